This design comes from an exercise in tuning for small area on the open sky130 flow, not from production work.
RTL that was checked went through simulation tests only; none was proved equivalent to the original.
Order is by start time. A run may have started before the one above it ended, and the first run may already hold edits.
Not every run is shown, and edits may drop behaviour that the tests do not exercise.
For runs 2, 3, 6 to 9, 11, 12, 15, 16, 23 and 24, only the layout was checked, not whether the RTL still works.
No activity file was given, so power comes from the tool's default toggle rates.

==> design/flow/design.v <==
module hadder
(
	input logic a, b,
	output logic s, o
);
always_comb
begin
	s = a ^ b;
	o = a & b;
end
endmodule
module fadder
(
	input logic a, b, c,
	output logic s, o
);
	logic h;
always_comb
begin
	h = a ^ b;
	s = h ^ c;
	o = (a & b) | (h & c);
end
endmodule
module la_adder
(
	input logic a, b, c,
	output logic s
);
always_comb
begin
	s = a ^ b ^ c;
end
endmodule
module la_logic
(
	input logic [3:0] a, b,
	input logic c,
	output logic [3:0] o
);
	logic p0, p1, p2, p3;
	logic g0, g1, g2, g3;
	logic gg;
always_comb
begin
	g0 = a[0] & b[0];
	g1 = a[1] & b[1];
	g2 = a[2] & b[2];
	g3 = a[3] & b[3];
	p0 = a[0] | b[0]; 
	p1 = a[1] | b[1];
	p2 = a[2] | b[2];
	p3 = a[3] | b[3];
	gg = g3 | (g2 & p3) | (g1 & p3 & p2) | (g0 & p3 & p2 & p1);
	o[0] = g0 | (p0 & c);
	o[1] = g1 | (p1 & o[0]);
	o[2] = g2 | (p2 & o[1]);
	o[3] = (p0 & p1 & p2 & p3 & c) | gg;
end
endmodule
module la_4
(
	input logic [3:0] a, b,
	input logic c,
	output logic [3:0] s,
	output logic o
);
	logic [3:0] c_wire;
	assign o = c_wire[3];
	la_adder unit0
	(
		.a(a[0]),
		.b(b[0]),
		.c(c),
		.s(s[0])
	);
	la_adder unit1
	(
		.a(a[1]),
		.b(b[1]),
		.c(c_wire[0]),
		.s(s[1])
	);
	la_adder unit2
	(
		.a(a[2]),
		.b(b[2]),
		.c(c_wire[1]),
		.s(s[2])
	);
	la_adder unit3
	(
		.a(a[3]),
		.b(b[3]),
		.c(c_wire[2]),
		.s(s[3])
	);
	la_logic unitA
	(
		.a(a),
		.b(b),
		.c(c),
		.o(c_wire)
	);
endmodule
module la_8
(
	input logic [7:0] a, b,
	input logic c,
	output logic [7:0] s,
	output logic o
);
	logic c_wire;
	la_4 unit0
	(
		.a(a[3:0]),
		.b(b[3:0]),
		.c(c),
		.s(s[3:0]),
		.o(c_wire)
	);
	la_4 unit1
	(
		.a(a[7:4]),
		.b(b[7:4]),
		.c(c_wire),
		.s(s[7:4]),
		.o(o)
	);
endmodule
module la_16
(
	input logic [15:0] a, b,
	input logic c,
	output logic [15:0] s,
	output logic o
);
	logic c_wire;
	la_8 unit0
	(
		.a(a[7:0]),
		.b(b[7:0]),
		.c(c),
		.s(s[7:0]),
		.o(c_wire)
	);
	la_8 unit1
	(
		.a(a[15:8]),
		.b(b[15:8]),
		.c(c_wire),
		.s(s[15:8]),
		.o(o)
	);
endmodule
module la_20
(
	input logic [19:0] a, b,
	input logic c,
	output logic [19:0] s,
	output logic o
);
	logic c_wire;
	la_16 unit0
	(
		.a(a[15:0]),
		.b(b[15:0]),
		.c(c),
		.s(s[15:0]),
		.o(c_wire)
	);
	la_4 unit1
	(
		.a(a[19:16]),
		.b(b[19:16]),
		.c(c_wire),
		.s(s[19:16]),
		.o(o)
	);
endmodule
module csa_4
(
	input logic [3:0] a, b, c,
	output logic [3:0] s, o
);
	fadder unit0
	(
		.a(a[0]),
		.b(b[0]),
		.c(c[0]),
		.s(s[0]),
		.o(o[0])
	);
	fadder unit1
	(
		.a(a[1]),
		.b(b[1]),
		.c(c[1]),
		.s(s[1]),
		.o(o[1])
	);
	fadder unit2
	(
		.a(a[2]),
		.b(b[2]),
		.c(c[2]),
		.s(s[2]),
		.o(o[2])
	);
	fadder unit3
	(
		.a(a[3]),
		.b(b[3]),
		.c(c[3]),
		.s(s[3]),
		.o(o[3])
	);	
endmodule
module csa_16
(
	input logic [15:0] a, b, c,
	output logic [15:0] s, o
);
	csa_4 unit0
	(
		.a(a[3:0]),
		.b(b[3:0]),
		.c(c[3:0]),
		.s(s[3:0]),
		.o(o[3:0])
	);
	csa_4 unit1
	(
		.a(a[7:4]),
		.b(b[7:4]),
		.c(c[7:4]),
		.s(s[7:4]),
		.o(o[7:4])
	);
	csa_4 unit2
	(
		.a(a[11:8]),
		.b(b[11:8]),
		.c(c[11:8]),
		.s(s[11:8]),
		.o(o[11:8])
	);
	csa_4 unit3
	(
		.a(a[15:12]),
		.b(b[15:12]),
		.c(c[15:12]),
		.s(s[15:12]),
		.o(o[15:12])
	);	
endmodule
module register #(parameter width = 16)
(
    input clk,
    input load,
    input [width-1:0] in,
    output logic [width-1:0] out
);
logic [width-1:0] data;
always @(posedge clk)
begin
    if (load)
    begin
        data <= in;
    end
end
always_comb
begin
    out = data;
end
endmodule
module dec_mux 
(
	input logic [2:0] sel,
	input logic [9:0] zer, p1, p2, m1, m2,
	output logic [9:0] o
);
always_comb
begin
	if (sel == 3'b000)
		o = zer;
	else if (sel == 3'b001)
		o = p1;
	else if (sel == 3'b010)
		o = p1;
	else if (sel == 3'b011)
		o = p2;
	else if (sel == 3'b100)
		o = m2;
	else if (sel == 3'b101)
		o = m1;
	else if (sel == 3'b110)
		o = m1;
	else
		o = zer;
end
endmodule
module booth_pp
(
	input logic [7:0] a, b,
	output logic [9:0] pp0, pp1, pp2, pp3
);
	logic [2:0] dec0, dec1, dec2, dec3;
	logic [7:0] invb;
	logic [7:0] negb;
	logic [9:0] zeros;
	logic negc;
	logic [9:0] p1;
	logic [9:0] p2;
	logic [9:0] m1;
	logic [9:0] m2;
	assign zeros = 10'h000;
	assign dec0[2:1] = a[1:0];
	assign dec0[0] = 1'b0;
	assign dec1 = a[3:1];
	assign dec2 = a[5:3];
	assign dec3 = a[7:5];
	assign invb = ~b;
	la_8 unitA
	(
		.a(zeros[7:0]),
		.b(invb),
		.c(1'b1),
		.s(negb),
		.o(negc)
	);
	assign p1 = {b[7], b[7], b};
	assign p2 = {b[7], b, 1'b0};	
	assign m1 = {~b[7] ^ negc, ~b[7] ^ negc, negb};
	assign m2 = {~b[7] ^ negc, negb, 1'b0};	
	dec_mux unit0
	(
		.sel(dec0),
		.zer(zeros),
		.p1(p1),
		.p2(p2),
		.m1(m1),
		.m2(m2),
		.o(pp0)
	);	
	dec_mux unit1
	(
		.sel(dec1),
		.zer(zeros),
		.p1(p1),
		.p2(p2),
		.m1(m1),
		.m2(m2),
		.o(pp1)
	);	
		dec_mux unit2
	(
		.sel(dec2),
		.zer(zeros),
		.p1(p1),
		.p2(p2),
		.m1(m1),
		.m2(m2),
		.o(pp2)
	);	
		dec_mux unit3
	(
		.sel(dec3),
		.zer(zeros),
		.p1(p1),
		.p2(p2),
		.m1(m1),
		.m2(m2),
		.o(pp3)
	);	
endmodule
module csa_12
(
	input logic [9:0] pp0, pp1, pp2, pp3,
	output logic [15:0] fp0, fp1
);
	logic [15:0] x0, x1, x2, x3;
	logic [15:0] s1, o1, s2, o2;
	assign x0 = {{6{pp0[9]}}, pp0};
	assign x1 = {{4{pp1[9]}}, pp1, 2'b00};
	assign x2 = {{2{pp2[9]}}, pp2, 4'b0000};
	assign x3 = {pp3, 6'b000000};
	csa_16 unit0 (.a(x0), .b(x1), .c(x2), .s(s1), .o(o1));
	csa_16 unit1 (.a(s1), .b({o1[14:0], 1'b0}), .c(x3), .s(s2), .o(o2));
	assign fp0 = s2;
	assign fp1 = {o2[14:0], 1'b0};
endmodule
module multi8_8
(
	input logic clk, load,
	input logic [7:0] a, b,
	output logic [15:0] m
);
	logic [9:0] pp0, pp1, pp2, pp3;
	logic [9:0] ppr0, ppr1, ppr2, ppr3;
	logic [15:0] fp0, fp1;
	booth_pp unit_0
	(
		.a(a),
		.b(b),
		.pp0(pp0),
		.pp1(pp1),
		.pp2(pp2),
		.pp3(pp3)
	);
	register #(10) unit_A
	(
		.clk(clk),
		.load(load),
		.in(pp0),
		.out(ppr0)
	);
	register #(10) unit_B
	(
		.clk(clk),
		.load(load),
		.in(pp1),
		.out(ppr1)
	);
	register #(10) unit_C
	(
		.clk(clk),
		.load(load),
		.in(pp2),
		.out(ppr2)
	);
	register #(10) unit_D
	(
		.clk(clk),
		.load(load),
		.in(pp3),
		.out(ppr3)
	);
	csa_12 unit_1
	(
		.pp0(ppr0),
		.pp1(ppr1),
		.pp2(ppr2),
		.pp3(ppr3),
		.fp0(fp0),
		.fp1(fp1)
	);
	la_16 unit_2
	(
		.a(fp0),
		.b(fp1),
		.c(1'b0),
		.s(m),
		.o()
	);	
endmodule
module accumulator_unit 
(
    input clk,
    input load,
    input [15:0] a,
	input [19:0] b,
    output logic [19:0] out
);
	logic [19:0] ase;
	logic [19:0] adder_out;
	assign ase = {a[15], a[15], a[15], a[15], a};
	la_20 unit_0
	(
		.a(ase),
		.b(b),
		.c(1'b0),
		.s(adder_out),
		.o()
	);
	register #(20) unit_1
	(
		.clk(clk),
		.load(load),
		.in(adder_out),
		.out(out)
	);
endmodule
module multiply_accumulate_unit
(
    input clk,
    input load,
    input [7:0] a, 
	input [7:0] b,
	input [19:0] c,
    output logic [19:0] out
);
	logic [15:0] multi_out;
	logic [15:0] reg_out;
	multi8_8 unit_0
	(
		.clk(clk),
		.load(load),
		.a(a),
		.b(b),
		.m(multi_out)
	);	
	register #(16) unit_1
	(
		.clk(clk),
		.load(load),
		.in(multi_out),
		.out(reg_out)
	);	
	accumulator_unit unit_2
	(
		.clk(clk),
		.load(load),
		.a(reg_out),
		.b(c),
		.out(out)
	);
endmodule
module multiply_accumulate_slice
(
    input clk,
    input load,
    input [7:0] a0, a1, a2, a3, a4, a5, a6, a7, 
	input [7:0] b0, b1, b2, b3, b4, b5, b6, b7,
	input [19:0] c,
    output logic [19:0] out
);
	logic [19:0] w01, w12, w23, w34, w45, w56, w67;
	multiply_accumulate_unit unit_0
	(
		.clk(clk),
		.load(load),
		.a(a0), 
		.b(b0),
		.c(c),
		.out(w01)
	);
	multiply_accumulate_unit unit_1
	(
		.clk(clk),
		.load(load),
		.a(a1), 
		.b(b1),
		.c(w01),
		.out(w12)
	);
	multiply_accumulate_unit unit_2
	(
		.clk(clk),
		.load(load),
		.a(a2), 
		.b(b2),
		.c(w12),
		.out(w23)
	);
	multiply_accumulate_unit unit_3
	(
		.clk(clk),
		.load(load),
		.a(a3), 
		.b(b3),
		.c(w23),
		.out(w34)
	);
	multiply_accumulate_unit unit_4
	(
		.clk(clk),
		.load(load),
		.a(a4), 
		.b(b4),
		.c(w34),
		.out(w45)
	);	
	multiply_accumulate_unit unit_5
	(
		.clk(clk),
		.load(load),
		.a(a5), 
		.b(b5),
		.c(w45),
		.out(w56)
	);
	multiply_accumulate_unit unit_6
	(
		.clk(clk),
		.load(load),
		.a(a6), 
		.b(b6),
		.c(w56),
		.out(w67)
	);
	multiply_accumulate_unit unit_7
	(
		.clk(clk),
		.load(load),
		.a(a7), 
		.b(b7),
		.c(w67),
		.out(out)
	);	
endmodule
module slice_reg
(
    input clk,
    input load,
	input load_w,
	input [19:0] c,
    input [63:0] a,
	input [63:0] b,
	output [63:0] breg,
    output logic [19:0] out
);
	register #(64) unit0
	(
		.clk(clk),
		.load(load_w),
		.in(b),
		.out(breg)
	);
	multiply_accumulate_slice unit1
	(
		.clk(clk),
		.load(load),
		.a0(a[7:0]), .a1(a[15:8]), .a2(a[23:16]), .a3(a[31:24]), .a4(a[39:32]), .a5(a[47:40]), .a6(a[55:48]), .a7(a[63:56]), 
		.b0(breg[7:0]), .b1(breg[15:8]), .b2(breg[23:16]), .b3(breg[31:24]), .b4(breg[39:32]), .b5(breg[47:40]), .b6(breg[55:48]), .b7(breg[63:56]),
		.c(c),
		.out(out)
	);
endmodule
module multiply_matrix
(
    input clk,
    input load,
	input load_w,
	input [159:0] c,
    input [63:0] a,
	input [63:0] b,
    output logic [159:0] out
);
	logic [63:0] b01, b12, b23, b34, b45, b56, b67;
	logic [63:0] ad;
	input_delay_chain inst
	(
		.clk(clk),
		.load(load),
		.a(a),
		.a_out(ad)
	);
	slice_reg unit0
	(
		.clk(clk),
		.load(load),
		.load_w(load_w),
		.c(c[19:0]),
		.a(ad),
		.b(b),
		.breg(b01),
		.out(out[19:0])
	);
	slice_reg unit1
	(
		.clk(clk),
		.load(load),
		.load_w(load_w),
		.c(c[39:20]),
		.a(ad),
		.b(b01),
		.breg(b12),
		.out(out[39:20])
	);
	slice_reg unit2
	(
		.clk(clk),
		.load(load),
		.load_w(load_w),
		.c(c[59:40]),
		.a(ad),
		.b(b12),
		.breg(b23),
		.out(out[59:40])
	);
	slice_reg unit3
	(
		.clk(clk),
		.load(load),
		.load_w(load_w),
		.c(c[79:60]),
		.a(ad),
		.b(b23),
		.breg(b34),
		.out(out[79:60])
	);
	slice_reg unit4
	(
		.clk(clk),
		.load(load),
		.load_w(load_w),
		.c(c[99:80]),
		.a(ad),
		.b(b34),
		.breg(b45),
		.out(out[99:80])
	);
	slice_reg unit5
	(
		.clk(clk),
		.load(load),
		.load_w(load_w),
		.c(c[119:100]),
		.a(ad),
		.b(b45),
		.breg(b56),
		.out(out[119:100])
	);
	slice_reg unit6
	(
		.clk(clk),
		.load(load),
		.load_w(load_w),
		.c(c[139:120]),
		.a(ad),
		.b(b56),
		.breg(b67),
		.out(out[139:120])
	);
	slice_reg unit7
	(
		.clk(clk),
		.load(load),
		.load_w(load_w),
		.c(c[159:140]),
		.a(ad),
		.b(b67),
		.breg(),
		.out(out[159:140])
	);	
endmodule
module input_delay_chain
(
    input clk,
    input load,
    input [63:0] a,
    output logic [63:0] a_out
);
	logic [7:0] a10, a11;
	logic [7:0] a20, a21, a22;
	logic [7:0] a30, a31, a32, a33;
	logic [7:0] a40, a41, a42, a43, a44;
	logic [7:0] a50, a51, a52, a53, a54, a55;
	logic [7:0] a60, a61, a62, a63, a64, a65, a66;
	logic [7:0] a70, a71, a72, a73, a74, a75, a76, a77;
	assign a10 = a[15:8];
	assign a20 = a[23:16];
	assign a30 = a[31:24];
	assign a40 = a[39:32];
	assign a50 = a[47:40];
	assign a60 = a[55:48];
	assign a70 = a[63:56];
	register #(8) unit1_0 (.clk(clk), .load(load), .in(a10), .out(a11));
	register #(8) unit2_0 (.clk(clk), .load(load), .in(a20), .out(a21));	
	register #(8) unit2_1 (.clk(clk), .load(load), .in(a21), .out(a22));
	register #(8) unit3_0 (.clk(clk), .load(load), .in(a30), .out(a31));
	register #(8) unit3_1 (.clk(clk), .load(load), .in(a31), .out(a32));
	register #(8) unit3_2 (.clk(clk), .load(load), .in(a32), .out(a33));
	register #(8) unit4_0 (.clk(clk), .load(load), .in(a40), .out(a41));
	register #(8) unit4_1 (.clk(clk), .load(load), .in(a41), .out(a42));
	register #(8) unit4_2 (.clk(clk), .load(load), .in(a42), .out(a43));
	register #(8) unit4_3 (.clk(clk), .load(load), .in(a43), .out(a44));
	register #(8) unit5_0 (.clk(clk), .load(load), .in(a50), .out(a51));
	register #(8) unit5_1 (.clk(clk), .load(load), .in(a51), .out(a52));
	register #(8) unit5_2 (.clk(clk), .load(load), .in(a52), .out(a53));
	register #(8) unit5_3 (.clk(clk), .load(load), .in(a53), .out(a54));
	register #(8) unit5_4 (.clk(clk), .load(load), .in(a54), .out(a55));
	register #(8) unit6_0 (.clk(clk), .load(load), .in(a60), .out(a61));
	register #(8) unit6_1 (.clk(clk), .load(load), .in(a61), .out(a62));
	register #(8) unit6_2 (.clk(clk), .load(load), .in(a62), .out(a63));
	register #(8) unit6_3 (.clk(clk), .load(load), .in(a63), .out(a64));
	register #(8) unit6_4 (.clk(clk), .load(load), .in(a64), .out(a65));
	register #(8) unit6_5 (.clk(clk), .load(load), .in(a65), .out(a66));
	register #(8) unit7_0 (.clk(clk), .load(load), .in(a70), .out(a71));
	register #(8) unit7_1 (.clk(clk), .load(load), .in(a71), .out(a72));
	register #(8) unit7_2 (.clk(clk), .load(load), .in(a72), .out(a73));
	register #(8) unit7_3 (.clk(clk), .load(load), .in(a73), .out(a74));
	register #(8) unit7_4 (.clk(clk), .load(load), .in(a74), .out(a75));
	register #(8) unit7_5 (.clk(clk), .load(load), .in(a75), .out(a76));
	register #(8) unit7_6 (.clk(clk), .load(load), .in(a76), .out(a77));
	assign a_out = {a77, a66, a55, a44, a33, a22, a11, a[7:0]};
endmodule
==> design/flow/run.sh <==
#!/bin/bash
# synth_recipe.tcl (not shown) runs the flow's synth.tcl, then flattens the netlist and writes it again
# the make line also repeats each setting of config.mk as NAME=value (left out here)
make -C /OpenROAD-flow-scripts/flow DESIGN_CONFIG=/design/flow/config.mk WORK_HOME=/design/flow/orfs CLKGATE_MAP_FILE= SYNTH_SCRIPT=/design/flow/synth_recipe.tcl finish
==> design/flow/config.mk <==
export PLATFORM = sky130hd
export DESIGN_NAME = multiply_matrix
export DESIGN_NICKNAME = multiply_matrix
export VERILOG_FILES = /design/flow/design.v
export SDC_FILE = /design/flow/constraint.sdc
export NUM_CORES = 8
export LEC_CHECK = 0
export CAP_MARGIN = 20
export CORE_MARGIN = 2
export CORE_UTILIZATION = 40
export SLEW_MARGIN = 20
==> design/flow/constraint.sdc <==
create_clock -name core_clock -period 5.0 [get_ports {clk}]
set_input_delay 1.0000 -clock core_clock [delete_from_list [all_inputs] [get_ports {clk}]]
set_output_delay 1.0000 -clock core_clock [all_outputs]
set_load 0.01 [all_outputs]
==> results.sh, run 1 <==
export IMPL_cp_end_kind="flip-flop"
export IMPL_num_rows=356
export IMPL_grt_pass1_vias=248000
export IMPL_drtAntennaViolNets=0
export IMPL_r2r_slack_ps=630
export IMPL_cts_hold_buffers=0
export IMPL_design_portCount=451
export IMPL_drt_pass1_iterations=10
export IMPL_fmax_mhz=229
export IMPL_seq_power_share_pct=37.3
export IMPL_finish_utilization_pct=44.3
export IMPL_grt_ovfl_total=0
export IMPL_hold_end="unit1.unit1.unit_2.unit_1.data[14]"
export IMPL_status="no timing/DRC/antenna violations"
export IMPL_wl_per_cell_um=25.8
export IMPL_cts_root_buf="clkbuf_16"
export IMPL_cts_path_max_buffers=5
export IMPL_setup_ws_ps=631
export IMPL_pwr_share_clk_pct=21.9
export IMPL_pre_cts_ws_ps=37.4
export IMPL_dp_hpwl_um=855000
export IMPL_fin_nets=38200
export IMPL_grt_max_degree=156
export IMPL_min_from="load"
export IMPL_worstPathCellList="inv_1 > fa_1 > fa_1 > inv_1 > ha_1 > a21oi_1 > nor2_1 > a211oi_1 > o21bai_1 > fa_1 > fa_1"
export IMPL_async_reset_ff_share_pct=0
export IMPL_area_growth_pct=10.6
export IMPL_routed_wl_um=1150000
export IMPL_finalSetupViolations=0
export IMPL_cpPeakStageDelay_ps=1000
export IMPL_clock_skew_ps=110
export IMPL_numClockSinks=5600
export IMPL_drt_initial_drc_count=29900
export IMPL_ys_top_cells_by_area="edfxtp_1, fa_1, ha_1"
export IMPL_p_comb_share_pct=40.8
export IMPL_hold_viol=0
export IMPL_power_switching_mw=91.1
export IMPL_port_buffers=450
export IMPL_ctsHtreeMaxLevel=6
export IMPL_critPathKind="flip-flop to flip-flop"
export IMPL_rsz0062_at_grt="false"
export IMPL_grt_usage_pct=23.8
export IMPL_syn_inst=31900
export IMPL_p_int_mw=135
export IMPL_leakage_nw=177
export IMPL_slew_headroom_pct=15.5
export IMPL_synth_seq_cells=5600
export IMPL_stdcell_area_sq_um=415000
export IMPL_yosysTopAreaCell="edfxtp_1"
export IMPL_reg2reg_from="unit4.unit1.unit_5.unit_0.unit_A.data[9]"
export IMPL_regToRegEndpoint="unit4.unit1.unit_5.unit_1.data[13]"
export IMPL_clkSlewWorstSetupHoldPaths_ps=60
export IMPL_numCtsBuffers=678
export IMPL_cts_setup_buffers=0
export IMPL_initial_core_util_pct=40.0
export IMPL_ys_flop_type="edfxtp_1"
export IMPL_netlist_area_sq_um=376000
export IMPL_synth_edf_count=5600
export IMPL_min_path_type="input port to flip-flop"
export IMPL_die_height_um=973
export IMPL_cp_arrival_ps=5120
export IMPL_die_area_sq_um=947000
export IMPL_finalMaxSlewViolations=0
export IMPL_finalCriticalPeriod_ps=4370
export IMPL_synth_common_cells="inv_1, edfxtp_1, ha_1"
export IMPL_crit_top_cell="fa_1"
export IMPL_vdd_drop_max_uv=340
export IMPL_core_sq_um=938000
export IMPL_cts_tree="done"
export IMPL_gp_congestion=0.918
export IMPL_cts_resized=0
export IMPL_r2r_cells=11
export IMPL_crit_path_start_kind="flip-flop"
export IMPL_synth_distinct_cells=59
export IMPL_clkLatencyLatePin_ps=1160
export IMPL_power_density_nw_per_um2=545
export IMPL_syn_area_per_cell_sq_um=11.8
export IMPL_swShare_pct=40.3
export IMPL_yosysSeqAreaShare_pct=44.8
export IMPL_worst_path_max_fanout=6
export IMPL_tightest_slew_ps=1270
export IMPL_place_area_sq_um=393000
export IMPL_synth_warnings=9
export IMPL_drc=0
export IMPL_post_drt_via_cell_ratio=5.54
export IMPL_yosysMostFrequentCell="inv_1"
export IMPL_max_cap_viol_count=0
export IMPL_via_count=248000
export IMPL_power_total_mw=226
export IMPL_required_ps=5750
export IMPL_fin_crit_sh_pct=87.4
export IMPL_synth_top_area_share_pct=44.8
export IMPL_cp_slowest_cell="fa_1"
export IMPL_nFillCells=85100
export IMPL_min_path_cells=1
export IMPL_drive_gt1_share_pct=5.84
export IMPL_die_w_um=973
export IMPL_grt_first_pass_wirelength_um=1670000
export IMPL_antenna_found_initial=128
## power groups by stage
| stage | Combinational, mW | Clock [mW] | Sequential, mW |
|---|---|---|---|
| 6_report | 92.3 | 49.5 | 84.5 |
| 2_1_floorplan | 50.9 | 0 | 77.8 |
| 5_1_grt | 102 | 52.0 | 85.6 |
| 4_1_cts | 93.0 | 50.3 | 84.5 |
| 3_5_place_dp | 92.4 | 0 | 85.4 |
| 3_3_place_gp | 90.0 | 0 | 85.1 |
## worst max-delay path by stage
| stage | startpoint | end | slack [ps] | depth (start not counted) |
|---|---|---|---|---|
| floorplan | unit7.unit1.unit_6.unit_0.unit_A.data[9] | unit7.unit1.unit_6.unit_1.data[15] | 1300 | 15 |
| global placement | c[1] | unit0.unit1.unit_0.unit_2.unit_1.data[19] | -80 | 16 |
| detailed placement | c[0] | unit0.unit1.unit_0.unit_2.unit_1.data[19] | 40 | 15 |
| CTS | unit4.unit1.unit_6.unit_0.unit_A.data[9] | unit4.unit1.unit_6.unit_1.data[14] | 730 | 14 |
| global route | unit4.unit1.unit_7.unit_0.unit_A.data[9] | unit4.unit1.unit_7.unit_1.data[15] | 480 | 15 |
| finish | unit4.unit1.unit_5.unit_0.unit_A.data[9] | unit4.unit1.unit_5.unit_1.data[13] | 630 | 11 |
## stage by stage
stage               hold slack, ps  TNS, ps  std cells
global route                   282        0      44700
floorplan                      400        0      31900
global placement               401    -77.8      43400
finish                         322        0      44800
CTS                            253        0      44600
detailed placement             405        0      43400
## metal layers
metal | global-route usage (%) | vias to the layer above | wire [um] | part of all wire [%]
li1 | - | 109000 | - | -
met1 | 29.6 | 124000 | 437000 | 38
met2 | 38.3 | 12400 | 534000 | 46
met3 | 5.19 | 2805 | 104000 | 9.0
met4 | 13.9 | 46 | 78500 | 6.8
met5 | 0.00500 | - | 301 | 0.026
## cells in the final DEF (no fill, tap or decap), drive strengths merged, types with 118 or more instances in the layout
cell / count
edfxtp: 5600
nor3: 295
a211o: 707
a21oi: 1762
o21ai: 1227
o22ai: 930
buf: 546
o31ai: 194
a21o: 129
o32ai: 192
a22oi: 435
nor2b: 118
ha: 3712
a22o: 277
a31oi: 128
nor2: 560
o21bai: 128
diode: 178
xnor2: 569
clkinv: 278
o211ai: 810
and2: 151
fa: 2624
inv: 6510
a221oi: 415
mux2i: 433
nand2: 854
clkbuf: 800
nor4: 128
clkdlybuf4s50: 443
xor2: 307
## state kept, by name (all words and copies together) (netlist names), 64 cells and up
| signal | flops |
|---|---|
| unit2.unit0.data | 64 |
| unit6.unit0.data | 64 |
| unit7.unit0.data | 64 |
| unit4.unit0.data | 64 |
| unit3.unit0.data | 64 |
| unit1.unit0.data | 64 |
| unit5.unit0.data | 64 |
| unit0.unit0.data | 64 |
## worst max-delay path, delay by kind of cell (launching register included)
kind,cells,cell delay [ps]
compound gates,3,580
flops,1,460
simple gates,1,60
buf+inv,2,290
fa+ha+maj,5,2620
## layout make-up
cell class / instances / area (sq um) / share of cell area (%)
Antenna cell: 178 / 445 / 0.107
Clock buffer: 800 / 17600 / 4.25
Clock inverter: 384 / 3930 / 0.946
Inverter: 6514 / 24500 / 5.89
Multi-Input combinational cell: 17800 / 175000 / 42.2
Sequential cell: 5600 / 168000 / 40.5
Tap cell: 12500 / 15700 / 3.77
Timing Repair Buffer: 989 / 9790 / 2.36
## logic make-up after synthesis
family | synth area share [%]
xor+xnor | 2.06
mux | 1.30
buf+inv | 8.84
simple gates | 3.16
compound gates | 13.5
fa+ha+maj | 26.3
flops | 44.8
==> inputs of run 2 (changes only) <==
==> design/flow/design.v (replaced) <==
module fa
(
	input logic a, b, ci,
	output logic s, co
);
	assign s = a ^ b ^ ci;
	assign co = (a & b) | (a & ci) | (b & ci);
endmodule
module booth_enc
(
	input logic [63:0] a,
	output logic [31:0] one, two, neg,
	output logic [19:0] nk
);
	integer k, i;
	logic [19:0] n;
	logic x2, x1, x0;
	always_comb begin
		n = 20'd0;
		for (k = 0; k < 8; k = k + 1) begin
			for (i = 0; i < 4; i = i + 1) begin
				x2 = a[8*k + 2*i + 1];
				x1 = a[8*k + 2*i];
				x0 = (i == 0) ? 1'b0 : a[8*k + 2*i - 1];
				one[4*k + i] = x1 ^ x0;
				two[4*k + i] = (x2 & ~x1 & ~x0) | (~x2 & x1 & x0);
				neg[4*k + i] = x2;
				n = n + ({19'd0, x2} << (2*i));
			end
		end
		nk = n + 20'hD5800;
	end
endmodule
module dot_row
(
	input logic [31:0] one, two, neg,
	input logic [63:0] w,
	input logic [19:0] c,
	input logic [19:0] nk,
	output logic [19:0] s
);
  wire p0_0_0 = (one[0] & w[0]) ^ neg[0];
  wire p0_0_1 = ((one[0] & w[1]) | (two[0] & w[0])) ^ neg[0];
  wire p0_0_2 = ((one[0] & w[2]) | (two[0] & w[1])) ^ neg[0];
  wire p0_0_3 = ((one[0] & w[3]) | (two[0] & w[2])) ^ neg[0];
  wire p0_0_4 = ((one[0] & w[4]) | (two[0] & w[3])) ^ neg[0];
  wire p0_0_5 = ((one[0] & w[5]) | (two[0] & w[4])) ^ neg[0];
  wire p0_0_6 = ((one[0] & w[6]) | (two[0] & w[5])) ^ neg[0];
  wire p0_0_7 = ((one[0] & w[7]) | (two[0] & w[6])) ^ neg[0];
  wire p0_0_8 = ~(((one[0] | two[0]) & w[7]) ^ neg[0]);
  wire p0_1_0 = (one[1] & w[0]) ^ neg[1];
  wire p0_1_1 = ((one[1] & w[1]) | (two[1] & w[0])) ^ neg[1];
  wire p0_1_2 = ((one[1] & w[2]) | (two[1] & w[1])) ^ neg[1];
  wire p0_1_3 = ((one[1] & w[3]) | (two[1] & w[2])) ^ neg[1];
  wire p0_1_4 = ((one[1] & w[4]) | (two[1] & w[3])) ^ neg[1];
  wire p0_1_5 = ((one[1] & w[5]) | (two[1] & w[4])) ^ neg[1];
  wire p0_1_6 = ((one[1] & w[6]) | (two[1] & w[5])) ^ neg[1];
  wire p0_1_7 = ((one[1] & w[7]) | (two[1] & w[6])) ^ neg[1];
  wire p0_1_8 = ~(((one[1] | two[1]) & w[7]) ^ neg[1]);
  wire p0_2_0 = (one[2] & w[0]) ^ neg[2];
  wire p0_2_1 = ((one[2] & w[1]) | (two[2] & w[0])) ^ neg[2];
  wire p0_2_2 = ((one[2] & w[2]) | (two[2] & w[1])) ^ neg[2];
  wire p0_2_3 = ((one[2] & w[3]) | (two[2] & w[2])) ^ neg[2];
  wire p0_2_4 = ((one[2] & w[4]) | (two[2] & w[3])) ^ neg[2];
  wire p0_2_5 = ((one[2] & w[5]) | (two[2] & w[4])) ^ neg[2];
  wire p0_2_6 = ((one[2] & w[6]) | (two[2] & w[5])) ^ neg[2];
  wire p0_2_7 = ((one[2] & w[7]) | (two[2] & w[6])) ^ neg[2];
  wire p0_2_8 = ~(((one[2] | two[2]) & w[7]) ^ neg[2]);
  wire p0_3_0 = (one[3] & w[0]) ^ neg[3];
  wire p0_3_1 = ((one[3] & w[1]) | (two[3] & w[0])) ^ neg[3];
  wire p0_3_2 = ((one[3] & w[2]) | (two[3] & w[1])) ^ neg[3];
  wire p0_3_3 = ((one[3] & w[3]) | (two[3] & w[2])) ^ neg[3];
  wire p0_3_4 = ((one[3] & w[4]) | (two[3] & w[3])) ^ neg[3];
  wire p0_3_5 = ((one[3] & w[5]) | (two[3] & w[4])) ^ neg[3];
  wire p0_3_6 = ((one[3] & w[6]) | (two[3] & w[5])) ^ neg[3];
  wire p0_3_7 = ((one[3] & w[7]) | (two[3] & w[6])) ^ neg[3];
  wire p0_3_8 = ~(((one[3] | two[3]) & w[7]) ^ neg[3]);
  wire p1_0_0 = (one[4] & w[8]) ^ neg[4];
  wire p1_0_1 = ((one[4] & w[9]) | (two[4] & w[8])) ^ neg[4];
  wire p1_0_2 = ((one[4] & w[10]) | (two[4] & w[9])) ^ neg[4];
  wire p1_0_3 = ((one[4] & w[11]) | (two[4] & w[10])) ^ neg[4];
  wire p1_0_4 = ((one[4] & w[12]) | (two[4] & w[11])) ^ neg[4];
  wire p1_0_5 = ((one[4] & w[13]) | (two[4] & w[12])) ^ neg[4];
  wire p1_0_6 = ((one[4] & w[14]) | (two[4] & w[13])) ^ neg[4];
  wire p1_0_7 = ((one[4] & w[15]) | (two[4] & w[14])) ^ neg[4];
  wire p1_0_8 = ~(((one[4] | two[4]) & w[15]) ^ neg[4]);
  wire p1_1_0 = (one[5] & w[8]) ^ neg[5];
  wire p1_1_1 = ((one[5] & w[9]) | (two[5] & w[8])) ^ neg[5];
  wire p1_1_2 = ((one[5] & w[10]) | (two[5] & w[9])) ^ neg[5];
  wire p1_1_3 = ((one[5] & w[11]) | (two[5] & w[10])) ^ neg[5];
  wire p1_1_4 = ((one[5] & w[12]) | (two[5] & w[11])) ^ neg[5];
  wire p1_1_5 = ((one[5] & w[13]) | (two[5] & w[12])) ^ neg[5];
  wire p1_1_6 = ((one[5] & w[14]) | (two[5] & w[13])) ^ neg[5];
  wire p1_1_7 = ((one[5] & w[15]) | (two[5] & w[14])) ^ neg[5];
  wire p1_1_8 = ~(((one[5] | two[5]) & w[15]) ^ neg[5]);
  wire p1_2_0 = (one[6] & w[8]) ^ neg[6];
  wire p1_2_1 = ((one[6] & w[9]) | (two[6] & w[8])) ^ neg[6];
  wire p1_2_2 = ((one[6] & w[10]) | (two[6] & w[9])) ^ neg[6];
  wire p1_2_3 = ((one[6] & w[11]) | (two[6] & w[10])) ^ neg[6];
  wire p1_2_4 = ((one[6] & w[12]) | (two[6] & w[11])) ^ neg[6];
  wire p1_2_5 = ((one[6] & w[13]) | (two[6] & w[12])) ^ neg[6];
  wire p1_2_6 = ((one[6] & w[14]) | (two[6] & w[13])) ^ neg[6];
  wire p1_2_7 = ((one[6] & w[15]) | (two[6] & w[14])) ^ neg[6];
  wire p1_2_8 = ~(((one[6] | two[6]) & w[15]) ^ neg[6]);
  wire p1_3_0 = (one[7] & w[8]) ^ neg[7];
  wire p1_3_1 = ((one[7] & w[9]) | (two[7] & w[8])) ^ neg[7];
  wire p1_3_2 = ((one[7] & w[10]) | (two[7] & w[9])) ^ neg[7];
  wire p1_3_3 = ((one[7] & w[11]) | (two[7] & w[10])) ^ neg[7];
  wire p1_3_4 = ((one[7] & w[12]) | (two[7] & w[11])) ^ neg[7];
  wire p1_3_5 = ((one[7] & w[13]) | (two[7] & w[12])) ^ neg[7];
  wire p1_3_6 = ((one[7] & w[14]) | (two[7] & w[13])) ^ neg[7];
  wire p1_3_7 = ((one[7] & w[15]) | (two[7] & w[14])) ^ neg[7];
  wire p1_3_8 = ~(((one[7] | two[7]) & w[15]) ^ neg[7]);
  wire p2_0_0 = (one[8] & w[16]) ^ neg[8];
  wire p2_0_1 = ((one[8] & w[17]) | (two[8] & w[16])) ^ neg[8];
  wire p2_0_2 = ((one[8] & w[18]) | (two[8] & w[17])) ^ neg[8];
  wire p2_0_3 = ((one[8] & w[19]) | (two[8] & w[18])) ^ neg[8];
  wire p2_0_4 = ((one[8] & w[20]) | (two[8] & w[19])) ^ neg[8];
  wire p2_0_5 = ((one[8] & w[21]) | (two[8] & w[20])) ^ neg[8];
  wire p2_0_6 = ((one[8] & w[22]) | (two[8] & w[21])) ^ neg[8];
  wire p2_0_7 = ((one[8] & w[23]) | (two[8] & w[22])) ^ neg[8];
  wire p2_0_8 = ~(((one[8] | two[8]) & w[23]) ^ neg[8]);
  wire p2_1_0 = (one[9] & w[16]) ^ neg[9];
  wire p2_1_1 = ((one[9] & w[17]) | (two[9] & w[16])) ^ neg[9];
  wire p2_1_2 = ((one[9] & w[18]) | (two[9] & w[17])) ^ neg[9];
  wire p2_1_3 = ((one[9] & w[19]) | (two[9] & w[18])) ^ neg[9];
  wire p2_1_4 = ((one[9] & w[20]) | (two[9] & w[19])) ^ neg[9];
  wire p2_1_5 = ((one[9] & w[21]) | (two[9] & w[20])) ^ neg[9];
  wire p2_1_6 = ((one[9] & w[22]) | (two[9] & w[21])) ^ neg[9];
  wire p2_1_7 = ((one[9] & w[23]) | (two[9] & w[22])) ^ neg[9];
  wire p2_1_8 = ~(((one[9] | two[9]) & w[23]) ^ neg[9]);
  wire p2_2_0 = (one[10] & w[16]) ^ neg[10];
  wire p2_2_1 = ((one[10] & w[17]) | (two[10] & w[16])) ^ neg[10];
  wire p2_2_2 = ((one[10] & w[18]) | (two[10] & w[17])) ^ neg[10];
  wire p2_2_3 = ((one[10] & w[19]) | (two[10] & w[18])) ^ neg[10];
  wire p2_2_4 = ((one[10] & w[20]) | (two[10] & w[19])) ^ neg[10];
  wire p2_2_5 = ((one[10] & w[21]) | (two[10] & w[20])) ^ neg[10];
  wire p2_2_6 = ((one[10] & w[22]) | (two[10] & w[21])) ^ neg[10];
  wire p2_2_7 = ((one[10] & w[23]) | (two[10] & w[22])) ^ neg[10];
  wire p2_2_8 = ~(((one[10] | two[10]) & w[23]) ^ neg[10]);
  wire p2_3_0 = (one[11] & w[16]) ^ neg[11];
  wire p2_3_1 = ((one[11] & w[17]) | (two[11] & w[16])) ^ neg[11];
  wire p2_3_2 = ((one[11] & w[18]) | (two[11] & w[17])) ^ neg[11];
  wire p2_3_3 = ((one[11] & w[19]) | (two[11] & w[18])) ^ neg[11];
  wire p2_3_4 = ((one[11] & w[20]) | (two[11] & w[19])) ^ neg[11];
  wire p2_3_5 = ((one[11] & w[21]) | (two[11] & w[20])) ^ neg[11];
  wire p2_3_6 = ((one[11] & w[22]) | (two[11] & w[21])) ^ neg[11];
  wire p2_3_7 = ((one[11] & w[23]) | (two[11] & w[22])) ^ neg[11];
  wire p2_3_8 = ~(((one[11] | two[11]) & w[23]) ^ neg[11]);
  wire p3_0_0 = (one[12] & w[24]) ^ neg[12];
  wire p3_0_1 = ((one[12] & w[25]) | (two[12] & w[24])) ^ neg[12];
  wire p3_0_2 = ((one[12] & w[26]) | (two[12] & w[25])) ^ neg[12];
  wire p3_0_3 = ((one[12] & w[27]) | (two[12] & w[26])) ^ neg[12];
  wire p3_0_4 = ((one[12] & w[28]) | (two[12] & w[27])) ^ neg[12];
  wire p3_0_5 = ((one[12] & w[29]) | (two[12] & w[28])) ^ neg[12];
  wire p3_0_6 = ((one[12] & w[30]) | (two[12] & w[29])) ^ neg[12];
  wire p3_0_7 = ((one[12] & w[31]) | (two[12] & w[30])) ^ neg[12];
  wire p3_0_8 = ~(((one[12] | two[12]) & w[31]) ^ neg[12]);
  wire p3_1_0 = (one[13] & w[24]) ^ neg[13];
  wire p3_1_1 = ((one[13] & w[25]) | (two[13] & w[24])) ^ neg[13];
  wire p3_1_2 = ((one[13] & w[26]) | (two[13] & w[25])) ^ neg[13];
  wire p3_1_3 = ((one[13] & w[27]) | (two[13] & w[26])) ^ neg[13];
  wire p3_1_4 = ((one[13] & w[28]) | (two[13] & w[27])) ^ neg[13];
  wire p3_1_5 = ((one[13] & w[29]) | (two[13] & w[28])) ^ neg[13];
  wire p3_1_6 = ((one[13] & w[30]) | (two[13] & w[29])) ^ neg[13];
  wire p3_1_7 = ((one[13] & w[31]) | (two[13] & w[30])) ^ neg[13];
  wire p3_1_8 = ~(((one[13] | two[13]) & w[31]) ^ neg[13]);
  wire p3_2_0 = (one[14] & w[24]) ^ neg[14];
  wire p3_2_1 = ((one[14] & w[25]) | (two[14] & w[24])) ^ neg[14];
  wire p3_2_2 = ((one[14] & w[26]) | (two[14] & w[25])) ^ neg[14];
  wire p3_2_3 = ((one[14] & w[27]) | (two[14] & w[26])) ^ neg[14];
  wire p3_2_4 = ((one[14] & w[28]) | (two[14] & w[27])) ^ neg[14];
  wire p3_2_5 = ((one[14] & w[29]) | (two[14] & w[28])) ^ neg[14];
  wire p3_2_6 = ((one[14] & w[30]) | (two[14] & w[29])) ^ neg[14];
  wire p3_2_7 = ((one[14] & w[31]) | (two[14] & w[30])) ^ neg[14];
  wire p3_2_8 = ~(((one[14] | two[14]) & w[31]) ^ neg[14]);
  wire p3_3_0 = (one[15] & w[24]) ^ neg[15];
  wire p3_3_1 = ((one[15] & w[25]) | (two[15] & w[24])) ^ neg[15];
  wire p3_3_2 = ((one[15] & w[26]) | (two[15] & w[25])) ^ neg[15];
  wire p3_3_3 = ((one[15] & w[27]) | (two[15] & w[26])) ^ neg[15];
  wire p3_3_4 = ((one[15] & w[28]) | (two[15] & w[27])) ^ neg[15];
  wire p3_3_5 = ((one[15] & w[29]) | (two[15] & w[28])) ^ neg[15];
  wire p3_3_6 = ((one[15] & w[30]) | (two[15] & w[29])) ^ neg[15];
  wire p3_3_7 = ((one[15] & w[31]) | (two[15] & w[30])) ^ neg[15];
  wire p3_3_8 = ~(((one[15] | two[15]) & w[31]) ^ neg[15]);
  wire p4_0_0 = (one[16] & w[32]) ^ neg[16];
  wire p4_0_1 = ((one[16] & w[33]) | (two[16] & w[32])) ^ neg[16];
  wire p4_0_2 = ((one[16] & w[34]) | (two[16] & w[33])) ^ neg[16];
  wire p4_0_3 = ((one[16] & w[35]) | (two[16] & w[34])) ^ neg[16];
  wire p4_0_4 = ((one[16] & w[36]) | (two[16] & w[35])) ^ neg[16];
  wire p4_0_5 = ((one[16] & w[37]) | (two[16] & w[36])) ^ neg[16];
  wire p4_0_6 = ((one[16] & w[38]) | (two[16] & w[37])) ^ neg[16];
  wire p4_0_7 = ((one[16] & w[39]) | (two[16] & w[38])) ^ neg[16];
  wire p4_0_8 = ~(((one[16] | two[16]) & w[39]) ^ neg[16]);
  wire p4_1_0 = (one[17] & w[32]) ^ neg[17];
  wire p4_1_1 = ((one[17] & w[33]) | (two[17] & w[32])) ^ neg[17];
  wire p4_1_2 = ((one[17] & w[34]) | (two[17] & w[33])) ^ neg[17];
  wire p4_1_3 = ((one[17] & w[35]) | (two[17] & w[34])) ^ neg[17];
  wire p4_1_4 = ((one[17] & w[36]) | (two[17] & w[35])) ^ neg[17];
  wire p4_1_5 = ((one[17] & w[37]) | (two[17] & w[36])) ^ neg[17];
  wire p4_1_6 = ((one[17] & w[38]) | (two[17] & w[37])) ^ neg[17];
  wire p4_1_7 = ((one[17] & w[39]) | (two[17] & w[38])) ^ neg[17];
  wire p4_1_8 = ~(((one[17] | two[17]) & w[39]) ^ neg[17]);
  wire p4_2_0 = (one[18] & w[32]) ^ neg[18];
  wire p4_2_1 = ((one[18] & w[33]) | (two[18] & w[32])) ^ neg[18];
  wire p4_2_2 = ((one[18] & w[34]) | (two[18] & w[33])) ^ neg[18];
  wire p4_2_3 = ((one[18] & w[35]) | (two[18] & w[34])) ^ neg[18];
  wire p4_2_4 = ((one[18] & w[36]) | (two[18] & w[35])) ^ neg[18];
  wire p4_2_5 = ((one[18] & w[37]) | (two[18] & w[36])) ^ neg[18];
  wire p4_2_6 = ((one[18] & w[38]) | (two[18] & w[37])) ^ neg[18];
  wire p4_2_7 = ((one[18] & w[39]) | (two[18] & w[38])) ^ neg[18];
  wire p4_2_8 = ~(((one[18] | two[18]) & w[39]) ^ neg[18]);
  wire p4_3_0 = (one[19] & w[32]) ^ neg[19];
  wire p4_3_1 = ((one[19] & w[33]) | (two[19] & w[32])) ^ neg[19];
  wire p4_3_2 = ((one[19] & w[34]) | (two[19] & w[33])) ^ neg[19];
  wire p4_3_3 = ((one[19] & w[35]) | (two[19] & w[34])) ^ neg[19];
  wire p4_3_4 = ((one[19] & w[36]) | (two[19] & w[35])) ^ neg[19];
  wire p4_3_5 = ((one[19] & w[37]) | (two[19] & w[36])) ^ neg[19];
  wire p4_3_6 = ((one[19] & w[38]) | (two[19] & w[37])) ^ neg[19];
  wire p4_3_7 = ((one[19] & w[39]) | (two[19] & w[38])) ^ neg[19];
  wire p4_3_8 = ~(((one[19] | two[19]) & w[39]) ^ neg[19]);
  wire p5_0_0 = (one[20] & w[40]) ^ neg[20];
  wire p5_0_1 = ((one[20] & w[41]) | (two[20] & w[40])) ^ neg[20];
  wire p5_0_2 = ((one[20] & w[42]) | (two[20] & w[41])) ^ neg[20];
  wire p5_0_3 = ((one[20] & w[43]) | (two[20] & w[42])) ^ neg[20];
  wire p5_0_4 = ((one[20] & w[44]) | (two[20] & w[43])) ^ neg[20];
  wire p5_0_5 = ((one[20] & w[45]) | (two[20] & w[44])) ^ neg[20];
  wire p5_0_6 = ((one[20] & w[46]) | (two[20] & w[45])) ^ neg[20];
  wire p5_0_7 = ((one[20] & w[47]) | (two[20] & w[46])) ^ neg[20];
  wire p5_0_8 = ~(((one[20] | two[20]) & w[47]) ^ neg[20]);
  wire p5_1_0 = (one[21] & w[40]) ^ neg[21];
  wire p5_1_1 = ((one[21] & w[41]) | (two[21] & w[40])) ^ neg[21];
  wire p5_1_2 = ((one[21] & w[42]) | (two[21] & w[41])) ^ neg[21];
  wire p5_1_3 = ((one[21] & w[43]) | (two[21] & w[42])) ^ neg[21];
  wire p5_1_4 = ((one[21] & w[44]) | (two[21] & w[43])) ^ neg[21];
  wire p5_1_5 = ((one[21] & w[45]) | (two[21] & w[44])) ^ neg[21];
  wire p5_1_6 = ((one[21] & w[46]) | (two[21] & w[45])) ^ neg[21];
  wire p5_1_7 = ((one[21] & w[47]) | (two[21] & w[46])) ^ neg[21];
  wire p5_1_8 = ~(((one[21] | two[21]) & w[47]) ^ neg[21]);
  wire p5_2_0 = (one[22] & w[40]) ^ neg[22];
  wire p5_2_1 = ((one[22] & w[41]) | (two[22] & w[40])) ^ neg[22];
  wire p5_2_2 = ((one[22] & w[42]) | (two[22] & w[41])) ^ neg[22];
  wire p5_2_3 = ((one[22] & w[43]) | (two[22] & w[42])) ^ neg[22];
  wire p5_2_4 = ((one[22] & w[44]) | (two[22] & w[43])) ^ neg[22];
  wire p5_2_5 = ((one[22] & w[45]) | (two[22] & w[44])) ^ neg[22];
  wire p5_2_6 = ((one[22] & w[46]) | (two[22] & w[45])) ^ neg[22];
  wire p5_2_7 = ((one[22] & w[47]) | (two[22] & w[46])) ^ neg[22];
  wire p5_2_8 = ~(((one[22] | two[22]) & w[47]) ^ neg[22]);
  wire p5_3_0 = (one[23] & w[40]) ^ neg[23];
  wire p5_3_1 = ((one[23] & w[41]) | (two[23] & w[40])) ^ neg[23];
  wire p5_3_2 = ((one[23] & w[42]) | (two[23] & w[41])) ^ neg[23];
  wire p5_3_3 = ((one[23] & w[43]) | (two[23] & w[42])) ^ neg[23];
  wire p5_3_4 = ((one[23] & w[44]) | (two[23] & w[43])) ^ neg[23];
  wire p5_3_5 = ((one[23] & w[45]) | (two[23] & w[44])) ^ neg[23];
  wire p5_3_6 = ((one[23] & w[46]) | (two[23] & w[45])) ^ neg[23];
  wire p5_3_7 = ((one[23] & w[47]) | (two[23] & w[46])) ^ neg[23];
  wire p5_3_8 = ~(((one[23] | two[23]) & w[47]) ^ neg[23]);
  wire p6_0_0 = (one[24] & w[48]) ^ neg[24];
  wire p6_0_1 = ((one[24] & w[49]) | (two[24] & w[48])) ^ neg[24];
  wire p6_0_2 = ((one[24] & w[50]) | (two[24] & w[49])) ^ neg[24];
  wire p6_0_3 = ((one[24] & w[51]) | (two[24] & w[50])) ^ neg[24];
  wire p6_0_4 = ((one[24] & w[52]) | (two[24] & w[51])) ^ neg[24];
  wire p6_0_5 = ((one[24] & w[53]) | (two[24] & w[52])) ^ neg[24];
  wire p6_0_6 = ((one[24] & w[54]) | (two[24] & w[53])) ^ neg[24];
  wire p6_0_7 = ((one[24] & w[55]) | (two[24] & w[54])) ^ neg[24];
  wire p6_0_8 = ~(((one[24] | two[24]) & w[55]) ^ neg[24]);
  wire p6_1_0 = (one[25] & w[48]) ^ neg[25];
  wire p6_1_1 = ((one[25] & w[49]) | (two[25] & w[48])) ^ neg[25];
  wire p6_1_2 = ((one[25] & w[50]) | (two[25] & w[49])) ^ neg[25];
  wire p6_1_3 = ((one[25] & w[51]) | (two[25] & w[50])) ^ neg[25];
  wire p6_1_4 = ((one[25] & w[52]) | (two[25] & w[51])) ^ neg[25];
  wire p6_1_5 = ((one[25] & w[53]) | (two[25] & w[52])) ^ neg[25];
  wire p6_1_6 = ((one[25] & w[54]) | (two[25] & w[53])) ^ neg[25];
  wire p6_1_7 = ((one[25] & w[55]) | (two[25] & w[54])) ^ neg[25];
  wire p6_1_8 = ~(((one[25] | two[25]) & w[55]) ^ neg[25]);
  wire p6_2_0 = (one[26] & w[48]) ^ neg[26];
  wire p6_2_1 = ((one[26] & w[49]) | (two[26] & w[48])) ^ neg[26];
  wire p6_2_2 = ((one[26] & w[50]) | (two[26] & w[49])) ^ neg[26];
  wire p6_2_3 = ((one[26] & w[51]) | (two[26] & w[50])) ^ neg[26];
  wire p6_2_4 = ((one[26] & w[52]) | (two[26] & w[51])) ^ neg[26];
  wire p6_2_5 = ((one[26] & w[53]) | (two[26] & w[52])) ^ neg[26];
  wire p6_2_6 = ((one[26] & w[54]) | (two[26] & w[53])) ^ neg[26];
  wire p6_2_7 = ((one[26] & w[55]) | (two[26] & w[54])) ^ neg[26];
  wire p6_2_8 = ~(((one[26] | two[26]) & w[55]) ^ neg[26]);
  wire p6_3_0 = (one[27] & w[48]) ^ neg[27];
  wire p6_3_1 = ((one[27] & w[49]) | (two[27] & w[48])) ^ neg[27];
  wire p6_3_2 = ((one[27] & w[50]) | (two[27] & w[49])) ^ neg[27];
  wire p6_3_3 = ((one[27] & w[51]) | (two[27] & w[50])) ^ neg[27];
  wire p6_3_4 = ((one[27] & w[52]) | (two[27] & w[51])) ^ neg[27];
  wire p6_3_5 = ((one[27] & w[53]) | (two[27] & w[52])) ^ neg[27];
  wire p6_3_6 = ((one[27] & w[54]) | (two[27] & w[53])) ^ neg[27];
  wire p6_3_7 = ((one[27] & w[55]) | (two[27] & w[54])) ^ neg[27];
  wire p6_3_8 = ~(((one[27] | two[27]) & w[55]) ^ neg[27]);
  wire p7_0_0 = (one[28] & w[56]) ^ neg[28];
  wire p7_0_1 = ((one[28] & w[57]) | (two[28] & w[56])) ^ neg[28];
  wire p7_0_2 = ((one[28] & w[58]) | (two[28] & w[57])) ^ neg[28];
  wire p7_0_3 = ((one[28] & w[59]) | (two[28] & w[58])) ^ neg[28];
  wire p7_0_4 = ((one[28] & w[60]) | (two[28] & w[59])) ^ neg[28];
  wire p7_0_5 = ((one[28] & w[61]) | (two[28] & w[60])) ^ neg[28];
  wire p7_0_6 = ((one[28] & w[62]) | (two[28] & w[61])) ^ neg[28];
  wire p7_0_7 = ((one[28] & w[63]) | (two[28] & w[62])) ^ neg[28];
  wire p7_0_8 = ~(((one[28] | two[28]) & w[63]) ^ neg[28]);
  wire p7_1_0 = (one[29] & w[56]) ^ neg[29];
  wire p7_1_1 = ((one[29] & w[57]) | (two[29] & w[56])) ^ neg[29];
  wire p7_1_2 = ((one[29] & w[58]) | (two[29] & w[57])) ^ neg[29];
  wire p7_1_3 = ((one[29] & w[59]) | (two[29] & w[58])) ^ neg[29];
  wire p7_1_4 = ((one[29] & w[60]) | (two[29] & w[59])) ^ neg[29];
  wire p7_1_5 = ((one[29] & w[61]) | (two[29] & w[60])) ^ neg[29];
  wire p7_1_6 = ((one[29] & w[62]) | (two[29] & w[61])) ^ neg[29];
  wire p7_1_7 = ((one[29] & w[63]) | (two[29] & w[62])) ^ neg[29];
  wire p7_1_8 = ~(((one[29] | two[29]) & w[63]) ^ neg[29]);
  wire p7_2_0 = (one[30] & w[56]) ^ neg[30];
  wire p7_2_1 = ((one[30] & w[57]) | (two[30] & w[56])) ^ neg[30];
  wire p7_2_2 = ((one[30] & w[58]) | (two[30] & w[57])) ^ neg[30];
  wire p7_2_3 = ((one[30] & w[59]) | (two[30] & w[58])) ^ neg[30];
  wire p7_2_4 = ((one[30] & w[60]) | (two[30] & w[59])) ^ neg[30];
  wire p7_2_5 = ((one[30] & w[61]) | (two[30] & w[60])) ^ neg[30];
  wire p7_2_6 = ((one[30] & w[62]) | (two[30] & w[61])) ^ neg[30];
  wire p7_2_7 = ((one[30] & w[63]) | (two[30] & w[62])) ^ neg[30];
  wire p7_2_8 = ~(((one[30] | two[30]) & w[63]) ^ neg[30]);
  wire p7_3_0 = (one[31] & w[56]) ^ neg[31];
  wire p7_3_1 = ((one[31] & w[57]) | (two[31] & w[56])) ^ neg[31];
  wire p7_3_2 = ((one[31] & w[58]) | (two[31] & w[57])) ^ neg[31];
  wire p7_3_3 = ((one[31] & w[59]) | (two[31] & w[58])) ^ neg[31];
  wire p7_3_4 = ((one[31] & w[60]) | (two[31] & w[59])) ^ neg[31];
  wire p7_3_5 = ((one[31] & w[61]) | (two[31] & w[60])) ^ neg[31];
  wire p7_3_6 = ((one[31] & w[62]) | (two[31] & w[61])) ^ neg[31];
  wire p7_3_7 = ((one[31] & w[63]) | (two[31] & w[62])) ^ neg[31];
  wire p7_3_8 = ~(((one[31] | two[31]) & w[63]) ^ neg[31]);
  wire s1, c2;
  fa us1 (.a(c[0]), .b(nk[0]), .ci(p0_0_0), .s(s1), .co(c2));
  wire s3, c4;
  fa us3 (.a(p1_0_0), .b(p2_0_0), .ci(p3_0_0), .s(s3), .co(c4));
  wire s5, c6;
  fa us5 (.a(p4_0_0), .b(p5_0_0), .ci(p6_0_0), .s(s5), .co(c6));
  wire s7, c8;
  fa us7 (.a(p7_0_0), .b(s1), .ci(s3), .s(s7), .co(c8));
  wire s9, c10;
  fa us9 (.a(c[1]), .b(nk[1]), .ci(p0_0_1), .s(s9), .co(c10));
  wire s11, c12;
  fa us11 (.a(p1_0_1), .b(p2_0_1), .ci(p3_0_1), .s(s11), .co(c12));
  wire s13, c14;
  fa us13 (.a(p4_0_1), .b(p5_0_1), .ci(p6_0_1), .s(s13), .co(c14));
  wire s15, c16;
  fa us15 (.a(p7_0_1), .b(c2), .ci(c4), .s(s15), .co(c16));
  wire s17, c18;
  fa us17 (.a(c6), .b(s11), .ci(s13), .s(s17), .co(c18));
  wire s19, c20;
  fa us19 (.a(s9), .b(c8), .ci(s15), .s(s19), .co(c20));
  wire s21, c22;
  fa us21 (.a(c[2]), .b(nk[2]), .ci(p0_0_2), .s(s21), .co(c22));
  wire s23, c24;
  fa us23 (.a(p0_1_0), .b(p1_0_2), .ci(p1_1_0), .s(s23), .co(c24));
  wire s25, c26;
  fa us25 (.a(p2_0_2), .b(p2_1_0), .ci(p3_0_2), .s(s25), .co(c26));
  wire s27, c28;
  fa us27 (.a(p3_1_0), .b(p4_0_2), .ci(p4_1_0), .s(s27), .co(c28));
  wire s29, c30;
  fa us29 (.a(p5_0_2), .b(p5_1_0), .ci(p6_0_2), .s(s29), .co(c30));
  wire s31, c32;
  fa us31 (.a(p6_1_0), .b(p7_0_2), .ci(p7_1_0), .s(s31), .co(c32));
  wire s33, c34;
  fa us33 (.a(c10), .b(c12), .ci(c14), .s(s33), .co(c34));
  wire s35, c36;
  fa us35 (.a(s21), .b(s23), .ci(s25), .s(s35), .co(c36));
  wire s37, c38;
  fa us37 (.a(s27), .b(s29), .ci(s31), .s(s37), .co(c38));
  wire s39, c40;
  fa us39 (.a(c16), .b(c18), .ci(s33), .s(s39), .co(c40));
  wire s41, c42;
  fa us41 (.a(s35), .b(s37), .ci(c20), .s(s41), .co(c42));
  wire s43, c44;
  fa us43 (.a(c[3]), .b(nk[3]), .ci(p0_0_3), .s(s43), .co(c44));
  wire s45, c46;
  fa us45 (.a(p0_1_1), .b(p1_0_3), .ci(p1_1_1), .s(s45), .co(c46));
  wire s47, c48;
  fa us47 (.a(p2_0_3), .b(p2_1_1), .ci(p3_0_3), .s(s47), .co(c48));
  wire s49, c50;
  fa us49 (.a(p3_1_1), .b(p4_0_3), .ci(p4_1_1), .s(s49), .co(c50));
  wire s51, c52;
  fa us51 (.a(p5_0_3), .b(p5_1_1), .ci(p6_0_3), .s(s51), .co(c52));
  wire s53, c54;
  fa us53 (.a(p6_1_1), .b(p7_0_3), .ci(p7_1_1), .s(s53), .co(c54));
  wire s55, c56;
  fa us55 (.a(c22), .b(c24), .ci(c26), .s(s55), .co(c56));
  wire s57, c58;
  fa us57 (.a(c28), .b(c30), .ci(c32), .s(s57), .co(c58));
  wire s59, c60;
  fa us59 (.a(s43), .b(s45), .ci(s47), .s(s59), .co(c60));
  wire s61, c62;
  fa us61 (.a(s49), .b(s51), .ci(s53), .s(s61), .co(c62));
  wire s63, c64;
  fa us63 (.a(c34), .b(c36), .ci(c38), .s(s63), .co(c64));
  wire s65, c66;
  fa us65 (.a(s55), .b(s57), .ci(s59), .s(s65), .co(c66));
  wire s67, c68;
  fa us67 (.a(s61), .b(c40), .ci(s63), .s(s67), .co(c68));
  wire s69, c70;
  fa us69 (.a(s65), .b(c42), .ci(s67), .s(s69), .co(c70));
  wire s71, c72;
  fa us71 (.a(c[4]), .b(nk[4]), .ci(p0_0_4), .s(s71), .co(c72));
  wire s73, c74;
  fa us73 (.a(p0_1_2), .b(p0_2_0), .ci(p1_0_4), .s(s73), .co(c74));
  wire s75, c76;
  fa us75 (.a(p1_1_2), .b(p1_2_0), .ci(p2_0_4), .s(s75), .co(c76));
  wire s77, c78;
  fa us77 (.a(p2_1_2), .b(p2_2_0), .ci(p3_0_4), .s(s77), .co(c78));
  wire s79, c80;
  fa us79 (.a(p3_1_2), .b(p3_2_0), .ci(p4_0_4), .s(s79), .co(c80));
  wire s81, c82;
  fa us81 (.a(p4_1_2), .b(p4_2_0), .ci(p5_0_4), .s(s81), .co(c82));
  wire s83, c84;
  fa us83 (.a(p5_1_2), .b(p5_2_0), .ci(p6_0_4), .s(s83), .co(c84));
  wire s85, c86;
  fa us85 (.a(p6_1_2), .b(p6_2_0), .ci(p7_0_4), .s(s85), .co(c86));
  wire s87, c88;
  fa us87 (.a(p7_1_2), .b(p7_2_0), .ci(c44), .s(s87), .co(c88));
  wire s89, c90;
  fa us89 (.a(c46), .b(c48), .ci(c50), .s(s89), .co(c90));
  wire s91, c92;
  fa us91 (.a(c52), .b(c54), .ci(s71), .s(s91), .co(c92));
  wire s93, c94;
  fa us93 (.a(s73), .b(s75), .ci(s77), .s(s93), .co(c94));
  wire s95, c96;
  fa us95 (.a(s79), .b(s81), .ci(s83), .s(s95), .co(c96));
  wire s97, c98;
  fa us97 (.a(s85), .b(c56), .ci(c58), .s(s97), .co(c98));
  wire s99, c100;
  fa us99 (.a(c60), .b(c62), .ci(s87), .s(s99), .co(c100));
  wire s101, c102;
  fa us101 (.a(s89), .b(s91), .ci(s93), .s(s101), .co(c102));
  wire s103, c104;
  fa us103 (.a(s95), .b(c64), .ci(s97), .s(s103), .co(c104));
  wire s105, c106;
  fa us105 (.a(c66), .b(s99), .ci(s101), .s(s105), .co(c106));
  wire s107, c108;
  fa us107 (.a(c68), .b(s103), .ci(s105), .s(s107), .co(c108));
  wire s109, c110;
  fa us109 (.a(c[5]), .b(nk[5]), .ci(p0_0_5), .s(s109), .co(c110));
  wire s111, c112;
  fa us111 (.a(p0_1_3), .b(p0_2_1), .ci(p1_0_5), .s(s111), .co(c112));
  wire s113, c114;
  fa us113 (.a(p1_1_3), .b(p1_2_1), .ci(p2_0_5), .s(s113), .co(c114));
  wire s115, c116;
  fa us115 (.a(p2_1_3), .b(p2_2_1), .ci(p3_0_5), .s(s115), .co(c116));
  wire s117, c118;
  fa us117 (.a(p3_1_3), .b(p3_2_1), .ci(p4_0_5), .s(s117), .co(c118));
  wire s119, c120;
  fa us119 (.a(p4_1_3), .b(p4_2_1), .ci(p5_0_5), .s(s119), .co(c120));
  wire s121, c122;
  fa us121 (.a(p5_1_3), .b(p5_2_1), .ci(p6_0_5), .s(s121), .co(c122));
  wire s123, c124;
  fa us123 (.a(p6_1_3), .b(p6_2_1), .ci(p7_0_5), .s(s123), .co(c124));
  wire s125, c126;
  fa us125 (.a(p7_1_3), .b(p7_2_1), .ci(c72), .s(s125), .co(c126));
  wire s127, c128;
  fa us127 (.a(c74), .b(c76), .ci(c78), .s(s127), .co(c128));
  wire s129, c130;
  fa us129 (.a(c80), .b(c82), .ci(c84), .s(s129), .co(c130));
  wire s131, c132;
  fa us131 (.a(c86), .b(s109), .ci(s111), .s(s131), .co(c132));
  wire s133, c134;
  fa us133 (.a(s113), .b(s115), .ci(s117), .s(s133), .co(c134));
  wire s135, c136;
  fa us135 (.a(s119), .b(s121), .ci(s123), .s(s135), .co(c136));
  wire s137, c138;
  fa us137 (.a(c88), .b(c90), .ci(c92), .s(s137), .co(c138));
  wire s139, c140;
  fa us139 (.a(c94), .b(c96), .ci(s125), .s(s139), .co(c140));
  wire s141, c142;
  fa us141 (.a(s127), .b(s129), .ci(s131), .s(s141), .co(c142));
  wire s143, c144;
  fa us143 (.a(s133), .b(s135), .ci(c98), .s(s143), .co(c144));
  wire s145, c146;
  fa us145 (.a(c100), .b(c102), .ci(s137), .s(s145), .co(c146));
  wire s147, c148;
  fa us147 (.a(s139), .b(s141), .ci(c104), .s(s147), .co(c148));
  wire s149, c150;
  fa us149 (.a(s143), .b(c106), .ci(s145), .s(s149), .co(c150));
  wire s151, c152;
  fa us151 (.a(s147), .b(c108), .ci(s149), .s(s151), .co(c152));
  wire s153, c154;
  fa us153 (.a(c[6]), .b(nk[6]), .ci(p0_0_6), .s(s153), .co(c154));
  wire s155, c156;
  fa us155 (.a(p0_1_4), .b(p0_2_2), .ci(p0_3_0), .s(s155), .co(c156));
  wire s157, c158;
  fa us157 (.a(p1_0_6), .b(p1_1_4), .ci(p1_2_2), .s(s157), .co(c158));
  wire s159, c160;
  fa us159 (.a(p1_3_0), .b(p2_0_6), .ci(p2_1_4), .s(s159), .co(c160));
  wire s161, c162;
  fa us161 (.a(p2_2_2), .b(p2_3_0), .ci(p3_0_6), .s(s161), .co(c162));
  wire s163, c164;
  fa us163 (.a(p3_1_4), .b(p3_2_2), .ci(p3_3_0), .s(s163), .co(c164));
  wire s165, c166;
  fa us165 (.a(p4_0_6), .b(p4_1_4), .ci(p4_2_2), .s(s165), .co(c166));
  wire s167, c168;
  fa us167 (.a(p4_3_0), .b(p5_0_6), .ci(p5_1_4), .s(s167), .co(c168));
  wire s169, c170;
  fa us169 (.a(p5_2_2), .b(p5_3_0), .ci(p6_0_6), .s(s169), .co(c170));
  wire s171, c172;
  fa us171 (.a(p6_1_4), .b(p6_2_2), .ci(p6_3_0), .s(s171), .co(c172));
  wire s173, c174;
  fa us173 (.a(p7_0_6), .b(p7_1_4), .ci(p7_2_2), .s(s173), .co(c174));
  wire s175, c176;
  fa us175 (.a(p7_3_0), .b(c110), .ci(c112), .s(s175), .co(c176));
  wire s177, c178;
  fa us177 (.a(c114), .b(c116), .ci(c118), .s(s177), .co(c178));
  wire s179, c180;
  fa us179 (.a(c120), .b(c122), .ci(c124), .s(s179), .co(c180));
  wire s181, c182;
  fa us181 (.a(s153), .b(s155), .ci(s157), .s(s181), .co(c182));
  wire s183, c184;
  fa us183 (.a(s159), .b(s161), .ci(s163), .s(s183), .co(c184));
  wire s185, c186;
  fa us185 (.a(s165), .b(s167), .ci(s169), .s(s185), .co(c186));
  wire s187, c188;
  fa us187 (.a(s171), .b(s173), .ci(c126), .s(s187), .co(c188));
  wire s189, c190;
  fa us189 (.a(c128), .b(c130), .ci(c132), .s(s189), .co(c190));
  wire s191, c192;
  fa us191 (.a(c134), .b(c136), .ci(s175), .s(s191), .co(c192));
  wire s193, c194;
  fa us193 (.a(s177), .b(s179), .ci(s181), .s(s193), .co(c194));
  wire s195, c196;
  fa us195 (.a(s183), .b(s185), .ci(c138), .s(s195), .co(c196));
  wire s197, c198;
  fa us197 (.a(c140), .b(s187), .ci(c142), .s(s197), .co(c198));
  wire s199, c200;
  fa us199 (.a(s189), .b(s191), .ci(s193), .s(s199), .co(c200));
  wire s201, c202;
  fa us201 (.a(c144), .b(c146), .ci(s195), .s(s201), .co(c202));
  wire s203, c204;
  fa us203 (.a(s197), .b(s199), .ci(c148), .s(s203), .co(c204));
  wire s205, c206;
  fa us205 (.a(c150), .b(s201), .ci(s203), .s(s205), .co(c206));
  wire s207, c208;
  fa us207 (.a(c[7]), .b(nk[7]), .ci(p0_0_7), .s(s207), .co(c208));
  wire s209, c210;
  fa us209 (.a(p0_1_5), .b(p0_2_3), .ci(p0_3_1), .s(s209), .co(c210));
  wire s211, c212;
  fa us211 (.a(p1_0_7), .b(p1_1_5), .ci(p1_2_3), .s(s211), .co(c212));
  wire s213, c214;
  fa us213 (.a(p1_3_1), .b(p2_0_7), .ci(p2_1_5), .s(s213), .co(c214));
  wire s215, c216;
  fa us215 (.a(p2_2_3), .b(p2_3_1), .ci(p3_0_7), .s(s215), .co(c216));
  wire s217, c218;
  fa us217 (.a(p3_1_5), .b(p3_2_3), .ci(p3_3_1), .s(s217), .co(c218));
  wire s219, c220;
  fa us219 (.a(p4_0_7), .b(p4_1_5), .ci(p4_2_3), .s(s219), .co(c220));
  wire s221, c222;
  fa us221 (.a(p4_3_1), .b(p5_0_7), .ci(p5_1_5), .s(s221), .co(c222));
  wire s223, c224;
  fa us223 (.a(p5_2_3), .b(p5_3_1), .ci(p6_0_7), .s(s223), .co(c224));
  wire s225, c226;
  fa us225 (.a(p6_1_5), .b(p6_2_3), .ci(p6_3_1), .s(s225), .co(c226));
  wire s227, c228;
  fa us227 (.a(p7_0_7), .b(p7_1_5), .ci(p7_2_3), .s(s227), .co(c228));
  wire s229, c230;
  fa us229 (.a(p7_3_1), .b(c154), .ci(c156), .s(s229), .co(c230));
  wire s231, c232;
  fa us231 (.a(c158), .b(c160), .ci(c162), .s(s231), .co(c232));
  wire s233, c234;
  fa us233 (.a(c164), .b(c166), .ci(c168), .s(s233), .co(c234));
  wire s235, c236;
  fa us235 (.a(c170), .b(c172), .ci(c174), .s(s235), .co(c236));
  wire s237, c238;
  fa us237 (.a(s207), .b(s209), .ci(s211), .s(s237), .co(c238));
  wire s239, c240;
  fa us239 (.a(s213), .b(s215), .ci(s217), .s(s239), .co(c240));
  wire s241, c242;
  fa us241 (.a(s219), .b(s221), .ci(s223), .s(s241), .co(c242));
  wire s243, c244;
  fa us243 (.a(s225), .b(s227), .ci(c176), .s(s243), .co(c244));
  wire s245, c246;
  fa us245 (.a(c178), .b(c180), .ci(c182), .s(s245), .co(c246));
  wire s247, c248;
  fa us247 (.a(c184), .b(c186), .ci(s229), .s(s247), .co(c248));
  wire s249, c250;
  fa us249 (.a(s231), .b(s233), .ci(s235), .s(s249), .co(c250));
  wire s251, c252;
  fa us251 (.a(s237), .b(s239), .ci(s241), .s(s251), .co(c252));
  wire s253, c254;
  fa us253 (.a(c188), .b(c190), .ci(c192), .s(s253), .co(c254));
  wire s255, c256;
  fa us255 (.a(s243), .b(c194), .ci(s245), .s(s255), .co(c256));
  wire s257, c258;
  fa us257 (.a(s247), .b(s249), .ci(s251), .s(s257), .co(c258));
  wire s259, c260;
  fa us259 (.a(c196), .b(c198), .ci(s253), .s(s259), .co(c260));
  wire s261, c262;
  fa us261 (.a(c200), .b(s255), .ci(s257), .s(s261), .co(c262));
  wire s263, c264;
  fa us263 (.a(c202), .b(s259), .ci(c204), .s(s263), .co(c264));
  wire s265, c266;
  fa us265 (.a(s261), .b(c206), .ci(s263), .s(s265), .co(c266));
  wire s267, c268;
  fa us267 (.a(c[8]), .b(nk[8]), .ci(p0_0_8), .s(s267), .co(c268));
  wire s269, c270;
  fa us269 (.a(p0_1_6), .b(p0_2_4), .ci(p0_3_2), .s(s269), .co(c270));
  wire s271, c272;
  fa us271 (.a(p1_0_8), .b(p1_1_6), .ci(p1_2_4), .s(s271), .co(c272));
  wire s273, c274;
  fa us273 (.a(p1_3_2), .b(p2_0_8), .ci(p2_1_6), .s(s273), .co(c274));
  wire s275, c276;
  fa us275 (.a(p2_2_4), .b(p2_3_2), .ci(p3_0_8), .s(s275), .co(c276));
  wire s277, c278;
  fa us277 (.a(p3_1_6), .b(p3_2_4), .ci(p3_3_2), .s(s277), .co(c278));
  wire s279, c280;
  fa us279 (.a(p4_0_8), .b(p4_1_6), .ci(p4_2_4), .s(s279), .co(c280));
  wire s281, c282;
  fa us281 (.a(p4_3_2), .b(p5_0_8), .ci(p5_1_6), .s(s281), .co(c282));
  wire s283, c284;
  fa us283 (.a(p5_2_4), .b(p5_3_2), .ci(p6_0_8), .s(s283), .co(c284));
  wire s285, c286;
  fa us285 (.a(p6_1_6), .b(p6_2_4), .ci(p6_3_2), .s(s285), .co(c286));
  wire s287, c288;
  fa us287 (.a(p7_0_8), .b(p7_1_6), .ci(p7_2_4), .s(s287), .co(c288));
  wire s289, c290;
  fa us289 (.a(p7_3_2), .b(c208), .ci(c210), .s(s289), .co(c290));
  wire s291, c292;
  fa us291 (.a(c212), .b(c214), .ci(c216), .s(s291), .co(c292));
  wire s293, c294;
  fa us293 (.a(c218), .b(c220), .ci(c222), .s(s293), .co(c294));
  wire s295, c296;
  fa us295 (.a(c224), .b(c226), .ci(c228), .s(s295), .co(c296));
  wire s297, c298;
  fa us297 (.a(s267), .b(s269), .ci(s271), .s(s297), .co(c298));
  wire s299, c300;
  fa us299 (.a(s273), .b(s275), .ci(s277), .s(s299), .co(c300));
  wire s301, c302;
  fa us301 (.a(s279), .b(s281), .ci(s283), .s(s301), .co(c302));
  wire s303, c304;
  fa us303 (.a(s285), .b(s287), .ci(c230), .s(s303), .co(c304));
  wire s305, c306;
  fa us305 (.a(c232), .b(c234), .ci(c236), .s(s305), .co(c306));
  wire s307, c308;
  fa us307 (.a(c238), .b(c240), .ci(c242), .s(s307), .co(c308));
  wire s309, c310;
  fa us309 (.a(s289), .b(s291), .ci(s293), .s(s309), .co(c310));
  wire s311, c312;
  fa us311 (.a(s295), .b(s297), .ci(s299), .s(s311), .co(c312));
  wire s313, c314;
  fa us313 (.a(s301), .b(c244), .ci(c246), .s(s313), .co(c314));
  wire s315, c316;
  fa us315 (.a(c248), .b(c250), .ci(s303), .s(s315), .co(c316));
  wire s317, c318;
  fa us317 (.a(s305), .b(c252), .ci(s307), .s(s317), .co(c318));
  wire s319, c320;
  fa us319 (.a(s309), .b(s311), .ci(c254), .s(s319), .co(c320));
  wire s321, c322;
  fa us321 (.a(c256), .b(s313), .ci(s315), .s(s321), .co(c322));
  wire s323, c324;
  fa us323 (.a(c258), .b(s317), .ci(c260), .s(s323), .co(c324));
  wire s325, c326;
  fa us325 (.a(s319), .b(s321), .ci(c262), .s(s325), .co(c326));
  wire s327, c328;
  fa us327 (.a(s323), .b(c264), .ci(s325), .s(s327), .co(c328));
  wire s329, c330;
  fa us329 (.a(c[9]), .b(nk[9]), .ci(p0_1_7), .s(s329), .co(c330));
  wire s331, c332;
  fa us331 (.a(p0_2_5), .b(p0_3_3), .ci(p1_1_7), .s(s331), .co(c332));
  wire s333, c334;
  fa us333 (.a(p1_2_5), .b(p1_3_3), .ci(p2_1_7), .s(s333), .co(c334));
  wire s335, c336;
  fa us335 (.a(p2_2_5), .b(p2_3_3), .ci(p3_1_7), .s(s335), .co(c336));
  wire s337, c338;
  fa us337 (.a(p3_2_5), .b(p3_3_3), .ci(p4_1_7), .s(s337), .co(c338));
  wire s339, c340;
  fa us339 (.a(p4_2_5), .b(p4_3_3), .ci(p5_1_7), .s(s339), .co(c340));
  wire s341, c342;
  fa us341 (.a(p5_2_5), .b(p5_3_3), .ci(p6_1_7), .s(s341), .co(c342));
  wire s343, c344;
  fa us343 (.a(p6_2_5), .b(p6_3_3), .ci(p7_1_7), .s(s343), .co(c344));
  wire s345, c346;
  fa us345 (.a(p7_2_5), .b(p7_3_3), .ci(c268), .s(s345), .co(c346));
  wire s347, c348;
  fa us347 (.a(c270), .b(c272), .ci(c274), .s(s347), .co(c348));
  wire s349, c350;
  fa us349 (.a(c276), .b(c278), .ci(c280), .s(s349), .co(c350));
  wire s351, c352;
  fa us351 (.a(c282), .b(c284), .ci(c286), .s(s351), .co(c352));
  wire s353, c354;
  fa us353 (.a(c288), .b(s329), .ci(s331), .s(s353), .co(c354));
  wire s355, c356;
  fa us355 (.a(s333), .b(s335), .ci(s337), .s(s355), .co(c356));
  wire s357, c358;
  fa us357 (.a(s339), .b(s341), .ci(s343), .s(s357), .co(c358));
  wire s359, c360;
  fa us359 (.a(c290), .b(c292), .ci(c294), .s(s359), .co(c360));
  wire s361, c362;
  fa us361 (.a(c296), .b(c298), .ci(c300), .s(s361), .co(c362));
  wire s363, c364;
  fa us363 (.a(c302), .b(s345), .ci(s347), .s(s363), .co(c364));
  wire s365, c366;
  fa us365 (.a(s349), .b(s351), .ci(s353), .s(s365), .co(c366));
  wire s367, c368;
  fa us367 (.a(s355), .b(s357), .ci(c304), .s(s367), .co(c368));
  wire s369, c370;
  fa us369 (.a(c306), .b(c308), .ci(c310), .s(s369), .co(c370));
  wire s371, c372;
  fa us371 (.a(s359), .b(c312), .ci(s361), .s(s371), .co(c372));
  wire s373, c374;
  fa us373 (.a(s363), .b(s365), .ci(c314), .s(s373), .co(c374));
  wire s375, c376;
  fa us375 (.a(c316), .b(s367), .ci(c318), .s(s375), .co(c376));
  wire s377, c378;
  fa us377 (.a(s369), .b(s371), .ci(c320), .s(s377), .co(c378));
  wire s379, c380;
  fa us379 (.a(c322), .b(s373), .ci(s375), .s(s379), .co(c380));
  wire s381, c382;
  fa us381 (.a(c324), .b(s377), .ci(c326), .s(s381), .co(c382));
  wire s383, c384;
  fa us383 (.a(s379), .b(c328), .ci(s381), .s(s383), .co(c384));
  wire s385, c386;
  fa us385 (.a(c[10]), .b(nk[10]), .ci(p0_1_8), .s(s385), .co(c386));
  wire s387, c388;
  fa us387 (.a(p0_2_6), .b(p0_3_4), .ci(p1_1_8), .s(s387), .co(c388));
  wire s389, c390;
  fa us389 (.a(p1_2_6), .b(p1_3_4), .ci(p2_1_8), .s(s389), .co(c390));
  wire s391, c392;
  fa us391 (.a(p2_2_6), .b(p2_3_4), .ci(p3_1_8), .s(s391), .co(c392));
  wire s393, c394;
  fa us393 (.a(p3_2_6), .b(p3_3_4), .ci(p4_1_8), .s(s393), .co(c394));
  wire s395, c396;
  fa us395 (.a(p4_2_6), .b(p4_3_4), .ci(p5_1_8), .s(s395), .co(c396));
  wire s397, c398;
  fa us397 (.a(p5_2_6), .b(p5_3_4), .ci(p6_1_8), .s(s397), .co(c398));
  wire s399, c400;
  fa us399 (.a(p6_2_6), .b(p6_3_4), .ci(p7_1_8), .s(s399), .co(c400));
  wire s401, c402;
  fa us401 (.a(p7_2_6), .b(p7_3_4), .ci(c330), .s(s401), .co(c402));
  wire s403, c404;
  fa us403 (.a(c332), .b(c334), .ci(c336), .s(s403), .co(c404));
  wire s405, c406;
  fa us405 (.a(c338), .b(c340), .ci(c342), .s(s405), .co(c406));
  wire s407, c408;
  fa us407 (.a(c344), .b(s385), .ci(s387), .s(s407), .co(c408));
  wire s409, c410;
  fa us409 (.a(s389), .b(s391), .ci(s393), .s(s409), .co(c410));
  wire s411, c412;
  fa us411 (.a(s395), .b(s397), .ci(s399), .s(s411), .co(c412));
  wire s413, c414;
  fa us413 (.a(c346), .b(c348), .ci(c350), .s(s413), .co(c414));
  wire s415, c416;
  fa us415 (.a(c352), .b(c354), .ci(c356), .s(s415), .co(c416));
  wire s417, c418;
  fa us417 (.a(c358), .b(s401), .ci(s403), .s(s417), .co(c418));
  wire s419, c420;
  fa us419 (.a(s405), .b(s407), .ci(s409), .s(s419), .co(c420));
  wire s421, c422;
  fa us421 (.a(s411), .b(c360), .ci(c362), .s(s421), .co(c422));
  wire s423, c424;
  fa us423 (.a(c364), .b(s413), .ci(c366), .s(s423), .co(c424));
  wire s425, c426;
  fa us425 (.a(s415), .b(s417), .ci(s419), .s(s425), .co(c426));
  wire s427, c428;
  fa us427 (.a(c368), .b(c370), .ci(c372), .s(s427), .co(c428));
  wire s429, c430;
  fa us429 (.a(s421), .b(s423), .ci(s425), .s(s429), .co(c430));
  wire s431, c432;
  fa us431 (.a(c374), .b(c376), .ci(s427), .s(s431), .co(c432));
  wire s433, c434;
  fa us433 (.a(c378), .b(s429), .ci(c380), .s(s433), .co(c434));
  wire s435, c436;
  fa us435 (.a(s431), .b(c382), .ci(s433), .s(s435), .co(c436));
  wire s437, c438;
  fa us437 (.a(c[11]), .b(nk[11]), .ci(p0_2_7), .s(s437), .co(c438));
  wire s439, c440;
  fa us439 (.a(p0_3_5), .b(p1_2_7), .ci(p1_3_5), .s(s439), .co(c440));
  wire s441, c442;
  fa us441 (.a(p2_2_7), .b(p2_3_5), .ci(p3_2_7), .s(s441), .co(c442));
  wire s443, c444;
  fa us443 (.a(p3_3_5), .b(p4_2_7), .ci(p4_3_5), .s(s443), .co(c444));
  wire s445, c446;
  fa us445 (.a(p5_2_7), .b(p5_3_5), .ci(p6_2_7), .s(s445), .co(c446));
  wire s447, c448;
  fa us447 (.a(p6_3_5), .b(p7_2_7), .ci(p7_3_5), .s(s447), .co(c448));
  wire s449, c450;
  fa us449 (.a(c386), .b(c388), .ci(c390), .s(s449), .co(c450));
  wire s451, c452;
  fa us451 (.a(c392), .b(c394), .ci(c396), .s(s451), .co(c452));
  wire s453, c454;
  fa us453 (.a(c398), .b(c400), .ci(s437), .s(s453), .co(c454));
  wire s455, c456;
  fa us455 (.a(s439), .b(s441), .ci(s443), .s(s455), .co(c456));
  wire s457, c458;
  fa us457 (.a(s445), .b(s447), .ci(c402), .s(s457), .co(c458));
  wire s459, c460;
  fa us459 (.a(c404), .b(c406), .ci(c408), .s(s459), .co(c460));
  wire s461, c462;
  fa us461 (.a(c410), .b(c412), .ci(s449), .s(s461), .co(c462));
  wire s463, c464;
  fa us463 (.a(s451), .b(s453), .ci(s455), .s(s463), .co(c464));
  wire s465, c466;
  fa us465 (.a(c414), .b(c416), .ci(c418), .s(s465), .co(c466));
  wire s467, c468;
  fa us467 (.a(s457), .b(c420), .ci(s459), .s(s467), .co(c468));
  wire s469, c470;
  fa us469 (.a(s461), .b(s463), .ci(c422), .s(s469), .co(c470));
  wire s471, c472;
  fa us471 (.a(c424), .b(s465), .ci(c426), .s(s471), .co(c472));
  wire s473, c474;
  fa us473 (.a(s467), .b(c428), .ci(s469), .s(s473), .co(c474));
  wire s475, c476;
  fa us475 (.a(c430), .b(s471), .ci(c432), .s(s475), .co(c476));
  wire s477, c478;
  fa us477 (.a(s473), .b(c434), .ci(s475), .s(s477), .co(c478));
  wire s479, c480;
  fa us479 (.a(c[12]), .b(nk[12]), .ci(p0_2_8), .s(s479), .co(c480));
  wire s481, c482;
  fa us481 (.a(p0_3_6), .b(p1_2_8), .ci(p1_3_6), .s(s481), .co(c482));
  wire s483, c484;
  fa us483 (.a(p2_2_8), .b(p2_3_6), .ci(p3_2_8), .s(s483), .co(c484));
  wire s485, c486;
  fa us485 (.a(p3_3_6), .b(p4_2_8), .ci(p4_3_6), .s(s485), .co(c486));
  wire s487, c488;
  fa us487 (.a(p5_2_8), .b(p5_3_6), .ci(p6_2_8), .s(s487), .co(c488));
  wire s489, c490;
  fa us489 (.a(p6_3_6), .b(p7_2_8), .ci(p7_3_6), .s(s489), .co(c490));
  wire s491, c492;
  fa us491 (.a(c438), .b(c440), .ci(c442), .s(s491), .co(c492));
  wire s493, c494;
  fa us493 (.a(c444), .b(c446), .ci(c448), .s(s493), .co(c494));
  wire s495, c496;
  fa us495 (.a(s479), .b(s481), .ci(s483), .s(s495), .co(c496));
  wire s497, c498;
  fa us497 (.a(s485), .b(s487), .ci(s489), .s(s497), .co(c498));
  wire s499, c500;
  fa us499 (.a(c450), .b(c452), .ci(c454), .s(s499), .co(c500));
  wire s501, c502;
  fa us501 (.a(c456), .b(s491), .ci(s493), .s(s501), .co(c502));
  wire s503, c504;
  fa us503 (.a(s495), .b(s497), .ci(c458), .s(s503), .co(c504));
  wire s505, c506;
  fa us505 (.a(c460), .b(c462), .ci(c464), .s(s505), .co(c506));
  wire s507, c508;
  fa us507 (.a(s499), .b(s501), .ci(c466), .s(s507), .co(c508));
  wire s509, c510;
  fa us509 (.a(s503), .b(c468), .ci(s505), .s(s509), .co(c510));
  wire s511, c512;
  fa us511 (.a(c470), .b(s507), .ci(c472), .s(s511), .co(c512));
  wire s513, c514;
  fa us513 (.a(s509), .b(c474), .ci(s511), .s(s513), .co(c514));
  wire s515, c516;
  fa us515 (.a(c476), .b(s513), .ci(c478), .s(s515), .co(c516));
  wire s517, c518;
  fa us517 (.a(c[13]), .b(nk[13]), .ci(p0_3_7), .s(s517), .co(c518));
  wire s519, c520;
  fa us519 (.a(p1_3_7), .b(p2_3_7), .ci(p3_3_7), .s(s519), .co(c520));
  wire s521, c522;
  fa us521 (.a(p4_3_7), .b(p5_3_7), .ci(p6_3_7), .s(s521), .co(c522));
  wire s523, c524;
  fa us523 (.a(p7_3_7), .b(c480), .ci(c482), .s(s523), .co(c524));
  wire s525, c526;
  fa us525 (.a(c484), .b(c486), .ci(c488), .s(s525), .co(c526));
  wire s527, c528;
  fa us527 (.a(c490), .b(s517), .ci(s519), .s(s527), .co(c528));
  wire s529, c530;
  fa us529 (.a(s521), .b(c492), .ci(c494), .s(s529), .co(c530));
  wire s531, c532;
  fa us531 (.a(c496), .b(c498), .ci(s523), .s(s531), .co(c532));
  wire s533, c534;
  fa us533 (.a(s525), .b(s527), .ci(c500), .s(s533), .co(c534));
  wire s535, c536;
  fa us535 (.a(c502), .b(s529), .ci(s531), .s(s535), .co(c536));
  wire s537, c538;
  fa us537 (.a(c504), .b(c506), .ci(s533), .s(s537), .co(c538));
  wire s539, c540;
  fa us539 (.a(s535), .b(c508), .ci(c510), .s(s539), .co(c540));
  wire s541, c542;
  fa us541 (.a(s537), .b(c512), .ci(s539), .s(s541), .co(c542));
  wire s543, c544;
  fa us543 (.a(c514), .b(s541), .ci(c516), .s(s543), .co(c544));
  wire s545, c546;
  fa us545 (.a(c[14]), .b(nk[14]), .ci(p0_3_8), .s(s545), .co(c546));
  wire s547, c548;
  fa us547 (.a(p1_3_8), .b(p2_3_8), .ci(p3_3_8), .s(s547), .co(c548));
  wire s549, c550;
  fa us549 (.a(p4_3_8), .b(p5_3_8), .ci(p6_3_8), .s(s549), .co(c550));
  wire s551, c552;
  fa us551 (.a(p7_3_8), .b(c518), .ci(c520), .s(s551), .co(c552));
  wire s553, c554;
  fa us553 (.a(c522), .b(s545), .ci(s547), .s(s553), .co(c554));
  wire s555, c556;
  fa us555 (.a(s549), .b(c524), .ci(c526), .s(s555), .co(c556));
  wire s557, c558;
  fa us557 (.a(c528), .b(s551), .ci(s553), .s(s557), .co(c558));
  wire s559, c560;
  fa us559 (.a(c530), .b(c532), .ci(s555), .s(s559), .co(c560));
  wire s561, c562;
  fa us561 (.a(s557), .b(c534), .ci(c536), .s(s561), .co(c562));
  wire s563, c564;
  fa us563 (.a(s559), .b(c538), .ci(s561), .s(s563), .co(c564));
  wire s565, c566;
  fa us565 (.a(c540), .b(s563), .ci(c542), .s(s565), .co(c566));
  wire s567, c568;
  fa us567 (.a(c[15]), .b(nk[15]), .ci(c546), .s(s567), .co(c568));
  wire s569, c570;
  fa us569 (.a(c548), .b(c550), .ci(c552), .s(s569), .co(c570));
  wire s571, c572;
  fa us571 (.a(c554), .b(s567), .ci(c556), .s(s571), .co(c572));
  wire s573, c574;
  fa us573 (.a(s569), .b(c558), .ci(c560), .s(s573), .co(c574));
  wire s575, c576;
  fa us575 (.a(s571), .b(c562), .ci(s573), .s(s575), .co(c576));
  wire s577, c578;
  fa us577 (.a(c564), .b(s575), .ci(c566), .s(s577), .co(c578));
  wire s579, c580;
  fa us579 (.a(c[16]), .b(nk[16]), .ci(c568), .s(s579), .co(c580));
  wire s581, c582;
  fa us581 (.a(c570), .b(s579), .ci(c572), .s(s581), .co(c582));
  wire s583, c584;
  fa us583 (.a(c574), .b(s581), .ci(c576), .s(s583), .co(c584));
  wire s585, c586;
  fa us585 (.a(c[17]), .b(nk[17]), .ci(c580), .s(s585), .co(c586));
  wire s587, c588;
  fa us587 (.a(s585), .b(c582), .ci(c584), .s(s587), .co(c588));
  wire s589, c590;
  fa us589 (.a(c[18]), .b(nk[18]), .ci(c586), .s(s589), .co(c590));
  wire s591, c592;
  fa us591 (.a(c[19]), .b(nk[19]), .ci(c590), .s(s591), .co(c592));
  wire [19:0] ra = {s591, s589, s587, s583, s577, s565, s543, s515, c436, c384, s383, c266, s265, c152, s151, c70, s69, s39, s17, s5};
  wire [19:0] rb = {1'b0, c588, 1'b0, c578, 1'b0, c544, 1'b0, 1'b0, s477, s435, 1'b0, s327, 1'b0, s205, 1'b0, s107, 1'b0, s41, s19, s7};
  assign s = ra + rb;
endmodule
module multiply_matrix
(
    input clk,
    input load,
	input load_w,
	input [159:0] c,
    input [63:0] a,
	input [63:0] b,
    output logic [159:0] out
);
	logic [63:0] w [0:7];
	logic [63:0] a1, a2;
	logic [159:0] s [0:7];
	logic [31:0] one, two, neg;
	logic [19:0] nk;
	booth_enc enc (.a(a2), .one(one), .two(two), .neg(neg), .nk(nk));
	logic [159:0] sum;
	genvar j;
	generate
		for (j = 0; j < 8; j = j + 1) begin : g_dot
			dot_row dr (.one(one), .two(two), .neg(neg), .w(w[j]), .c(c[20*j +: 20]), .nk(nk), .s(sum[20*j +: 20]));
		end
	endgenerate
	integer i;
	always @(posedge clk) begin
		if (load_w) begin
			w[0] <= b;
			for (i = 1; i < 8; i = i + 1)
				w[i] <= w[i-1];
		end
		if (load) begin
			a1 <= a;
			a2 <= a1;
			s[0] <= sum;
			for (i = 1; i < 8; i = i + 1)
				s[i] <= s[i-1];
		end
	end
	assign out = s[7];
endmodule
--- a/design/flow/config.mk
+++ b/design/flow/config.mk
@@ -9,3 +9,4 @@
 export CORE_MARGIN = 2
 export CORE_UTILIZATION = 40
 export SLEW_MARGIN = 20
+export SYNTH_HIERARCHICAL = 1
==> run 2 against run 1 <==
The layout now fails its checks (negative setup slack). Count of clock-buffer cells in the layout shrank 550. Critical path depth grew 19. Hold slack gained 52 ps. Synthesized cell count shrank 65%. Clock skew shrank 36 ps. Setup slack lost 4800 ps. Core utilization grew 5.9 points. Synthesized area shrank 59%. Critical endpoint is now s[0][139].
==> results.sh, run 2 <==
export IMPL_antenna_found_initial=23
export IMPL_ys_flop_type="edfxtp_1"
export IMPL_syn_area_per_cell_sq_um=13.8
export IMPL_mostFrequentLayoutCells="fa_1, xnor2_1, buf_4"
export IMPL_slew_headroom_pct=19.9
export IMPL_status="finished with violations"
export IMPL_synth_edf_count=1920
export IMPL_fmax_mhz=109
export IMPL_layout_commonest_cell="fa_1"
export IMPL_die_w_um=622
export IMPL_cp_depth=30
export IMPL_crit_buf_inv=5
export IMPL_grt_pass1_vias=113000
export IMPL_post_drt_via_cell_ratio=5.90
export IMPL_syn_inst=11100
export IMPL_setup_ws_ps=-4180
export IMPL_tightest_slew_ps=1200
export IMPL_fin_nets=15700
export IMPL_yosysMostFrequentCell="fa_1"
export IMPL_num_rows=227
export IMPL_grt_ovfl_total=0
export IMPL_min_path_type="flip-flop to flip-flop"
export IMPL_ys_top_cells_by_area="edfxtp_1, fa_1, xnor2_1"
export IMPL_top_regs="s: 1280 flops, w: 512 flops"
export IMPL_clkSlewWorstSetupHoldPaths_ps=70
export IMPL_grt_max_degree=152
export IMPL_worst_path_max_fanout=4
export IMPL_port_buffers=450
export IMPL_r2r_cells=30
export IMPL_clkLatencyLatePin_ps=970
export IMPL_async_reset_ff_share_pct=0
export IMPL_die_height_um=622
export IMPL_wl_per_cell_um=36.0
export IMPL_cp_slowest_cell="fa_1"
export IMPL_design_portCount=451
export IMPL_core_sq_um=381000
export IMPL_drc=0
export IMPL_synth_common_cells="fa_1, xnor2_1, edfxtp_1"
export IMPL_routed_wl_um=652000
export IMPL_fin_crit_sh_pct=184
export IMPL_area_growth_pct=25.0
export IMPL_cts_tree="done"
export IMPL_die_area_sq_um=387000
export IMPL_required_ps=5660
export IMPL_clock_skew_ps=74.0
export IMPL_finalSetupViolations=146
export IMPL_cp_arrival_ps=9840
export IMPL_netlist_area_sq_um=153000
export IMPL_gp_congestion=1.04
export IMPL_drt_initial_drc_count=13400
export IMPL_grt_first_pass_wirelength_um=896000
export IMPL_initial_core_util_pct=40.1
export IMPL_regMostFlops="s"
export IMPL_synth_distinct_cells=45
export IMPL_fin_tns_setup_ps=-430850
export IMPL_yosysTopAreaCell="edfxtp_1"
export IMPL_yosysSeqAreaShare_pct=37.7
export IMPL_critPathKind="flip-flop to flip-flop"
export IMPL_synth_top_area_share_pct=37.7
export IMPL_cpPeakStageDelay_ps=560
export IMPL_multi_input_area_sq_um=93800
export IMPL_hold_viol=0
export IMPL_drt_pass1_iterations=6
export IMPL_drtAntennaViolNets=0
export IMPL_rsz0062_at_grt="true"
export IMPL_finish_utilization_pct=50.1
export IMPL_max_cap_viol_count=0
export IMPL_grt_usage_pct=33.5
export IMPL_crit_path_start_kind="flip-flop"
export IMPL_cts_path_max_buffers=4
export IMPL_numCtsBuffers=211
export IMPL_nFillCells=32500
export IMPL_drive_gt1_share_pct=25.4
export IMPL_cp_top_family="adder cells"
export IMPL_violations="negative setup slack"
export IMPL_via_count=107000
export IMPL_cts_root_buf="clkbuf_16"
export IMPL_synth_seq_cells=1920
export IMPL_regArea_sq_um=57700
export IMPL_synth_warnings=12
export IMPL_finalCriticalPeriod_ps=9180
export IMPL_ctsHtreeMaxLevel=4
export IMPL_min_path_cells=0
export IMPL_numClockSinks=1920
export IMPL_dp_hpwl_um=516000
export IMPL_cp_end_kind="flip-flop"
export IMPL_largest_register_ffs=1280
export IMPL_finalMaxSlewViolations=0
==> run 2: cell types whose count changed after synthesis, moves of 1358 or more <==
cell and delta:
a21oi_1 -1726, a22oi_1 +1358, edfxtp_1 -3680, ha_1 -3602
inv_1 -6450, xnor2_1 +1546
==> run 2: worst reg2reg max path, delay by kind of cell, from the launching register on <==
family	cells	cell delay, ps
adders and majority gates	16	6360
AOI/OAI and AO/OA	5	1120
buffers and inverters	5	470
DFF	1	420
and+or+nand+nor	3	350
xor gates and xnor gates	1	150
==> run 2: timing repair <==
item                       4_1_cts  5_1_grt
hold buffers                     0        0
gates resized for setup        439      114
pin swaps                      205      122
setup endpoints to repair      144      145
gates cloned                     0        0
buffers inserted                55       32
==> run 2: layer usage <==
metal / routed length [um] / vias to the layer above / part of all wire, % / GRT usage (%)
met5: 188 / - / 0.029 / 0.284
met2: 287000 / 6743 / 44 / 50.7
met1: 248000 / 55900 / 38 / 43.1
met3: 61900 / 1696 / 9.5 / 7.26
met4: 54900 / 8 / 8.4 / 22.9
li1: - / 42400 / - / -
==> run 2: layout make-up <==
class | instances | share of cell area [%]
multi-input combinational | 7873 | 49.0
sequential | 1920 | 30.1
timing repair buffer | 2844 | 14.0
tap | 5038 | 3.30
clock buffer | 250 | 2.87
clock inverter | 138 | 0.637
inverter | 36 | 0.0706
antenna | 12 | 0.0157
==> run 2: path summary, 6_finish.rpt <==
kind | to | slack, ps | from
max | s[0][139] | -4180 | a2[19]
min | s[5][6] | 370 | s[4][6]
max reg2reg | s[0][139] | -4180 | a2[19]
min reg2reg | s[5][6] | 370 | s[4][6]
==> run 2: kinds of logic after synthesis <==
group           after synthesis  share of synthesized area [%]
compound gates             2316                           10.9
buf+inv                    1302                           3.32
flops                      1920                           37.7
simple gates                585                           1.76
other cells                   2                        0.00491
xor+xnor                   2459                           14.1
fa+ha+maj                  2503                           32.2
==> run 2: modules after synthesis, one instance, submodules excluded <==
module	area [sq um]	cells inside
booth_enc	1950	239
fa	20.0	1
dot_row	5750	820
multiply_matrix	57700	1920
==> run 2: metrics by stage <==
stage	cell area, sq um	hold slack, ps	cells	setup WS, ps
floorplan	154000	400	11100	-3910
global placement	182000	400	17600	-4340
detailed placement	182000	405	17600	-4360
CTS	191000	358	18100	-4120
global route	191000	374	18100	-4390
finish	191000	374	18100	-4180
Power of run 2 is left out: the tool's default activity adds up to more than one toggle a clock period on the data nets, which glitch-free logic cannot reach.
## Run 3: large edit since run 2, in outline
design/flow/design.v: 965 -> 1065 lines; modules unchanged: 1
  ha: new, 8 lines
  booth_enc: edited, 25 -> 21 lines
  booth_negsum: new, 19 lines
  dot_lo: new, 484 lines, shown in part
  dot_hi: new, 472 lines, not shown
  multiply_matrix: edited, 40 -> 53 lines
  removed: dot_row
==> module ha as of run 3 <==
module ha
(
	input logic a, b,
	output logic s, co
);
	assign s = a ^ b;
	assign co = a & b;
endmodule
==> module booth_enc as of run 3 <==
module booth_enc
(
	input logic [31:0] a,
	output logic [15:0] one, two, neg, nz
);
	integer k, i;
	logic x2, x1, x0;
	always_comb begin
		for (k = 0; k < 4; k = k + 1) begin
			for (i = 0; i < 4; i = i + 1) begin
				x2 = a[8*k + 2*i + 1];
				x1 = a[8*k + 2*i];
				x0 = (i == 0) ? 1'b0 : a[8*k + 2*i - 1];
				one[4*k + i] = x1 ^ x0;
				two[4*k + i] = (x2 & ~x1 & ~x0) | (~x2 & x1 & x0);
				neg[4*k + i] = x2 & ~(x1 & x0);
				nz[4*k + i] = one[4*k + i] | two[4*k + i];
			end
		end
	end
endmodule
==> module booth_negsum as of run 3 <==
module booth_negsum
(
	input logic [31:0] a,
	output logic [8:0] n
);
	integer k, i;
	logic x2, x1, x0;
	always_comb begin
		n = 9'd0;
		for (k = 0; k < 4; k = k + 1) begin
			for (i = 0; i < 4; i = i + 1) begin
				x2 = a[8*k + 2*i + 1];
				x1 = a[8*k + 2*i];
				x0 = (i == 0) ? 1'b0 : a[8*k + 2*i - 1];
				n = n + ({8'd0, x2 & ~(x1 & x0)} << (2*i));
			end
		end
	end
endmodule
==> module dot_lo as of run 3, first 38 of 484 lines <==
module dot_lo
(
	input logic [15:0] one, two, neg, nz,
	input logic [31:0] w,
	input logic [19:0] acc,
	input logic [8:0] n,
	output logic [19:0] s
);
  wire [7:0] t0_0 = w[0 +: 8] ^ {8{neg[0]}};
  wire p0_0_0 = (one[0] & t0_0[0]) | (two[0] & neg[0]);
  wire p0_0_1 = (one[0] & t0_0[1]) | (two[0] & t0_0[0]);
  wire p0_0_2 = (one[0] & t0_0[2]) | (two[0] & t0_0[1]);
  wire p0_0_3 = (one[0] & t0_0[3]) | (two[0] & t0_0[2]);
  wire p0_0_4 = (one[0] & t0_0[4]) | (two[0] & t0_0[3]);
  wire p0_0_5 = (one[0] & t0_0[5]) | (two[0] & t0_0[4]);
  wire p0_0_6 = (one[0] & t0_0[6]) | (two[0] & t0_0[5]);
  wire p0_0_7 = (one[0] & t0_0[7]) | (two[0] & t0_0[6]);
  wire p0_0_8 = ~(nz[0] & t0_0[7]);
  wire [7:0] t0_1 = w[0 +: 8] ^ {8{neg[1]}};
  wire p0_1_0 = (one[1] & t0_1[0]) | (two[1] & neg[1]);
  wire p0_1_1 = (one[1] & t0_1[1]) | (two[1] & t0_1[0]);
  wire p0_1_2 = (one[1] & t0_1[2]) | (two[1] & t0_1[1]);
  wire p0_1_3 = (one[1] & t0_1[3]) | (two[1] & t0_1[2]);
  wire p0_1_4 = (one[1] & t0_1[4]) | (two[1] & t0_1[3]);
  wire p0_1_5 = (one[1] & t0_1[5]) | (two[1] & t0_1[4]);
  wire p0_1_6 = (one[1] & t0_1[6]) | (two[1] & t0_1[5]);
  wire p0_1_7 = (one[1] & t0_1[7]) | (two[1] & t0_1[6]);
  wire p0_1_8 = ~(nz[1] & t0_1[7]);
  wire [7:0] t0_2 = w[0 +: 8] ^ {8{neg[2]}};
  wire p0_2_0 = (one[2] & t0_2[0]) | (two[2] & neg[2]);
  wire p0_2_1 = (one[2] & t0_2[1]) | (two[2] & t0_2[0]);
  wire p0_2_2 = (one[2] & t0_2[2]) | (two[2] & t0_2[1]);
  wire p0_2_3 = (one[2] & t0_2[3]) | (two[2] & t0_2[2]);
  wire p0_2_4 = (one[2] & t0_2[4]) | (two[2] & t0_2[3]);
  wire p0_2_5 = (one[2] & t0_2[5]) | (two[2] & t0_2[4]);
  wire p0_2_6 = (one[2] & t0_2[6]) | (two[2] & t0_2[5]);
  wire p0_2_7 = (one[2] & t0_2[7]) | (two[2] & t0_2[6]);
  wire p0_2_8 = ~(nz[2] & t0_2[7]);
==> module multiply_matrix as of run 3 <==
module multiply_matrix
(
    input clk,
    input load,
	input load_w,
	input [159:0] c,
    input [63:0] a,
	input [63:0] b,
    output logic [159:0] out
);
	logic [63:0] w [0:7];
	logic [63:0] a1, a2;
	logic [31:0] a3;
	logic [8:0] n2, n3;
	logic [159:0] s [0:7];
	logic [15:0] one_lo, two_lo, neg_lo, nz_lo;
	logic [15:0] one_hi, two_hi, neg_hi, nz_hi;
	booth_enc enc_lo (.a(a2[31:0]), .one(one_lo), .two(two_lo), .neg(neg_lo), .nz(nz_lo));
	booth_enc enc_hi (.a(a3), .one(one_hi), .two(two_hi), .neg(neg_hi), .nz(nz_hi));
	logic [8:0] n_lo, n_hi;
	booth_negsum ns_lo (.a(a1[31:0]), .n(n_lo));
	booth_negsum ns_hi (.a(a2[63:32]), .n(n_hi));
	logic [159:0] sum_lo, sum_hi;
	genvar j;
	generate
		for (j = 0; j < 8; j = j + 1) begin : g_dot
			dot_lo dl (.one(one_lo), .two(two_lo), .neg(neg_lo), .nz(nz_lo), .w(w[j][31:0]),
				.acc(c[20*j +: 20]), .n(n2), .s(sum_lo[20*j +: 20]));
			dot_hi dh (.one(one_hi), .two(two_hi), .neg(neg_hi), .nz(nz_hi), .w(w[j][63:32]),
				.acc(s[0][20*j +: 20]), .n(n3), .s(sum_hi[20*j +: 20]));
		end
	endgenerate
	integer i;
	always @(posedge clk) begin
		if (load_w) begin
			w[0] <= b;
			for (i = 1; i < 8; i = i + 1)
				w[i] <= w[i-1];
		end
		if (load) begin
			a1 <= a;
			a2 <= a1;
			a3 <= a2[63:32];
			n2 <= n_lo;
			n3 <= n_hi;
			s[0] <= sum_lo;
			s[1] <= sum_hi;
			for (i = 2; i < 8; i = i + 1)
				s[i] <= s[i-1];
		end
	end
	assign out = s[7];
endmodule
--- a/design/flow/config.mk
+++ b/design/flow/config.mk
@@ -5,6 +5,7 @@
 export SDC_FILE = /design/flow/constraint.sdc
 export NUM_CORES = 8
 export LEC_CHECK = 0
+export ABC_AREA = 1
 export CAP_MARGIN = 20
 export CORE_MARGIN = 2
 export CORE_UTILIZATION = 40
==> run 3 against run 2 <==
The layout still fails its checks (negative setup slack). Setup slack improved by 3400 ps. Sequential cell count up 50. Register-to-register slack better by 3400 ps. Cell area is 14% higher. Synthesized cell count is 31% higher. Non-clock buffer count is 1310 higher.
==> results.sh, run 3 <==
export IMPL_required_ps=5700
export IMPL_dp_hpwl_um=527000
export IMPL_clkLatencyLatePin_ps=1000
export IMPL_yosysTopAreaCell="edfxtp_1"
export IMPL_drt_pass1_iterations=19
export IMPL_port_buffers=450
export IMPL_ys_top_cells_by_area="edfxtp_1, fa_1, xnor2_1"
export IMPL_fmax_mhz=173
export IMPL_cts_tree="done"
export IMPL_finalMaxSlewViolations=0
export IMPL_violations="negative setup slack"
export IMPL_worst_path_max_fanout=15
export IMPL_core_sq_um=412000
export IMPL_ys_flop_type="edfxtp_1"
export IMPL_grt_max_degree=142
export IMPL_finalSetupViolations=240
export IMPL_min_path_type="flip-flop to flip-flop"
export IMPL_r2r_slack_ps=-780
export IMPL_gp_congestion=1.04
export IMPL_max_cap_viol_count=0
export IMPL_synth_edf_count=1970
export IMPL_area_growth_pct=32.0
export IMPL_die_height_um=647
export IMPL_grt_usage_pct=30.0
export IMPL_cts_hold_buffers=0
export IMPL_die_area_sq_um=418000
export IMPL_regMostFlops="s"
export IMPL_r2r_cells=23
export IMPL_cp_end_kind="flip-flop"
export IMPL_drc=0
export IMPL_clkSlewWorstSetupHoldPaths_ps=70
export IMPL_post_drt_via_cell_ratio=5.30
export IMPL_regArea_sq_um=59200
export IMPL_fin_crit_sh_pct=116
export IMPL_via_count=126000
export IMPL_syn_area_per_cell_sq_um=11.4
export IMPL_routed_wl_um=634000
export IMPL_synth_top_area_share_pct=35.8
export IMPL_die_w_um=647
export IMPL_yosysSeqAreaShare_pct=35.8
export IMPL_regToRegEndpoint="s[1][138]"
export IMPL_min_from="s[2][20]"
export IMPL_fin_nets=21200
export IMPL_grt_first_pass_wirelength_um=890000
export IMPL_crit_path_start_kind="flip-flop"
export IMPL_wl_per_cell_um=26.7
export IMPL_numCtsBuffers=227
export IMPL_antenna_found_initial=42
export IMPL_min_path_cells=0
export IMPL_tightest_slew_ps=1020
export IMPL_async_reset_ff_share_pct=0
export IMPL_drive_gt1_share_pct=28.3
export IMPL_crit_start="a3[5]"
export IMPL_setup_ws_ps=-778
export IMPL_yosysMostFrequentCell="fa_1"
export IMPL_netlist_area_sq_um=165000
export IMPL_reg2reg_from="a3[5]"
export IMPL_grt_pass1_vias=125000
export IMPL_drtAntennaViolNets=0
export IMPL_top_regs="s: 1280 flops, w: 512 flops"
export IMPL_slew_headroom_pct=31.8
export IMPL_synth_warnings=13
export IMPL_clock_skew_ps=100
export IMPL_initial_core_util_pct=40.1
export IMPL_synth_distinct_cells=31
export IMPL_numClockSinks=1970
export IMPL_multi_input_area_sq_um=103000
export IMPL_hold_viol=0
export IMPL_design_portCount=451
export IMPL_finalCriticalPeriod_ps=5780
export IMPL_cts_path_max_buffers=4
export IMPL_synth_common_cells="fa_1, xnor2_1, nand2_1"
export IMPL_critPathKind="flip-flop to flip-flop"
export IMPL_nFillCells=36100
export IMPL_syn_inst=14500
export IMPL_num_rows=236
export IMPL_largest_register_ffs=1280
export IMPL_rsz0062_at_grt="true"
export IMPL_hold_end="s[3][20]"
export IMPL_synth_seq_cells=1970
export IMPL_cts_root_buf="clkbuf_16"
export IMPL_status="finished with violations"
export IMPL_finish_utilization_pct=52.9
export IMPL_cp_arrival_ps=6470
export IMPL_drt_initial_drc_count=13200
export IMPL_layout_commonest_cell="buf_4"
export IMPL_ctsHtreeMaxLevel=4
export IMPL_mostFrequentLayoutCells="buf_4, fa_1, edfxtp_1"
export IMPL_fin_tns_setup_ps=-144350
export IMPL_grt_ovfl_total=0
run 3: modules after synthesis (local to each module, per instance):
module	copies in the design	flip-flops and latches	cells inside
booth_enc	2	0	128
ha	240	0	1
fa	2184	0	1
booth_negsum	2	0	71
multiply_matrix	1	1970	1970
dot_hi	8	0	600
dot_lo	8	0	614
run 3: worst max-delay path by stage:
stage | endpoint | depth (start not counted)
after floorplan | s[1][93] | 20
after global placement | s[0][98] | 16
after detailed placement | s[0][98] | 16
after CTS | s[1][157] | 22
after global routing | s[0][113] | 23
final | s[1][138] | 23
run 3: metrics by stage:
step	hold slack (ps)	setup slack (ps)	instances	area [sq um]
global route	371	-952	23800	218000
detailed placement	405	-1050	23200	205000
finish	374	-778	23800	218000
CTS	344	-738	23700	216000
floorplan	400	-192	14500	167000
global placement	400	-997	23200	205000
run 3: kinds of logic (layout without fill, tap and decap cells):
logic type	Yosys count	in the layout	share of synthesized area, %
AOI/OAI and AO/OA	2406	2406	8.74
other	0	13	0
adders and majority gates	2786	2786	31.1
buffers and inverters	2236	6020	5.31
DFF	1970	1970	35.8
xor gates and xnor gates	2214	2214	11.7
and+or+nand+nor	2892	2892	7.29
run 3: worst max-delay path: stages (launching register included):
cell      delay (ps)
edfxtp_1         440
inv_2             90
buf_6            100
nor2_4            40
buf_12           120
buf_12           140
buf_16           160
buf_4            140
xnor2_1          210
o22ai_1          130
fa_1             500
fa_2             600
fa_1             440
fa_1             390
fa_1             510
fa_1             460
ha_4             320
nand2_1           80
nor2_1           130
nand3_1          100
nand3_2          150
nand2_1           90
nand3_1           70
nand2_1           50
run 3: routing by layer:
| metal | global-route usage [%] | up-vias | part of all wire (%) |
|---|---|---|---|
| met5 | 0 | - | 0.012 |
| met4 | 13.6 | 12 | 5.7 |
| met3 | 5.95 | 1097 | 9.0 |
| met2 | 44.6 | 5517 | 43 |
| met1 | 42.3 | 63000 | 43 |
| li1 | - | 56400 | - |
run 3: area by class of cell:
cell class	instances	share of cell area [%]
timing repair buffer	4154	16.7
tap	5474	3.14
clock inverter	156	0.738
clock buffer	258	2.66
multi-input combinational	10300	47.1
inverter	1452	2.51
sequential	1970	27.1
antenna	13	0.0149
run 3: timing repair:
action,CTS,global route
setup endpoints to repair,242,250
pin swaps,137,173
buffers inserted,88,43
gates cloned,13,3
resized for setup,550,406
Power of run 3 is left out for the same reason.
## Run 4: large edit since run 3, in outline
design/flow/design.v: 1065 -> 913 lines; modules unchanged: 2
  booth_sel: new, 17 lines
  booth_enc: edited, 21 -> 23 lines
  dot_lo: edited, 484 -> 355 lines, not shown
  dot_hi: edited, 472 -> 380 lines, shown in part
  cpa20: new, 61 lines, not shown
  multiply_matrix: edited, 53 -> 61 lines
  removed: booth_negsum
==> module booth_sel as of run 4 <==
module booth_sel
(
	input logic onen, twon, negn, nzn,
	input logic [7:0] w,
	output logic [8:0] p
);
	logic [7:0] tn;
	assign tn = w ^ {8{negn}};
	assign p[0] = ~((onen | tn[0]) & (twon | negn));
	genvar b;
	generate
		for (b = 1; b < 8; b = b + 1) begin : g_b
			assign p[b] = ~((onen | tn[b]) & (twon | tn[b-1]));
		end
	endgenerate
	assign p[8] = nzn | tn[7];
endmodule
==> module booth_enc as of run 4 <==
module booth_enc
(
	input logic [31:0] a,
	output logic [47:0] e,
	output logic [8:0] n
);
	integer k, i;
	logic x2, x1, x0;
	always_comb begin
		n = 9'd0;
		for (k = 0; k < 4; k = k + 1) begin
			for (i = 0; i < 4; i = i + 1) begin
				x2 = a[8*k + 2*i + 1];
				x1 = a[8*k + 2*i];
				x0 = (i == 0) ? 1'b0 : a[8*k + 2*i - 1];
				e[4*k + i] = ~(x1 ^ x0);
				e[16 + 4*k + i] = ~((x2 & ~x1 & ~x0) | (~x2 & x1 & x0));
				e[32 + 4*k + i] = ~(x2 & ~(x1 & x0));
				n = n + ({8'd0, x2 & ~(x1 & x0)} << (2*i));
			end
		end
	end
endmodule
==> module dot_hi, changes in run 4, first 40 of 711 lines <==
@@ -1,472 +1,380 @@
 module dot_hi
 (
-	input logic [15:0] one, two, neg, nz,
+	input logic [15:0] onen, twon, negn, nzn,
 	input logic [31:0] w,
-	input logic [19:0] acc,
+	input logic [19:0] acc0,
+	input logic [19:0] acc1,
 	input logic [8:0] n,
-	output logic [19:0] s
+	output logic [19:0] sa, sb
 );
-  wire [7:0] t0_0 = w[0 +: 8] ^ {8{neg[0]}};
-  wire p0_0_0 = (one[0] & t0_0[0]) | (two[0] & neg[0]);
-  wire p0_0_1 = (one[0] & t0_0[1]) | (two[0] & t0_0[0]);
-  wire p0_0_2 = (one[0] & t0_0[2]) | (two[0] & t0_0[1]);
-  wire p0_0_3 = (one[0] & t0_0[3]) | (two[0] & t0_0[2]);
-  wire p0_0_4 = (one[0] & t0_0[4]) | (two[0] & t0_0[3]);
-  wire p0_0_5 = (one[0] & t0_0[5]) | (two[0] & t0_0[4]);
-  wire p0_0_6 = (one[0] & t0_0[6]) | (two[0] & t0_0[5]);
-  wire p0_0_7 = (one[0] & t0_0[7]) | (two[0] & t0_0[6]);
-  wire p0_0_8 = ~(nz[0] & t0_0[7]);
-  wire [7:0] t0_1 = w[0 +: 8] ^ {8{neg[1]}};
-  wire p0_1_0 = (one[1] & t0_1[0]) | (two[1] & neg[1]);
-  wire p0_1_1 = (one[1] & t0_1[1]) | (two[1] & t0_1[0]);
-  wire p0_1_2 = (one[1] & t0_1[2]) | (two[1] & t0_1[1]);
-  wire p0_1_3 = (one[1] & t0_1[3]) | (two[1] & t0_1[2]);
-  wire p0_1_4 = (one[1] & t0_1[4]) | (two[1] & t0_1[3]);
-  wire p0_1_5 = (one[1] & t0_1[5]) | (two[1] & t0_1[4]);
-  wire p0_1_6 = (one[1] & t0_1[6]) | (two[1] & t0_1[5]);
-  wire p0_1_7 = (one[1] & t0_1[7]) | (two[1] & t0_1[6]);
-  wire p0_1_8 = ~(nz[1] & t0_1[7]);
-  wire [7:0] t0_2 = w[0 +: 8] ^ {8{neg[2]}};
-  wire p0_2_0 = (one[2] & t0_2[0]) | (two[2] & neg[2]);
-  wire p0_2_1 = (one[2] & t0_2[1]) | (two[2] & t0_2[0]);
-  wire p0_2_2 = (one[2] & t0_2[2]) | (two[2] & t0_2[1]);
-  wire p0_2_3 = (one[2] & t0_2[3]) | (two[2] & t0_2[2]);
-  wire p0_2_4 = (one[2] & t0_2[4]) | (two[2] & t0_2[3]);
-  wire p0_2_5 = (one[2] & t0_2[5]) | (two[2] & t0_2[4]);
==> module multiply_matrix as of run 4 <==
module multiply_matrix
(
    input clk,
    input load,
	input load_w,
	input [159:0] c,
    input [63:0] a,
	input [63:0] b,
    output logic [159:0] out
);
	logic [63:0] w [0:7];
	logic [63:0] a1;
	logic [31:0] a2;
	logic [47:0] e2, e3;
	logic [8:0] n2, n3;
	logic [159:0] s0a, s0b, s1a, s1b;
	logic [159:0] s [2:7];
	logic [47:0] e_lo, e_hi;
	logic [8:0] n_lo, n_hi;
	booth_enc enc_lo (.a(a1[31:0]), .e(e_lo), .n(n_lo));
	booth_enc enc_hi (.a(a2), .e(e_hi), .n(n_hi));
	logic [15:0] nzn2, nzn3;
	assign nzn2 = e2[15:0] & e2[31:16];
	assign nzn3 = e3[15:0] & e3[31:16];
	logic [159:0] t0a, t0b, t1a, t1b, sum;
	genvar j;
	generate
		for (j = 0; j < 8; j = j + 1) begin : g_dot
			dot_lo dl (.onen(e2[15:0]), .twon(e2[31:16]), .negn(e2[47:32]), .nzn(nzn2), .w(w[j][31:0]),
				.acc0(c[20*j +: 20]), .n(n2), .sa(t0a[20*j +: 20]), .sb(t0b[20*j +: 20]));
			dot_hi dh (.onen(e3[15:0]), .twon(e3[31:16]), .negn(e3[47:32]), .nzn(nzn3), .w(w[j][63:32]),
				.acc0(s0a[20*j +: 20]), .acc1(s0b[20*j +: 20]), .n(n3),
				.sa(t1a[20*j +: 20]), .sb(t1b[20*j +: 20]));
			cpa20 ad (.a(s1a[20*j +: 20]), .b(s1b[20*j +: 20]), .s(sum[20*j +: 20]));
		end
	endgenerate
	integer i;
	always @(posedge clk) begin
		if (load_w) begin
			w[0] <= b;
			for (i = 1; i < 8; i = i + 1)
				w[i] <= w[i-1];
		end
		if (load) begin
			a1 <= a;
			e2 <= e_lo;
			n2 <= n_lo;
			a2 <= a1[63:32];
			e3 <= e_hi;
			n3 <= n_hi;
			s0a <= t0a;
			s0b <= t0b;
			s1a <= t1a;
			s1b <= t1b;
			s[2] <= sum;
			for (i = 3; i < 8; i = i + 1)
				s[i] <= s[i-1];
		end
	end
	assign out = s[7];
endmodule
--- a/design/flow/config.mk
+++ b/design/flow/config.mk
@@ -5,7 +5,6 @@
 export SDC_FILE = /design/flow/constraint.sdc
 export NUM_CORES = 8
 export LEC_CHECK = 0
-export ABC_AREA = 1
 export CAP_MARGIN = 20
 export CORE_MARGIN = 2
 export CORE_UTILIZATION = 40
==> run 4 against run 3 <==
The run now finishes clean. Sequential cell count grew 352. Global-route usage shrank 1.4 points. Setup slack gained 950 ps. Hold slack gained 20 ps. Largest cell class unchanged.
==> results.sh, run 4 <==
export IMPL_worst_path_max_fanout=30
export IMPL_regMostFlops="s"
export IMPL_design_portCount=451
export IMPL_cts_path_max_buffers=4
export IMPL_die_area_sq_um=427000
export IMPL_layout_commonest_cell="fa_1"
export IMPL_grt_first_pass_wirelength_um=847000
export IMPL_drc=0
export IMPL_regToRegEndpoint="s0b[49]"
export IMPL_critPathKind="flip-flop to flip-flop"
export IMPL_gp_congestion=1.01
export IMPL_finish_utilization_pct=44.0
export IMPL_fin_tns_setup_ps=0
export IMPL_grt_ovfl_total=0
export IMPL_synth_seq_cells=2322
export IMPL_die_w_um=653
export IMPL_wl_per_cell_um=36.0
export IMPL_min_from="s[2][65]"
export IMPL_reg2reg_from="e2[37]"
export IMPL_regArea_sq_um=69700
export IMPL_ys_top_cells_by_area="edfxtp_1, fa_1, xor2_1"
export IMPL_place_area_sq_um=175000
export IMPL_finalMaxSlewViolations=0
export IMPL_status="no timing/DRC/antenna violations"
export IMPL_fin_crit_sh_pct=96.5
export IMPL_initial_core_util_pct=40.2
export IMPL_async_reset_ff_share_pct=0
export IMPL_drtAntennaViolNets=0
export IMPL_ctsHtreeMaxLevel=5
export IMPL_synth_common_cells="fa_1, edfxtp_1, xor2_1"
export IMPL_tightest_slew_ps=1050
export IMPL_crit_path_start_kind="flip-flop"
export IMPL_clock_skew_ps=55.2
export IMPL_min_path_cells=0
export IMPL_yosysMostFrequentCell="fa_1"
export IMPL_area_growth_pct=9.65
export IMPL_wl_met1_um=256000
export IMPL_slew_headroom_pct=30.1
export IMPL_mostFrequentLayoutCells="fa_1, edfxtp_1, xor2_1"
export IMPL_cts_root_buf="clkbuf_16"
export IMPL_cts_hold_buffers=0
export IMPL_synth_warnings=12
export IMPL_cts_tree="done"
export IMPL_hold_end="s[3][65]"
export IMPL_nFillCells=37300
export IMPL_syn_inst=11400
export IMPL_hold_viol=0
export IMPL_highest_signal_layer="met5"
export IMPL_rsz0062_at_grt="false"
export IMPL_cp_end_kind="flip-flop"
export IMPL_via_count=99500
export IMPL_drt_initial_drc_count=12200
export IMPL_r2r_slack_ps=170
export IMPL_syn_area_per_cell_sq_um=14.7
export IMPL_ys_flop_type="edfxtp_1"
export IMPL_whs_ps=394
export IMPL_clkSlewWorstSetupHoldPaths_ps=60
export IMPL_die_height_um=653
export IMPL_netlist_area_sq_um=169000
export IMPL_largest_register_ffs=960
export IMPL_top_regs="s: 960 flops, w: 512 flops"
export IMPL_synth_top_area_share_pct=41.4
export IMPL_max_cap_viol_count=0
export IMPL_yosysTopAreaCell="edfxtp_1"
export IMPL_min_path_type="flip-flop to flip-flop"
export IMPL_r2r_cells=9
export IMPL_finalSetupViolations=0
export IMPL_numCtsBuffers=281
export IMPL_num_rows=238
export IMPL_core_sq_um=420000
export IMPL_grt_usage_pct=28.6
export IMPL_wl_met3_um=69600
export IMPL_fmax_mhz=207
export IMPL_port_buffers=450
export IMPL_finalCriticalPeriod_ps=4830
export IMPL_synth_distinct_cells=30
export IMPL_fin_nets=14300
export IMPL_multi_input_area_sq_um=88400
export IMPL_post_drt_via_cell_ratio=5.86
export IMPL_drt_pass1_iterations=6
export IMPL_cp_arrival_ps=5500
export IMPL_synth_edf_count=2322
export IMPL_grt_pass1_vias=104000
export IMPL_clkLatencyLatePin_ps=950
export IMPL_yosysSeqAreaShare_pct=41.4
export IMPL_numClockSinks=2322
export IMPL_drive_gt1_share_pct=8.20
export IMPL_dp_hpwl_um=468000
export IMPL_routed_wl_um=612000
export IMPL_required_ps=5670
export IMPL_grt_max_degree=156
export IMPL_route_met2_wl_um=255000
export IMPL_stdcell_area_sq_um=185000
export IMPL_antenna_found_initial=49
-- run 4: changes by cell type in the layout (fill, tap and decap cells not counted), moves of 281 or more --
cell / delta
buf_4: -3033
xor2_1: +1979
xnor2_1: -1918
nand2_1: -1855
inv_1: -1283
fa_1: +485
o22ai_1: +404
edfxtp_1: +352
nand3_1: -286
o21ai_0: -281
-- run 4: layout make-up --
| type | count | share of cell area, % |
|---|---|---|
| diodes | 62 | 0.0839 |
| flip-flops and latches | 2322 | 37.7 |
| inverters | 124 | 0.252 |
| clock buffers | 318 | 3.95 |
| clock inverters | 178 | 1.05 |
| multi-input cells | 7530 | 47.8 |
| well taps | 5520 | 3.74 |
| repair buffers | 918 | 5.40 |
-- run 4: timing repair --
action                                  4_1_cts  5_1_grt
endpoints found under the hold margin         0        0
setup buffers                                 0        0
endpoints found under the setup margin        0        2
gates resized for setup                       0        1
-- run 4: worst max path at each step --
stage | from | end | depth (start not counted)
finish | e2[37] | s0b[49] | 9
global route | e2[37] | s0b[49] | 9
CTS | e3[33] | s1b[69] | 10
detailed placement | e3[33] | s1b[69] | 10
global placement | e3[33] | s1b[69] | 10
floorplan | e3[32] | s1b[109] | 10
-- run 4: per-stage QoR --
stage | std cells | setup slack, ps
final | 17000 | 174
after global routing | 16900 | 130
after CTS | 16900 | 117
after detailed placement | 16400 | 104
after global placement | 16400 | 133
after floorplan | 11400 | 735
-- run 4: cells by family (layout without fill, tap and decap cells) --
logic type / count (synthesis) / in the layout / share of synthesized area (%)
adders and majority gates: 2794 / 2794 / 31.7
and+or+nand+nor: 498 / 498 / 1.78
other: 0 / 62 / 0
buffers and inverters: 1588 / 1538 / 6.22
xor gates and xnor gates: 2144 / 2144 / 11.1
DFF: 2322 / 2322 / 41.4
AOI/OAI and AO/OA: 2094 / 2094 / 7.80
-- run 4: per-module statistics from Yosys (local to each module, per instance) --
| module | area [sq um] | copies in the design |
|---|---|---|
| multiply_matrix | 69900 | 1 |
| booth_enc | 873 | 2 |
| dot_lo | 323 | 8 |
| dot_hi | 300 | 8 |
| cpa20 | 279 | 8 |
| booth_sel | 145 | 256 |
| fa | 20.0 | 2456 |
| ha | 12.5 | 272 |
-- run 4: layer usage --
layer  vias up  GRT usage, %
met2      6164          40.6
met5         -        0.0679
met1     52400          40.0
met3      1175          9.58
li1      39700             -
met4        24          11.9
-- run 4: critical path, stage by stage, from the launching register on --
cell and delay [ps]:
edfxtp_1 400, buf_12 270, xor2_1 600, o22ai_1 210
fa_1 580, fa_1 470, fa_1 500, fa_1 480
fa_1 540, fa_1 440
Power of run 4 is not shown: the default activity estimate is doubtful for this run.
==> inputs of run 5 (changes only) <==
--- a/design/flow/config.mk
+++ b/design/flow/config.mk
@@ -8,5 +8,8 @@
 export CAP_MARGIN = 20
 export CORE_MARGIN = 2
 export CORE_UTILIZATION = 40
+export CTS_BUF_LIST = sky130_fd_sc_hd__clkbuf_4 sky130_fd_sc_hd__clkbuf_8
+export CTS_CLUSTER_DIAMETER = 60
+export CTS_CLUSTER_SIZE = 20
 export SLEW_MARGIN = 20
 export SYNTH_HIERARCHICAL = 1
==> run 5 against run 4 <==
Cell area down 1.4%. Synthesized area stayed put. Non-clock buffer count did not move. Core utilization down 0.62 points. Highest routed layer unchanged. Still clean on timing, DRC and antenna. Clock skew increased by 57 ps. Register-to-register slack got worse by 20 ps. Sequential share of layout area is 0.54 points higher. Largest cell class unchanged. Final cell count grew 0.15%. First-iteration DRC count increased by 2.1%. Count of clock-buffer cells in the layout fell by 24. Fmax decreased by 0.40%. Synthesized cell count stayed put.
==> results.sh, run 5 <==
export IMPL_numClockSinks=2322
export IMPL_synth_seq_cells=2322
export IMPL_min_path_cells=1
export IMPL_num_rows=238
export IMPL_cpPeakStageDelay_ps=650
export IMPL_cts_root_buf="clkbuf_8"
export IMPL_cts_path_max_buffers=4
export IMPL_fin_crit_sh_pct=96.9
export IMPL_finalCriticalPeriod_ps=4850
export IMPL_required_ps=5900
export IMPL_ctsHtreeMaxLevel=5
export IMPL_r2r_slack_ps=150
export IMPL_status="no timing/DRC/antenna violations"
export IMPL_grt_pass1_vias=104000
export IMPL_largest_register_ffs=960
export IMPL_initial_core_util_pct=40.2
export IMPL_drtAntennaViolNets=0
export IMPL_cp_end_kind="flip-flop"
export IMPL_r2r_cells=9
export IMPL_layout_commonest_cell="fa_1"
export IMPL_finalMaxSlewViolations=0
export IMPL_clkSlewWorstSetupHoldPaths_ps=100
export IMPL_dp_hpwl_um=468000
export IMPL_netlist_area_sq_um=169000
export IMPL_slew_headroom_pct=30.6
export IMPL_gp_congestion=1.01
export IMPL_wl_per_cell_um=35.9
export IMPL_grt_max_degree=156
export IMPL_cts_tree="done"
export IMPL_fin_nets=14300
export IMPL_critPathKind="flip-flop to flip-flop"
export IMPL_drc=0
export IMPL_cp_top_family="adder cells"
export IMPL_finalSetupViolations=0
export IMPL_core_sq_um=420000
export IMPL_yosysTopAreaCell="edfxtp_1"
export IMPL_post_drt_via_cell_ratio=5.86
export IMPL_fin_cells=17000
export IMPL_synth_common_cells="fa_1, edfxtp_1, xor2_1"
export IMPL_die_height_um=653
export IMPL_cp_arrival_ps=5750
export IMPL_synth_edf_count=2322
export IMPL_rsz0062_at_grt="false"
export IMPL_grt_first_pass_wirelength_um=845000
export IMPL_max_cap_viol_count=0
export IMPL_drt_pass1_iterations=6
export IMPL_grt_usage_pct=28.5
export IMPL_synth_top_area_share_pct=41.4
export IMPL_die_w_um=653
export IMPL_worst_path_max_fanout=53
export IMPL_regMostFlops="s"
export IMPL_die_area_sq_um=427000
export IMPL_antenna_found_initial=49
export IMPL_numCtsBuffers=279
export IMPL_syn_inst=11400
export IMPL_cts_resized=0
export IMPL_regToRegEndpoint="s0b[67]"
export IMPL_synth_warnings=12
export IMPL_top_regs="s: 960 flops, w: 512 flops"
export IMPL_ys_flop_type="edfxtp_1"
export IMPL_cp_slowest_cell="fa_1"
export IMPL_drive_gt1_share_pct=8.98
export IMPL_ys_top_cells_by_area="edfxtp_1, fa_1, xor2_1"
export IMPL_crit_path_start_kind="flip-flop"
export IMPL_worstPathCellList="buf_12 > xor2_1 > o22ai_1 > fa_1 > fa_1 > fa_1 > fa_1 > fa_1 > fa_1"
export IMPL_design_portCount=451
export IMPL_hold_end="a1[14]"
export IMPL_yosysMostFrequentCell="fa_1"
export IMPL_min_path_type="input port to flip-flop"
export IMPL_hold_viol=0
export IMPL_fmax_mhz=206
export IMPL_cts_hold_buffers=0
export IMPL_grt_ovfl_total=0
export IMPL_cts_setup_buffers=0
export IMPL_min_from="a[14]"
export IMPL_routed_wl_um=611000
export IMPL_drt_initial_drc_count=12500
export IMPL_tightest_slew_ps=1040
export IMPL_syn_area_per_cell_sq_um=14.7
export IMPL_crit_buf_inv=1
export IMPL_fin_tns_setup_ps=0
export IMPL_synth_distinct_cells=30
export IMPL_area_growth_pct=8.10
export IMPL_dp_cells=16400
export IMPL_clkLatencyLatePin_ps=1200
export IMPL_async_reset_ff_share_pct=0
export IMPL_reg2reg_from="e2[33]"
export IMPL_crit_top_cell="fa_1"
export IMPL_yosysSeqAreaShare_pct=41.4
export IMPL_port_buffers=450
export IMPL_via_count=99500
export IMPL_mostFrequentLayoutCells="fa_1, edfxtp_1, xor2_1"
export IMPL_clock_skew_ps=113
run 5: layout make-up:
cell class,instances,area (sq um)
Fill cell,37600,238000
Multi-Input combinational cell,7530,88400
Sequential cell,2322,69700
Timing Repair Buffer,918,9990
Tap cell,5520,6910
Clock buffer,294,4000
Clock inverter,217,2590
Inverter,124,465
Antenna cell,73,183
run 5: Yosys stat by module (local to each module, per instance):
| module | flops+latches | cells inside |
|---|---|---|
| dot_hi | 0 | 40 |
| cpa20 | 0 | 34 |
| booth_sel | 0 | 20 |
| ha | 0 | 1 |
| dot_lo | 0 | 46 |
| fa | 0 | 1 |
| booth_enc | 0 | 139 |
| multiply_matrix | 2322 | 2354 |
run 5: how the worst max path moves through the flow:
| stage | from | end | depth (start not counted) |
|---|---|---|---|
| after floorplan | e3[32] | s1b[109] | 10 |
| after detailed placement | e3[33] | s1b[69] | 10 |
| final | e2[33] | s0b[67] | 9 |
| after global routing | e2[37] | s0b[49] | 9 |
| after global placement | e3[33] | s1b[69] | 10 |
| after CTS | e3[33] | s1b[69] | 10 |
run 5: logic make-up after synthesis:
kind of cell	Yosys count	synth area share, %
xor+xnor	2144	11.1
compound gates	2094	7.80
buf+inv	1588	6.22
fa+ha+maj	2794	31.7
flops	2322	41.4
simple gates	498	1.78
run 5: metal layers:
metal  up-vias  part of all wire (%)  track usage, %
li1      39700                     -               -
met1     52300                    42            39.9
met2      6435                    42            40.5
met3      1119                    12            9.66
met4         8                   4.5            11.6
met5         -                0.0084          0.0340
run 5: stage by stage:
step	utilization, %	hold WS (ps)	setup WS [ps]	area [sq um]
2_1_floorplan	-	400	735	169000
3_3_place_gp	41.8	401	133	175000
3_5_place_dp	41.8	405	104	175000
4_1_cts	43.4	262	92.5	182000
5_1_grt	43.4	298	99.6	182000
6_report	43.4	348	154	182000
Power of run 5 is not shown: the default activity estimate is doubtful for this run.
==> run 6: too many edits to list; what changed since run 5 <==
design/flow/design.v: 913 -> 893 lines; modules unchanged: 6
  dot_lo: edited, 355 -> 343 lines, not shown
  dot_hi: edited, 380 -> 372 lines, shown in part
==> module dot_hi, changes in run 6, first 37 of 515 lines <==
@@ -43,338 +43,330 @@
   fa f1 (.a(acc0[4]), .b(acc1[4]), .ci(n[4]), .s(s1), .co(c1));
   wire s2, c2;
   fa f2 (.a(acc0[5]), .b(acc1[5]), .ci(n[5]), .s(s2), .co(c2));
-  wire hs1, hc1;
-  ha h1 (.a(p0_0[5]), .b(p0_1[3]), .s(hs1), .co(hc1));
   wire s3, c3;
-  fa f3 (.a(acc0[6]), .b(acc1[6]), .ci(n[6]), .s(s3), .co(c3));
+  fa f3 (.a(p0_0[5]), .b(p0_1[3]), .ci(p0_2[1]), .s(s3), .co(c3));
   wire s4, c4;
-  fa f4 (.a(p0_0[6]), .b(p0_1[4]), .ci(p0_2[2]), .s(s4), .co(c4));
+  fa f4 (.a(acc0[6]), .b(acc1[6]), .ci(n[6]), .s(s4), .co(c4));
   wire s5, c5;
-  fa f5 (.a(p0_3[0]), .b(p1_0[6]), .ci(p1_1[4]), .s(s5), .co(c5));
+  fa f5 (.a(p0_0[6]), .b(p0_1[4]), .ci(p0_2[2]), .s(s5), .co(c5));
   wire s6, c6;
-  fa f6 (.a(p1_2[2]), .b(p1_3[0]), .ci(p2_0[6]), .s(s6), .co(c6));
+  fa f6 (.a(p0_3[0]), .b(p1_0[6]), .ci(p1_1[4]), .s(s6), .co(c6));
   wire s7, c7;
-  fa f7 (.a(acc0[7]), .b(acc1[7]), .ci(n[7]), .s(s7), .co(c7));
+  fa f7 (.a(p1_2[2]), .b(p1_3[0]), .ci(p2_0[6]), .s(s7), .co(c7));
   wire s8, c8;
-  fa f8 (.a(p0_0[7]), .b(p0_1[5]), .ci(p0_2[3]), .s(s8), .co(c8));
+  fa f8 (.a(acc0[7]), .b(acc1[7]), .ci(n[7]), .s(s8), .co(c8));
   wire s9, c9;
-  fa f9 (.a(p0_3[1]), .b(p1_0[7]), .ci(p1_1[5]), .s(s9), .co(c9));
+  fa f9 (.a(p0_0[7]), .b(p0_1[5]), .ci(p0_2[3]), .s(s9), .co(c9));
   wire s10, c10;
-  fa f10 (.a(p1_2[3]), .b(p1_3[1]), .ci(p2_0[7]), .s(s10), .co(c10));
+  fa f10 (.a(p0_3[1]), .b(p1_0[7]), .ci(p1_1[5]), .s(s10), .co(c10));
   wire s11, c11;
-  fa f11 (.a(p2_1[5]), .b(p2_2[3]), .ci(p2_3[1]), .s(s11), .co(c11));
+  fa f11 (.a(p1_2[3]), .b(p1_3[1]), .ci(p2_0[7]), .s(s11), .co(c11));
   wire s12, c12;
-  fa f12 (.a(acc0[8]), .b(acc1[8]), .ci(n[8]), .s(s12), .co(c12));
+  fa f12 (.a(p2_1[5]), .b(p2_2[3]), .ci(p2_3[1]), .s(s12), .co(c12));
   wire s13, c13;
--- a/design/flow/config.mk
+++ b/design/flow/config.mk
@@ -7,9 +7,10 @@
 export LEC_CHECK = 0
 export CAP_MARGIN = 20
 export CORE_MARGIN = 2
-export CORE_UTILIZATION = 40
+export CORE_UTILIZATION = 60
 export CTS_BUF_LIST = sky130_fd_sc_hd__clkbuf_4 sky130_fd_sc_hd__clkbuf_8
 export CTS_CLUSTER_DIAMETER = 60
 export CTS_CLUSTER_SIZE = 20
+export PLACE_DENSITY = 0.72
 export SLEW_MARGIN = 20
 export SYNTH_HIERARCHICAL = 1
==> run 6 against run 5 <==
Synthesized cell count fell by 0.56%. Fmax grew 1.5%. Sequential cell count unchanged. Cell area shrank 2.7%. Sequential share of layout area grew 1.0 points. First-iteration DRC count up 22%. Via count increased by 0.87%. Core utilization up 20 points. Synthesized area down 0.49%. Routed wire length decreased by 5.5%. Hold slack gained 24 ps. Final cell count fell by 12%. Critical path type unchanged. Largest cell class unchanged.
==> results.sh, run 6 <==
export IMPL_status="no timing/DRC/antenna violations"
export IMPL_clkSlewWorstSetupHoldPaths_ps=110
export IMPL_die_area_sq_um=284000
export IMPL_critPathKind="flip-flop to flip-flop"
export IMPL_top_regs="s: 960 flops, w: 512 flops"
export IMPL_via_count=100000
export IMPL_drc=0
export IMPL_grt_first_pass_wirelength_um=803000
export IMPL_drt_initial_drc_count=15200
export IMPL_yosysMostFrequentCell="fa_1"
export IMPL_post_drt_via_cell_ratio=6.71
export IMPL_fmax_mhz=210
export IMPL_min_path_type="flip-flop to flip-flop"
export IMPL_grt_usage_pct=41.0
export IMPL_max_cap_viol_count=0
export IMPL_yosysTopAreaCell="edfxtp_1"
export IMPL_slew_headroom_pct=30.7
export IMPL_wl_per_cell_um=38.5
export IMPL_synth_distinct_cells=31
export IMPL_grt_ovfl_total=0
export IMPL_cts_hold_buffers=0
export IMPL_clkLatencyLatePin_ps=1140
export IMPL_die_w_um=533
export IMPL_num_rows=194
export IMPL_async_reset_ff_share_pct=0
export IMPL_cts_root_buf="clkbuf_8"
export IMPL_port_buffers=450
export IMPL_r2r_slack_ps=230
export IMPL_ctsHtreeMaxLevel=4
export IMPL_crit_path_start_kind="flip-flop"
export IMPL_syn_area_per_cell_sq_um=14.7
export IMPL_cts_setup_buffers=0
export IMPL_grt_pass1_vias=104000
export IMPL_tightest_slew_ps=1040
export IMPL_initial_core_util_pct=60.2
export IMPL_regMostFlops="s"
export IMPL_cp_end_kind="flip-flop"
export IMPL_cts_resized=0
export IMPL_fin_nets=14100
export IMPL_finalSetupViolations=0
export IMPL_drtAntennaViolNets=0
export IMPL_required_ps=5780
export IMPL_grt_max_degree=194
export IMPL_cts_path_max_buffers=4
export IMPL_rsz0062_at_grt="false"
export IMPL_gp_congestion=1.06
export IMPL_layout_commonest_cell="fa_1"
export IMPL_design_portCount=451
export IMPL_area_growth_pct=5.73
export IMPL_mostFrequentLayoutCells="fa_1, edfxtp_1, xor2_1"
export IMPL_r2r_cells=10
export IMPL_numCtsBuffers=206
export IMPL_drive_gt1_share_pct=7.93
export IMPL_dp_hpwl_um=448000
export IMPL_antenna_found_initial=33
export IMPL_numClockSinks=2322
export IMPL_netlist_area_sq_um=168000
export IMPL_largest_register_ffs=960
export IMPL_core_sq_um=279000
export IMPL_fin_crit_sh_pct=95.4
export IMPL_finalMaxSlewViolations=0
export IMPL_syn_inst=11400
export IMPL_cts_tree="done"
export IMPL_finalCriticalPeriod_ps=4770
export IMPL_synth_seq_cells=2322
export IMPL_routed_wl_um=577000
export IMPL_synth_common_cells="fa_1, edfxtp_1, xor2_1"
export IMPL_die_height_um=533
export IMPL_hold_viol=0
export IMPL_ys_flop_type="edfxtp_1"
export IMPL_fin_tns_setup_ps=0
export IMPL_cp_arrival_ps=5550
export IMPL_synth_warnings=12
export IMPL_drt_pass1_iterations=7
export IMPL_synth_top_area_share_pct=41.6
export IMPL_yosysSeqAreaShare_pct=41.6
export IMPL_synth_edf_count=2322
export IMPL_clock_skew_ps=110
export IMPL_min_path_cells=0
export IMPL_worst_path_max_fanout=31
export IMPL_ys_top_cells_by_area="edfxtp_1, fa_1, xor2_1"
[run 6: cell types whose count changed after synthesis]
cell    delta
ha_1      -96
conb_1    +16
fa_1      +16
[run 6: final cells by class]
cell class / instances / area (sq um)
Fill cell: 20200 / 101000
Multi-Input combinational cell: 7466 / 87600
Sequential cell: 2322 / 69700
Timing Repair Buffer: 945 / 10200
Tap cell: 3724 / 4660
Clock buffer: 216 / 2930
Clock inverter: 131 / 1730
Inverter: 124 / 465
Antenna cell: 40 / 100
[run 6: per-module statistics from Yosys (local to each module, per instance)]
module | times used | cells inside
multiply_matrix | 1 | 2354
cpa20 | 8 | 34
dot_hi | 8 | 41
fa | 2472 | 1
booth_enc | 2 | 139
ha | 176 | 1
dot_lo | 8 | 47
booth_sel | 256 | 20
[run 6: final timing paths]
| kind | start | endpoint |
|---|---|---|
| hold / removal | s[2][5] | s[3][5] |
| setup reg to reg | e3[37] | s1b[110] |
| hold reg to reg | s[2][5] | s[3][5] |
| setup / recovery | e3[37] | s1b[110] |
[run 6: worst max-delay path: stages, from the launching register on]
cell and delay, ps:
edfxtp_1 410, buf_12 280, buf_4 260, xor2_1 300, o22ai_1 170, fa_1 430, fa_1 450, fa_1 490
fa_1 460, fa_1 620, fa_1 430
[run 6: stage by stage]
step                utilization [%]  worst slack (ps)  cell area [sq um]  cells  hold WS (ps)
floorplan                         -               737             168000  11400           400
global placement               62.0               355             173000  14600           400
detailed placement             62.0               411             173000  14600           405
CTS                            63.6               320             177000  14900           335
global route                   63.6               155             177000  14900           384
finish                         63.7               228             177000  15000           373
[run 6: routing by layer]
layer / up-vias / share of wire [%] / global-route usage [%]
li1: 39200 / - / -
met1: 51900 / 39 / 58.2
met2: 7901 / 41 / 55.7
met3: 1447 / 14 / 15.9
met4: 12 / 5.8 / 19.1
met5: - / 0.016 / 0
[run 6: cells by family after synthesis]
logic type,synth area share (%)
adder cells (fa/ha/maj),31.3
flip-flops,41.6
XOR/XNOR,11.2
AO/OA/AOI/OAI,7.84
buffers and inverters,6.25
AND/OR/NAND/NOR,1.79
other,0.0358
Power of run 6 is not shown: the default activity estimate is doubtful for this run.
==> inputs of run 7 (changes only) <==
==> design/flow/design.v (replaced) <==
module booth_sel
(
	input logic onen, twon, negn, nzn,
	input logic [7:0] w,
	output logic [8:0] p
);
	logic [7:0] tn;
	assign tn = w ^ {8{negn}};
	assign p[0] = ~((onen | tn[0]) & (twon | negn));
	genvar b;
	generate
		for (b = 1; b < 8; b = b + 1) begin : g_b
			assign p[b] = ~((onen | tn[b]) & (twon | tn[b-1]));
		end
	endgenerate
	assign p[8] = nzn | tn[7];
endmodule
module fa
(
	input logic a, b, ci,
	output logic s, co
);
	assign s = a ^ b ^ ci;
	assign co = (a & b) | (a & ci) | (b & ci);
endmodule
module fac
(
	input logic a, b,
	output logic s, co
);
	assign s = ~(a ^ b);
	assign co = a | b;
endmodule
module ha
(
	input logic a, b,
	output logic s, co
);
	assign s = a ^ b;
	assign co = a & b;
endmodule
module booth_enc
(
	input logic [31:0] a,
	output logic [47:0] e
);
	integer k, i;
	logic x2, x1, x0;
	always_comb begin
		for (k = 0; k < 4; k = k + 1) begin
			for (i = 0; i < 4; i = i + 1) begin
				x2 = a[8*k + 2*i + 1];
				x1 = a[8*k + 2*i];
				x0 = (i == 0) ? 1'b0 : a[8*k + 2*i - 1];
				e[4*k + i] = ~(x1 ^ x0);
				e[16 + 4*k + i] = ~((x2 & ~x1 & ~x0) | (~x2 & x1 & x0));
				e[32 + 4*k + i] = ~(x2 & ~(x1 & x0));
			end
		end
	end
endmodule
module negsum
(
	input logic [63:0] a,
	output logic [9:0] n
);
	integer k, i;
	logic x2, x1, x0;
	always_comb begin
		n = 10'd0;
		for (k = 0; k < 8; k = k + 1) begin
			for (i = 0; i < 4; i = i + 1) begin
				x2 = a[8*k + 2*i + 1];
				x1 = a[8*k + 2*i];
				x0 = (i == 0) ? 1'b0 : a[8*k + 2*i - 1];
				n = n + ({9'd0, x2 & ~(x1 & x0)} << (2*i));
			end
		end
	end
endmodule
module dot_lo
(
	input logic [15:0] onen, twon, negn, nzn,
	input logic [31:0] w,
	input logic [19:0] acc0,
	input logic [9:0] n,
	output logic [19:0] sa, sb
);
  wire [8:0] p0_0;
  booth_sel b0_0 (.onen(onen[0]), .twon(twon[0]), .negn(negn[0]), .nzn(nzn[0]), .w(w[0 +: 8]), .p(p0_0));
  wire [8:0] p0_1;
  booth_sel b0_1 (.onen(onen[1]), .twon(twon[1]), .negn(negn[1]), .nzn(nzn[1]), .w(w[0 +: 8]), .p(p0_1));
  wire [8:0] p0_2;
  booth_sel b0_2 (.onen(onen[2]), .twon(twon[2]), .negn(negn[2]), .nzn(nzn[2]), .w(w[0 +: 8]), .p(p0_2));
  wire [8:0] p0_3;
  booth_sel b0_3 (.onen(onen[3]), .twon(twon[3]), .negn(negn[3]), .nzn(nzn[3]), .w(w[0 +: 8]), .p(p0_3));
  wire [8:0] p1_0;
  booth_sel b1_0 (.onen(onen[4]), .twon(twon[4]), .negn(negn[4]), .nzn(nzn[4]), .w(w[8 +: 8]), .p(p1_0));
  wire [8:0] p1_1;
  booth_sel b1_1 (.onen(onen[5]), .twon(twon[5]), .negn(negn[5]), .nzn(nzn[5]), .w(w[8 +: 8]), .p(p1_1));
  wire [8:0] p1_2;
  booth_sel b1_2 (.onen(onen[6]), .twon(twon[6]), .negn(negn[6]), .nzn(nzn[6]), .w(w[8 +: 8]), .p(p1_2));
  wire [8:0] p1_3;
  booth_sel b1_3 (.onen(onen[7]), .twon(twon[7]), .negn(negn[7]), .nzn(nzn[7]), .w(w[8 +: 8]), .p(p1_3));
  wire [8:0] p2_0;
  booth_sel b2_0 (.onen(onen[8]), .twon(twon[8]), .negn(negn[8]), .nzn(nzn[8]), .w(w[16 +: 8]), .p(p2_0));
  wire [8:0] p2_1;
  booth_sel b2_1 (.onen(onen[9]), .twon(twon[9]), .negn(negn[9]), .nzn(nzn[9]), .w(w[16 +: 8]), .p(p2_1));
  wire [8:0] p2_2;
  booth_sel b2_2 (.onen(onen[10]), .twon(twon[10]), .negn(negn[10]), .nzn(nzn[10]), .w(w[16 +: 8]), .p(p2_2));
  wire [8:0] p2_3;
  booth_sel b2_3 (.onen(onen[11]), .twon(twon[11]), .negn(negn[11]), .nzn(nzn[11]), .w(w[16 +: 8]), .p(p2_3));
  wire [8:0] p3_0;
  booth_sel b3_0 (.onen(onen[12]), .twon(twon[12]), .negn(negn[12]), .nzn(nzn[12]), .w(w[24 +: 8]), .p(p3_0));
  wire [8:0] p3_1;
  booth_sel b3_1 (.onen(onen[13]), .twon(twon[13]), .negn(negn[13]), .nzn(nzn[13]), .w(w[24 +: 8]), .p(p3_1));
  wire [8:0] p3_2;
  booth_sel b3_2 (.onen(onen[14]), .twon(twon[14]), .negn(negn[14]), .nzn(nzn[14]), .w(w[24 +: 8]), .p(p3_2));
  wire [8:0] p3_3;
  booth_sel b3_3 (.onen(onen[15]), .twon(twon[15]), .negn(negn[15]), .nzn(nzn[15]), .w(w[24 +: 8]), .p(p3_3));
  wire ks1, kc1;
  fac k1 (.a(p0_2[7]), .b(p0_3[5]), .s(ks1), .co(kc1));
  wire ks2, kc2;
  fac k2 (.a(p0_2[8]), .b(p0_3[6]), .s(ks2), .co(kc2));
  wire ks3, kc3;
  fac k3 (.a(p0_3[8]), .b(p1_3[8]), .s(ks3), .co(kc3));
  wire i16_0 = ~acc0[16];
  wire i18_0 = ~acc0[18];
  wire ks4, kc4;
  fac k4 (.a(acc0[18]), .b(acc0[19]), .s(ks4), .co(kc4));
  wire s1, c1;
  fa f1 (.a(n[4]), .b(p0_0[4]), .ci(p0_1[2]), .s(s1), .co(c1));
  wire s2, c2;
  fa f2 (.a(n[5]), .b(p0_0[5]), .ci(p0_1[3]), .s(s2), .co(c2));
  wire s3, c3;
  fa f3 (.a(n[6]), .b(p0_0[6]), .ci(p0_1[4]), .s(s3), .co(c3));
  wire s4, c4;
  fa f4 (.a(p0_2[2]), .b(p0_3[0]), .ci(p1_0[6]), .s(s4), .co(c4));
  wire s5, c5;
  fa f5 (.a(p1_1[4]), .b(p1_2[2]), .ci(p1_3[0]), .s(s5), .co(c5));
  wire s6, c6;
  fa f6 (.a(n[7]), .b(p0_0[7]), .ci(p0_1[5]), .s(s6), .co(c6));
  wire s7, c7;
  fa f7 (.a(p0_2[3]), .b(p0_3[1]), .ci(p1_0[7]), .s(s7), .co(c7));
  wire s8, c8;
  fa f8 (.a(p1_1[5]), .b(p1_2[3]), .ci(p1_3[1]), .s(s8), .co(c8));
  wire s9, c9;
  fa f9 (.a(p2_0[7]), .b(p2_1[5]), .ci(p2_2[3]), .s(s9), .co(c9));
  wire s10, c10;
  fa f10 (.a(n[8]), .b(p0_0[8]), .ci(p0_1[6]), .s(s10), .co(c10));
  wire s11, c11;
  fa f11 (.a(p0_2[4]), .b(p0_3[2]), .ci(p1_0[8]), .s(s11), .co(c11));
  wire s12, c12;
  fa f12 (.a(p1_1[6]), .b(p1_2[4]), .ci(p1_3[2]), .s(s12), .co(c12));
  wire s13, c13;
  fa f13 (.a(p2_0[8]), .b(p2_1[6]), .ci(p2_2[4]), .s(s13), .co(c13));
  wire s14, c14;
  fa f14 (.a(p2_3[2]), .b(p3_0[8]), .ci(p3_1[6]), .s(s14), .co(c14));
  wire s15, c15;
  fa f15 (.a(n[9]), .b(p0_1[7]), .ci(p0_2[5]), .s(s15), .co(c15));
  wire s16, c16;
  fa f16 (.a(p0_3[3]), .b(p1_1[7]), .ci(p1_2[5]), .s(s16), .co(c16));
  wire s17, c17;
  fa f17 (.a(p1_3[3]), .b(p2_1[7]), .ci(p2_2[5]), .s(s17), .co(c17));
  wire s18, c18;
  fa f18 (.a(p0_1[8]), .b(p0_2[6]), .ci(p0_3[4]), .s(s18), .co(c18));
  wire s19, c19;
  fa f19 (.a(p1_1[8]), .b(p1_2[6]), .ci(p1_3[4]), .s(s19), .co(c19));
  wire s20, c20;
  fa f20 (.a(n[2]), .b(p0_0[2]), .ci(p0_1[0]), .s(s20), .co(c20));
  wire s21, c21;
  fa f21 (.a(n[3]), .b(p0_0[3]), .ci(p0_1[1]), .s(s21), .co(c21));
  wire s22, c22;
  fa f22 (.a(p0_2[0]), .b(p1_0[4]), .ci(p1_1[2]), .s(s22), .co(c22));
  wire s23, c23;
  fa f23 (.a(p1_2[0]), .b(p2_0[4]), .ci(p2_1[2]), .s(s23), .co(c23));
  wire s24, c24;
  fa f24 (.a(p0_2[1]), .b(p1_0[5]), .ci(p1_1[3]), .s(s24), .co(c24));
  wire s25, c25;
  fa f25 (.a(p1_2[1]), .b(p2_0[5]), .ci(p2_1[3]), .s(s25), .co(c25));
  wire s26, c26;
  fa f26 (.a(p2_2[1]), .b(p3_0[5]), .ci(p3_1[3]), .s(s26), .co(c26));
  wire s27, c27;
  fa f27 (.a(p2_0[6]), .b(p2_1[4]), .ci(p2_2[2]), .s(s27), .co(c27));
  wire s28, c28;
  fa f28 (.a(p2_3[0]), .b(p3_0[6]), .ci(p3_1[4]), .s(s28), .co(c28));
  wire s29, c29;
  fa f29 (.a(p3_2[2]), .b(p3_3[0]), .ci(acc0[6]), .s(s29), .co(c29));
  wire s30, c30;
  fa f30 (.a(c2), .b(s3), .ci(s4), .s(s30), .co(c30));
  wire s31, c31;
  fa f31 (.a(p2_3[1]), .b(p3_0[7]), .ci(p3_1[5]), .s(s31), .co(c31));
  wire s32, c32;
  fa f32 (.a(p3_2[3]), .b(p3_3[1]), .ci(acc0[7]), .s(s32), .co(c32));
  wire s33, c33;
  fa f33 (.a(c3), .b(c4), .ci(c5), .s(s33), .co(c33));
  wire s34, c34;
  fa f34 (.a(s6), .b(s7), .ci(s8), .s(s34), .co(c34));
  wire s35, c35;
  fa f35 (.a(p3_2[4]), .b(p3_3[2]), .ci(acc0[8]), .s(s35), .co(c35));
  wire s36, c36;
  fa f36 (.a(c6), .b(c7), .ci(c8), .s(s36), .co(c36));
  wire s37, c37;
  fa f37 (.a(c9), .b(s10), .ci(s11), .s(s37), .co(c37));
  wire s38, c38;
  fa f38 (.a(s12), .b(s13), .ci(s14), .s(s38), .co(c38));
  wire s39, c39;
  fa f39 (.a(p2_3[3]), .b(p3_1[7]), .ci(p3_2[5]), .s(s39), .co(c39));
  wire s40, c40;
  fa f40 (.a(p3_3[3]), .b(acc0[9]), .ci(c10), .s(s40), .co(c40));
  wire s41, c41;
  fa f41 (.a(c11), .b(c12), .ci(c13), .s(s41), .co(c41));
  wire s42, c42;
  fa f42 (.a(c14), .b(s15), .ci(s16), .s(s42), .co(c42));
  wire s43, c43;
  fa f43 (.a(p2_1[8]), .b(p2_2[6]), .ci(p2_3[4]), .s(s43), .co(c43));
  wire s44, c44;
  fa f44 (.a(p3_1[8]), .b(p3_2[6]), .ci(p3_3[4]), .s(s44), .co(c44));
  wire s45, c45;
  fa f45 (.a(acc0[10]), .b(c15), .ci(c16), .s(s45), .co(c45));
  wire s46, c46;
  fa f46 (.a(c17), .b(s18), .ci(s19), .s(s46), .co(c46));
  wire s47, c47;
  fa f47 (.a(p1_2[7]), .b(p1_3[5]), .ci(p2_2[7]), .s(s47), .co(c47));
  wire s48, c48;
  fa f48 (.a(p2_3[5]), .b(p3_2[7]), .ci(p3_3[5]), .s(s48), .co(c48));
  wire s49, c49;
  fa f49 (.a(ks1), .b(acc0[11]), .ci(c18), .s(s49), .co(c49));
  wire s50, c50;
  fa f50 (.a(p1_2[8]), .b(p1_3[6]), .ci(p2_2[8]), .s(s50), .co(c50));
  wire s51, c51;
  fa f51 (.a(p2_3[6]), .b(p3_2[8]), .ci(p3_3[6]), .s(s51), .co(c51));
  wire s52, c52;
  fa f52 (.a(p1_0[2]), .b(p1_1[0]), .ci(p2_0[2]), .s(s52), .co(c52));
  wire s53, c53;
  fa f53 (.a(p1_0[3]), .b(p1_1[1]), .ci(p2_0[3]), .s(s53), .co(c53));
  wire s54, c54;
  fa f54 (.a(p2_1[1]), .b(p3_0[3]), .ci(p3_1[1]), .s(s54), .co(c54));
  wire s55, c55;
  fa f55 (.a(p2_2[0]), .b(p3_0[4]), .ci(p3_1[2]), .s(s55), .co(c55));
  wire s56, c56;
  fa f56 (.a(p3_2[0]), .b(acc0[4]), .ci(c21), .s(s56), .co(c56));
  wire s57, c57;
  fa f57 (.a(s1), .b(s22), .ci(s23), .s(s57), .co(c57));
  wire s58, c58;
  fa f58 (.a(p3_2[1]), .b(acc0[5]), .ci(c1), .s(s58), .co(c58));
  wire s59, c59;
  fa f59 (.a(c22), .b(c23), .ci(s2), .s(s59), .co(c59));
  wire s60, c60;
  fa f60 (.a(s24), .b(s25), .ci(s26), .s(s60), .co(c60));
  wire s61, c61;
  fa f61 (.a(c24), .b(c25), .ci(c26), .s(s61), .co(c61));
  wire s62, c62;
  fa f62 (.a(s27), .b(s28), .ci(s5), .s(s62), .co(c62));
  wire hs5, hc5;
  ha h5 (.a(s29), .b(s30), .s(hs5), .co(hc5));
  wire s63, c63;
  fa f63 (.a(c27), .b(c28), .ci(s31), .s(s63), .co(c63));
  wire s64, c64;
  fa f64 (.a(s9), .b(c29), .ci(s32), .s(s64), .co(c64));
  wire s65, c65;
  fa f65 (.a(c30), .b(s33), .ci(s34), .s(s65), .co(c65));
  wire s66, c66;
  fa f66 (.a(c31), .b(c32), .ci(s35), .s(s66), .co(c66));
  wire s67, c67;
  fa f67 (.a(c33), .b(c34), .ci(s36), .s(s67), .co(c67));
  wire hs6, hc6;
  ha h6 (.a(s37), .b(s38), .s(hs6), .co(hc6));
  wire s68, c68;
  fa f68 (.a(s17), .b(s39), .ci(c35), .s(s68), .co(c68));
  wire s69, c69;
  fa f69 (.a(c36), .b(s40), .ci(c37), .s(s69), .co(c69));
  wire s70, c70;
  fa f70 (.a(c38), .b(s41), .ci(s42), .s(s70), .co(c70));
  wire s71, c71;
  fa f71 (.a(c39), .b(s43), .ci(s44), .s(s71), .co(c71));
  wire s72, c72;
  fa f72 (.a(c40), .b(c41), .ci(c42), .s(s72), .co(c72));
  wire hs7, hc7;
  ha h7 (.a(s45), .b(s46), .s(hs7), .co(hc7));
  wire s73, c73;
  fa f73 (.a(c19), .b(c43), .ci(c44), .s(s73), .co(c73));
  wire s74, c74;
  fa f74 (.a(s47), .b(s48), .ci(c45), .s(s74), .co(c74));
  wire hs8, hc8;
  ha h8 (.a(s49), .b(c46), .s(hs8), .co(hc8));
  wire s75, c75;
  fa f75 (.a(kc1), .b(ks2), .ci(acc0[12]), .s(s75), .co(c75));
  wire s76, c76;
  fa f76 (.a(c47), .b(c48), .ci(s50), .s(s76), .co(c76));
  wire hs9, hc9;
  ha h9 (.a(s51), .b(c49), .s(hs9), .co(hc9));
  wire s77, c77;
  fa f77 (.a(p0_3[7]), .b(p1_3[7]), .ci(p2_3[7]), .s(s77), .co(c77));
  wire s78, c78;
  fa f78 (.a(p3_3[7]), .b(kc2), .ci(acc0[13]), .s(s78), .co(c78));
  wire hs10, hc10;
  ha h10 (.a(c50), .b(c51), .s(hs10), .co(hc10));
  wire s79, c79;
  fa f79 (.a(p2_3[8]), .b(p3_3[8]), .ci(ks3), .s(s79), .co(c79));
  wire s80, c80;
  fa f80 (.a(n[0]), .b(p0_0[0]), .ci(p1_0[0]), .s(s80), .co(c80));
  wire s81, c81;
  fa f81 (.a(n[1]), .b(p0_0[1]), .ci(p1_0[1]), .s(s81), .co(c81));
  wire s82, c82;
  fa f82 (.a(p2_0[1]), .b(p3_0[1]), .ci(acc0[1]), .s(s82), .co(c82));
  wire s83, c83;
  fa f83 (.a(p2_1[0]), .b(p3_0[2]), .ci(p3_1[0]), .s(s83), .co(c83));
  wire s84, c84;
  fa f84 (.a(acc0[2]), .b(s20), .ci(s52), .s(s84), .co(c84));
  wire s85, c85;
  fa f85 (.a(acc0[3]), .b(c20), .ci(c52), .s(s85), .co(c85));
  wire s86, c86;
  fa f86 (.a(s21), .b(s53), .ci(s54), .s(s86), .co(c86));
  wire s87, c87;
  fa f87 (.a(c53), .b(c54), .ci(s55), .s(s87), .co(c87));
  wire hs11, hc11;
  ha h11 (.a(s56), .b(s57), .s(hs11), .co(hc11));
  wire s88, c88;
  fa f88 (.a(c55), .b(c56), .ci(s58), .s(s88), .co(c88));
  wire s89, c89;
  fa f89 (.a(c57), .b(s59), .ci(s60), .s(s89), .co(c89));
  wire s90, c90;
  fa f90 (.a(c58), .b(c59), .ci(c60), .s(s90), .co(c90));
  wire s91, c91;
  fa f91 (.a(s61), .b(s62), .ci(hs5), .s(s91), .co(c91));
  wire s92, c92;
  fa f92 (.a(c61), .b(c62), .ci(s63), .s(s92), .co(c92));
  wire s93, c93;
  fa f93 (.a(s64), .b(hc5), .ci(s65), .s(s93), .co(c93));
  wire s94, c94;
  fa f94 (.a(c63), .b(c64), .ci(s66), .s(s94), .co(c94));
  wire s95, c95;
  fa f95 (.a(hs6), .b(c65), .ci(s67), .s(s95), .co(c95));
  wire s96, c96;
  fa f96 (.a(s68), .b(c66), .ci(c67), .s(s96), .co(c96));
  wire s97, c97;
  fa f97 (.a(hc6), .b(s69), .ci(s70), .s(s97), .co(c97));
  wire s98, c98;
  fa f98 (.a(s71), .b(c68), .ci(c69), .s(s98), .co(c98));
  wire s99, c99;
  fa f99 (.a(hs7), .b(s72), .ci(c70), .s(s99), .co(c99));
  wire s100, c100;
  fa f100 (.a(c71), .b(s73), .ci(hs8), .s(s100), .co(c100));
  wire s101, c101;
  fa f101 (.a(s74), .b(c72), .ci(hc7), .s(s101), .co(c101));
  wire s102, c102;
  fa f102 (.a(c73), .b(s75), .ci(s76), .s(s102), .co(c102));
  wire s103, c103;
  fa f103 (.a(hs9), .b(c74), .ci(hc8), .s(s103), .co(c103));
  wire s104, c104;
  fa f104 (.a(s77), .b(hs10), .ci(c75), .s(s104), .co(c104));
  wire s105, c105;
  fa f105 (.a(s78), .b(c76), .ci(hc9), .s(s105), .co(c105));
  wire s106, c106;
  fa f106 (.a(acc0[14]), .b(c77), .ci(hc10), .s(s106), .co(c106));
  wire hs12, hc12;
  ha h12 (.a(c78), .b(s79), .s(hs12), .co(hc12));
  wire s107, c107;
  fa f107 (.a(kc3), .b(acc0[15]), .ci(c79), .s(s107), .co(c107));
  wire s108, c108;
  fa f108 (.a(p2_0[0]), .b(p3_0[0]), .ci(acc0[0]), .s(s108), .co(c108));
  wire s109, c109;
  fa f109 (.a(c80), .b(s81), .ci(s82), .s(s109), .co(c109));
  wire s110, c110;
  fa f110 (.a(c81), .b(s83), .ci(c82), .s(s110), .co(c110));
  wire s111, c111;
  fa f111 (.a(c83), .b(c84), .ci(s85), .s(s111), .co(c111));
  wire s112, c112;
  fa f112 (.a(c85), .b(c86), .ci(s87), .s(s112), .co(c112));
  wire s113, c113;
  fa f113 (.a(c87), .b(hc11), .ci(s88), .s(s113), .co(c113));
  wire s114, c114;
  fa f114 (.a(c88), .b(c89), .ci(s90), .s(s114), .co(c114));
  wire s115, c115;
  fa f115 (.a(c90), .b(s92), .ci(c91), .s(s115), .co(c115));
  wire s116, c116;
  fa f116 (.a(c92), .b(s94), .ci(c93), .s(s116), .co(c116));
  wire s117, c117;
  fa f117 (.a(c94), .b(s96), .ci(c95), .s(s117), .co(c117));
  wire s118, c118;
  fa f118 (.a(c96), .b(s98), .ci(c97), .s(s118), .co(c118));
  wire s119, c119;
  fa f119 (.a(s100), .b(c98), .ci(c99), .s(s119), .co(c119));
  wire s120, c120;
  fa f120 (.a(s102), .b(c100), .ci(c101), .s(s120), .co(c120));
  wire s121, c121;
  fa f121 (.a(s104), .b(c102), .ci(s105), .s(s121), .co(c121));
  wire s122, c122;
  fa f122 (.a(hs12), .b(c104), .ci(s106), .s(s122), .co(c122));
  wire s123, c123;
  fa f123 (.a(hc12), .b(c106), .ci(s107), .s(s123), .co(c123));
  wire s124, c124;
  fa f124 (.a(s84), .b(s110), .ci(c109), .s(s124), .co(c124));
  wire s125, c125;
  fa f125 (.a(s86), .b(c110), .ci(s111), .s(s125), .co(c125));
  wire s126, c126;
  fa f126 (.a(c111), .b(hs11), .ci(s112), .s(s126), .co(c126));
  wire s127, c127;
  fa f127 (.a(c112), .b(s89), .ci(s113), .s(s127), .co(c127));
  wire s128, c128;
  fa f128 (.a(c113), .b(s91), .ci(s114), .s(s128), .co(c128));
  wire s129, c129;
  fa f129 (.a(c114), .b(s93), .ci(s115), .s(s129), .co(c129));
  wire s130, c130;
  fa f130 (.a(s95), .b(c115), .ci(s116), .s(s130), .co(c130));
  wire s131, c131;
  fa f131 (.a(s97), .b(c116), .ci(s117), .s(s131), .co(c131));
  wire s132, c132;
  fa f132 (.a(s99), .b(c117), .ci(s118), .s(s132), .co(c132));
  wire s133, c133;
  fa f133 (.a(s101), .b(c118), .ci(s119), .s(s133), .co(c133));
  wire s134, c134;
  fa f134 (.a(s103), .b(s120), .ci(c119), .s(s134), .co(c134));
  wire s135, c135;
  fa f135 (.a(c103), .b(s121), .ci(c120), .s(s135), .co(c135));
  wire s136, c136;
  fa f136 (.a(c105), .b(s122), .ci(c121), .s(s136), .co(c136));
  wire hs13, hc13;
  ha h13 (.a(c122), .b(s123), .s(hs13), .co(hc13));
  wire s137, c137;
  fa f137 (.a(i16_0), .b(c107), .ci(c123), .s(s137), .co(c137));
  wire hs14, hc14;
  ha h14 (.a(acc0[16]), .b(acc0[17]), .s(hs14), .co(hc14));
  assign sa = {ks4, hc14, c137, hc13, c136, c135, c134, c133, c132, c131, c130, c129, c128, c127, c126, c125, c124, s124, c108, s80};
  assign sb = {1'b0, i18_0, hs14, s137, hs13, s136, s135, s134, s133, s132, s131, s130, s129, s128, s127, s126, s125, 1'b0, s109, s108};
endmodule
module dot_hi
(
	input logic [15:0] onen, twon, negn, nzn,
	input logic [31:0] w,
	input logic [19:0] acc0,
	input logic [19:0] acc1,
	output logic [19:0] sa, sb
);
  wire [8:0] p0_0;
  booth_sel b0_0 (.onen(onen[0]), .twon(twon[0]), .negn(negn[0]), .nzn(nzn[0]), .w(w[0 +: 8]), .p(p0_0));
  wire [8:0] p0_1;
  booth_sel b0_1 (.onen(onen[1]), .twon(twon[1]), .negn(negn[1]), .nzn(nzn[1]), .w(w[0 +: 8]), .p(p0_1));
  wire [8:0] p0_2;
  booth_sel b0_2 (.onen(onen[2]), .twon(twon[2]), .negn(negn[2]), .nzn(nzn[2]), .w(w[0 +: 8]), .p(p0_2));
  wire [8:0] p0_3;
  booth_sel b0_3 (.onen(onen[3]), .twon(twon[3]), .negn(negn[3]), .nzn(nzn[3]), .w(w[0 +: 8]), .p(p0_3));
  wire [8:0] p1_0;
  booth_sel b1_0 (.onen(onen[4]), .twon(twon[4]), .negn(negn[4]), .nzn(nzn[4]), .w(w[8 +: 8]), .p(p1_0));
  wire [8:0] p1_1;
  booth_sel b1_1 (.onen(onen[5]), .twon(twon[5]), .negn(negn[5]), .nzn(nzn[5]), .w(w[8 +: 8]), .p(p1_1));
  wire [8:0] p1_2;
  booth_sel b1_2 (.onen(onen[6]), .twon(twon[6]), .negn(negn[6]), .nzn(nzn[6]), .w(w[8 +: 8]), .p(p1_2));
  wire [8:0] p1_3;
  booth_sel b1_3 (.onen(onen[7]), .twon(twon[7]), .negn(negn[7]), .nzn(nzn[7]), .w(w[8 +: 8]), .p(p1_3));
  wire [8:0] p2_0;
  booth_sel b2_0 (.onen(onen[8]), .twon(twon[8]), .negn(negn[8]), .nzn(nzn[8]), .w(w[16 +: 8]), .p(p2_0));
  wire [8:0] p2_1;
  booth_sel b2_1 (.onen(onen[9]), .twon(twon[9]), .negn(negn[9]), .nzn(nzn[9]), .w(w[16 +: 8]), .p(p2_1));
  wire [8:0] p2_2;
  booth_sel b2_2 (.onen(onen[10]), .twon(twon[10]), .negn(negn[10]), .nzn(nzn[10]), .w(w[16 +: 8]), .p(p2_2));
  wire [8:0] p2_3;
  booth_sel b2_3 (.onen(onen[11]), .twon(twon[11]), .negn(negn[11]), .nzn(nzn[11]), .w(w[16 +: 8]), .p(p2_3));
  wire [8:0] p3_0;
  booth_sel b3_0 (.onen(onen[12]), .twon(twon[12]), .negn(negn[12]), .nzn(nzn[12]), .w(w[24 +: 8]), .p(p3_0));
  wire [8:0] p3_1;
  booth_sel b3_1 (.onen(onen[13]), .twon(twon[13]), .negn(negn[13]), .nzn(nzn[13]), .w(w[24 +: 8]), .p(p3_1));
  wire [8:0] p3_2;
  booth_sel b3_2 (.onen(onen[14]), .twon(twon[14]), .negn(negn[14]), .nzn(nzn[14]), .w(w[24 +: 8]), .p(p3_2));
  wire [8:0] p3_3;
  booth_sel b3_3 (.onen(onen[15]), .twon(twon[15]), .negn(negn[15]), .nzn(nzn[15]), .w(w[24 +: 8]), .p(p3_3));
  wire s1, c1;
  fa f1 (.a(acc0[4]), .b(acc1[4]), .ci(p0_0[4]), .s(s1), .co(c1));
  wire s2, c2;
  fa f2 (.a(acc0[5]), .b(acc1[5]), .ci(p0_0[5]), .s(s2), .co(c2));
  wire s3, c3;
  fa f3 (.a(acc0[6]), .b(acc1[6]), .ci(p0_0[6]), .s(s3), .co(c3));
  wire s4, c4;
  fa f4 (.a(p0_1[4]), .b(p0_2[2]), .ci(p0_3[0]), .s(s4), .co(c4));
  wire s5, c5;
  fa f5 (.a(p1_0[6]), .b(p1_1[4]), .ci(p1_2[2]), .s(s5), .co(c5));
  wire s6, c6;
  fa f6 (.a(acc0[7]), .b(acc1[7]), .ci(p0_0[7]), .s(s6), .co(c6));
  wire s7, c7;
  fa f7 (.a(p0_1[5]), .b(p0_2[3]), .ci(p0_3[1]), .s(s7), .co(c7));
  wire s8, c8;
  fa f8 (.a(p1_0[7]), .b(p1_1[5]), .ci(p1_2[3]), .s(s8), .co(c8));
  wire s9, c9;
  fa f9 (.a(p1_3[1]), .b(p2_0[7]), .ci(p2_1[5]), .s(s9), .co(c9));
  wire s10, c10;
  fa f10 (.a(acc0[8]), .b(acc1[8]), .ci(p0_0[8]), .s(s10), .co(c10));
  wire s11, c11;
  fa f11 (.a(p0_1[6]), .b(p0_2[4]), .ci(p0_3[2]), .s(s11), .co(c11));
  wire s12, c12;
  fa f12 (.a(p1_0[8]), .b(p1_1[6]), .ci(p1_2[4]), .s(s12), .co(c12));
  wire s13, c13;
  fa f13 (.a(p1_3[2]), .b(p2_0[8]), .ci(p2_1[6]), .s(s13), .co(c13));
  wire s14, c14;
  fa f14 (.a(p2_2[4]), .b(p2_3[2]), .ci(p3_0[8]), .s(s14), .co(c14));
  wire s15, c15;
  fa f15 (.a(acc0[9]), .b(acc1[9]), .ci(p0_1[7]), .s(s15), .co(c15));
  wire s16, c16;
  fa f16 (.a(p0_2[5]), .b(p0_3[3]), .ci(p1_1[7]), .s(s16), .co(c16));
  wire s17, c17;
  fa f17 (.a(p1_2[5]), .b(p1_3[3]), .ci(p2_1[7]), .s(s17), .co(c17));
  wire s18, c18;
  fa f18 (.a(acc0[10]), .b(acc1[10]), .ci(p0_1[8]), .s(s18), .co(c18));
  wire s19, c19;
  fa f19 (.a(p0_2[6]), .b(p0_3[4]), .ci(p1_1[8]), .s(s19), .co(c19));
  wire s20, c20;
  fa f20 (.a(acc0[2]), .b(acc1[2]), .ci(p0_0[2]), .s(s20), .co(c20));
  wire s21, c21;
  fa f21 (.a(acc0[3]), .b(acc1[3]), .ci(p0_0[3]), .s(s21), .co(c21));
  wire s22, c22;
  fa f22 (.a(p0_1[2]), .b(p0_2[0]), .ci(p1_0[4]), .s(s22), .co(c22));
  wire s23, c23;
  fa f23 (.a(p1_1[2]), .b(p1_2[0]), .ci(p2_0[4]), .s(s23), .co(c23));
  wire s24, c24;
  fa f24 (.a(p0_1[3]), .b(p0_2[1]), .ci(p1_0[5]), .s(s24), .co(c24));
  wire s25, c25;
  fa f25 (.a(p1_1[3]), .b(p1_2[1]), .ci(p2_0[5]), .s(s25), .co(c25));
  wire s26, c26;
  fa f26 (.a(p2_1[3]), .b(p2_2[1]), .ci(p3_0[5]), .s(s26), .co(c26));
  wire s27, c27;
  fa f27 (.a(p1_3[0]), .b(p2_0[6]), .ci(p2_1[4]), .s(s27), .co(c27));
  wire s28, c28;
  fa f28 (.a(p2_2[2]), .b(p2_3[0]), .ci(p3_0[6]), .s(s28), .co(c28));
  wire s29, c29;
  fa f29 (.a(p3_1[4]), .b(p3_2[2]), .ci(p3_3[0]), .s(s29), .co(c29));
  wire s30, c30;
  fa f30 (.a(c2), .b(s3), .ci(s4), .s(s30), .co(c30));
  wire s31, c31;
  fa f31 (.a(p2_2[3]), .b(p2_3[1]), .ci(p3_0[7]), .s(s31), .co(c31));
  wire s32, c32;
  fa f32 (.a(p3_1[5]), .b(p3_2[3]), .ci(p3_3[1]), .s(s32), .co(c32));
  wire s33, c33;
  fa f33 (.a(c3), .b(c4), .ci(c5), .s(s33), .co(c33));
  wire s34, c34;
  fa f34 (.a(s6), .b(s7), .ci(s8), .s(s34), .co(c34));
  wire s35, c35;
  fa f35 (.a(p3_1[6]), .b(p3_2[4]), .ci(p3_3[2]), .s(s35), .co(c35));
  wire s36, c36;
  fa f36 (.a(c6), .b(c7), .ci(c8), .s(s36), .co(c36));
  wire s37, c37;
  fa f37 (.a(c9), .b(s10), .ci(s11), .s(s37), .co(c37));
  wire s38, c38;
  fa f38 (.a(s12), .b(s13), .ci(s14), .s(s38), .co(c38));
  wire s39, c39;
  fa f39 (.a(p2_2[5]), .b(p2_3[3]), .ci(p3_1[7]), .s(s39), .co(c39));
  wire s40, c40;
  fa f40 (.a(p3_2[5]), .b(p3_3[3]), .ci(c10), .s(s40), .co(c40));
  wire s41, c41;
  fa f41 (.a(c11), .b(c12), .ci(c13), .s(s41), .co(c41));
  wire s42, c42;
  fa f42 (.a(c14), .b(s15), .ci(s16), .s(s42), .co(c42));
  wire s43, c43;
  fa f43 (.a(p1_2[6]), .b(p1_3[4]), .ci(p2_1[8]), .s(s43), .co(c43));
  wire s44, c44;
  fa f44 (.a(p2_2[6]), .b(p2_3[4]), .ci(p3_1[8]), .s(s44), .co(c44));
  wire s45, c45;
  fa f45 (.a(p3_2[6]), .b(p3_3[4]), .ci(c15), .s(s45), .co(c45));
  wire s46, c46;
  fa f46 (.a(c16), .b(c17), .ci(s18), .s(s46), .co(c46));
  wire s47, c47;
  fa f47 (.a(acc0[11]), .b(acc1[11]), .ci(p0_2[7]), .s(s47), .co(c47));
  wire s48, c48;
  fa f48 (.a(p0_3[5]), .b(p1_2[7]), .ci(p1_3[5]), .s(s48), .co(c48));
  wire s49, c49;
  fa f49 (.a(p2_2[7]), .b(p2_3[5]), .ci(p3_2[7]), .s(s49), .co(c49));
  wire s50, c50;
  fa f50 (.a(p3_3[5]), .b(c18), .ci(c19), .s(s50), .co(c50));
  wire s51, c51;
  fa f51 (.a(acc0[12]), .b(acc1[12]), .ci(p0_2[8]), .s(s51), .co(c51));
  wire s52, c52;
  fa f52 (.a(p0_3[6]), .b(p1_2[8]), .ci(p1_3[6]), .s(s52), .co(c52));
  wire s53, c53;
  fa f53 (.a(p2_2[8]), .b(p2_3[6]), .ci(p3_2[8]), .s(s53), .co(c53));
  wire s54, c54;
  fa f54 (.a(p0_1[0]), .b(p1_0[2]), .ci(p1_1[0]), .s(s54), .co(c54));
  wire s55, c55;
  fa f55 (.a(p0_1[1]), .b(p1_0[3]), .ci(p1_1[1]), .s(s55), .co(c55));
  wire s56, c56;
  fa f56 (.a(p2_0[3]), .b(p2_1[1]), .ci(p3_0[3]), .s(s56), .co(c56));
  wire s57, c57;
  fa f57 (.a(p2_1[2]), .b(p2_2[0]), .ci(p3_0[4]), .s(s57), .co(c57));
  wire s58, c58;
  fa f58 (.a(p3_1[2]), .b(p3_2[0]), .ci(c21), .s(s58), .co(c58));
  wire s59, c59;
  fa f59 (.a(s1), .b(s22), .ci(s23), .s(s59), .co(c59));
  wire s60, c60;
  fa f60 (.a(p3_1[3]), .b(p3_2[1]), .ci(c1), .s(s60), .co(c60));
  wire s61, c61;
  fa f61 (.a(c22), .b(c23), .ci(s2), .s(s61), .co(c61));
  wire s62, c62;
  fa f62 (.a(s24), .b(s25), .ci(s26), .s(s62), .co(c62));
  wire s63, c63;
  fa f63 (.a(c24), .b(c25), .ci(c26), .s(s63), .co(c63));
  wire s64, c64;
  fa f64 (.a(s27), .b(s28), .ci(s29), .s(s64), .co(c64));
  wire hs1, hc1;
  ha h1 (.a(s5), .b(s30), .s(hs1), .co(hc1));
  wire s65, c65;
  fa f65 (.a(c27), .b(c28), .ci(c29), .s(s65), .co(c65));
  wire s66, c66;
  fa f66 (.a(s31), .b(s32), .ci(s9), .s(s66), .co(c66));
  wire s67, c67;
  fa f67 (.a(c30), .b(s33), .ci(s34), .s(s67), .co(c67));
  wire s68, c68;
  fa f68 (.a(c31), .b(c32), .ci(s35), .s(s68), .co(c68));
  wire s69, c69;
  fa f69 (.a(c33), .b(c34), .ci(s36), .s(s69), .co(c69));
  wire hs2, hc2;
  ha h2 (.a(s37), .b(s38), .s(hs2), .co(hc2));
  wire s70, c70;
  fa f70 (.a(c35), .b(s17), .ci(s39), .s(s70), .co(c70));
  wire s71, c71;
  fa f71 (.a(c36), .b(s40), .ci(c37), .s(s71), .co(c71));
  wire s72, c72;
  fa f72 (.a(c38), .b(s41), .ci(s42), .s(s72), .co(c72));
  wire s73, c73;
  fa f73 (.a(c39), .b(s19), .ci(s43), .s(s73), .co(c73));
  wire s74, c74;
  fa f74 (.a(s44), .b(c40), .ci(c41), .s(s74), .co(c74));
  wire s75, c75;
  fa f75 (.a(s45), .b(c42), .ci(s46), .s(s75), .co(c75));
  wire s76, c76;
  fa f76 (.a(c43), .b(c44), .ci(s47), .s(s76), .co(c76));
  wire s77, c77;
  fa f77 (.a(s48), .b(s49), .ci(c45), .s(s77), .co(c77));
  wire hs3, hc3;
  ha h3 (.a(c46), .b(s50), .s(hs3), .co(hc3));
  wire s78, c78;
  fa f78 (.a(p3_3[6]), .b(c47), .ci(c48), .s(s78), .co(c78));
  wire s79, c79;
  fa f79 (.a(c49), .b(s51), .ci(s52), .s(s79), .co(c79));
  wire hs4, hc4;
  ha h4 (.a(s53), .b(c50), .s(hs4), .co(hc4));
  wire s80, c80;
  fa f80 (.a(acc0[13]), .b(acc1[13]), .ci(p0_3[7]), .s(s80), .co(c80));
  wire s81, c81;
  fa f81 (.a(p1_3[7]), .b(p2_3[7]), .ci(p3_3[7]), .s(s81), .co(c81));
  wire s82, c82;
  fa f82 (.a(c51), .b(c52), .ci(c53), .s(s82), .co(c82));
  wire s83, c83;
  fa f83 (.a(acc0[14]), .b(acc1[14]), .ci(p0_3[8]), .s(s83), .co(c83));
  wire s84, c84;
  fa f84 (.a(p1_3[8]), .b(p2_3[8]), .ci(p3_3[8]), .s(s84), .co(c84));
  wire s85, c85;
  fa f85 (.a(acc0[0]), .b(acc1[0]), .ci(p0_0[0]), .s(s85), .co(c85));
  wire s86, c86;
  fa f86 (.a(acc0[1]), .b(acc1[1]), .ci(p0_0[1]), .s(s86), .co(c86));
  wire s87, c87;
  fa f87 (.a(p1_0[1]), .b(p2_0[1]), .ci(p3_0[1]), .s(s87), .co(c87));
  wire s88, c88;
  fa f88 (.a(p2_0[2]), .b(p2_1[0]), .ci(p3_0[2]), .s(s88), .co(c88));
  wire s89, c89;
  fa f89 (.a(p3_1[0]), .b(s20), .ci(s54), .s(s89), .co(c89));
  wire s90, c90;
  fa f90 (.a(p3_1[1]), .b(c20), .ci(c54), .s(s90), .co(c90));
  wire s91, c91;
  fa f91 (.a(s21), .b(s55), .ci(s56), .s(s91), .co(c91));
  wire s92, c92;
  fa f92 (.a(c55), .b(c56), .ci(s57), .s(s92), .co(c92));
  wire hs5, hc5;
  ha h5 (.a(s58), .b(s59), .s(hs5), .co(hc5));
  wire s93, c93;
  fa f93 (.a(c57), .b(c58), .ci(s60), .s(s93), .co(c93));
  wire s94, c94;
  fa f94 (.a(c59), .b(s61), .ci(s62), .s(s94), .co(c94));
  wire s95, c95;
  fa f95 (.a(c60), .b(c61), .ci(c62), .s(s95), .co(c95));
  wire s96, c96;
  fa f96 (.a(s63), .b(s64), .ci(hs1), .s(s96), .co(c96));
  wire s97, c97;
  fa f97 (.a(c63), .b(c64), .ci(s65), .s(s97), .co(c97));
  wire s98, c98;
  fa f98 (.a(s66), .b(hc1), .ci(s67), .s(s98), .co(c98));
  wire s99, c99;
  fa f99 (.a(c65), .b(c66), .ci(s68), .s(s99), .co(c99));
  wire s100, c100;
  fa f100 (.a(hs2), .b(c67), .ci(s69), .s(s100), .co(c100));
  wire s101, c101;
  fa f101 (.a(c68), .b(s70), .ci(c69), .s(s101), .co(c101));
  wire s102, c102;
  fa f102 (.a(hc2), .b(s71), .ci(s72), .s(s102), .co(c102));
  wire s103, c103;
  fa f103 (.a(c70), .b(s73), .ci(c71), .s(s103), .co(c103));
  wire s104, c104;
  fa f104 (.a(s74), .b(c72), .ci(s75), .s(s104), .co(c104));
  wire s105, c105;
  fa f105 (.a(c73), .b(s76), .ci(c74), .s(s105), .co(c105));
  wire s106, c106;
  fa f106 (.a(hs3), .b(s77), .ci(c75), .s(s106), .co(c106));
  wire s107, c107;
  fa f107 (.a(c76), .b(s78), .ci(s79), .s(s107), .co(c107));
  wire s108, c108;
  fa f108 (.a(hs4), .b(c77), .ci(hc3), .s(s108), .co(c108));
  wire s109, c109;
  fa f109 (.a(s80), .b(s81), .ci(c78), .s(s109), .co(c109));
  wire s110, c110;
  fa f110 (.a(c79), .b(s82), .ci(hc4), .s(s110), .co(c110));
  wire s111, c111;
  fa f111 (.a(c80), .b(c81), .ci(s83), .s(s111), .co(c111));
  wire hs6, hc6;
  ha h6 (.a(s84), .b(c82), .s(hs6), .co(hc6));
  wire s112, c112;
  fa f112 (.a(acc0[15]), .b(acc1[15]), .ci(c83), .s(s112), .co(c112));
  wire s113, c113;
  fa f113 (.a(p1_0[0]), .b(p2_0[0]), .ci(p3_0[0]), .s(s113), .co(c113));
  wire s114, c114;
  fa f114 (.a(c85), .b(s86), .ci(s87), .s(s114), .co(c114));
  wire s115, c115;
  fa f115 (.a(c86), .b(c87), .ci(s88), .s(s115), .co(c115));
  wire s116, c116;
  fa f116 (.a(c88), .b(c89), .ci(s90), .s(s116), .co(c116));
  wire s117, c117;
  fa f117 (.a(c90), .b(c91), .ci(s92), .s(s117), .co(c117));
  wire s118, c118;
  fa f118 (.a(c92), .b(hc5), .ci(s93), .s(s118), .co(c118));
  wire s119, c119;
  fa f119 (.a(c93), .b(s95), .ci(c94), .s(s119), .co(c119));
  wire s120, c120;
  fa f120 (.a(c95), .b(s97), .ci(c96), .s(s120), .co(c120));
  wire s121, c121;
  fa f121 (.a(c97), .b(s99), .ci(c98), .s(s121), .co(c121));
  wire s122, c122;
  fa f122 (.a(c99), .b(s101), .ci(c100), .s(s122), .co(c122));
  wire s123, c123;
  fa f123 (.a(c101), .b(s103), .ci(c102), .s(s123), .co(c123));
  wire s124, c124;
  fa f124 (.a(s105), .b(c103), .ci(s106), .s(s124), .co(c124));
  wire s125, c125;
  fa f125 (.a(s107), .b(c105), .ci(c106), .s(s125), .co(c125));
  wire s126, c126;
  fa f126 (.a(s109), .b(c107), .ci(s110), .s(s126), .co(c126));
  wire s127, c127;
  fa f127 (.a(s111), .b(hs6), .ci(c109), .s(s127), .co(c127));
  wire s128, c128;
  fa f128 (.a(c84), .b(c111), .ci(s112), .s(s128), .co(c128));
  wire s129, c129;
  fa f129 (.a(acc0[16]), .b(acc1[16]), .ci(c112), .s(s129), .co(c129));
  wire s130, c130;
  fa f130 (.a(c114), .b(s115), .ci(s89), .s(s130), .co(c130));
  wire s131, c131;
  fa f131 (.a(c115), .b(s91), .ci(s116), .s(s131), .co(c131));
  wire s132, c132;
  fa f132 (.a(c116), .b(hs5), .ci(s117), .s(s132), .co(c132));
  wire s133, c133;
  fa f133 (.a(c117), .b(s94), .ci(s118), .s(s133), .co(c133));
  wire s134, c134;
  fa f134 (.a(c118), .b(s96), .ci(s119), .s(s134), .co(c134));
  wire s135, c135;
  fa f135 (.a(c119), .b(s98), .ci(s120), .s(s135), .co(c135));
  wire s136, c136;
  fa f136 (.a(s100), .b(c120), .ci(s121), .s(s136), .co(c136));
  wire s137, c137;
  fa f137 (.a(s102), .b(c121), .ci(s122), .s(s137), .co(c137));
  wire s138, c138;
  fa f138 (.a(s104), .b(c122), .ci(s123), .s(s138), .co(c138));
  wire s139, c139;
  fa f139 (.a(c104), .b(c123), .ci(s124), .s(s139), .co(c139));
  wire s140, c140;
  fa f140 (.a(s108), .b(c124), .ci(s125), .s(s140), .co(c140));
  wire s141, c141;
  fa f141 (.a(c108), .b(s126), .ci(c125), .s(s141), .co(c141));
  wire s142, c142;
  fa f142 (.a(c110), .b(s127), .ci(c126), .s(s142), .co(c142));
  wire s143, c143;
  fa f143 (.a(hc6), .b(s128), .ci(c127), .s(s143), .co(c143));
  wire hs7, hc7;
  ha h7 (.a(c128), .b(s129), .s(hs7), .co(hc7));
  wire s144, c144;
  fa f144 (.a(acc0[17]), .b(acc1[17]), .ci(c129), .s(s144), .co(c144));
  wire hs8, hc8;
  ha h8 (.a(acc0[18]), .b(acc1[18]), .s(hs8), .co(hc8));
  wire hs9, hc9;
  ha h9 (.a(acc0[19]), .b(acc1[19]), .s(hs9), .co(hc9));
  assign sa = {hc8, c144, hc7, c143, c142, c141, c140, c139, c138, c137, c136, c135, c134, c133, c132, c131, c130, s130, c113, s85};
  assign sb = {hs9, hs8, s144, hs7, s143, s142, s141, s140, s139, s138, s137, s136, s135, s134, s133, s132, s131, 1'b0, s114, s113};
endmodule
module cpa20
(
	input logic [19:0] a, b,
	output logic [19:0] s
);
  wire [19:0] r, g;
  ha h0 (.a(a[0]), .b(b[0]), .s(r[0]), .co(g[0]));
  fa f1 (.a(a[1]), .b(b[1]), .ci(g[0]), .s(r[1]), .co(g[1]));
  fa f2 (.a(a[2]), .b(b[2]), .ci(g[1]), .s(r[2]), .co(g[2]));
  fa f3 (.a(a[3]), .b(b[3]), .ci(g[2]), .s(r[3]), .co(g[3]));
  fa f4 (.a(a[4]), .b(b[4]), .ci(g[3]), .s(r[4]), .co(g[4]));
  fa f5 (.a(a[5]), .b(b[5]), .ci(g[4]), .s(r[5]), .co(g[5]));
  fa f6 (.a(a[6]), .b(b[6]), .ci(g[5]), .s(r[6]), .co(g[6]));
  assign s[6:0] = r[6:0];
  wire c1 = g[6];
  ha h7 (.a(a[7]), .b(b[7]), .s(r[7]), .co(g[7]));
  fa f8 (.a(a[8]), .b(b[8]), .ci(g[7]), .s(r[8]), .co(g[8]));
  fa f9 (.a(a[9]), .b(b[9]), .ci(g[8]), .s(r[9]), .co(g[9]));
  fa f10 (.a(a[10]), .b(b[10]), .ci(g[9]), .s(r[10]), .co(g[10]));
  fa f11 (.a(a[11]), .b(b[11]), .ci(g[10]), .s(r[11]), .co(g[11]));
  fa f12 (.a(a[12]), .b(b[12]), .ci(g[11]), .s(r[12]), .co(g[12]));
  fa f13 (.a(a[13]), .b(b[13]), .ci(g[12]), .s(r[13]), .co(g[13]));
  wire [7:0] p1;
  assign p1[0] = 1'b1;
  assign p1[1] = p1[0] & r[7];
  assign s[7] = r[7] ^ (c1 & p1[0]);
  assign p1[2] = p1[1] & r[8];
  assign s[8] = r[8] ^ (c1 & p1[1]);
  assign p1[3] = p1[2] & r[9];
  assign s[9] = r[9] ^ (c1 & p1[2]);
  assign p1[4] = p1[3] & r[10];
  assign s[10] = r[10] ^ (c1 & p1[3]);
  assign p1[5] = p1[4] & r[11];
  assign s[11] = r[11] ^ (c1 & p1[4]);
  assign p1[6] = p1[5] & r[12];
  assign s[12] = r[12] ^ (c1 & p1[5]);
  assign p1[7] = p1[6] & r[13];
  assign s[13] = r[13] ^ (c1 & p1[6]);
  wire c2 = g[13] | (c1 & p1[7]);
  ha h14 (.a(a[14]), .b(b[14]), .s(r[14]), .co(g[14]));
  fa f15 (.a(a[15]), .b(b[15]), .ci(g[14]), .s(r[15]), .co(g[15]));
  fa f16 (.a(a[16]), .b(b[16]), .ci(g[15]), .s(r[16]), .co(g[16]));
  fa f17 (.a(a[17]), .b(b[17]), .ci(g[16]), .s(r[17]), .co(g[17]));
  fa f18 (.a(a[18]), .b(b[18]), .ci(g[17]), .s(r[18]), .co(g[18]));
  fa f19 (.a(a[19]), .b(b[19]), .ci(g[18]), .s(r[19]), .co(g[19]));
  wire [6:0] p2;
  assign p2[0] = 1'b1;
  assign p2[1] = p2[0] & r[14];
  assign s[14] = r[14] ^ (c2 & p2[0]);
  assign p2[2] = p2[1] & r[15];
  assign s[15] = r[15] ^ (c2 & p2[1]);
  assign p2[3] = p2[2] & r[16];
  assign s[16] = r[16] ^ (c2 & p2[2]);
  assign p2[4] = p2[3] & r[17];
  assign s[17] = r[17] ^ (c2 & p2[3]);
  assign p2[5] = p2[4] & r[18];
  assign s[18] = r[18] ^ (c2 & p2[4]);
  assign p2[6] = p2[5] & r[19];
  assign s[19] = r[19] ^ (c2 & p2[5]);
  wire c3 = g[19] | (c2 & p2[6]);
endmodule
module multiply_matrix
(
    input clk,
    input load,
	input load_w,
	input [159:0] c,
    input [63:0] a,
	input [63:0] b,
    output logic [159:0] out
);
	logic [63:0] w [0:7];
	logic [63:0] a1;
	logic [31:0] a2;
	logic [47:0] e2, e3;
	logic [9:0] n2;
	logic [159:0] s0a, s0b, s1a, s1b;
	logic [159:0] s [2:7];
	logic [47:0] e_lo, e_hi;
	logic [9:0] n1;
	booth_enc enc_lo (.a(a1[31:0]), .e(e_lo));
	booth_enc enc_hi (.a(a2), .e(e_hi));
	negsum ns (.a(a1), .n(n1));
	logic [15:0] nzn2, nzn3;
	assign nzn2 = e2[15:0] & e2[31:16];
	assign nzn3 = e3[15:0] & e3[31:16];
	logic [159:0] t0a, t0b, t1a, t1b, sum;
	genvar j;
	generate
		for (j = 0; j < 8; j = j + 1) begin : g_dot
			dot_lo dl (.onen(e2[15:0]), .twon(e2[31:16]), .negn(e2[47:32]), .nzn(nzn2), .w(w[j][31:0]),
				.acc0(c[20*j +: 20]), .n(n2), .sa(t0a[20*j +: 20]), .sb(t0b[20*j +: 20]));
			dot_hi dh (.onen(e3[15:0]), .twon(e3[31:16]), .negn(e3[47:32]), .nzn(nzn3), .w(w[j][63:32]),
				.acc0(s0a[20*j +: 20]), .acc1(s0b[20*j +: 20]),
				.sa(t1a[20*j +: 20]), .sb(t1b[20*j +: 20]));
			cpa20 ad (.a(s1a[20*j +: 20]), .b(s1b[20*j +: 20]), .s(sum[20*j +: 20]));
		end
	endgenerate
	integer i;
	always @(posedge clk) begin
		if (load_w) begin
			w[0] <= b;
			for (i = 1; i < 8; i = i + 1)
				w[i] <= w[i-1];
		end
		if (load) begin
			a1 <= a;
			e2 <= e_lo;
			n2 <= n1;
			a2 <= a1[63:32];
			e3 <= e_hi;
			s0a <= t0a;
			s0b <= t0b;
			s1a <= t1a;
			s1b <= t1b;
			s[2] <= sum;
			for (i = 3; i < 8; i = i + 1)
				s[i] <= s[i-1];
		end
	end
	assign out = s[7];
endmodule
--- a/design/flow/config.mk
+++ b/design/flow/config.mk
@@ -7,10 +7,9 @@
 export LEC_CHECK = 0
 export CAP_MARGIN = 20
 export CORE_MARGIN = 2
-export CORE_UTILIZATION = 60
+export CORE_UTILIZATION = 40
 export CTS_BUF_LIST = sky130_fd_sc_hd__clkbuf_4 sky130_fd_sc_hd__clkbuf_8
 export CTS_CLUSTER_DIAMETER = 60
 export CTS_CLUSTER_SIZE = 20
-export PLACE_DENSITY = 0.72
 export SLEW_MARGIN = 20
 export SYNTH_HIERARCHICAL = 1
==> run 7 against run 6 <==
Cell area is 2.0% higher. First-iteration DRC count decreased by 18%. Clock skew increased by 1.5 ps. Critical endpoint is now s0b[51]. Largest cell class unchanged. Highest routed layer unchanged.
==> results.sh, run 7 <==
export IMPL_min_path_type="input port to flip-flop"
export IMPL_design_portCount=451
export IMPL_grt_usage_pct=28.9
export IMPL_clkSlewWorstSetupHoldPaths_ps=110
export IMPL_cp_end_kind="flip-flop"
export IMPL_cts_path_max_buffers=4
export IMPL_slew_headroom_pct=21.4
export IMPL_syn_inst=11400
export IMPL_clock_skew_ps=111
export IMPL_wl_per_cell_um=36.3
export IMPL_die_w_um=650
export IMPL_required_ps=5870
export IMPL_ctsHtreeMaxLevel=5
export IMPL_r2r_slack_ps=130
export IMPL_die_area_sq_um=422000
export IMPL_post_drt_via_cell_ratio=5.81
export IMPL_min_path_cells=1
export IMPL_regToRegEndpoint="s0b[51]"
export IMPL_reg2reg_from="e2[33]"
export IMPL_dp_cells=16400
export IMPL_netlist_area_sq_um=167000
export IMPL_crit_start="e2[33]"
export IMPL_initial_core_util_pct=40.1
export IMPL_cts_resized=0
export IMPL_hold_viol=0
export IMPL_fmax_mhz=205
export IMPL_fin_crit_sh_pct=97.4
export IMPL_routed_wl_um=616000
export IMPL_worst_path_max_fanout=38
export IMPL_grt_first_pass_wirelength_um=851000
export IMPL_syn_area_per_cell_sq_um=14.6
export IMPL_clkLatencyLatePin_ps=1180
export IMPL_numCtsBuffers=272
export IMPL_fin_cells=17000
export IMPL_grt_ovfl_total=0
export IMPL_tightest_slew_ps=1170
export IMPL_area_growth_pct=8.43
export IMPL_gp_congestion=1.03
export IMPL_drtAntennaViolNets=0
export IMPL_status="no timing/DRC/antenna violations"
export IMPL_cts_setup_buffers=0
export IMPL_fin_nets=14200
export IMPL_grt_max_degree=152
export IMPL_fin_tns_setup_ps=0
export IMPL_dp_hpwl_um=476000
export IMPL_mostFrequentLayoutCells="fa_1, edfxtp_1, xor2_1"
export IMPL_largest_register_ffs=960
export IMPL_num_rows=237
export IMPL_grt_pass1_vias=104000
export IMPL_drt_initial_drc_count=12500
export IMPL_via_count=98700
export IMPL_critPathKind="flip-flop to flip-flop"
export IMPL_cts_tree="done"
export IMPL_top_regs="s: 960 flops, w: 512 flops"
export IMPL_rsz0062_at_grt="false"
export IMPL_antenna_found_initial=37
export IMPL_drive_gt1_share_pct=9.51
export IMPL_drc=0
export IMPL_drt_pass1_iterations=6
export IMPL_regMostFlops="s"
export IMPL_stdcell_area_sq_um=181000
export IMPL_synth_warnings=13
export IMPL_cp_arrival_ps=5740
export IMPL_die_height_um=650
export IMPL_crit_path_start_kind="flip-flop"
export IMPL_max_cap_viol_count=0
export IMPL_port_buffers=450
export IMPL_cts_root_buf="clkbuf_8"
export IMPL_finalCriticalPeriod_ps=4870
export IMPL_r2r_cells=9
export IMPL_endpoint="s0b[51]"
export IMPL_cts_hold_buffers=0
export IMPL_finalSetupViolations=0
export IMPL_numClockSinks=2314
export IMPL_layout_commonest_cell="fa_1"
export IMPL_finalMaxSlewViolations=0
export IMPL_core_sq_um=416000
export IMPL_place_area_sq_um=175000
[run 7: through the flow]
stage / hold WS [ps] / util, % / setup WS (ps)
after global routing: 335 / 43.5 / 50.9
final: 326 / 43.5 / 130
after detailed placement: 405 / 42.0 / 250
after CTS: 252 / 43.5 / 238
after global placement: 400 / 42.0 / 263
after floorplan: 400 / - / 762
[run 7: layer usage]
layer  up-vias  global-route usage, %  wire [um]
li1      39500                      -          -
met1     52200                   41.3     263000
met2      5995                   41.1     257000
met3       994                   9.07      67700
met4        24                   11.0      27700
met5         -                  0.328        313
[run 7: worst min path at each step]
stage / from / endpoint / slack (ps)
after detailed placement: s[2][104] / s[3][104] / 400
after global placement: s[4][157] / s[5][157] / 400
after CTS: load / s[4][16] / 250
final: load / s[4][16] / 330
after floorplan: a1[32] / a2[0] / 400
after global routing: load / s[3][15] / 330
[run 7: cell type report]
| cell class | count | area, sq um |
|---|---|---|
| flip-flops and latches | 2314 | 69500 |
| inverters | 207 | 777 |
| clock inverters | 202 | 2270 |
| repair buffers | 997 | 10900 |
| multi-input cells | 7430 | 86700 |
| diodes | 42 | 105 |
| fillers | 37200 | 235000 |
| well taps | 5497 | 6880 |
| clock buffers | 287 | 3870 |
[run 7: worst max-delay path: stages (launching register included)]
cell and delay [ps]:
edfxtp_1 580, buf_12 360, xor2_1 410, o22ai_1 160, fa_1 550, fa_1 560, fa_1 460, fa_1 420
fa_1 400, fa_1 600
Power of run 7 is not shown: the default activity estimate is doubtful for this run.
==> inputs of run 8 (changes only) <==
--- a/design/flow/config.mk
+++ b/design/flow/config.mk
@@ -7,9 +7,10 @@
 export LEC_CHECK = 0
 export CAP_MARGIN = 20
 export CORE_MARGIN = 2
-export CORE_UTILIZATION = 40
-export CTS_BUF_LIST = sky130_fd_sc_hd__clkbuf_4 sky130_fd_sc_hd__clkbuf_8
+export CORE_UTILIZATION = 60
+export CTS_BUF_LIST = sky130_fd_sc_hd__clkbuf_8 sky130_fd_sc_hd__clkbuf_16
 export CTS_CLUSTER_DIAMETER = 60
 export CTS_CLUSTER_SIZE = 20
+export PLACE_DENSITY = 0.72
 export SLEW_MARGIN = 20
 export SYNTH_HIERARCHICAL = 1
==> run 8 against run 7 <==
Final cell count fell by 12%. Routed wire length fell by 4.4%. Sequential share of layout area rose by 0.55 points. First-iteration DRC count rose by 23%. Critical path type unchanged. Non-clock buffer count fell by 78. Die area fell by 33%. Still clean.
==> results.sh, run 8 <==
export IMPL_status="no timing/DRC/antenna violations"
export IMPL_crit_path_start_kind="flip-flop"
export IMPL_cp_end_kind="flip-flop"
export IMPL_top_regs="s: 960 flops, w: 512 flops"
export IMPL_hold_viol=0
export IMPL_cp_arrival_ps=5530
export IMPL_post_drt_via_cell_ratio=6.78
export IMPL_place_area_sq_um=171000
export IMPL_clock_skew_ps=61.1
export IMPL_clkSlewWorstSetupHoldPaths_ps=80
export IMPL_fin_tns_setup_ps=0
export IMPL_drc=0
export IMPL_cts_path_max_buffers=4
export IMPL_ctsHtreeMaxLevel=4
export IMPL_fmax_mhz=205
export IMPL_slew_headroom_pct=30.1
export IMPL_die_height_um=531
export IMPL_synth_warnings=13
export IMPL_grt_max_degree=137
export IMPL_cts_hold_buffers=0
export IMPL_design_portCount=451
export IMPL_drt_initial_drc_count=15400
export IMPL_critPathKind="flip-flop to flip-flop"
export IMPL_finalCriticalPeriod_ps=4870
export IMPL_die_w_um=531
export IMPL_area_growth_pct=6.88
export IMPL_antenna_found_initial=32
export IMPL_largest_register_ffs=960
export IMPL_drive_gt1_share_pct=7.62
export IMPL_fin_nets=14000
export IMPL_nFillCells=19400
export IMPL_drtAntennaViolNets=0
export IMPL_stdcell_area_sq_um=178000
export IMPL_num_rows=193
export IMPL_cts_root_buf="clkbuf_16"
export IMPL_initial_core_util_pct=60.4
export IMPL_via_count=101000
export IMPL_grt_pass1_vias=105000
export IMPL_finalMaxSlewViolations=0
export IMPL_cts_setup_buffers=0
export IMPL_dp_cells=14600
export IMPL_fin_cells=14900
export IMPL_port_buffers=450
export IMPL_routed_wl_um=589000
export IMPL_die_area_sq_um=282000
export IMPL_finalSetupViolations=0
export IMPL_numCtsBuffers=201
export IMPL_netlist_area_sq_um=167000
export IMPL_required_ps=5660
export IMPL_rsz0062_at_grt="false"
export IMPL_cts_resized=0
export IMPL_clkLatencyLatePin_ps=930
export IMPL_grt_ovfl_total=0
export IMPL_core_sq_um=276000
export IMPL_layout_commonest_cell="fa_1"
export IMPL_syn_inst=11400
export IMPL_numClockSinks=2314
export IMPL_cts_tree="done"
export IMPL_regMostFlops="s"
export IMPL_dp_hpwl_um=444000
export IMPL_grt_first_pass_wirelength_um=820000
export IMPL_max_cap_viol_count=0
export IMPL_wl_per_cell_um=39.4
export IMPL_worst_path_max_fanout=31
export IMPL_grt_usage_pct=41.9
export IMPL_min_path_type="flip-flop to flip-flop"
export IMPL_gp_congestion=1.06
export IMPL_fin_crit_sh_pct=97.5
export IMPL_syn_area_per_cell_sq_um=14.6
export IMPL_mostFrequentLayoutCells="fa_1, edfxtp_1, xor2_1"
export IMPL_drt_pass1_iterations=9
export IMPL_tightest_slew_ps=1050
run 8: area by class of cell:
class                   count  area [sq um]  share of cell area, %
inverters                 207           777                  0.436
flip-flops and latches   2314         69500                   39.0
well taps                3705          4640                   2.60
clock buffers             203          5080                   2.85
clock inverters           134          1780                   1.00
diodes                     29          72.6                 0.0407
repair buffers            919          9910                   5.56
multi-input cells        7430         86600                   48.6
run 8: metal layers:
metal,part of all wire [%],track usage [%]
met5,0.089,0.945
met4,5.4,17.9
met3,15,16.9
met2,41,56.9
met1,39,59.6
run 8: worst max-delay path, stage by stage (launching register included):
cell and delay [ps]:
edfxtp_1 380, buf_12 280, buf_4 270, xor2_1 460
o22ai_1 210, fa_1 550, fa_1 610, fa_1 440
fa_1 400, fa_1 520, fa_1 400
run 8: metrics by stage:
stage,hold WS (ps),setup WS (ps),util [%]
finish,410,126,64.5
global route,412,0.317,64.5
CTS,406,269,64.5
detailed placement,405,293,62.0
global placement,401,266,62.0
floorplan,400,762,-
run 8: worst paths after layout:
kind,depth (start not counted),startpoint,slack [ps],end
worst min register to register,0,s[2][109],410,s[3][109]
worst max register to register,10,e3[43],130,s1b[130]
worst min-delay path,0,s[2][109],410,s[3][109]
worst max-delay path,10,e3[43],130,s1b[130]
Power of run 8 is not shown: the default activity estimate is doubtful for this run.
==> inputs of run 9 (changes only) <==
==> design/flow/flow/run.sh (new file) <==
#!/bin/bash
# Layout: the standard flow (standard.sh, unchanged synthesis and steps),
# with the input and output port buffers made of sky130_fd_sc_hd__buf_1.
set -euo pipefail
export BUFFER_PORTS_ARGS="-buffer_cell sky130_fd_sc_hd__buf_1"
bash standard.sh > standard_flow.log 2>&1
==> design/flow/standard.sh (new file) <==
#!/bin/bash
# synth_recipe.tcl (not shown) runs the flow's synth.tcl, then flattens the netlist and writes it again
# the make line also repeats each setting of config.mk as NAME=value (left out here)
make -C /OpenROAD-flow-scripts/flow DESIGN_CONFIG=/design/flow/config.mk WORK_HOME=/design/flow/orfs CLKGATE_MAP_FILE= SYNTH_SCRIPT=/design/flow/synth_recipe.tcl "${@:-finish}"
removed: design/flow/run.sh
==> run 9 against run 8 <==
Cell area fell by 1.2%. Synthesized area did not move. Count of clock-buffer cells in the layout rose by 19. Sequential share of layout area rose by 0.46 points. Final cell count rose by 0.23%. Still clean on timing, DRC and antenna. Clock skew fell by 9.3 ps. Critical endpoint is now s0a[111]. Setup slack improved by 83 ps. Non-clock buffer count did not move. Register-to-register slack improved by 80 ps. Critical path depth fell by 1. Fmax rose by 1.7%.
==> results.sh, run 9 <==
export IMPL_status="no timing/DRC/antenna violations"
export IMPL_multi_input_area_sq_um=86600
export IMPL_stdcell_area_sq_um=176000
export IMPL_drtAntennaViolNets=0
export IMPL_grt_max_degree=166
export IMPL_critPathKind="flip-flop to flip-flop"
export IMPL_syn_area_per_cell_sq_um=14.6
export IMPL_cts_root_buf="clkbuf_16"
export IMPL_numClockSinks=2314
export IMPL_nFillCells=20100
export IMPL_num_rows=193
export IMPL_clock_skew_ps=51.8
export IMPL_via_count=99900
export IMPL_fmax_mhz=209
export IMPL_die_area_sq_um=282000
export IMPL_cts_resized=0
export IMPL_syn_inst=11400
export IMPL_ctsHtreeMaxLevel=4
export IMPL_fin_tns_setup_ps=0
export IMPL_synth_warnings=13
export IMPL_regMostFlops="s"
export IMPL_core_sq_um=276000
export IMPL_worst_path_max_fanout=30
export IMPL_crit_path_start_kind="flip-flop"
export IMPL_dp_hpwl_um=429000
export IMPL_post_drt_via_cell_ratio=6.67
export IMPL_drc=0
export IMPL_routed_wl_um=565000
export IMPL_min_path_type="input port to flip-flop"
export IMPL_grt_use_met3_pct=16.3
export IMPL_cp_arrival_ps=5410
export IMPL_finalMaxSlewViolations=0
export IMPL_die_height_um=531
export IMPL_port_buffers=450
export IMPL_cts_setup_buffers=0
export IMPL_clkLatencyLatePin_ps=950
export IMPL_design_portCount=451
export IMPL_required_ps=5610
export IMPL_grt_use_met1_pct=57.4
export IMPL_grt_first_pass_wirelength_um=792000
export IMPL_mostFrequentLayoutCells="fa_1, edfxtp_1, xor2_1"
export IMPL_layout_commonest_cell="fa_1"
export IMPL_finalCriticalPeriod_ps=4790
export IMPL_setup_ws_ps=209
export IMPL_place_area_sq_um=169000
export IMPL_rsz0062_at_grt="false"
export IMPL_drive_gt1_share_pct=7.86
export IMPL_finalSetupViolations=0
export IMPL_drt_initial_drc_count=14600
export IMPL_regArea_sq_um=69500
export IMPL_met2_usage_pct=54.7
export IMPL_initial_core_util_pct=60.4
export IMPL_clkSlewWorstSetupHoldPaths_ps=80
export IMPL_die_w_um=531
export IMPL_tightest_slew_ps=1190
export IMPL_wl_per_cell_um=37.7
export IMPL_top_regs="s: 960 flops, w: 512 flops"
export IMPL_max_cap_viol_count=0
export IMPL_antenna_found_initial=25
export IMPL_fin_nets=14100
export IMPL_grt_pass1_vias=104000
export IMPL_gp_congestion=1.06
export IMPL_area_growth_pct=5.62
export IMPL_cts_tree="done"
export IMPL_pre_cts_ws_ps=348
export IMPL_hold_viol=0
export IMPL_grt_usage_pct=40.2
export IMPL_cp_end_kind="flip-flop"
export IMPL_fin_crit_sh_pct=95.8
export IMPL_cts_path_max_buffers=4
export IMPL_grt_ovfl_total=0
export IMPL_numCtsBuffers=217
export IMPL_grt_busiest_layer="met1"
export IMPL_largest_register_ffs=960
export IMPL_drt_pass1_iterations=8
export IMPL_cts_hold_buffers=0
export IMPL_finish_utilization_pct=63.8
export IMPL_slew_headroom_pct=20.4
export IMPL_netlist_area_sq_um=167000
==> run 9: metrics by stage <==
step / std cells / hold slack [ps]
floorplan: 11400 / 400
global placement: 14600 / 400
detailed placement: 14600 / 405
CTS: 14900 / 168
global route: 15000 / 206
finish: 15000 / 220
==> run 9: final timing paths <==
check / start / to / slack, ps / cells past startpoint
min: b[12] / w[0][12] / 220 / 1
max: e2[35] / s0a[111] / 210 / 9
min reg2reg: s[6][69] / s[7][69] / 420 / 0
max reg2reg: e2[35] / s0a[111] / 210 / 9
==> run 9: final cells by class <==
| type | instances | area share (%) |
|---|---|---|
| well taps | 3705 | 2.63 |
| clock buffers | 222 | 3.15 |
| inverters | 207 | 0.441 |
| flip-flops and latches | 2314 | 39.4 |
| multi-input cells | 7430 | 49.1 |
| repair buffers | 919 | 4.08 |
| diodes | 36 | 0.0511 |
| clock inverters | 143 | 1.09 |
==> run 9: critical path, cell delays in order, from the launching register on <==
cell and delay [ps]:
edfxtp_1 570, buf_12 330, xor2_1 390, o22ai_1 200, fa_1 490, fa_1 580
fa_1 460, fa_1 420, fa_1 470, fa_1 520
==> run 9: metal layers <==
layer | vias up | part of all wire, %
li1 | 39300 | -
met4 | 18 | 5.2
met1 | 51500 | 39
met3 | 1345 | 15
met5 | - | 0.062
met2 | 7766 | 41
Power of run 9 is not shown: the default activity estimate is doubtful for this run.
==> inputs of run 10 (changes only) <==
--- a/design/flow/design.v
+++ b/design/flow/design.v
@@ -84,7 +84,9 @@
 	input logic [31:0] w,
 	input logic [19:0] acc0,
 	input logic [9:0] n,
-	output logic [19:0] sa, sb
+	output logic [19:0] sa,
+	output logic [13:0] sb,
+	output logic sc
 );
   wire [8:0] p0_0;
   booth_sel b0_0 (.onen(onen[0]), .twon(twon[0]), .negn(negn[0]), .nzn(nzn[0]), .w(w[0 +: 8]), .p(p0_0));
@@ -422,16 +424,32 @@
   fa f137 (.a(i16_0), .b(c107), .ci(c123), .s(s137), .co(c137));
   wire hs14, hc14;
   ha h14 (.a(acc0[16]), .b(acc0[17]), .s(hs14), .co(hc14));
-  assign sa = {ks4, hc14, c137, hc13, c136, c135, c134, c133, c132, c131, c130, c129, c128, c127, c126, c125, c124, s124, c108, s80};
-  assign sb = {1'b0, i18_0, hs14, s137, hs13, s136, s135, s134, s133, s132, s131, s130, s129, s128, s127, s126, s125, 1'b0, s109, s108};
+  wire rs15, rc15;
+  ha r15 (.a(i18_0), .b(hc14), .s(rs15), .co(rc15));
+  wire rs16, rc16;
+  ha r16 (.a(ks4), .b(rc15), .s(rs16), .co(rc16));
+  wire rs17, rc17;
+  ha r17 (.a(s80), .b(s108), .s(rs17), .co(rc17));
+  wire s138, c138;
+  fa f138 (.a(c108), .b(rc17), .ci(s109), .s(s138), .co(c138));
+  wire rs18, rc18;
+  ha r18 (.a(c138), .b(s124), .s(rs18), .co(rc18));
+  wire s139, c139;
+  fa f139 (.a(c124), .b(s125), .ci(rc18), .s(s139), .co(c139));
+  assign sa = {rs16, rs15, c137, hc13, c136, c135, c134, c133, c132, c131, c130, c129, c128, c127, c126, c125, s139, rs18, s138, rs17};
+  assign sb = {hs14, s137, hs13, s136, s135, s134, s133, s132, s131, s130, s129, s128, s127, s126};
+  assign sc = c139;
 endmodule
 module dot_hi
 (
 	input logic [15:0] onen, twon, negn, nzn,
 	input logic [31:0] w,
 	input logic [19:0] acc0,
-	input logic [19:0] acc1,
-	output logic [19:0] sa, sb
+	input logic [13:0] acc1,
+	input logic [0:0] acc2,
+	output logic [19:0] sa,
+	output logic [11:0] sb,
+	output logic sc
 );
   wire [8:0] p0_0;
   booth_sel b0_0 (.onen(onen[0]), .twon(twon[0]), .negn(negn[0]), .nzn(nzn[0]), .w(w[0 +: 8]), .p(p0_0));
@@ -466,17 +484,17 @@
   wire [8:0] p3_3;
   booth_sel b3_3 (.onen(onen[15]), .twon(twon[15]), .negn(negn[15]), .nzn(nzn[15]), .w(w[24 +: 8]), .p(p3_3));
   wire s1, c1;
-  fa f1 (.a(acc0[4]), .b(acc1[4]), .ci(p0_0[4]), .s(s1), .co(c1));
+  fa f1 (.a(acc0[4]), .b(acc1[0]), .ci(acc2[0]), .s(s1), .co(c1));
   wire s2, c2;
-  fa f2 (.a(acc0[5]), .b(acc1[5]), .ci(p0_0[5]), .s(s2), .co(c2));
+  fa f2 (.a(acc0[5]), .b(acc1[1]), .ci(p0_0[5]), .s(s2), .co(c2));
   wire s3, c3;
-  fa f3 (.a(acc0[6]), .b(acc1[6]), .ci(p0_0[6]), .s(s3), .co(c3));
+  fa f3 (.a(acc0[6]), .b(acc1[2]), .ci(p0_0[6]), .s(s3), .co(c3));
   wire s4, c4;
   fa f4 (.a(p0_1[4]), .b(p0_2[2]), .ci(p0_3[0]), .s(s4), .co(c4));
   wire s5, c5;
   fa f5 (.a(p1_0[6]), .b(p1_1[4]), .ci(p1_2[2]), .s(s5), .co(c5));
   wire s6, c6;
-  fa f6 (.a(acc0[7]), .b(acc1[7]), .ci(p0_0[7]), .s(s6), .co(c6));
+  fa f6 (.a(acc0[7]), .b(acc1[3]), .ci(p0_0[7]), .s(s6), .co(c6));
   wire s7, c7;
   fa f7 (.a(p0_1[5]), .b(p0_2[3]), .ci(p0_3[1]), .s(s7), .co(c7));
   wire s8, c8;
@@ -484,7 +502,7 @@
   wire s9, c9;
   fa f9 (.a(p1_3[1]), .b(p2_0[7]), .ci(p2_1[5]), .s(s9), .co(c9));
   wire s10, c10;
-  fa f10 (.a(acc0[8]), .b(acc1[8]), .ci(p0_0[8]), .s(s10), .co(c10));
+  fa f10 (.a(acc0[8]), .b(acc1[4]), .ci(p0_0[8]), .s(s10), .co(c10));
   wire s11, c11;
   fa f11 (.a(p0_1[6]), .b(p0_2[4]), .ci(p0_3[2]), .s(s11), .co(c11));
   wire s12, c12;
@@ -494,346 +512,341 @@
   wire s14, c14;
   fa f14 (.a(p2_2[4]), .b(p2_3[2]), .ci(p3_0[8]), .s(s14), .co(c14));
   wire s15, c15;
-  fa f15 (.a(acc0[9]), .b(acc1[9]), .ci(p0_1[7]), .s(s15), .co(c15));
+  fa f15 (.a(acc0[9]), .b(acc1[5]), .ci(p0_1[7]), .s(s15), .co(c15));
   wire s16, c16;
   fa f16 (.a(p0_2[5]), .b(p0_3[3]), .ci(p1_1[7]), .s(s16), .co(c16));
   wire s17, c17;
   fa f17 (.a(p1_2[5]), .b(p1_3[3]), .ci(p2_1[7]), .s(s17), .co(c17));
   wire s18, c18;
-  fa f18 (.a(acc0[10]), .b(acc1[10]), .ci(p0_1[8]), .s(s18), .co(c18));
+  fa f18 (.a(acc0[10]), .b(acc1[6]), .ci(p0_1[8]), .s(s18), .co(c18));
   wire s19, c19;
   fa f19 (.a(p0_2[6]), .b(p0_3[4]), .ci(p1_1[8]), .s(s19), .co(c19));
   wire s20, c20;
-  fa f20 (.a(acc0[2]), .b(acc1[2]), .ci(p0_0[2]), .s(s20), .co(c20));
+  fa f20 (.a(p0_0[4]), .b(p0_1[2]), .ci(p0_2[0]), .s(s20), .co(c20));
   wire s21, c21;
-  fa f21 (.a(acc0[3]), .b(acc1[3]), .ci(p0_0[3]), .s(s21), .co(c21));
+  fa f21 (.a(p1_0[4]), .b(p1_1[2]), .ci(p1_2[0]), .s(s21), .co(c21));
   wire s22, c22;
-  fa f22 (.a(p0_1[2]), .b(p0_2[0]), .ci(p1_0[4]), .s(s22), .co(c22));
+  fa f22 (.a(p0_1[3]), .b(p0_2[1]), .ci(p1_0[5]), .s(s22), .co(c22));
   wire s23, c23;
-  fa f23 (.a(p1_1[2]), .b(p1_2[0]), .ci(p2_0[4]), .s(s23), .co(c23));
+  fa f23 (.a(p1_1[3]), .b(p1_2[1]), .ci(p2_0[5]), .s(s23), .co(c23));
   wire s24, c24;
-  fa f24 (.a(p0_1[3]), .b(p0_2[1]), .ci(p1_0[5]), .s(s24), .co(c24));
+  fa f24 (.a(p2_1[3]), .b(p2_2[1]), .ci(p3_0[5]), .s(s24), .co(c24));
   wire s25, c25;
-  fa f25 (.a(p1_1[3]), .b(p1_2[1]), .ci(p2_0[5]), .s(s25), .co(c25));
+  fa f25 (.a(p1_3[0]), .b(p2_0[6]), .ci(p2_1[4]), .s(s25), .co(c25));
   wire s26, c26;
-  fa f26 (.a(p2_1[3]), .b(p2_2[1]), .ci(p3_0[5]), .s(s26), .co(c26));
+  fa f26 (.a(p2_2[2]), .b(p2_3[0]), .ci(p3_0[6]), .s(s26), .co(c26));
   wire s27, c27;
-  fa f27 (.a(p1_3[0]), .b(p2_0[6]), .ci(p2_1[4]), .s(s27), .co(c27));
+  fa f27 (.a(p3_1[4]), .b(p3_2[2]), .ci(p3_3[0]), .s(s27), .co(c27));
   wire s28, c28;
-  fa f28 (.a(p2_2[2]), .b(p2_3[0]), .ci(p3_0[6]), .s(s28), .co(c28));
+  fa f28 (.a(c2), .b(s3), .ci(s4), .s(s28), .co(c28));
   wire s29, c29;
-  fa f29 (.a(p3_1[4]), .b(p3_2[2]), .ci(p3_3[0]), .s(s29), .co(c29));
+  fa f29 (.a(p2_2[3]), .b(p2_3[1]), .ci(p3_0[7]), .s(s29), .co(c29));
   wire s30, c30;
-  fa f30 (.a(c2), .b(s3), .ci(s4), .s(s30), .co(c30));
+  fa f30 (.a(p3_1[5]), .b(p3_2[3]), .ci(p3_3[1]), .s(s30), .co(c30));
   wire s31, c31;
-  fa f31 (.a(p2_2[3]), .b(p2_3[1]), .ci(p3_0[7]), .s(s31), .co(c31));
+  fa f31 (.a(c3), .b(c4), .ci(c5), .s(s31), .co(c31));
   wire s32, c32;
-  fa f32 (.a(p3_1[5]), .b(p3_2[3]), .ci(p3_3[1]), .s(s32), .co(c32));
+  fa f32 (.a(s6), .b(s7), .ci(s8), .s(s32), .co(c32));
   wire s33, c33;
-  fa f33 (.a(c3), .b(c4), .ci(c5), .s(s33), .co(c33));
+  fa f33 (.a(p3_1[6]), .b(p3_2[4]), .ci(p3_3[2]), .s(s33), .co(c33));
   wire s34, c34;
-  fa f34 (.a(s6), .b(s7), .ci(s8), .s(s34), .co(c34));
+  fa f34 (.a(c6), .b(c7), .ci(c8), .s(s34), .co(c34));
   wire s35, c35;
-  fa f35 (.a(p3_1[6]), .b(p3_2[4]), .ci(p3_3[2]), .s(s35), .co(c35));
+  fa f35 (.a(c9), .b(s10), .ci(s11), .s(s35), .co(c35));
   wire s36, c36;
-  fa f36 (.a(c6), .b(c7), .ci(c8), .s(s36), .co(c36));
+  fa f36 (.a(s12), .b(s13), .ci(s14), .s(s36), .co(c36));
   wire s37, c37;
-  fa f37 (.a(c9), .b(s10), .ci(s11), .s(s37), .co(c37));
+  fa f37 (.a(p2_2[5]), .b(p2_3[3]), .ci(p3_1[7]), .s(s37), .co(c37));
   wire s38, c38;
-  fa f38 (.a(s12), .b(s13), .ci(s14), .s(s38), .co(c38));
+  fa f38 (.a(p3_2[5]), .b(p3_3[3]), .ci(c10), .s(s38), .co(c38));
   wire s39, c39;
-  fa f39 (.a(p2_2[5]), .b(p2_3[3]), .ci(p3_1[7]), .s(s39), .co(c39));
+  fa f39 (.a(c11), .b(c12), .ci(c13), .s(s39), .co(c39));
   wire s40, c40;
-  fa f40 (.a(p3_2[5]), .b(p3_3[3]), .ci(c10), .s(s40), .co(c40));
+  fa f40 (.a(c14), .b(s15), .ci(s16), .s(s40), .co(c40));
   wire s41, c41;
-  fa f41 (.a(c11), .b(c12), .ci(c13), .s(s41), .co(c41));
+  fa f41 (.a(p1_2[6]), .b(p1_3[4]), .ci(p2_1[8]), .s(s41), .co(c41));
   wire s42, c42;
-  fa f42 (.a(c14), .b(s15), .ci(s16), .s(s42), .co(c42));
+  fa f42 (.a(p2_2[6]), .b(p2_3[4]), .ci(p3_1[8]), .s(s42), .co(c42));
   wire s43, c43;
-  fa f43 (.a(p1_2[6]), .b(p1_3[4]), .ci(p2_1[8]), .s(s43), .co(c43));
+  fa f43 (.a(p3_2[6]), .b(p3_3[4]), .ci(c15), .s(s43), .co(c43));
   wire s44, c44;
-  fa f44 (.a(p2_2[6]), .b(p2_3[4]), .ci(p3_1[8]), .s(s44), .co(c44));
+  fa f44 (.a(c16), .b(c17), .ci(s18), .s(s44), .co(c44));
   wire s45, c45;
-  fa f45 (.a(p3_2[6]), .b(p3_3[4]), .ci(c15), .s(s45), .co(c45));
+  fa f45 (.a(acc0[11]), .b(acc1[7]), .ci(p0_2[7]), .s(s45), .co(c45));
   wire s46, c46;
-  fa f46 (.a(c16), .b(c17), .ci(s18), .s(s46), .co(c46));
+  fa f46 (.a(p0_3[5]), .b(p1_2[7]), .ci(p1_3[5]), .s(s46), .co(c46));
   wire s47, c47;
-  fa f47 (.a(acc0[11]), .b(acc1[11]), .ci(p0_2[7]), .s(s47), .co(c47));
+  fa f47 (.a(p2_2[7]), .b(p2_3[5]), .ci(p3_2[7]), .s(s47), .co(c47));
   wire s48, c48;
-  fa f48 (.a(p0_3[5]), .b(p1_2[7]), .ci(p1_3[5]), .s(s48), .co(c48));
+  fa f48 (.a(p3_3[5]), .b(c18), .ci(c19), .s(s48), .co(c48));
   wire s49, c49;
-  fa f49 (.a(p2_2[7]), .b(p2_3[5]), .ci(p3_2[7]), .s(s49), .co(c49));
+  fa f49 (.a(acc0[12]), .b(acc1[8]), .ci(p0_2[8]), .s(s49), .co(c49));
   wire s50, c50;
-  fa f50 (.a(p3_3[5]), .b(c18), .ci(c19), .s(s50), .co(c50));
+  fa f50 (.a(p0_3[6]), .b(p1_2[8]), .ci(p1_3[6]), .s(s50), .co(c50));
   wire s51, c51;
-  fa f51 (.a(acc0[12]), .b(acc1[12]), .ci(p0_2[8]), .s(s51), .co(c51));
+  fa f51 (.a(p2_2[8]), .b(p2_3[6]), .ci(p3_2[8]), .s(s51), .co(c51));
   wire s52, c52;
-  fa f52 (.a(p0_3[6]), .b(p1_2[8]), .ci(p1_3[6]), .s(s52), .co(c52));
+  fa f52 (.a(acc0[2]), .b(p0_0[2]), .ci(p0_1[0]), .s(s52), .co(c52));
   wire s53, c53;
-  fa f53 (.a(p2_2[8]), .b(p2_3[6]), .ci(p3_2[8]), .s(s53), .co(c53));
+  fa f53 (.a(p1_0[2]), .b(p1_1[0]), .ci(p2_0[2]), .s(s53), .co(c53));
   wire s54, c54;
-  fa f54 (.a(p0_1[0]), .b(p1_0[2]), .ci(p1_1[0]), .s(s54), .co(c54));
+  fa f54 (.a(acc0[3]), .b(p0_0[3]), .ci(p0_1[1]), .s(s54), .co(c54));
   wire s55, c55;
-  fa f55 (.a(p0_1[1]), .b(p1_0[3]), .ci(p1_1[1]), .s(s55), .co(c55));
+  fa f55 (.a(p1_0[3]), .b(p1_1[1]), .ci(p2_0[3]), .s(s55), .co(c55));
   wire s56, c56;
-  fa f56 (.a(p2_0[3]), .b(p2_1[1]), .ci(p3_0[3]), .s(s56), .co(c56));
+  fa f56 (.a(p2_1[1]), .b(p3_0[3]), .ci(p3_1[1]), .s(s56), .co(c56));
   wire s57, c57;
-  fa f57 (.a(p2_1[2]), .b(p2_2[0]), .ci(p3_0[4]), .s(s57), .co(c57));
+  fa f57 (.a(p2_0[4]), .b(p2_1[2]), .ci(p2_2[0]), .s(s57), .co(c57));
   wire s58, c58;
-  fa f58 (.a(p3_1[2]), .b(p3_2[0]), .ci(c21), .s(s58), .co(c58));
+  fa f58 (.a(p3_0[4]), .b(p3_1[2]), .ci(p3_2[0]), .s(s58), .co(c58));
   wire s59, c59;
-  fa f59 (.a(s1), .b(s22), .ci(s23), .s(s59), .co(c59));
+  fa f59 (.a(s1), .b(s20), .ci(s21), .s(s59), .co(c59));
   wire s60, c60;
   fa f60 (.a(p3_1[3]), .b(p3_2[1]), .ci(c1), .s(s60), .co(c60));
   wire s61, c61;
-  fa f61 (.a(c22), .b(c23), .ci(s2), .s(s61), .co(c61));
+  fa f61 (.a(c20), .b(c21), .ci(s2), .s(s61), .co(c61));
   wire s62, c62;
-  fa f62 (.a(s24), .b(s25), .ci(s26), .s(s62), .co(c62));
+  fa f62 (.a(s22), .b(s23), .ci(s24), .s(s62), .co(c62));
   wire s63, c63;
-  fa f63 (.a(c24), .b(c25), .ci(c26), .s(s63), .co(c63));
+  fa f63 (.a(c22), .b(c23), .ci(c24), .s(s63), .co(c63));
   wire s64, c64;
-  fa f64 (.a(s27), .b(s28), .ci(s29), .s(s64), .co(c64));
+  fa f64 (.a(s25), .b(s26), .ci(s27), .s(s64), .co(c64));
   wire hs1, hc1;
-  ha h1 (.a(s5), .b(s30), .s(hs1), .co(hc1));
+  ha h1 (.a(s5), .b(s28), .s(hs1), .co(hc1));
   wire s65, c65;
-  fa f65 (.a(c27), .b(c28), .ci(c29), .s(s65), .co(c65));
+  fa f65 (.a(c25), .b(c26), .ci(c27), .s(s65), .co(c65));
   wire s66, c66;
-  fa f66 (.a(s31), .b(s32), .ci(s9), .s(s66), .co(c66));
+  fa f66 (.a(s29), .b(s30), .ci(s9), .s(s66), .co(c66));
   wire s67, c67;
-  fa f67 (.a(c30), .b(s33), .ci(s34), .s(s67), .co(c67));
+  fa f67 (.a(c28), .b(s31), .ci(s32), .s(s67), .co(c67));
   wire s68, c68;
-  fa f68 (.a(c31), .b(c32), .ci(s35), .s(s68), .co(c68));
+  fa f68 (.a(c29), .b(c30), .ci(s33), .s(s68), .co(c68));
   wire s69, c69;
-  fa f69 (.a(c33), .b(c34), .ci(s36), .s(s69), .co(c69));
+  fa f69 (.a(c31), .b(c32), .ci(s34), .s(s69), .co(c69));
   wire hs2, hc2;
-  ha h2 (.a(s37), .b(s38), .s(hs2), .co(hc2));
+  ha h2 (.a(s35), .b(s36), .s(hs2), .co(hc2));
   wire s70, c70;
-  fa f70 (.a(c35), .b(s17), .ci(s39), .s(s70), .co(c70));
+  fa f70 (.a(c33), .b(s17), .ci(s37), .s(s70), .co(c70));
   wire s71, c71;
-  fa f71 (.a(c36), .b(s40), .ci(c37), .s(s71), .co(c71));
+  fa f71 (.a(c34), .b(s38), .ci(c35), .s(s71), .co(c71));
   wire s72, c72;
-  fa f72 (.a(c38), .b(s41), .ci(s42), .s(s72), .co(c72));
+  fa f72 (.a(c36), .b(s39), .ci(s40), .s(s72), .co(c72));
   wire s73, c73;
-  fa f73 (.a(c39), .b(s19), .ci(s43), .s(s73), .co(c73));
+  fa f73 (.a(c37), .b(s19), .ci(s41), .s(s73), .co(c73));
   wire s74, c74;
-  fa f74 (.a(s44), .b(c40), .ci(c41), .s(s74), .co(c74));
+  fa f74 (.a(s42), .b(c38), .ci(c39), .s(s74), .co(c74));
   wire s75, c75;
-  fa f75 (.a(s45), .b(c42), .ci(s46), .s(s75), .co(c75));
+  fa f75 (.a(s43), .b(c40), .ci(s44), .s(s75), .co(c75));
   wire s76, c76;
-  fa f76 (.a(c43), .b(c44), .ci(s47), .s(s76), .co(c76));
+  fa f76 (.a(c41), .b(c42), .ci(s45), .s(s76), .co(c76));
   wire s77, c77;
-  fa f77 (.a(s48), .b(s49), .ci(c45), .s(s77), .co(c77));
+  fa f77 (.a(s46), .b(s47), .ci(c43), .s(s77), .co(c77));
   wire hs3, hc3;
-  ha h3 (.a(c46), .b(s50), .s(hs3), .co(hc3));
+  ha h3 (.a(c44), .b(s48), .s(hs3), .co(hc3));
   wire s78, c78;
-  fa f78 (.a(p3_3[6]), .b(c47), .ci(c48), .s(s78), .co(c78));
+  fa f78 (.a(p3_3[6]), .b(c45), .ci(c46), .s(s78), .co(c78));
   wire s79, c79;
-  fa f79 (.a(c49), .b(s51), .ci(s52), .s(s79), .co(c79));
+  fa f79 (.a(c47), .b(s49), .ci(s50), .s(s79), .co(c79));
   wire hs4, hc4;
-  ha h4 (.a(s53), .b(c50), .s(hs4), .co(hc4));
+  ha h4 (.a(s51), .b(c48), .s(hs4), .co(hc4));
   wire s80, c80;
-  fa f80 (.a(acc0[13]), .b(acc1[13]), .ci(p0_3[7]), .s(s80), .co(c80));
+  fa f80 (.a(acc0[13]), .b(acc1[9]), .ci(p0_3[7]), .s(s80), .co(c80));
   wire s81, c81;
   fa f81 (.a(p1_3[7]), .b(p2_3[7]), .ci(p3_3[7]), .s(s81), .co(c81));
   wire s82, c82;
-  fa f82 (.a(c51), .b(c52), .ci(c53), .s(s82), .co(c82));
+  fa f82 (.a(c49), .b(c50), .ci(c51), .s(s82), .co(c82));
   wire s83, c83;
-  fa f83 (.a(acc0[14]), .b(acc1[14]), .ci(p0_3[8]), .s(s83), .co(c83));
+  fa f83 (.a(acc0[14]), .b(acc1[10]), .ci(p0_3[8]), .s(s83), .co(c83));
   wire s84, c84;
   fa f84 (.a(p1_3[8]), .b(p2_3[8]), .ci(p3_3[8]), .s(s84), .co(c84));
   wire s85, c85;
-  fa f85 (.a(acc0[0]), .b(acc1[0]), .ci(p0_0[0]), .s(s85), .co(c85));
+  fa f85 (.a(acc0[0]), .b(p0_0[0]), .ci(p1_0[0]), .s(s85), .co(c85));
   wire s86, c86;
-  fa f86 (.a(acc0[1]), .b(acc1[1]), .ci(p0_0[1]), .s(s86), .co(c86));
+  fa f86 (.a(acc0[1]), .b(p0_0[1]), .ci(p1_0[1]), .s(s86), .co(c86));
   wire s87, c87;
-  fa f87 (.a(p1_0[1]), .b(p2_0[1]), .ci(p3_0[1]), .s(s87), .co(c87));
+  fa f87 (.a(p2_1[0]), .b(p3_0[2]), .ci(p3_1[0]), .s(s87), .co(c87));
   wire s88, c88;
-  fa f88 (.a(p2_0[2]), .b(p2_1[0]), .ci(p3_0[2]), .s(s88), .co(c88));
+  fa f88 (.a(c52), .b(c53), .ci(s54), .s(s88), .co(c88));
   wire s89, c89;
-  fa f89 (.a(p3_1[0]), .b(s20), .ci(s54), .s(s89), .co(c89));
+  fa f89 (.a(c54), .b(c55), .ci(c56), .s(s89), .co(c89));
   wire s90, c90;
-  fa f90 (.a(p3_1[1]), .b(c20), .ci(c54), .s(s90), .co(c90));
+  fa f90 (.a(s57), .b(s58), .ci(s59), .s(s90), .co(c90));
   wire s91, c91;
-  fa f91 (.a(s21), .b(s55), .ci(s56), .s(s91), .co(c91));
+  fa f91 (.a(c57), .b(c58), .ci(s60), .s(s91), .co(c91));
   wire s92, c92;
-  fa f92 (.a(c55), .b(c56), .ci(s57), .s(s92), .co(c92));
-  wire hs5, hc5;
-  ha h5 (.a(s58), .b(s59), .s(hs5), .co(hc5));
+  fa f92 (.a(c59), .b(s61), .ci(s62), .s(s92), .co(c92));
   wire s93, c93;
-  fa f93 (.a(c57), .b(c58), .ci(s60), .s(s93), .co(c93));
+  fa f93 (.a(c60), .b(c61), .ci(c62), .s(s93), .co(c93));
   wire s94, c94;
-  fa f94 (.a(c59), .b(s61), .ci(s62), .s(s94), .co(c94));
+  fa f94 (.a(s63), .b(s64), .ci(hs1), .s(s94), .co(c94));
   wire s95, c95;
-  fa f95 (.a(c60), .b(c61), .ci(c62), .s(s95), .co(c95));
+  fa f95 (.a(c63), .b(c64), .ci(s65), .s(s95), .co(c95));
   wire s96, c96;
-  fa f96 (.a(s63), .b(s64), .ci(hs1), .s(s96), .co(c96));
+  fa f96 (.a(s66), .b(hc1), .ci(s67), .s(s96), .co(c96));
   wire s97, c97;
-  fa f97 (.a(c63), .b(c64), .ci(s65), .s(s97), .co(c97));
+  fa f97 (.a(c65), .b(c66), .ci(s68), .s(s97), .co(c97));
   wire s98, c98;
-  fa f98 (.a(s66), .b(hc1), .ci(s67), .s(s98), .co(c98));
+  fa f98 (.a(hs2), .b(c67), .ci(s69), .s(s98), .co(c98));
   wire s99, c99;
-  fa f99 (.a(c65), .b(c66), .ci(s68), .s(s99), .co(c99));
+  fa f99 (.a(c68), .b(s70), .ci(c69), .s(s99), .co(c99));
   wire s100, c100;
-  fa f100 (.a(hs2), .b(c67), .ci(s69), .s(s100), .co(c100));
+  fa f100 (.a(hc2), .b(s71), .ci(s72), .s(s100), .co(c100));
   wire s101, c101;
-  fa f101 (.a(c68), .b(s70), .ci(c69), .s(s101), .co(c101));
+  fa f101 (.a(c70), .b(s73), .ci(c71), .s(s101), .co(c101));
   wire s102, c102;
-  fa f102 (.a(hc2), .b(s71), .ci(s72), .s(s102), .co(c102));
+  fa f102 (.a(s74), .b(c72), .ci(s75), .s(s102), .co(c102));
   wire s103, c103;
-  fa f103 (.a(c70), .b(s73), .ci(c71), .s(s103), .co(c103));
+  fa f103 (.a(c73), .b(s76), .ci(c74), .s(s103), .co(c103));
   wire s104, c104;
-  fa f104 (.a(s74), .b(c72), .ci(s75), .s(s104), .co(c104));
+  fa f104 (.a(hs3), .b(s77), .ci(c75), .s(s104), .co(c104));
   wire s105, c105;
-  fa f105 (.a(c73), .b(s76), .ci(c74), .s(s105), .co(c105));
+  fa f105 (.a(c76), .b(s78), .ci(s79), .s(s105), .co(c105));
   wire s106, c106;
-  fa f106 (.a(hs3), .b(s77), .ci(c75), .s(s106), .co(c106));
+  fa f106 (.a(hs4), .b(c77), .ci(hc3), .s(s106), .co(c106));
   wire s107, c107;
-  fa f107 (.a(c76), .b(s78), .ci(s79), .s(s107), .co(c107));
+  fa f107 (.a(s80), .b(s81), .ci(c78), .s(s107), .co(c107));
   wire s108, c108;
-  fa f108 (.a(hs4), .b(c77), .ci(hc3), .s(s108), .co(c108));
+  fa f108 (.a(c79), .b(s82), .ci(hc4), .s(s108), .co(c108));
   wire s109, c109;
-  fa f109 (.a(s80), .b(s81), .ci(c78), .s(s109), .co(c109));
+  fa f109 (.a(c80), .b(c81), .ci(s83), .s(s109), .co(c109));
+  wire hs5, hc5;
+  ha h5 (.a(s84), .b(c82), .s(hs5), .co(hc5));
   wire s110, c110;
-  fa f110 (.a(c79), .b(s82), .ci(hc4), .s(s110), .co(c110));
+  fa f110 (.a(acc0[15]), .b(acc1[11]), .ci(c83), .s(s110), .co(c110));
   wire s111, c111;
-  fa f111 (.a(c80), .b(c81), .ci(s83), .s(s111), .co(c111));
-  wire hs6, hc6;
-  ha h6 (.a(s84), .b(c82), .s(hs6), .co(hc6));
+  fa f111 (.a(p2_0[1]), .b(p3_0[1]), .ci(c85), .s(s111), .co(c111));
   wire s112, c112;
-  fa f112 (.a(acc0[15]), .b(acc1[15]), .ci(c83), .s(s112), .co(c112));
+  fa f112 (.a(c86), .b(s52), .ci(s53), .s(s112), .co(c112));
   wire s113, c113;
-  fa f113 (.a(p1_0[0]), .b(p2_0[0]), .ci(p3_0[0]), .s(s113), .co(c113));
+  fa f113 (.a(c87), .b(s55), .ci(s56), .s(s113), .co(c113));
   wire s114, c114;
-  fa f114 (.a(c85), .b(s86), .ci(s87), .s(s114), .co(c114));
+  fa f114 (.a(c88), .b(s89), .ci(s90), .s(s114), .co(c114));
   wire s115, c115;
-  fa f115 (.a(c86), .b(c87), .ci(s88), .s(s115), .co(c115));
+  fa f115 (.a(c89), .b(s91), .ci(c90), .s(s115), .co(c115));
   wire s116, c116;
-  fa f116 (.a(c88), .b(c89), .ci(s90), .s(s116), .co(c116));
+  fa f116 (.a(c91), .b(s93), .ci(c92), .s(s116), .co(c116));
   wire s117, c117;
-  fa f117 (.a(c90), .b(c91), .ci(s92), .s(s117), .co(c117));
+  fa f117 (.a(c93), .b(s95), .ci(c94), .s(s117), .co(c117));
   wire s118, c118;
-  fa f118 (.a(c92), .b(hc5), .ci(s93), .s(s118), .co(c118));
+  fa f118 (.a(c95), .b(s97), .ci(c96), .s(s118), .co(c118));
   wire s119, c119;
-  fa f119 (.a(c93), .b(s95), .ci(c94), .s(s119), .co(c119));
+  fa f119 (.a(c97), .b(s99), .ci(c98), .s(s119), .co(c119));
   wire s120, c120;
-  fa f120 (.a(c95), .b(s97), .ci(c96), .s(s120), .co(c120));
+  fa f120 (.a(c99), .b(s101), .ci(c100), .s(s120), .co(c120));
   wire s121, c121;
-  fa f121 (.a(c97), .b(s99), .ci(c98), .s(s121), .co(c121));
+  fa f121 (.a(s103), .b(c101), .ci(s104), .s(s121), .co(c121));
   wire s122, c122;
-  fa f122 (.a(c99), .b(s101), .ci(c100), .s(s122), .co(c122));
+  fa f122 (.a(s105), .b(c103), .ci(c104), .s(s122), .co(c122));
   wire s123, c123;
-  fa f123 (.a(c101), .b(s103), .ci(c102), .s(s123), .co(c123));
+  fa f123 (.a(s107), .b(c105), .ci(s108), .s(s123), .co(c123));
   wire s124, c124;
-  fa f124 (.a(s105), .b(c103), .ci(s106), .s(s124), .co(c124));
+  fa f124 (.a(s109), .b(hs5), .ci(c107), .s(s124), .co(c124));
   wire s125, c125;
-  fa f125 (.a(s107), .b(c105), .ci(c106), .s(s125), .co(c125));
+  fa f125 (.a(c84), .b(c109), .ci(s110), .s(s125), .co(c125));
   wire s126, c126;
-  fa f126 (.a(s109), .b(c107), .ci(s110), .s(s126), .co(c126));
+  fa f126 (.a(acc0[16]), .b(acc1[12]), .ci(c110), .s(s126), .co(c126));
   wire s127, c127;
-  fa f127 (.a(s111), .b(hs6), .ci(c109), .s(s127), .co(c127));
+  fa f127 (.a(p2_0[0]), .b(p3_0[0]), .ci(s85), .s(s127), .co(c127));
+  wire hs6, hc6;
+  ha h6 (.a(s86), .b(s111), .s(hs6), .co(hc6));
   wire s128, c128;
-  fa f128 (.a(c84), .b(c111), .ci(s112), .s(s128), .co(c128));
+  fa f128 (.a(s87), .b(c111), .ci(s112), .s(s128), .co(c128));
   wire s129, c129;
-  fa f129 (.a(acc0[16]), .b(acc1[16]), .ci(c112), .s(s129), .co(c129));
+  fa f129 (.a(c112), .b(s88), .ci(s113), .s(s129), .co(c129));
+  wire hs7, hc7;
+  ha h7 (.a(c113), .b(s114), .s(hs7), .co(hc7));
   wire s130, c130;
-  fa f130 (.a(c114), .b(s115), .ci(s89), .s(s130), .co(c130));
+  fa f130 (.a(s92), .b(c114), .ci(s115), .s(s130), .co(c130));
   wire s131, c131;
-  fa f131 (.a(c115), .b(s91), .ci(s116), .s(s131), .co(c131));
+  fa f131 (.a(s94), .b(c115), .ci(s116), .s(s131), .co(c131));
   wire s132, c132;
-  fa f132 (.a(c116), .b(hs5), .ci(s117), .s(s132), .co(c132));
+  fa f132 (.a(c116), .b(s96), .ci(s117), .s(s132), .co(c132));
   wire s133, c133;
-  fa f133 (.a(c117), .b(s94), .ci(s118), .s(s133), .co(c133));
+  fa f133 (.a(s98), .b(c117), .ci(s118), .s(s133), .co(c133));
   wire s134, c134;
-  fa f134 (.a(c118), .b(s96), .ci(s119), .s(s134), .co(c134));
+  fa f134 (.a(s100), .b(c118), .ci(s119), .s(s134), .co(c134));
   wire s135, c135;
-  fa f135 (.a(c119), .b(s98), .ci(s120), .s(s135), .co(c135));
+  fa f135 (.a(s102), .b(c119), .ci(s120), .s(s135), .co(c135));
   wire s136, c136;
-  fa f136 (.a(s100), .b(c120), .ci(s121), .s(s136), .co(c136));
+  fa f136 (.a(c102), .b(c120), .ci(s121), .s(s136), .co(c136));
   wire s137, c137;
-  fa f137 (.a(s102), .b(c121), .ci(s122), .s(s137), .co(c137));
+  fa f137 (.a(s106), .b(c121), .ci(s122), .s(s137), .co(c137));
   wire s138, c138;
-  fa f138 (.a(s104), .b(c122), .ci(s123), .s(s138), .co(c138));
+  fa f138 (.a(c106), .b(s123), .ci(c122), .s(s138), .co(c138));
   wire s139, c139;
-  fa f139 (.a(c104), .b(c123), .ci(s124), .s(s139), .co(c139));
+  fa f139 (.a(c108), .b(s124), .ci(c123), .s(s139), .co(c139));
   wire s140, c140;
-  fa f140 (.a(s108), .b(c124), .ci(s125), .s(s140), .co(c140));
+  fa f140 (.a(hc5), .b(s125), .ci(c124), .s(s140), .co(c140));
+  wire hs8, hc8;
+  ha h8 (.a(c125), .b(s126), .s(hs8), .co(hc8));
   wire s141, c141;
-  fa f141 (.a(c108), .b(s126), .ci(c125), .s(s141), .co(c141));
+  fa f141 (.a(acc0[17]), .b(acc1[13]), .ci(c126), .s(s141), .co(c141));
+  wire rs9, rc9;
+  ha r9 (.a(hc8), .b(s141), .s(rs9), .co(rc9));
   wire s142, c142;
-  fa f142 (.a(c110), .b(s127), .ci(c126), .s(s142), .co(c142));
+  fa f142 (.a(acc0[18]), .b(c141), .ci(rc9), .s(s142), .co(c142));
+  wire rs10, rc10;
+  ha r10 (.a(acc0[19]), .b(c142), .s(rs10), .co(rc10));
+  wire rs11, rc11;
+  ha r11 (.a(c127), .b(hs6), .s(rs11), .co(rc11));
   wire s143, c143;
-  fa f143 (.a(hc6), .b(s128), .ci(c127), .s(s143), .co(c143));
-  wire hs7, hc7;
-  ha h7 (.a(c128), .b(s129), .s(hs7), .co(hc7));
+  fa f143 (.a(hc6), .b(rc11), .ci(s128), .s(s143), .co(c143));
   wire s144, c144;
-  fa f144 (.a(acc0[17]), .b(acc1[17]), .ci(c129), .s(s144), .co(c144));
-  wire hs8, hc8;
-  ha h8 (.a(acc0[18]), .b(acc1[18]), .s(hs8), .co(hc8));
-  wire hs9, hc9;
-  ha h9 (.a(acc0[19]), .b(acc1[19]), .s(hs9), .co(hc9));
-  assign sa = {hc8, c144, hc7, c143, c142, c141, c140, c139, c138, c137, c136, c135, c134, c133, c132, c131, c130, s130, c113, s85};
-  assign sb = {hs9, hs8, s144, hs7, s143, s142, s141, s140, s139, s138, s137, s136, s135, s134, s133, s132, s131, 1'b0, s114, s113};
+  fa f144 (.a(c128), .b(s129), .ci(c143), .s(s144), .co(c144));
+  wire s145, c145;
+  fa f145 (.a(c129), .b(hs7), .ci(c144), .s(s145), .co(c145));
+  assign sa = {rs10, s142, rs9, c140, c139, c138, c137, c136, c135, c134, c133, c132, c131, c130, hc7, s145, s144, s143, rs11, s127};
+  assign sb = {hs8, s140, s139, s138, s137, s136, s135, s134, s133, s132, s131, s130};
+  assign sc = c145;
 endmodule
 module cpa20
 (
-	input logic [19:0] a, b,
+	input logic [19:0] a,
+	input logic [11:0] b,
+	input logic ci,
 	output logic [19:0] s
 );
   wire [19:0] r, g;
-  ha h0 (.a(a[0]), .b(b[0]), .s(r[0]), .co(g[0]));
-  fa f1 (.a(a[1]), .b(b[1]), .ci(g[0]), .s(r[1]), .co(g[1]));
-  fa f2 (.a(a[2]), .b(b[2]), .ci(g[1]), .s(r[2]), .co(g[2]));
-  fa f3 (.a(a[3]), .b(b[3]), .ci(g[2]), .s(r[3]), .co(g[3]));
-  fa f4 (.a(a[4]), .b(b[4]), .ci(g[3]), .s(r[4]), .co(g[4]));
-  fa f5 (.a(a[5]), .b(b[5]), .ci(g[4]), .s(r[5]), .co(g[5]));
-  fa f6 (.a(a[6]), .b(b[6]), .ci(g[5]), .s(r[6]), .co(g[6]));
-  assign s[6:0] = r[6:0];
-  wire c1 = g[6];
-  ha h7 (.a(a[7]), .b(b[7]), .s(r[7]), .co(g[7]));
-  fa f8 (.a(a[8]), .b(b[8]), .ci(g[7]), .s(r[8]), .co(g[8]));
-  fa f9 (.a(a[9]), .b(b[9]), .ci(g[8]), .s(r[9]), .co(g[9]));
-  fa f10 (.a(a[10]), .b(b[10]), .ci(g[9]), .s(r[10]), .co(g[10]));
-  fa f11 (.a(a[11]), .b(b[11]), .ci(g[10]), .s(r[11]), .co(g[11]));
-  fa f12 (.a(a[12]), .b(b[12]), .ci(g[11]), .s(r[12]), .co(g[12]));
-  fa f13 (.a(a[13]), .b(b[13]), .ci(g[12]), .s(r[13]), .co(g[13]));
+  assign s[4:0] = a[4:0];
+  fa f5 (.a(a[5]), .b(b[0]), .ci(ci), .s(r[5]), .co(g[5]));
+  fa f6 (.a(a[6]), .b(b[1]), .ci(g[5]), .s(r[6]), .co(g[6]));
+  fa f7 (.a(a[7]), .b(b[2]), .ci(g[6]), .s(r[7]), .co(g[7]));
+  fa f8 (.a(a[8]), .b(b[3]), .ci(g[7]), .s(r[8]), .co(g[8]));
+  fa f9 (.a(a[9]), .b(b[4]), .ci(g[8]), .s(r[9]), .co(g[9]));
+  fa f10 (.a(a[10]), .b(b[5]), .ci(g[9]), .s(r[10]), .co(g[10]));
+  fa f11 (.a(a[11]), .b(b[6]), .ci(g[10]), .s(r[11]), .co(g[11]));
+  assign s[11:5] = r[11:5];
+  wire c1 = g[11];
+  ha h12 (.a(a[12]), .b(b[7]), .s(r[12]), .co(g[12]));
+  fa f13 (.a(a[13]), .b(b[8]), .ci(g[12]), .s(r[13]), .co(g[13]));
+  fa f14 (.a(a[14]), .b(b[9]), .ci(g[13]), .s(r[14]), .co(g[14]));
+  fa f15 (.a(a[15]), .b(b[10]), .ci(g[14]), .s(r[15]), .co(g[15]));
+  fa f16 (.a(a[16]), .b(b[11]), .ci(g[15]), .s(r[16]), .co(g[16]));
+  ha h17 (.a(a[17]), .b(g[16]), .s(r[17]), .co(g[17]));
+  ha h18 (.a(a[18]), .b(g[17]), .s(r[18]), .co(g[18]));
   wire [7:0] p1;
   assign p1[0] = 1'b1;
-  assign p1[1] = p1[0] & r[7];
-  assign s[7] = r[7] ^ (c1 & p1[0]);
-  assign p1[2] = p1[1] & r[8];
-  assign s[8] = r[8] ^ (c1 & p1[1]);
-  assign p1[3] = p1[2] & r[9];
-  assign s[9] = r[9] ^ (c1 & p1[2]);
-  assign p1[4] = p1[3] & r[10];
-  assign s[10] = r[10] ^ (c1 & p1[3]);
-  assign p1[5] = p1[4] & r[11];
-  assign s[11] = r[11] ^ (c1 & p1[4]);
-  assign p1[6] = p1[5] & r[12];
-  assign s[12] = r[12] ^ (c1 & p1[5]);
-  assign p1[7] = p1[6] & r[13];
-  assign s[13] = r[13] ^ (c1 & p1[6]);
-  wire c2 = g[13] | (c1 & p1[7]);
-  ha h14 (.a(a[14]), .b(b[14]), .s(r[14]), .co(g[14]));
-  fa f15 (.a(a[15]), .b(b[15]), .ci(g[14]), .s(r[15]), .co(g[15]));
-  fa f16 (.a(a[16]), .b(b[16]), .ci(g[15]), .s(r[16]), .co(g[16]));
-  fa f17 (.a(a[17]), .b(b[17]), .ci(g[16]), .s(r[17]), .co(g[17]));
-  fa f18 (.a(a[18]), .b(b[18]), .ci(g[17]), .s(r[18]), .co(g[18]));
-  fa f19 (.a(a[19]), .b(b[19]), .ci(g[18]), .s(r[19]), .co(g[19]));
-  wire [6:0] p2;
+  assign p1[1] = p1[0] & r[12];
+  assign s[12] = r[12] ^ (c1 & p1[0]);
+  assign p1[2] = p1[1] & r[13];
+  assign s[13] = r[13] ^ (c1 & p1[1]);
+  assign p1[3] = p1[2] & r[14];
+  assign s[14] = r[14] ^ (c1 & p1[2]);
+  assign p1[4] = p1[3] & r[15];
+  assign s[15] = r[15] ^ (c1 & p1[3]);
+  assign p1[5] = p1[4] & r[16];
+  assign s[16] = r[16] ^ (c1 & p1[4]);
+  assign p1[6] = p1[5] & r[17];
+  assign s[17] = r[17] ^ (c1 & p1[5]);
+  assign p1[7] = p1[6] & r[18];
+  assign s[18] = r[18] ^ (c1 & p1[6]);
+  wire c2 = g[18] | (c1 & p1[7]);
+  assign r[19] = a[19];
+  assign g[19] = 1'b0;
+  wire [1:0] p2;
   assign p2[0] = 1'b1;
-  assign p2[1] = p2[0] & r[14];
-  assign s[14] = r[14] ^ (c2 & p2[0]);
-  assign p2[2] = p2[1] & r[15];
-  assign s[15] = r[15] ^ (c2 & p2[1]);
-  assign p2[3] = p2[2] & r[16];
-  assign s[16] = r[16] ^ (c2 & p2[2]);
-  assign p2[4] = p2[3] & r[17];
-  assign s[17] = r[17] ^ (c2 & p2[3]);
-  assign p2[5] = p2[4] & r[18];
-  assign s[18] = r[18] ^ (c2 & p2[4]);
-  assign p2[6] = p2[5] & r[19];
-  assign s[19] = r[19] ^ (c2 & p2[5]);
-  wire c3 = g[19] | (c2 & p2[6]);
+  assign p2[1] = p2[0] & r[19];
+  assign s[19] = r[19] ^ (c2 & p2[0]);
 endmodule
 module multiply_matrix
 (
@@ -850,7 +863,10 @@
 	logic [31:0] a2;
 	logic [47:0] e2, e3;
 	logic [9:0] n2;
-	logic [159:0] s0a, s0b, s1a, s1b;
+	logic [159:0] s0a, s1a;
+	logic [111:0] s0b;
+	logic [95:0] s1b;
+	logic [7:0] s0c, s1c;
 	logic [159:0] s [2:7];
 	logic [47:0] e_lo, e_hi;
 	logic [9:0] n1;
@@ -860,16 +876,20 @@
 	logic [15:0] nzn2, nzn3;
 	assign nzn2 = e2[15:0] & e2[31:16];
 	assign nzn3 = e3[15:0] & e3[31:16];
-	logic [159:0] t0a, t0b, t1a, t1b, sum;
+	logic [159:0] t0a, t1a, sum;
+	logic [111:0] t0b;
+	logic [95:0] t1b;
+	logic [7:0] t0c, t1c;
 	genvar j;
 	generate
 		for (j = 0; j < 8; j = j + 1) begin : g_dot
 			dot_lo dl (.onen(e2[15:0]), .twon(e2[31:16]), .negn(e2[47:32]), .nzn(nzn2), .w(w[j][31:0]),
-				.acc0(c[20*j +: 20]), .n(n2), .sa(t0a[20*j +: 20]), .sb(t0b[20*j +: 20]));
+				.acc0(c[20*j +: 20]), .n(n2),
+				.sa(t0a[20*j +: 20]), .sb(t0b[14*j +: 14]), .sc(t0c[j]));
 			dot_hi dh (.onen(e3[15:0]), .twon(e3[31:16]), .negn(e3[47:32]), .nzn(nzn3), .w(w[j][63:32]),
-				.acc0(s0a[20*j +: 20]), .acc1(s0b[20*j +: 20]),
-				.sa(t1a[20*j +: 20]), .sb(t1b[20*j +: 20]));
-			cpa20 ad (.a(s1a[20*j +: 20]), .b(s1b[20*j +: 20]), .s(sum[20*j +: 20]));
+				.acc0(s0a[20*j +: 20]), .acc1(s0b[14*j +: 14]), .acc2(s0c[j]),
+				.sa(t1a[20*j +: 20]), .sb(t1b[12*j +: 12]), .sc(t1c[j]));
+			cpa20 ad (.a(s1a[20*j +: 20]), .b(s1b[12*j +: 12]), .ci(s1c[j]), .s(sum[20*j +: 20]));
 		end
 	endgenerate
 	integer i;
@@ -887,8 +907,10 @@
 			e3 <= e_hi;
 			s0a <= t0a;
 			s0b <= t0b;
+			s0c <= t0c;
 			s1a <= t1a;
 			s1b <= t1b;
+			s1c <= t1c;
 			s[2] <= sum;
 			for (i = 3; i < 8; i = i + 1)
 				s[i] <= s[i-1];
--- a/design/flow/config.mk
+++ b/design/flow/config.mk
@@ -7,10 +7,10 @@
 export LEC_CHECK = 0
 export CAP_MARGIN = 20
 export CORE_MARGIN = 2
-export CORE_UTILIZATION = 60
+export CORE_UTILIZATION = 50
 export CTS_BUF_LIST = sky130_fd_sc_hd__clkbuf_8 sky130_fd_sc_hd__clkbuf_16
 export CTS_CLUSTER_DIAMETER = 60
 export CTS_CLUSTER_SIZE = 20
-export PLACE_DENSITY = 0.72
+export PLACE_DENSITY = 0.65
 export SLEW_MARGIN = 20
 export SYNTH_HIERARCHICAL = 1
==> run 10 against run 9 <==
Setup slack worse by 70 ps. Core utilization is 10 points lower. Critical endpoint is now s1b[39]. Global-route usage is 6.0 points lower. Register-to-register slack worse by 70 ps. Largest cell class unchanged.
==> results.sh, run 10 <==
export IMPL_antenna_found_initial=42
export IMPL_grt_usage_pct=34.3
export IMPL_nFillCells=26500
export IMPL_cp_arrival_ps=5580
export IMPL_cp_slowest_cell="xor2_1"
export IMPL_cts_hold_buffers=0
export IMPL_via_count=96800
export IMPL_grt_pass1_vias=100000
export IMPL_grt_ovfl_total=0
export IMPL_regMostFlops="s"
export IMPL_cts_path_max_buffers=4
export IMPL_worstPathCellList="buf_12 > xor2_1 > buf_4 > o22ai_1 > fa_1 > fa_1 > fa_1 > fa_1 > fa_1 > fa_1"
export IMPL_finalCriticalPeriod_ps=4860
export IMPL_area_growth_pct=6.70
export IMPL_drive_gt1_share_pct=7.55
export IMPL_cts_resized=0
export IMPL_status="no timing/DRC/antenna violations"
export IMPL_grt_first_pass_wirelength_um=784000
export IMPL_tightest_slew_ps=1150
export IMPL_drt_initial_drc_count=13100
export IMPL_syn_inst=11200
export IMPL_largest_register_ffs=960
export IMPL_hold_viol=0
export IMPL_finalSetupViolations=0
export IMPL_wl_per_cell_um=36.6
export IMPL_top_regs="s: 960 flops, w: 512 flops"
export IMPL_synth_warnings=13
export IMPL_crit_top_cell="fa_1"
export IMPL_die_w_um=574
export IMPL_routed_wl_um=564000
export IMPL_fin_nets=13800
export IMPL_clock_skew_ps=69.6
export IMPL_dp_cells=15000
export IMPL_grt_max_degree=190
export IMPL_fmax_mhz=206
export IMPL_critPathKind="flip-flop to flip-flop"
export IMPL_rsz0062_at_grt="false"
export IMPL_cts_root_buf="clkbuf_16"
export IMPL_ctsHtreeMaxLevel=4
export IMPL_drt_pass1_iterations=25
export IMPL_fin_tns_setup_ps=0
export IMPL_pre_cts_ws_ps=245
export IMPL_netlist_area_sq_um=163000
export IMPL_clkLatencyLatePin_ps=980
export IMPL_max_cap_viol_count=0
export IMPL_syn_area_per_cell_sq_um=14.6
export IMPL_slew_headroom_pct=23.4
export IMPL_core_sq_um=324000
export IMPL_die_area_sq_um=330000
export IMPL_crit_path_start_kind="flip-flop"
export IMPL_fin_crit_sh_pct=97.2
export IMPL_mostFrequentLayoutCells="fa_1, edfxtp_1, xor2_1"
export IMPL_cpPeakStageDelay_ps=680
export IMPL_layout_commonest_cell="fa_1"
export IMPL_setup_ws_ps=139
export IMPL_cts_tree="done"
export IMPL_required_ps=5720
export IMPL_port_buffers=450
export IMPL_drc=0
export IMPL_cts_setup_buffers=0
export IMPL_worst_path_max_fanout=28
export IMPL_min_path_type="input port to flip-flop"
export IMPL_dp_hpwl_um=431000
export IMPL_initial_core_util_pct=50.2
export IMPL_gp_congestion=1.02
export IMPL_fin_cells=15400
export IMPL_cp_end_kind="flip-flop"
export IMPL_finalMaxSlewViolations=0
export IMPL_die_height_um=574
export IMPL_numClockSinks=2218
export IMPL_numCtsBuffers=228
export IMPL_num_rows=209
export IMPL_clkSlewWorstSetupHoldPaths_ps=80
export IMPL_post_drt_via_cell_ratio=6.28
export IMPL_drtAntennaViolNets=0
export IMPL_design_portCount=451
run 10: cell count changes in the layout (fill, tap and decap cells not counted), sizes merged, moves of 20 or more:
cell / delta
edfxtp: -96
xor2: -48
buf: -43
ha: +40
diode: +25
conb: -24
fa: -24
clkinv: +20
run 10: worst paths after layout:
path	endpoint	from	cells past startpoint	slack, ps
max reg2reg	s1b[39]	e3[32]	10	140
max	s1b[39]	e3[32]	10	140
min	w[0][32]	b[32]	1	180
min reg2reg	s[2][23]	s1a[23]	0	390
run 10: per-stage QoR:
stage               hold slack (ps)  util [%]  cell area (sq um)
CTS                             126      53.5             173000
floorplan                       400         -             163000
global placement                400      51.0             165000
finish                          183      53.6             174000
detailed placement              405      51.0             165000
global route                    148      53.6             174000
run 10: layout make-up:
cell class,instances,area [sq um],area share [%]
multi-input combinational,7342,85800,49.4
tap,4325,5410,3.12
antenna,61,153,0.0879
inverter,199,747,0.430
clock inverter,178,2350,1.35
clock buffer,228,5710,3.29
sequential,2218,66600,38.4
timing repair buffer,876,6810,3.92
run 10: critical path: cells and delay by family (launching register included):
kind	cells	cell delay, ps
buffers and inverters	2	520
AO/OA/AOI/OAI	1	80
flip-flops	1	390
XOR/XNOR	1	680
adder cells (fa/ha/maj)	6	2950
run 10: per-layer routing:
| layer | GRT usage [%] | routed length [um] | up-vias |
|---|---|---|---|
| li1 | - | - | 38700 |
| met1 | 47.8 | 227000 | 50200 |
| met2 | 47.0 | 229000 | 6731 |
| met3 | 14.1 | 79300 | 1176 |
| met4 | 14.8 | 29100 | 26 |
| met5 | 0.301 | 282 | - |
Power of run 10 is not shown: the default activity estimate is doubtful for this run.
## Run 11: large edit since run 10, in outline
design/flow/design.v: 920 -> 976 lines; modules unchanged: 4
  low_sel: new, 15 lines
  booth_enc: edited, 20 -> 26 lines
  negsum: edited, 19 -> 27 lines
  dot_lo: edited, 362 -> 364 lines, shown in part
  dot_hi: edited, 359 -> 359 lines, not shown
  cpa20: edited, 49 -> 49 lines
  multiply_matrix: edited, 70 -> 95 lines, not shown
==> module low_sel as of run 11 <==
module low_sel
(
	input logic p1, p2, m1, p12, z,
	input logic [7:0] w, wn,
	output logic [8:0] p
);
	assign p[0] = ~((p1 & wn[0]) | p2 | (m1 & w[0]));
	genvar b;
	generate
		for (b = 1; b < 8; b = b + 1) begin : g_b
			assign p[b] = ~((p1 & wn[b]) | (p2 & wn[b-1]) | (m1 & w[b]));
		end
	endgenerate
	assign p[8] = ~((p12 & w[7]) | (m1 & wn[7]) | z);
endmodule
==> module booth_enc as of run 11 <==
module booth_enc
(
	input logic [31:0] a,
	output logic [47:0] e
);
	integer k, i;
	logic [2:0] r;
	logic cy;
	logic signed [2:0] t;
	always_comb begin
		for (k = 0; k < 4; k = k + 1) begin
			cy = 1'b0;
			for (i = 0; i < 3; i = i + 1) begin
				r = {1'b0, a[8*k + 2*i + 1], a[8*k + 2*i]} + {2'b0, cy};
				e[12*k + 3*i] = (r == 3'd1);
				e[12*k + 3*i + 1] = (r == 3'd2);
				e[12*k + 3*i + 2] = (r == 3'd3);
				cy = r[2] | (r[1] & r[0]);
			end
			t = $signed({a[8*k + 7], a[8*k + 7], a[8*k + 6]}) + $signed({2'b0, cy});
			e[12*k + 9] = ~((t == 3'sd1) | (t == -3'sd1));
			e[12*k + 10] = ~((t == 3'sd2) | (t == -3'sd2));
			e[12*k + 11] = ~(t < 3'sd0);
		end
	end
endmodule
==> module negsum as of run 11 <==
module negsum
(
	input logic [63:0] a,
	output logic [9:0] n
);
	integer k, i;
	logic [2:0] r;
	logic cy;
	logic signed [2:0] t;
	logic [31:0] u;
	always_comb begin
		for (k = 0; k < 8; k = k + 1) begin
			cy = 1'b0;
			for (i = 0; i < 3; i = i + 1) begin
				r = {1'b0, a[8*k + 2*i + 1], a[8*k + 2*i]} + {2'b0, cy};
				u[4*k + i] = (r == 3'd0) | (r == 3'd3) | (r == 3'd4);
				cy = r[2] | (r[1] & r[0]);
			end
			t = $signed({a[8*k + 7], a[8*k + 7], a[8*k + 6]}) + $signed({2'b0, cy});
			u[4*k + 3] = t < 3'sd0;
		end
		n = 10'd0;
		for (k = 0; k < 8; k = k + 1)
			for (i = 0; i < 4; i = i + 1)
				n = n + ({9'd0, u[4*k + i]} << (2*i));
	end
endmodule
==> module dot_lo, changes in run 11, first 32 of 429 lines <==
@@ -1,6 +1,7 @@
 module dot_lo
 (
-	input logic [15:0] onen, twon, negn, nzn,
+	input logic [11:0] p1, p2, m1, p12, z,
+	input logic [3:0] onen, twon, negn, nzn,
 	input logic [31:0] w,
 	input logic [19:0] acc0,
 	input logic [9:0] n,
@@ -8,42 +9,43 @@
 	output logic [13:0] sb,
 	output logic sc
 );
+  wire [31:0] wn = ~w;
   wire [8:0] p0_0;
-  booth_sel b0_0 (.onen(onen[0]), .twon(twon[0]), .negn(negn[0]), .nzn(nzn[0]), .w(w[0 +: 8]), .p(p0_0));
+  low_sel b0_0 (.p1(p1[0]), .p2(p2[0]), .m1(m1[0]), .p12(p12[0]), .z(z[0]), .w(w[0 +: 8]), .wn(wn[0 +: 8]), .p(p0_0));
   wire [8:0] p0_1;
-  booth_sel b0_1 (.onen(onen[1]), .twon(twon[1]), .negn(negn[1]), .nzn(nzn[1]), .w(w[0 +: 8]), .p(p0_1));
+  low_sel b0_1 (.p1(p1[1]), .p2(p2[1]), .m1(m1[1]), .p12(p12[1]), .z(z[1]), .w(w[0 +: 8]), .wn(wn[0 +: 8]), .p(p0_1));
   wire [8:0] p0_2;
-  booth_sel b0_2 (.onen(onen[2]), .twon(twon[2]), .negn(negn[2]), .nzn(nzn[2]), .w(w[0 +: 8]), .p(p0_2));
+  low_sel b0_2 (.p1(p1[2]), .p2(p2[2]), .m1(m1[2]), .p12(p12[2]), .z(z[2]), .w(w[0 +: 8]), .wn(wn[0 +: 8]), .p(p0_2));
   wire [8:0] p0_3;
-  booth_sel b0_3 (.onen(onen[3]), .twon(twon[3]), .negn(negn[3]), .nzn(nzn[3]), .w(w[0 +: 8]), .p(p0_3));
+  booth_sel b0_3 (.onen(onen[0]), .twon(twon[0]), .negn(negn[0]), .nzn(nzn[0]), .w(w[0 +: 8]), .p(p0_3));
   wire [8:0] p1_0;
-  booth_sel b1_0 (.onen(onen[4]), .twon(twon[4]), .negn(negn[4]), .nzn(nzn[4]), .w(w[8 +: 8]), .p(p1_0));
+  low_sel b1_0 (.p1(p1[3]), .p2(p2[3]), .m1(m1[3]), .p12(p12[3]), .z(z[3]), .w(w[8 +: 8]), .wn(wn[8 +: 8]), .p(p1_0));
   wire [8:0] p1_1;
-  booth_sel b1_1 (.onen(onen[5]), .twon(twon[5]), .negn(negn[5]), .nzn(nzn[5]), .w(w[8 +: 8]), .p(p1_1));
+  low_sel b1_1 (.p1(p1[4]), .p2(p2[4]), .m1(m1[4]), .p12(p12[4]), .z(z[4]), .w(w[8 +: 8]), .wn(wn[8 +: 8]), .p(p1_1));
==> module cpa20, changes in run 11 <==
@@ -1,7 +1,7 @@
 module cpa20
 (
 	input logic [19:0] a,
-	input logic [11:0] b,
+	input logic [12:0] b,
 	input logic ci,
 	output logic [19:0] s
 );
@@ -21,7 +21,7 @@
   fa f14 (.a(a[14]), .b(b[9]), .ci(g[13]), .s(r[14]), .co(g[14]));
   fa f15 (.a(a[15]), .b(b[10]), .ci(g[14]), .s(r[15]), .co(g[15]));
   fa f16 (.a(a[16]), .b(b[11]), .ci(g[15]), .s(r[16]), .co(g[16]));
-  ha h17 (.a(a[17]), .b(g[16]), .s(r[17]), .co(g[17]));
+  fa f17 (.a(a[17]), .b(b[12]), .ci(g[16]), .s(r[17]), .co(g[17]));
   ha h18 (.a(a[18]), .b(g[17]), .s(r[18]), .co(g[18]));
   wire [7:0] p1;
   assign p1[0] = 1'b1;
--- a/design/flow/config.mk
+++ b/design/flow/config.mk
@@ -7,10 +7,10 @@
 export LEC_CHECK = 0
 export CAP_MARGIN = 20
 export CORE_MARGIN = 2
-export CORE_UTILIZATION = 50
+export CORE_UTILIZATION = 60
 export CTS_BUF_LIST = sky130_fd_sc_hd__clkbuf_8 sky130_fd_sc_hd__clkbuf_16
 export CTS_CLUSTER_DIAMETER = 60
 export CTS_CLUSTER_SIZE = 20
-export PLACE_DENSITY = 0.65
+export PLACE_DENSITY = 0.72
 export SLEW_MARGIN = 20
 export SYNTH_HIERARCHICAL = 1
==> run 11 against run 10 <==
The layout now fails its checks (negative setup slack). Via count increased by 9.4%. Sequential share of layout area increased by 1.1 points. Die area decreased by 19%. Global-route usage increased by 10 points. Critical endpoint is now n2[9]. Largest cell class unchanged. Highest routed layer unchanged.
==> results.sh, run 11 <==
export IMPL_min_path_type="input port to flip-flop"
export IMPL_synth_warnings=13
export IMPL_port_buffers=450
export IMPL_initial_core_util_pct=60.2
export IMPL_crit_top_cell="inv_2"
export IMPL_critPathKind="flip-flop to flip-flop"
export IMPL_ctsHtreeMaxLevel=4
export IMPL_reg2reg_from="a1[40]"
export IMPL_grt_first_pass_wirelength_um=822000
export IMPL_grt_busiest_layer="met2"
export IMPL_finalCriticalPeriod_ps=5110
export IMPL_area_growth_pct=7.51
export IMPL_cp_arrival_ps=5770
export IMPL_violations="negative setup slack"
export IMPL_stdcell_area_sq_um=169000
export IMPL_finish_utilization_pct=64.7
export IMPL_cp_end_kind="flip-flop"
export IMPL_tightest_slew_ps=1110
export IMPL_rsz0062_at_grt="true"
export IMPL_grt_ovfl_total=0
export IMPL_nFillCells=18300
export IMPL_place_area_sq_um=163000
export IMPL_drt_pass1_iterations=28
export IMPL_setup_ws_ps=-114
export IMPL_cts_path_max_buffers=4
export IMPL_fin_crit_sh_pct=102
export IMPL_dp_hpwl_um=446000
export IMPL_clock_skew_ps=62.0
export IMPL_fin_cells=13900
export IMPL_antenna_found_initial=18
export IMPL_crit_path_start_kind="flip-flop"
export IMPL_top_regs="s: 960 flops, w: 512 flops"
export IMPL_drc=0
export IMPL_hold_viol=0
export IMPL_finalMaxSlewViolations=0
export IMPL_drt_initial_drc_count=31600
export IMPL_fin_nets=13300
export IMPL_regMostFlops="s"
export IMPL_drtAntennaViolNets=0
export IMPL_core_sq_um=262000
export IMPL_pre_cts_ws_ps=-438
export IMPL_worst_path_max_fanout=3
export IMPL_cp_slowest_cell="fa_2"
export IMPL_gp_congestion=1.08
export IMPL_cpPeakStageDelay_ps=560
export IMPL_wl_per_cell_um=43.0
export IMPL_clkSlewWorstSetupHoldPaths_ps=80
export IMPL_grt_usage_pct=44.8
export IMPL_dp_cells=13600
export IMPL_grt_use_met3_pct=20.9
export IMPL_via_count=106000
export IMPL_die_area_sq_um=267000
export IMPL_min_path_cells=1
export IMPL_grt_use_met1_pct=60.1
export IMPL_met2_usage_pct=60.4
export IMPL_clkLatencyLatePin_ps=920
export IMPL_routed_wl_um=597000
export IMPL_syn_inst=10200
export IMPL_numCtsBuffers=192
export IMPL_post_drt_via_cell_ratio=7.63
export IMPL_min_from="b[57]"
export IMPL_grt_pass1_vias=107000
export IMPL_slew_headroom_pct=25.7
export IMPL_finalSetupViolations=5
export IMPL_cts_tree="done"
export IMPL_grt_max_degree=131
export IMPL_die_height_um=516
export IMPL_r2r_cells=20
export IMPL_netlist_area_sq_um=158000
export IMPL_drive_gt1_share_pct=11.1
export IMPL_cts_hold_buffers=0
export IMPL_numClockSinks=2226
export IMPL_status="finished with violations"
export IMPL_largest_register_ffs=960
export IMPL_worstPathCellList="ha_2 > ha_4 > inv_2 > fa_2 > inv_2 > ha_4 > fa_2 > buf_6 > clkinvlp_4 > fa_1 > ha_2 > inv_2 > fa_1 > inv_2 > fa_2 > ha_4 > nand3_1 > nand2_2 > a31oi_4 > o21ai_1"
export IMPL_num_rows=188
export IMPL_die_w_um=516
export IMPL_required_ps=5660
export IMPL_design_portCount=451
export IMPL_mostFrequentLayoutCells="fa_1, edfxtp_1, a222oi_1"
export IMPL_layout_commonest_cell="fa_1"
export IMPL_cts_root_buf="clkbuf_16"
export IMPL_max_cap_viol_count=0
export IMPL_crit_start="a1[40]"
export IMPL_syn_area_per_cell_sq_um=15.4
export IMPL_fmax_mhz=196
-- run 11: final timing paths --
path / end / slack (ps)
worst max-delay path: n2[9] / -110
worst min-delay path: w[0][57] / 240
worst max register to register: n2[9] / -110
worst min register to register: s[3][111] / 400
-- run 11: per-layer routing --
metal,up-vias,routed length [um]
met5,-,77
met4,12,43100
met3,2147,106000
met2,11000,238000
met1,53600,209000
li1,39200,-
-- run 11: what timing repair did --
item | 4_1_cts | 5_1_grt
gates resized for setup | 24 | 8
hold endpoints to repair | 0 | 0
pin swaps | 14 | 8
endpoints found under the setup margin | 6 | 9
setup buffers | 2 | 3
-- run 11: final cells by class --
cell class              instances  area, sq um  share of cell area, %
inverters                     716         2690                   1.59
multi-input cells            5868        79500                   46.9
flip-flops and latches       2226        66800                   39.5
diodes                         18         45.0                 0.0266
clock buffers                 194         4850                   2.87
repair buffers               1232         9540                   5.63
clock inverters               115         1490                  0.881
well taps                    3515         4400                   2.60
-- run 11: per-stage QoR --
step	setup TNS, ps	hold slack (ps)
after floorplan	0	400
after global placement	-1710	400
after detailed placement	-1640	405
after CTS	-292	213
after global routing	-816	245
final	-350	244
-- run 11: worst max-delay path: cells and delay by family (launching register included) --
| kind | cells | cell delay, ps |
|---|---|---|
| fa+ha+maj | 10 | 3490 |
| buf+inv | 6 | 470 |
| flops | 1 | 430 |
| compound gates | 2 | 250 |
| simple gates | 2 | 180 |
Power of run 11 is not shown: the default activity estimate is doubtful for this run.
==> inputs of run 12 (changes only) <==
==> design/flow/flow/run.sh (replaced) <==
#!/bin/bash
# Layout: the standard flow (standard.sh, unchanged synthesis and steps),
# with the input and output port buffers made of sky130_fd_sc_hd__buf_1 and
# clock tree synthesis without dummy loads and with larger sink clusters.
set -euo pipefail
export BUFFER_PORTS_ARGS="-buffer_cell sky130_fd_sc_hd__buf_1"
export CTS_ARGS="-sink_clustering_enable -repair_clock_nets -dont_use_dummy_load -sink_clustering_size 30 -sink_clustering_max_diameter 80 -buf_list sky130_fd_sc_hd__clkbuf_16"
bash standard.sh > standard_flow.log 2>&1
==> run 12 against run 11 <==
Still fails the layout checks on negative setup slack. Count of clock-buffer cells in the layout decreased by 52. Cell area fell by 1.6%. Sequential share of layout area grew 0.66 points. Critical path type unchanged. Highest routed layer unchanged.
==> results.sh, run 12 <==
export IMPL_status="finished with violations"
export IMPL_violations="negative setup slack"
export IMPL_wl_per_cell_um=43.1
export IMPL_setup_ws_ps=-163
export IMPL_die_height_um=516
export IMPL_drc=0
export IMPL_cts_root_buf="clkbuf_16"
export IMPL_worst_path_max_fanout=4
export IMPL_fin_tns_setup_ps=-506
export IMPL_reg2reg_from="a1[40]"
export IMPL_port_buffers=450
export IMPL_syn_inst=10200
export IMPL_fin_crit_sh_pct=103
export IMPL_crit_start="a1[40]"
export IMPL_post_drt_via_cell_ratio=7.65
export IMPL_synth_warnings=13
export IMPL_layout_commonest_cell="fa_1"
export IMPL_drt_pass1_iterations=23
export IMPL_drive_gt1_share_pct=9.72
export IMPL_cts_path_max_buffers=4
export IMPL_crit_path_start_kind="flip-flop"
export IMPL_clock_skew_ps=106
export IMPL_tightest_slew_ps=1160
export IMPL_hold_viol=0
export IMPL_clkLatencyLatePin_ps=910
export IMPL_ctsHtreeMaxLevel=4
export IMPL_whs_ps=261
export IMPL_min_from="b[16]"
export IMPL_required_ps=5620
export IMPL_crit_buf_inv=7
export IMPL_grt_max_degree=131
export IMPL_clkSlewWorstSetupHoldPaths_ps=110
export IMPL_mostFrequentLayoutCells="fa_1, edfxtp_1, a222oi_1"
export IMPL_rsz0062_at_grt="true"
export IMPL_grt_usage_pct=44.3
export IMPL_worstPathCellList="ha_4 > ha_4 > inv_2 > fa_2 > inv_2 > ha_4 > fa_2 > buf_6 > clkinvlp_4 > fa_1 > ha_2 > inv_2 > fa_1 > inv_2 > fa_2 > ha_4 > buf_6 > o21ai_2 > o21bai_1 > a21oi_2 > xnor2_1"
export IMPL_cts_tree="done"
export IMPL_die_area_sq_um=267000
export IMPL_critPathKind="flip-flop to flip-flop"
export IMPL_cpPeakStageDelay_ps=570
export IMPL_fmax_mhz=194
export IMPL_grt_first_pass_wirelength_um=813000
export IMPL_netlist_area_sq_um=158000
export IMPL_largest_register_ffs=960
export IMPL_grt_ovfl_total=0
export IMPL_drtAntennaViolNets=0
export IMPL_nFillCells=18600
export IMPL_drt_initial_drc_count=31000
export IMPL_top_regs="s: 960 flops, w: 512 flops"
export IMPL_initial_core_util_pct=60.2
export IMPL_cp_end_kind="flip-flop"
export IMPL_finalCriticalPeriod_ps=5160
export IMPL_routed_wl_um=591000
export IMPL_core_sq_um=262000
export IMPL_numCtsBuffers=142
export IMPL_die_w_um=516
export IMPL_cp_arrival_ps=5780
export IMPL_area_growth_pct=5.75
export IMPL_numClockSinks=2226
export IMPL_cp_slowest_cell="fa_2"
export IMPL_grt_pass1_vias=106000
export IMPL_min_path_type="input port to flip-flop"
export IMPL_finish_utilization_pct=63.6
export IMPL_fin_nets=13200
export IMPL_finalSetupViolations=4
export IMPL_via_count=105000
export IMPL_antenna_found_initial=17
export IMPL_slew_headroom_pct=22.8
export IMPL_dp_hpwl_um=446000
export IMPL_finalMaxSlewViolations=0
export IMPL_syn_area_per_cell_sq_um=15.4
export IMPL_max_cap_viol_count=0
export IMPL_num_rows=188
export IMPL_regMostFlops="s"
export IMPL_gp_congestion=1.08
export IMPL_cp_top_family="adder cells"
export IMPL_design_portCount=451
==> run 12: layout make-up <==
type	instances	area, sq um	share of cell area [%]
multi-input cells	5868	79500	47.7
flip-flops and latches	2226	66800	40.1
repair buffers	1231	9530	5.72
well taps	3515	4400	2.64
clock buffers	142	3550	2.13
inverters	716	2690	1.62
diodes	19	47.5	0.0285
==> run 12: final timing paths <==
kind	endpoint	slack, ps	depth (start not counted)
min reg2reg	s[3][80]	360	0
max reg2reg	n2[8]	-160	21
min	w[0][16]	260	1
max	n2[8]	-160	21
==> run 12: stage by stage <==
| stage | setup WS, ps | instances | area (sq um) |
|---|---|---|---|
| 2_1_floorplan | 124 | 10200 | 158000 |
| 3_3_place_gp | -463 | 13600 | 163000 |
| 3_5_place_dp | -438 | 13600 | 163000 |
| 4_1_cts | -161 | 13700 | 166000 |
| 5_1_grt | -281 | 13700 | 167000 |
| 6_report | -163 | 13700 | 167000 |
==> run 12: what timing repair did <==
item                                    in CTS  in global routing
buffers inserted                             2                  2
endpoints found under the hold margin        0                  0
resized for setup                           22                 13
hold buffers                                 0                  0
pin swaps                                   13                  7
endpoints found under the setup margin       7                  9
==> run 12: per-layer routing <==
metal  wire length [um]  up-vias  track usage (%)  share of wire [%]
met1             209000    53300             59.7                 35
met2             237000    10600             59.8                 40
met5                460        -             1.08              0.078
li1                   -    39000                -                  -
met4              41100       14             23.0                7.0
met3             103000     2045             20.7                 18
Power of run 12 is not shown: the default activity estimate is doubtful for this run.
==> inputs of run 13 (changes only) <==
==> design/flow/design.v: back to that of run 10 <==
==> design/flow/flow/run.sh (replaced) <==
#!/bin/bash
# Layout: the standard flow (standard.sh, unchanged synthesis and steps),
# with the input and output port buffers made of sky130_fd_sc_hd__buf_1.
set -euo pipefail
export BUFFER_PORTS_ARGS="-buffer_cell sky130_fd_sc_hd__buf_1"
bash standard.sh > standard_flow.log 2>&1
==> run 13 against run 12 <==
Fmax up 4.5%. Global-route usage fell by 4.7 points. Via count is 7.0% lower. Critical endpoint is now s1a[19]. Routed wire length shrank 8.3%. Highest routed layer unchanged. Core utilization fell by 0.43 points. Sequential share of layout area shrank 1.1 points. Now clean on timing, DRC and antenna. Non-clock buffer count shrank 375.
==> results.sh, run 13 <==
export IMPL_required_ps=5670
export IMPL_cts_hold_buffers=0
export IMPL_finalMaxSlewViolations=0
export IMPL_antenna_found_initial=41
export IMPL_core_sq_um=270000
export IMPL_route_met2_wl_um=223000
export IMPL_top_regs="s: 960 flops, w: 512 flops"
export IMPL_drive_gt1_share_pct=6.71
export IMPL_layout_commonest_cell="fa_1"
export IMPL_syn_inst=11200
export IMPL_fin_tns_setup_ps=0
export IMPL_die_height_um=525
export IMPL_clock_skew_ps=58.2
export IMPL_r2r_cells=10
export IMPL_endpoint="s1a[19]"
export IMPL_area_growth_pct=5.01
export IMPL_grt_first_pass_wirelength_um=761000
export IMPL_largest_register_ffs=960
export IMPL_highest_signal_layer="met5"
export IMPL_synth_warnings=13
export IMPL_status="no timing/DRC/antenna violations"
export IMPL_slew_headroom_pct=19.9
export IMPL_drtAntennaViolNets=0
export IMPL_crit_path_start_kind="flip-flop"
export IMPL_gp_congestion=1.05
export IMPL_wl_met1_um=209000
export IMPL_fmax_mhz=202
export IMPL_mostFrequentLayoutCells="fa_1, edfxtp_1, xor2_1"
export IMPL_wl_per_cell_um=37.2
export IMPL_dp_hpwl_um=412000
export IMPL_cts_tree="done"
export IMPL_numCtsBuffers=192
export IMPL_clkSlewWorstSetupHoldPaths_ps=90
export IMPL_r2r_slack_ps=60
export IMPL_numClockSinks=2218
export IMPL_grt_pass1_vias=101000
export IMPL_crit_start="e3[35]"
export IMPL_multi_input_area_sq_um=85800
export IMPL_cts_setup_buffers=0
export IMPL_finalSetupViolations=0
export IMPL_grt_usage_pct=39.6
export IMPL_die_w_um=525
export IMPL_critPathKind="flip-flop to flip-flop"
export IMPL_finalCriticalPeriod_ps=4940
export IMPL_port_buffers=450
export IMPL_tightest_slew_ps=1200
export IMPL_initial_core_util_pct=60.2
export IMPL_grt_max_degree=153
export IMPL_nFillCells=19900
export IMPL_drt_pass1_iterations=8
export IMPL_regToRegEndpoint="s1a[19]"
export IMPL_reg2reg_from="e3[35]"
export IMPL_clkLatencyLatePin_ps=940
export IMPL_min_path_type="input port to flip-flop"
export IMPL_rsz0062_at_grt="false"
export IMPL_ctsHtreeMaxLevel=4
export IMPL_post_drt_via_cell_ratio=6.71
export IMPL_regArea_sq_um=66600
export IMPL_max_cap_viol_count=0
export IMPL_syn_area_per_cell_sq_um=14.6
export IMPL_via_count=97600
export IMPL_cp_end_kind="flip-flop"
export IMPL_drc=0
export IMPL_cts_path_max_buffers=4
export IMPL_cp_arrival_ps=5610
export IMPL_cts_resized=0
export IMPL_netlist_area_sq_um=163000
export IMPL_hold_viol=0
export IMPL_die_area_sq_um=275000
export IMPL_routed_wl_um=542000
export IMPL_fin_nets=13800
export IMPL_design_portCount=451
export IMPL_regMostFlops="s"
export IMPL_wl_met3_um=77200
export IMPL_drt_initial_drc_count=13700
export IMPL_fin_crit_sh_pct=98.8
export IMPL_num_rows=191
export IMPL_cts_root_buf="clkbuf_16"
export IMPL_grt_ovfl_total=0
export IMPL_worst_path_max_fanout=31
==> run 13: worst max-delay path, stage by stage, from the launching register on <==
cell and delay, ps:
edfxtp_1 370, buf_12 270, xor2_1 780, o22ai_1 600, fa_1 570, fa_1 460, fa_1 470, ha_1 230
ha_1 210, fa_1 370, ha_1 280
==> run 13: worst min path at each step <==
| stage | start | to | slack (ps) | depth (start not counted) |
|---|---|---|---|---|
| detailed placement | s1a[140] | s[2][140] | 400 | 0 |
| global route | a[32] | a1[32] | 240 | 1 |
| finish | a[29] | a1[29] | 230 | 1 |
| CTS | a[16] | a1[16] | 200 | 1 |
| global placement | s[4][5] | s[5][5] | 400 | 0 |
| floorplan | a1[32] | a2[0] | 400 | 0 |
==> run 13: metal layers <==
metal | up-vias | GRT usage (%)
li1 | 38400 | -
met4 | 16 | 19.3
met5 | - | 0.173
met2 | 7192 | 54.5
met1 | 50600 | 54.7
met3 | 1344 | 15.8
==> run 13: cell type report <==
type / count / area share [%]
multi-input combinational: 7342 / 50.2
sequential: 2218 / 39.0
timing repair buffer: 856 / 3.84
clock buffer: 194 / 2.84
tap: 3570 / 2.61
clock inverter: 124 / 0.977
inverter: 199 / 0.437
antenna: 48 / 0.0703
==> run 13: stage by stage <==
step | std cells | cell area [sq um] | hold slack (ps) | setup WS [ps] | utilization [%]
finish | 14600 | 171000 | 234 | 58.4 | 63.2
detailed placement | 14200 | 164000 | 405 | 302 | 60.7
CTS | 14500 | 171000 | 200 | 240 | 63.2
global placement | 14200 | 164000 | 400 | 184 | 60.7
floorplan | 11200 | 163000 | 400 | 762 | -
global route | 14500 | 171000 | 240 | 25.6 | 63.2
Power of run 13 is not shown: the default activity estimate is doubtful for this run.
==> inputs of run 14 (changes only) <==
==> design/flow/flow/run.sh (replaced) <==
#!/bin/bash
# Layout: the standard flow (standard.sh, unchanged synthesis and steps),
# with the input and output port buffers made of sky130_fd_sc_hd__buf_1 and
# clock tree synthesis without dummy loads and with larger sink clusters.
set -euo pipefail
export BUFFER_PORTS_ARGS="-buffer_cell sky130_fd_sc_hd__buf_1"
export CTS_ARGS="-sink_clustering_enable -repair_clock_nets -dont_use_dummy_load -sink_clustering_size 30 -sink_clustering_max_diameter 80 -buf_list sky130_fd_sc_hd__clkbuf_16"
bash standard.sh > standard_flow.log 2>&1
==> run 14 against run 13 <==
Highest routed layer unchanged. Register-to-register slack better by 50 ps. Cell area down 1.8%. Still clean. Synthesized area unchanged. Critical endpoint is now s1a[159].
==> results.sh, run 14 <==
export IMPL_regToRegEndpoint="s1a[159]"
export IMPL_core_sq_um=270000
export IMPL_required_ps=5620
export IMPL_hold_viol=0
export IMPL_design_portCount=451
export IMPL_numClockSinks=2218
export IMPL_mostFrequentLayoutCells="fa_1, edfxtp_1, xor2_1"
export IMPL_grt_first_pass_wirelength_um=757000
export IMPL_via_count=96900
export IMPL_die_area_sq_um=275000
export IMPL_cts_tree="done"
export IMPL_r2r_cells=10
export IMPL_gp_congestion=1.05
export IMPL_grt_max_degree=153
export IMPL_status="no timing/DRC/antenna violations"
export IMPL_synth_warnings=13
export IMPL_routed_wl_um=539000
export IMPL_cp_arrival_ps=5510
export IMPL_worst_path_max_fanout=31
export IMPL_fmax_mhz=204
export IMPL_fin_crit_sh_pct=97.8
export IMPL_drive_gt1_share_pct=5.24
export IMPL_antenna_found_initial=45
export IMPL_cp_end_kind="flip-flop"
export IMPL_post_drt_via_cell_ratio=6.75
export IMPL_r2r_slack_ps=110
export IMPL_critPathKind="flip-flop to flip-flop"
export IMPL_crit_path_start_kind="flip-flop"
export IMPL_port_buffers=450
export IMPL_initial_core_util_pct=60.2
export IMPL_finalSetupViolations=0
export IMPL_nFillCells=20200
export IMPL_slew_headroom_pct=19.0
export IMPL_reg2reg_from="e3[35]"
export IMPL_clkSlewWorstSetupHoldPaths_ps=110
export IMPL_drt_initial_drc_count=14000
export IMPL_top_regs="s: 960 flops, w: 512 flops"
export IMPL_netlist_area_sq_um=163000
export IMPL_max_cap_viol_count=0
export IMPL_clkLatencyLatePin_ps=900
export IMPL_drt_pass1_iterations=6
export IMPL_dp_hpwl_um=412000
export IMPL_numCtsBuffers=141
export IMPL_min_path_type="input port to flip-flop"
export IMPL_ctsHtreeMaxLevel=4
export IMPL_die_w_um=525
export IMPL_grt_ovfl_total=0
export IMPL_cts_path_max_buffers=4
export IMPL_grt_pass1_vias=100000
export IMPL_worstPathCellList="buf_12 > xor2_1 > o22ai_1 > fa_1 > fa_1 > fa_1 > ha_1 > ha_1 > fa_1 > ha_1"
export IMPL_cp_slowest_cell="xor2_1"
export IMPL_finalCriticalPeriod_ps=4890
export IMPL_crit_start="e3[35]"
export IMPL_fin_tns_setup_ps=0
export IMPL_fin_nets=13700
export IMPL_hold_end="w[0][34]"
export IMPL_cts_resized=0
export IMPL_cts_setup_buffers=0
export IMPL_cts_root_buf="clkbuf_16"
export IMPL_drc=0
export IMPL_syn_area_per_cell_sq_um=14.6
export IMPL_min_from="b[34]"
export IMPL_tightest_slew_ps=1210
export IMPL_cpPeakStageDelay_ps=790
export IMPL_layout_commonest_cell="fa_1"
export IMPL_grt_usage_pct=39.4
export IMPL_rsz0062_at_grt="false"
export IMPL_min_path_cells=1
export IMPL_clock_skew_ps=93.7
export IMPL_num_rows=191
export IMPL_regMostFlops="s"
export IMPL_largest_register_ffs=960
export IMPL_drtAntennaViolNets=0
export IMPL_area_growth_pct=3.16
export IMPL_crit_top_cell="fa_1"
export IMPL_wl_per_cell_um=37.5
export IMPL_die_height_um=525
export IMPL_cts_hold_buffers=0
export IMPL_syn_inst=11200
export IMPL_finalMaxSlewViolations=0
-- run 14: metal layers --
metal | share of wire [%] | track usage [%]
met1 | 39 | 54.9
met2 | 41 | 54.3
met3 | 14 | 15.3
met4 | 5.8 | 19.0
met5 | 0.025 | 0.173
-- run 14: cell type report --
type	instances	area (sq um)	share of cell area [%]
multi-input cells	7342	85800	51.1
flip-flops and latches	2218	66600	39.7
repair buffers	856	6560	3.91
well taps	3570	4470	2.66
clock buffers	141	3530	2.10
inverters	199	747	0.445
diodes	42	105	0.0626
-- run 14: critical path, delay by kind of cell (launching register included) --
family                     cells  cell delay (ps)
adders and majority gates      7             2530
AOI/OAI and AO/OA              1              670
xor gates and xnor gates       1              790
DFF                            1              370
buffers and inverters          1              270
-- run 14: how the worst max path moves through the flow --
stage / to / slack, ps
after CTS: s1a[19] / 270
final: s1a[159] / 110
after detailed placement: s1a[159] / 300
after floorplan: s1b[17] / 760
after global routing: s1a[159] / 100
after global placement: s1a[159] / 180
-- run 14: per-stage QoR --
step	instances	utilization (%)	setup slack, ps	hold WS, ps	cell area, sq um
3_5_place_dp	14200	60.7	302	405	164000
2_1_floorplan	11200	-	762	400	163000
4_1_cts	14300	62.1	266	207	168000
6_report	14400	62.1	109	248	168000
5_1_grt	14300	62.1	104	230	168000
3_3_place_gp	14200	60.7	184	400	164000
Power of run 14 is not shown: the default activity estimate is doubtful for this run.
--- run 15: outline of the changes from run 14 ---
design/flow/design.v: 920 -> 1015 lines; modules unchanged: 5
  low_sel: new, 15 lines
  booth_enc: edited, 20 -> 26 lines
  negsum: edited, 19 -> 64 lines, not shown
  dot_lo: edited, 362 -> 364 lines, not shown
  dot_hi: edited, 359 -> 361 lines, shown in part
  multiply_matrix: edited, 70 -> 95 lines, not shown
==> module low_sel as of run 15 <==
module low_sel
(
	input logic p1, p2, m1, p12, z,
	input logic [7:0] w, wn,
	output logic [8:0] p
);
	assign p[0] = ~((p1 & wn[0]) | p2 | (m1 & w[0]));
	genvar b;
	generate
		for (b = 1; b < 8; b = b + 1) begin : g_b
			assign p[b] = ~((p1 & wn[b]) | (p2 & wn[b-1]) | (m1 & w[b]));
		end
	endgenerate
	assign p[8] = ~((p12 & w[7]) | (m1 & wn[7]) | z);
endmodule
==> module booth_enc as of run 15 <==
module booth_enc
(
	input logic [31:0] a,
	output logic [47:0] e
);
	integer k, i;
	logic [2:0] r;
	logic cy;
	logic signed [2:0] t;
	always_comb begin
		for (k = 0; k < 4; k = k + 1) begin
			cy = 1'b0;
			for (i = 0; i < 3; i = i + 1) begin
				r = {1'b0, a[8*k + 2*i + 1], a[8*k + 2*i]} + {2'b0, cy};
				e[12*k + 3*i] = (r == 3'd1);
				e[12*k + 3*i + 1] = (r == 3'd2);
				e[12*k + 3*i + 2] = (r == 3'd3);
				cy = r[2] | (r[1] & r[0]);
			end
			t = $signed({a[8*k + 7], a[8*k + 7], a[8*k + 6]}) + $signed({2'b0, cy});
			e[12*k + 9] = ~((t == 3'sd1) | (t == -3'sd1));
			e[12*k + 10] = ~((t == 3'sd2) | (t == -3'sd2));
			e[12*k + 11] = ~(t < 3'sd0);
		end
	end
endmodule
==> module dot_hi, changes in run 15, first 31 of 270 lines <==
@@ -1,6 +1,7 @@
 module dot_hi
 (
-	input logic [15:0] onen, twon, negn, nzn,
+	input logic [11:0] p1, p2, m1, p12, z,
+	input logic [3:0] onen, twon, negn, nzn,
 	input logic [31:0] w,
 	input logic [19:0] acc0,
 	input logic [13:0] acc1,
@@ -9,38 +10,39 @@
 	output logic [11:0] sb,
 	output logic sc
 );
+  wire [31:0] wn = ~w;
   wire [8:0] p0_0;
-  booth_sel b0_0 (.onen(onen[0]), .twon(twon[0]), .negn(negn[0]), .nzn(nzn[0]), .w(w[0 +: 8]), .p(p0_0));
+  low_sel b0_0 (.p1(p1[0]), .p2(p2[0]), .m1(m1[0]), .p12(p12[0]), .z(z[0]), .w(w[0 +: 8]), .wn(wn[0 +: 8]), .p(p0_0));
   wire [8:0] p0_1;
-  booth_sel b0_1 (.onen(onen[1]), .twon(twon[1]), .negn(negn[1]), .nzn(nzn[1]), .w(w[0 +: 8]), .p(p0_1));
+  low_sel b0_1 (.p1(p1[1]), .p2(p2[1]), .m1(m1[1]), .p12(p12[1]), .z(z[1]), .w(w[0 +: 8]), .wn(wn[0 +: 8]), .p(p0_1));
   wire [8:0] p0_2;
-  booth_sel b0_2 (.onen(onen[2]), .twon(twon[2]), .negn(negn[2]), .nzn(nzn[2]), .w(w[0 +: 8]), .p(p0_2));
+  low_sel b0_2 (.p1(p1[2]), .p2(p2[2]), .m1(m1[2]), .p12(p12[2]), .z(z[2]), .w(w[0 +: 8]), .wn(wn[0 +: 8]), .p(p0_2));
   wire [8:0] p0_3;
-  booth_sel b0_3 (.onen(onen[3]), .twon(twon[3]), .negn(negn[3]), .nzn(nzn[3]), .w(w[0 +: 8]), .p(p0_3));
+  booth_sel b0_3 (.onen(onen[0]), .twon(twon[0]), .negn(negn[0]), .nzn(nzn[0]), .w(w[0 +: 8]), .p(p0_3));
   wire [8:0] p1_0;
-  booth_sel b1_0 (.onen(onen[4]), .twon(twon[4]), .negn(negn[4]), .nzn(nzn[4]), .w(w[8 +: 8]), .p(p1_0));
+  low_sel b1_0 (.p1(p1[3]), .p2(p2[3]), .m1(m1[3]), .p12(p12[3]), .z(z[3]), .w(w[8 +: 8]), .wn(wn[8 +: 8]), .p(p1_0));
   wire [8:0] p1_1;
-  booth_sel b1_1 (.onen(onen[5]), .twon(twon[5]), .negn(negn[5]), .nzn(nzn[5]), .w(w[8 +: 8]), .p(p1_1));
==> design/flow/flow/run.sh (replaced) <==
#!/bin/bash
# Layout: the standard flow (standard.sh, unchanged synthesis and steps),
# with the input and output port buffers made of sky130_fd_sc_hd__buf_1,
# clock tree synthesis without dummy loads and with larger sink clusters, and
# global routing that offers less of met1/met2 (flow/fastroute.tcl).
set -euo pipefail
export BUFFER_PORTS_ARGS="-buffer_cell sky130_fd_sc_hd__buf_1"
export CTS_ARGS="-sink_clustering_enable -repair_clock_nets -dont_use_dummy_load -sink_clustering_size 30 -sink_clustering_max_diameter 80 -buf_list sky130_fd_sc_hd__clkbuf_16"
export FASTROUTE_TCL="$PWD/flow/fastroute.tcl"
bash standard.sh > standard_flow.log 2>&1
==> design/flow/flow/fastroute.tcl (new file) <==
# Global routing layers as the platform sets them, with less of met1 and met2
# offered to the global router so that it uses more met3 and met4.
set_global_routing_layer_adjustment $::env(MIN_ROUTING_LAYER)-$::env(MAX_ROUTING_LAYER) 0.2
set_global_routing_layer_adjustment met1 0.5
set_global_routing_layer_adjustment met2 0.4

set_routing_layers -clock $::env(MIN_CLK_ROUTING_LAYER)-$::env(MAX_ROUTING_LAYER)
set_routing_layers -signal $::env(MIN_ROUTING_LAYER)-$::env(MAX_ROUTING_LAYER)
--- a/design/flow/config.mk
+++ b/design/flow/config.mk
@@ -7,10 +7,10 @@
 export LEC_CHECK = 0
 export CAP_MARGIN = 20
 export CORE_MARGIN = 2
-export CORE_UTILIZATION = 60
+export CORE_UTILIZATION = 55
 export CTS_BUF_LIST = sky130_fd_sc_hd__clkbuf_8 sky130_fd_sc_hd__clkbuf_16
 export CTS_CLUSTER_DIAMETER = 60
 export CTS_CLUSTER_SIZE = 20
-export PLACE_DENSITY = 0.72
+export PLACE_DENSITY = 0.68
 export SLEW_MARGIN = 20
 export SYNTH_HIERARCHICAL = 1
==> run 15 against run 14 <==
The layout now fails its checks (negative setup slack). First-iteration DRC count increased by 17%. Routed wire length increased by 17%. Non-clock buffer count grew 504. Fmax decreased by 2.2%. Register-to-register slack worse by 110 ps. Die area up 5.5%. Critical endpoint is now s1b[17]. Largest cell class unchanged.
==> results.sh, run 15 <==
export IMPL_violations="negative setup slack"
export IMPL_numClockSinks=2218
export IMPL_ctsHtreeMaxLevel=4
export IMPL_fin_nets=13400
export IMPL_finish_utilization_pct=58.9
export IMPL_finalMaxSlewViolations=0
export IMPL_place_area_sq_um=164000
export IMPL_fmax_mhz=200
export IMPL_grt_ovfl_total=0
export IMPL_drt_initial_drc_count=16500
export IMPL_status="finished with violations"
export IMPL_top_regs="s: 960 flops, w: 512 flops"
export IMPL_cp_end_kind="flip-flop"
export IMPL_antenna_found_initial=45
export IMPL_tightest_slew_ps=1200
export IMPL_drt_pass1_iterations=17
export IMPL_post_drt_via_cell_ratio=7.36
export IMPL_gp_congestion=1.13
export IMPL_worst_path_max_fanout=5
export IMPL_num_rows=196
export IMPL_cts_root_buf="clkbuf_16"
export IMPL_finalSetupViolations=1
export IMPL_dp_hpwl_um=477000
export IMPL_pre_cts_ws_ps=-193
export IMPL_grt_max_degree=137
export IMPL_die_height_um=539
export IMPL_cts_path_max_buffers=4
export IMPL_clock_skew_ps=91.5
export IMPL_syn_area_per_cell_sq_um=15.4
export IMPL_netlist_area_sq_um=157000
export IMPL_die_area_sq_um=290000
export IMPL_area_growth_pct=6.64
export IMPL_numCtsBuffers=141
export IMPL_cp_arrival_ps=5650
export IMPL_crit_path_start_kind="flip-flop"
export IMPL_grt_first_pass_wirelength_um=878000
export IMPL_regMostFlops="s"
export IMPL_routed_wl_um=631000
export IMPL_clkLatencyLatePin_ps=920
export IMPL_whs_ps=250
export IMPL_die_w_um=539
export IMPL_drc=0
export IMPL_slew_headroom_pct=19.9
export IMPL_required_ps=5640
export IMPL_layout_commonest_cell="fa_1"
export IMPL_min_path_type="input port to flip-flop"
export IMPL_wl_per_cell_um=44.6
export IMPL_max_cap_viol_count=0
export IMPL_multi_input_area_sq_um=79500
export IMPL_largest_register_ffs=960
export IMPL_hold_viol=0
export IMPL_core_sq_um=285000
export IMPL_initial_core_util_pct=55.2
export IMPL_setup_ws_ps=-1.95
export IMPL_regArea_sq_um=66600
export IMPL_syn_inst=10200
export IMPL_grt_pass1_vias=118000
export IMPL_grt_usage_pct=54.4
export IMPL_mostFrequentLayoutCells="fa_1, edfxtp_1, a222oi_1"
export IMPL_critPathKind="flip-flop to flip-flop"
export IMPL_finalCriticalPeriod_ps=5000
export IMPL_drive_gt1_share_pct=10.8
export IMPL_drtAntennaViolNets=0
export IMPL_cts_tree="done"
export IMPL_synth_warnings=13
export IMPL_nFillCells=21500
export IMPL_fin_crit_sh_pct=100
export IMPL_stdcell_area_sq_um=168000
export IMPL_design_portCount=451
export IMPL_port_buffers=450
export IMPL_via_count=104000
export IMPL_clkSlewWorstSetupHoldPaths_ps=100
-- run 15: what timing repair did --
action	in CTS	in global routing
setup buffers	0	5
hold buffers	0	0
pin swaps	0	11
resized for setup	6	23
endpoints found under the setup margin	6	78
-- run 15: routing by layer --
| layer | part of all wire [%] | vias to the layer above | wire [um] | track usage (%) |
|---|---|---|---|---|
| li1 | - | 39300 | - | - |
| met1 | 32 | 51800 | 200000 | 69.4 |
| met2 | 37 | 10200 | 233000 | 69.7 |
| met3 | 21 | 2716 | 131000 | 41.1 |
| met4 | 10 | 76 | 64700 | 40.0 |
| met5 | 0.46 | - | 2920 | 7.63 |
-- run 15: worst max-delay path: stages (launching register included) --
cell	delay, ps
edfxtp_1	420
or2_1	290
buf_12	170
a221oi_1	990
fa_1	600
fa_1	430
fa_1	480
fa_1	430
fa_1	530
fa_1	410
-- run 15: path summary, 6_finish.rpt --
check / slack [ps] / startpoint / end / depth (start not counted)
max: -2 / e3[37] / s1b[17] / 9
min: 250 / a[62] / a1[62] / 1
max reg2reg: -2 / e3[37] / s1b[17] / 9
min reg2reg: 370 / s[4][158] / s[5][158] / 0
-- run 15: cell type report --
cell class	instances	area share [%]
clock buffer	141	2.10
sequential	2218	39.7
tap	3762	2.81
antenna	38	0.0567
multi-input combinational	5872	47.4
inverter	737	1.65
timing repair buffer	1360	6.30
-- run 15: stage by stage --
stage	TNS [ps]	cells
finish	-1.95	14100
global route	-3.26	14100
CTS	-35.9	14100
detailed placement	-487	13900
global placement	-730	13900
floorplan	0	10200
Power of run 15 is not shown: the default activity estimate is doubtful for this run.
==> inputs of run 16 (changes only) <==
--- a/design/flow/config.mk
+++ b/design/flow/config.mk
@@ -7,10 +7,10 @@
 export LEC_CHECK = 0
 export CAP_MARGIN = 20
 export CORE_MARGIN = 2
-export CORE_UTILIZATION = 55
+export CORE_UTILIZATION = 45
 export CTS_BUF_LIST = sky130_fd_sc_hd__clkbuf_8 sky130_fd_sc_hd__clkbuf_16
 export CTS_CLUSTER_DIAMETER = 60
 export CTS_CLUSTER_SIZE = 20
-export PLACE_DENSITY = 0.68
+export PLACE_DENSITY = 0.6
 export SLEW_MARGIN = 20
 export SYNTH_HIERARCHICAL = 1
==> run 16 against run 15 <==
Synthesized cell count is the same. Hold slack worse by 49 ps. Clock skew increased by 25 ps. Die area is 22% higher. Critical path depth unchanged. Via count down 2.5%. Cell area increased by 1.2%. Global-route usage down 7.5 points. Non-clock buffer count is 93 higher. The run now finishes clean. Final cell count grew 6.6%. Routed wire length up 5.8%.
==> results.sh, run 16 <==
export IMPL_tightest_slew_ps=1130
export IMPL_ctsHtreeMaxLevel=4
export IMPL_pre_cts_ws_ps=-144
export IMPL_mostFrequentLayoutCells="fa_1, edfxtp_1, a222oi_1"
export IMPL_required_ps=5620
export IMPL_setup_ws_ps=96.2
export IMPL_cts_hold_buffers=0
export IMPL_finalMaxSlewViolations=0
export IMPL_antenna_found_initial=57
export IMPL_hold_viol=0
export IMPL_core_sq_um=349000
export IMPL_dp_hpwl_um=514000
export IMPL_routed_wl_um=668000
export IMPL_grt_usage_pct=47.0
export IMPL_top_regs="s: 960 flops, w: 512 flops"
export IMPL_cpPeakStageDelay_ps=720
export IMPL_drtAntennaViolNets=0
export IMPL_rsz0062_at_grt="false"
export IMPL_grt_first_pass_wirelength_um=912000
export IMPL_status="no timing/DRC/antenna violations"
export IMPL_worstPathCellList="buf_12 > buf_12 > a222oi_1 > fa_1 > fa_1 > fa_1 > fa_1 > fa_1 > fa_1"
export IMPL_drt_initial_drc_count=15400
export IMPL_drive_gt1_share_pct=11.5
export IMPL_critPathKind="flip-flop to flip-flop"
export IMPL_worst_path_max_fanout=17
export IMPL_finalSetupViolations=0
export IMPL_fin_nets=13500
export IMPL_clkSlewWorstSetupHoldPaths_ps=100
export IMPL_grt_use_met1_pct=63.3
export IMPL_die_height_um=595
export IMPL_grt_max_degree=102
export IMPL_wl_per_cell_um=44.3
export IMPL_max_cap_viol_count=0
export IMPL_crit_path_start_kind="flip-flop"
export IMPL_min_path_type="input port to flip-flop"
export IMPL_largest_register_ffs=960
export IMPL_fin_crit_sh_pct=98.1
export IMPL_clock_skew_ps=116
export IMPL_cp_slowest_cell="a222oi_1"
export IMPL_cp_end_kind="flip-flop"
export IMPL_drt_pass1_iterations=17
export IMPL_numClockSinks=2218
export IMPL_gp_congestion=1.07
export IMPL_area_growth_pct=7.93
export IMPL_grt_busiest_layer="met1"
export IMPL_netlist_area_sq_um=157000
export IMPL_finalCriticalPeriod_ps=4900
export IMPL_via_count=101000
export IMPL_die_w_um=595
export IMPL_port_buffers=450
export IMPL_design_portCount=451
export IMPL_regMostFlops="s"
export IMPL_syn_inst=10200
export IMPL_cts_path_max_buffers=4
export IMPL_slew_headroom_pct=24.4
export IMPL_fin_cells=15100
export IMPL_clkLatencyLatePin_ps=960
export IMPL_numCtsBuffers=150
export IMPL_grt_pass1_vias=114000
export IMPL_drc=0
export IMPL_layout_commonest_cell="fa_1"
export IMPL_dp_cells=14900
export IMPL_cts_root_buf="clkbuf_16"
export IMPL_fin_tns_setup_ps=0
export IMPL_die_area_sq_um=354000
export IMPL_grt_ovfl_total=0
export IMPL_fmax_mhz=204
export IMPL_cts_tree="done"
export IMPL_crit_top_cell="fa_1"
export IMPL_num_rows=217
export IMPL_synth_warnings=13
export IMPL_syn_area_per_cell_sq_um=15.4
export IMPL_met2_usage_pct=62.5
export IMPL_grt_use_met3_pct=33.1
export IMPL_initial_core_util_pct=45.1
export IMPL_cp_arrival_ps=5520
export IMPL_post_drt_via_cell_ratio=6.74
## run 16: cell types whose count changed in the layout (fill, tap and decap cells not counted), sizes merged
| cell | previous run | this run |
|---|---|---|
| clkbuf | 143 | 152 |
| diode | 38 | 36 |
| clkinv | 0 | 1 |
| inv | 737 | 736 |
| buf | 1358 | 1451 |
## run 16: worst max-delay path: cells and delay by family, from the launching register on
| kind | cells | cell delay [ps] |
|---|---|---|
| adder cells (fa/ha/maj) | 6 | 3030 |
| flip-flops | 1 | 420 |
| buffers and inverters | 2 | 390 |
| AO/OA/AOI/OAI | 1 | 720 |
## run 16: worst paths after layout
kind,startpoint,end,slack (ps),cells after the start
worst max register to register,e2[6],s0b[62],100,9
worst min-delay path,b[45],w[0][45],200,1
worst max-delay path,e2[6],s0b[62],100,9
worst min register to register,s[4][107],s[5][107],380,0
## run 16: routing by layer
| metal | wire length, um | up-vias |
|---|---|---|
| met4 | 59700 | 68 |
| met1 | 227000 | 51700 |
| met2 | 250000 | 8176 |
| met5 | 1320 | - |
| met3 | 129000 | 2113 |
| li1 | - | 39500 |
## run 16: per-stage QoR
| step | hold slack, ps | instance area (sq um) | utilization [%] |
|---|---|---|---|
| after CTS | 159 | 170000 | 48.7 |
| after detailed placement | 405 | 166000 | 47.6 |
| final | 201 | 170000 | 48.7 |
| after global routing | 180 | 170000 | 48.7 |
| after global placement | 400 | 166000 | 47.6 |
| after floorplan | 400 | 157000 | - |
## run 16: timing repair
action / CTS / global route
cloned: 0 / 0
buffers inserted: 0 / 3
setup endpoints to repair: 3 / 9
resized for setup: 3 / 12
pin swaps: 0 / 2
## run 16: layout make-up
cell class | instances | area, sq um
well taps | 4599 | 5750
inverters | 737 | 2770
flip-flops and latches | 2218 | 66600
multi-input cells | 5872 | 79400
clock buffers | 150 | 3750
fillers | 29700 | 179000
diodes | 36 | 90.1
repair buffers | 1453 | 11400
Power of run 16 is not shown: the default activity estimate is doubtful for this run.
==> inputs of run 17 (changes only) <==
==> design/flow/design.v: back to that of run 10 <==
==> design/flow/flow/run.sh (replaced) <==
#!/bin/bash
# Layout: the standard flow (standard.sh, unchanged synthesis and steps),
# with the input and output port buffers made of sky130_fd_sc_hd__buf_1 and
# clock tree synthesis without dummy loads and with larger sink clusters.
set -euo pipefail
export BUFFER_PORTS_ARGS="-buffer_cell sky130_fd_sc_hd__buf_1"
export CTS_ARGS="-sink_clustering_enable -repair_clock_nets -dont_use_dummy_load -sink_clustering_size 30 -sink_clustering_max_diameter 80 -buf_list sky130_fd_sc_hd__clkbuf_16"
bash standard.sh > standard_flow.log 2>&1
==> design/flow/config.mk (replaced) <==
export PLATFORM = sky130hd
export DESIGN_NAME = multiply_matrix
export DESIGN_NICKNAME = multiply_matrix
export VERILOG_FILES = /design/flow/design.v
export SDC_FILE = /design/flow/constraint.sdc
export NUM_CORES = 8
export LEC_CHECK = 0
export CAP_MARGIN = 5
export CORE_MARGIN = 2
export CORE_UTILIZATION = 60
export CTS_BUF_LIST = sky130_fd_sc_hd__clkbuf_8 sky130_fd_sc_hd__clkbuf_16
export CTS_CLUSTER_DIAMETER = 60
export CTS_CLUSTER_SIZE = 20
export PLACE_DENSITY = 0.72
export SLEW_MARGIN = 5
export SYNTH_HIERARCHICAL = 1
removed: design/flow/flow/fastroute.tcl
==> run 17 against run 16 <==
Clock skew decreased by 22 ps. Synthesized cell count increased by 9.1%. Core utilization increased by 13 points. Critical path type unchanged. Critical endpoint is now s1a[159]. Highest routed layer unchanged.
==> results.sh, run 17 <==
export IMPL_highest_signal_layer="met5"
export IMPL_grt_ovfl_total=0
export IMPL_tightest_slew_ps=1420
export IMPL_dp_cells=14200
export IMPL_post_drt_via_cell_ratio=6.75
export IMPL_drt_pass1_iterations=6
export IMPL_numClockSinks=2218
export IMPL_finalSetupViolations=0
export IMPL_regMostFlops="s"
export IMPL_die_height_um=525
export IMPL_grt_max_degree=153
export IMPL_clkLatencyLatePin_ps=900
export IMPL_min_from="b[34]"
export IMPL_slew_headroom_pct=5.54
export IMPL_grt_pass1_vias=100000
export IMPL_clkSlewWorstSetupHoldPaths_ps=110
export IMPL_largest_register_ffs=960
export IMPL_antenna_found_initial=45
export IMPL_hold_end="w[0][34]"
export IMPL_reg2reg_from="e3[35]"
export IMPL_syn_area_per_cell_sq_um=14.6
export IMPL_netlist_area_sq_um=163000
export IMPL_setup_ws_ps=109
export IMPL_min_path_type="input port to flip-flop"
export IMPL_gp_congestion=1.05
export IMPL_crit_top_cell="fa_1"
export IMPL_cts_setup_buffers=0
export IMPL_cpPeakStageDelay_ps=790
export IMPL_mostFrequentLayoutCells="fa_1, edfxtp_1, xor2_1"
export IMPL_drive_gt1_share_pct=5.23
export IMPL_drtAntennaViolNets=0
export IMPL_worstPathCellList="buf_12 > xor2_1 > o22ai_1 > fa_1 > fa_1 > fa_1 > ha_1 > ha_1 > fa_1 > ha_1"
export IMPL_ctsHtreeMaxLevel=4
export IMPL_fin_cells=14400
export IMPL_cts_hold_buffers=0
export IMPL_numCtsBuffers=141
export IMPL_drt_initial_drc_count=14000
export IMPL_port_buffers=450
export IMPL_area_growth_pct=3.17
export IMPL_required_ps=5620
export IMPL_fin_tns_setup_ps=0
export IMPL_cp_end_kind="flip-flop"
export IMPL_max_cap_viol_count=0
export IMPL_cts_root_buf="clkbuf_16"
export IMPL_min_path_cells=1
export IMPL_grt_first_pass_wirelength_um=757000
export IMPL_regToRegEndpoint="s1a[159]"
export IMPL_fmax_mhz=204
export IMPL_status="no timing/DRC/antenna violations"
export IMPL_dp_hpwl_um=412000
export IMPL_wl_met1_um=209000
export IMPL_initial_core_util_pct=60.2
export IMPL_fin_nets=13700
export IMPL_synth_warnings=13
export IMPL_critPathKind="flip-flop to flip-flop"
export IMPL_die_area_sq_um=275000
export IMPL_r2r_slack_ps=110
export IMPL_wl_per_cell_um=37.5
export IMPL_syn_inst=11200
export IMPL_r2r_cells=10
export IMPL_finalCriticalPeriod_ps=4890
export IMPL_rsz0062_at_grt="false"
export IMPL_drc=0
export IMPL_worst_path_max_fanout=31
export IMPL_cp_slowest_cell="xor2_1"
export IMPL_routed_wl_um=539000
export IMPL_design_portCount=451
export IMPL_finalMaxSlewViolations=0
export IMPL_grt_usage_pct=39.4
export IMPL_route_met2_wl_um=222000
export IMPL_cts_resized=0
export IMPL_num_rows=191
export IMPL_crit_path_start_kind="flip-flop"
export IMPL_via_count=96900
export IMPL_layout_commonest_cell="fa_1"
export IMPL_wl_met3_um=76400
export IMPL_top_regs="s: 960 flops, w: 512 flops"
export IMPL_fin_crit_sh_pct=97.8
export IMPL_hold_viol=0
export IMPL_cts_tree="done"
export IMPL_die_w_um=525
export IMPL_core_sq_um=270000
export IMPL_pre_cts_ws_ps=287
export IMPL_clock_skew_ps=93.9
export IMPL_cp_arrival_ps=5510
export IMPL_cts_path_max_buffers=4
run 17: critical path, delay by kind of cell (launching register included):
family	cells	cell delay, ps
buffers and inverters	1	270
flip-flops	1	370
adder cells (fa/ha/maj)	7	2530
AO/OA/AOI/OAI	1	670
XOR/XNOR	1	790
run 17: how the worst max path moves through the flow:
| stage | end | slack, ps | cells after the start | start |
|---|---|---|---|---|
| finish | s1a[159] | 110 | 10 | e3[35] |
| global route | s1a[159] | 100 | 10 | e3[35] |
| CTS | s1a[19] | 270 | 10 | e3[35] |
| detailed placement | s1a[39] | 290 | 10 | e3[19] |
| global placement | s1a[159] | 180 | 10 | e3[35] |
| floorplan | s1b[17] | 760 | 10 | e3[36] |
run 17: per-layer routing:
metal,up-vias,GRT usage [%]
met5,-,0.173
met4,16,19.0
met3,1269,15.3
met2,7059,54.3
met1,50400,54.9
li1,38200,-
run 17: area by class of cell:
type | count | area [sq um]
clock buffer | 141 | 3530
timing repair buffer | 856 | 6560
multi-input combinational | 7342 | 85800
fill | 20200 | 102000
sequential | 2218 | 66600
tap | 3570 | 4470
inverter | 199 | 747
antenna | 46 | 115
run 17: stage by stage:
step	hold WS (ps)	area (sq um)	utilization [%]
floorplan	400	163000	-
global placement	400	164000	60.7
detailed placement	405	164000	60.7
CTS	207	168000	62.1
global route	230	168000	62.1
finish	248	168000	62.1
Power of run 17 is not shown: the default activity estimate is doubtful for this run.
==> inputs of run 18 (changes only) <==
==> design/flow/config.mk (replaced) <==
export PLATFORM = sky130hd
export DESIGN_NAME = multiply_matrix
export DESIGN_NICKNAME = multiply_matrix
export VERILOG_FILES = /design/flow/design.v
export SDC_FILE = /design/flow/constraint.sdc
export NUM_CORES = 8
export LEC_CHECK = 0
export CAP_MARGIN = 20
export CORE_MARGIN = 2
export CORE_UTILIZATION = 66
export CTS_BUF_LIST = sky130_fd_sc_hd__clkbuf_8 sky130_fd_sc_hd__clkbuf_16
export CTS_CLUSTER_DIAMETER = 60
export CTS_CLUSTER_SIZE = 20
export PLACE_DENSITY = 0.78
export SLEW_MARGIN = 20
export SYNTH_HIERARCHICAL = 1
==> run 18 against run 17 <==
Highest routed layer unchanged. Sequential share of layout area grew 0.056 points. Critical endpoint is now s1b[90]. Register-to-register slack gained 170 ps. Count of clock-buffer cells in the layout shrank 4. Synthesized cell count is the same. Global-route usage grew 5.5 points. Still clean on timing, DRC and antenna. Routed wire length grew 3.2%. Via count grew 4.0%. Cell area shrank 0.14%. Final cell count shrank 2.1%. Setup slack gained 170 ps.
==> results.sh, run 18 <==
export IMPL_drt_initial_drc_count=16800
export IMPL_finalMaxSlewViolations=0
export IMPL_fin_nets=13800
export IMPL_post_drt_via_cell_ratio=7.17
export IMPL_hold_viol=0
export IMPL_drtAntennaViolNets=0
export IMPL_critPathKind="flip-flop to flip-flop"
export IMPL_cp_end_kind="flip-flop"
export IMPL_clock_skew_ps=125
export IMPL_fin_crit_sh_pct=94.5
export IMPL_max_cap_viol_count=0
export IMPL_worst_path_max_fanout=17
export IMPL_min_path_cells=1
export IMPL_top_regs="s: 960 flops, w: 512 flops"
export IMPL_die_height_um=500
export IMPL_cts_setup_buffers=0
export IMPL_finalCriticalPeriod_ps=4720
export IMPL_drt_pass1_iterations=10
export IMPL_gp_congestion=1.04
export IMPL_via_count=101000
export IMPL_grt_pass1_vias=104000
export IMPL_num_rows=182
export IMPL_reg2reg_from="e3[43]"
export IMPL_dp_hpwl_um=417000
export IMPL_status="no timing/DRC/antenna violations"
export IMPL_finalSetupViolations=0
export IMPL_slew_headroom_pct=19.4
export IMPL_fin_tns_setup_ps=0
export IMPL_numCtsBuffers=137
export IMPL_fmax_mhz=212
export IMPL_crit_path_start_kind="flip-flop"
export IMPL_clkLatencyLatePin_ps=880
export IMPL_syn_area_per_cell_sq_um=14.6
export IMPL_design_portCount=451
export IMPL_r2r_cells=10
export IMPL_die_w_um=500
export IMPL_cts_hold_buffers=0
export IMPL_ctsHtreeMaxLevel=4
export IMPL_mostFrequentLayoutCells="fa_1, edfxtp_1, xor2_1"
export IMPL_rsz0062_at_grt="false"
export IMPL_die_area_sq_um=250000
export IMPL_hold_end="w[0][46]"
export IMPL_regToRegEndpoint="s1b[90]"
export IMPL_wl_per_cell_um=39.6
export IMPL_core_sq_um=245000
export IMPL_cts_root_buf="clkbuf_16"
export IMPL_cts_tree="done"
export IMPL_antenna_found_initial=36
export IMPL_largest_register_ffs=960
export IMPL_port_buffers=450
export IMPL_grt_use_met1_pct=60.9
export IMPL_grt_use_met3_pct=18.9
export IMPL_met2_usage_pct=61.7
export IMPL_regMostFlops="s"
export IMPL_grt_ovfl_total=0
export IMPL_layout_commonest_cell="fa_1"
export IMPL_netlist_area_sq_um=163000
export IMPL_cts_path_max_buffers=3
export IMPL_drc=0
export IMPL_required_ps=5530
export IMPL_r2r_slack_ps=280
export IMPL_clkSlewWorstSetupHoldPaths_ps=110
export IMPL_area_growth_pct=3.02
export IMPL_min_path_type="input port to flip-flop"
export IMPL_grt_usage_pct=44.9
export IMPL_grt_max_degree=110
export IMPL_cp_arrival_ps=5260
export IMPL_grt_busiest_layer="met2"
export IMPL_cts_resized=0
export IMPL_synth_warnings=13
export IMPL_syn_inst=11200
export IMPL_routed_wl_um=557000
export IMPL_grt_first_pass_wirelength_um=778000
export IMPL_min_from="b[46]"
export IMPL_tightest_slew_ps=1210
export IMPL_initial_core_util_pct=66.3
export IMPL_drive_gt1_share_pct=5.50
export IMPL_numClockSinks=2218
[run 18: worst max path at each step]
stage	from	slack, ps	end
finish	e3[43]	280	s1b[90]
global route	e3[32]	270	s1b[64]
CTS	e3[43]	370	s1b[90]
detailed placement	e3[43]	390	s1b[90]
global placement	e3[43]	390	s1b[89]
floorplan	e3[36]	760	s1b[17]
[run 18: critical path: stages, from the launching register on]
cell,delay (ps)
edfxtp_1,380
buf_12,280
buf_4,330
xor2_1,390
o22ai_1,190
fa_1,530
fa_1,600
fa_1,440
fa_1,400
fa_1,440
fa_1,480
[run 18: area by class of cell]
| class | count | area [sq um] |
|---|---|---|
| Fill cell | 16400 | 77900 |
| Inverter | 199 | 747 |
| Clock buffer | 137 | 3430 |
| Tap cell | 3220 | 4030 |
| Timing Repair Buffer | 895 | 6850 |
| Sequential cell | 2218 | 66600 |
| Antenna cell | 57 | 143 |
| Multi-Input combinational cell | 7342 | 85800 |
[run 18: metal layers]
layer | part of all wire (%) | vias to the layer above
li1 | - | 38200
met1 | 36 | 51200
met2 | 41 | 9247
met3 | 16 | 2118
met4 | 7.2 | 24
met5 | 0.029 | -
[run 18: metrics by stage]
| stage | setup slack, ps | hold WS, ps | util, % | std cells | area [sq um] |
|---|---|---|---|---|---|
| CTS | 374 | 267 | 68.2 | 14000 | 167000 |
| global route | 273 | 288 | 68.2 | 14000 | 168000 |
| detailed placement | 387 | 405 | 66.8 | 13900 | 164000 |
| finish | 275 | 306 | 68.3 | 14100 | 168000 |
| floorplan | 762 | 400 | - | 11200 | 163000 |
| global placement | 392 | 400 | 66.8 | 13900 | 164000 |
Power of run 18 is not shown: the default activity estimate is doubtful for this run.
==> inputs of run 19 (changes only) <==
--- a/design/flow/config.mk
+++ b/design/flow/config.mk
@@ -7,10 +7,11 @@
 export LEC_CHECK = 0
 export CAP_MARGIN = 20
 export CORE_MARGIN = 2
-export CORE_UTILIZATION = 66
+export CORE_UTILIZATION = 60
 export CTS_BUF_LIST = sky130_fd_sc_hd__clkbuf_8 sky130_fd_sc_hd__clkbuf_16
 export CTS_CLUSTER_DIAMETER = 60
 export CTS_CLUSTER_SIZE = 20
-export PLACE_DENSITY = 0.78
+export GPL_TIMING_DRIVEN = 0
+export PLACE_DENSITY = 0.72
 export SLEW_MARGIN = 20
 export SYNTH_HIERARCHICAL = 1
==> run 19 against run 18 <==
Now fails the layout checks on negative setup slack. Non-clock buffer count grew 1273. First-iteration DRC count is 13% lower. Clock skew grew 15 ps. Critical path type unchanged. Largest cell class unchanged.
==> results.sh, run 19 <==
export IMPL_num_rows=191
export IMPL_cp_arrival_ps=5820
export IMPL_clock_skew_ps=141
export IMPL_grt_ovfl_total=0
export IMPL_via_count=102000
export IMPL_grt_first_pass_wirelength_um=770000
export IMPL_cp_slowest_cell="and2_1"
export IMPL_design_portCount=451
export IMPL_crit_path_start_kind="flip-flop"
export IMPL_min_path_type="input port to flip-flop"
export IMPL_finalSetupViolations=15
export IMPL_drtAntennaViolNets=0
export IMPL_max_cap_viol_count=0
export IMPL_post_drt_via_cell_ratio=6.47
export IMPL_core_sq_um=270000
export IMPL_grt_pass1_vias=102000
export IMPL_setup_ws_ps=-190
export IMPL_syn_inst=11200
export IMPL_finalCriticalPeriod_ps=5190
export IMPL_grt_use_met3_pct=11.5
export IMPL_die_area_sq_um=275000
export IMPL_netlist_area_sq_um=163000
export IMPL_fin_crit_sh_pct=104
export IMPL_status="finished with violations"
export IMPL_crit_top_cell="fa_1"
export IMPL_required_ps=5630
export IMPL_nFillCells=18700
export IMPL_cts_path_max_buffers=4
export IMPL_area_growth_pct=9.03
export IMPL_drt_pass1_iterations=7
export IMPL_regMostFlops="s"
export IMPL_worst_path_max_fanout=13
export IMPL_dp_hpwl_um=457000
export IMPL_grt_busiest_layer="met1"
export IMPL_antenna_found_initial=55
export IMPL_clkLatencyLatePin_ps=900
export IMPL_numClockSinks=2218
export IMPL_grt_max_degree=41
export IMPL_port_buffers=450
export IMPL_drive_gt1_share_pct=11.5
export IMPL_finish_utilization_pct=65.6
export IMPL_cts_tree="done"
export IMPL_cts_hold_buffers=0
export IMPL_tightest_slew_ps=1290
export IMPL_grt_use_met1_pct=57.9
export IMPL_largest_register_ffs=960
export IMPL_top_regs="s: 960 flops, w: 512 flops"
export IMPL_hold_viol=0
export IMPL_gp_congestion=1.02
export IMPL_die_w_um=525
export IMPL_critPathKind="flip-flop to flip-flop"
export IMPL_ctsHtreeMaxLevel=4
export IMPL_syn_area_per_cell_sq_um=14.6
export IMPL_wl_per_cell_um=35.7
export IMPL_numCtsBuffers=134
export IMPL_drc=0
export IMPL_die_height_um=525
export IMPL_cpPeakStageDelay_ps=1060
export IMPL_stdcell_area_sq_um=177000
export IMPL_drt_initial_drc_count=14600
export IMPL_grt_usage_pct=40.7
export IMPL_slew_headroom_pct=14.2
export IMPL_layout_commonest_cell="fa_1"
export IMPL_fin_nets=15000
export IMPL_cp_end_kind="flip-flop"
export IMPL_synth_warnings=13
export IMPL_mostFrequentLayoutCells="fa_1, edfxtp_1, xor2_1"
export IMPL_met2_usage_pct=57.2
export IMPL_fmax_mhz=193
export IMPL_worstPathCellList="and2_1 > or2_1 > fa_1 > fa_1 > fa_1 > fa_1 > fa_1 > buf_4"
export IMPL_initial_core_util_pct=60.2
export IMPL_routed_wl_um=560000
export IMPL_place_area_sq_um=172000
export IMPL_violations="negative setup slack"
export IMPL_clkSlewWorstSetupHoldPaths_ps=110
export IMPL_finalMaxSlewViolations=0
export IMPL_cts_root_buf="clkbuf_16"
==> run 19: layout make-up <==
type / instances / area (sq um) / share of cell area, %
diodes: 72 / 180 / 0.102
clock buffers: 134 / 3350 / 1.89
well taps: 3570 / 4470 / 2.52
inverters: 199 / 747 / 0.421
flip-flops and latches: 2218 / 66600 / 37.6
plain buffers: 1400 / 9530 / 5.37
multi-input cells: 7342 / 85900 / 48.4
repair buffers: 768 / 6620 / 3.73
==> run 19: through the flow <==
step / cells / hold slack [ps] / setup slack (ps) / TNS [ps]
after floorplan: 11200 / 400 / 762 / 0
after detailed placement: 15300 / 405 / -1030 / -292310
after CTS: 15600 / 206 / 2.35 / 0
after global placement: 15200 / 400 / -58170 / -
after global routing: 15700 / 243 / -3.19 / -3.19
final: 15700 / 256 / -190 / -1090
==> run 19: metal layers <==
| metal | part of all wire, % | wire length, um |
|---|---|---|
| met3 | 12 | 67800 |
| met1 | 40 | 221000 |
| met2 | 42 | 233000 |
| met5 | 0.023 | 129 |
| met4 | 6.7 | 37500 |
==> run 19: repair_timing <==
| action | CTS | global route |
|---|---|---|
| buffers inserted | 117 | 32 |
| cloned | 0 | 2 |
| gates resized for setup | 20 | 11 |
| setup endpoints to repair | 307 | 232 |
==> run 19: path summary, 6_finish.rpt <==
kind	start	to	slack (ps)	cells after the start
worst max-delay path	e3[10]	s1b[92]	-190	8
worst min-delay path	a[50]	a1[50]	260	1
worst max register to register	e3[10]	s1b[92]	-190	8
worst min register to register	s[4][136]	s[5][136]	390	0
==> run 19: critical path, delay by kind of cell, from the launching register on <==
kind / cells / cell delay [ps]
simple gates: 2 / 1520
flops: 1 / 1020
buf+inv: 1 / 140
fa+ha+maj: 5 / 2200
Power of run 19 is not shown: the default activity estimate is doubtful for this run.
==> inputs of run 20 (changes only) <==
--- a/design/flow/config.mk
+++ b/design/flow/config.mk
@@ -11,7 +11,6 @@
 export CTS_BUF_LIST = sky130_fd_sc_hd__clkbuf_8 sky130_fd_sc_hd__clkbuf_16
 export CTS_CLUSTER_DIAMETER = 60
 export CTS_CLUSTER_SIZE = 20
-export GPL_TIMING_DRIVEN = 0
-export PLACE_DENSITY = 0.72
+export PLACE_DENSITY = 0.65
 export SLEW_MARGIN = 20
 export SYNTH_HIERARCHICAL = 1
==> run 20 against run 19 <==
Now clean on timing, DRC and antenna. Hold slack gained 12 ps. Setup slack gained 370 ps. Final cell count shrank 7.9%. Fmax grew 7.7%. Core utilization shrank 3.1 points. Critical path depth grew 2. Synthesized cell count is the same. Die area is the same. Critical endpoint is now s1b[39]. Count of clock-buffer cells in the layout grew 10.
==> results.sh, run 20 <==
export IMPL_status="no timing/DRC/antenna violations"
export IMPL_ctsHtreeMaxLevel=4
export IMPL_syn_area_per_cell_sq_um=14.6
export IMPL_numClockSinks=2218
export IMPL_min_path_cells=1
export IMPL_top_regs="s: 960 flops, w: 512 flops"
export IMPL_grt_first_pass_wirelength_um=772000
export IMPL_min_path_type="input port to flip-flop"
export IMPL_num_rows=191
export IMPL_gp_congestion=1.05
export IMPL_fmax_mhz=208
export IMPL_die_w_um=525
export IMPL_cts_tree="done"
export IMPL_synth_warnings=13
export IMPL_crit_start="e3[33]"
export IMPL_hold_viol=0
export IMPL_max_cap_viol_count=0
export IMPL_cp_end_kind="flip-flop"
export IMPL_mostFrequentLayoutCells="fa_1, edfxtp_1, xor2_1"
export IMPL_initial_core_util_pct=60.2
export IMPL_grt_pass1_vias=101000
export IMPL_area_growth_pct=3.86
export IMPL_dp_hpwl_um=426000
export IMPL_finalMaxSlewViolations=0
export IMPL_fin_nets=13900
export IMPL_numCtsBuffers=144
export IMPL_worst_path_max_fanout=11
export IMPL_cts_path_max_buffers=4
export IMPL_fin_tns_setup_ps=0
export IMPL_core_sq_um=270000
export IMPL_grt_max_degree=172
export IMPL_min_from="a[34]"
export IMPL_grt_usage_pct=40.4
export IMPL_rsz0062_at_grt="false"
export IMPL_required_ps=5620
export IMPL_drive_gt1_share_pct=6.21
export IMPL_die_height_um=525
export IMPL_finalSetupViolations=0
export IMPL_netlist_area_sq_um=163000
export IMPL_cts_resized=0
export IMPL_port_buffers=450
export IMPL_crit_top_cell="fa_1"
export IMPL_drt_initial_drc_count=14000
export IMPL_post_drt_via_cell_ratio=6.74
export IMPL_drc=0
export IMPL_slew_headroom_pct=23.2
export IMPL_drtAntennaViolNets=0
export IMPL_r2r_cells=10
export IMPL_largest_register_ffs=960
export IMPL_cp_slowest_cell="fa_1"
export IMPL_cts_root_buf="clkbuf_16"
export IMPL_drt_pass1_iterations=6
export IMPL_crit_path_start_kind="flip-flop"
export IMPL_via_count=97500
export IMPL_design_portCount=451
export IMPL_wl_per_cell_um=38.2
export IMPL_cts_setup_buffers=0
export IMPL_layout_commonest_cell="fa_1"
export IMPL_reg2reg_from="e3[33]"
export IMPL_cp_arrival_ps=5440
export IMPL_clkLatencyLatePin_ps=900
export IMPL_critPathKind="flip-flop to flip-flop"
export IMPL_antenna_found_initial=35
export IMPL_routed_wl_um=553000
export IMPL_clock_skew_ps=102
export IMPL_die_area_sq_um=275000
export IMPL_finalCriticalPeriod_ps=4820
export IMPL_fin_crit_sh_pct=96.4
export IMPL_cts_hold_buffers=0
export IMPL_cpPeakStageDelay_ps=600
export IMPL_regMostFlops="s"
export IMPL_clkSlewWorstSetupHoldPaths_ps=100
export IMPL_syn_inst=11200
export IMPL_worstPathCellList="buf_12 > buf_4 > xor2_1 > o22ai_1 > fa_1 > fa_1 > fa_1 > fa_1 > fa_1 > fa_1"
export IMPL_tightest_slew_ps=1150
export IMPL_grt_ovfl_total=0
-- run 20: cell type report --
| class | count | area, sq um |
|---|---|---|
| inverters | 199 | 747 |
| diodes | 26 | 65.1 |
| repair buffers | 968 | 7660 |
| well taps | 3570 | 4470 |
| clock buffers | 144 | 3600 |
| multi-input cells | 7342 | 85800 |
| fillers | 19900 | 101000 |
| flip-flops and latches | 2218 | 66600 |
-- run 20: final timing paths --
check	endpoint	slack, ps
worst max-delay path	s1b[39]	180
worst min-delay path	a1[34]	270
worst max register to register	s1b[39]	180
worst min register to register	s[5][33]	370
-- run 20: worst max-delay path: cells and delay by family (launching register included) --
family                     cells  cell delay (ps)
xor gates and xnor gates       1              420
AOI/OAI and AO/OA              1              240
DFF                            1              470
adders and majority gates      6             2960
buffers and inverters          2              450
-- run 20: metal layers --
| metal | track usage [%] | vias to the layer above | wire, um | share of wire [%] |
|---|---|---|---|---|
| met5 | 0 | - | 214 | 0.039 |
| met4 | 18.8 | 22 | 32000 | 5.8 |
| met3 | 16.2 | 1313 | 79800 | 14 |
| met2 | 55.1 | 7283 | 225000 | 41 |
| met1 | 56.8 | 50500 | 216000 | 39 |
| li1 | - | 38400 | - | - |
-- run 20: stage by stage --
step                setup WS (ps)  util, %  hold slack (ps)  instances  area (sq um)
floorplan                     762        -              400      11200        163000
global placement              266     61.2              400      14300        165000
detailed placement            293     61.2              405      14300        165000
CTS                           294     62.5              229      14400        169000
global route                  124     62.5              269      14400        169000
finish                        182     62.5              268      14500        169000
Power of run 20 is not shown: the default activity estimate is doubtful for this run.
==> inputs of run 21 (changes only) <==
--- a/design/flow/config.mk
+++ b/design/flow/config.mk
@@ -11,6 +11,6 @@
 export CTS_BUF_LIST = sky130_fd_sc_hd__clkbuf_8 sky130_fd_sc_hd__clkbuf_16
 export CTS_CLUSTER_DIAMETER = 60
 export CTS_CLUSTER_SIZE = 20
-export PLACE_DENSITY = 0.65
+export PLACE_DENSITY = 0.8
 export SLEW_MARGIN = 20
 export SYNTH_HIERARCHICAL = 1
==> run 21 against run 20 <==
Hold slack got worse by 35 ps. Via count increased by 0.26%. Fmax increased by 0.15%. Global-route usage decreased by 0.46 points. Count of clock-buffer cells in the layout increased by 2. Synthesized cell count unchanged. Core utilization decreased by 0.17 points. Synthesized area unchanged. Clock skew decreased by 3.5 ps. Sequential share of layout area increased by 0.11 points. Cell area decreased by 0.28%. First-iteration DRC count increased by 3.0%.
==> results.sh, run 21 <==
export IMPL_mostFrequentLayoutCells="fa_1, edfxtp_1, xor2_1"
export IMPL_routed_wl_um=547000
export IMPL_cpPeakStageDelay_ps=550
export IMPL_rsz0062_at_grt="false"
export IMPL_cts_hold_buffers=0
export IMPL_fin_nets=13800
export IMPL_grt_first_pass_wirelength_um=766000
export IMPL_critPathKind="flip-flop to flip-flop"
export IMPL_cp_top_family="adder cells"
export IMPL_gp_congestion=1.06
export IMPL_die_area_sq_um=275000
export IMPL_post_drt_via_cell_ratio=6.78
export IMPL_fin_crit_sh_pct=96.2
export IMPL_required_ps=5560
export IMPL_finalMaxSlewViolations=0
export IMPL_numClockSinks=2218
export IMPL_antenna_found_initial=32
export IMPL_cts_tree="done"
export IMPL_syn_inst=11200
export IMPL_top_regs="s: 960 flops, w: 512 flops"
export IMPL_max_cap_viol_count=0
export IMPL_crit_top_cell="fa_1"
export IMPL_reg2reg_from="e2[39]"
export IMPL_tightest_slew_ps=1250
export IMPL_dp_cells=14200
export IMPL_cts_root_buf="clkbuf_16"
export IMPL_crit_buf_inv=2
export IMPL_min_path_type="input port to flip-flop"
export IMPL_crit_start="e2[39]"
export IMPL_finalSetupViolations=0
export IMPL_num_rows=191
export IMPL_cts_path_max_buffers=4
export IMPL_clkLatencyLatePin_ps=910
export IMPL_clkSlewWorstSetupHoldPaths_ps=110
export IMPL_port_buffers=450
export IMPL_met2_usage_pct=54.6
export IMPL_finish_utilization_pct=62.3
export IMPL_core_sq_um=270000
export IMPL_design_portCount=451
export IMPL_clock_skew_ps=98.3
export IMPL_cp_slowest_cell="fa_1"
export IMPL_drive_gt1_share_pct=5.79
export IMPL_synth_warnings=13
export IMPL_finalCriticalPeriod_ps=4810
export IMPL_netlist_area_sq_um=163000
export IMPL_initial_core_util_pct=60.2
export IMPL_die_height_um=525
export IMPL_hold_viol=0
export IMPL_cp_depth=10
export IMPL_fin_cells=14400
export IMPL_dp_hpwl_um=418000
export IMPL_cp_arrival_ps=5370
export IMPL_grt_ovfl_total=0
export IMPL_regToRegEndpoint="s0b[46]"
export IMPL_via_count=97800
export IMPL_endpoint="s0b[46]"
export IMPL_wl_per_cell_um=37.9
export IMPL_largest_register_ffs=960
export IMPL_grt_use_met3_pct=16.0
export IMPL_slew_headroom_pct=16.6
export IMPL_regMostFlops="s"
export IMPL_layout_commonest_cell="fa_1"
export IMPL_grt_usage_pct=39.9
export IMPL_grt_pass1_vias=101000
export IMPL_die_w_um=525
export IMPL_r2r_cells=10
export IMPL_r2r_slack_ps=190
export IMPL_fin_tns_setup_ps=0
export IMPL_drc=0
export IMPL_nFillCells=19900
export IMPL_status="no timing/DRC/antenna violations"
export IMPL_drt_pass1_iterations=9
export IMPL_worst_path_max_fanout=33
export IMPL_grt_use_met1_pct=55.0
export IMPL_cp_end_kind="flip-flop"
export IMPL_ctsHtreeMaxLevel=4
export IMPL_numCtsBuffers=146
export IMPL_area_growth_pct=3.57
export IMPL_crit_path_start_kind="flip-flop"
export IMPL_grt_max_degree=133
export IMPL_fmax_mhz=208
export IMPL_syn_area_per_cell_sq_um=14.6
export IMPL_drtAntennaViolNets=0
export IMPL_grt_busiest_layer="met1"
export IMPL_drt_initial_drc_count=14400
export IMPL_worstPathCellList="buf_12 > buf_4 > xor2_1 > o22ai_1 > fa_1 > fa_1 > fa_1 > fa_1 > fa_1 > fa_1"
-- run 21: cell count changes in the layout (fill, tap and decap cells not counted), moves of 2 or more --
cell / delta
clkbuf_16: +2
buf_12: -13
diode_2: +4
buf_4: -36
-- run 21: routing by layer --
layer,vias up,wire (um)
met2,7627,224000
met1,50400,207000
met3,1495,80400
met4,26,35200
met5,-,369
li1,38300,-
-- run 21: stage by stage --
stage / hold slack [ps] / instance area [sq um] / setup WS [ps]
2_1_floorplan: 400 / 163000 / 762
3_3_place_gp: 400 / 165000 / 195
3_5_place_dp: 405 / 165000 / 152
4_1_cts: 180 / 168000 / 186
5_1_grt: 239 / 168000 / 156
6_report: 233 / 168000 / 189
-- run 21: area by class of cell --
type	instances	area (sq um)	area share, %
diodes	30	75.1	0.0446
clock buffers	146	3650	2.17
inverters	199	747	0.443
multi-input cells	7342	85800	50.9
flip-flops and latches	2218	66600	39.5
well taps	3570	4470	2.65
repair buffers	919	7130	4.23
-- run 21: repair_timing --
item,4_1_cts,5_1_grt
endpoints found under the setup margin,0,3
endpoints found under the hold margin,0,0
resized for setup,0,1
setup buffers,0,0
-- run 21: worst reg2reg max path, stage by stage, from the launching register on --
cell,delay [ps]
edfxtp_1,400
buf_12,280
buf_4,350
xor2_1,290
o22ai_1,170
fa_1,520
fa_1,440
fa_1,510
fa_1,410
fa_1,540
fa_1,550
-- run 21: how the worst min path moves through the flow --
stage              start         to  slack, ps  depth (start not counted)
2_1_floorplan     a1[32]      a2[0]        400                          0
3_3_place_gp    s[5][97]   s[6][97]        400                          0
3_5_place_dp   s[2][101]  s[3][101]        400                          0
4_1_cts            b[48]   w[0][48]        180                          1
5_1_grt            b[48]   w[0][48]        240                          1
6_report           b[48]   w[0][48]        230                          1
Power of run 21 is not shown: the default activity estimate is doubtful for this run.
==> inputs of run 22 (changes only) <==
==> design/flow/flow/run.sh (replaced) <==
#!/bin/bash
# Layout: the standard flow (standard.sh, unchanged synthesis and steps),
# with the input and output port buffers made of sky130_fd_sc_hd__buf_1 and
# clock tree synthesis without dummy loads and with larger sink clusters.
set -euo pipefail
export BUFFER_PORTS_ARGS="-buffer_cell sky130_fd_sc_hd__buf_1"
export CTS_ARGS="-sink_clustering_enable -repair_clock_nets -dont_use_dummy_load -sink_clustering_size 30 -sink_clustering_max_diameter 90 -buf_list sky130_fd_sc_hd__clkbuf_16"
bash standard.sh > standard_flow.log 2>&1
--- a/design/flow/config.mk
+++ b/design/flow/config.mk
@@ -11,6 +11,6 @@
 export CTS_BUF_LIST = sky130_fd_sc_hd__clkbuf_8 sky130_fd_sc_hd__clkbuf_16
 export CTS_CLUSTER_DIAMETER = 60
 export CTS_CLUSTER_SIZE = 20
-export PLACE_DENSITY = 0.8
+export PLACE_DENSITY = 0.72
 export SLEW_MARGIN = 20
 export SYNTH_HIERARCHICAL = 1
==> run 22 against run 21 <==
Critical endpoint is now s0a[91]. Synthesized area unchanged. Critical path type unchanged. Final cell count fell by 0.46%. Fmax down 1.1%.
==> results.sh, run 22 <==
export IMPL_cts_tree="done"
export IMPL_synth_warnings=13
export IMPL_clock_skew_ps=86.5
export IMPL_die_height_um=525
export IMPL_fin_tns_setup_ps=0
export IMPL_clkLatencyLatePin_ps=960
export IMPL_grt_pass1_vias=100000
export IMPL_syn_inst=11200
export IMPL_nFillCells=20300
export IMPL_design_portCount=451
export IMPL_die_area_sq_um=275000
export IMPL_finalCriticalPeriod_ps=4860
export IMPL_cts_resized=0
export IMPL_min_path_type="input port to flip-flop"
export IMPL_drive_gt1_share_pct=5.10
export IMPL_worst_path_max_fanout=8
export IMPL_required_ps=5580
export IMPL_rsz0062_at_grt="false"
export IMPL_tightest_slew_ps=1190
export IMPL_grt_ovfl_total=0
export IMPL_fmax_mhz=206
export IMPL_wl_per_cell_um=37.5
export IMPL_syn_area_per_cell_sq_um=14.6
export IMPL_via_count=97100
export IMPL_area_growth_pct=2.92
export IMPL_dp_hpwl_um=412000
export IMPL_cp_arrival_ps=5440
export IMPL_cts_path_max_buffers=4
export IMPL_numCtsBuffers=125
export IMPL_drt_initial_drc_count=14300
export IMPL_hold_viol=0
export IMPL_mostFrequentLayoutCells="fa_1, edfxtp_1, xor2_1"
export IMPL_max_cap_viol_count=0
export IMPL_numClockSinks=2218
export IMPL_whs_ps=207
export IMPL_die_w_um=525
export IMPL_drc=0
export IMPL_grt_usage_pct=39.3
export IMPL_num_rows=191
export IMPL_fin_crit_sh_pct=97.3
export IMPL_gp_congestion=1.05
export IMPL_slew_headroom_pct=20.8
export IMPL_initial_core_util_pct=60.2
export IMPL_fin_nets=13700
export IMPL_largest_register_ffs=960
export IMPL_cts_hold_buffers=0
export IMPL_place_area_sq_um=164000
export IMPL_critPathKind="flip-flop to flip-flop"
export IMPL_routed_wl_um=539000
export IMPL_finalSetupViolations=0
export IMPL_port_buffers=450
export IMPL_post_drt_via_cell_ratio=6.76
export IMPL_grt_first_pass_wirelength_um=756000
export IMPL_finish_utilization_pct=62.0
export IMPL_stdcell_area_sq_um=167000
export IMPL_antenna_found_initial=41
export IMPL_clkSlewWorstSetupHoldPaths_ps=110
export IMPL_status="no timing/DRC/antenna violations"
export IMPL_crit_path_start_kind="flip-flop"
export IMPL_regMostFlops="s"
export IMPL_drt_pass1_iterations=6
export IMPL_drtAntennaViolNets=0
export IMPL_top_regs="s: 960 flops, w: 512 flops"
export IMPL_finalMaxSlewViolations=0
export IMPL_ctsHtreeMaxLevel=3
export IMPL_core_sq_um=270000
export IMPL_netlist_area_sq_um=163000
export IMPL_grt_max_degree=153
export IMPL_cts_setup_buffers=0
export IMPL_cts_root_buf="clkbuf_16"
export IMPL_cp_end_kind="flip-flop"
export IMPL_layout_commonest_cell="fa_1"
run 22: routing by layer:
layer  GRT usage [%]  wire length (um)  up-vias
met3            15.0             76100     1295
met5           0.173               179        -
met2            54.4            223000     7267
li1                -                 -    38100
met1            55.0            209000    50300
met4            18.4             30500       24
run 22: worst max-delay path: stages (launching register included):
cell      delay [ps]
edfxtp_1         840
buf_4            350
xor2_1           280
o22ai_1          140
fa_1             490
fa_1             470
fa_1             410
fa_1             570
fa_1             460
fa_1             510
run 22: worst paths after layout:
| check | depth (start not counted) | slack [ps] | endpoint | from |
|---|---|---|---|---|
| setup / recovery | 9 | 140 | s0a[91] | e2[41] |
| hold / removal | 1 | 210 | w[0][34] | b[34] |
| setup reg to reg | 9 | 140 | s0a[91] | e2[41] |
| hold reg to reg | 0 | 350 | s[2][82] | s1a[82] |
run 22: area by class of cell:
type | instances | area, sq um | share of cell area (%)
antenna | 48 | 120 | 0.0717
clock buffer | 125 | 3130 | 1.87
multi-input combinational | 7342 | 85800 | 51.3
timing repair buffer | 856 | 6560 | 3.92
sequential | 2218 | 66600 | 39.8
inverter | 199 | 747 | 0.446
tap | 3570 | 4470 | 2.67
run 22: metrics by stage:
stage          setup WS (ps)  cells
2_1_floorplan            762  11200
3_3_place_gp             184  14200
3_5_place_dp             302  14200
4_1_cts                  241  14300
5_1_grt                 75.1  14300
6_report                 136  14400
Power of run 22 is not shown: the default activity estimate is doubtful for this run.
==> inputs of run 23 (changes only) <==
==> design/flow/design.v (replaced) <==
module booth_sel
(
	input logic onen, twon, negn, nzn,
	input logic [7:0] w,
	output logic [8:0] p
);
	logic [7:0] tn;
	assign tn = w ^ {8{negn}};
	assign p[0] = ~((onen | tn[0]) & (twon | negn));
	genvar b;
	generate
		for (b = 1; b < 8; b = b + 1) begin : g_b
			assign p[b] = ~((onen | tn[b]) & (twon | tn[b-1]));
		end
	endgenerate
	assign p[8] = nzn | tn[7];
endmodule
module fa
(
	input logic a, b, ci,
	output logic s, co
);
	assign s = a ^ b ^ ci;
	assign co = (a & b) | (a & ci) | (b & ci);
endmodule
module fac
(
	input logic a, b,
	output logic s, co
);
	assign s = ~(a ^ b);
	assign co = a | b;
endmodule
module ha
(
	input logic a, b,
	output logic s, co
);
	assign s = a ^ b;
	assign co = a & b;
endmodule
module booth_enc
(
	input logic [31:0] a,
	output logic [47:0] e
);
	integer k, i;
	logic x2, x1, x0;
	always_comb begin
		for (k = 0; k < 4; k = k + 1) begin
			for (i = 0; i < 4; i = i + 1) begin
				x2 = a[8*k + 2*i + 1];
				x1 = a[8*k + 2*i];
				x0 = (i == 0) ? 1'b0 : a[8*k + 2*i - 1];
				e[4*k + i] = ~(x1 ^ x0);
				e[16 + 4*k + i] = ~((x2 & ~x1 & ~x0) | (~x2 & x1 & x0));
				e[32 + 4*k + i] = ~(x2 & ~(x1 & x0));
			end
		end
	end
endmodule
module negsum
(
	input logic [63:0] a,
	output logic [9:0] n
);
	integer k, i;
	logic x2, x1, x0;
	always_comb begin
		n = 10'd0;
		for (k = 0; k < 8; k = k + 1) begin
			for (i = 0; i < 4; i = i + 1) begin
				x2 = a[8*k + 2*i + 1];
				x1 = a[8*k + 2*i];
				x0 = (i == 0) ? 1'b0 : a[8*k + 2*i - 1];
				n = n + ({9'd0, x2 & ~(x1 & x0)} << (2*i));
			end
		end
	end
endmodule
module dot_lo
(
	input logic [15:0] onen, twon, negn, nzn,
	input logic [31:0] w,
	input logic [19:0] acc0,
	input logic [9:0] n,
	output logic [19:0] sa,
	output logic [12:0] sb,
	output logic sc
);
  wire [8:0] p0_0;
  booth_sel b0_0 (.onen(onen[0]), .twon(twon[0]), .negn(negn[0]), .nzn(nzn[0]), .w(w[0 +: 8]), .p(p0_0));
  wire [8:0] p0_1;
  booth_sel b0_1 (.onen(onen[1]), .twon(twon[1]), .negn(negn[1]), .nzn(nzn[1]), .w(w[0 +: 8]), .p(p0_1));
  wire [8:0] p0_2;
  booth_sel b0_2 (.onen(onen[2]), .twon(twon[2]), .negn(negn[2]), .nzn(nzn[2]), .w(w[0 +: 8]), .p(p0_2));
  wire [8:0] p0_3;
  booth_sel b0_3 (.onen(onen[3]), .twon(twon[3]), .negn(negn[3]), .nzn(nzn[3]), .w(w[0 +: 8]), .p(p0_3));
  wire [8:0] p1_0;
  booth_sel b1_0 (.onen(onen[4]), .twon(twon[4]), .negn(negn[4]), .nzn(nzn[4]), .w(w[8 +: 8]), .p(p1_0));
  wire [8:0] p1_1;
  booth_sel b1_1 (.onen(onen[5]), .twon(twon[5]), .negn(negn[5]), .nzn(nzn[5]), .w(w[8 +: 8]), .p(p1_1));
  wire [8:0] p1_2;
  booth_sel b1_2 (.onen(onen[6]), .twon(twon[6]), .negn(negn[6]), .nzn(nzn[6]), .w(w[8 +: 8]), .p(p1_2));
  wire [8:0] p1_3;
  booth_sel b1_3 (.onen(onen[7]), .twon(twon[7]), .negn(negn[7]), .nzn(nzn[7]), .w(w[8 +: 8]), .p(p1_3));
  wire [8:0] p2_0;
  booth_sel b2_0 (.onen(onen[8]), .twon(twon[8]), .negn(negn[8]), .nzn(nzn[8]), .w(w[16 +: 8]), .p(p2_0));
  wire [8:0] p2_1;
  booth_sel b2_1 (.onen(onen[9]), .twon(twon[9]), .negn(negn[9]), .nzn(nzn[9]), .w(w[16 +: 8]), .p(p2_1));
  wire [8:0] p2_2;
  booth_sel b2_2 (.onen(onen[10]), .twon(twon[10]), .negn(negn[10]), .nzn(nzn[10]), .w(w[16 +: 8]), .p(p2_2));
  wire [8:0] p2_3;
  booth_sel b2_3 (.onen(onen[11]), .twon(twon[11]), .negn(negn[11]), .nzn(nzn[11]), .w(w[16 +: 8]), .p(p2_3));
  wire [8:0] p3_0;
  booth_sel b3_0 (.onen(onen[12]), .twon(twon[12]), .negn(negn[12]), .nzn(nzn[12]), .w(w[24 +: 8]), .p(p3_0));
  wire [8:0] p3_1;
  booth_sel b3_1 (.onen(onen[13]), .twon(twon[13]), .negn(negn[13]), .nzn(nzn[13]), .w(w[24 +: 8]), .p(p3_1));
  wire [8:0] p3_2;
  booth_sel b3_2 (.onen(onen[14]), .twon(twon[14]), .negn(negn[14]), .nzn(nzn[14]), .w(w[24 +: 8]), .p(p3_2));
  wire [8:0] p3_3;
  booth_sel b3_3 (.onen(onen[15]), .twon(twon[15]), .negn(negn[15]), .nzn(nzn[15]), .w(w[24 +: 8]), .p(p3_3));
  wire ks1, kc1;
  fac k1 (.a(acc0[11]), .b(p0_2[7]), .s(ks1), .co(kc1));
  wire ks2, kc2;
  fac k2 (.a(acc0[12]), .b(p0_2[8]), .s(ks2), .co(kc2));
  wire ks3, kc3;
  fac k3 (.a(acc0[14]), .b(p0_3[8]), .s(ks3), .co(kc3));
  wire i16_0 = ~acc0[16];
  wire i18_0 = ~acc0[18];
  wire ks4, kc4;
  fac k4 (.a(acc0[18]), .b(acc0[19]), .s(ks4), .co(kc4));
  wire s1, c1;
  fa f1 (.a(acc0[4]), .b(n[4]), .ci(p0_0[4]), .s(s1), .co(c1));
  wire s2, c2;
  fa f2 (.a(acc0[5]), .b(n[5]), .ci(p0_0[5]), .s(s2), .co(c2));
  wire s3, c3;
  fa f3 (.a(acc0[6]), .b(n[6]), .ci(p0_0[6]), .s(s3), .co(c3));
  wire s4, c4;
  fa f4 (.a(p0_1[4]), .b(p0_2[2]), .ci(p0_3[0]), .s(s4), .co(c4));
  wire s5, c5;
  fa f5 (.a(p1_0[6]), .b(p1_1[4]), .ci(p1_2[2]), .s(s5), .co(c5));
  wire s6, c6;
  fa f6 (.a(acc0[7]), .b(n[7]), .ci(p0_0[7]), .s(s6), .co(c6));
  wire s7, c7;
  fa f7 (.a(p0_1[5]), .b(p0_2[3]), .ci(p0_3[1]), .s(s7), .co(c7));
  wire s8, c8;
  fa f8 (.a(p1_0[7]), .b(p1_1[5]), .ci(p1_2[3]), .s(s8), .co(c8));
  wire s9, c9;
  fa f9 (.a(p1_3[1]), .b(p2_0[7]), .ci(p2_1[5]), .s(s9), .co(c9));
  wire s10, c10;
  fa f10 (.a(acc0[8]), .b(n[8]), .ci(p0_0[8]), .s(s10), .co(c10));
  wire s11, c11;
  fa f11 (.a(p0_1[6]), .b(p0_2[4]), .ci(p0_3[2]), .s(s11), .co(c11));
  wire s12, c12;
  fa f12 (.a(p1_0[8]), .b(p1_1[6]), .ci(p1_2[4]), .s(s12), .co(c12));
  wire s13, c13;
  fa f13 (.a(p1_3[2]), .b(p2_0[8]), .ci(p2_1[6]), .s(s13), .co(c13));
  wire s14, c14;
  fa f14 (.a(p2_2[4]), .b(p2_3[2]), .ci(p3_0[8]), .s(s14), .co(c14));
  wire s15, c15;
  fa f15 (.a(acc0[9]), .b(n[9]), .ci(p0_1[7]), .s(s15), .co(c15));
  wire s16, c16;
  fa f16 (.a(p0_2[5]), .b(p0_3[3]), .ci(p1_1[7]), .s(s16), .co(c16));
  wire s17, c17;
  fa f17 (.a(p1_2[5]), .b(p1_3[3]), .ci(p2_1[7]), .s(s17), .co(c17));
  wire s18, c18;
  fa f18 (.a(acc0[10]), .b(p0_1[8]), .ci(p0_2[6]), .s(s18), .co(c18));
  wire s19, c19;
  fa f19 (.a(p0_3[4]), .b(p1_1[8]), .ci(p1_2[6]), .s(s19), .co(c19));
  wire s20, c20;
  fa f20 (.a(acc0[2]), .b(n[2]), .ci(p0_0[2]), .s(s20), .co(c20));
  wire s21, c21;
  fa f21 (.a(acc0[3]), .b(n[3]), .ci(p0_0[3]), .s(s21), .co(c21));
  wire s22, c22;
  fa f22 (.a(p0_1[2]), .b(p0_2[0]), .ci(p1_0[4]), .s(s22), .co(c22));
  wire s23, c23;
  fa f23 (.a(p1_1[2]), .b(p1_2[0]), .ci(p2_0[4]), .s(s23), .co(c23));
  wire s24, c24;
  fa f24 (.a(p0_1[3]), .b(p0_2[1]), .ci(p1_0[5]), .s(s24), .co(c24));
  wire s25, c25;
  fa f25 (.a(p1_1[3]), .b(p1_2[1]), .ci(p2_0[5]), .s(s25), .co(c25));
  wire s26, c26;
  fa f26 (.a(p2_1[3]), .b(p2_2[1]), .ci(p3_0[5]), .s(s26), .co(c26));
  wire s27, c27;
  fa f27 (.a(p1_3[0]), .b(p2_0[6]), .ci(p2_1[4]), .s(s27), .co(c27));
  wire s28, c28;
  fa f28 (.a(p2_2[2]), .b(p2_3[0]), .ci(p3_0[6]), .s(s28), .co(c28));
  wire s29, c29;
  fa f29 (.a(p3_1[4]), .b(p3_2[2]), .ci(p3_3[0]), .s(s29), .co(c29));
  wire s30, c30;
  fa f30 (.a(c2), .b(s3), .ci(s4), .s(s30), .co(c30));
  wire s31, c31;
  fa f31 (.a(p2_2[3]), .b(p2_3[1]), .ci(p3_0[7]), .s(s31), .co(c31));
  wire s32, c32;
  fa f32 (.a(p3_1[5]), .b(p3_2[3]), .ci(p3_3[1]), .s(s32), .co(c32));
  wire s33, c33;
  fa f33 (.a(c3), .b(c4), .ci(c5), .s(s33), .co(c33));
  wire s34, c34;
  fa f34 (.a(s6), .b(s7), .ci(s8), .s(s34), .co(c34));
  wire s35, c35;
  fa f35 (.a(p3_1[6]), .b(p3_2[4]), .ci(p3_3[2]), .s(s35), .co(c35));
  wire s36, c36;
  fa f36 (.a(c6), .b(c7), .ci(c8), .s(s36), .co(c36));
  wire s37, c37;
  fa f37 (.a(c9), .b(s10), .ci(s11), .s(s37), .co(c37));
  wire s38, c38;
  fa f38 (.a(s12), .b(s13), .ci(s14), .s(s38), .co(c38));
  wire s39, c39;
  fa f39 (.a(p2_2[5]), .b(p2_3[3]), .ci(p3_1[7]), .s(s39), .co(c39));
  wire s40, c40;
  fa f40 (.a(p3_2[5]), .b(p3_3[3]), .ci(c10), .s(s40), .co(c40));
  wire s41, c41;
  fa f41 (.a(c11), .b(c12), .ci(c13), .s(s41), .co(c41));
  wire s42, c42;
  fa f42 (.a(c14), .b(s15), .ci(s16), .s(s42), .co(c42));
  wire s43, c43;
  fa f43 (.a(p1_3[4]), .b(p2_1[8]), .ci(p2_2[6]), .s(s43), .co(c43));
  wire s44, c44;
  fa f44 (.a(p2_3[4]), .b(p3_1[8]), .ci(p3_2[6]), .s(s44), .co(c44));
  wire s45, c45;
  fa f45 (.a(p3_3[4]), .b(c15), .ci(c16), .s(s45), .co(c45));
  wire s46, c46;
  fa f46 (.a(c17), .b(s18), .ci(s19), .s(s46), .co(c46));
  wire s47, c47;
  fa f47 (.a(p0_3[5]), .b(p1_2[7]), .ci(p1_3[5]), .s(s47), .co(c47));
  wire s48, c48;
  fa f48 (.a(p2_2[7]), .b(p2_3[5]), .ci(p3_2[7]), .s(s48), .co(c48));
  wire s49, c49;
  fa f49 (.a(p3_3[5]), .b(ks1), .ci(c18), .s(s49), .co(c49));
  wire s50, c50;
  fa f50 (.a(p0_3[6]), .b(p1_2[8]), .ci(p1_3[6]), .s(s50), .co(c50));
  wire s51, c51;
  fa f51 (.a(p2_2[8]), .b(p2_3[6]), .ci(p3_2[8]), .s(s51), .co(c51));
  wire s52, c52;
  fa f52 (.a(p0_1[0]), .b(p1_0[2]), .ci(p1_1[0]), .s(s52), .co(c52));
  wire s53, c53;
  fa f53 (.a(p0_1[1]), .b(p1_0[3]), .ci(p1_1[1]), .s(s53), .co(c53));
  wire s54, c54;
  fa f54 (.a(p2_0[3]), .b(p2_1[1]), .ci(p3_0[3]), .s(s54), .co(c54));
  wire s55, c55;
  fa f55 (.a(p2_1[2]), .b(p2_2[0]), .ci(p3_0[4]), .s(s55), .co(c55));
  wire s56, c56;
  fa f56 (.a(p3_1[2]), .b(p3_2[0]), .ci(c21), .s(s56), .co(c56));
  wire s57, c57;
  fa f57 (.a(s1), .b(s22), .ci(s23), .s(s57), .co(c57));
  wire s58, c58;
  fa f58 (.a(p3_1[3]), .b(p3_2[1]), .ci(c1), .s(s58), .co(c58));
  wire s59, c59;
  fa f59 (.a(c22), .b(c23), .ci(s2), .s(s59), .co(c59));
  wire s60, c60;
  fa f60 (.a(s24), .b(s25), .ci(s26), .s(s60), .co(c60));
  wire s61, c61;
  fa f61 (.a(c24), .b(c25), .ci(c26), .s(s61), .co(c61));
  wire s62, c62;
  fa f62 (.a(s27), .b(s28), .ci(s29), .s(s62), .co(c62));
  wire hs5, hc5;
  ha h5 (.a(s5), .b(s30), .s(hs5), .co(hc5));
  wire s63, c63;
  fa f63 (.a(c27), .b(c28), .ci(c29), .s(s63), .co(c63));
  wire s64, c64;
  fa f64 (.a(s31), .b(s32), .ci(s9), .s(s64), .co(c64));
  wire s65, c65;
  fa f65 (.a(c30), .b(s33), .ci(s34), .s(s65), .co(c65));
  wire s66, c66;
  fa f66 (.a(c31), .b(c32), .ci(s35), .s(s66), .co(c66));
  wire s67, c67;
  fa f67 (.a(c33), .b(c34), .ci(s36), .s(s67), .co(c67));
  wire hs6, hc6;
  ha h6 (.a(s37), .b(s38), .s(hs6), .co(hc6));
  wire s68, c68;
  fa f68 (.a(c35), .b(s17), .ci(s39), .s(s68), .co(c68));
  wire s69, c69;
  fa f69 (.a(c36), .b(s40), .ci(c37), .s(s69), .co(c69));
  wire s70, c70;
  fa f70 (.a(c38), .b(s41), .ci(s42), .s(s70), .co(c70));
  wire s71, c71;
  fa f71 (.a(c39), .b(s43), .ci(s44), .s(s71), .co(c71));
  wire s72, c72;
  fa f72 (.a(c40), .b(c41), .ci(c42), .s(s72), .co(c72));
  wire hs7, hc7;
  ha h7 (.a(s45), .b(s46), .s(hs7), .co(hc7));
  wire s73, c73;
  fa f73 (.a(c19), .b(c43), .ci(c44), .s(s73), .co(c73));
  wire s74, c74;
  fa f74 (.a(s47), .b(s48), .ci(c45), .s(s74), .co(c74));
  wire hs8, hc8;
  ha h8 (.a(s49), .b(c46), .s(hs8), .co(hc8));
  wire s75, c75;
  fa f75 (.a(p3_3[6]), .b(kc1), .ci(ks2), .s(s75), .co(c75));
  wire s76, c76;
  fa f76 (.a(c47), .b(c48), .ci(s50), .s(s76), .co(c76));
  wire hs9, hc9;
  ha h9 (.a(s51), .b(c49), .s(hs9), .co(hc9));
  wire s77, c77;
  fa f77 (.a(acc0[13]), .b(p0_3[7]), .ci(p1_3[7]), .s(s77), .co(c77));
  wire s78, c78;
  fa f78 (.a(p2_3[7]), .b(p3_3[7]), .ci(kc2), .s(s78), .co(c78));
  wire hs10, hc10;
  ha h10 (.a(c50), .b(c51), .s(hs10), .co(hc10));
  wire s79, c79;
  fa f79 (.a(p1_3[8]), .b(p2_3[8]), .ci(p3_3[8]), .s(s79), .co(c79));
  wire s80, c80;
  fa f80 (.a(acc0[0]), .b(n[0]), .ci(p0_0[0]), .s(s80), .co(c80));
  wire s81, c81;
  fa f81 (.a(acc0[1]), .b(n[1]), .ci(p0_0[1]), .s(s81), .co(c81));
  wire s82, c82;
  fa f82 (.a(p1_0[1]), .b(p2_0[1]), .ci(p3_0[1]), .s(s82), .co(c82));
  wire s83, c83;
  fa f83 (.a(p2_0[2]), .b(p2_1[0]), .ci(p3_0[2]), .s(s83), .co(c83));
  wire s84, c84;
  fa f84 (.a(p3_1[0]), .b(s20), .ci(s52), .s(s84), .co(c84));
  wire s85, c85;
  fa f85 (.a(p3_1[1]), .b(c20), .ci(c52), .s(s85), .co(c85));
  wire s86, c86;
  fa f86 (.a(s21), .b(s53), .ci(s54), .s(s86), .co(c86));
  wire s87, c87;
  fa f87 (.a(c53), .b(c54), .ci(s55), .s(s87), .co(c87));
  wire hs11, hc11;
  ha h11 (.a(s56), .b(s57), .s(hs11), .co(hc11));
  wire s88, c88;
  fa f88 (.a(c55), .b(c56), .ci(s58), .s(s88), .co(c88));
  wire s89, c89;
  fa f89 (.a(c57), .b(s59), .ci(s60), .s(s89), .co(c89));
  wire s90, c90;
  fa f90 (.a(c58), .b(c59), .ci(c60), .s(s90), .co(c90));
  wire s91, c91;
  fa f91 (.a(s61), .b(s62), .ci(hs5), .s(s91), .co(c91));
  wire s92, c92;
  fa f92 (.a(c61), .b(c62), .ci(s63), .s(s92), .co(c92));
  wire s93, c93;
  fa f93 (.a(s64), .b(hc5), .ci(s65), .s(s93), .co(c93));
  wire s94, c94;
  fa f94 (.a(c63), .b(c64), .ci(s66), .s(s94), .co(c94));
  wire s95, c95;
  fa f95 (.a(hs6), .b(c65), .ci(s67), .s(s95), .co(c95));
  wire s96, c96;
  fa f96 (.a(c66), .b(s68), .ci(c67), .s(s96), .co(c96));
  wire s97, c97;
  fa f97 (.a(hc6), .b(s69), .ci(s70), .s(s97), .co(c97));
  wire s98, c98;
  fa f98 (.a(c68), .b(s71), .ci(c69), .s(s98), .co(c98));
  wire s99, c99;
  fa f99 (.a(hs7), .b(c70), .ci(s72), .s(s99), .co(c99));
  wire s100, c100;
  fa f100 (.a(c71), .b(s73), .ci(hs8), .s(s100), .co(c100));
  wire s101, c101;
  fa f101 (.a(s74), .b(c72), .ci(hc7), .s(s101), .co(c101));
  wire s102, c102;
  fa f102 (.a(c73), .b(s75), .ci(s76), .s(s102), .co(c102));
  wire s103, c103;
  fa f103 (.a(hs9), .b(c74), .ci(hc8), .s(s103), .co(c103));
  wire s104, c104;
  fa f104 (.a(s77), .b(c75), .ci(hs10), .s(s104), .co(c104));
  wire s105, c105;
  fa f105 (.a(s78), .b(c76), .ci(hc9), .s(s105), .co(c105));
  wire s106, c106;
  fa f106 (.a(ks3), .b(c77), .ci(s79), .s(s106), .co(c106));
  wire hs12, hc12;
  ha h12 (.a(c78), .b(hc10), .s(hs12), .co(hc12));
  wire s107, c107;
  fa f107 (.a(acc0[15]), .b(kc3), .ci(c79), .s(s107), .co(c107));
  wire s108, c108;
  fa f108 (.a(p1_0[0]), .b(p2_0[0]), .ci(p3_0[0]), .s(s108), .co(c108));
  wire s109, c109;
  fa f109 (.a(c80), .b(s81), .ci(s82), .s(s109), .co(c109));
  wire s110, c110;
  fa f110 (.a(c81), .b(c82), .ci(s83), .s(s110), .co(c110));
  wire s111, c111;
  fa f111 (.a(c83), .b(c84), .ci(s85), .s(s111), .co(c111));
  wire s112, c112;
  fa f112 (.a(c85), .b(c86), .ci(s87), .s(s112), .co(c112));
  wire s113, c113;
  fa f113 (.a(c87), .b(hc11), .ci(s88), .s(s113), .co(c113));
  wire s114, c114;
  fa f114 (.a(c88), .b(s90), .ci(c89), .s(s114), .co(c114));
  wire s115, c115;
  fa f115 (.a(c90), .b(s92), .ci(c91), .s(s115), .co(c115));
  wire s116, c116;
  fa f116 (.a(c92), .b(s94), .ci(c93), .s(s116), .co(c116));
  wire s117, c117;
  fa f117 (.a(c94), .b(s96), .ci(c95), .s(s117), .co(c117));
  wire s118, c118;
  fa f118 (.a(c96), .b(s98), .ci(c97), .s(s118), .co(c118));
  wire s119, c119;
  fa f119 (.a(s100), .b(c98), .ci(c99), .s(s119), .co(c119));
  wire s120, c120;
  fa f120 (.a(s102), .b(c100), .ci(s103), .s(s120), .co(c120));
  wire s121, c121;
  fa f121 (.a(s104), .b(c102), .ci(s105), .s(s121), .co(c121));
  wire s122, c122;
  fa f122 (.a(s106), .b(hs12), .ci(c104), .s(s122), .co(c122));
  wire s123, c123;
  fa f123 (.a(s107), .b(c106), .ci(hc12), .s(s123), .co(c123));
  wire s124, c124;
  fa f124 (.a(c109), .b(s110), .ci(s84), .s(s124), .co(c124));
  wire s125, c125;
  fa f125 (.a(c110), .b(s86), .ci(s111), .s(s125), .co(c125));
  wire s126, c126;
  fa f126 (.a(c111), .b(hs11), .ci(s112), .s(s126), .co(c126));
  wire s127, c127;
  fa f127 (.a(c112), .b(s89), .ci(s113), .s(s127), .co(c127));
  wire s128, c128;
  fa f128 (.a(c113), .b(s91), .ci(s114), .s(s128), .co(c128));
  wire s129, c129;
  fa f129 (.a(c114), .b(s93), .ci(s115), .s(s129), .co(c129));
  wire s130, c130;
  fa f130 (.a(s95), .b(c115), .ci(s116), .s(s130), .co(c130));
  wire s131, c131;
  fa f131 (.a(s97), .b(s117), .ci(c116), .s(s131), .co(c131));
  wire s132, c132;
  fa f132 (.a(s99), .b(c117), .ci(s118), .s(s132), .co(c132));
  wire s133, c133;
  fa f133 (.a(s101), .b(s119), .ci(c118), .s(s133), .co(c133));
  wire s134, c134;
  fa f134 (.a(c101), .b(s120), .ci(c119), .s(s134), .co(c134));
  wire s135, c135;
  fa f135 (.a(c103), .b(s121), .ci(c120), .s(s135), .co(c135));
  wire s136, c136;
  fa f136 (.a(c105), .b(s122), .ci(c121), .s(s136), .co(c136));
  wire hs13, hc13;
  ha h13 (.a(s123), .b(c122), .s(hs13), .co(hc13));
  wire s137, c137;
  fa f137 (.a(i16_0), .b(c107), .ci(c123), .s(s137), .co(c137));
  wire hs14, hc14;
  ha h14 (.a(acc0[16]), .b(acc0[17]), .s(hs14), .co(hc14));
  wire rs15, rc15;
  ha r15 (.a(i18_0), .b(hc14), .s(rs15), .co(rc15));
  wire rs16, rc16;
  ha r16 (.a(ks4), .b(rc15), .s(rs16), .co(rc16));
  wire rs17, rc17;
  ha r17 (.a(s80), .b(s108), .s(rs17), .co(rc17));
  wire s138, c138;
  fa f138 (.a(c108), .b(rc17), .ci(s109), .s(s138), .co(c138));
  wire rs18, rc18;
  ha r18 (.a(c138), .b(s124), .s(rs18), .co(rc18));
  wire s139, c139;
  fa f139 (.a(c124), .b(rc18), .ci(s125), .s(s139), .co(c139));
  wire s140, c140;
  fa f140 (.a(c125), .b(s126), .ci(c139), .s(s140), .co(c140));
  assign sa = {rs16, rs15, c137, hc13, c136, c135, c134, c133, c132, c131, c130, c129, c128, c127, c126, s140, s139, rs18, s138, rs17};
  assign sb = {hs14, s137, hs13, s136, s135, s134, s133, s132, s131, s130, s129, s128, s127};
  assign sc = c140;
endmodule
module dot_hi
(
	input logic [15:0] onen, twon, negn, nzn,
	input logic [31:0] w,
	input logic [19:0] acc0,
	input logic [12:0] acc1,
	input logic [0:0] acc2,
	output logic [19:0] sa,
	output logic [11:0] sb,
	output logic sc
);
  wire [8:0] p0_0;
  booth_sel b0_0 (.onen(onen[0]), .twon(twon[0]), .negn(negn[0]), .nzn(nzn[0]), .w(w[0 +: 8]), .p(p0_0));
  wire [8:0] p0_1;
  booth_sel b0_1 (.onen(onen[1]), .twon(twon[1]), .negn(negn[1]), .nzn(nzn[1]), .w(w[0 +: 8]), .p(p0_1));
  wire [8:0] p0_2;
  booth_sel b0_2 (.onen(onen[2]), .twon(twon[2]), .negn(negn[2]), .nzn(nzn[2]), .w(w[0 +: 8]), .p(p0_2));
  wire [8:0] p0_3;
  booth_sel b0_3 (.onen(onen[3]), .twon(twon[3]), .negn(negn[3]), .nzn(nzn[3]), .w(w[0 +: 8]), .p(p0_3));
  wire [8:0] p1_0;
  booth_sel b1_0 (.onen(onen[4]), .twon(twon[4]), .negn(negn[4]), .nzn(nzn[4]), .w(w[8 +: 8]), .p(p1_0));
  wire [8:0] p1_1;
  booth_sel b1_1 (.onen(onen[5]), .twon(twon[5]), .negn(negn[5]), .nzn(nzn[5]), .w(w[8 +: 8]), .p(p1_1));
  wire [8:0] p1_2;
  booth_sel b1_2 (.onen(onen[6]), .twon(twon[6]), .negn(negn[6]), .nzn(nzn[6]), .w(w[8 +: 8]), .p(p1_2));
  wire [8:0] p1_3;
  booth_sel b1_3 (.onen(onen[7]), .twon(twon[7]), .negn(negn[7]), .nzn(nzn[7]), .w(w[8 +: 8]), .p(p1_3));
  wire [8:0] p2_0;
  booth_sel b2_0 (.onen(onen[8]), .twon(twon[8]), .negn(negn[8]), .nzn(nzn[8]), .w(w[16 +: 8]), .p(p2_0));
  wire [8:0] p2_1;
  booth_sel b2_1 (.onen(onen[9]), .twon(twon[9]), .negn(negn[9]), .nzn(nzn[9]), .w(w[16 +: 8]), .p(p2_1));
  wire [8:0] p2_2;
  booth_sel b2_2 (.onen(onen[10]), .twon(twon[10]), .negn(negn[10]), .nzn(nzn[10]), .w(w[16 +: 8]), .p(p2_2));
  wire [8:0] p2_3;
  booth_sel b2_3 (.onen(onen[11]), .twon(twon[11]), .negn(negn[11]), .nzn(nzn[11]), .w(w[16 +: 8]), .p(p2_3));
  wire [8:0] p3_0;
  booth_sel b3_0 (.onen(onen[12]), .twon(twon[12]), .negn(negn[12]), .nzn(nzn[12]), .w(w[24 +: 8]), .p(p3_0));
  wire [8:0] p3_1;
  booth_sel b3_1 (.onen(onen[13]), .twon(twon[13]), .negn(negn[13]), .nzn(nzn[13]), .w(w[24 +: 8]), .p(p3_1));
  wire [8:0] p3_2;
  booth_sel b3_2 (.onen(onen[14]), .twon(twon[14]), .negn(negn[14]), .nzn(nzn[14]), .w(w[24 +: 8]), .p(p3_2));
  wire [8:0] p3_3;
  booth_sel b3_3 (.onen(onen[15]), .twon(twon[15]), .negn(negn[15]), .nzn(nzn[15]), .w(w[24 +: 8]), .p(p3_3));
  wire s1, c1;
  fa f1 (.a(acc0[5]), .b(acc1[0]), .ci(acc2[0]), .s(s1), .co(c1));
  wire s2, c2;
  fa f2 (.a(acc0[6]), .b(acc1[1]), .ci(p0_0[6]), .s(s2), .co(c2));
  wire s3, c3;
  fa f3 (.a(p0_1[4]), .b(p0_2[2]), .ci(p0_3[0]), .s(s3), .co(c3));
  wire s4, c4;
  fa f4 (.a(p1_0[6]), .b(p1_1[4]), .ci(p1_2[2]), .s(s4), .co(c4));
  wire s5, c5;
  fa f5 (.a(acc0[7]), .b(acc1[2]), .ci(p0_0[7]), .s(s5), .co(c5));
  wire s6, c6;
  fa f6 (.a(p0_1[5]), .b(p0_2[3]), .ci(p0_3[1]), .s(s6), .co(c6));
  wire s7, c7;
  fa f7 (.a(p1_0[7]), .b(p1_1[5]), .ci(p1_2[3]), .s(s7), .co(c7));
  wire s8, c8;
  fa f8 (.a(p1_3[1]), .b(p2_0[7]), .ci(p2_1[5]), .s(s8), .co(c8));
  wire s9, c9;
  fa f9 (.a(acc0[8]), .b(acc1[3]), .ci(p0_0[8]), .s(s9), .co(c9));
  wire s10, c10;
  fa f10 (.a(p0_1[6]), .b(p0_2[4]), .ci(p0_3[2]), .s(s10), .co(c10));
  wire s11, c11;
  fa f11 (.a(p1_0[8]), .b(p1_1[6]), .ci(p1_2[4]), .s(s11), .co(c11));
  wire s12, c12;
  fa f12 (.a(p1_3[2]), .b(p2_0[8]), .ci(p2_1[6]), .s(s12), .co(c12));
  wire s13, c13;
  fa f13 (.a(p2_2[4]), .b(p2_3[2]), .ci(p3_0[8]), .s(s13), .co(c13));
  wire s14, c14;
  fa f14 (.a(acc0[9]), .b(acc1[4]), .ci(p0_1[7]), .s(s14), .co(c14));
  wire s15, c15;
  fa f15 (.a(p0_2[5]), .b(p0_3[3]), .ci(p1_1[7]), .s(s15), .co(c15));
  wire s16, c16;
  fa f16 (.a(p1_2[5]), .b(p1_3[3]), .ci(p2_1[7]), .s(s16), .co(c16));
  wire s17, c17;
  fa f17 (.a(acc0[10]), .b(acc1[5]), .ci(p0_1[8]), .s(s17), .co(c17));
  wire s18, c18;
  fa f18 (.a(p0_2[6]), .b(p0_3[4]), .ci(p1_1[8]), .s(s18), .co(c18));
  wire s19, c19;
  fa f19 (.a(acc0[4]), .b(p0_0[4]), .ci(p0_1[2]), .s(s19), .co(c19));
  wire s20, c20;
  fa f20 (.a(p0_2[0]), .b(p1_0[4]), .ci(p1_1[2]), .s(s20), .co(c20));
  wire s21, c21;
  fa f21 (.a(s1), .b(p0_0[5]), .ci(p0_1[3]), .s(s21), .co(c21));
  wire s22, c22;
  fa f22 (.a(p0_2[1]), .b(p1_0[5]), .ci(p1_1[3]), .s(s22), .co(c22));
  wire s23, c23;
  fa f23 (.a(p1_2[1]), .b(p2_0[5]), .ci(p2_1[3]), .s(s23), .co(c23));
  wire s24, c24;
  fa f24 (.a(c1), .b(p1_3[0]), .ci(p2_0[6]), .s(s24), .co(c24));
  wire s25, c25;
  fa f25 (.a(p2_1[4]), .b(p2_2[2]), .ci(p2_3[0]), .s(s25), .co(c25));
  wire s26, c26;
  fa f26 (.a(p3_0[6]), .b(p3_1[4]), .ci(p3_2[2]), .s(s26), .co(c26));
  wire s27, c27;
  fa f27 (.a(p3_3[0]), .b(s2), .ci(s3), .s(s27), .co(c27));
  wire s28, c28;
  fa f28 (.a(p2_2[3]), .b(p2_3[1]), .ci(p3_0[7]), .s(s28), .co(c28));
  wire s29, c29;
  fa f29 (.a(p3_1[5]), .b(p3_2[3]), .ci(p3_3[1]), .s(s29), .co(c29));
  wire s30, c30;
  fa f30 (.a(c2), .b(c3), .ci(c4), .s(s30), .co(c30));
  wire s31, c31;
  fa f31 (.a(s5), .b(s6), .ci(s7), .s(s31), .co(c31));
  wire s32, c32;
  fa f32 (.a(p3_1[6]), .b(p3_2[4]), .ci(p3_3[2]), .s(s32), .co(c32));
  wire s33, c33;
  fa f33 (.a(c5), .b(c6), .ci(c7), .s(s33), .co(c33));
  wire s34, c34;
  fa f34 (.a(c8), .b(s9), .ci(s10), .s(s34), .co(c34));
  wire s35, c35;
  fa f35 (.a(s11), .b(s12), .ci(s13), .s(s35), .co(c35));
  wire s36, c36;
  fa f36 (.a(p2_2[5]), .b(p2_3[3]), .ci(p3_1[7]), .s(s36), .co(c36));
  wire s37, c37;
  fa f37 (.a(p3_2[5]), .b(p3_3[3]), .ci(c10), .s(s37), .co(c37));
  wire s38, c38;
  fa f38 (.a(c11), .b(c12), .ci(c13), .s(s38), .co(c38));
  wire s39, c39;
  fa f39 (.a(c9), .b(s14), .ci(s15), .s(s39), .co(c39));
  wire s40, c40;
  fa f40 (.a(p1_2[6]), .b(p1_3[4]), .ci(p2_1[8]), .s(s40), .co(c40));
  wire s41, c41;
  fa f41 (.a(p2_2[6]), .b(p2_3[4]), .ci(p3_1[8]), .s(s41), .co(c41));
  wire s42, c42;
  fa f42 (.a(p3_2[6]), .b(p3_3[4]), .ci(c14), .s(s42), .co(c42));
  wire s43, c43;
  fa f43 (.a(c15), .b(c16), .ci(s17), .s(s43), .co(c43));
  wire s44, c44;
  fa f44 (.a(acc0[11]), .b(acc1[6]), .ci(p0_2[7]), .s(s44), .co(c44));
  wire s45, c45;
  fa f45 (.a(p0_3[5]), .b(p1_2[7]), .ci(p1_3[5]), .s(s45), .co(c45));
  wire s46, c46;
  fa f46 (.a(p2_2[7]), .b(p2_3[5]), .ci(p3_2[7]), .s(s46), .co(c46));
  wire s47, c47;
  fa f47 (.a(p3_3[5]), .b(c17), .ci(c18), .s(s47), .co(c47));
  wire s48, c48;
  fa f48 (.a(acc0[12]), .b(acc1[7]), .ci(p0_2[8]), .s(s48), .co(c48));
  wire s49, c49;
  fa f49 (.a(p0_3[6]), .b(p1_2[8]), .ci(p1_3[6]), .s(s49), .co(c49));
  wire s50, c50;
  fa f50 (.a(p2_2[8]), .b(p2_3[6]), .ci(p3_2[8]), .s(s50), .co(c50));
  wire s51, c51;
  fa f51 (.a(acc0[2]), .b(p0_0[2]), .ci(p0_1[0]), .s(s51), .co(c51));
  wire s52, c52;
  fa f52 (.a(p1_0[2]), .b(p1_1[0]), .ci(p2_0[2]), .s(s52), .co(c52));
  wire s53, c53;
  fa f53 (.a(acc0[3]), .b(p0_0[3]), .ci(p0_1[1]), .s(s53), .co(c53));
  wire s54, c54;
  fa f54 (.a(p1_0[3]), .b(p1_1[1]), .ci(p2_0[3]), .s(s54), .co(c54));
  wire s55, c55;
  fa f55 (.a(p2_1[1]), .b(p3_0[3]), .ci(p3_1[1]), .s(s55), .co(c55));
  wire s56, c56;
  fa f56 (.a(p1_2[0]), .b(p2_0[4]), .ci(p2_1[2]), .s(s56), .co(c56));
  wire s57, c57;
  fa f57 (.a(p2_2[0]), .b(p3_0[4]), .ci(p3_1[2]), .s(s57), .co(c57));
  wire s58, c58;
  fa f58 (.a(p3_2[0]), .b(s19), .ci(s20), .s(s58), .co(c58));
  wire s59, c59;
  fa f59 (.a(p2_2[1]), .b(p3_0[5]), .ci(p3_1[3]), .s(s59), .co(c59));
  wire s60, c60;
  fa f60 (.a(p3_2[1]), .b(c19), .ci(c20), .s(s60), .co(c60));
  wire s61, c61;
  fa f61 (.a(s21), .b(s22), .ci(s23), .s(s61), .co(c61));
  wire s62, c62;
  fa f62 (.a(c21), .b(c22), .ci(c23), .s(s62), .co(c62));
  wire s63, c63;
  fa f63 (.a(s24), .b(s25), .ci(s26), .s(s63), .co(c63));
  wire hs1, hc1;
  ha h1 (.a(s4), .b(s27), .s(hs1), .co(hc1));
  wire s64, c64;
  fa f64 (.a(c24), .b(c25), .ci(c26), .s(s64), .co(c64));
  wire s65, c65;
  fa f65 (.a(s28), .b(s29), .ci(s8), .s(s65), .co(c65));
  wire s66, c66;
  fa f66 (.a(c27), .b(s30), .ci(s31), .s(s66), .co(c66));
  wire s67, c67;
  fa f67 (.a(c28), .b(c29), .ci(s32), .s(s67), .co(c67));
  wire s68, c68;
  fa f68 (.a(c30), .b(c31), .ci(s33), .s(s68), .co(c68));
  wire hs2, hc2;
  ha h2 (.a(s34), .b(s35), .s(hs2), .co(hc2));
  wire s69, c69;
  fa f69 (.a(c32), .b(s16), .ci(s36), .s(s69), .co(c69));
  wire s70, c70;
  fa f70 (.a(c33), .b(s37), .ci(c34), .s(s70), .co(c70));
  wire s71, c71;
  fa f71 (.a(c35), .b(s38), .ci(s39), .s(s71), .co(c71));
  wire s72, c72;
  fa f72 (.a(c36), .b(s18), .ci(s40), .s(s72), .co(c72));
  wire s73, c73;
  fa f73 (.a(s41), .b(c37), .ci(c38), .s(s73), .co(c73));
  wire s74, c74;
  fa f74 (.a(s42), .b(c39), .ci(s43), .s(s74), .co(c74));
  wire s75, c75;
  fa f75 (.a(c40), .b(c41), .ci(s44), .s(s75), .co(c75));
  wire s76, c76;
  fa f76 (.a(s45), .b(s46), .ci(c42), .s(s76), .co(c76));
  wire hs3, hc3;
  ha h3 (.a(c43), .b(s47), .s(hs3), .co(hc3));
  wire s77, c77;
  fa f77 (.a(p3_3[6]), .b(c44), .ci(c45), .s(s77), .co(c77));
  wire s78, c78;
  fa f78 (.a(c46), .b(s48), .ci(s49), .s(s78), .co(c78));
  wire hs4, hc4;
  ha h4 (.a(s50), .b(c47), .s(hs4), .co(hc4));
  wire s79, c79;
  fa f79 (.a(acc0[13]), .b(acc1[8]), .ci(p0_3[7]), .s(s79), .co(c79));
  wire s80, c80;
  fa f80 (.a(p1_3[7]), .b(p2_3[7]), .ci(p3_3[7]), .s(s80), .co(c80));
  wire s81, c81;
  fa f81 (.a(c48), .b(c49), .ci(c50), .s(s81), .co(c81));
  wire s82, c82;
  fa f82 (.a(acc0[14]), .b(acc1[9]), .ci(p0_3[8]), .s(s82), .co(c82));
  wire s83, c83;
  fa f83 (.a(p1_3[8]), .b(p2_3[8]), .ci(p3_3[8]), .s(s83), .co(c83));
  wire s84, c84;
  fa f84 (.a(acc0[0]), .b(p0_0[0]), .ci(p1_0[0]), .s(s84), .co(c84));
  wire s85, c85;
  fa f85 (.a(acc0[1]), .b(p0_0[1]), .ci(p1_0[1]), .s(s85), .co(c85));
  wire s86, c86;
  fa f86 (.a(p2_1[0]), .b(p3_0[2]), .ci(p3_1[0]), .s(s86), .co(c86));
  wire s87, c87;
  fa f87 (.a(c51), .b(c52), .ci(s53), .s(s87), .co(c87));
  wire s88, c88;
  fa f88 (.a(c53), .b(c54), .ci(c55), .s(s88), .co(c88));
  wire s89, c89;
  fa f89 (.a(s56), .b(s57), .ci(s58), .s(s89), .co(c89));
  wire s90, c90;
  fa f90 (.a(c56), .b(c57), .ci(s59), .s(s90), .co(c90));
  wire s91, c91;
  fa f91 (.a(c58), .b(s60), .ci(s61), .s(s91), .co(c91));
  wire s92, c92;
  fa f92 (.a(c59), .b(c60), .ci(c61), .s(s92), .co(c92));
  wire s93, c93;
  fa f93 (.a(s62), .b(s63), .ci(hs1), .s(s93), .co(c93));
  wire s94, c94;
  fa f94 (.a(c62), .b(c63), .ci(s64), .s(s94), .co(c94));
  wire s95, c95;
  fa f95 (.a(s65), .b(hc1), .ci(s66), .s(s95), .co(c95));
  wire s96, c96;
  fa f96 (.a(c64), .b(c65), .ci(s67), .s(s96), .co(c96));
  wire s97, c97;
  fa f97 (.a(hs2), .b(c66), .ci(s68), .s(s97), .co(c97));
  wire s98, c98;
  fa f98 (.a(c67), .b(s69), .ci(c68), .s(s98), .co(c98));
  wire s99, c99;
  fa f99 (.a(hc2), .b(s70), .ci(s71), .s(s99), .co(c99));
  wire s100, c100;
  fa f100 (.a(c69), .b(s72), .ci(c70), .s(s100), .co(c100));
  wire s101, c101;
  fa f101 (.a(s73), .b(c71), .ci(s74), .s(s101), .co(c101));
  wire s102, c102;
  fa f102 (.a(c72), .b(s75), .ci(c73), .s(s102), .co(c102));
  wire s103, c103;
  fa f103 (.a(hs3), .b(s76), .ci(c74), .s(s103), .co(c103));
  wire s104, c104;
  fa f104 (.a(c75), .b(s77), .ci(s78), .s(s104), .co(c104));
  wire s105, c105;
  fa f105 (.a(hs4), .b(c76), .ci(hc3), .s(s105), .co(c105));
  wire s106, c106;
  fa f106 (.a(s79), .b(s80), .ci(c77), .s(s106), .co(c106));
  wire s107, c107;
  fa f107 (.a(c78), .b(s81), .ci(hc4), .s(s107), .co(c107));
  wire s108, c108;
  fa f108 (.a(c79), .b(c80), .ci(s82), .s(s108), .co(c108));
  wire hs5, hc5;
  ha h5 (.a(s83), .b(c81), .s(hs5), .co(hc5));
  wire s109, c109;
  fa f109 (.a(acc0[15]), .b(acc1[10]), .ci(c82), .s(s109), .co(c109));
  wire s110, c110;
  fa f110 (.a(p2_0[1]), .b(p3_0[1]), .ci(c84), .s(s110), .co(c110));
  wire s111, c111;
  fa f111 (.a(c85), .b(s51), .ci(s52), .s(s111), .co(c111));
  wire s112, c112;
  fa f112 (.a(c86), .b(s54), .ci(s55), .s(s112), .co(c112));
  wire s113, c113;
  fa f113 (.a(c87), .b(s88), .ci(s89), .s(s113), .co(c113));
  wire s114, c114;
  fa f114 (.a(c88), .b(s90), .ci(c89), .s(s114), .co(c114));
  wire s115, c115;
  fa f115 (.a(c90), .b(s92), .ci(c91), .s(s115), .co(c115));
  wire s116, c116;
  fa f116 (.a(c92), .b(s94), .ci(c93), .s(s116), .co(c116));
  wire s117, c117;
  fa f117 (.a(c94), .b(s96), .ci(c95), .s(s117), .co(c117));
  wire s118, c118;
  fa f118 (.a(c96), .b(s98), .ci(c97), .s(s118), .co(c118));
  wire s119, c119;
  fa f119 (.a(c98), .b(s100), .ci(c99), .s(s119), .co(c119));
  wire s120, c120;
  fa f120 (.a(s102), .b(c100), .ci(s103), .s(s120), .co(c120));
  wire s121, c121;
  fa f121 (.a(s104), .b(c102), .ci(s105), .s(s121), .co(c121));
  wire s122, c122;
  fa f122 (.a(s106), .b(c104), .ci(s107), .s(s122), .co(c122));
  wire s123, c123;
  fa f123 (.a(s108), .b(hs5), .ci(c106), .s(s123), .co(c123));
  wire s124, c124;
  fa f124 (.a(c83), .b(c108), .ci(s109), .s(s124), .co(c124));
  wire s125, c125;
  fa f125 (.a(acc0[16]), .b(acc1[11]), .ci(c109), .s(s125), .co(c125));
  wire s126, c126;
  fa f126 (.a(p2_0[0]), .b(p3_0[0]), .ci(s84), .s(s126), .co(c126));
  wire hs6, hc6;
  ha h6 (.a(s85), .b(s110), .s(hs6), .co(hc6));
  wire s127, c127;
  fa f127 (.a(s86), .b(c110), .ci(s111), .s(s127), .co(c127));
  wire s128, c128;
  fa f128 (.a(c111), .b(s87), .ci(s112), .s(s128), .co(c128));
  wire hs7, hc7;
  ha h7 (.a(c112), .b(s113), .s(hs7), .co(hc7));
  wire s129, c129;
  fa f129 (.a(s91), .b(s114), .ci(c113), .s(s129), .co(c129));
  wire s130, c130;
  fa f130 (.a(s93), .b(c114), .ci(s115), .s(s130), .co(c130));
  wire s131, c131;
  fa f131 (.a(c115), .b(s95), .ci(s116), .s(s131), .co(c131));
  wire s132, c132;
  fa f132 (.a(s97), .b(c116), .ci(s117), .s(s132), .co(c132));
  wire s133, c133;
  fa f133 (.a(s99), .b(s118), .ci(c117), .s(s133), .co(c133));
  wire s134, c134;
  fa f134 (.a(s101), .b(c118), .ci(s119), .s(s134), .co(c134));
  wire s135, c135;
  fa f135 (.a(c101), .b(s120), .ci(c119), .s(s135), .co(c135));
  wire s136, c136;
  fa f136 (.a(c103), .b(s121), .ci(c120), .s(s136), .co(c136));
  wire s137, c137;
  fa f137 (.a(c105), .b(s122), .ci(c121), .s(s137), .co(c137));
  wire s138, c138;
  fa f138 (.a(c107), .b(s123), .ci(c122), .s(s138), .co(c138));
  wire s139, c139;
  fa f139 (.a(hc5), .b(s124), .ci(c123), .s(s139), .co(c139));
  wire hs8, hc8;
  ha h8 (.a(c124), .b(s125), .s(hs8), .co(hc8));
  wire s140, c140;
  fa f140 (.a(acc0[17]), .b(acc1[12]), .ci(c125), .s(s140), .co(c140));
  wire rs9, rc9;
  ha r9 (.a(hc8), .b(s140), .s(rs9), .co(rc9));
  wire s141, c141;
  fa f141 (.a(acc0[18]), .b(c140), .ci(rc9), .s(s141), .co(c141));
  wire rs10, rc10;
  ha r10 (.a(acc0[19]), .b(c141), .s(rs10), .co(rc10));
  wire rs11, rc11;
  ha r11 (.a(c126), .b(hs6), .s(rs11), .co(rc11));
  wire s142, c142;
  fa f142 (.a(hc6), .b(rc11), .ci(s127), .s(s142), .co(c142));
  wire s143, c143;
  fa f143 (.a(c127), .b(s128), .ci(c142), .s(s143), .co(c143));
  wire s144, c144;
  fa f144 (.a(c128), .b(hs7), .ci(c143), .s(s144), .co(c144));
  assign sa = {rs10, s141, rs9, c139, c138, c137, c136, c135, c134, c133, c132, c131, c130, c129, hc7, s144, s143, s142, rs11, s126};
  assign sb = {hs8, s139, s138, s137, s136, s135, s134, s133, s132, s131, s130, s129};
  assign sc = c144;
endmodule
module cpa20
(
	input logic [19:0] a,
	input logic [11:0] b,
	input logic ci,
	output logic [19:0] s
);
  wire [19:0] r, g;
  assign s[4:0] = a[4:0];
  fa f5 (.a(a[5]), .b(b[0]), .ci(ci), .s(r[5]), .co(g[5]));
  fa f6 (.a(a[6]), .b(b[1]), .ci(g[5]), .s(r[6]), .co(g[6]));
  fa f7 (.a(a[7]), .b(b[2]), .ci(g[6]), .s(r[7]), .co(g[7]));
  fa f8 (.a(a[8]), .b(b[3]), .ci(g[7]), .s(r[8]), .co(g[8]));
  fa f9 (.a(a[9]), .b(b[4]), .ci(g[8]), .s(r[9]), .co(g[9]));
  fa f10 (.a(a[10]), .b(b[5]), .ci(g[9]), .s(r[10]), .co(g[10]));
  fa f11 (.a(a[11]), .b(b[6]), .ci(g[10]), .s(r[11]), .co(g[11]));
  assign s[11:5] = r[11:5];
  wire c1 = g[11];
  ha h12 (.a(a[12]), .b(b[7]), .s(r[12]), .co(g[12]));
  fa f13 (.a(a[13]), .b(b[8]), .ci(g[12]), .s(r[13]), .co(g[13]));
  fa f14 (.a(a[14]), .b(b[9]), .ci(g[13]), .s(r[14]), .co(g[14]));
  fa f15 (.a(a[15]), .b(b[10]), .ci(g[14]), .s(r[15]), .co(g[15]));
  fa f16 (.a(a[16]), .b(b[11]), .ci(g[15]), .s(r[16]), .co(g[16]));
  ha h17 (.a(a[17]), .b(g[16]), .s(r[17]), .co(g[17]));
  ha h18 (.a(a[18]), .b(g[17]), .s(r[18]), .co(g[18]));
  wire [7:0] p1;
  assign p1[0] = 1'b1;
  assign p1[1] = p1[0] & r[12];
  assign s[12] = r[12] ^ (c1 & p1[0]);
  assign p1[2] = p1[1] & r[13];
  assign s[13] = r[13] ^ (c1 & p1[1]);
  assign p1[3] = p1[2] & r[14];
  assign s[14] = r[14] ^ (c1 & p1[2]);
  assign p1[4] = p1[3] & r[15];
  assign s[15] = r[15] ^ (c1 & p1[3]);
  assign p1[5] = p1[4] & r[16];
  assign s[16] = r[16] ^ (c1 & p1[4]);
  assign p1[6] = p1[5] & r[17];
  assign s[17] = r[17] ^ (c1 & p1[5]);
  assign p1[7] = p1[6] & r[18];
  assign s[18] = r[18] ^ (c1 & p1[6]);
  wire c2 = g[18] | (c1 & p1[7]);
  assign r[19] = a[19];
  assign g[19] = 1'b0;
  wire [1:0] p2;
  assign p2[0] = 1'b1;
  assign p2[1] = p2[0] & r[19];
  assign s[19] = r[19] ^ (c2 & p2[0]);
endmodule
module multiply_matrix
(
    input clk,
    input load,
	input load_w,
	input [159:0] c,
    input [63:0] a,
	input [63:0] b,
    output logic [159:0] out
);
	logic [63:0] w [0:7];
	logic [63:0] a1;
	logic [31:0] a2;
	logic [47:0] e2, e3;
	logic [9:0] n2;
	logic [159:0] s0a, s1a;
	logic [103:0] s0b;
	logic [95:0] s1b;
	logic [7:0] s0c, s1c;
	logic [159:0] s [2:7];
	logic [47:0] e_lo, e_hi;
	logic [9:0] n1;
	booth_enc enc_lo (.a(a1[31:0]), .e(e_lo));
	booth_enc enc_hi (.a(a2), .e(e_hi));
	negsum ns (.a(a1), .n(n1));
	logic [15:0] nzn2, nzn3;
	assign nzn2 = e2[15:0] & e2[31:16];
	assign nzn3 = e3[15:0] & e3[31:16];
	logic [159:0] t0a, t1a, sum;
	logic [103:0] t0b;
	logic [95:0] t1b;
	logic [7:0] t0c, t1c;
	genvar j;
	generate
		for (j = 0; j < 8; j = j + 1) begin : g_dot
			dot_lo dl (.onen(e2[15:0]), .twon(e2[31:16]), .negn(e2[47:32]), .nzn(nzn2), .w(w[j][31:0]),
				.acc0(c[20*j +: 20]), .n(n2),
				.sa(t0a[20*j +: 20]), .sb(t0b[13*j +: 13]), .sc(t0c[j]));
			dot_hi dh (.onen(e3[15:0]), .twon(e3[31:16]), .negn(e3[47:32]), .nzn(nzn3), .w(w[j][63:32]),
				.acc0(s0a[20*j +: 20]), .acc1(s0b[13*j +: 13]), .acc2(s0c[j]),
				.sa(t1a[20*j +: 20]), .sb(t1b[12*j +: 12]), .sc(t1c[j]));
			cpa20 ad (.a(s1a[20*j +: 20]), .b(s1b[12*j +: 12]), .ci(s1c[j]), .s(sum[20*j +: 20]));
		end
	endgenerate
	integer i;
	always @(posedge clk) begin
		if (load_w) begin
			w[0] <= b;
			for (i = 1; i < 8; i = i + 1)
				w[i] <= w[i-1];
		end
		if (load) begin
			a1 <= a;
			e2 <= e_lo;
			n2 <= n1;
			a2 <= a1[63:32];
			e3 <= e_hi;
			s0a <= t0a;
			s0b <= t0b;
			s0c <= t0c;
			s1a <= t1a;
			s1b <= t1b;
			s1c <= t1c;
			s[2] <= sum;
			for (i = 3; i < 8; i = i + 1)
				s[i] <= s[i-1];
		end
	end
	assign out = s[7];
endmodule
==> run 23 against run 22 <==
Still clean. Non-clock buffer count increased by 33. Core utilization increased by 0.54 points. Register-to-register slack about the same. Sequential cell count decreased by 8. Count of clock-buffer cells in the layout increased by 10. Sequential share of layout area decreased by 0.24 points. Critical path depth increased by 1. Final cell count about the same. Cell area increased by 0.25%. Fmax about the same.
==> results.sh, run 23 <==
export IMPL_layout_commonest_cell="fa_1"
export IMPL_numCtsBuffers=135
export IMPL_die_w_um=524
export IMPL_cp_top_family="adder cells"
export IMPL_slew_headroom_pct=20.1
export IMPL_design_portCount=451
export IMPL_required_ps=5580
export IMPL_nFillCells=20000
export IMPL_pre_cts_ws_ps=159
export IMPL_numClockSinks=2210
export IMPL_cp_slowest_cell="edfxtp_1"
export IMPL_min_path_type="input port to flip-flop"
export IMPL_top_regs="s: 960 flops, w: 512 flops"
export IMPL_num_rows=190
export IMPL_ctsHtreeMaxLevel=4
export IMPL_grt_first_pass_wirelength_um=769000
export IMPL_crit_buf_inv=2
export IMPL_fin_tns_setup_ps=0
export IMPL_hold_viol=0
export IMPL_finalMaxSlewViolations=0
export IMPL_mostFrequentLayoutCells="fa_1, edfxtp_1, xor2_1"
export IMPL_fmax_mhz=206
export IMPL_cts_path_max_buffers=4
export IMPL_clock_skew_ps=83.5
export IMPL_cts_setup_buffers=0
export IMPL_clkSlewWorstSetupHoldPaths_ps=100
export IMPL_crit_path_start_kind="flip-flop"
export IMPL_routed_wl_um=551000
export IMPL_rsz0062_at_grt="false"
export IMPL_die_height_um=524
export IMPL_clkLatencyLatePin_ps=880
export IMPL_cpPeakStageDelay_ps=940
export IMPL_grt_max_degree=158
export IMPL_drt_pass1_iterations=6
export IMPL_status="no timing/DRC/antenna violations"
export IMPL_max_cap_viol_count=0
export IMPL_initial_core_util_pct=60.4
export IMPL_cts_root_buf="clkbuf_16"
export IMPL_finalSetupViolations=0
export IMPL_cp_arrival_ps=5440
export IMPL_largest_register_ffs=960
export IMPL_fin_crit_sh_pct=97.3
export IMPL_setup_ws_ps=135
export IMPL_post_drt_via_cell_ratio=6.80
export IMPL_antenna_found_initial=40
export IMPL_finalCriticalPeriod_ps=4860
export IMPL_port_buffers=450
export IMPL_crit_top_cell="fa_1"
export IMPL_gp_congestion=1.03
export IMPL_drive_gt1_share_pct=5.46
export IMPL_syn_area_per_cell_sq_um=14.6
export IMPL_drc=0
export IMPL_via_count=97600
export IMPL_core_sq_um=269000
export IMPL_cp_end_kind="flip-flop"
export IMPL_wl_per_cell_um=38.4
export IMPL_synth_warnings=13
export IMPL_whs_ps=282
export IMPL_stdcell_area_sq_um=168000
export IMPL_cts_resized=0
export IMPL_die_area_sq_um=275000
export IMPL_worstPathCellList="buf_12 > buf_4 > xor2_1 > o22ai_1 > fa_1 > fa_1 > fa_1 > fa_1 > fa_1 > fa_1"
export IMPL_drtAntennaViolNets=0
export IMPL_tightest_slew_ps=1200
export IMPL_critPathKind="flip-flop to flip-flop"
export IMPL_area_growth_pct=3.37
export IMPL_cts_hold_buffers=0
export IMPL_grt_usage_pct=40.5
export IMPL_cts_tree="done"
export IMPL_dp_hpwl_um=417000
export IMPL_place_area_sq_um=164000
export IMPL_drt_initial_drc_count=13800
export IMPL_syn_inst=11100
export IMPL_grt_pass1_vias=101000
export IMPL_fin_nets=13800
export IMPL_regMostFlops="s"
export IMPL_grt_ovfl_total=0
export IMPL_netlist_area_sq_um=162000
export IMPL_worst_path_max_fanout=18
[run 23: worst paths after layout]
| kind | end | slack [ps] | startpoint | cells after the start |
|---|---|---|---|---|
| worst min register to register | s[2][83] | 370 | s1a[83] | 0 |
| worst max-delay path | s0a[24] | 140 | e2[32] | 10 |
| worst min-delay path | w[0][32] | 280 | b[32] | 1 |
| worst max register to register | s0a[24] | 140 | e2[32] | 10 |
[run 23: worst reg2reg max path, stage by stage (launching register included)]
cell and delay [ps]:
edfxtp_1 940, buf_12 310, buf_4 210, xor2_1 80, o22ai_1 270, fa_1 490
fa_1 430, fa_1 540, fa_1 440, fa_1 420, fa_1 480
[run 23: layer usage]
| metal | track usage (%) | wire length [um] | vias to the layer above |
|---|---|---|---|
| li1 | - | - | 38200 |
| met1 | 56.9 | 214000 | 50500 |
| met2 | 55.3 | 224000 | 7518 |
| met3 | 16.6 | 80600 | 1378 |
| met4 | 18.5 | 31700 | 26 |
| met5 | 0.260 | 279 | - |
[run 23: metrics by stage]
stage,utilization [%],std cells
floorplan,-,11100
global route,62.5,14300
CTS,62.5,14300
detailed placement,61.2,14200
finish,62.5,14400
global placement,61.2,14200
[run 23: area by class of cell]
type / count / area, sq um / share of cell area, %
clock buffers: 135 / 3380 / 2.01
flip-flops and latches: 2210 / 66400 / 39.5
repair buffers: 889 / 7040 / 4.20
multi-input cells: 7342 / 85800 / 51.1
inverters: 199 / 747 / 0.445
diodes: 27 / 67.6 / 0.0402
well taps: 3552 / 4440 / 2.65
Power of run 23 is not shown: the default activity estimate is doubtful for this run.
## Run 24: large edit since run 23, in outline
design/flow/design.v: 920 -> 920 lines; modules unchanged: 5
  booth_sel: edited, 17 -> 17 lines
  booth_enc: edited, 20 -> 20 lines
  dot_lo: edited, 364 -> 362 lines, not shown
  dot_hi: edited, 357 -> 359 lines, shown in part
  multiply_matrix: edited, 70 -> 70 lines
==> module booth_sel as of run 24 <==
module booth_sel
(
	input logic onen, twon, neg, negn, nzn,
	input logic [7:0] w,
	output logic [8:0] p
);
	logic [7:0] tn;
	assign tn = ~(w ^ {8{neg}});
	assign p[0] = ~((onen | tn[0]) & (twon | negn));
	genvar b;
	generate
		for (b = 1; b < 8; b = b + 1) begin : g_b
			assign p[b] = ~((onen | tn[b]) & (twon | tn[b-1]));
		end
	endgenerate
	assign p[8] = nzn | tn[7];
endmodule
==> module booth_enc, changes in run 24 <==
@@ -13,7 +13,7 @@
 				x0 = (i == 0) ? 1'b0 : a[8*k + 2*i - 1];
 				e[4*k + i] = ~(x1 ^ x0);
 				e[16 + 4*k + i] = ~((x2 & ~x1 & ~x0) | (~x2 & x1 & x0));
-				e[32 + 4*k + i] = ~(x2 & ~(x1 & x0));
+				e[32 + 4*k + i] = x2;
 			end
 		end
 	end
==> module dot_hi, changes in run 24, first 31 of 546 lines <==
@@ -1,357 +1,359 @@
 module dot_hi
 (
-	input logic [15:0] onen, twon, negn, nzn,
+	input logic [15:0] onen, twon, neg, negn, nzn,
 	input logic [31:0] w,
 	input logic [19:0] acc0,
-	input logic [12:0] acc1,
+	input logic [13:0] acc1,
 	input logic [0:0] acc2,
 	output logic [19:0] sa,
 	output logic [11:0] sb,
 	output logic sc
 );
   wire [8:0] p0_0;
-  booth_sel b0_0 (.onen(onen[0]), .twon(twon[0]), .negn(negn[0]), .nzn(nzn[0]), .w(w[0 +: 8]), .p(p0_0));
+  booth_sel b0_0 (.onen(onen[0]), .twon(twon[0]), .neg(neg[0]), .negn(negn[0]), .nzn(nzn[0]), .w(w[0 +: 8]), .p(p0_0));
   wire [8:0] p0_1;
-  booth_sel b0_1 (.onen(onen[1]), .twon(twon[1]), .negn(negn[1]), .nzn(nzn[1]), .w(w[0 +: 8]), .p(p0_1));
+  booth_sel b0_1 (.onen(onen[1]), .twon(twon[1]), .neg(neg[1]), .negn(negn[1]), .nzn(nzn[1]), .w(w[0 +: 8]), .p(p0_1));
   wire [8:0] p0_2;
-  booth_sel b0_2 (.onen(onen[2]), .twon(twon[2]), .negn(negn[2]), .nzn(nzn[2]), .w(w[0 +: 8]), .p(p0_2));
+  booth_sel b0_2 (.onen(onen[2]), .twon(twon[2]), .neg(neg[2]), .negn(negn[2]), .nzn(nzn[2]), .w(w[0 +: 8]), .p(p0_2));
   wire [8:0] p0_3;
-  booth_sel b0_3 (.onen(onen[3]), .twon(twon[3]), .negn(negn[3]), .nzn(nzn[3]), .w(w[0 +: 8]), .p(p0_3));
+  booth_sel b0_3 (.onen(onen[3]), .twon(twon[3]), .neg(neg[3]), .negn(negn[3]), .nzn(nzn[3]), .w(w[0 +: 8]), .p(p0_3));
   wire [8:0] p1_0;
-  booth_sel b1_0 (.onen(onen[4]), .twon(twon[4]), .negn(negn[4]), .nzn(nzn[4]), .w(w[8 +: 8]), .p(p1_0));
+  booth_sel b1_0 (.onen(onen[4]), .twon(twon[4]), .neg(neg[4]), .negn(negn[4]), .nzn(nzn[4]), .w(w[8 +: 8]), .p(p1_0));
   wire [8:0] p1_1;
-  booth_sel b1_1 (.onen(onen[5]), .twon(twon[5]), .negn(negn[5]), .nzn(nzn[5]), .w(w[8 +: 8]), .p(p1_1));
==> module multiply_matrix as of run 24 <==
module multiply_matrix
(
    input clk,
    input load,
	input load_w,
	input [159:0] c,
    input [63:0] a,
	input [63:0] b,
    output logic [159:0] out
);
	logic [63:0] w [0:7];
	logic [63:0] a1, a2;
	logic [31:0] a3;
	logic [47:0] e2, e3;
	logic [9:0] n2;
	logic [159:0] s0a, s1a;
	logic [111:0] s0b;
	logic [95:0] s1b;
	logic [7:0] s0c, s1c;
	logic [159:0] s [2:7];
	logic [9:0] n1;
	booth_enc enc_lo (.a(a2[31:0]), .e(e2));
	booth_enc enc_hi (.a(a3), .e(e3));
	negsum ns (.a(a1), .n(n1));
	logic [15:0] nzn2, nzn3, negn2, negn3;
	assign nzn2 = e2[15:0] & e2[31:16];
	assign nzn3 = e3[15:0] & e3[31:16];
	assign negn2 = ~e2[47:32];
	assign negn3 = ~e3[47:32];
	logic [159:0] t0a, t1a, sum;
	logic [111:0] t0b;
	logic [95:0] t1b;
	logic [7:0] t0c, t1c;
	genvar j;
	generate
		for (j = 0; j < 8; j = j + 1) begin : g_dot
			dot_lo dl (.onen(e2[15:0]), .twon(e2[31:16]), .neg(e2[47:32]), .negn(negn2), .nzn(nzn2), .w(w[j][31:0]),
				.acc0(c[20*j +: 20]), .n(n2),
				.sa(t0a[20*j +: 20]), .sb(t0b[14*j +: 14]), .sc(t0c[j]));
			dot_hi dh (.onen(e3[15:0]), .twon(e3[31:16]), .neg(e3[47:32]), .negn(negn3), .nzn(nzn3), .w(w[j][63:32]),
				.acc0(s0a[20*j +: 20]), .acc1(s0b[14*j +: 14]), .acc2(s0c[j]),
				.sa(t1a[20*j +: 20]), .sb(t1b[12*j +: 12]), .sc(t1c[j]));
			cpa20 ad (.a(s1a[20*j +: 20]), .b(s1b[12*j +: 12]), .ci(s1c[j]), .s(sum[20*j +: 20]));
		end
	endgenerate
	integer i;
	always @(posedge clk) begin
		if (load_w) begin
			w[0] <= b;
			for (i = 1; i < 8; i = i + 1)
				w[i] <= w[i-1];
		end
		if (load) begin
			a1 <= a;
			a2 <= a1;
			n2 <= n1;
			a3 <= a2[63:32];
			s0a <= t0a;
			s0b <= t0b;
			s0c <= t0c;
			s1a <= t1a;
			s1b <= t1b;
			s1c <= t1c;
			s[2] <= sum;
			for (i = 3; i < 8; i = i + 1)
				s[i] <= s[i-1];
		end
	end
	assign out = s[7];
endmodule
==> run 24 against run 23 <==
Hold slack lost 28 ps. Routed wire length grew 8.6%. Fmax shrank 1.6%. Register-to-register slack lost 80 ps. Die area shrank 0.42%. Synthesized cell count is essentially flat. Via count grew 4.1%. Global-route usage grew 3.6 points. Count of clock-buffer cells in the layout grew 2. Clock skew grew 2.9 ps. Largest cell class unchanged. Non-clock buffer count grew 311. Still clean on timing, DRC and antenna. Synthesized area shrank 0.42%.
==> results.sh, run 24 <==
export IMPL_status="no timing/DRC/antenna violations"
export IMPL_finalMaxSlewViolations=0
export IMPL_rsz0062_at_grt="false"
export IMPL_numClockSinks=2186
export IMPL_worst_path_max_fanout=27
export IMPL_cts_setup_buffers=0
export IMPL_port_buffers=450
export IMPL_numCtsBuffers=137
export IMPL_cts_root_buf="clkbuf_16"
export IMPL_fin_nets=14000
export IMPL_min_from="b[25]"
export IMPL_cts_tree="done"
export IMPL_initial_core_util_pct=60.4
export IMPL_clock_skew_ps=86.4
export IMPL_regMostFlops="s"
export IMPL_wl_per_cell_um=40.9
export IMPL_grt_max_degree=125
export IMPL_finalCriticalPeriod_ps=4940
export IMPL_min_path_cells=1
export IMPL_fin_tns_setup_ps=0
export IMPL_grt_use_met1_pct=60.8
export IMPL_gp_congestion=1.06
export IMPL_routed_wl_um=598000
export IMPL_ctsHtreeMaxLevel=4
export IMPL_crit_path_start_kind="flip-flop"
export IMPL_multi_input_area_sq_um=86000
export IMPL_min_path_type="input port to flip-flop"
export IMPL_grt_pass1_vias=104000
export IMPL_critPathKind="flip-flop to flip-flop"
export IMPL_die_height_um=523
export IMPL_cp_end_kind="flip-flop"
export IMPL_cts_resized=0
export IMPL_setup_ws_ps=57.7
export IMPL_drt_pass1_iterations=9
export IMPL_grt_ovfl_total=0
export IMPL_hold_viol=0
export IMPL_num_rows=190
export IMPL_area_growth_pct=5.21
export IMPL_r2r_cells=11
export IMPL_top_regs="s: 960 flops, w: 512 flops"
export IMPL_drc=0
export IMPL_fin_crit_sh_pct=98.8
export IMPL_drt_initial_drc_count=15900
export IMPL_die_area_sq_um=274000
export IMPL_r2r_slack_ps=60
export IMPL_syn_inst=11100
export IMPL_regArea_sq_um=65600
export IMPL_grt_first_pass_wirelength_um=823000
export IMPL_max_cap_viol_count=0
export IMPL_finalSetupViolations=0
export IMPL_core_sq_um=268000
export IMPL_layout_commonest_cell="fa_1"
export IMPL_synth_warnings=13
export IMPL_clkSlewWorstSetupHoldPaths_ps=110
export IMPL_largest_register_ffs=960
export IMPL_antenna_found_initial=33
export IMPL_regToRegEndpoint="s1a[19]"
export IMPL_grt_usage_pct=44.1
export IMPL_required_ps=5630
export IMPL_cp_arrival_ps=5570
export IMPL_slew_headroom_pct=17.9
export IMPL_hold_end="w[0][25]"
export IMPL_via_count=102000
export IMPL_mostFrequentLayoutCells="fa_1, edfxtp_1, xnor2_1"
export IMPL_clkLatencyLatePin_ps=900
export IMPL_nFillCells=19500
export IMPL_grt_busiest_layer="met1"
export IMPL_dp_hpwl_um=455000
export IMPL_cts_path_max_buffers=4
export IMPL_met2_usage_pct=58.9
export IMPL_drtAntennaViolNets=0
export IMPL_pre_cts_ws_ps=142
export IMPL_reg2reg_from="a3[7]"
export IMPL_post_drt_via_cell_ratio=6.94
export IMPL_syn_area_per_cell_sq_um=14.5
export IMPL_grt_use_met3_pct=19.5
export IMPL_die_w_um=523
export IMPL_cts_hold_buffers=0
export IMPL_fmax_mhz=202
export IMPL_drive_gt1_share_pct=8.71
export IMPL_design_portCount=451
export IMPL_tightest_slew_ps=1230
export IMPL_netlist_area_sq_um=162000
run 24: per-stage QoR:
step           util [%]  cells  hold slack (ps)  area (sq um)
2_1_floorplan         -  11100              400        162000
3_3_place_gp       62.2  14500              400        167000
5_1_grt            63.5  14600              252        170000
3_5_place_dp       62.2  14500              405        167000
6_report           63.5  14600              254        170000
4_1_cts            63.5  14600              209        170000
run 24: critical path, stage by stage (launching register included):
cell and delay [ps]:
edfxtp_1 430, buf_12 200, buf_12 200, xnor2_1 680, o22ai_1 580, fa_1 570
fa_1 470, fa_1 420, ha_1 220, ha_1 210, fa_1 380, ha_1 290
run 24: worst max-delay path by stage:
| stage | endpoint | cells past startpoint | slack, ps | startpoint |
|---|---|---|---|---|
| floorplan | s0b[104] | 11 | 510 | a2[21] |
| global placement | s1a[19] | 11 | 270 | a3[7] |
| detailed placement | s1a[44] | 12 | 140 | a3[9] |
| CTS | s1b[16] | 12 | 150 | a3[5] |
| global route | s1b[17] | 11 | 30 | a3[21] |
| finish | s1a[19] | 11 | 60 | a3[7] |
run 24: area by class of cell:
| cell class | instances | area share (%) |
|---|---|---|
| well taps | 3552 | 2.61 |
| clock buffers | 137 | 2.02 |
| multi-input cells | 7318 | 50.6 |
| diodes | 42 | 0.0618 |
| inverters | 199 | 0.439 |
| flip-flops and latches | 2186 | 38.6 |
| repair buffers | 1200 | 5.73 |
run 24: layer usage:
| layer | wire, um | vias to the layer above |
|---|---|---|
| met5 | 439 | - |
| met4 | 39300 | 30 |
| met3 | 94100 | 1815 |
| met2 | 239000 | 8887 |
| met1 | 225000 | 52000 |
| li1 | - | 38800 |
Power of run 24 is not shown: the default activity estimate is doubtful for this run.
==> inputs of run 25 (changes only) <==
==> design/flow/design.v: back to that of run 10 <==
--- a/design/flow/config.mk
+++ b/design/flow/config.mk
@@ -14,3 +14,4 @@
 export PLACE_DENSITY = 0.72
 export SLEW_MARGIN = 20
 export SYNTH_HIERARCHICAL = 1
+export TNS_END_PERCENT = 10
==> run 25 against run 24 <==
Sequential cell count is 32 higher. Critical path type unchanged. Register-to-register slack improved by 80 ps. Non-clock buffer count down 344. Still clean on timing, DRC and antenna.
==> results.sh, run 25 <==
export IMPL_setup_ws_ps=136
export IMPL_status="no timing/DRC/antenna violations"
export IMPL_routed_wl_um=539000
export IMPL_initial_core_util_pct=60.2
export IMPL_drt_initial_drc_count=14300
export IMPL_grt_ovfl_total=0
export IMPL_finish_utilization_pct=62.0
export IMPL_cts_hold_buffers=0
export IMPL_numCtsBuffers=125
export IMPL_die_w_um=525
export IMPL_ctsHtreeMaxLevel=3
export IMPL_critPathKind="flip-flop to flip-flop"
export IMPL_layout_commonest_cell="fa_1"
export IMPL_grt_usage_pct=39.3
export IMPL_finalSetupViolations=0
export IMPL_drt_pass1_iterations=6
export IMPL_wl_per_cell_um=37.5
export IMPL_num_rows=191
export IMPL_whs_ps=207
export IMPL_mostFrequentLayoutCells="fa_1, edfxtp_1, xor2_1"
export IMPL_max_cap_viol_count=0
export IMPL_die_area_sq_um=275000
export IMPL_required_ps=5580
export IMPL_dp_hpwl_um=412000
export IMPL_cts_setup_buffers=0
export IMPL_regMostFlops="s"
export IMPL_post_drt_via_cell_ratio=6.76
export IMPL_rsz0062_at_grt="false"
export IMPL_cp_slowest_cell="edfxtp_1"
export IMPL_multi_input_area_sq_um=85800
export IMPL_via_count=97100
export IMPL_crit_path_start_kind="flip-flop"
export IMPL_min_path_type="input port to flip-flop"
export IMPL_gp_congestion=1.05
export IMPL_worstPathCellList="buf_4 > xor2_1 > o22ai_1 > fa_1 > fa_1 > fa_1 > fa_1 > fa_1 > fa_1"
export IMPL_fin_crit_sh_pct=97.3
export IMPL_cts_root_buf="clkbuf_16"
export IMPL_cp_arrival_ps=5440
export IMPL_numClockSinks=2218
export IMPL_cts_path_max_buffers=4
export IMPL_pre_cts_ws_ps=302
export IMPL_antenna_found_initial=41
export IMPL_finalMaxSlewViolations=0
export IMPL_finalCriticalPeriod_ps=4860
export IMPL_drtAntennaViolNets=0
export IMPL_grt_first_pass_wirelength_um=756000
export IMPL_largest_register_ffs=960
export IMPL_area_growth_pct=2.92
export IMPL_cp_end_kind="flip-flop"
export IMPL_cpPeakStageDelay_ps=840
export IMPL_fin_tns_setup_ps=0
export IMPL_clkSlewWorstSetupHoldPaths_ps=110
export IMPL_netlist_area_sq_um=163000
export IMPL_synth_warnings=13
export IMPL_cp_top_family="adder cells"
export IMPL_slew_headroom_pct=20.8
export IMPL_syn_area_per_cell_sq_um=14.6
export IMPL_cts_resized=0
export IMPL_crit_top_cell="fa_1"
export IMPL_clock_skew_ps=86.5
export IMPL_regArea_sq_um=66600
export IMPL_crit_buf_inv=1
export IMPL_top_regs="s: 960 flops, w: 512 flops"
export IMPL_syn_inst=11200
export IMPL_tightest_slew_ps=1190
export IMPL_core_sq_um=270000
export IMPL_fmax_mhz=206
export IMPL_drive_gt1_share_pct=5.10
export IMPL_hold_viol=0
export IMPL_nFillCells=20300
export IMPL_cts_tree="done"
export IMPL_grt_pass1_vias=100000
export IMPL_drc=0
export IMPL_design_portCount=451
export IMPL_die_height_um=525
export IMPL_fin_nets=13700
export IMPL_worst_path_max_fanout=8
export IMPL_clkLatencyLatePin_ps=960
export IMPL_port_buffers=450
export IMPL_grt_max_degree=153
## run 25: final cells by class
class | count | share of cell area (%)
Multi-Input combinational cell | 7342 | 51.3
Sequential cell | 2218 | 39.8
Timing Repair Buffer | 856 | 3.92
Tap cell | 3570 | 2.67
Clock buffer | 125 | 1.87
Inverter | 199 | 0.446
Antenna cell | 48 | 0.0717
## run 25: stage by stage
step | instances | cell area, sq um
after detailed placement | 14200 | 164000
after global routing | 14300 | 167000
final | 14400 | 167000
after floorplan | 11200 | 163000
after CTS | 14300 | 167000
after global placement | 14200 | 164000
## run 25: worst paths after layout
check	from	to	slack, ps	depth (start not counted)
setup / recovery	e2[41]	s0a[91]	140	9
hold / removal	b[34]	w[0][34]	210	1
setup reg to reg	e2[41]	s0a[91]	140	9
hold reg to reg	s1a[82]	s[2][82]	350	0
## run 25: layer usage
layer  track usage, %  up-vias  wire length (um)  share of wire [%]
met1             55.0    50300            209000                 39
met3             15.0     1295             76100                 14
met5            0.173        -               179              0.033
li1                 -    38100                 -                  -
met4             18.4       24             30500                5.7
met2             54.4     7267            223000                 41
Power of run 25 is not shown: the default activity estimate is doubtful for this run.
==> inputs of run 26 (changes only) <==
==> design/flow/config.mk (replaced) <==
export PLATFORM = sky130hd
export DESIGN_NAME = multiply_matrix
export DESIGN_NICKNAME = multiply_matrix
export VERILOG_FILES = /design/flow/design.v
export SDC_FILE = /design/flow/constraint.sdc
export NUM_CORES = 8
export LEC_CHECK = 0
export CAP_MARGIN = 20
export CORE_MARGIN = 2
export CORE_UTILIZATION = 64
export PLACE_DENSITY = 0.76
export SLEW_MARGIN = 20
export SYNTH_HIERARCHICAL = 1
==> run 26 against run 25 <==
Still clean. Die area fell by 6.2%. Core utilization rose by 4.1 points. Via count rose by 2.9%. First-iteration DRC count rose by 9.9%. Critical path depth did not move. Hold slack improved by 92 ps. Register-to-register slack improved by 40 ps. Global-route usage rose by 4.5 points. Non-clock buffer count rose by 43. Count of clock-buffer cells in the layout fell by 4. Clock skew rose by 2.5 ps. Synthesized area did not move. Critical path type unchanged. Largest cell class unchanged.
==> results.sh, run 26 <==
export IMPL_status="no timing/DRC/antenna violations"
export IMPL_clkLatencyLatePin_ps=860
export IMPL_ctsHtreeMaxLevel=3
export IMPL_dp_cells=14000
export IMPL_clock_skew_ps=89.0
export IMPL_syn_area_per_cell_sq_um=14.6
export IMPL_slew_headroom_pct=29.7
export IMPL_drtAntennaViolNets=0
export IMPL_fin_tns_setup_ps=0
export IMPL_numCtsBuffers=121
export IMPL_finalMaxSlewViolations=0
export IMPL_initial_core_util_pct=64.2
export IMPL_grt_first_pass_wirelength_um=782000
export IMPL_wl_per_cell_um=39.5
export IMPL_drt_initial_drc_count=15700
export IMPL_layout_commonest_cell="fa_1"
export IMPL_post_drt_via_cell_ratio=7.05
export IMPL_dp_hpwl_um=423000
export IMPL_required_ps=5590
export IMPL_finalSetupViolations=0
export IMPL_min_path_type="input port to flip-flop"
export IMPL_worst_path_max_fanout=18
export IMPL_grt_pass1_vias=104000
export IMPL_drc=0
export IMPL_mostFrequentLayoutCells="fa_1, edfxtp_1, xor2_1"
export IMPL_finish_utilization_pct=66.1
export IMPL_cts_path_max_buffers=3
export IMPL_antenna_found_initial=31
export IMPL_design_portCount=451
export IMPL_drt_pass1_iterations=10
export IMPL_fin_nets=13800
export IMPL_die_height_um=508
export IMPL_crit_path_start_kind="flip-flop"
export IMPL_grt_usage_pct=43.8
export IMPL_cp_arrival_ps=5420
export IMPL_fmax_mhz=207
export IMPL_cp_end_kind="flip-flop"
export IMPL_gp_congestion=1.06
export IMPL_rsz0062_at_grt="false"
export IMPL_pre_cts_ws_ps=304
export IMPL_routed_wl_um=561000
export IMPL_num_rows=185
export IMPL_area_growth_pct=2.93
export IMPL_largest_register_ffs=960
export IMPL_synth_warnings=13
export IMPL_netlist_area_sq_um=163000
export IMPL_setup_ws_ps=176
export IMPL_clkSlewWorstSetupHoldPaths_ps=110
export IMPL_top_regs="s: 960 flops, w: 512 flops"
export IMPL_min_path_cells=1
export IMPL_r2r_cells=9
export IMPL_cts_root_buf="clkbuf_16"
export IMPL_fin_cells=14200
export IMPL_fin_crit_sh_pct=96.5
export IMPL_finalCriticalPeriod_ps=4820
export IMPL_critPathKind="flip-flop to flip-flop"
export IMPL_via_count=99900
export IMPL_die_w_um=508
export IMPL_max_cap_viol_count=0
export IMPL_regMostFlops="s"
export IMPL_port_buffers=450
export IMPL_syn_inst=11200
export IMPL_drive_gt1_share_pct=5.40
export IMPL_grt_max_degree=143
export IMPL_core_sq_um=253000
export IMPL_cts_hold_buffers=0
export IMPL_die_area_sq_um=258000
export IMPL_nFillCells=17600
export IMPL_cts_resized=0
export IMPL_hold_viol=0
export IMPL_numClockSinks=2218
export IMPL_cts_tree="done"
export IMPL_tightest_slew_ps=1050
export IMPL_cts_setup_buffers=0
export IMPL_grt_ovfl_total=0
## run 26: final cells by class
type,count,area [sq um],share of cell area [%]
flip-flops and latches,2218,66600,39.8
repair buffers,899,6990,4.17
clock buffers,121,3030,1.81
diodes,28,70.1,0.0418
multi-input cells,7342,85800,51.2
inverters,199,747,0.446
well taps,3366,4210,2.51
## run 26: per-layer routing
metal / GRT usage, % / vias up / routed length (um)
li1: - / 38200 / -
met1: 59.5 / 51100 / 204000
met2: 60.9 / 8725 / 233000
met3: 18.2 / 1827 / 87200
met4: 22.2 / 22 / 36000
met5: 0.537 / - / 328
## run 26: critical path, stage by stage, from the launching register on
cell and delay [ps]:
edfxtp_1 410, buf_4 370, xor2_1 520, o22ai_1 170, fa_1 620, fa_1 620, fa_1 440, fa_1 440
fa_1 550, fa_1 440
## run 26: through the flow
| step | cell area, sq um | hold WS [ps] |
|---|---|---|
| floorplan | 163000 | 400 |
| global placement | 164000 | 400 |
| detailed placement | 164000 | 405 |
| CTS | 167000 | 262 |
| global route | 167000 | 301 |
| finish | 167000 | 300 |
## run 26: path summary, 6_finish.rpt
kind	start	to	slack, ps
max	e3[32]	s1b[75]	180
max reg2reg	e3[32]	s1b[75]	180
min reg2reg	s[5][7]	s[6][7]	380
min	a[46]	a1[46]	300
Power of run 26 is not shown: the default activity estimate is doubtful for this run.
==> inputs of run 27 (changes only) <==
--- a/design/flow/config.mk
+++ b/design/flow/config.mk
@@ -7,7 +7,7 @@
 export LEC_CHECK = 0
 export CAP_MARGIN = 20
 export CORE_MARGIN = 2
-export CORE_UTILIZATION = 64
-export PLACE_DENSITY = 0.76
+export CORE_UTILIZATION = 57
+export PLACE_DENSITY = 0.7
 export SLEW_MARGIN = 20
 export SYNTH_HIERARCHICAL = 1
==> run 27 against run 26 <==
Setup slack got worse by 37 ps. Via count decreased by 3.2%. First-iteration DRC count fell by 16%. Register-to-register slack got worse by 40 ps. Fmax is 0.77% lower. Sequential cell count did not move. Sequential share of layout area fell by 0.20 points.
==> results.sh, run 27 <==
export IMPL_status="no timing/DRC/antenna violations"
export IMPL_synth_warnings=13
export IMPL_whs_ps=268
export IMPL_top_regs="s: 960 flops, w: 512 flops"
export IMPL_grt_use_met3_pct=14.6
export IMPL_max_cap_viol_count=0
export IMPL_grt_usage_pct=38.9
export IMPL_fin_nets=13800
export IMPL_grt_first_pass_wirelength_um=779000
export IMPL_layout_commonest_cell="fa_1"
export IMPL_syn_area_per_cell_sq_um=14.6
export IMPL_fin_cells=14600
export IMPL_required_ps=5620
export IMPL_regMostFlops="s"
export IMPL_worst_path_max_fanout=53
export IMPL_via_count=96700
export IMPL_multi_input_area_sq_um=85800
export IMPL_area_growth_pct=3.45
export IMPL_wl_per_cell_um=38.6
export IMPL_cts_root_buf="clkbuf_16"
export IMPL_cts_path_max_buffers=4
export IMPL_crit_start="e3[32]"
export IMPL_clkSlewWorstSetupHoldPaths_ps=110
export IMPL_grt_max_degree=142
export IMPL_slew_headroom_pct=19.7
export IMPL_netlist_area_sq_um=163000
export IMPL_ctsHtreeMaxLevel=4
export IMPL_cp_end_kind="flip-flop"
export IMPL_cp_arrival_ps=5480
export IMPL_die_area_sq_um=290000
export IMPL_tightest_slew_ps=1200
export IMPL_finalSetupViolations=0
export IMPL_grt_use_met1_pct=54.8
export IMPL_cts_setup_buffers=0
export IMPL_mostFrequentLayoutCells="fa_1, edfxtp_1, xor2_1"
export IMPL_stdcell_area_sq_um=168000
export IMPL_nFillCells=22000
export IMPL_finalCriticalPeriod_ps=4860
export IMPL_drt_initial_drc_count=13200
export IMPL_drtAntennaViolNets=0
export IMPL_post_drt_via_cell_ratio=6.63
export IMPL_design_portCount=451
export IMPL_finalMaxSlewViolations=0
export IMPL_drive_gt1_share_pct=5.38
export IMPL_largest_register_ffs=960
export IMPL_reg2reg_from="e3[32]"
export IMPL_cts_tree="done"
export IMPL_rsz0062_at_grt="false"
export IMPL_core_sq_um=284000
export IMPL_fmax_mhz=206
export IMPL_dp_cells=14400
export IMPL_port_buffers=450
export IMPL_place_area_sq_um=165000
export IMPL_drt_pass1_iterations=8
export IMPL_die_height_um=538
export IMPL_clkLatencyLatePin_ps=890
export IMPL_antenna_found_initial=36
export IMPL_crit_path_start_kind="flip-flop"
export IMPL_r2r_slack_ps=140
export IMPL_cts_hold_buffers=0
export IMPL_r2r_cells=9
export IMPL_min_path_type="input port to flip-flop"
export IMPL_initial_core_util_pct=57.2
export IMPL_regToRegEndpoint="s1b[64]"
export IMPL_hold_viol=0
export IMPL_grt_pass1_vias=100000
export IMPL_gp_congestion=1.02
export IMPL_regArea_sq_um=66600
export IMPL_drc=0
export IMPL_cts_resized=0
export IMPL_num_rows=196
export IMPL_met2_usage_pct=54.3
export IMPL_numCtsBuffers=137
export IMPL_critPathKind="flip-flop to flip-flop"
export IMPL_grt_busiest_layer="met1"
export IMPL_numClockSinks=2218
export IMPL_routed_wl_um=562000
export IMPL_endpoint="s1b[64]"
export IMPL_die_w_um=538
export IMPL_fin_tns_setup_ps=0
export IMPL_dp_hpwl_um=430000
export IMPL_grt_ovfl_total=0
export IMPL_clock_skew_ps=95.4
export IMPL_fin_crit_sh_pct=97.2
export IMPL_syn_inst=11200
run 27: layout make-up:
| class | instances | share of cell area (%) |
|---|---|---|
| diodes | 49 | 0.0729 |
| clock buffers | 137 | 2.04 |
| inverters | 199 | 0.444 |
| multi-input cells | 7342 | 51.0 |
| flip-flops and latches | 2218 | 39.6 |
| well taps | 3762 | 2.80 |
| repair buffers | 878 | 4.09 |
run 27: worst min path at each step:
stage	start	to	cells after the start
final	a[56]	a1[56]	1
after global routing	b[34]	w[0][34]	1
after CTS	a[56]	a1[56]	1
after detailed placement	s1a[3]	s[2][3]	0
after global placement	s[4][49]	s[5][49]	0
after floorplan	a1[32]	a2[0]	0
run 27: per-stage QoR:
step	utilization, %	setup slack [ps]
2_1_floorplan	-	762
3_3_place_gp	57.9	232
3_5_place_dp	57.9	276
4_1_cts	59.1	283
5_1_grt	59.1	54.2
6_report	59.2	139
run 27: critical path, cell delays in order (launching register included):
cell      delay, ps
edfxtp_1        410
buf_12          440
xor2_1          630
o22ai_1         180
fa_1            550
fa_1            490
fa_1            450
fa_1            450
fa_1            540
fa_1            460
run 27: routing by layer:
| layer | share of wire (%) | vias up |
|---|---|---|
| met1 | 40 | 50400 |
| li1 | - | 38200 |
| met4 | 5.1 | 12 |
| met3 | 13 | 1189 |
| met5 | 0.016 | - |
| met2 | 42 | 6873 |
Power of run 27 is not shown: the default activity estimate is doubtful for this run.

## afterwards: timing with drivers on the ports
In the flow no input, the clock included, has a driving cell. The finished layouts below were timed again as built, in two steps.
Step 1, drivers: a clkbuf_16 drives clk and a buf_2 each remaining input, both assumed.
Step 2 times the ports against the registers' clock, not the clock port: input delays grow and output delays shrink by t, the midpoint of the rising clock arrivals with the driver on.
a / b / c = ideal ports / drivers / drivers and shift; a / b = the first two.
run | t, ns | setup slack, ns | worst hold slack (ns) | clock arrival spread, ns | worst data-port slew with drivers (ns)
run 1 | 1.260 | 0.631 / 0.631 / 0.159 | 0.322 / 0.253 / 0.363 | 0.123 / 0.123 | 0.32
run 2 | 1.047 | -4.178 / -4.178 / -4.178 | 0.374 / 0.374 / 0.374 | 0.079 / 0.079 | 0.13
run 3 | 1.060 | -0.778 / -0.778 / -0.858 | 0.374 / 0.374 / 0.374 | 0.110 / 0.110 | 0.27
run 4 | 1.044 | 0.174 / 0.174 / 0.174 | 0.394 / 0.394 / 0.394 | 0.065 / 0.065 | 0.29
run 5 | 1.233 | 0.154 / 0.154 / 0.154 | 0.348 / 0.271 / 0.364 | 0.127 / 0.127 | 0.32
run 6 | 1.197 | 0.228 / 0.228 / 0.228 | 0.373 / 0.354 / 0.373 | 0.115 / 0.116 | 0.17
run 7 | 1.236 | 0.130 / 0.130 / 0.130 | 0.326 / 0.274 / 0.396 | 0.130 / 0.129 | 0.29
run 8 | 1.014 | 0.126 / 0.126 / 0.126 | 0.410 / 0.410 / 0.410 | 0.068 / 0.068 | 0.19
run 9 | 1.028 | 0.209 / 0.209 / 0.209 | 0.220 / 0.134 / 0.416 | 0.060 / 0.060 | 0.17
run 10 | 1.054 | 0.139 / 0.139 / 0.139 | 0.183 / 0.102 / 0.386 | 0.073 / 0.073 | 0.13
run 11 | 1.011 | -0.114 / -0.114 / -0.114 | 0.244 / 0.156 / 0.402 | 0.075 / 0.075 | 0.09
run 12 | 0.969 | -0.163 / -0.163 / -0.163 | 0.261 / 0.187 / 0.356 | 0.108 / 0.107 | 0.08
run 13 | 1.015 | 0.058 / 0.058 / 0.058 | 0.234 / 0.147 / 0.413 | 0.058 / 0.058 | 0.08
run 14 | 0.974 | 0.109 / 0.109 / 0.109 | 0.248 / 0.161 / 0.378 | 0.100 / 0.100 | 0.08
run 15 | 0.963 | -0.002 / -0.002 / -0.002 | 0.250 / 0.175 / 0.373 | 0.112 / 0.112 | 0.15
run 16 | 1.024 | 0.096 / 0.096 / 0.096 | 0.201 / 0.108 / 0.376 | 0.125 / 0.125 | 0.22
run 17 | 0.974 | 0.109 / 0.109 / 0.109 | 0.248 / 0.161 / 0.378 | 0.100 / 0.100 | 0.08
run 18 | 0.928 | 0.275 / 0.275 / 0.275 | 0.306 / 0.222 / 0.357 | 0.132 / 0.132 | 0.11
run 19 | 0.950 | -0.190 / -0.190 / -0.589 | 0.256 / 0.173 / 0.386 | 0.157 / 0.157 | 0.25
run 20 | 0.954 | 0.182 / 0.182 / 0.182 | 0.268 / 0.193 / 0.365 | 0.103 / 0.103 | 0.11
run 21 | 0.982 | 0.189 / 0.189 / 0.189 | 0.233 / 0.151 / 0.363 | 0.117 / 0.117 | 0.12
run 22 | 1.016 | 0.136 / 0.135 / 0.135 | 0.207 / 0.124 / 0.348 | 0.105 / 0.106 | 0.08
run 23 | 0.951 | 0.135 / 0.135 / 0.135 | 0.282 / 0.203 / 0.374 | 0.098 / 0.098 | 0.06
run 24 | 0.955 | 0.058 / 0.058 / 0.058 | 0.254 / 0.180 / 0.373 | 0.098 / 0.098 | 0.12
run 25 | 1.016 | 0.136 / 0.135 / 0.135 | 0.207 / 0.124 / 0.348 | 0.105 / 0.106 | 0.08
run 26 | 0.914 | 0.176 / 0.176 / 0.176 | 0.300 / 0.225 / 0.378 | 0.101 / 0.101 | 0.10
run 27 | 0.962 | 0.139 / 0.139 / 0.139 | 0.268 / 0.181 / 0.381 | 0.100 / 0.100 | 0.12
The setup slack of run 1, which loses most, moves by 0.000 ns with the drivers and by -0.472 ns with both steps.
